From an optimization exercise on the open Yosys and OpenROAD flow, aimed at small area, a short achievable clock period and few clock cycles; shortcuts taken in it are not production practice. Where RTL was checked, it was by simulation tests only, not by an equivalence proof against the original. Runs are listed by start time; runs that overlapped did not see each other's results, and the first one shown may already differ from the original design. Not every run is shown, and edits may drop behaviour that the tests do not exercise. Function not checked in runs 7, 9 to 14, 20, 22, 29 to 31, 33, 35, 38 and 39: the RTL went through the layout flow alone. No activity file was given, so power comes from the tool's default toggle rates.

--- flow/run.sh ---
#!/bin/bash
# synth_recipe.tcl (not shown) runs the flow's synth.tcl, then flattens the netlist and writes it again
# the make line also repeats each setting of config.mk as NAME=value (left out here)
make -C /OpenROAD-flow-scripts/flow DESIGN_CONFIG=/design/flow/config.mk WORK_HOME=/design/flow/orfs CLKGATE_MAP_FILE= SYNTH_SCRIPT=/design/flow/synth_recipe.tcl finish
--- flow/design.v ---
module gpio_top(
	wb_clk_i, wb_rst_i, wb_cyc_i, wb_adr_i, wb_dat_i, wb_sel_i, wb_we_i, wb_stb_i,
	wb_dat_o, wb_ack_o, wb_err_o, wb_inta_o,
	aux_i,
	ext_pad_i, ext_pad_o, ext_padoe_o
  , clk_pad_i 
);
parameter dw = 32;
parameter aw = 8;
parameter gw = 32;
input             wb_clk_i;	 
input             wb_rst_i;	 
input             wb_cyc_i;	 
input   [aw-1:0]	wb_adr_i;	 
input   [dw-1:0]	wb_dat_i;	 
input	  [3:0]     wb_sel_i;	 
input             wb_we_i;	 
input             wb_stb_i;	 
output  [dw-1:0]  wb_dat_o;	 
output            wb_ack_o;	 
output            wb_err_o;	 
output            wb_inta_o;	 
input	  [gw-1:0]  aux_i;		 
input   [gw-1:0]  ext_pad_i;	 
input             clk_pad_i;	 
output  [gw-1:0]  ext_pad_o;	 
output  [gw-1:0]  ext_padoe_o;	 
reg	[gw-1:0]	rgpio_in;	 
reg	[gw-1:0]	rgpio_out;	 
reg	[gw-1:0]	rgpio_oe;	 
reg	[gw-1:0]	rgpio_inte;	 
reg	[gw-1:0]	rgpio_ptrig;	 
reg	[gw-1:0]	rgpio_aux;	 
reg	[1:0]		rgpio_ctrl;	 
reg	[gw-1:0]	rgpio_ints;	 
reg	[gw-1:0]	rgpio_eclk;	 
reg	[gw-1:0]	rgpio_nec;	 
reg  [gw-1:0]  sync      ,
               ext_pad_s ;
wire            rgpio_out_sel;   
wire            rgpio_oe_sel;  
wire            rgpio_inte_sel;  
wire            rgpio_ptrig_sel; 
wire            rgpio_aux_sel;   
wire            rgpio_ctrl_sel;  
wire            rgpio_ints_sel;  
wire            rgpio_eclk_sel ;
wire            rgpio_nec_sel ;
wire            full_decoding;   
wire  [gw-1:0]  in_muxed;  
wire            wb_ack;    
wire            wb_err;    
wire            wb_inta;   
reg   [dw-1:0]  wb_dat;    
reg             wb_ack_o;  
reg             wb_err_o;  
reg             wb_inta_o;   
reg   [dw-1:0]  wb_dat_o;  
wire  [gw-1:0]  out_pad;   
reg   [gw-1:0]  ext_pad_o;   
wire  [gw-1:0]  extc_in;   
wire  [gw-1:0]  pext_clk;  
reg   [gw-1:0]  pextc_sampled;   
reg   [gw-1:0]  nextc_sampled;   
assign wb_ack = wb_cyc_i & wb_stb_i & !wb_err_o;
always @(posedge wb_clk_i or posedge wb_rst_i)
	if (wb_rst_i)
		wb_ack_o <= 1'b0;
	else
		wb_ack_o <= wb_ack & ~wb_ack_o & (!wb_err) ;
assign wb_err = wb_cyc_i & wb_stb_i & !full_decoding;
always @(posedge wb_clk_i or posedge wb_rst_i)
	if (wb_rst_i)
		wb_err_o <= 1'b0;
	else
		wb_err_o <= wb_err & ~wb_err_o;
assign full_decoding = (wb_adr_i[7:6] == {7-6+1{1'b0}}) &
			(wb_adr_i[1:0] == {1-0+1{1'b0}});
assign rgpio_out_sel = wb_cyc_i & wb_stb_i & (wb_adr_i[6-1:1+1] == 8'h1) & full_decoding;
assign rgpio_oe_sel = wb_cyc_i & wb_stb_i & (wb_adr_i[6-1:1+1] == 8'h2) & full_decoding;
assign rgpio_inte_sel = wb_cyc_i & wb_stb_i & (wb_adr_i[6-1:1+1] == 8'h3) & full_decoding;
assign rgpio_ptrig_sel = wb_cyc_i & wb_stb_i & (wb_adr_i[6-1:1+1] == 8'h4) & full_decoding;
assign rgpio_aux_sel = wb_cyc_i & wb_stb_i & (wb_adr_i[6-1:1+1] == 8'h5) & full_decoding;
assign rgpio_ctrl_sel = wb_cyc_i & wb_stb_i & (wb_adr_i[6-1:1+1] == 8'h6) & full_decoding;
assign rgpio_ints_sel = wb_cyc_i & wb_stb_i & (wb_adr_i[6-1:1+1] == 8'h7) & full_decoding;
assign rgpio_eclk_sel = wb_cyc_i & wb_stb_i & (wb_adr_i[6-1:1+1] == 8'h8) & full_decoding;
assign rgpio_nec_sel = wb_cyc_i & wb_stb_i & (wb_adr_i[6-1:1+1] == 8'h9) & full_decoding;
always @(posedge wb_clk_i or posedge wb_rst_i)
	if (wb_rst_i)
		rgpio_ctrl <= 2'b0;
	else if (rgpio_ctrl_sel && wb_we_i)
		rgpio_ctrl <= wb_dat_i[1:0];
	else if (rgpio_ctrl[0])
		rgpio_ctrl[1] <= rgpio_ctrl[1] | wb_inta_o;
always @(posedge wb_clk_i or posedge wb_rst_i)
	if (wb_rst_i)
		rgpio_out <= {gw{1'b0}};
	else if (rgpio_out_sel && wb_we_i)
    begin
     if ( wb_sel_i [3] == 1'b1 )
       rgpio_out [gw-1:24] <= wb_dat_i [gw-1:24] ;
     if ( wb_sel_i [2] == 1'b1 )
       rgpio_out [23:16] <= wb_dat_i [23:16] ;
     if ( wb_sel_i [1] == 1'b1 )
       rgpio_out [15:8] <= wb_dat_i [15:8] ;
     if ( wb_sel_i [0] == 1'b1 )
       rgpio_out [7:0] <= wb_dat_i [7:0] ;
   end
always @(posedge wb_clk_i or posedge wb_rst_i)
	if (wb_rst_i)
		rgpio_oe <= {gw{1'b0}};
	else if (rgpio_oe_sel && wb_we_i)
  begin
     if ( wb_sel_i [3] == 1'b1 )
       rgpio_oe [gw-1:24] <= wb_dat_i [gw-1:24] ;
     if ( wb_sel_i [2] == 1'b1 )
       rgpio_oe [23:16] <= wb_dat_i [23:16] ;
     if ( wb_sel_i [1] == 1'b1 )
       rgpio_oe [15:8] <= wb_dat_i [15:8] ;
     if ( wb_sel_i [0] == 1'b1 )
       rgpio_oe [7:0] <= wb_dat_i [7:0] ;
   end
always @(posedge wb_clk_i or posedge wb_rst_i)
	if (wb_rst_i)
		rgpio_inte <= {gw{1'b0}};
	else if (rgpio_inte_sel && wb_we_i)
  begin
     if ( wb_sel_i [3] == 1'b1 )
       rgpio_inte [gw-1:24] <= wb_dat_i [gw-1:24] ;
     if ( wb_sel_i [2] == 1'b1 )
       rgpio_inte [23:16] <= wb_dat_i [23:16] ;
     if ( wb_sel_i [1] == 1'b1 )
       rgpio_inte [15:8] <= wb_dat_i [15:8] ;
     if ( wb_sel_i [0] == 1'b1 )
       rgpio_inte [7:0] <= wb_dat_i [7:0] ;
   end
always @(posedge wb_clk_i or posedge wb_rst_i)
	if (wb_rst_i)
		rgpio_ptrig <= {gw{1'b0}};
	else if (rgpio_ptrig_sel && wb_we_i)
  begin
     if ( wb_sel_i [3] == 1'b1 )
       rgpio_ptrig [gw-1:24] <= wb_dat_i [gw-1:24] ;
     if ( wb_sel_i [2] == 1'b1 )
       rgpio_ptrig [23:16] <= wb_dat_i [23:16] ;
     if ( wb_sel_i [1] == 1'b1 )
       rgpio_ptrig [15:8] <= wb_dat_i [15:8] ;
     if ( wb_sel_i [0] == 1'b1 )
       rgpio_ptrig [7:0] <= wb_dat_i [7:0] ;
   end
always @(posedge wb_clk_i or posedge wb_rst_i)
	if (wb_rst_i)
		rgpio_aux <= {gw{1'b0}};
	else if (rgpio_aux_sel && wb_we_i)
  begin
     if ( wb_sel_i [3] == 1'b1 )
       rgpio_aux [gw-1:24] <= wb_dat_i [gw-1:24] ;
     if ( wb_sel_i [2] == 1'b1 )
       rgpio_aux [23:16] <= wb_dat_i [23:16] ;
     if ( wb_sel_i [1] == 1'b1 )
       rgpio_aux [15:8] <= wb_dat_i [15:8] ;
     if ( wb_sel_i [0] == 1'b1 )
       rgpio_aux [7:0] <= wb_dat_i [7:0] ;
   end
always @(posedge wb_clk_i or posedge wb_rst_i)
	if (wb_rst_i)
		rgpio_eclk <= {gw{1'b0}};
	else if (rgpio_eclk_sel && wb_we_i)
  begin
     if ( wb_sel_i [3] == 1'b1 )
       rgpio_eclk [gw-1:24] <= wb_dat_i [gw-1:24] ;
     if ( wb_sel_i [2] == 1'b1 )
       rgpio_eclk [23:16] <= wb_dat_i [23:16] ;
     if ( wb_sel_i [1] == 1'b1 )
       rgpio_eclk [15:8] <= wb_dat_i [15:8] ;
     if ( wb_sel_i [0] == 1'b1 )
       rgpio_eclk [7:0] <= wb_dat_i [7:0] ;
   end
always @(posedge wb_clk_i or posedge wb_rst_i)
	if (wb_rst_i)
		rgpio_nec <= {gw{1'b0}};
	else if (rgpio_nec_sel && wb_we_i)
  begin
     if ( wb_sel_i [3] == 1'b1 )
       rgpio_nec [gw-1:24] <= wb_dat_i [gw-1:24] ;
     if ( wb_sel_i [2] == 1'b1 )
       rgpio_nec [23:16] <= wb_dat_i [23:16] ;
     if ( wb_sel_i [1] == 1'b1 )
       rgpio_nec [15:8] <= wb_dat_i [15:8] ;
     if ( wb_sel_i [0] == 1'b1 )
       rgpio_nec [7:0] <= wb_dat_i [7:0] ;
   end
always @(posedge wb_clk_i or posedge wb_rst_i)
  if (wb_rst_i) begin
    sync      <= {gw{1'b0}} ; 
    ext_pad_s <= {gw{1'b0}} ; 
  end else begin
    sync      <= ext_pad_i  ; 
    ext_pad_s <= sync       ; 
  end
always @(posedge wb_clk_i or posedge wb_rst_i)
	if (wb_rst_i)
		rgpio_in <= {gw{1'b0}};
	else
		rgpio_in <= in_muxed;
reg  sync_clk,
     clk_s   ,
     clk_r   ;
wire pedge   ,
     nedge   ;
wire [gw-1:0] pedge_vec   ,
              nedge_vec   ;
wire [gw-1:0] in_lach     ;
assign pedge =  clk_s & !clk_r ; 
assign nedge = !clk_s &  clk_r ; 
assign pedge_vec = {gw{pedge}} ;   
assign nedge_vec = {gw{nedge}} ;   
assign in_lach = (~rgpio_nec & pedge_vec) | (rgpio_nec & nedge_vec) ;
assign extc_in = (in_lach & ext_pad_s) | (~in_lach & pextc_sampled) ;
always @(posedge wb_clk_i or posedge wb_rst_i)
  if (wb_rst_i) begin
    sync_clk <= 1'b0 ;
    clk_s    <= 1'b0 ;
    clk_r    <= 1'b0 ;
  end else begin
    sync_clk <= clk_pad_i ;
    clk_s    <= sync_clk  ;
    clk_r    <= clk_s     ;
  end
always @(posedge wb_clk_i or posedge wb_rst_i)
  if (wb_rst_i) begin
    pextc_sampled <= {gw{1'b0}};
  end else begin
    pextc_sampled <= extc_in ;
  end
assign in_muxed = (rgpio_eclk & pextc_sampled) | (~rgpio_eclk & ext_pad_s) ;
always @(wb_adr_i or rgpio_in or rgpio_out or rgpio_oe or rgpio_inte or
		rgpio_ptrig or rgpio_aux or rgpio_ctrl or rgpio_ints or rgpio_eclk or rgpio_nec)
	case (wb_adr_i[6-1:1+1])
  	8'h1: begin
			wb_dat[dw-1:0] = rgpio_out;
		end
		8'h2: begin
			wb_dat[dw-1:0] = rgpio_oe;
		end
		8'h3: begin
			wb_dat[dw-1:0] = rgpio_inte;
		end
		8'h4: begin
			wb_dat[dw-1:0] = rgpio_ptrig;
		end
		8'h9: begin
			wb_dat[dw-1:0] = rgpio_nec;
		end
		8'h8: begin
			wb_dat[dw-1:0] = rgpio_eclk;
		end
		8'h5: begin
			wb_dat[dw-1:0] = rgpio_aux;
		end
		8'h6: begin
			wb_dat[1:0] = rgpio_ctrl;
			wb_dat[dw-1:2] = {dw-2{1'b0}};
		end
		8'h7: begin
			wb_dat[dw-1:0] = rgpio_ints;
		end
		default: begin
			wb_dat[dw-1:0] = rgpio_in;
		end
	endcase
always @(posedge wb_clk_i or posedge wb_rst_i)
	if (wb_rst_i)
		wb_dat_o <= {dw{1'b0}};
	else
		wb_dat_o <= wb_dat;
always @(posedge wb_clk_i or posedge wb_rst_i)
	if (wb_rst_i)
		rgpio_ints <= {gw{1'b0}};
	else if (rgpio_ints_sel && wb_we_i)
		rgpio_ints <= wb_dat_i[gw-1:0];
	else if (rgpio_ctrl[0])
		rgpio_ints <= (rgpio_ints | ((in_muxed ^ rgpio_in) & ~(in_muxed ^ rgpio_ptrig)) & rgpio_inte);
assign wb_inta = |rgpio_ints ? rgpio_ctrl[0] : 1'b0;
always @(posedge wb_clk_i or posedge wb_rst_i)
	if (wb_rst_i)
		wb_inta_o <= 1'b0;
	else
		wb_inta_o <= wb_inta;
assign ext_padoe_o = rgpio_oe;
assign out_pad = rgpio_out & ~rgpio_aux | aux_i & rgpio_aux;
always @(posedge wb_clk_i or posedge wb_rst_i)
	if (wb_rst_i)
		ext_pad_o <= {gw{1'b0}};
	else
		ext_pad_o <= out_pad;
endmodule
--- flow/config.mk ---
export PLATFORM = sky130hd
export DESIGN_NAME = gpio_top
export DESIGN_NICKNAME = gpio_top
export VERILOG_FILES = /design/flow/design.v
export SDC_FILE = /design/flow/constraint.sdc
export NUM_CORES = 4
export LEC_CHECK = 0
export CAP_MARGIN = 20
export CORE_MARGIN = 2
export CORE_UTILIZATION = 40
export PLACE_DENSITY = 0.6
export SLEW_MARGIN = 20
--- flow/constraint.sdc ---
create_clock -name core_clock -period 5.0 [get_ports {wb_clk_i}]
set_input_delay 1.0000 -clock core_clock [delete_from_list [all_inputs] [get_ports {wb_clk_i}]]
set_output_delay 1.0000 -clock core_clock [all_outputs]
set_load 0.01 [all_outputs]
==> results of run 1 <==
-- metrics by stage --
step	power (mW)	utilization, %
final	8.176	50.31
after global routing	8.469	50.31
after CTS	8.264	50.31
after detailed placement	4.481	46.66
after global placement	4.470	46.65
after floorplan	4.175	-
-- synth_stat cells (26+ instances only) --
cell	n
a2bb2oi_1	31
clkbuf_1	59
a22oi_1	34
a22o_1	31
mux2_2	309
mux2i_1	34
nand2b_1	60
nand2_1	53
dfrtp_1	456
o21ai_0	26
nand3_1	59
nor2_1	46
a222oi_1	30
a221oi_1	31
-- how the worst min path moves through the flow --
stage / startpoint / to / slack, ns / cells past startpoint
2_1_floorplan: sync_clk / clk_s / 0.33 / 0
3_3_place_gp: sync[12] / ext_pad_s[12] / 0.33 / 0
3_5_place_dp: sync[15] / ext_pad_s[15] / 0.33 / 0
4_1_cts: sync[6] / ext_pad_s[6] / 0.34 / 0
5_1_grt: sync[6] / ext_pad_s[6] / 0.34 / 0
6_report: sync[26] / ext_pad_s[26] / 0.34 / 0
-- worst max-delay path, stage by stage --
cell,delay [ns]
clkdlybuf4s50_1,1.00
nor4b_4,0.40
and2_0,0.42
nand2_1,0.44
mux2_1,0.43
-- power groups by stage --
stage	clock network (mW)	logic, mW	registers (mW)
6_report	3.76	0.527	3.88
5_1_grt	4.00	0.572	3.90
4_1_cts	3.85	0.535	3.88
3_5_place_dp	0	0.533	3.95
3_3_place_gp	0	0.525	3.94
2_1_floorplan	0	0.235	3.94
-- kinds of logic (layout without fill, tap and decap cells) --
group           count (synthesis)  count (layout)
simple gates                  272             272
other cells                     0               1
buf+inv                        65             332
compound gates                204             204
mux                           354             354
flops                         456             456
-- area by class of cell --
| cell class | count | share of cell area, % |
|---|---|---|
| clock buffers | 81 | 6.738 |
| repair buffers | 239 | 10.18 |
| diodes | 1 | 0.01073 |
| multi-input cells | 830 | 30.31 |
| flip-flops and latches | 456 | 48.92 |
| well taps | 607 | 3.256 |
| clock inverters | 9 | 0.5150 |
| inverters | 3 | 0.06437 |
-- metal layers --
metal / GRT usage, % / vias up / wire [µm]
met2: 36.95 / 383 / 25900
met5: 0 / - / 0
met3: 4.141 / 92 / 3079
met1: 31.12 / 6546 / 23980
met4: 7.718 / 0 / 1515
li1: - / 5514 / -
==> flow_metrics.env, run 1 <==
export IMPL_synth_top_area_share_pct=61.11
export IMPL_die_y_um=220.1
export IMPL_rsz0062_at_grt="no"
export IMPL_timing_slew_headroom_pct=22.86
export IMPL_gp_congestion=0.8228
export IMPL_critPathCapture="rgpio_ptrig[4]"
export IMPL_drive_gt1_share_pct=26.33
export IMPL_clkTransAtPathRegs_ns=0.06
export IMPL_wire_per_inst_um=24.47
export IMPL_setup_worst_path_start="wb_adr_i[4]"
export IMPL_post_dp_hpwl_um=34510
export IMPL_row_count=79
export IMPL_antenna_found_initial=1
export IMPL_maxCapViolCount=0
export IMPL_num_fill_cells=4004
export IMPL_final_cell_mix="dfrtp_1 (456), mux2_2 (309), clkdlybuf4s50_1 (212), nand3_1 (59), nand2b_1 (59)"
export IMPL_areaGrowthSynthToFinish_pct=24.90
export IMPL_p_sw_share_pct=22.35
export IMPL_p_comb_share_pct=6.4
export IMPL_ant_nets=0
export IMPL_p_switching_mw=1.828
export IMPL_arrival_ns=3.71
export IMPL_synthXorXnorAreaFrac_pct=0
export IMPL_cts_tree="built"
export IMPL_synth_top_family_by_area="multiplexers"
export IMPL_layout_commonest_cell="dfrtp_1"
export IMPL_muxShareOfSynthArea_pct=21.12
export IMPL_worstSetupPathType="input pin to register"
export IMPL_multi_input_area_mm2=0.007069
export IMPL_post_cts_resized=0
export IMPL_stdcell_area_mm2=0.02332
export IMPL_synth_edf_count=0
export IMPL_root_buffer="clkbuf_16"
export IMPL_ys_types=43
export IMPL_vias=12535
export IMPL_core_area_mm2=0.04636
export IMPL_cts_buffers=50
export IMPL_r2r_start="clk_s"
export IMPL_synth_area_leader_cell="dfrtp_1"
export IMPL_outcome="timing/DRC/antenna clean"
export IMPL_required_ns=5.47
export IMPL_finalNonFillerCells=2226
export IMPL_netlist_area_mm2=0.01867
export IMPL_min_path_type="register to register"
export IMPL_dr_pass1_iters=6
export IMPL_overflow=0
export IMPL_synth_compound_area_share_pct=8.690
export IMPL_p_per_area_mw_per_mm2=350.6
export IMPL_vias_per_cell=5.631
export IMPL_power_share_clock_pct=46.0
export IMPL_finalSetupViolCount=0
export IMPL_grt_use_total_pct=22.87
export IMPL_dieArea_mm2=0.04843
export IMPL_endpoint_kind="register"
export IMPL_fin_ws_ns=1.759
export IMPL_die_w_um=220.1
export IMPL_skew_ns=0.01586
export IMPL_synth_nets=1465
export IMPL_synth_avg_cell_area_um2=13.82
export IMPL_htreeDepth=2
export IMPL_yosys_area_share_simple_pct=7.772
export IMPL_worstSetupStartpointType="input pin"
export IMPL_placed_area_mm2=0.02163
export IMPL_holdBufCountCts=0
export IMPL_seqPwrFrac_pct=47.5
export IMPL_vdd_ir_drop_max_v=0.0002190
export IMPL_yosys_area_share_adder_pct=0
export IMPL_drc_errors=0
export IMPL_ys_flop_type="dfrtp_1"
export IMPL_fin_hold_ws_ns=0.3385
export IMPL_synth_warnings=1
export IMPL_fmax_ghz=0.3086
export IMPL_yosysSeqAreaShare_pct=61.11
export IMPL_post_route_period_util_pct=64.82
export IMPL_ios=213
export IMPL_drt_iter0_markers=1068
export IMPL_drt_total_wl_um=54480
export IMPL_clkLatencyLatePin_ns=0.59
export IMPL_grt_max_degree=83
export IMPL_grt_pass1_wl_um=82470
export IMPL_ys_top_cells_by_area="dfrtp_1 (61%), mux2_2 (19%), nand2b_1 (2.0%), mux2i_1 (1.8%), a222oi_1 (1.6%)"
export IMPL_initial_core_util_pct=40.28
export IMPL_total_leakage_power_nw=10.59
export IMPL_worst_slew_pin_transition_ns=1.157
export IMPL_fin_crit_ns=3.241
export IMPL_hold_viol=0
export IMPL_placement_io_buffers=212
export IMPL_cts_setup_buffers=0
export IMPL_reg2reg_depth=5
export IMPL_nets=1694
export IMPL_cts_sinks=456
export IMPL_rrSetupSlack_ns=2.76
export IMPL_place_inst=2135
export IMPL_syn_instance_count=1351
export IMPL_worst_path_max_fanout=17
export IMPL_maxSlewViolCount=0
export IMPL_synth_seq_cells=456
export IMPL_cts_max_path_buffers=3
export IMPL_grt_pass1_vias=13311
export IMPL_intPower_mw=6.349
export IMPL_seq_area_mm2=0.01141
export IMPL_place_worst_setup_slack_ns=1.206
export IMPL_tns_ns=0
export IMPL_synthArstFlopShare_pct=100.0
Testbench counts, summed over its fixed seeds: cycles 48,000.
==> run 2, diff against run 1 <==
==> flow/design.v (replaced) <==
module gpio_top(
	wb_clk_i, wb_rst_i, wb_cyc_i, wb_adr_i, wb_dat_i, wb_sel_i, wb_we_i, wb_stb_i,
	wb_dat_o, wb_ack_o, wb_err_o, wb_inta_o,
	aux_i,
	ext_pad_i, ext_pad_o, ext_padoe_o,
	clk_pad_i
);
parameter dw = 32;
parameter aw = 8;
parameter gw = 32;
input             wb_clk_i;
input             wb_rst_i;
input             wb_cyc_i;
input   [aw-1:0]  wb_adr_i;
input   [dw-1:0]  wb_dat_i;
input   [3:0]     wb_sel_i;
input             wb_we_i;
input             wb_stb_i;
output  [dw-1:0]  wb_dat_o;
output            wb_ack_o;
output            wb_err_o;
output            wb_inta_o;
input   [gw-1:0]  aux_i;
input   [gw-1:0]  ext_pad_i;
input             clk_pad_i;
output  [gw-1:0]  ext_pad_o;
output  [gw-1:0]  ext_padoe_o;
reg  [gw-1:0] rgpio_in;
reg  [gw-1:0] rgpio_out;
reg  [gw-1:0] rgpio_oe;
reg  [gw-1:0] rgpio_inte;
reg  [gw-1:0] rgpio_ptrig;
reg  [gw-1:0] rgpio_aux;
reg  [1:0]    rgpio_ctrl;
reg  [gw-1:0] rgpio_ints;
reg  [gw-1:0] rgpio_eclk;
reg  [gw-1:0] rgpio_nec;
reg  [gw-1:0] sync, ext_pad_s;
reg  [gw-1:0] pextc_sampled;
reg           sync_clk, clk_s, clk_r;
reg           wb_inta_o;
reg  [gw-1:0] ext_pad_o;
wire       req    = wb_cyc_i & wb_stb_i;
wire       valid  = (wb_adr_i[7:6] == 2'b00) & (wb_adr_i[1:0] == 2'b00);
wire [3:0] ofs    = wb_adr_i[5:2];
wire       wr     = req & wb_we_i & valid;
assign wb_ack_o = req & valid & ~wb_rst_i;
assign wb_err_o = req & ~valid & ~wb_rst_i;
wire wr_out   = wr & (ofs == 4'h1);
wire wr_oe    = wr & (ofs == 4'h2);
wire wr_inte  = wr & (ofs == 4'h3);
wire wr_ptrig = wr & (ofs == 4'h4);
wire wr_aux   = wr & (ofs == 4'h5);
wire wr_ctrl  = wr & (ofs == 4'h6);
wire wr_ints  = wr & (ofs == 4'h7);
wire wr_eclk  = wr & (ofs == 4'h8);
wire wr_nec   = wr & (ofs == 4'h9);
function [gw-1:0] bytewr;
	input [gw-1:0] old;
	input [dw-1:0] d;
	input [3:0]    s;
	begin
		bytewr[31:24] = s[3] ? d[31:24] : old[31:24];
		bytewr[23:16] = s[2] ? d[23:16] : old[23:16];
		bytewr[15:8]  = s[1] ? d[15:8]  : old[15:8];
		bytewr[7:0]   = s[0] ? d[7:0]   : old[7:0];
	end
endfunction
always @(posedge wb_clk_i or posedge wb_rst_i)
	if (wb_rst_i) begin
		rgpio_out   <= {gw{1'b0}};
		rgpio_oe    <= {gw{1'b0}};
		rgpio_inte  <= {gw{1'b0}};
		rgpio_ptrig <= {gw{1'b0}};
		rgpio_aux   <= {gw{1'b0}};
		rgpio_eclk  <= {gw{1'b0}};
		rgpio_nec   <= {gw{1'b0}};
	end else begin
		if (wr_out)   rgpio_out   <= bytewr(rgpio_out,   wb_dat_i, wb_sel_i);
		if (wr_oe)    rgpio_oe    <= bytewr(rgpio_oe,    wb_dat_i, wb_sel_i);
		if (wr_inte)  rgpio_inte  <= bytewr(rgpio_inte,  wb_dat_i, wb_sel_i);
		if (wr_ptrig) rgpio_ptrig <= bytewr(rgpio_ptrig, wb_dat_i, wb_sel_i);
		if (wr_aux)   rgpio_aux   <= bytewr(rgpio_aux,   wb_dat_i, wb_sel_i);
		if (wr_eclk)  rgpio_eclk  <= bytewr(rgpio_eclk,  wb_dat_i, wb_sel_i);
		if (wr_nec)   rgpio_nec   <= bytewr(rgpio_nec,   wb_dat_i, wb_sel_i);
	end
always @(posedge wb_clk_i or posedge wb_rst_i)
	if (wb_rst_i)
		rgpio_ctrl <= 2'b0;
	else if (wr_ctrl)
		rgpio_ctrl <= wb_dat_i[1:0];
	else if (rgpio_ctrl[0])
		rgpio_ctrl[1] <= rgpio_ctrl[1] | wb_inta_o;
always @(posedge wb_clk_i or posedge wb_rst_i)
	if (wb_rst_i) begin
		sync      <= {gw{1'b0}};
		ext_pad_s <= {gw{1'b0}};
		sync_clk  <= 1'b0;
		clk_s     <= 1'b0;
		clk_r     <= 1'b0;
	end else begin
		sync      <= ext_pad_i;
		ext_pad_s <= sync;
		sync_clk  <= clk_pad_i;
		clk_s     <= sync_clk;
		clk_r     <= clk_s;
	end
wire          pedge   = clk_s & ~clk_r;
wire          nedge   = ~clk_s & clk_r;
wire [gw-1:0] in_lach = (~rgpio_nec & {gw{pedge}}) | (rgpio_nec & {gw{nedge}});
wire [gw-1:0] extc_in = (in_lach & ext_pad_s) | (~in_lach & pextc_sampled);
wire [gw-1:0] in_muxed = (rgpio_eclk & pextc_sampled) | (~rgpio_eclk & ext_pad_s);
always @(posedge wb_clk_i or posedge wb_rst_i)
	if (wb_rst_i) begin
		pextc_sampled <= {gw{1'b0}};
		rgpio_in      <= {gw{1'b0}};
	end else begin
		pextc_sampled <= extc_in;
		rgpio_in      <= in_muxed;
	end
always @(posedge wb_clk_i or posedge wb_rst_i)
	if (wb_rst_i)
		rgpio_ints <= {gw{1'b0}};
	else if (wr_ints)
		rgpio_ints <= wb_dat_i;
	else if (rgpio_ctrl[0])
		rgpio_ints <= rgpio_ints | (((in_muxed ^ rgpio_in) & ~(in_muxed ^ rgpio_ptrig)) & rgpio_inte);
always @(posedge wb_clk_i or posedge wb_rst_i)
	if (wb_rst_i)
		wb_inta_o <= 1'b0;
	else
		wb_inta_o <= (|rgpio_ints) & rgpio_ctrl[0];
assign ext_padoe_o = rgpio_oe;
always @(posedge wb_clk_i or posedge wb_rst_i)
	if (wb_rst_i)
		ext_pad_o <= {gw{1'b0}};
	else
		ext_pad_o <= (rgpio_out & ~rgpio_aux) | (aux_i & rgpio_aux);
reg [dw-1:0] rdat;
always @(*)
	case (ofs)
		4'h1:    rdat = rgpio_out;
		4'h2:    rdat = rgpio_oe;
		4'h3:    rdat = rgpio_inte;
		4'h4:    rdat = rgpio_ptrig;
		4'h5:    rdat = rgpio_aux;
		4'h6:    rdat = {{dw-2{1'b0}}, rgpio_ctrl};
		4'h7:    rdat = rgpio_ints;
		4'h8:    rdat = rgpio_eclk;
		4'h9:    rdat = rgpio_nec;
		default: rdat = rgpio_in;
	endcase
assign wb_dat_o = rdat;
endmodule
==> run 2 against run 1 <==
  * Still clean
  * Power fell by 7.8%
  * Register-to-register slack improved by 0.51 ns
  * Maximum frequency shrank 30%
  * Wire length fell by 6.2%
  * Synthesized cell count decreased by 0.52%
  * Core utilization grew 0.53 points
  * Non-clock buffer count is 8 higher
  * Clock skew grew 0.0082 ns
  * Clock power fell by 8.5%
  * Critical path depth grew 3
  * First-iteration DRC count down 15%
  * Count of clock-buffer cells in the layout fell by 15
  * Critical path type is now input pin to output port
  * Critical endpoint is now wb_dat_o[14]
  * Largest power group unchanged
==> flow_metrics.env, run 2 <==
export IMPL_power_mw=7.537
export IMPL_tns_ns=0
export IMPL_cts_sinks=422
export IMPL_ys_types=48
export IMPL_post_dp_hpwl_um=33730
export IMPL_path_delay_family="buffers and inverters"
export IMPL_cts_buffers=47
export IMPL_final_cell_mix="dfrtp_1 (422), mux2_1 (226), clkdlybuf4s50_1 (212), mux2_2 (95)"
export IMPL_dr_pass1_iters=6
export IMPL_cts_setup_buffers=0
export IMPL_vias_per_cell=5.593
export IMPL_clkLatencyLatePin_ns=0.59
export IMPL_grt_max_degree=124
export IMPL_syn_instance_count=1344
export IMPL_dieArea_mm2=0.04693
export IMPL_p_per_area_mw_per_mm2=333.8
export IMPL_yosysSeqAreaShare_pct=58.39
export IMPL_drc_errors=0
export IMPL_maxSlewViolCount=0
export IMPL_worst_slew_pin_transition_ns=0.8506
export IMPL_nets=1688
export IMPL_initial_core_util_pct=40.72
export IMPL_maxCapViolCount=0
export IMPL_synth_avg_cell_area_um2=13.46
export IMPL_arrival_ns=3.62
export IMPL_synth_seq_cells=422
export IMPL_fin_crit_ns=4.618
export IMPL_areaGrowthSynthToFinish_pct=24.84
export IMPL_fmax_ghz=0.2165
export IMPL_gp_congestion=0.8003
export IMPL_grt_pass1_vias=12704
export IMPL_timing_slew_headroom_pct=43.16
export IMPL_synth_warnings=1
export IMPL_row_count=77
export IMPL_rsz0062_at_grt="no"
export IMPL_hold_path_endpoint="ext_pad_s[21]"
export IMPL_antenna_found_initial=6
export IMPL_max_stage_delay_ns=0.68
export IMPL_rrSetupSlack_ns=3.27
export IMPL_synth_area_leader_cell="dfrtp_1"
export IMPL_path_cells="clkdlybuf4s50_1 -> buf_12 -> nor4b_4 -> buf_4 -> a22o_1 -> a221oi_1 -> nand4_1 -> clkdlybuf4s50_1"
export IMPL_netlist_area_mm2=0.01809
export IMPL_grt_pass1_wl_um=78400
export IMPL_total_leakage_power_nw=10.39
export IMPL_cts_tree="built"
export IMPL_ys_flop_type="dfrtp_1"
export IMPL_die_w_um=216.6
export IMPL_synth_edf_count=0
export IMPL_worstSetupStartpointType="input pin"
export IMPL_outcome="timing/DRC/antenna clean"
export IMPL_vdd_ir_drop_max_v=0.0002267
export IMPL_ys_top_cells_by_area="dfrtp_1 (58%), mux2_1 (14%), mux2_2 (5.9%), a22oi_1 (2.3%), mux2i_1 (1.7%)"
export IMPL_hold_depth=0
export IMPL_worst_path_max_fanout=19
export IMPL_post_route_period_util_pct=92.37
export IMPL_skew_ns=0.02403
export IMPL_post_cts_resized=0
export IMPL_hold_viol=0
export IMPL_holdBufCountCts=0
export IMPL_ios=213
export IMPL_worstSetupPathType="input pin to output port"
export IMPL_cp_slowest_cell="clkdlybuf4s50_1"
export IMPL_crit_top_cell="clkdlybuf4s50_1"
export IMPL_r2r_start="clk_s"
export IMPL_root_buffer="clkbuf_16"
export IMPL_ys_top_cells_by_count="dfrtp_1 (422), mux2_1 (226), mux2_2 (95)"
export IMPL_grt_use_total_pct=21.99
export IMPL_cts_max_path_buffers=3
export IMPL_htreeDepth=2
export IMPL_finalSetupViolCount=0
export IMPL_overflow=0
export IMPL_layout_commonest_cell="dfrtp_1"
export IMPL_hp_start="sync[21]"
export IMPL_placement_io_buffers=212
export IMPL_drt_iter0_markers=911
export IMPL_die_y_um=216.6
export IMPL_required_ns=4.00
export IMPL_ant_nets=0
export IMPL_core_area_mm2=0.04441
export IMPL_wire_per_inst_um=23.19
export IMPL_clkTransAtPathRegs_ns=0.06
export IMPL_crit_buf_inv=4
export IMPL_drt_total_wl_um=51090
export IMPL_synth_nets=1458
export IMPL_drive_gt1_share_pct=15.28
export IMPL_min_path_type="register to register"
export IMPL_synthArstFlopShare_pct=100.0
export IMPL_vias=12321
export IMPL_reg2reg_depth=5
export IMPL_endpoint_kind="output port"
export IMPL_synth_top_area_share_pct=58.39
export IMPL_yosysMostFrequentCell="dfrtp_1"
==> run 2: cell families (layout without fill, tap and decap cells) <==
kind of cell           after synthesis  in the layout  share of synthesized area, %
flip-flops                         422            422                         58.39
AO/OA/AOI/OAI                      207            207                         8.862
multiplexers                       352            352                         21.77
buffers and inverters               69            335                         1.723
other                                0              1                             0
AND/OR/NAND/NOR                    294            294                         9.256
==> run 2: layout make-up <==
cell class              instances  area [µm²]
well taps                     592       740.7
inverters                       3       15.01
clock inverters                19       158.9
multi-input cells             853        7252
fillers                      3834       21830
diodes                          1       2.502
flip-flops and latches        422       10560
repair buffers                247        2472
clock buffers                  66        1378
==> run 2: per-stage QoR <==
stage / util, % / hold WS [ns] / instance area, µm² / setup slack [ns] / std cells
floorplan: - / 0.3312 / 18090 / -1.693 / 1344
global placement: 47.37 / 0.3334 / 21040 / 0.4408 / 2117
detailed placement: 47.37 / 0.3347 / 21040 / 0.3988 / 2117
CTS: 50.83 / 0.3384 / 22580 / 0.3841 / 2202
global route: 50.84 / 0.3489 / 22580 / 0.2580 / 2203
finish: 50.84 / 0.3427 / 22580 / 0.3817 / 2203
==> run 2: where the power goes <==
group	switching [mW]	internal (mW)	total (mW)
clock network	1.42	2.02	3.44
logic	0.270	0.250	0.520
registers	0.0601	3.52	3.58
==> run 2: worst max-delay path by stage <==
stage / end / slack, ns / cells past startpoint / start
6_report: wb_dat_o[14] / 0.38 / 8 / wb_adr_i[5]
5_1_grt: wb_dat_o[10] / 0.26 / 8 / wb_adr_i[5]
4_1_cts: wb_dat_o[16] / 0.38 / 8 / wb_adr_i[5]
3_5_place_dp: wb_dat_o[16] / 0.40 / 8 / wb_adr_i[5]
3_3_place_gp: wb_dat_o[16] / 0.44 / 8 / wb_adr_i[5]
2_1_floorplan: asynchronous set/reset pin / -1.69 / 1 / wb_rst_i
==> run 2: metal layers <==
metal	track usage [%]	wire length [µm]	up-vias
li1	-	-	5484
met1	31.17	23420	6366
met2	33.61	23160	395
met3	4.982	3212	76
met4	6.849	1299	0
met5	0	0	-
==> run 2: worst register-to-register path, cell delays in order (launching register included) <==
cell and delay (ns):
dfrtp_1 0.43, nand2b_1 0.09, buf_4 0.48, nor2_1 0.10, a21oi_1 0.17, mux2_2 0.35
Testbench counts for the RTL of run 2, summed over its fixed seeds: cycles 24,000.
==> run 3, diff against run 2 <==
--- a/flow/config.mk
+++ b/flow/config.mk
@@ -9,4 +9,5 @@
 export CORE_MARGIN = 2
 export CORE_UTILIZATION = 40
 export PLACE_DENSITY = 0.6
+export SETUP_SLACK_MARGIN = 1.0
 export SLEW_MARGIN = 20
==> run 3 against run 2 <==
  * Still clean on timing, DRC and antenna
  * Synthesized cell count did not move
  * Setup slack improved by 0.67 ns
  * Core utilization rose by 0.28 points
  * Sequential power barely moved
  * Clock power hardly changed
==> flow_metrics.env, run 3 <==
export IMPL_skew_ns=0.02534
export IMPL_placement_io_buffers=212
export IMPL_syn_instance_count=1344
export IMPL_cts_max_path_buffers=3
export IMPL_seqPwrFrac_pct=47.5
export IMPL_arrival_ns=2.95
export IMPL_ys_types=48
export IMPL_post_route_period_util_pct=78.99
export IMPL_required_ns=4.00
export IMPL_row_count=77
export IMPL_cts_tree="built"
export IMPL_final_cell_mix="dfrtp_1 (422), mux2_1 (226), clkdlybuf4s50_1 (176), mux2_2 (95)"
export IMPL_worstSetupPathType="input pin to output port"
export IMPL_p_per_area_mw_per_mm2=332.1
export IMPL_htreeDepth=2
export IMPL_vias_per_cell=5.574
export IMPL_antenna_found_initial=6
export IMPL_finalSetupViolCount=0
export IMPL_netlist_area_mm2=0.01809
export IMPL_synth_nets=1458
export IMPL_ant_nets=0
export IMPL_synth_seq_cells=422
export IMPL_p_switching_mw=1.755
export IMPL_intPower_mw=5.783
export IMPL_die_w_um=216.6
export IMPL_fin_hold_ws_ns=0.3438
export IMPL_ys_top_cells_by_count="dfrtp_1 (422), mux2_1 (226), mux2_2 (95)"
export IMPL_dieArea_mm2=0.04693
export IMPL_fin_ws_ns=1.050
export IMPL_ys_top_cells_by_area="dfrtp_1 (58%), mux2_1 (14%), mux2_2 (5.9%), a22oi_1 (2.3%), mux2i_1 (1.7%)"
export IMPL_grt_use_total_pct=22.33
export IMPL_drc_errors=0
export IMPL_power_share_clock_pct=45.7
export IMPL_ios=213
export IMPL_p_sw_share_pct=23.28
export IMPL_areaGrowthSynthToFinish_pct=25.52
export IMPL_timing_slew_headroom_pct=42.78
export IMPL_grt_max_degree=124
export IMPL_ys_flop_type="dfrtp_1"
export IMPL_drt_total_wl_um=51720
export IMPL_vias=12313
export IMPL_cts_sinks=422
export IMPL_layout_commonest_cell="dfrtp_1"
export IMPL_yosysMostFrequentCell="dfrtp_1"
export IMPL_place_inst=2117
export IMPL_power_mw=7.538
export IMPL_synth_warnings=1
export IMPL_overflow=0
export IMPL_root_buffer="clkbuf_16"
export IMPL_maxCapViolCount=0
export IMPL_synth_edf_count=0
export IMPL_p_comb_share_pct=6.9
export IMPL_core_area_mm2=0.04441
export IMPL_worst_slew_pin_transition_ns=0.8562
export IMPL_dr_pass1_iters=7
export IMPL_vdd_ir_drop_max_v=0.0002251
export IMPL_synth_avg_cell_area_um2=13.46
export IMPL_finalNonFillerCells=2209
export IMPL_die_y_um=216.6
export IMPL_nets=1693
export IMPL_post_dp_hpwl_um=33730
export IMPL_clkTransAtPathRegs_ns=0.06
export IMPL_wire_per_inst_um=23.41
export IMPL_grt_pass1_wl_um=79450
export IMPL_worstSetupStartpointType="input pin"
export IMPL_endpoint_kind="output port"
export IMPL_outcome="timing/DRC/antenna clean"
export IMPL_worst_path_max_fanout=12
export IMPL_gp_congestion=0.8003
export IMPL_synth_area_leader_cell="dfrtp_1"
export IMPL_grt_pass1_vias=12727
export IMPL_drt_iter0_markers=941
export IMPL_synthArstFlopShare_pct=100.0
export IMPL_fin_crit_ns=3.950
export IMPL_place_worst_setup_slack_ns=0.3988
export IMPL_fmax_ghz=0.2532
export IMPL_cts_buffers=47
export IMPL_hold_viol=0
export IMPL_maxSlewViolCount=0
export IMPL_total_leakage_power_nw=10.55
export IMPL_synth_top_area_share_pct=58.39
export IMPL_min_path_type="register to register"
export IMPL_clkLatencyLatePin_ns=0.59
export IMPL_initial_core_util_pct=40.72
export IMPL_rsz0062_at_grt="no"
export IMPL_drive_gt1_share_pct=16.59
export IMPL_yosysSeqAreaShare_pct=58.39
run 3: stage by stage:
stage | utilization (%) | area (µm²) | setup TNS, ns
after floorplan | - | 18090 | -714.65
after global placement | 47.37 | 21040 | 0
after detailed placement | 47.37 | 21040 | 0
after CTS | 51.08 | 22690 | 0
after global routing | 51.11 | 22700 | 0
final | 51.11 | 22700 | 0
run 3: final timing paths:
check                                                  end  slack, ns  cells past startpoint   startpoint
worst max-delay path                          wb_dat_o[16]       1.05                      9  wb_adr_i[3]
worst min-delay path                         ext_pad_s[21]       0.34                      0     sync[21]
worst max register to register                    register       3.26                      5        clk_s
worst min register to register               ext_pad_s[21]       0.34                      0     sync[21]
max in group asynchronous       asynchronous set/reset pin       3.03                      3     wb_rst_i
min in group asynchronous                         sync[13]       0.90                      2     wb_rst_i
run 3: repair_timing:
action / 4_1_cts / 5_1_grt
endpoints found under the hold margin: 0 / 0
cloned: 3 / 0
setup buffers: 2 / 0
hold buffers: 0 / 0
gates resized for setup: 62 / 20
endpoints found under the setup margin: 32 / 15
pin swaps: 8 / 11
run 3: layer usage:
metal / global-route usage (%) / vias up / part of all wire (%)
met5: 0 / - / 0
met4: 6.781 / 0 / 2.5
met3: 4.632 / 77 / 6.3
met2: 34.04 / 401 / 45
met1: 32.08 / 6338 / 46
li1: - / 5497 / -
run 3: layout make-up:
type	count	area [µm²]
clock buffer	66	1378
tap	592	740.7
timing repair buffer	252	2549
inverter	3	15.01
antenna	2	5.005
multi-input combinational	853	7296
sequential	422	10560
fill	3829	21710
clock inverter	19	158.9
run 3: critical path, stage by stage:
cell,delay (ns)
dlygate4sd2_1,0.30
buf_12,0.18
nor4b_4,0.13
buf_4,0.16
buf_12,0.15
a22o_1,0.27
a221oi_1,0.23
nand4_1,0.21
clkdlybuf4s15_1,0.29
run 3: kinds of logic (layout without fill, tap and decap cells):
kind of cell | Yosys count | after routing | synth area share, %
simple gates | 294 | 294 | 9.256
other cells | 0 | 2 | 0
compound gates | 207 | 207 | 8.862
buf+inv | 69 | 340 | 1.723
mux | 352 | 352 | 21.77
flops | 422 | 422 | 58.39
run 3: power groups by stage:
stage / Clock, mW / Combinational, mW / Sequential, mW
floorplan: 0 / 0.249 / 3.62
detailed placement: 0 / 0.525 / 3.64
CTS: 3.52 / 0.526 / 3.58
global placement: 0 / 0.520 / 3.63
finish: 3.44 / 0.519 / 3.58
global route: 3.68 / 0.565 / 3.59
==> run 4, diff against run 3 <==
--- a/flow/config.mk
+++ b/flow/config.mk
@@ -9,5 +9,5 @@
 export CORE_MARGIN = 2
 export CORE_UTILIZATION = 40
 export PLACE_DENSITY = 0.6
-export SETUP_SLACK_MARGIN = 1.0
+export SETUP_SLACK_MARGIN = 2.0
 export SLEW_MARGIN = 20
==> run 4 against run 3 <==
  * Die area unchanged
  * Register-to-register slack worse by 0.04 ns
  * Setup slack improved by 0.33 ns
  * Hold slack worse by 0.0053 ns
  * Wire length grew 7.3%
  * Non-clock buffer count rose by 68
  * Sequential cell count is the same
  * Largest cell class unchanged
  * Clock skew fell by 0.0018 ns
  * Critical path depth up 2
  * Via count increased by 3.9%
  * Final cell count grew 3.1%
  * Maximum frequency grew 9.2%
==> flow_metrics.env, run 4 <==
export IMPL_outcome="timing/DRC/antenna clean"
export IMPL_drive_gt1_share_pct=23.65
export IMPL_grt_use_total_pct=23.72
export IMPL_dieArea_mm2=0.04693
export IMPL_arrival_ns=2.62
export IMPL_place_worst_setup_slack_ns=0.4743
export IMPL_vias_per_cell=5.620
export IMPL_post_dp_hpwl_um=34700
export IMPL_worst_slew_pin_transition_ns=0.8341
export IMPL_fin_crit_ns=3.616
export IMPL_layout_commonest_cell="dfrtp_1"
export IMPL_clkTransAtPathRegs_ns=0.06
export IMPL_netlist_area_mm2=0.01809
export IMPL_nets=1761
export IMPL_rsz0062_at_grt="yes"
export IMPL_path_cells="buf_8 -> buf_12 -> buf_12 -> nor4b_4 -> buf_6 -> buf_12 -> buf_6 -> a22o_1 -> a221oi_2 -> nand4_1 -> buf_2"
export IMPL_ant_nets=0
export IMPL_cp_slowest_cell="nor4b_4"
export IMPL_yosysMostFrequentCell="dfrtp_1"
export IMPL_drt_iter0_markers=1033
export IMPL_drt_total_wl_um=55500
export IMPL_ys_top_cells_by_count="dfrtp_1 (422), mux2_1 (226), mux2_2 (95)"
export IMPL_finalSetupViolCount=0
export IMPL_fin_ws_ns=1.384
export IMPL_fmax_ghz=0.2765
export IMPL_ios=213
export IMPL_ys_top_cells_by_area="dfrtp_1 (58%), mux2_1 (14%), mux2_2 (5.9%), a22oi_1 (2.3%), mux2i_1 (1.7%)"
export IMPL_post_route_period_util_pct=72.33
export IMPL_worstSetupPathType="input pin to output port"
export IMPL_initial_core_util_pct=40.72
export IMPL_hold_viol=0
export IMPL_endpoint_kind="output port"
export IMPL_ys_types=48
export IMPL_placement_io_buffers=212
export IMPL_hold_path_endpoint="ext_pad_s[5]"
export IMPL_areaGrowthSynthToFinish_pct=32.02
export IMPL_ys_flop_type="dfrtp_1"
export IMPL_syn_instance_count=1344
export IMPL_gp_congestion=0.8058
export IMPL_synth_top_area_share_pct=58.39
export IMPL_vdd_ir_drop_max_v=0.0001763
export IMPL_synth_edf_count=0
export IMPL_required_ns=4.00
export IMPL_grt_max_degree=68
export IMPL_skew_ns=0.02355
export IMPL_overflow=0
export IMPL_p_per_area_mw_per_mm2=322.9
export IMPL_core_area_mm2=0.04441
export IMPL_min_path_type="register to register"
export IMPL_cts_max_path_buffers=3
export IMPL_drc_errors=0
export IMPL_cts_sinks=422
export IMPL_r2r_start="clk_s"
export IMPL_crit_top_cell="buf_12"
export IMPL_reg2reg_depth=5
export IMPL_cts_tree="built"
export IMPL_synthArstFlopShare_pct=100.0
export IMPL_synth_seq_cells=422
export IMPL_yosysSeqAreaShare_pct=58.39
export IMPL_power_mw=7.709
export IMPL_rrSetupSlack_ns=3.22
export IMPL_cts_buffers=47
export IMPL_die_w_um=216.6
export IMPL_die_y_um=216.6
export IMPL_htreeDepth=2
export IMPL_synth_warnings=1
export IMPL_grt_pass1_vias=13319
export IMPL_maxSlewViolCount=0
export IMPL_final_cell_mix="dfrtp_1 (422), mux2_1 (226), clkdlybuf4s50_1 (170), mux2_2 (95), nor2_1 (55)"
export IMPL_timing_slew_headroom_pct=44.26
export IMPL_hp_start="sync[5]"
export IMPL_vias=12797
export IMPL_synth_avg_cell_area_um2=13.46
export IMPL_worstSetupStartpointType="input pin"
export IMPL_synth_nets=1458
export IMPL_row_count=77
export IMPL_worst_path_max_fanout=5
export IMPL_holdBufCountCts=0
export IMPL_dr_pass1_iters=7
export IMPL_hold_depth=0
export IMPL_root_buffer="clkbuf_16"
export IMPL_grt_pass1_wl_um=83710
export IMPL_max_stage_delay_ns=0.31
export IMPL_synth_area_leader_cell="dfrtp_1"
export IMPL_wire_per_inst_um=24.38
export IMPL_maxCapViolCount=0
export IMPL_total_leakage_power_nw=11.12
export IMPL_antenna_found_initial=3
export IMPL_clkLatencyLatePin_ns=0.59
run 4: final cells by class:
| type | count | area [µm²] |
|---|---|---|
| inverters | 3 | 15.01 |
| clock buffers | 75 | 1454 |
| well taps | 592 | 740.7 |
| fillers | 3682 | 20540 |
| diodes | 2 | 5.005 |
| repair buffers | 320 | 3461 |
| clock inverters | 10 | 125.1 |
| flip-flops and latches | 422 | 10560 |
| multi-input cells | 853 | 7516 |
run 4: logic make-up (layout without fill, tap and decap cells):
| family | Yosys count | count (layout) | synth area share, % |
|---|---|---|---|
| flops | 422 | 422 | 58.39 |
| mux | 352 | 352 | 21.77 |
| simple gates | 294 | 294 | 9.256 |
| compound gates | 207 | 207 | 8.862 |
| buf+inv | 69 | 408 | 1.723 |
| other cells | 0 | 2 | 0 |
run 4: report_power, final:
group,total [mW],switching (mW),internal [mW]
clock network,3.54,1.40,2.14
logic,0.591,0.295,0.296
registers,3.58,0.0633,3.52
total,7.71,1.76,5.95
run 4: what timing repair did:
item / in CTS / in global routing
pin swaps: 50 / 28
cloned: 8 / 1
endpoints found under the hold margin: 0 / 0
endpoints found under the setup margin: 62 / 34
setup buffers: 47 / 10
gates resized for setup: 237 / 43
run 4: worst max-delay path, delay by kind of cell:
family                 cells  cell delay [ns]
buffers and inverters      7             0.97
AOI/OAI and AO/OA          2             0.20
and+or+nand+nor            2             0.43
run 4: worst max path at each step:
stage               slack (ns)                    endpoint         from
floorplan                -1.69  asynchronous set/reset pin     wb_rst_i
global placement          0.49                wb_dat_o[24]  wb_adr_i[3]
detailed placement        0.47                wb_dat_o[24]  wb_adr_i[3]
CTS                       1.36                wb_dat_o[26]  wb_adr_i[5]
global route              1.35                wb_dat_o[30]  wb_adr_i[5]
finish                    1.38                wb_dat_o[30]  wb_adr_i[5]
run 4: layer usage:
metal / vias to the layer above / wire length (µm) / track usage [%]
met5: - / 13 / 0
met1: 6602 / 24800 / 33.57
li1: 5611 / - / -
met3: 106 / 3662 / 4.491
met4: 2 / 1786 / 8.881
met2: 476 / 25240 / 36.31
run 4: metrics by stage:
step | utilization, % | TNS, ns | area (µm²) | std cells | hold slack [ns]
2_1_floorplan | - | -714.65 | 18350 | 1344 | 0.3312
3_3_place_gp | 47.70 | 0 | 21180 | 2124 | 0.3336
3_5_place_dp | 47.70 | 0 | 21180 | 2124 | 0.3355
4_1_cts | 53.13 | 0 | 23600 | 2264 | 0.3461
5_1_grt | 53.75 | 0 | 23870 | 2276 | 0.3524
6_report | 53.76 | 0 | 23880 | 2277 | 0.3385
==> run 5, diff against run 4 <==
==> flow/flow/run.sh (new file) <==
#!/bin/bash
cp standard.sh standard_sh.txt
export BUFFER_PORTS_ARGS="-buffer_cell sky130_fd_sc_hd__buf_1"
bash standard.sh > standard.log 2>&1
==> flow/standard.sh (new file) <==
#!/bin/bash
# synth_recipe.tcl (not shown) runs the flow's synth.tcl, then flattens the netlist and writes it again
# the make line also repeats each setting of config.mk as NAME=value (left out here)
make -C /OpenROAD-flow-scripts/flow DESIGN_CONFIG=/design/flow/config.mk WORK_HOME=/design/flow/orfs CLKGATE_MAP_FILE= SYNTH_SCRIPT=/design/flow/synth_recipe.tcl "${@:-finish}"
--- a/flow/config.mk
+++ b/flow/config.mk
@@ -9,5 +9,4 @@
 export CORE_MARGIN = 2
 export CORE_UTILIZATION = 40
 export PLACE_DENSITY = 0.6
-export SETUP_SLACK_MARGIN = 2.0
 export SLEW_MARGIN = 20
removed: flow/run.sh
==> run 5 against run 4 <==
  * Global-route usage decreased by 1.4 points
  * Setup slack lost 0.65 ns
  * Via count decreased by 3.6%
  * Wire length is 5.9% lower
  * Hold slack improved by 0.0069 ns
  * Register-to-register slack improved by 0.03 ns
  * Design area fell by 11%
==> flow_metrics.env, run 5 <==
export IMPL_post_cts_resized=0
export IMPL_hold_viol=0
export IMPL_setup_worst_path_start="wb_adr_i[4]"
export IMPL_path_cells="buf_1 -> o21a_1 -> a21o_1 -> buf_12 -> nand2_1 -> nand4_1 -> buf_1"
export IMPL_min_path_type="register to register"
export IMPL_antenna_found_initial=4
export IMPL_max_stage_delay_ns=0.74
export IMPL_layout_commonest_cell="dfrtp_1"
export IMPL_required_ns=4.00
export IMPL_r2r_start="clk_r"
export IMPL_vias_per_cell=5.610
export IMPL_synth_top_area_share_pct=58.39
export IMPL_ys_top_cells_by_count="dfrtp_1 (422), mux2_1 (226), mux2_2 (95)"
export IMPL_dr_pass1_iters=5
export IMPL_cp_slowest_cell="buf_1"
export IMPL_cts_sinks=422
export IMPL_cts_buffers=46
export IMPL_worst_path_max_fanout=19
export IMPL_synth_edf_count=0
export IMPL_synthArstFlopShare_pct=100.0
export IMPL_arrival_ns=3.26
export IMPL_cts_tree="built"
export IMPL_areaGrowthSynthToFinish_pct=17.17
export IMPL_ios=213
export IMPL_grt_use_total_pct=22.32
export IMPL_die_w_um=216.6
export IMPL_maxCapViolCount=0
export IMPL_fmax_ghz=0.2346
export IMPL_p_per_area_mw_per_mm2=350.6
export IMPL_clkTransAtPathRegs_ns=0.06
export IMPL_holdBufCountCts=0
export IMPL_die_y_um=216.6
export IMPL_ys_flop_type="dfrtp_1"
export IMPL_vias=12337
export IMPL_worstSetupPathType="input pin to output port"
export IMPL_synth_seq_cells=422
export IMPL_drt_total_wl_um=52230
export IMPL_netlist_area_mm2=0.01809
export IMPL_stdcell_area_mm2=0.02119
export IMPL_yosysMostFrequentCell="dfrtp_1"
export IMPL_synth_area_leader_cell="dfrtp_1"
export IMPL_maxSlewViolCount=0
export IMPL_drive_gt1_share_pct=14.84
export IMPL_syn_instance_count=1344
export IMPL_grt_pass1_vias=12697
export IMPL_nets=1681
export IMPL_synth_nets=1458
export IMPL_worstSetupStartpointType="input pin"
export IMPL_yosysSeqAreaShare_pct=58.39
export IMPL_num_fill_cells=4010
export IMPL_placement_io_buffers=212
export IMPL_overflow=0
export IMPL_endpoint_kind="output port"
export IMPL_reg2reg_depth=5
export IMPL_timing_slew_headroom_pct=31.63
export IMPL_critPathCapture="wb_dat_o[15]"
export IMPL_worst_slew_pin_transition_ns=1.026
export IMPL_rrSetupSlack_ns=3.25
export IMPL_clkLatencyLatePin_ns=0.59
export IMPL_rsz0062_at_grt="no"
export IMPL_dieArea_mm2=0.04693
export IMPL_ys_types=48
export IMPL_initial_core_util_pct=40.72
export IMPL_gp_congestion=0.8062
export IMPL_outcome="timing/DRC/antenna clean"
export IMPL_finalSetupViolCount=0
export IMPL_drt_iter0_markers=908
export IMPL_row_count=77
export IMPL_synth_avg_cell_area_um2=13.46
export IMPL_post_route_period_util_pct=85.24
export IMPL_post_dp_hpwl_um=34060
export IMPL_total_leakage_power_nw=9.811
export IMPL_cts_max_path_buffers=3
export IMPL_fin_hold_ws_ns=0.3455
export IMPL_crit_top_cell="buf_1"
export IMPL_cts_setup_buffers=0
export IMPL_placed_area_mm2=0.01966
export IMPL_drc_errors=0
export IMPL_vdd_ir_drop_max_v=0.0002437
export IMPL_wire_per_inst_um=23.75
export IMPL_htreeDepth=2
export IMPL_skew_ns=0.02387
export IMPL_core_area_mm2=0.04441
export IMPL_root_buffer="clkbuf_16"
export IMPL_grt_pass1_wl_um=78990
export IMPL_ys_top_cells_by_area="dfrtp_1 (58%), mux2_1 (14%), mux2_2 (5.9%), a22oi_1 (2.3%), mux2i_1 (1.7%)"
export IMPL_final_cell_mix="dfrtp_1 (422), mux2_1 (226), buf_1 (212), mux2_2 (95)"
export IMPL_ant_nets=0
export IMPL_grt_max_degree=109
export IMPL_synth_warnings=1
export IMPL_fin_crit_ns=4.262
[run 5: cell counts after synthesis]
No cell type changed its count.
[run 5: layout make-up]
class | instances | area [µm²] | share of cell area [%]
Antenna cell | 3 | 7.507 | 0.03543
Tap cell | 592 | 740.7 | 3.495
Clock buffer | 68 | 1374 | 6.483
Timing Repair Buffer | 241 | 1089 | 5.137
Multi-Input combinational cell | 853 | 7252 | 34.22
Clock inverter | 17 | 153.9 | 0.7262
Sequential cell | 422 | 10560 | 49.83
Inverter | 3 | 15.01 | 0.07085
[run 5: worst min-delay path by stage]
| stage | from | endpoint | slack, ns | depth (start not counted) |
|---|---|---|---|---|
| 3_5_place_dp | sync[26] | ext_pad_s[26] | 0.33 | 0 |
| 6_report | sync[15] | ext_pad_s[15] | 0.35 | 0 |
| 2_1_floorplan | sync_clk | clk_s | 0.33 | 0 |
| 3_3_place_gp | sync[12] | ext_pad_s[12] | 0.33 | 0 |
| 4_1_cts | sync[26] | ext_pad_s[26] | 0.35 | 0 |
| 5_1_grt | sync[26] | ext_pad_s[26] | 0.36 | 0 |
[run 5: kinds of logic after synthesis]
kind of cell	share of synthesized area, %
buffers and inverters	1.723
and+or+nand+nor	9.256
AOI/OAI and AO/OA	8.862
muxes	21.77
DFF	58.39
[run 5: where the power goes]
group	internal, mW	switching (mW)
combinational	0.156	0.273
sequential	3.52	0.0615
clock	2.01	1.42
[run 5: metrics by stage]
step / instances / utilization (%) / TNS, ns / worst slack, ns / total power [mW]
2_1_floorplan: 1344 / - / -714.65 / -1.693 / 3.871
3_3_place_gp: 2111 / 44.26 / 0 / 0.7775 / 4.058
3_5_place_dp: 2111 / 44.26 / 0 / 0.7569 / 4.071
4_1_cts: 2196 / 47.70 / 0 / 0.7594 / 7.517
5_1_grt: 2198 / 47.71 / 0 / 0.5881 / 7.698
6_report: 2199 / 47.71 / 0 / 0.7382 / 7.430
[run 5: routing by layer]
layer	global-route usage, %	wire length [µm]
met5	0	27
met4	6.963	1157
met2	34.44	23850
met1	31.51	23630
met3	4.842	3572
[run 5: critical path, delay by kind of cell]
kind,cells,cell delay (ns)
buf+inv,3,1.20
compound gates,2,0.84
simple gates,2,0.22
==> run 6, diff against run 5 <==
==> flow/run.sh (new file) <==
#!/bin/bash
# synth_recipe.tcl (not shown) runs the flow's synth.tcl, then flattens the netlist and writes it again
# the make line also repeats each setting of config.mk as NAME=value (left out here)
make -C /OpenROAD-flow-scripts/flow DESIGN_CONFIG=/design/flow/config.mk WORK_HOME=/design/flow/orfs CLKGATE_MAP_FILE= SYNTH_SCRIPT=/design/flow/synth_recipe.tcl finish
--- a/flow/config.mk
+++ b/flow/config.mk
@@ -9,4 +9,5 @@
 export CORE_MARGIN = 2
 export CORE_UTILIZATION = 40
 export PLACE_DENSITY = 0.6
+export SETUP_SLACK_MARGIN = 3.0
 export SLEW_MARGIN = 20
removed: flow/flow/run.sh
removed: flow/standard.sh
==> run 6 against run 5 <==
  * Power rose by 8.3%
  * Still clean on timing, DRC and antenna
  * Design area rose by 25%
  * Synthesized area did not move
  * Clock skew is 0.014 ns lower
  * Critical endpoint is now wb_dat_o[23]
  * Register-to-register slack got worse by 0.03 ns
  * Synthesized cell count stayed put
  * Die area stayed put
  * Sequential power hardly changed
  * Final cell count grew 5.5%
  * Highest routed layer is now met4
  * Wire length rose by 17%
  * Via count grew 6.8%
  * Largest power group is now the clock network
==> flow_metrics.env, run 6 <==
export IMPL_outcome="timing/DRC/antenna clean"
export IMPL_hold_viol=0
export IMPL_ant_nets=0
export IMPL_post_dp_hpwl_um=34490
export IMPL_reg2reg_depth=5
export IMPL_multi_input_area_mm2=0.009200
export IMPL_cp_depth=10
export IMPL_overflow=0
export IMPL_maxCapViolCount=0
export IMPL_grt_use_total_pct=25.83
export IMPL_timing_slew_headroom_pct=42.07
export IMPL_place_inst=2117
export IMPL_synth_area_leader_cell="dfrtp_1"
export IMPL_cts_sinks=422
export IMPL_path_cells="buf_12 -> buf_12 -> nor4b_4 -> buf_6 -> buf_12 -> buf_16 -> a22o_1 -> a221oi_2 -> nand4_1 -> buf_2"
export IMPL_yosysSeqAreaShare_pct=58.39
export IMPL_path_delay_family="buffers and inverters"
export IMPL_drc_errors=0
export IMPL_areaGrowthSynthToFinish_pct=45.98
export IMPL_initial_core_util_pct=40.72
export IMPL_finalNonFillerCells=2320
export IMPL_cts_tree="built"
export IMPL_endpoint_kind="output port"
export IMPL_fin_hold_ws_ns=0.3439
export IMPL_grt_pass1_vias=14031
export IMPL_vias_per_cell=5.678
export IMPL_worstSetupPathType="input pin to output port"
export IMPL_post_route_period_util_pct=71.76
export IMPL_crit_buf_inv=6
export IMPL_antenna_found_initial=2
export IMPL_ys_types=48
export IMPL_vdd_ir_drop_max_v=0.0002211
export IMPL_place_worst_setup_slack_ns=0.2109
export IMPL_ys_top_cells_by_count="dfrtp_1 (422), mux2_1 (226), mux2_2 (95)"
export IMPL_root_buffer="clkbuf_16"
export IMPL_syn_instance_count=1344
export IMPL_synth_warnings=1
export IMPL_htreeDepth=2
export IMPL_nets=1806
export IMPL_die_y_um=216.6
export IMPL_netlist_area_mm2=0.01809
export IMPL_skew_ns=0.009718
export IMPL_synthArstFlopShare_pct=100.0
export IMPL_finalSetupViolCount=0
export IMPL_synth_nets=1458
export IMPL_worstSetupStartpointType="input pin"
export IMPL_cts_buffers=47
export IMPL_wire_per_inst_um=26.24
export IMPL_yosysMostFrequentCell="dfrtp_1"
export IMPL_total_leakage_power_nw=12.31
export IMPL_tns_ns=0
export IMPL_row_count=77
export IMPL_hold_depth=0
export IMPL_maxSlewViolCount=0
export IMPL_ios=213
export IMPL_dieArea_mm2=0.04693
export IMPL_seq_area_mm2=0.01056
export IMPL_grt_pass1_wl_um=90610
export IMPL_synth_top_area_share_pct=58.39
export IMPL_dr_pass1_iters=5
export IMPL_final_cell_mix="dfrtp_1 (421), mux2_4 (225), clkdlybuf4s50_1 (102), mux2_2 (95), buf_6 (93)"
export IMPL_synth_edf_count=0
export IMPL_placed_area_mm2=0.02238
export IMPL_ys_flop_type="dfrtp_1"
export IMPL_stdcell_area_mm2=0.02640
export IMPL_core_area_mm2=0.04441
export IMPL_fmax_ghz=0.2787
export IMPL_synth_avg_cell_area_um2=13.46
export IMPL_gp_congestion=0.8251
export IMPL_grt_max_degree=89
export IMPL_placement_io_buffers=212
export IMPL_drt_total_wl_um=60890
export IMPL_cp_slowest_cell="a22o_1"
export IMPL_num_fill_cells=3397
export IMPL_rsz0062_at_grt="yes"
export IMPL_fin_ws_ns=1.412
export IMPL_cts_max_path_buffers=3
export IMPL_clkLatencyLatePin_ns=0.58
export IMPL_max_stage_delay_ns=0.24
export IMPL_required_ns=4.00
export IMPL_drt_iter0_markers=969
export IMPL_fin_crit_ns=3.588
export IMPL_drive_gt1_share_pct=47.10
export IMPL_worst_slew_pin_transition_ns=0.8642
export IMPL_layout_commonest_cell="dfrtp_1"
export IMPL_vias=13173
export IMPL_worst_path_max_fanout=6
export IMPL_synth_seq_cells=422
export IMPL_min_path_type="register to register"
export IMPL_arrival_ns=2.59
export IMPL_die_w_um=216.6
export IMPL_clkTransAtPathRegs_ns=0.06
export IMPL_crit_top_cell="buf_12"
export IMPL_p_per_area_mw_per_mm2=304.7
export IMPL_ys_top_cells_by_area="dfrtp_1 (58%), mux2_1 (14%), mux2_2 (5.9%), a22oi_1 (2.3%), mux2i_1 (1.7%)"
[run 6: power by group]
group	internal, mW	total, mW	leakage, nW	switching [mW]
clock	2.38	3.80	0.821	1.42
sequential	3.52	3.58	5.42	0.0654
combinational	0.330	0.662	6.07	0.332
total	6.23	8.05	12.3	1.82
[run 6: logic make-up after synthesis]
| group | after synthesis | share of synthesized area (%) |
|---|---|---|
| simple gates | 294 | 9.256 |
| mux | 352 | 21.77 |
| flops | 422 | 58.39 |
| compound gates | 207 | 8.862 |
| buf+inv | 69 | 1.723 |
[run 6: layer usage]
layer / global-route usage [%] / part of all wire (%)
met5: 0 / 0
met4: 9.795 / 3.7
met3: 4.561 / 6.2
met2: 41.36 / 46
met1: 35.13 / 44
[run 6: stage by stage]
step | power [mW] | utilization (%)
after floorplan | 3.913 | -
final | 8.046 | 59.44
after CTS | 8.074 | 57.76
after global routing | 8.308 | 59.44
after detailed placement | 4.200 | 50.38
after global placement | 4.190 | 50.38
[run 6: layout make-up]
type,instances,area share [%]
multi-input combinational,853,34.85
tap,592,2.806
timing repair inverter,1,0.01896
clock inverter,17,1.213
antenna,2,0.01896
sequential,422,40.00
inverter,3,0.05687
timing repair buffer,364,15.81
clock buffer,66,5.227
[run 6: repair_timing]
item                                    CTS  global route
hold buffers                              0             0
cloned                                   19             5
pin swaps                                50            62
setup buffers                            74            20
resized for setup                       631           106
endpoints found under the setup margin  658           471
[run 6: worst paths after layout]
kind,slack (ns),endpoint,start
max in group asynchronous,3.28,rgpio_aux[3],wb_rst_i
min reg2reg,0.34,ext_pad_s[7],sync[7]
min,0.34,ext_pad_s[7],sync[7]
max,1.41,wb_dat_o[23],wb_adr_i[3]
min in group asynchronous,0.83,rgpio_inte[13],wb_rst_i
max reg2reg,3.22,register,clk_s
==> run 7, diff against run 6 <==
--- a/flow/design.v
+++ b/flow/design.v
@@ -136,19 +136,33 @@
 		ext_pad_o <= {gw{1'b0}};
 	else
 		ext_pad_o <= (rgpio_out & ~rgpio_aux) | (aux_i & rgpio_aux);
-reg [dw-1:0] rdat;
-always @(*)
-	case (ofs)
-		4'h1:    rdat = rgpio_out;
-		4'h2:    rdat = rgpio_oe;
-		4'h3:    rdat = rgpio_inte;
-		4'h4:    rdat = rgpio_ptrig;
-		4'h5:    rdat = rgpio_aux;
-		4'h6:    rdat = {{dw-2{1'b0}}, rgpio_ctrl};
-		4'h7:    rdat = rgpio_ints;
-		4'h8:    rdat = rgpio_eclk;
-		4'h9:    rdat = rgpio_nec;
+wire [3:0] ofs_r = wb_adr_i[5:2];
+wire [dw-1:0] ctrl_w = {{dw-2{1'b0}}, rgpio_ctrl};
+reg  [dw-1:0] g0, g1, g2, rdat;
+always @(*) begin
+	case (ofs_r[1:0])
+		2'd0: g0 = rgpio_in;
+		2'd1: g0 = rgpio_out;
+		2'd2: g0 = rgpio_oe;
+		default: g0 = rgpio_inte;
+	endcase
+	case (ofs_r[1:0])
+		2'd0: g1 = rgpio_ptrig;
+		2'd1: g1 = rgpio_aux;
+		2'd2: g1 = ctrl_w;
+		default: g1 = rgpio_ints;
+	endcase
+	case (ofs_r[1:0])
+		2'd0: g2 = rgpio_eclk;
+		2'd1: g2 = rgpio_nec;
+		default: g2 = rgpio_in;
+	endcase
+	case (ofs_r[3:2])
+		2'd0: rdat = g0;
+		2'd1: rdat = g1;
+		2'd2: rdat = g2;
 		default: rdat = rgpio_in;
 	endcase
+end
 assign wb_dat_o = rdat;
 endmodule
==> flow/flow/run.sh (new file) <==
#!/bin/bash
cp standard.sh standard_sh.txt
export BUFFER_PORTS_ARGS="-buffer_cell sky130_fd_sc_hd__buf_1"
bash standard.sh > standard.log 2>&1
==> flow/standard.sh (new file) <==
#!/bin/bash
# synth_recipe.tcl (not shown) runs the flow's synth.tcl, then flattens the netlist and writes it again
# the make line also repeats each setting of config.mk as NAME=value (left out here)
make -C /OpenROAD-flow-scripts/flow DESIGN_CONFIG=/design/flow/config.mk WORK_HOME=/design/flow/orfs CLKGATE_MAP_FILE= SYNTH_SCRIPT=/design/flow/synth_recipe.tcl "${@:-finish}"
--- a/flow/config.mk
+++ b/flow/config.mk
@@ -9,5 +9,5 @@
 export CORE_MARGIN = 2
 export CORE_UTILIZATION = 40
 export PLACE_DENSITY = 0.6
-export SETUP_SLACK_MARGIN = 3.0
+export SETUP_SLACK_MARGIN = 2.0
 export SLEW_MARGIN = 20
removed: flow/run.sh
==> run 7 against run 6 <==
  * Combinational power up 3.8%
  * Setup slack improved by 0.32 ns
  * Sequential cell count stayed put
  * Count of clock-buffer cells in the layout grew 2
  * Critical path depth is 3 lower
  * Die area grew 4.3%
  * Non-clock buffer count down 85
  * Critical path type unchanged
  * Hold slack barely moved
  * Clock skew about the same
  * Wire length shrank 7.9%
  * Via count fell by 1.2%
==> flow_metrics.env, run 7 <==
export IMPL_initial_core_util_pct=40.57
export IMPL_cts_max_path_buffers=3
export IMPL_ant_nets=0
export IMPL_cts_tree="built"
export IMPL_rrSetupSlack_ns=3.07
export IMPL_fmax_ghz=0.3063
export IMPL_ys_types=41
export IMPL_r2r_start="rgpio_ints[19]"
export IMPL_drt_iter0_markers=962
export IMPL_yosysSeqAreaShare_pct=55.91
export IMPL_dr_pass1_iters=5
export IMPL_antenna_found_initial=4
export IMPL_r2r_end="wb_inta_o"
export IMPL_synth_top_area_share_pct=55.91
export IMPL_synth_area_leader_cell="dfrtp_1"
export IMPL_place_worst_setup_slack_ns=1.101
export IMPL_vias_per_cell=5.535
export IMPL_grt_pass1_wl_um=83750
export IMPL_clkTransAtPathRegs_ns=0.06
export IMPL_worstSetupPathType="input pin to output port"
export IMPL_maxCapViolCount=0
export IMPL_wire_per_inst_um=23.84
export IMPL_row_count=79
export IMPL_grt_max_degree=120
export IMPL_clkLatencyLatePin_ns=0.58
export IMPL_min_path_type="register to register"
export IMPL_netlist_area_mm2=0.01889
export IMPL_place_inst=2209
export IMPL_vdd_ir_drop_max_v=0.0002711
export IMPL_fin_hold_ws_ns=0.3435
export IMPL_placement_io_buffers=212
export IMPL_post_route_period_util_pct=65.29
export IMPL_synth_avg_cell_area_um2=13.14
export IMPL_hold_depth=0
export IMPL_ys_top_cells_by_count="dfrtp_1 (422), mux2_2 (312), mux2i_1 (116)"
export IMPL_finalNonFillerCells=2351
export IMPL_synth_seq_cells=422
export IMPL_ios=213
export IMPL_p_per_area_mw_per_mm2=342.7
export IMPL_layout_commonest_cell="dfrtp_1"
export IMPL_fin_crit_ns=3.264
export IMPL_hold_path_endpoint="ext_pad_s[24]"
export IMPL_drive_gt1_share_pct=34.94
export IMPL_synth_edf_count=0
export IMPL_power_mw=8.116
export IMPL_worst_slew_pin_transition_ns=1.060
export IMPL_reg2reg_depth=3
export IMPL_drc_errors=0
export IMPL_total_leakage_power_nw=10.94
export IMPL_htreeDepth=2
export IMPL_nets=1817
export IMPL_syn_instance_count=1437
export IMPL_drt_total_wl_um=56060
export IMPL_vias=13012
export IMPL_arrival_ns=2.26
export IMPL_finalSetupViolCount=0
export IMPL_required_ns=4.00
export IMPL_setup_worst_path_start="wb_adr_i[3]"
export IMPL_fin_util_pct=50.87
export IMPL_cts_buffers=47
export IMPL_post_dp_hpwl_um=33210
export IMPL_synth_nets=1551
export IMPL_overflow=0
export IMPL_maxSlewViolCount=0
export IMPL_ys_top_cells_by_area="dfrtp_1 (56%), mux2_2 (19%), mux2i_1 (6.1%), a21oi_1 (2.8%), nand2b_1 (2.4%)"
export IMPL_timing_slew_headroom_pct=28.68
export IMPL_dieArea_mm2=0.04897
export IMPL_yosysMostFrequentCell="dfrtp_1"
export IMPL_grt_use_total_pct=22.47
export IMPL_hp_start="sync[24]"
export IMPL_root_buffer="clkbuf_16"
export IMPL_areaGrowthSynthToFinish_pct=25.38
export IMPL_die_y_um=221.3
export IMPL_worst_path_max_fanout=7
export IMPL_synth_warnings=1
export IMPL_cts_sinks=422
export IMPL_ys_flop_type="dfrtp_1"
export IMPL_outcome="timing/DRC/antenna clean"
export IMPL_core_area_mm2=0.04656
export IMPL_grt_pass1_vias=13387
export IMPL_worstSetupStartpointType="input pin"
export IMPL_endpoint_kind="output port"
export IMPL_die_w_um=221.3
export IMPL_rsz0062_at_grt="yes"
export IMPL_fin_ws_ns=1.736
export IMPL_final_cell_mix="dfrtp_1 (422), mux2_2 (311), buf_1 (178), mux2i_1 (110), a21oi_1 (96)"
export IMPL_hold_viol=0
export IMPL_stdcell_area_mm2=0.02368
export IMPL_skew_ns=0.009530
export IMPL_synthArstFlopShare_pct=100.0
export IMPL_placed_area_mm2=0.02052
export IMPL_tns_ns=0
export IMPL_gp_congestion=0.7871
## run 7: metal layers
layer,GRT usage [%],wire (µm),up-vias,share of wire (%)
met3,5.086,3326,87,5.9
met2,34.67,25810,386,46
li1,-,-,5823,-
met1,31.56,25430,6714,45
met4,6.971,1483,2,2.6
met5,0,12,-,0.021
## run 7: how the worst max path moves through the flow
stage	endpoint	slack (ns)	cells past startpoint
after floorplan	asynchronous set/reset pin	-1.69	1
after global placement	wb_dat_o[7]	1.12	7
after detailed placement	wb_dat_o[7]	1.10	7
after CTS	wb_dat_o[17]	1.69	8
after global routing	wb_dat_o[22]	1.69	7
final	wb_dat_o[22]	1.74	7
## run 7: area by class of cell
type | count | area, µm²
clock inverters | 18 | 325.3
diodes | 4 | 10.01
well taps | 607 | 759.5
clock buffers | 68 | 1408
flip-flops and latches | 422 | 10560
repair buffers | 279 | 2097
multi-input cells | 949 | 8504
inverters | 4 | 18.77
fillers | 4021 | 22870
## run 7: repair_timing
| action | CTS | global route |
|---|---|---|
| pin swaps | 14 | 20 |
| gates resized for setup | 110 | 51 |
| setup buffers | 23 | 3 |
| setup endpoints to repair | 88 | 49 |
| hold buffers | 0 | 0 |
| cloned | 21 | 5 |
## run 7: critical path: stages
cell and delay, ns:
clkbuf_16 0.15, or2_4 0.32, buf_12 0.17, buf_8 0.12, o211ai_1 0.17, o211a_1 0.19
buf_2 0.13
## run 7: logic make-up after synthesis
family	share of synthesized area [%]
flip-flops	55.91
multiplexers	27.73
AND/OR/NAND/NOR	7.240
AO/OA/AOI/OAI	7.565
buffers and inverters	1.557
## run 7: report_power, final
group          leakage, nW  internal, mW  switching [mW]
Sequential            5.43          3.52          0.0665
Clock                0.857          2.42            1.43
Combinational         4.65         0.304           0.384
==> run 8, diff against run 7 <==
--- a/flow/design.v
+++ b/flow/design.v
@@ -136,33 +136,19 @@
 		ext_pad_o <= {gw{1'b0}};
 	else
 		ext_pad_o <= (rgpio_out & ~rgpio_aux) | (aux_i & rgpio_aux);
-wire [3:0] ofs_r = wb_adr_i[5:2];
-wire [dw-1:0] ctrl_w = {{dw-2{1'b0}}, rgpio_ctrl};
-reg  [dw-1:0] g0, g1, g2, rdat;
-always @(*) begin
-	case (ofs_r[1:0])
-		2'd0: g0 = rgpio_in;
-		2'd1: g0 = rgpio_out;
-		2'd2: g0 = rgpio_oe;
-		default: g0 = rgpio_inte;
-	endcase
-	case (ofs_r[1:0])
-		2'd0: g1 = rgpio_ptrig;
-		2'd1: g1 = rgpio_aux;
-		2'd2: g1 = ctrl_w;
-		default: g1 = rgpio_ints;
-	endcase
-	case (ofs_r[1:0])
-		2'd0: g2 = rgpio_eclk;
-		2'd1: g2 = rgpio_nec;
-		default: g2 = rgpio_in;
-	endcase
-	case (ofs_r[3:2])
-		2'd0: rdat = g0;
-		2'd1: rdat = g1;
-		2'd2: rdat = g2;
+reg [dw-1:0] rdat;
+always @(*)
+	case (ofs)
+		4'h1:    rdat = rgpio_out;
+		4'h2:    rdat = rgpio_oe;
+		4'h3:    rdat = rgpio_inte;
+		4'h4:    rdat = rgpio_ptrig;
+		4'h5:    rdat = rgpio_aux;
+		4'h6:    rdat = {{dw-2{1'b0}}, rgpio_ctrl};
+		4'h7:    rdat = rgpio_ints;
+		4'h8:    rdat = rgpio_eclk;
+		4'h9:    rdat = rgpio_nec;
 		default: rdat = rgpio_in;
 	endcase
-end
 assign wb_dat_o = rdat;
 endmodule
==> run 8 against run 7 <==
  * Still clean on timing, DRC and antenna
  * First-iteration DRC count shrank 13%
  * Combinational power shrank 29%
  * Clock skew grew 0.0029 ns
  * Synthesized area shrank 4.2%
  * Count of clock-buffer cells in the layout grew 5
  * Critical path type unchanged
  * Critical endpoint is now wb_dat_o[31]
  * Largest power group is now registers
==> flow_metrics.env, run 8 <==
export IMPL_drc_errors=0
export IMPL_vias=12477
export IMPL_nets=1722
export IMPL_maxSlewViolCount=0
export IMPL_finalSetupViolCount=0
export IMPL_drive_gt1_share_pct=21.52
export IMPL_placement_io_buffers=212
export IMPL_cts_tree="built"
export IMPL_post_dp_hpwl_um=33640
export IMPL_root_buffer="clkbuf_16"
export IMPL_initial_core_util_pct=40.72
export IMPL_grt_pass1_wl_um=80310
export IMPL_drt_iter0_markers=835
export IMPL_p_per_area_mw_per_mm2=340.9
export IMPL_arrival_ns=2.47
export IMPL_grt_use_total_pct=22.71
export IMPL_post_route_period_util_pct=69.46
export IMPL_rrSetupSlack_ns=3.24
export IMPL_syn_instance_count=1344
export IMPL_grt_pass1_vias=12925
export IMPL_endpoint_kind="output port"
export IMPL_ys_top_cells_by_area="dfrtp_1 (58%), mux2_1 (14%), mux2_2 (5.9%), a22oi_1 (2.3%), mux2i_1 (1.7%)"
export IMPL_antenna_found_initial=5
export IMPL_maxCapViolCount=0
export IMPL_ios=213
export IMPL_vdd_ir_drop_max_v=0.0002206
export IMPL_cts_buffers=47
export IMPL_stdcell_area_mm2=0.02218
export IMPL_synthArstFlopShare_pct=100.0
export IMPL_worst_path_max_fanout=6
export IMPL_synth_nets=1458
export IMPL_cts_sinks=422
export IMPL_min_path_type="register to register"
export IMPL_core_area_mm2=0.04441
export IMPL_fin_ws_ns=1.527
export IMPL_row_count=77
export IMPL_total_leakage_power_nw=10.36
export IMPL_wire_per_inst_um=23.94
export IMPL_dr_pass1_iters=5
export IMPL_die_w_um=216.6
export IMPL_timing_slew_headroom_pct=36.01
export IMPL_synth_edf_count=0
export IMPL_vias_per_cell=5.568
export IMPL_ant_nets=0
export IMPL_place_worst_setup_slack_ns=0.9737
export IMPL_cts_max_path_buffers=3
export IMPL_skew_ns=0.01245
export IMPL_fmax_ghz=0.2879
export IMPL_ys_types=48
export IMPL_layout_commonest_cell="dfrtp_1"
export IMPL_dieArea_mm2=0.04693
export IMPL_placed_area_mm2=0.01971
export IMPL_overflow=0
export IMPL_synth_avg_cell_area_um2=13.46
export IMPL_gp_congestion=0.8030
export IMPL_outcome="timing/DRC/antenna clean"
export IMPL_synth_top_area_share_pct=58.39
export IMPL_worstSetupStartpointType="input pin"
export IMPL_drt_total_wl_um=53640
export IMPL_ys_top_cells_by_count="dfrtp_1 (422), mux2_1 (226), mux2_2 (95)"
export IMPL_grt_max_degree=155
export IMPL_required_ns=4.00
export IMPL_synth_seq_cells=422
export IMPL_fin_crit_ns=3.473
export IMPL_worstSetupPathType="input pin to output port"
export IMPL_yosysMostFrequentCell="dfrtp_1"
export IMPL_synth_warnings=1
export IMPL_yosysSeqAreaShare_pct=58.39
export IMPL_clkLatencyLatePin_ns=0.57
export IMPL_htreeDepth=2
export IMPL_hold_viol=0
export IMPL_rsz0062_at_grt="yes"
export IMPL_netlist_area_mm2=0.01809
export IMPL_ys_flop_type="dfrtp_1"
export IMPL_final_cell_mix="dfrtp_1 (422), mux2_1 (226), buf_1 (181), mux2_2 (95), nor2_1 (55)"
export IMPL_worst_slew_pin_transition_ns=0.9598
export IMPL_clkTransAtPathRegs_ns=0.06
export IMPL_fin_hold_ws_ns=0.3461
export IMPL_areaGrowthSynthToFinish_pct=22.64
export IMPL_synth_area_leader_cell="dfrtp_1"
export IMPL_die_y_um=216.6
==> run 8: changes by cell type after synthesis, moves of 30 or more <==
| cell | before | now |
|---|---|---|
| a2bb2oi_1 | 0 | 32 |
| nor2_1 | 88 | 56 |
| a22oi_1 | 1 | 56 |
| a21oi_1 | 104 | 20 |
| a31oi_1 | 32 | 2 |
| mux2i_1 | 116 | 30 |
| mux2_1 | 16 | 226 |
| mux2_2 | 312 | 95 |
==> run 8: critical path, stage by stage <==
cell and delay (ns):
buf_12 0.12, buf_2 0.16, and4b_4 0.23, buf_12 0.14, a221o_1 0.29, o32a_1 0.39
buf_2 0.15
==> run 8: cell families (layout without fill, tap and decap cells) <==
family	after synthesis	in the layout	synth area share, %
buf+inv	69	370	1.723
mux	352	352	21.77
compound gates	207	207	8.862
simple gates	294	294	9.256
flops	422	422	58.39
other cells	0	4	0
==> run 8: metrics by stage <==
step	power [mW]	setup TNS, ns	std cells	util [%]
finish	7.561	0	2241	49.94
global route	7.830	0	2238	49.93
CTS	7.638	0	2228	49.40
detailed placement	4.070	0	2114	44.37
global placement	4.060	0	2114	44.37
floorplan	3.889	-714.65	1344	-
==> run 8: final cells by class <==
| cell class | count | area, µm² |
|---|---|---|
| inverters | 3 | 15.01 |
| multi-input cells | 853 | 7536 |
| fillers | 3877 | 22230 |
| clock buffers | 73 | 1446 |
| diodes | 4 | 10.01 |
| flip-flops and latches | 422 | 10560 |
| clock inverters | 13 | 130.1 |
| repair buffers | 281 | 1743 |
| well taps | 592 | 740.7 |
==> run 8: repair_timing <==
| action | CTS | global route |
|---|---|---|
| hold buffers | 0 | 0 |
| gates resized for setup | 103 | 28 |
| gates cloned | 6 | 3 |
| buffers inserted | 22 | 6 |
| pin swaps | 33 | 20 |
| endpoints found under the setup margin | 33 | 32 |
==> run 8: path summary, 6_finish.rpt <==
check                             from            end  cells past startpoint
setup / recovery           wb_adr_i[3]   wb_dat_o[31]                      7
hold / removal                 sync[5]   ext_pad_s[5]                      0
setup reg to reg                 clk_r       register                      5
hold reg to reg                sync[5]   ext_pad_s[5]                      0
max in group asynchronous     wb_rst_i  ext_pad_s[21]                      3
min in group asynchronous     wb_rst_i  ext_pad_o[15]                      2
==> run 8: routing by layer <==
metal | vias up | GRT usage (%) | wire length, µm
li1 | 5565 | - | -
met1 | 6435 | 32.28 | 24410
met2 | 379 | 34.84 | 24380
met3 | 96 | 3.986 | 3090
met4 | 2 | 8.470 | 1746
met5 | - | 0 | 10
==> run 8: where the power goes <==
group / internal [mW] / switching, mW
Combinational: 0.202 / 0.287
Sequential: 3.52 / 0.0620
Clock: 2.09 / 1.40
Testbench counts for the RTL of run 8, summed over its fixed seeds: cycles 24,000.
==> run 9, diff against run 8 <==
--- a/flow/design.v
+++ b/flow/design.v
@@ -136,19 +136,33 @@
 		ext_pad_o <= {gw{1'b0}};
 	else
 		ext_pad_o <= (rgpio_out & ~rgpio_aux) | (aux_i & rgpio_aux);
-reg [dw-1:0] rdat;
-always @(*)
-	case (ofs)
-		4'h1:    rdat = rgpio_out;
-		4'h2:    rdat = rgpio_oe;
-		4'h3:    rdat = rgpio_inte;
-		4'h4:    rdat = rgpio_ptrig;
-		4'h5:    rdat = rgpio_aux;
-		4'h6:    rdat = {{dw-2{1'b0}}, rgpio_ctrl};
-		4'h7:    rdat = rgpio_ints;
-		4'h8:    rdat = rgpio_eclk;
-		4'h9:    rdat = rgpio_nec;
+wire [3:0] ofs_r = wb_adr_i[5:2];
+wire [dw-1:0] ctrl_w = {{dw-2{1'b0}}, rgpio_ctrl};
+reg  [dw-1:0] g0, g1, g2, rdat;
+always @(*) begin
+	case (ofs_r[1:0])
+		2'd0: g0 = rgpio_in;
+		2'd1: g0 = rgpio_out;
+		2'd2: g0 = rgpio_oe;
+		default: g0 = rgpio_inte;
+	endcase
+	case (ofs_r[1:0])
+		2'd0: g1 = rgpio_ptrig;
+		2'd1: g1 = rgpio_aux;
+		2'd2: g1 = ctrl_w;
+		default: g1 = rgpio_ints;
+	endcase
+	case (ofs_r[1:0])
+		2'd0: g2 = rgpio_eclk;
+		2'd1: g2 = rgpio_nec;
+		default: g2 = rgpio_in;
+	endcase
+	case (ofs_r[3:2])
+		2'd0: rdat = g0;
+		2'd1: rdat = g1;
+		2'd2: rdat = g2;
 		default: rdat = rgpio_in;
 	endcase
+end
 assign wb_dat_o = rdat;
 endmodule
--- a/flow/config.mk
+++ b/flow/config.mk
@@ -8,6 +8,7 @@
 export CAP_MARGIN = 20
 export CORE_MARGIN = 2
 export CORE_UTILIZATION = 40
+export CTS_BUF_LIST = sky130_fd_sc_hd__clkbuf_4 sky130_fd_sc_hd__clkbuf_8
 export PLACE_DENSITY = 0.6
 export SETUP_SLACK_MARGIN = 2.0
 export SLEW_MARGIN = 20
==> run 9 against run 8 <==
  * Largest cell class unchanged
  * Global-route usage is 0.56 points lower
  * Still clean
  * Non-clock buffer count grew 12
  * Core utilization rose by 0.26 points
==> flow_metrics.env, run 9 <==
export IMPL_outcome="timing/DRC/antenna clean"
export IMPL_ios=213
export IMPL_synth_top_area_share_pct=55.91
export IMPL_ys_top_cells_by_area="dfrtp_1 (56%), mux2_2 (19%), mux2i_1 (6.1%), a21oi_1 (2.8%), nand2b_1 (2.4%)"
export IMPL_synth_nets=1551
export IMPL_p_per_area_mw_per_mm2=320.2
export IMPL_drive_gt1_share_pct=36.50
export IMPL_required_ns=4.00
export IMPL_yosysSeqAreaShare_pct=55.91
export IMPL_dr_pass1_iters=5
export IMPL_final_cell_mix="dfrtp_1 (422), mux2_2 (312), buf_1 (180), mux2i_1 (110), clkbuf_8 (94)"
export IMPL_synthArstFlopShare_pct=100.0
export IMPL_fmax_ghz=0.2930
export IMPL_finalSetupViolCount=0
export IMPL_grt_use_total_pct=22.15
export IMPL_total_leakage_power_nw=10.87
export IMPL_ys_top_cells_by_count="dfrtp_1 (422), mux2_2 (312), mux2i_1 (116)"
export IMPL_endpoint_kind="output port"
export IMPL_place_worst_setup_slack_ns=1.101
export IMPL_vias=13060
export IMPL_stdcell_area_mm2=0.02337
export IMPL_fin_util_pct=50.20
export IMPL_ys_flop_type="dfrtp_1"
export IMPL_grt_max_degree=120
export IMPL_layout_commonest_cell="dfrtp_1"
export IMPL_die_y_um=221.3
export IMPL_wire_per_inst_um=23.18
export IMPL_initial_core_util_pct=40.57
export IMPL_drt_total_wl_um=55570
export IMPL_ys_types=41
export IMPL_placed_area_mm2=0.02052
export IMPL_synth_edf_count=0
export IMPL_place_inst=2209
export IMPL_min_path_type="register to register"
export IMPL_reg2reg_depth=3
export IMPL_drc_errors=0
export IMPL_cts_sinks=422
export IMPL_ant_nets=0
export IMPL_post_dp_hpwl_um=33210
export IMPL_cts_max_path_buffers=3
export IMPL_synth_avg_cell_area_um2=13.14
export IMPL_rsz0062_at_grt="yes"
export IMPL_holdBufCountCts=0
export IMPL_antenna_found_initial=2
export IMPL_worstSetupStartpointType="input pin"
export IMPL_worstSetupPathType="input pin to output port"
export IMPL_synth_seq_cells=422
export IMPL_power_mw=7.483
export IMPL_timing_slew_headroom_pct=37.32
export IMPL_clkLatencyLatePin_ns=0.64
export IMPL_hold_depth=0
export IMPL_areaGrowthSynthToFinish_pct=23.73
export IMPL_yosysMostFrequentCell="dfrtp_1"
export IMPL_cts_buffers=74
export IMPL_clkTransAtPathRegs_ns=0.06
export IMPL_multi_input_area_mm2=0.008441
export IMPL_netlist_area_mm2=0.01889
export IMPL_gp_congestion=0.7871
export IMPL_vias_per_cell=5.448
export IMPL_placement_io_buffers=212
export IMPL_die_w_um=221.3
export IMPL_hold_viol=0
export IMPL_worst_path_max_fanout=8
export IMPL_cts_tree="built"
export IMPL_synth_warnings=1
export IMPL_row_count=79
export IMPL_dieArea_mm2=0.04897
export IMPL_vdd_ir_drop_max_v=0.0001929
export IMPL_core_area_mm2=0.04656
export IMPL_fin_ws_ns=1.586
export IMPL_grt_pass1_vias=13422
export IMPL_finalNonFillerCells=2397
export IMPL_maxSlewViolCount=0
export IMPL_num_fill_cells=4120
export IMPL_seq_area_mm2=0.01056
export IMPL_nets=1857
export IMPL_arrival_ns=2.41
export IMPL_maxCapViolCount=0
export IMPL_synth_area_leader_cell="dfrtp_1"
export IMPL_fin_crit_ns=3.414
export IMPL_syn_instance_count=1437
export IMPL_skew_ns=0.02947
export IMPL_post_route_period_util_pct=68.27
export IMPL_htreeDepth=3
export IMPL_root_buffer="clkbuf_8"
export IMPL_worst_slew_pin_transition_ns=0.9375
export IMPL_overflow=0
export IMPL_drt_iter0_markers=1002
export IMPL_grt_pass1_wl_um=82660
-- run 9: changes by cell type in the layout (fill, tap and decap cells not counted), sizes merged, moves of 32 or more --
cell and change:
a2bb2oi -32, a21oi +84, mux2i +86, clkbuf +50
a22oi -55, nor2 +32
-- run 9: worst max-delay path, cell delays in order --
cell and delay [ns]:
clkbuf_16 0.15, buf_6 0.13, buf_16 0.13, buf_8 0.13, mux2i_1 0.14, nor2_1 0.06
a2111oi_0 0.37, a21oi_1 0.10, buf_2 0.17
-- run 9: stage by stage --
step,hold WS [ns],setup TNS (ns)
global placement,0.3339,0
detailed placement,0.3347,0
floorplan,0.3312,-714.65
global route,0.3528,0
finish,0.3351,0
CTS,0.3446,0
-- run 9: layout make-up --
class	count	area share (%)
multi-input cells	948	36.12
repair buffers	293	9.000
clock buffers	117	6.221
flip-flops and latches	422	45.19
diodes	1	0.01071
well taps	607	3.250
inverters	4	0.08031
clock inverters	5	0.1338
-- run 9: what timing repair did --
item,4_1_cts,5_1_grt
pin swaps,14,29
buffers inserted,24,20
resized for setup,100,53
setup endpoints to repair,74,43
cloned,12,9
-- run 9: logic make-up (layout without fill, tap and decap cells) --
| group | Yosys count | after routing | share of synthesized area, % |
|---|---|---|---|
| AOI/OAI and AO/OA | 231 | 231 | 7.565 |
| muxes | 461 | 461 | 27.73 |
| DFF | 422 | 422 | 55.91 |
| buffers and inverters | 71 | 419 | 1.557 |
| other | 0 | 1 | 0 |
| and+or+nand+nor | 252 | 256 | 7.240 |
-- run 9: metal layers --
layer | track usage, % | up-vias | share of wire, %
met5 | 0 | - | 0.018
met4 | 6.885 | 2 | 2.0
met3 | 4.594 | 74 | 5.7
met2 | 35.07 | 380 | 47
met1 | 30.60 | 6706 | 45
li1 | - | 5898 | -
-- run 9: final timing paths --
kind / startpoint / endpoint / slack, ns
setup / recovery: wb_adr_i[2] / wb_dat_o[9] / 1.59
hold / removal: sync[24] / ext_pad_s[24] / 0.34
setup reg to reg: rgpio_ints[10] / wb_inta_o / 3.11
hold reg to reg: sync[24] / ext_pad_s[24] / 0.34
max in group asynchronous: wb_rst_i / sync[21] / 3.24
min in group asynchronous: wb_rst_i / rgpio_ctrl[0] / 0.61
-- run 9: power breakdown --
part	switching, mW	internal, mW	leakage, nW
logic	0.376	0.299	4.66
clock network	1.40	1.83	0.793
registers	0.0667	3.52	5.43
total	1.84	5.64	10.9
==> run 10, diff against run 9 <==
==> flow/config.mk (replaced) <==
export PLATFORM = sky130hd
export DESIGN_NAME = gpio_top
export DESIGN_NICKNAME = gpio_top
export VERILOG_FILES = /design/flow/design.v
export SDC_FILE = /design/flow/constraint.sdc
export NUM_CORES = 4
export LEC_CHECK = 0
export ABC_CLOCK_PERIOD_IN_PS = 800
export CAP_MARGIN = 20
export CORE_MARGIN = 2
export CORE_UTILIZATION = 40
export PLACE_DENSITY = 0.6
export SETUP_SLACK_MARGIN = 2.0
export SLEW_MARGIN = 20
==> run 10 against run 9 <==
  * Register-to-register slack worse by 0.04 ns
  * Clock skew fell by 0.020 ns
  * Final cell count decreased by 1.9%
  * Combinational power increased by 2%
  * Hold slack improved by 0.0084 ns
  * Global-route usage is 0.32 points higher
  * Synthesized area is the same
  * Power increased by 8.4%
  * Die area stayed put
==> flow_metrics.env, run 10 <==
export IMPL_maxCapViolCount=0
export IMPL_r2r_end="wb_inta_o"
export IMPL_clkLatencyLatePin_ns=0.58
export IMPL_syn_instance_count=1437
export IMPL_root_buffer="clkbuf_16"
export IMPL_p_per_area_mw_per_mm2=342.7
export IMPL_row_count=79
export IMPL_synth_warnings=1
export IMPL_min_path_type="register to register"
export IMPL_yosysMostFrequentCell="dfrtp_1"
export IMPL_initial_core_util_pct=40.57
export IMPL_fin_hold_ws_ns=0.3435
export IMPL_r2r_start="rgpio_ints[19]"
export IMPL_rsz0062_at_grt="yes"
export IMPL_drt_iter0_markers=962
export IMPL_post_dp_hpwl_um=33210
export IMPL_rrSetupSlack_ns=3.07
export IMPL_dr_pass1_iters=5
export IMPL_synthArstFlopShare_pct=100.0
export IMPL_grt_max_degree=120
export IMPL_synth_area_leader_cell="dfrtp_1"
export IMPL_worst_slew_pin_transition_ns=1.060
export IMPL_reg2reg_depth=3
export IMPL_areaGrowthSynthToFinish_pct=25.38
export IMPL_post_route_period_util_pct=65.29
export IMPL_vias_per_cell=5.535
export IMPL_yosysSeqAreaShare_pct=55.91
export IMPL_ys_top_cells_by_area="dfrtp_1 (56%), mux2_2 (19%), mux2i_1 (6.1%), a21oi_1 (2.8%), nand2b_1 (2.4%)"
export IMPL_placement_io_buffers=212
export IMPL_antenna_found_initial=4
export IMPL_synth_avg_cell_area_um2=13.14
export IMPL_grt_use_total_pct=22.47
export IMPL_num_fill_cells=4021
export IMPL_worstSetupPathType="input pin to output port"
export IMPL_worst_path_max_fanout=7
export IMPL_holdBufCountCts=0
export IMPL_hold_viol=0
export IMPL_total_leakage_power_nw=10.94
export IMPL_arrival_ns=2.26
export IMPL_ys_flop_type="dfrtp_1"
export IMPL_die_y_um=221.3
export IMPL_layout_commonest_cell="dfrtp_1"
export IMPL_hold_depth=0
export IMPL_maxSlewViolCount=0
export IMPL_vias=13012
export IMPL_endpoint_kind="output port"
export IMPL_clkTransAtPathRegs_ns=0.06
export IMPL_ys_types=41
export IMPL_cts_max_path_buffers=3
export IMPL_required_ns=4.00
export IMPL_core_area_mm2=0.04656
export IMPL_grt_pass1_wl_um=83750
export IMPL_skew_ns=0.009530
export IMPL_synth_seq_cells=422
export IMPL_drc_errors=0
export IMPL_worstSetupStartpointType="input pin"
export IMPL_netlist_area_mm2=0.01889
export IMPL_cts_tree="built"
export IMPL_synth_nets=1551
export IMPL_vdd_ir_drop_max_v=0.0002711
export IMPL_dieArea_mm2=0.04897
export IMPL_cts_buffers=47
export IMPL_timing_slew_headroom_pct=28.68
export IMPL_ios=213
export IMPL_synth_top_area_share_pct=55.91
export IMPL_ant_nets=0
export IMPL_overflow=0
export IMPL_final_cell_mix="dfrtp_1 (422), mux2_2 (311), buf_1 (178), mux2i_1 (110), a21oi_1 (96)"
export IMPL_ys_top_cells_by_count="dfrtp_1 (422), mux2_2 (312), mux2i_1 (116)"
export IMPL_htreeDepth=2
export IMPL_drt_total_wl_um=56060
export IMPL_hold_path_endpoint="ext_pad_s[24]"
export IMPL_nets=1817
export IMPL_fin_crit_ns=3.264
export IMPL_die_w_um=221.3
export IMPL_power_mw=8.116
export IMPL_cts_sinks=422
export IMPL_outcome="timing/DRC/antenna clean"
export IMPL_wire_per_inst_um=23.84
export IMPL_grt_pass1_vias=13387
export IMPL_finalSetupViolCount=0
export IMPL_gp_congestion=0.7871
export IMPL_synth_edf_count=0
export IMPL_fmax_ghz=0.3063
export IMPL_hp_start="sync[24]"
export IMPL_drive_gt1_share_pct=34.94
run 10: cell types whose count changed in the layout (fill, tap and decap cells not counted), moves of 4 or more:
cell / change
clkbuf_2: +6
clkbuf_8: -80
buf_16: +5
buf_4: -15
o21ai_1: -5
clkbuf_4: -25
bufinv_16: +9
clkinv_2: +4
a21oi_2: -4
a21oi_1: +4
clkbuf_1: +8
clkbuf_16: +47
buf_6: -8
run 10: worst max-delay path by stage:
stage	startpoint	cells past startpoint	end	slack, ns
floorplan	wb_rst_i	1	asynchronous set/reset pin	-1.69
global placement	wb_adr_i[2]	7	wb_dat_o[7]	1.12
detailed placement	wb_adr_i[2]	7	wb_dat_o[7]	1.10
CTS	wb_adr_i[3]	8	wb_dat_o[17]	1.69
global route	wb_adr_i[3]	7	wb_dat_o[22]	1.69
finish	wb_adr_i[3]	7	wb_dat_o[22]	1.74
run 10: stage by stage:
stage / instance area, µm² / setup slack (ns) / std cells / utilization [%] / TNS, ns
detailed placement: 20520 / 1.101 / 2209 / 44.08 / 0
CTS: 23350 / 1.694 / 2339 / 50.15 / 0
global route: 23680 / 1.687 / 2349 / 50.86 / 0
floorplan: 19310 / -1.693 / 1437 / - / -714.65
finish: 23680 / 1.736 / 2351 / 50.87 / 0
global placement: 20520 / 1.120 / 2209 / 44.08 / 0
run 10: timing repair:
item,CTS,global route
setup endpoints to repair,88,49
buffers inserted,23,3
pin swaps,14,20
resized for setup,110,51
gates cloned,21,5
run 10: layout make-up:
type / count / area, µm² / share of cell area [%]
clock inverter: 18 / 325.3 / 1.374
timing repair buffer: 279 / 2097 / 8.855
multi-input combinational: 949 / 8504 / 35.91
tap: 607 / 759.5 / 3.207
clock buffer: 68 / 1408 / 5.944
inverter: 4 / 18.77 / 0.07925
sequential: 422 / 10560 / 44.59
antenna: 4 / 10.01 / 0.04227
run 10: per-layer routing:
layer / global-route usage [%] / vias up / share of wire, %
met5: 0 / - / 0.021
met4: 6.971 / 2 / 2.6
met3: 5.086 / 87 / 5.9
met2: 34.67 / 386 / 46
met1: 31.56 / 6714 / 45
li1: - / 5823 / -
run 10: kinds of logic after synthesis:
| family | Yosys count | share of synthesized area (%) |
|---|---|---|
| AOI/OAI and AO/OA | 231 | 7.565 |
| buffers and inverters | 71 | 1.557 |
| DFF | 422 | 55.91 |
| muxes | 461 | 27.73 |
| and+or+nand+nor | 252 | 7.240 |
run 10: where the power goes:
group	switching, mW	internal [mW]	total (mW)
sequential	0.0665	3.52	3.58
clock	1.43	2.42	3.85
combinational	0.384	0.304	0.687
total	1.88	6.24	8.12
run 10: critical path, stage by stage:
cell and delay [ns]:
clkbuf_16 0.15, or2_4 0.32, buf_12 0.17, buf_8 0.12
o211ai_1 0.17, o211a_1 0.19, buf_2 0.13
==> run 11, diff against run 10 <==
--- a/flow/design.v
+++ b/flow/design.v
@@ -55,17 +55,27 @@
 wire wr_ints  = wr & (ofs == 4'h7);
 wire wr_eclk  = wr & (ofs == 4'h8);
 wire wr_nec   = wr & (ofs == 4'h9);
-function [gw-1:0] bytewr;
-	input [gw-1:0] old;
-	input [dw-1:0] d;
-	input [3:0]    s;
-	begin
-		bytewr[31:24] = s[3] ? d[31:24] : old[31:24];
-		bytewr[23:16] = s[2] ? d[23:16] : old[23:16];
-		bytewr[15:8]  = s[1] ? d[15:8]  : old[15:8];
-		bytewr[7:0]   = s[0] ? d[7:0]   : old[7:0];
+wire [3:0] sel = wb_sel_i;
+wire [gw-1:0] out_d, oe_d, inte_d, ptrig_d, aux_d, eclk_d, nec_d;
+genvar b;
+generate
+	for (b = 0; b < 4; b = b + 1) begin : lane
+		wire en_out   = wr_out   & sel[b];
+		wire en_oe    = wr_oe    & sel[b];
+		wire en_inte  = wr_inte  & sel[b];
+		wire en_ptrig = wr_ptrig & sel[b];
+		wire en_aux   = wr_aux   & sel[b];
+		wire en_eclk  = wr_eclk  & sel[b];
+		wire en_nec   = wr_nec   & sel[b];
+		gpio_wlane u_out   (.en(en_out),   .en_n(~en_out),   .d(wb_dat_i[8*b+:8]), .q(rgpio_out[8*b+:8]),   .y(out_d[8*b+:8]));
+		gpio_wlane u_oe    (.en(en_oe),    .en_n(~en_oe),    .d(wb_dat_i[8*b+:8]), .q(rgpio_oe[8*b+:8]),    .y(oe_d[8*b+:8]));
+		gpio_wlane u_inte  (.en(en_inte),  .en_n(~en_inte),  .d(wb_dat_i[8*b+:8]), .q(rgpio_inte[8*b+:8]),  .y(inte_d[8*b+:8]));
+		gpio_wlane u_ptrig (.en(en_ptrig), .en_n(~en_ptrig), .d(wb_dat_i[8*b+:8]), .q(rgpio_ptrig[8*b+:8]), .y(ptrig_d[8*b+:8]));
+		gpio_wlane u_aux   (.en(en_aux),   .en_n(~en_aux),   .d(wb_dat_i[8*b+:8]), .q(rgpio_aux[8*b+:8]),   .y(aux_d[8*b+:8]));
+		gpio_wlane u_eclk  (.en(en_eclk),  .en_n(~en_eclk),  .d(wb_dat_i[8*b+:8]), .q(rgpio_eclk[8*b+:8]),  .y(eclk_d[8*b+:8]));
+		gpio_wlane u_nec   (.en(en_nec),   .en_n(~en_nec),   .d(wb_dat_i[8*b+:8]), .q(rgpio_nec[8*b+:8]),   .y(nec_d[8*b+:8]));
 	end
-endfunction
+endgenerate
 always @(posedge wb_clk_i or posedge wb_rst_i)
 	if (wb_rst_i) begin
 		rgpio_out   <= {gw{1'b0}};
@@ -76,13 +86,13 @@
 		rgpio_eclk  <= {gw{1'b0}};
 		rgpio_nec   <= {gw{1'b0}};
 	end else begin
-		if (wr_out)   rgpio_out   <= bytewr(rgpio_out,   wb_dat_i, wb_sel_i);
-		if (wr_oe)    rgpio_oe    <= bytewr(rgpio_oe,    wb_dat_i, wb_sel_i);
-		if (wr_inte)  rgpio_inte  <= bytewr(rgpio_inte,  wb_dat_i, wb_sel_i);
-		if (wr_ptrig) rgpio_ptrig <= bytewr(rgpio_ptrig, wb_dat_i, wb_sel_i);
-		if (wr_aux)   rgpio_aux   <= bytewr(rgpio_aux,   wb_dat_i, wb_sel_i);
-		if (wr_eclk)  rgpio_eclk  <= bytewr(rgpio_eclk,  wb_dat_i, wb_sel_i);
-		if (wr_nec)   rgpio_nec   <= bytewr(rgpio_nec,   wb_dat_i, wb_sel_i);
+		rgpio_out   <= out_d;
+		rgpio_oe    <= oe_d;
+		rgpio_inte  <= inte_d;
+		rgpio_ptrig <= ptrig_d;
+		rgpio_aux   <= aux_d;
+		rgpio_eclk  <= eclk_d;
+		rgpio_nec   <= nec_d;
 	end
 always @(posedge wb_clk_i or posedge wb_rst_i)
 	if (wb_rst_i)
@@ -137,32 +147,53 @@
 	else
 		ext_pad_o <= (rgpio_out & ~rgpio_aux) | (aux_i & rgpio_aux);
 wire [3:0] ofs_r = wb_adr_i[5:2];
-wire [dw-1:0] ctrl_w = {{dw-2{1'b0}}, rgpio_ctrl};
-reg  [dw-1:0] g0, g1, g2, rdat;
-always @(*) begin
-	case (ofs_r[1:0])
-		2'd0: g0 = rgpio_in;
-		2'd1: g0 = rgpio_out;
-		2'd2: g0 = rgpio_oe;
-		default: g0 = rgpio_inte;
-	endcase
-	case (ofs_r[1:0])
-		2'd0: g1 = rgpio_ptrig;
-		2'd1: g1 = rgpio_aux;
-		2'd2: g1 = ctrl_w;
-		default: g1 = rgpio_ints;
-	endcase
-	case (ofs_r[1:0])
-		2'd0: g2 = rgpio_eclk;
-		2'd1: g2 = rgpio_nec;
-		default: g2 = rgpio_in;
-	endcase
-	case (ofs_r[3:2])
-		2'd0: rdat = g0;
-		2'd1: rdat = g1;
-		2'd2: rdat = g2;
-		default: rdat = rgpio_in;
-	endcase
-end
-assign wb_dat_o = rdat;
+genvar i;
+generate
+	for (b = 0; b < 4; b = b + 1) begin : rd
+		wire [9:0] s;
+		gpio_rdec u_dec (.a(ofs_r), .s(s));
+		for (i = 8*b; i < 8*b+8; i = i + 1) begin : bt
+			if (i < 2) begin : c
+				gpio_rbit_c u_bit (.s(s), .r({rgpio_nec[i], rgpio_eclk[i], rgpio_ints[i], rgpio_ctrl[i],
+					rgpio_aux[i], rgpio_ptrig[i], rgpio_inte[i], rgpio_oe[i], rgpio_out[i], rgpio_in[i]}),
+					.y(wb_dat_o[i]));
+			end else begin : n
+				gpio_rbit u_bit (.s(s), .r({rgpio_nec[i], rgpio_eclk[i], rgpio_ints[i],
+					rgpio_aux[i], rgpio_ptrig[i], rgpio_inte[i], rgpio_oe[i], rgpio_out[i], rgpio_in[i]}),
+					.y(wb_dat_o[i]));
+			end
+		end
+	end
+endgenerate
 endmodule
+module gpio_wlane(en, en_n, d, q, y);
+input        en, en_n;
+input  [7:0] d, q;
+output [7:0] y;
+assign y = ({8{en}} & d) | ({8{en_n}} & q);
+endmodule
+module gpio_rdec(a, s);
+input  [3:0] a;
+output [9:0] s;
+assign s[0] = (a == 4'd0) | (a >= 4'd10);
+assign s[1] = (a == 4'd1);
+assign s[2] = (a == 4'd2);
+assign s[3] = (a == 4'd3);
+assign s[4] = (a == 4'd4);
+assign s[5] = (a == 4'd5);
+assign s[6] = (a == 4'd6);
+assign s[7] = (a == 4'd7);
+assign s[8] = (a == 4'd8);
+assign s[9] = (a == 4'd9);
+endmodule
+module gpio_rbit_c(s, r, y);
+input  [9:0] s, r;
+output       y;
+assign y = |(s & r);
+endmodule
+module gpio_rbit(s, r, y);
+input  [9:0] s;
+input  [8:0] r;
+output       y;
+assign y = |({s[9:7], s[5:0]} & r);
+endmodule
==> flow/run.sh (new file) <==
#!/bin/bash
# synth_recipe.tcl (not shown) runs the flow's synth.tcl, then flattens the netlist and writes it again
# the make line also repeats each setting of config.mk as NAME=value (left out here)
make -C /OpenROAD-flow-scripts/flow DESIGN_CONFIG=/design/flow/config.mk WORK_HOME=/design/flow/orfs CLKGATE_MAP_FILE= SYNTH_SCRIPT=/design/flow/synth_recipe.tcl finish
--- a/flow/config.mk
+++ b/flow/config.mk
@@ -5,10 +5,11 @@
 export SDC_FILE = /design/flow/constraint.sdc
 export NUM_CORES = 4
 export LEC_CHECK = 0
-export ABC_CLOCK_PERIOD_IN_PS = 800
 export CAP_MARGIN = 20
 export CORE_MARGIN = 2
 export CORE_UTILIZATION = 40
 export PLACE_DENSITY = 0.6
 export SETUP_SLACK_MARGIN = 2.0
 export SLEW_MARGIN = 20
+export SYNTH_HIERARCHICAL = 1
+export SYNTH_MINIMUM_KEEP_SIZE = 0
removed: flow/flow/run.sh
removed: flow/standard.sh
==> run 11 against run 10 <==
  * First-iteration DRC count grew 51%
  * Critical endpoint is now wb_dat_o[10]
  * Setup slack lost 0.16 ns
  * Still clean
  * Non-clock buffer count is 24 higher
==> flow_metrics.env, run 11 <==
export IMPL_ant_nets=0
export IMPL_initial_core_util_pct=40.66
export IMPL_grt_pass1_vias=14036
export IMPL_core_area_mm2=0.04441
export IMPL_vias_per_cell=5.902
export IMPL_syn_instance_count=1402
export IMPL_total_leakage_power_nw=10.18
export IMPL_worst_path_max_fanout=8
export IMPL_rrSetupSlack_ns=2.59
export IMPL_cts_tree="built"
export IMPL_num_fill_cells=3829
export IMPL_worst_slew_pin_transition_ns=1.002
export IMPL_clkTransAtPathRegs_ns=0.06
export IMPL_maxCapViolCount=0
export IMPL_row_count=77
export IMPL_synth_nets=1516
export IMPL_clkLatencyLatePin_ns=0.57
export IMPL_seqPwrFrac_pct=47.8
export IMPL_wire_per_inst_um=24.64
export IMPL_nets=1790
export IMPL_intPower_mw=5.737
export IMPL_power_mw=7.486
export IMPL_cts_sinks=422
export IMPL_antenna_found_initial=2
export IMPL_required_ns=4.00
export IMPL_rsz0062_at_grt="yes"
export IMPL_power_share_clock_pct=44.0
export IMPL_placement_io_buffers=212
export IMPL_grt_max_degree=135
export IMPL_dieArea_mm2=0.04686
export IMPL_cts_max_path_buffers=3
export IMPL_hold_depth=0
export IMPL_fmax_ghz=0.2919
export IMPL_p_switching_mw=1.749
export IMPL_fin_crit_ns=3.426
export IMPL_p_per_area_mw_per_mm2=322.0
export IMPL_grt_pass1_wl_um=87370
export IMPL_root_buffer="clkbuf_16"
export IMPL_drive_gt1_share_pct=22.78
export IMPL_final_cell_mix="dfrtp_1 (422), a22o_1 (256), clkdlybuf4s50_1 (170), mux2_2 (96), nand2b_1 (70)"
export IMPL_arrival_ns=2.43
export IMPL_layout_commonest_cell="dfrtp_1"
export IMPL_post_dp_hpwl_um=35190
export IMPL_reg2reg_depth=5
export IMPL_vias=13581
export IMPL_ios=213
export IMPL_maxSlewViolCount=0
export IMPL_worstSetupStartpointType="input pin"
export IMPL_overflow=0
export IMPL_grt_use_total_pct=24.51
export IMPL_min_path_type="register to register"
export IMPL_synth_warnings=7
export IMPL_r2r_start="clk_s"
export IMPL_post_route_period_util_pct=68.52
export IMPL_p_comb_share_pct=8.2
export IMPL_seq_area_mm2=0.01056
export IMPL_drt_total_wl_um=56710
export IMPL_worstSetupPathType="input pin to output port"
export IMPL_die_w_um=216.5
export IMPL_hold_path_endpoint="ext_pad_s[12]"
export IMPL_drc_errors=0
export IMPL_htreeDepth=2
export IMPL_vdd_ir_drop_max_v=0.0002135
export IMPL_p_sw_share_pct=23.36
export IMPL_fin_util_pct=52.34
export IMPL_hold_viol=0
export IMPL_finalSetupViolCount=0
export IMPL_gp_congestion=0.8572
export IMPL_timing_slew_headroom_pct=32.89
export IMPL_outcome="timing/DRC/antenna clean"
export IMPL_multi_input_area_mm2=0.007392
export IMPL_areaGrowthSynthToFinish_pct=28.73
export IMPL_hp_start="sync[12]"
export IMPL_netlist_area_mm2=0.01806
export IMPL_cts_buffers=46
export IMPL_endpoint_kind="output port"
export IMPL_synth_avg_cell_area_um2=12.88
export IMPL_drt_iter0_markers=1456
export IMPL_skew_ns=0.01780
export IMPL_dr_pass1_iters=7
export IMPL_die_y_um=216.5
==> run 11: critical path: stages <==
cell      delay (ns)
buf_12          0.11
buf_12          0.14
or4_4           0.57
nand2_8         0.12
buf_6           0.11
a222oi_1        0.08
nand3_1         0.13
buf_2           0.15
==> run 11: timing repair <==
item	4_1_cts	5_1_grt
buffers inserted	40	6
hold buffers	0	0
setup endpoints to repair	255	71
resized for setup	260	16
pin swaps	87	35
hold endpoints to repair	0	0
gates cloned	9	0
==> run 11: worst max-delay path by stage <==
stage / start / end
detailed placement: wb_adr_i[4] / wb_dat_o[15]
global route: wb_adr_i[4] / wb_dat_o[7]
CTS: wb_adr_i[2] / wb_dat_o[12]
global placement: wb_adr_i[3] / wb_dat_o[27]
finish: wb_adr_i[2] / wb_dat_o[10]
floorplan: wb_rst_i / asynchronous set/reset pin
==> run 11: through the flow <==
step                      worst slack [ns]  cell area (µm²)  TNS (ns)  hold WS, ns  std cells
final                                1.574            23250         0       0.3429       2301
after global routing                 1.523            23240         0       0.3486       2300
after floorplan                     -1.693            18160   -714.65       0.3312       1402
after detailed placement            0.4386            20850         0       0.3356       2165
after global placement              0.1271            20850         0       0.3320       2165
after CTS                            1.583            23150         0       0.3485       2294
==> run 11: power by group through the flow <==
| stage | Sequential, mW | Clock (mW) | Combinational, mW |
|---|---|---|---|
| finish | 3.58 | 3.29 | 0.615 |
| global route | 3.59 | 3.52 | 0.666 |
| CTS | 3.58 | 3.36 | 0.613 |
| detailed placement | 3.64 | 0 | 0.540 |
| global placement | 3.64 | 0 | 0.532 |
| floorplan | 3.62 | 0 | 0.248 |
==> run 11: routing by layer <==
metal | track usage, % | vias to the layer above | share of wire, %
met1 | 33.55 | 6945 | 43
met3 | 5.347 | 107 | 7.7
met2 | 38.29 | 566 | 46
li1 | - | 5961 | -
met5 | 0 | - | 0.023
met4 | 9.292 | 2 | 3.2
==> run 11: layout make-up <==
cell class                      instances  area share (%)
Antenna cell                            1         0.01076
Clock buffer                           66           5.667
Clock inverter                         14          0.5436
Inverter                                3         0.06459
Multi-Input combinational cell        900           31.80
Sequential cell                       422           45.43
Tap cell                              592           3.186
Timing Repair Buffer                  303           13.30
==> run 12, diff against run 11 <==
==> flow/flow/run.sh (new file) <==
#!/bin/bash
cp standard.sh standard_sh.txt
export BUFFER_PORTS_ARGS="-buffer_cell sky130_fd_sc_hd__buf_1"
bash standard.sh > standard.log 2>&1
==> flow/standard.sh (new file) <==
#!/bin/bash
# synth_recipe.tcl (not shown) runs the flow's synth.tcl, then flattens the netlist and writes it again
# the make line also repeats each setting of config.mk as NAME=value (left out here)
make -C /OpenROAD-flow-scripts/flow DESIGN_CONFIG=/design/flow/config.mk WORK_HOME=/design/flow/orfs CLKGATE_MAP_FILE= SYNTH_SCRIPT=/design/flow/synth_recipe.tcl "${@:-finish}"
removed: flow/run.sh
==> run 12 against run 11 <==
  * Design area is 6.3% lower
  * Synthesized area stayed put
  * Largest cell class unchanged
  * Clock skew is 0.0036 ns higher
  * Sequential power hardly changed
  * Register-to-register slack better by 0.37 ns
  * Die area stayed put
==> flow_metrics.env, run 12 <==
export IMPL_outcome="timing/DRC/antenna clean"
export IMPL_total_leakage_power_nw=9.509
export IMPL_drive_gt1_share_pct=20.95
export IMPL_maxSlewViolCount=0
export IMPL_synth_nets=1516
export IMPL_reg2reg_depth=3
export IMPL_p_switching_mw=1.734
export IMPL_finalSetupViolCount=0
export IMPL_clkTransAtPathRegs_ns=0.06
export IMPL_row_count=77
export IMPL_syn_instance_count=1402
export IMPL_power_mw=7.421
export IMPL_synth_warnings=7
export IMPL_grt_use_total_pct=24.05
export IMPL_areaGrowthSynthToFinish_pct=20.64
export IMPL_grt_pass1_wl_um=85440
export IMPL_cts_sinks=422
export IMPL_dr_pass1_iters=9
export IMPL_place_worst_setup_slack_ns=0.7619
export IMPL_vdd_ir_drop_max_v=0.0001981
export IMPL_stdcell_area_mm2=0.02179
export IMPL_endpoint_kind="output port"
export IMPL_dieArea_mm2=0.04686
export IMPL_multi_input_area_mm2=0.007347
export IMPL_place_inst=2153
export IMPL_seqPwrFrac_pct=48.2
export IMPL_clkLatencyLatePin_ns=0.57
export IMPL_hold_depth=0
export IMPL_grt_pass1_vias=13854
export IMPL_fin_hold_ws_ns=0.3430
export IMPL_wire_per_inst_um=24.76
export IMPL_initial_core_util_pct=40.66
export IMPL_worstSetupStartpointType="input pin"
export IMPL_drc_errors=0
export IMPL_intPower_mw=5.687
export IMPL_gp_congestion=0.8365
export IMPL_hold_viol=0
export IMPL_layout_commonest_cell="dfrtp_1"
export IMPL_final_cell_mix="dfrtp_1 (422), a22o_1 (256), buf_1 (181), mux2_2 (96), nand2b_1 (71)"
export IMPL_seq_area_mm2=0.01056
export IMPL_finalNonFillerCells=2279
export IMPL_required_ns=4.00
export IMPL_die_w_um=216.5
export IMPL_p_per_area_mw_per_mm2=340.6
export IMPL_fin_util_pct=49.05
export IMPL_fin_ws_ns=1.610
export IMPL_overflow=0
export IMPL_fmax_ghz=0.2950
export IMPL_root_buffer="clkbuf_16"
export IMPL_grt_max_degree=149
export IMPL_vias_per_cell=5.929
export IMPL_synth_avg_cell_area_um2=12.88
export IMPL_rrSetupSlack_ns=2.96
export IMPL_p_sw_share_pct=23.36
export IMPL_ios=213
export IMPL_vias=13513
export IMPL_htreeDepth=2
export IMPL_antenna_found_initial=3
export IMPL_cts_tree="built"
export IMPL_ant_nets=0
export IMPL_placed_area_mm2=0.01938
export IMPL_netlist_area_mm2=0.01806
export IMPL_num_fill_cells=3962
export IMPL_placement_io_buffers=212
export IMPL_core_area_mm2=0.04441
export IMPL_min_path_type="register to register"
export IMPL_power_share_clock_pct=44.9
export IMPL_fin_crit_ns=3.390
export IMPL_timing_slew_headroom_pct=41.14
export IMPL_arrival_ns=2.39
export IMPL_tns_ns=0
export IMPL_post_dp_hpwl_um=35160
export IMPL_cts_buffers=47
export IMPL_drt_total_wl_um=56440
export IMPL_worst_slew_pin_transition_ns=0.8830
export IMPL_post_route_period_util_pct=67.80
export IMPL_cts_max_path_buffers=3
export IMPL_worstSetupPathType="input pin to output port"
export IMPL_worst_path_max_fanout=8
export IMPL_p_comb_share_pct=6.9
export IMPL_nets=1771
export IMPL_skew_ns=0.02143
export IMPL_rsz0062_at_grt="yes"
export IMPL_drt_iter0_markers=1285
export IMPL_die_y_um=216.5
export IMPL_maxCapViolCount=0
-- run 12: final timing paths --
kind	startpoint	to
worst max register to register	clk_r	register
worst min-delay path	sync[30]	ext_pad_s[30]
worst max-delay path	wb_adr_i[5]	wb_dat_o[25]
max in group asynchronous	wb_rst_i	rgpio_oe[7]
worst min register to register	sync[30]	ext_pad_s[30]
min in group asynchronous	wb_rst_i	sync[31]
-- run 12: power groups by stage --
stage               Clock (mW)  Sequential [mW]  Combinational (mW)
floorplan                    0             3.62               0.248
detailed placement           0             3.64               0.441
global placement             0             3.64               0.432
CTS                       3.40             3.58               0.505
finish                    3.33             3.58               0.512
global route              3.54             3.59               0.557
-- run 12: area by class of cell --
class	instances	share of cell area, %
well taps	592	3.400
repair buffers	283	7.656
clock buffers	71	6.272
diodes	2	0.02297
flip-flops and latches	422	48.47
inverters	3	0.06892
clock inverters	6	0.3848
multi-input cells	900	33.72
-- run 12: critical path, stage by stage --
cell       delay, ns
clkbuf_16       0.15
buf_12          0.14
or4_4           0.55
nand2_8         0.13
a222oi_1        0.11
nand3_1         0.15
buf_2           0.14
-- run 12: layer usage --
layer  global-route usage (%)  routed length, µm  vias up
li1                         -                  -     5920
met4                    9.384               1853        2
met2                    38.11              26370      571
met1                    31.86              23460     6911
met3                    5.979               4737      109
met5                        0                 16        -
-- run 12: timing repair --
item / in CTS / in global routing
pin swaps: 46 / 17
hold buffers: 0 / 0
gates cloned: 3 / 2
gates resized for setup: 104 / 19
setup endpoints to repair: 33 / 32
buffers inserted: 37 / 5
==> run 13, diff against run 12 <==
--- a/flow/design.v
+++ b/flow/design.v
@@ -42,19 +42,21 @@
 reg  [gw-1:0] ext_pad_o;
 wire       req    = wb_cyc_i & wb_stb_i;
 wire       valid  = (wb_adr_i[7:6] == 2'b00) & (wb_adr_i[1:0] == 2'b00);
-wire [3:0] ofs    = wb_adr_i[5:2];
 wire       wr     = req & wb_we_i & valid;
 assign wb_ack_o = req & valid & ~wb_rst_i;
 assign wb_err_o = req & ~valid & ~wb_rst_i;
-wire wr_out   = wr & (ofs == 4'h1);
-wire wr_oe    = wr & (ofs == 4'h2);
-wire wr_inte  = wr & (ofs == 4'h3);
-wire wr_ptrig = wr & (ofs == 4'h4);
-wire wr_aux   = wr & (ofs == 4'h5);
-wire wr_ctrl  = wr & (ofs == 4'h6);
-wire wr_ints  = wr & (ofs == 4'h7);
-wire wr_eclk  = wr & (ofs == 4'h8);
-wire wr_nec   = wr & (ofs == 4'h9);
+wire [3:0] pn, qn;
+gpio_pdec u_pdec_p (.a(wb_adr_i[3:2]), .yn(pn));
+gpio_pdec u_pdec_q (.a(wb_adr_i[5:4]), .yn(qn));
+wire wr_out   = wr & ~pn[1] & ~qn[0];
+wire wr_oe    = wr & ~pn[2] & ~qn[0];
+wire wr_inte  = wr & ~pn[3] & ~qn[0];
+wire wr_ptrig = wr & ~pn[0] & ~qn[1];
+wire wr_aux   = wr & ~pn[1] & ~qn[1];
+wire wr_ctrl  = wr & ~pn[2] & ~qn[1];
+wire wr_ints  = wr & ~pn[3] & ~qn[1];
+wire wr_eclk  = wr & ~pn[0] & ~qn[2];
+wire wr_nec   = wr & ~pn[1] & ~qn[2];
 wire [3:0] sel = wb_sel_i;
 wire [gw-1:0] out_d, oe_d, inte_d, ptrig_d, aux_d, eclk_d, nec_d;
 genvar b;
@@ -146,12 +148,11 @@
 		ext_pad_o <= {gw{1'b0}};
 	else
 		ext_pad_o <= (rgpio_out & ~rgpio_aux) | (aux_i & rgpio_aux);
-wire [3:0] ofs_r = wb_adr_i[5:2];
 genvar i;
 generate
 	for (b = 0; b < 4; b = b + 1) begin : rd
 		wire [9:0] s;
-		gpio_rdec u_dec (.a(ofs_r), .s(s));
+		gpio_rsel u_sel (.pn(pn), .qn(qn), .a1(wb_adr_i[3]), .s(s));
 		for (i = 8*b; i < 8*b+8; i = i + 1) begin : bt
 			if (i < 2) begin : c
 				gpio_rbit_c u_bit (.s(s), .r({rgpio_nec[i], rgpio_eclk[i], rgpio_ints[i], rgpio_ctrl[i],
@@ -172,28 +173,63 @@
 output [7:0] y;
 assign y = ({8{en}} & d) | ({8{en_n}} & q);
 endmodule
-module gpio_rdec(a, s);
-input  [3:0] a;
+module gpio_pdec(a, yn);
+input  [1:0] a;
+output [3:0] yn;
+wire [1:0] an;
+gpio_inv   u_i0 (.a(a[0]), .y(an[0]));
+gpio_inv   u_i1 (.a(a[1]), .y(an[1]));
+gpio_nand2 u_n0 (.a(an[1]), .b(an[0]), .y(yn[0]));
+gpio_nand2 u_n1 (.a(an[1]), .b(a[0]),  .y(yn[1]));
+gpio_nand2 u_n2 (.a(a[1]),  .b(an[0]), .y(yn[2]));
+gpio_nand2 u_n3 (.a(a[1]),  .b(a[0]),  .y(yn[3]));
+endmodule
+module gpio_inv(a, y);
+input  a;
+output y;
+assign y = ~a;
+endmodule
+module gpio_nand2(a, b, y);
+input  a, b;
+output y;
+assign y = ~(a & b);
+endmodule
+module gpio_rsel(pn, qn, a1, s);
+input  [3:0] pn, qn;
+input        a1;
 output [9:0] s;
-assign s[0] = (a == 4'd0) | (a >= 4'd10);
-assign s[1] = (a == 4'd1);
-assign s[2] = (a == 4'd2);
-assign s[3] = (a == 4'd3);
-assign s[4] = (a == 4'd4);
-assign s[5] = (a == 4'd5);
-assign s[6] = (a == 4'd6);
-assign s[7] = (a == 4'd7);
-assign s[8] = (a == 4'd8);
-assign s[9] = (a == 4'd9);
+assign s[1] = ~(pn[1] | qn[0]);
+assign s[2] = ~(pn[2] | qn[0]);
+assign s[3] = ~(pn[3] | qn[0]);
+assign s[4] = ~(pn[0] | qn[1]);
+assign s[5] = ~(pn[1] | qn[1]);
+assign s[6] = ~(pn[2] | qn[1]);
+assign s[7] = ~(pn[3] | qn[1]);
+assign s[8] = ~(pn[0] | qn[2]);
+assign s[9] = ~(pn[1] | qn[2]);
+assign s[0] = ~(pn[0] | qn[0]) | ~qn[3] | (~qn[2] & a1);
+endmodule
+module gpio_aoi222(a1, a2, b1, b2, c1, c2, y);
+input  a1, a2, b1, b2, c1, c2;
+output y;
+assign y = ~((a1 & a2) | (b1 & b2) | (c1 & c2));
 endmodule
 module gpio_rbit_c(s, r, y);
 input  [9:0] s, r;
 output       y;
-assign y = |(s & r);
+wire x0, x1, x2;
+gpio_aoi222 u0 (.a1(s[1]), .a2(r[1]), .b1(s[2]), .b2(r[2]), .c1(s[3]), .c2(r[3]), .y(x0));
+gpio_aoi222 u1 (.a1(s[4]), .a2(r[4]), .b1(s[5]), .b2(r[5]), .c1(s[7]), .c2(r[7]), .y(x1));
+gpio_aoi222 u2 (.a1(s[8]), .a2(r[8]), .b1(s[9]), .b2(r[9]), .c1(s[0]), .c2(r[0]), .y(x2));
+assign y = ~(x0 & x1 & x2 & ~(s[6] & r[6]));
 endmodule
 module gpio_rbit(s, r, y);
 input  [9:0] s;
 input  [8:0] r;
 output       y;
-assign y = |({s[9:7], s[5:0]} & r);
-endmodule
+wire x0, x1, x2;
+gpio_aoi222 u0 (.a1(s[1]), .a2(r[1]), .b1(s[2]), .b2(r[2]), .c1(s[3]), .c2(r[3]), .y(x0));
+gpio_aoi222 u1 (.a1(s[4]), .a2(r[4]), .b1(s[5]), .b2(r[5]), .c1(s[7]), .c2(r[6]), .y(x1));
+gpio_aoi222 u2 (.a1(s[8]), .a2(r[7]), .b1(s[9]), .b2(r[8]), .c1(s[0]), .c2(r[0]), .y(x2));
+assign y = ~(x0 & x1 & x2);
+endmodule
--- a/flow/config.mk
+++ b/flow/config.mk
@@ -8,6 +8,8 @@
 export CAP_MARGIN = 20
 export CORE_MARGIN = 2
 export CORE_UTILIZATION = 40
+export CTS_BUF_LIST = sky130_fd_sc_hd__clkbuf_8
+export CTS_CLUSTER_SIZE = 20
 export PLACE_DENSITY = 0.6
 export SETUP_SLACK_MARGIN = 2.0
 export SLEW_MARGIN = 20
==> run 13 against run 12 <==
  * Global-route usage increased by 0.47 points
  * Still clean
  * Core utilization decreased by 1.2 points
  * Synthesized area decreased by 1.4%
  * Final cell count decreased by 0.79%
  * Critical endpoint is now wb_dat_o[20]
  * Synthesized cell count decreased by 2.1%
  * Sequential share of layout area increased by 1.6 points
  * Via count increased by 0.30%
  * Die area decreased by 1.4%
  * Critical path depth increased by 1
  * Power decreased by 2.6%
  * Clock power decreased by 6.0%
==> flow_metrics.env, run 13 <==
export IMPL_fin_util_pct=47.86
export IMPL_vdd_ir_drop_max_v=0.0002313
export IMPL_grt_pass1_wl_um=86080
export IMPL_power_mw=7.226
export IMPL_tns_ns=0
export IMPL_grt_max_degree=115
export IMPL_dieArea_mm2=0.04621
export IMPL_post_dp_hpwl_um=36170
export IMPL_intPower_mw=5.407
export IMPL_synth_nets=1487
export IMPL_row_count=77
export IMPL_fmax_ghz=0.2816
export IMPL_p_sw_share_pct=25.16
export IMPL_ios=213
export IMPL_die_w_um=215.0
export IMPL_final_cell_mix="dfrtp_1 (421), a22o_1 (224), buf_1 (199), nor2_1 (104), a222oi_1 (96)"
export IMPL_cts_buffers=73
export IMPL_worst_slew_pin_transition_ns=1.077
export IMPL_drc_errors=0
export IMPL_vias_per_cell=5.994
export IMPL_die_y_um=215.0
export IMPL_fin_crit_ns=3.551
export IMPL_grt_use_total_pct=24.52
export IMPL_power_share_clock_pct=43.3
export IMPL_p_switching_mw=1.818
export IMPL_rsz0062_at_grt="yes"
export IMPL_seqPwrFrac_pct=49.8
export IMPL_maxCapViolCount=0
export IMPL_p_comb_share_pct=7.0
export IMPL_htreeDepth=3
export IMPL_cts_max_path_buffers=3
export IMPL_ant_nets=0
export IMPL_hold_viol=0
export IMPL_root_buffer="clkbuf_8"
export IMPL_skew_ns=0.02412
export IMPL_drt_iter0_markers=1949
export IMPL_num_fill_cells=3990
export IMPL_syn_instance_count=1373
export IMPL_arrival_ns=2.55
export IMPL_timing_slew_headroom_pct=28.18
export IMPL_antenna_found_initial=4
export IMPL_clkLatencyLatePin_ns=0.66
export IMPL_cts_tree="built"
export IMPL_gp_congestion=0.8545
export IMPL_post_route_period_util_pct=71.02
export IMPL_initial_core_util_pct=40.43
export IMPL_vias=13553
export IMPL_worstSetupStartpointType="input pin"
export IMPL_clkTransAtPathRegs_ns=0.06
export IMPL_p_per_area_mw_per_mm2=342.9
export IMPL_core_area_mm2=0.04403
export IMPL_drt_total_wl_um=56740
export IMPL_layout_commonest_cell="dfrtp_1"
export IMPL_maxSlewViolCount=0
export IMPL_overflow=0
export IMPL_netlist_area_mm2=0.01780
export IMPL_nets=1732
export IMPL_drive_gt1_share_pct=18.94
export IMPL_wire_per_inst_um=25.09
export IMPL_areaGrowthSynthToFinish_pct=18.38
export IMPL_grt_pass1_vias=14082
export IMPL_finalSetupViolCount=0
export IMPL_holdBufCountCts=0
export IMPL_placement_io_buffers=212
export IMPL_required_ns=4.00
export IMPL_worst_path_max_fanout=8
export IMPL_endpoint_kind="output port"
export IMPL_dr_pass1_iters=9
export IMPL_total_leakage_power_nw=9.373
export IMPL_outcome="timing/DRC/antenna clean"
export IMPL_worstSetupPathType="input pin to output port"
export IMPL_synth_avg_cell_area_um2=12.96
export IMPL_synth_warnings=7
export IMPL_min_path_type="register to register"
export IMPL_cts_sinks=422
==> run 13: layout make-up <==
| class | instances | area [µm²] | area share [%] |
|---|---|---|---|
| clock buffer | 92 | 1266 | 6.009 |
| timing repair buffer | 247 | 1222 | 5.801 |
| inverter | 10 | 62.56 | 0.2969 |
| antenna | 1 | 2.502 | 0.01188 |
| multi-input combinational | 864 | 7042 | 33.42 |
| sequential | 422 | 10560 | 50.12 |
| clock inverter | 33 | 175.2 | 0.8313 |
| tap | 592 | 740.7 | 3.515 |
==> run 13: worst paths after layout <==
check                                      to  cells after the start   startpoint  slack, ns
worst min-delay path            ext_pad_s[19]                      0     sync[19]       0.34
worst max-delay path             wb_dat_o[20]                      8  wb_adr_i[2]       1.45
worst max register to register       register                      4        clk_s       2.73
min in group asynchronous            sync[24]                      2     wb_rst_i       0.54
worst min register to register  ext_pad_s[19]                      0     sync[19]       0.34
max in group asynchronous        rgpio_oe[10]                      4     wb_rst_i       3.18
==> run 13: what timing repair did <==
item | CTS | global route
pin swaps | 50 | 22
cloned | 3 | 1
endpoints found under the setup margin | 33 | 32
setup buffers | 18 | 9
hold endpoints to repair | 0 | 0
resized for setup | 100 | 11
==> run 13: stage by stage <==
| step | cell area, µm² | setup WS (ns) | cells | hold slack (ns) |
|---|---|---|---|---|
| global route | 21070 | 1.438 | 2260 | 0.3507 |
| floorplan | 17830 | -1.693 | 1373 | 0.3312 |
| finish | 21070 | 1.449 | 2261 | 0.3419 |
| detailed placement | 18880 | 1.022 | 2104 | 0.3347 |
| global placement | 18880 | 1.105 | 2104 | 0.3329 |
| CTS | 20930 | 1.545 | 2250 | 0.3436 |
==> run 13: metal layers <==
metal | global-route usage [%] | up-vias | part of all wire [%]
met5 | 0 | - | 0.078
met4 | 10.14 | 6 | 3.6
met3 | 7.530 | 139 | 9.8
met2 | 36.43 | 726 | 44
met1 | 33.40 | 6825 | 42
li1 | - | 5857 | -
==> run 13: power groups by stage <==
| stage | logic (mW) | registers, mW | clock network [mW] |
|---|---|---|---|
| 3_3_place_gp | 0.432 | 3.65 | 0 |
| 6_report | 0.505 | 3.60 | 3.13 |
| 2_1_floorplan | 0.259 | 3.63 | 0 |
| 5_1_grt | 0.552 | 3.60 | 3.36 |
| 3_5_place_dp | 0.441 | 3.65 | 0 |
| 4_1_cts | 0.495 | 3.59 | 3.21 |
==> run 13: worst max-delay path, cell delays in order <==
cell	delay [ns]
buf_12	0.08
clkinvlp_4	0.18
nand2_8	0.17
buf_12	0.11
o221ai_4	0.19
a222oi_1	0.41
nand3_1	0.21
buf_1	0.18
==> run 14, diff against run 13 <==
--- a/flow/config.mk
+++ b/flow/config.mk
@@ -8,8 +8,6 @@
 export CAP_MARGIN = 20
 export CORE_MARGIN = 2
 export CORE_UTILIZATION = 40
-export CTS_BUF_LIST = sky130_fd_sc_hd__clkbuf_8
-export CTS_CLUSTER_SIZE = 20
 export PLACE_DENSITY = 0.6
 export SETUP_SLACK_MARGIN = 2.0
 export SLEW_MARGIN = 20
==> run 14 against run 13 <==
  * Via count decreased by 0.35%
  * Hold slack gained 0.0029 ns
  * Setup slack better by 0.082 ns
  * Global-route usage down 0.21 points
  * Synthesized area did not move
  * Wire length is 0.93% lower
  * Register-to-register slack is essentially flat
  * Power increased by 5.7%
  * Critical path depth unchanged
  * Clock power is 13% higher
  * Die area stayed put
  * Design area increased by 1.2%
  * Largest power group unchanged
==> flow_metrics.env, run 14 <==
export IMPL_row_count=77
export IMPL_fin_ws_ns=1.531
export IMPL_place_inst=2104
export IMPL_nets=1711
export IMPL_drt_total_wl_um=56210
export IMPL_reg2reg_depth=4
export IMPL_synth_avg_cell_area_um2=12.96
export IMPL_timing_slew_headroom_pct=29.67
export IMPL_synth_warnings=7
export IMPL_power_mw=7.637
export IMPL_crit_buf_inv=4
export IMPL_skew_ns=0.009218
export IMPL_rrSetupSlack_ns=2.73
export IMPL_cp_slowest_cell="a222oi_1"
export IMPL_ant_nets=0
export IMPL_place_worst_setup_slack_ns=1.022
export IMPL_grt_max_degree=115
export IMPL_layout_commonest_cell="dfrtp_1"
export IMPL_worst_path_max_fanout=8
export IMPL_initial_core_util_pct=40.43
export IMPL_core_area_mm2=0.04403
export IMPL_cts_tree="built"
export IMPL_grt_pass1_wl_um=85810
export IMPL_outcome="timing/DRC/antenna clean"
export IMPL_synth_nets=1487
export IMPL_worstSetupStartpointType="input pin"
export IMPL_required_ns=4.00
export IMPL_worstSetupPathType="input pin to output port"
export IMPL_p_per_area_mw_per_mm2=358.3
export IMPL_die_y_um=215.0
export IMPL_path_delay_family="compound AO/OA/AOI/OAI gates"
export IMPL_post_dp_hpwl_um=36170
export IMPL_drive_gt1_share_pct=18.15
export IMPL_cts_buffers=47
export IMPL_maxCapViolCount=0
export IMPL_dr_pass1_iters=6
export IMPL_clkLatencyLatePin_ns=0.57
export IMPL_path_cells="buf_12 -> clkinvlp_4 -> nand2_8 -> buf_12 -> o221ai_4 -> a222oi_1 -> nand3_1 -> buf_2"
export IMPL_fin_hold_ws_ns=0.3448
export IMPL_placement_io_buffers=212
export IMPL_total_leakage_power_nw=9.401
export IMPL_tns_ns=0
export IMPL_maxSlewViolCount=0
export IMPL_grt_use_total_pct=24.32
export IMPL_drc_errors=0
export IMPL_overflow=0
export IMPL_die_w_um=215.0
export IMPL_vias_per_cell=6.072
export IMPL_antenna_found_initial=4
export IMPL_fin_crit_ns=3.469
export IMPL_ios=213
export IMPL_dieArea_mm2=0.04621
export IMPL_areaGrowthSynthToFinish_pct=19.74
export IMPL_finalNonFillerCells=2224
export IMPL_rsz0062_at_grt="yes"
export IMPL_root_buffer="clkbuf_16"
export IMPL_fmax_ghz=0.2883
export IMPL_final_cell_mix="dfrtp_1 (421), a22o_1 (224), buf_1 (195), nor2_1 (104), a222oi_1 (96)"
export IMPL_r2r_start="clk_s"
export IMPL_cts_sinks=422
export IMPL_hold_viol=0
export IMPL_vias=13505
export IMPL_gp_congestion=0.8545
export IMPL_finalSetupViolCount=0
export IMPL_max_stage_delay_ns=0.44
export IMPL_wire_per_inst_um=25.28
export IMPL_cp_depth=8
export IMPL_vdd_ir_drop_max_v=0.0001957
export IMPL_clkTransAtPathRegs_ns=0.05
export IMPL_holdBufCountCts=0
export IMPL_drt_iter0_markers=1765
export IMPL_endpoint_kind="output port"
export IMPL_htreeDepth=2
export IMPL_critPathCapture="wb_dat_o[26]"
export IMPL_grt_pass1_vias=13828
export IMPL_num_fill_cells=3922
export IMPL_cts_max_path_buffers=3
export IMPL_post_route_period_util_pct=69.38
export IMPL_setup_worst_path_start="wb_adr_i[2]"
export IMPL_worst_slew_pin_transition_ns=1.055
export IMPL_syn_instance_count=1373
export IMPL_min_path_type="register to register"
export IMPL_netlist_area_mm2=0.01780
export IMPL_crit_top_cell="buf_12"
export IMPL_arrival_ns=2.47
run 14: how the worst min path moves through the flow:
stage,endpoint,depth (start not counted),startpoint
after floorplan,clk_s,0,sync_clk
after global placement,ext_pad_s[21],0,sync[21]
final,ext_pad_s[29],0,sync[29]
after global routing,ext_pad_s[21],0,sync[21]
after detailed placement,ext_pad_s[17],0,sync[17]
after CTS,ext_pad_s[21],0,sync[21]
run 14: repair_timing:
| action | in CTS | in global routing |
|---|---|---|
| endpoints found under the hold margin | 0 | 0 |
| setup endpoints to repair | 37 | 32 |
| cloned | 5 | 0 |
| pin swaps | 60 | 31 |
| resized for setup | 111 | 20 |
| setup buffers | 25 | 6 |
run 14: worst register-to-register path, delay by kind of cell, from the launching register on:
kind | cells | cell delay [ns]
compound gates | 1 | 0.07
simple gates | 2 | 0.99
flops | 1 | 0.80
mux | 1 | 0.30
run 14: layer usage:
layer  wire, µm  vias up  track usage (%)  part of all wire [%]
met5         43        -                0                 0.076
met4       2162        6            10.19                   3.8
met3       5128      136            6.143                   9.1
met2      25060      696            36.35                    45
met1      23820     6863            33.74                    42
li1           -     5804                -                     -
run 14: area by class of cell:
cell class	count	area, µm²	share of cell area [%]
flip-flops and latches	422	10560	49.55
multi-input cells	865	7077	33.20
clock buffers	64	1383	6.486
repair buffers	251	1284	6.023
well taps	592	740.7	3.475
clock inverters	19	202.7	0.9509
inverters	10	65.06	0.3052
diodes	1	2.502	0.01174
run 14: through the flow:
step / instance area, µm² / utilization [%]
global route: 21310 / 48.41
global placement: 18880 / 42.89
detailed placement: 18880 / 42.89
finish: 21320 / 48.41
CTS: 21190 / 48.13
floorplan: 17830 / -
run 14: report_power, final:
| part | total (mW) | switching (mW) | internal, mW | leakage, nW |
|---|---|---|---|---|
| Clock | 3.53 | 1.40 | 2.13 | 0.786 |
| Combinational | 0.514 | 0.322 | 0.192 | 3.04 |
| Sequential | 3.59 | 0.0751 | 3.52 | 5.58 |
| Total | 7.64 | 1.79 | 5.84 | 9.40 |
==> run 15, diff against run 14 <==
--- a/flow/design.v
+++ b/flow/design.v
@@ -42,21 +42,19 @@
 reg  [gw-1:0] ext_pad_o;
 wire       req    = wb_cyc_i & wb_stb_i;
 wire       valid  = (wb_adr_i[7:6] == 2'b00) & (wb_adr_i[1:0] == 2'b00);
+wire [3:0] ofs    = wb_adr_i[5:2];
 wire       wr     = req & wb_we_i & valid;
 assign wb_ack_o = req & valid & ~wb_rst_i;
 assign wb_err_o = req & ~valid & ~wb_rst_i;
-wire [3:0] pn, qn;
-gpio_pdec u_pdec_p (.a(wb_adr_i[3:2]), .yn(pn));
-gpio_pdec u_pdec_q (.a(wb_adr_i[5:4]), .yn(qn));
-wire wr_out   = wr & ~pn[1] & ~qn[0];
-wire wr_oe    = wr & ~pn[2] & ~qn[0];
-wire wr_inte  = wr & ~pn[3] & ~qn[0];
-wire wr_ptrig = wr & ~pn[0] & ~qn[1];
-wire wr_aux   = wr & ~pn[1] & ~qn[1];
-wire wr_ctrl  = wr & ~pn[2] & ~qn[1];
-wire wr_ints  = wr & ~pn[3] & ~qn[1];
-wire wr_eclk  = wr & ~pn[0] & ~qn[2];
-wire wr_nec   = wr & ~pn[1] & ~qn[2];
+wire wr_out   = wr & (ofs == 4'h1);
+wire wr_oe    = wr & (ofs == 4'h2);
+wire wr_inte  = wr & (ofs == 4'h3);
+wire wr_ptrig = wr & (ofs == 4'h4);
+wire wr_aux   = wr & (ofs == 4'h5);
+wire wr_ctrl  = wr & (ofs == 4'h6);
+wire wr_ints  = wr & (ofs == 4'h7);
+wire wr_eclk  = wr & (ofs == 4'h8);
+wire wr_nec   = wr & (ofs == 4'h9);
 wire [3:0] sel = wb_sel_i;
 wire [gw-1:0] out_d, oe_d, inte_d, ptrig_d, aux_d, eclk_d, nec_d;
 genvar b;
@@ -148,6 +146,15 @@
 		ext_pad_o <= {gw{1'b0}};
 	else
 		ext_pad_o <= (rgpio_out & ~rgpio_aux) | (aux_i & rgpio_aux);
+wire [3:0] pn, qn;
+assign pn[0] = ~(wb_adr_i[3:2] == 2'd0);
+assign pn[1] = ~(wb_adr_i[3:2] == 2'd1);
+assign pn[2] = ~(wb_adr_i[3:2] == 2'd2);
+assign pn[3] = ~(wb_adr_i[3:2] == 2'd3);
+assign qn[0] = ~(wb_adr_i[5:4] == 2'd0);
+assign qn[1] = ~(wb_adr_i[5:4] == 2'd1);
+assign qn[2] = ~(wb_adr_i[5:4] == 2'd2);
+assign qn[3] = ~(wb_adr_i[5:4] == 2'd3);
 genvar i;
 generate
 	for (b = 0; b < 4; b = b + 1) begin : rd
@@ -173,27 +180,6 @@
 output [7:0] y;
 assign y = ({8{en}} & d) | ({8{en_n}} & q);
 endmodule
-module gpio_pdec(a, yn);
-input  [1:0] a;
-output [3:0] yn;
-wire [1:0] an;
-gpio_inv   u_i0 (.a(a[0]), .y(an[0]));
-gpio_inv   u_i1 (.a(a[1]), .y(an[1]));
-gpio_nand2 u_n0 (.a(an[1]), .b(an[0]), .y(yn[0]));
-gpio_nand2 u_n1 (.a(an[1]), .b(a[0]),  .y(yn[1]));
-gpio_nand2 u_n2 (.a(a[1]),  .b(an[0]), .y(yn[2]));
-gpio_nand2 u_n3 (.a(a[1]),  .b(a[0]),  .y(yn[3]));
-endmodule
-module gpio_inv(a, y);
-input  a;
-output y;
-assign y = ~a;
-endmodule
-module gpio_nand2(a, b, y);
-input  a, b;
-output y;
-assign y = ~(a & b);
-endmodule
 module gpio_rsel(pn, qn, a1, s);
 input  [3:0] pn, qn;
 input        a1;
==> run 15 against run 14 <==
  * Core utilization decreased by 0.26 points
  * Sequential share of layout area increased by 0.26 points
  * Register-to-register slack got worse by 0.04 ns
  * Sequential cell count unchanged
  * Non-clock buffer count decreased by 4
  * Hold slack got worse by 0.0027 ns
  * Synthesized area about the same
  * Wire length decreased by 2.8%
  * Sequential power about the same
  * Critical path depth decreased by 1
  * Synthesized cell count decreased by 0.15%
  * Power increased by 2.2%
  * Critical path type unchanged
  * Highest routed layer unchanged
==> flow_metrics.env, run 15 <==
export IMPL_timing_slew_headroom_pct=31.37
export IMPL_layout_commonest_cell="dfrtp_1"
export IMPL_core_area_mm2=0.04403
export IMPL_max_stage_delay_ns=0.32
export IMPL_holdBufCountCts=0
export IMPL_synth_nets=1485
export IMPL_wire_per_inst_um=24.62
export IMPL_rsz0062_at_grt="yes"
export IMPL_cp_slowest_cell="or2_4"
export IMPL_final_cell_mix="dfrtp_1 (422), a22o_1 (224), buf_1 (184), a222oi_1 (96), mux2_2 (92)"
export IMPL_worst_slew_pin_transition_ns=1.027
export IMPL_num_fill_cells=3951
export IMPL_root_buffer="clkbuf_16"
export IMPL_vias=13223
export IMPL_dr_pass1_iters=9
export IMPL_areaGrowthSynthToFinish_pct=19.14
export IMPL_cts_sinks=422
export IMPL_required_ns=4.00
export IMPL_nets=1702
export IMPL_synth_warnings=7
export IMPL_setup_worst_path_start="wb_adr_i[3]"
export IMPL_drt_iter0_markers=1624
export IMPL_placed_area_mm2=0.01896
export IMPL_post_dp_hpwl_um=36410
export IMPL_overflow=0
export IMPL_antenna_found_initial=4
export IMPL_netlist_area_mm2=0.01779
export IMPL_critPathCapture="wb_dat_o[11]"
export IMPL_worst_path_max_fanout=8
export IMPL_cts_max_path_buffers=3
export IMPL_drive_gt1_share_pct=20.01
export IMPL_htreeDepth=2
export IMPL_vdd_ir_drop_max_v=0.0002318
export IMPL_grt_use_total_pct=23.53
export IMPL_stdcell_area_mm2=0.02120
export IMPL_endpoint_kind="output port"
export IMPL_drt_total_wl_um=54620
export IMPL_worstSetupPathType="input pin to output port"
export IMPL_vias_per_cell=5.962
export IMPL_die_y_um=214.9
export IMPL_ant_nets=0
export IMPL_grt_pass1_wl_um=83220
export IMPL_power_mw=7.807
export IMPL_syn_instance_count=1371
export IMPL_placement_io_buffers=212
export IMPL_cts_tree="built"
export IMPL_maxCapViolCount=0
export IMPL_fmax_ghz=0.2916
export IMPL_die_w_um=214.9
export IMPL_outcome="timing/DRC/antenna clean"
export IMPL_p_per_area_mw_per_mm2=368.3
export IMPL_row_count=77
export IMPL_skew_ns=0.02045
export IMPL_dieArea_mm2=0.04619
export IMPL_rrSetupSlack_ns=2.69
export IMPL_worstSetupStartpointType="input pin"
export IMPL_arrival_ns=2.43
export IMPL_fin_crit_ns=3.430
export IMPL_cts_buffers=47
export IMPL_synth_avg_cell_area_um2=12.98
export IMPL_initial_core_util_pct=40.42
export IMPL_gp_congestion=0.9041
export IMPL_maxSlewViolCount=0
export IMPL_ios=213
export IMPL_fin_hold_ws_ns=0.3421
export IMPL_clkLatencyLatePin_ns=0.58
export IMPL_grt_max_degree=128
export IMPL_total_leakage_power_nw=9.285
export IMPL_post_route_period_util_pct=68.59
export IMPL_r2r_start="clk_s"
export IMPL_drc_errors=0
export IMPL_min_path_type="register to register"
export IMPL_finalSetupViolCount=0
export IMPL_reg2reg_depth=4
export IMPL_grt_pass1_vias=13372
export IMPL_hold_viol=0
export IMPL_path_cells="buf_12 -> or2_4 -> buf_4 -> nor2_4 -> a222oi_1 -> nand3_1 -> buf_1"
export IMPL_clkTransAtPathRegs_ns=0.06
-- run 15: cell count changes in the layout (fill, tap and decap cells not counted), moves of 7 or more --
cell      change
buf_1        -11
nor2_1       -32
buf_2         +7
and2_2        -8
a21oi_2      +30
nor2_4        -8
inv_1         +7
a311oi_1     -32
nand2_8       -8
nor2_2       +11
a31oi_1      +32
-- run 15: repair_timing --
action,4_1_cts,5_1_grt
pin swaps,42,30
setup endpoints to repair,74,90
gates resized for setup,86,18
buffers inserted,17,5
gates cloned,4,0
-- run 15: worst min-delay path by stage --
stage	start	slack, ns	to	cells after the start
floorplan	sync_clk	0.33	clk_s	0
global placement	sync[0]	0.33	ext_pad_s[0]	0
detailed placement	sync[8]	0.33	ext_pad_s[8]	0
CTS	sync[7]	0.34	ext_pad_s[7]	0
global route	sync[13]	0.35	ext_pad_s[13]	0
finish	sync[22]	0.34	ext_pad_s[22]	0
-- run 15: where the power goes --
part / switching [mW] / leakage, nW / internal, mW
logic: 0.310 / 3.04 / 0.187
registers: 0.0685 / 5.42 / 3.52
clock network: 1.43 / 0.832 / 2.30
-- run 15: area by class of cell --
type	count	area, µm²	share of cell area [%]
repair buffers	247	1244	5.866
diodes	2	5.005	0.02361
inverters	13	52.55	0.2479
flip-flops and latches	422	10560	49.81
well taps	592	740.7	3.494
multi-input cells	857	6910	32.60
clock buffers	67	1434	6.763
clock inverters	18	254.0	1.198
-- run 15: stage by stage --
stage          TNS [ns]  util (%)  worst slack [ns]  cells
2_1_floorplan   -714.65         -            -1.693   1371
3_5_place_dp          0     43.06             1.116   2105
4_1_cts               0     47.96             1.623   2211
6_report              0     48.15             1.570   2218
5_1_grt               0     48.15             1.526   2217
3_3_place_gp          0     43.06             1.201   2105
-- run 15: critical path: cells and delay by family --
| kind | cells | cell delay, ns |
|---|---|---|
| and+or+nand+nor | 3 | 0.77 |
| buffers and inverters | 3 | 0.48 |
| AOI/OAI and AO/OA | 1 | 0.18 |
-- run 15: metal layers --
metal	share of wire [%]	GRT usage, %
met4	3.1	7.986
met3	8.0	5.916
met2	46	35.97
met1	43	32.65
met5	0.15	1.042
Testbench counts for the RTL of run 15, summed over its fixed seeds: cycles 24,000.
==> run 16, diff against run 15 <==
--- a/flow/config.mk
+++ b/flow/config.mk
@@ -7,8 +7,8 @@
 export LEC_CHECK = 0
 export CAP_MARGIN = 20
 export CORE_MARGIN = 2
-export CORE_UTILIZATION = 40
-export PLACE_DENSITY = 0.6
+export CORE_UTILIZATION = 60
+export PLACE_DENSITY = 0.75
 export SETUP_SLACK_MARGIN = 2.0
 export SLEW_MARGIN = 20
 export SYNTH_HIERARCHICAL = 1
==> run 16 against run 15 <==
  * Via count rose by 4.8%
  * Synthesized cell count did not move
  * Sequential cell count did not move
  * Still clean
  * Count of clock-buffer cells in the layout rose by 3
  * Synthesized area did not move
  * Design area fell by 0.16%
  * First-iteration DRC count rose by 26%
  * Core utilization rose by 24 points
  * Critical path depth rose by 1
  * Sequential share of layout area rose by 0.079 points
==> flow_metrics.env, run 16 <==
export IMPL_vdd_ir_drop_max_v=0.0002798
export IMPL_rsz0062_at_grt="yes"
export IMPL_dr_pass1_iters=11
export IMPL_cts_buffers=44
export IMPL_finalNonFillerCells=2035
export IMPL_finalSetupViolCount=0
export IMPL_core_area_mm2=0.02940
export IMPL_tns_ns=0
export IMPL_path_cells="buf_12 -> or2_4 -> buf_4 -> o221ai_4 -> buf_12 -> a222oi_1 -> nand3_1 -> clkbuf_2"
export IMPL_grt_pass1_vias=13864
export IMPL_worstSetupPathType="input pin to output port"
export IMPL_wire_per_inst_um=25.63
export IMPL_hp_start="sync[15]"
export IMPL_endpoint_kind="output port"
export IMPL_skew_ns=0.01754
export IMPL_grt_use_total_pct=33.17
export IMPL_maxSlewViolCount=0
export IMPL_hold_path_endpoint="ext_pad_s[15]"
export IMPL_gp_congestion=0.9184
export IMPL_reg2reg_depth=4
export IMPL_grt_max_degree=140
export IMPL_cts_sinks=422
export IMPL_cts_max_path_buffers=3
export IMPL_initial_core_util_pct=60.52
export IMPL_dieArea_mm2=0.03105
export IMPL_row_count=63
export IMPL_holdBufCountCts=0
export IMPL_outcome="timing/DRC/antenna clean"
export IMPL_synth_warnings=7
export IMPL_maxCapViolCount=0
export IMPL_cp_slowest_cell="a222oi_1"
export IMPL_cts_tree="built"
export IMPL_min_path_type="register to register"
export IMPL_required_ns=4.00
export IMPL_worst_path_max_fanout=8
export IMPL_placement_io_buffers=212
export IMPL_r2r_start="clk_s"
export IMPL_post_route_period_util_pct=69.08
export IMPL_hold_viol=0
export IMPL_drt_iter0_markers=2039
export IMPL_rrSetupSlack_ns=2.69
export IMPL_areaGrowthSynthToFinish_pct=18.95
export IMPL_htreeDepth=2
export IMPL_crit_top_cell="buf_12"
export IMPL_netlist_area_mm2=0.01779
export IMPL_drc_errors=0
export IMPL_final_cell_mix="dfrtp_1 (422), a22o_1 (224), buf_1 (179), a222oi_1 (96), mux2_2 (92)"
export IMPL_fmax_ghz=0.2895
export IMPL_vias=13860
export IMPL_syn_instance_count=1371
export IMPL_ant_nets=0
export IMPL_layout_commonest_cell="dfrtp_1"
export IMPL_drive_gt1_share_pct=21.23
export IMPL_crit_buf_inv=4
export IMPL_worstSetupStartpointType="input pin"
export IMPL_die_y_um=176.2
export IMPL_vias_per_cell=6.811
export IMPL_clkLatencyLatePin_ns=0.54
export IMPL_max_stage_delay_ns=0.34
export IMPL_antenna_found_initial=2
export IMPL_root_buffer="clkbuf_16"
export IMPL_drt_total_wl_um=52150
export IMPL_arrival_ns=2.45
export IMPL_fin_crit_ns=3.454
export IMPL_total_leakage_power_nw=9.387
export IMPL_clkTransAtPathRegs_ns=0.05
export IMPL_nets=1724
export IMPL_place_inst=1897
export IMPL_hold_depth=0
export IMPL_grt_pass1_wl_um=79340
export IMPL_timing_slew_headroom_pct=32.63
export IMPL_synth_avg_cell_area_um2=12.98
export IMPL_power_mw=7.446
export IMPL_worst_slew_pin_transition_ns=1.008
export IMPL_die_w_um=176.2
export IMPL_synth_nets=1485
export IMPL_post_dp_hpwl_um=33320
export IMPL_ios=213
export IMPL_path_delay_family="buffers and inverters"
export IMPL_num_fill_cells=1979
export IMPL_overflow=0
export IMPL_p_per_area_mw_per_mm2=351.8
## run 16: what timing repair did
action	CTS	global route
resized for setup	106	27
pin swaps	44	54
endpoints found under the setup margin	97	53
setup buffers	39	13
gates cloned	5	0
## run 16: layout make-up
class,count,area [µm²],share of cell area [%]
diodes,1,2.502,0.01182
clock buffers,70,1391,6.573
clock inverters,10,116.4,0.5497
inverters,13,52.55,0.2483
multi-input cells,857,6979,32.97
flip-flops and latches,422,10560,49.89
well taps,390,488.0,2.305
repair buffers,272,1577,7.448
## run 16: how the worst max path moves through the flow
| stage | startpoint | to | cells after the start | slack (ns) |
|---|---|---|---|---|
| 3_5_place_dp | wb_adr_i[3] | wb_dat_o[11] | 6 | 1.18 |
| 2_1_floorplan | wb_rst_i | asynchronous set/reset pin | 1 | -1.69 |
| 4_1_cts | wb_adr_i[4] | wb_dat_o[30] | 6 | 1.64 |
| 6_report | wb_adr_i[4] | wb_dat_o[11] | 8 | 1.55 |
| 5_1_grt | wb_adr_i[4] | wb_dat_o[30] | 6 | 1.54 |
| 3_3_place_gp | wb_adr_i[3] | wb_dat_o[11] | 6 | 1.28 |
## run 16: power breakdown
group          switching (mW)  leakage, nW  internal, mW
Sequential             0.0712         5.42          3.52
Combinational           0.313         3.23         0.212
Clock                    1.33        0.740          2.01
Total                    1.71         9.39          5.74
## run 16: through the flow
stage	setup WS (ns)	utilization (%)	hold WS (ns)	instance area, µm²
final	1.546	71.99	0.3453	21170
after global routing	1.539	71.99	0.3549	21170
after CTS	1.638	71.35	0.3474	20980
after detailed placement	1.185	63.38	0.3347	18640
after global placement	1.276	63.38	0.3323	18640
after floorplan	-1.693	-	0.3312	17890
## run 16: per-layer routing
| layer | share of wire, % | global-route usage, % | up-vias |
|---|---|---|---|
| li1 | - | - | 5811 |
| met4 | 4.2 | 14.43 | 2 |
| met3 | 11 | 7.020 | 178 |
| met2 | 47 | 51.47 | 975 |
| met1 | 38 | 45.69 | 6894 |
| met5 | 0.025 | 0 | - |
==> run 17, diff against run 16 <==
--- a/flow/config.mk
+++ b/flow/config.mk
@@ -7,9 +7,9 @@
 export LEC_CHECK = 0
 export CAP_MARGIN = 20
 export CORE_MARGIN = 2
-export CORE_UTILIZATION = 60
-export PLACE_DENSITY = 0.75
-export SETUP_SLACK_MARGIN = 2.0
+export CORE_UTILIZATION = 40
+export PLACE_DENSITY = 0.6
+export SETUP_SLACK_MARGIN = 2.5
 export SLEW_MARGIN = 20
 export SYNTH_HIERARCHICAL = 1
 export SYNTH_MINIMUM_KEEP_SIZE = 0
==> run 17 against run 16 <==
  * Via count fell by 1.9%
  * Clock skew rose by 0.012 ns
  * Sequential power barely moved
  * Design area rose by 2.5%
  * Final cell count rose by 10%
  * Sequential share of layout area fell by 1.2 points
  * Maximum frequency fell by 1.3%
  * Power rose by 2.4%
  * Register-to-register slack improved by 0.23 ns
  * Synthesized area did not move
  * Synthesized cell count did not move
  * Non-clock buffer count rose by 6
  * Critical path type unchanged
  * Largest cell class unchanged
==> flow_metrics.env, run 17 <==
export IMPL_outcome="timing/DRC/antenna clean"
export IMPL_path_cells="buf_12 -> or2_4 -> buf_12 -> buf_12 -> nor2_4 -> a222oi_1 -> nand3_1 -> buf_2"
export IMPL_die_w_um=214.9
export IMPL_root_buffer="clkbuf_16"
export IMPL_vias=13601
export IMPL_post_dp_hpwl_um=39940
export IMPL_num_fill_cells=3943
export IMPL_cts_max_path_buffers=3
export IMPL_core_area_mm2=0.04403
export IMPL_rrSetupSlack_ns=2.92
export IMPL_crit_buf_inv=4
export IMPL_maxCapViolCount=0
export IMPL_max_stage_delay_ns=0.53
export IMPL_drive_gt1_share_pct=25.00
export IMPL_ios=213
export IMPL_grt_use_total_pct=24.22
export IMPL_fin_crit_ns=3.499
export IMPL_worst_slew_pin_transition_ns=1.269
export IMPL_p_per_area_mw_per_mm2=351.5
export IMPL_setup_worst_path_start="wb_adr_i[2]"
export IMPL_total_leakage_power_nw=9.557
export IMPL_path_delay_family="compound AO/OA/AOI/OAI gates"
export IMPL_clkLatencyLatePin_ns=0.59
export IMPL_netlist_area_mm2=0.01779
export IMPL_power_mw=7.626
export IMPL_wire_per_inst_um=25.29
export IMPL_arrival_ns=2.50
export IMPL_drc_errors=0
export IMPL_gp_congestion=0.9303
export IMPL_fmax_ghz=0.2858
export IMPL_antenna_found_initial=1
export IMPL_overflow=0
export IMPL_r2r_start="clk_r"
export IMPL_required_ns=4.00
export IMPL_cp_slowest_cell="a222oi_1"
export IMPL_htreeDepth=2
export IMPL_placement_io_buffers=212
export IMPL_holdBufCountCts=0
export IMPL_crit_top_cell="buf_12"
export IMPL_post_route_period_util_pct=69.98
export IMPL_synth_avg_cell_area_um2=12.98
export IMPL_grt_max_degree=112
export IMPL_hold_viol=0
export IMPL_worstSetupPathType="input pin to output port"
export IMPL_vdd_ir_drop_max_v=0.0003073
export IMPL_nets=1732
export IMPL_synth_nets=1485
export IMPL_areaGrowthSynthToFinish_pct=21.92
export IMPL_layout_commonest_cell="dfrtp_1"
export IMPL_ant_nets=0
export IMPL_endpoint_kind="output port"
export IMPL_seq_area_mm2=0.01056
export IMPL_drt_total_wl_um=56840
export IMPL_timing_slew_headroom_pct=15.42
export IMPL_dieArea_mm2=0.04619
export IMPL_die_y_um=214.9
export IMPL_cts_buffers=47
export IMPL_finalSetupViolCount=0
export IMPL_grt_pass1_wl_um=85530
export IMPL_syn_instance_count=1371
export IMPL_grt_pass1_vias=13290
export IMPL_drt_iter0_markers=1774
export IMPL_vias_per_cell=6.050
export IMPL_row_count=77
export IMPL_initial_core_util_pct=40.42
export IMPL_cts_tree="built"
export IMPL_worst_path_max_fanout=8
export IMPL_hp_start="sync[26]"
export IMPL_antennaDiodeCount=0
export IMPL_cts_sinks=422
export IMPL_worstSetupStartpointType="input pin"
export IMPL_final_cell_mix="dfrtp_1 (422), a22o_1 (224), buf_1 (187), a222oi_1 (96), mux2_2 (92)"
export IMPL_rsz0062_at_grt="yes"
export IMPL_min_path_type="register to register"
export IMPL_clkTransAtPathRegs_ns=0.06
export IMPL_tns_ns=0
export IMPL_multi_input_area_mm2=0.007163
export IMPL_synth_warnings=7
export IMPL_dr_pass1_iters=10
export IMPL_skew_ns=0.02913
export IMPL_maxSlewViolCount=0
[run 17: worst paths after layout]
kind                                 endpoint  cells past startpoint
worst max-delay path              wb_dat_o[7]                      8
worst min-delay path            ext_pad_s[26]                      0
worst max register to register       register                      5
worst min register to register  ext_pad_s[26]                      0
max in group asynchronous       rgpio_out[10]                      3
min in group asynchronous        rgpio_nec[7]                      2
[run 17: final cells by class]
cell class	instances	share of cell area, %
Tap cell	592	3.414
Timing Repair Buffer	278	7.324
Multi-Input combinational cell	856	33.02
Clock inverter	26	1.165
Clock buffer	61	6.084
Sequential cell	422	48.67
Inverter	13	0.3230
[run 17: metrics by stage]
stage	setup WS, ns	utilization, %	instance area [µm²]	hold WS, ns	instances
finish	1.501	49.28	21700	0.3430	2248
global route	1.483	49.28	21700	0.3505	2248
CTS	1.575	48.07	21170	0.3452	2222
detailed placement	1.205	43.25	19040	0.3347	2101
global placement	1.223	43.25	19040	0.3341	2101
floorplan	-1.693	-	18160	0.3312	1371
[run 17: routing by layer]
layer | part of all wire [%] | global-route usage [%]
met3 | 7.7 | 4.147
met1 | 45 | 35.45
met5 | 0 | 0
met2 | 45 | 36.50
met4 | 2.5 | 8.125
[run 17: power by group]
| group | switching (mW) | total [mW] | internal (mW) |
|---|---|---|---|
| clock | 1.44 | 3.51 | 2.07 |
| sequential | 0.0723 | 3.59 | 3.52 |
| combinational | 0.330 | 0.529 | 0.199 |
| total | 1.84 | 7.63 | 5.79 |
[run 17: repair_timing]
action                     in CTS  in global routing
setup endpoints to repair     219                267
gates cloned                    2                  2
hold endpoints to repair        0                  0
pin swaps                      30                 65
buffers inserted               32                 24
gates resized for setup        81                106
==> run 18, diff against run 17 <==
--- a/flow/config.mk
+++ b/flow/config.mk
@@ -8,8 +8,10 @@
 export CAP_MARGIN = 20
 export CORE_MARGIN = 2
 export CORE_UTILIZATION = 40
+export CTS_CLUSTER_DIAMETER = 80
+export CTS_CLUSTER_SIZE = 24
 export PLACE_DENSITY = 0.6
-export SETUP_SLACK_MARGIN = 2.5
+export SETUP_SLACK_MARGIN = 2.0
 export SLEW_MARGIN = 20
 export SYNTH_HIERARCHICAL = 1
 export SYNTH_MINIMUM_KEEP_SIZE = 0
==> run 18 against run 17 <==
  * The layout now fails its checks (antenna violations)
  * Highest routed layer is now met5
  * Clock power decreased by 28%
  * Count of clock-buffer cells in the layout down 31
  * Critical path type unchanged
  * Clock skew fell by 0.012 ns
==> flow_metrics.env, run 18 <==
export IMPL_cts_sinks=422
export IMPL_p_per_area_mw_per_mm2=321.5
export IMPL_dieArea_mm2=0.04619
export IMPL_fin_crit_ns=3.400
export IMPL_vias=13049
export IMPL_cts_tree="built"
export IMPL_setup_worst_path_start="wb_adr_i[5]"
export IMPL_synth_avg_cell_area_um2=12.98
export IMPL_root_buffer="clkbuf_16"
export IMPL_synth_warnings=7
export IMPL_post_dp_hpwl_um=36410
export IMPL_skew_ns=0.01697
export IMPL_fin_hold_ws_ns=0.3520
export IMPL_power_share_clock_pct=38.1
export IMPL_vdd_ir_drop_max_v=0.0002383
export IMPL_fmax_ghz=0.2941
export IMPL_cts_max_path_buffers=3
export IMPL_p_comb_share_pct=7.6
export IMPL_cts_buffers=26
export IMPL_p_sw_share_pct=25.07
export IMPL_timing_slew_headroom_pct=29.41
export IMPL_clkTransAtPathRegs_ns=0.08
export IMPL_arrival_ns=2.40
export IMPL_hold_viol=0
export IMPL_hold_path_endpoint="ext_pad_s[18]"
export IMPL_vias_per_cell=5.975
export IMPL_intPower_mw=4.940
export IMPL_ios=213
export IMPL_hp_start="sync[18]"
export IMPL_netlist_area_mm2=0.01779
export IMPL_rsz0062_at_grt="yes"
export IMPL_total_leakage_power_nw=8.940
export IMPL_outcome="finished with violations"
export IMPL_seqPwrFrac_pct=54.3
export IMPL_grt_pass1_vias=13110
export IMPL_ant_nets=1
export IMPL_nets=1682
export IMPL_min_path_type="register to register"
export IMPL_stdcell_area_mm2=0.02051
export IMPL_die_w_um=214.9
export IMPL_initial_core_util_pct=40.42
export IMPL_worstSetupPathType="input pin to output port"
export IMPL_antenna_found_initial=3
export IMPL_wire_per_inst_um=24.75
export IMPL_maxCapViolCount=0
export IMPL_clkLatencyLatePin_ns=0.58
export IMPL_violatedChecks="antenna violations"
export IMPL_drt_total_wl_um=54050
export IMPL_overflow=0
export IMPL_final_cell_mix="dfrtp_1 (422), a22o_1 (224), buf_1 (182), a222oi_1 (96), mux2_2 (92)"
export IMPL_grt_use_total_pct=23.10
export IMPL_hold_depth=0
export IMPL_gp_congestion=0.9041
export IMPL_post_route_period_util_pct=68.00
export IMPL_drive_gt1_share_pct=18.23
export IMPL_rrSetupSlack_ns=2.70
export IMPL_dr_pass1_iters=14
export IMPL_required_ns=4.00
export IMPL_endpoint_kind="output port"
export IMPL_grt_pass1_wl_um=82320
export IMPL_p_switching_mw=1.653
export IMPL_syn_instance_count=1371
export IMPL_htreeDepth=1
export IMPL_finalSetupViolCount=0
export IMPL_placed_area_mm2=0.01896
export IMPL_reg2reg_depth=4
export IMPL_grt_max_degree=128
export IMPL_worst_path_max_fanout=8
export IMPL_core_area_mm2=0.04403
export IMPL_areaGrowthSynthToFinish_pct=15.24
export IMPL_row_count=77
export IMPL_layout_commonest_cell="dfrtp_1"
export IMPL_placement_io_buffers=212
export IMPL_maxSlewViolCount=0
export IMPL_die_y_um=214.9
export IMPL_worst_slew_pin_transition_ns=1.057
export IMPL_drt_iter0_markers=1566
export IMPL_r2r_start="clk_s"
export IMPL_worstSetupStartpointType="input pin"
export IMPL_synth_nets=1485
export IMPL_drc_errors=0
==> run 18: worst max-delay path by stage <==
| stage | to | slack [ns] | cells after the start |
|---|---|---|---|
| after detailed placement | wb_dat_o[11] | 1.12 | 6 |
| after global placement | wb_dat_o[11] | 1.20 | 6 |
| final | wb_dat_o[14] | 1.60 | 7 |
| after floorplan | asynchronous set/reset pin | -1.69 | 1 |
| after global routing | wb_dat_o[23] | 1.56 | 6 |
| after CTS | wb_dat_o[26] | 1.63 | 6 |
==> run 18: final cells by class <==
class	count	area, µm²
diodes	7	17.52
fillers	4020	23520
well taps	592	740.7
multi-input cells	856	6892
repair buffers	249	1310
inverters	13	52.55
clock inverters	15	246.5
flip-flops and latches	422	10560
clock buffers	30	686.9
==> run 18: metal layers <==
layer  track usage, %  vias up  share of wire, %
met5           0.3125        -             0.020
met4            6.968        2               2.8
met3            4.473       93               7.2
met2            35.94      585                46
met1            32.80     6643                44
li1                 -     5726                 -
==> run 18: stage by stage <==
step	power (mW)	cells	util, %	setup TNS, ns	setup slack (ns)
global route	6.850	2178	46.54	0	1.558
detailed placement	4.092	2105	43.06	0	1.116
finish	6.592	2184	46.57	0	1.600
global placement	4.080	2105	43.06	0	1.201
CTS	6.665	2177	46.47	0	1.628
floorplan	3.889	1371	-	-714.65	-1.693
==> run 18: power by group through the flow <==
stage / clock [mW] / sequential [mW] / combinational, mW
final: 2.51 / 3.58 / 0.500
after global placement: 0 / 3.64 / 0.441
after detailed placement: 0 / 3.64 / 0.448
after CTS: 2.59 / 3.58 / 0.500
after floorplan: 0 / 3.62 / 0.265
after global routing: 2.71 / 3.59 / 0.543
==> run 18: critical path, stage by stage <==
cell,delay [ns]
buf_12,0.12
nand2b_4,0.20
buf_4,0.17
nor2_2,0.42
a222oi_1,0.17
nand3_1,0.16
clkbuf_2,0.15
==> run 18: repair_timing <==
action	4_1_cts	5_1_grt
gates resized for setup	94	14
gates cloned	4	0
setup endpoints to repair	73	90
pin swaps	52	35
setup buffers	23	0
hold buffers	0	0
hold endpoints to repair	0	0
==> run 19, diff against run 18 <==
--- a/flow/config.mk
+++ b/flow/config.mk
@@ -8,10 +8,8 @@
 export CAP_MARGIN = 20
 export CORE_MARGIN = 2
 export CORE_UTILIZATION = 40
-export CTS_CLUSTER_DIAMETER = 80
-export CTS_CLUSTER_SIZE = 24
 export PLACE_DENSITY = 0.6
-export SETUP_SLACK_MARGIN = 2.0
+export SETUP_SLACK_MARGIN = 1.5
 export SLEW_MARGIN = 20
 export SYNTH_HIERARCHICAL = 1
 export SYNTH_MINIMUM_KEEP_SIZE = 0
==> run 19 against run 18 <==
  * Now clean on timing, DRC and antenna
  * Wire length is 1.6% higher
  * Synthesized cell count stayed put
  * Register-to-register slack better by 0.04 ns
  * Sequential power hardly changed
  * First-iteration DRC count is 4.8% higher
  * Setup slack worse by 0.057 ns
  * Global-route usage is 0.47 points higher
  * Die area stayed put
==> flow_metrics.env, run 19 <==
export IMPL_cts_buffers=47
export IMPL_maxCapViolCount=0
export IMPL_path_delay_family="buffers and inverters"
export IMPL_grt_pass1_wl_um=83370
export IMPL_power_mw=7.656
export IMPL_grt_max_degree=106
export IMPL_p_per_area_mw_per_mm2=364.5
export IMPL_maxSlewViolCount=0
export IMPL_areaGrowthSynthToFinish_pct=18.04
export IMPL_use_met3_pct=5.605
export IMPL_fin_crit_ns=3.457
export IMPL_min_path_type="register to register"
export IMPL_worst_slew_pin_transition_ns=0.9853
export IMPL_clkLatencyLatePin_ns=0.57
export IMPL_post_route_period_util_pct=69.14
export IMPL_root_buffer="clkbuf_16"
export IMPL_met1_usage_pct=31.87
export IMPL_wire_per_inst_um=24.73
export IMPL_endpoint_kind="output port"
export IMPL_grt_busiest_layer="met2"
export IMPL_worstSetupStartpointType="input pin"
export IMPL_final_cell_mix="dfrtp_1 (422), a22o_1 (224), buf_1 (205), a222oi_1 (96), mux2_2 (92)"
export IMPL_max_stage_delay_ns=0.37
export IMPL_fmax_ghz=0.2893
export IMPL_dieArea_mm2=0.04619
export IMPL_total_leakage_power_nw=9.178
export IMPL_cts_max_path_buffers=3
export IMPL_gr_usage_met2_pct=36.75
export IMPL_grt_pass1_vias=13343
export IMPL_place_worst_setup_slack_ns=0.9285
export IMPL_vias=13160
export IMPL_vdd_ir_drop_max_v=0.0001856
export IMPL_initial_core_util_pct=40.42
export IMPL_drt_iter0_markers=1641
export IMPL_vias_per_cell=5.928
export IMPL_cts_sinks=422
export IMPL_skew_ns=0.007324
export IMPL_worst_path_max_fanout=7
export IMPL_worstSetupPathType="input pin to output port"
export IMPL_path_cells="buf_6 -> or2_4 -> nor2_2 -> buf_4 -> buf_4 -> a222oi_1 -> nand3_1 -> buf_1"
export IMPL_core_area_mm2=0.04403
export IMPL_post_dp_hpwl_um=37100
export IMPL_cp_slowest_cell="a222oi_1"
export IMPL_arrival_ns=2.46
export IMPL_finalNonFillerCells=2220
export IMPL_drc_errors=0
export IMPL_ant_nets=0
export IMPL_clkTransAtPathRegs_ns=0.06
export IMPL_die_w_um=214.9
export IMPL_cts_tree="built"
export IMPL_ios=213
export IMPL_crit_buf_inv=4
export IMPL_timing_slew_headroom_pct=34.18
export IMPL_drt_total_wl_um=54900
export IMPL_outcome="timing/DRC/antenna clean"
export IMPL_drive_gt1_share_pct=18.14
export IMPL_row_count=77
export IMPL_hold_viol=0
export IMPL_antenna_found_initial=3
export IMPL_dr_pass1_iters=8
export IMPL_layout_commonest_cell="dfrtp_1"
export IMPL_gp_congestion=0.9082
export IMPL_num_fill_cells=3967
export IMPL_fin_hold_ws_ns=0.3415
export IMPL_fin_ws_ns=1.543
export IMPL_nets=1708
export IMPL_synth_warnings=7
export IMPL_placement_io_buffers=212
export IMPL_finalSetupViolCount=0
export IMPL_die_y_um=214.9
export IMPL_htreeDepth=2
export IMPL_synth_nets=1485
export IMPL_grt_use_total_pct=23.57
export IMPL_place_inst=2107
export IMPL_netlist_area_mm2=0.01779
export IMPL_crit_top_cell="buf_4"
export IMPL_overflow=0
export IMPL_required_ns=4.00
export IMPL_syn_instance_count=1371
export IMPL_rsz0062_at_grt="no"
export IMPL_synth_avg_cell_area_um2=12.98
## run 19: what timing repair did
action | CTS | global route
endpoints found under the setup margin | 32 | 24
setup buffers | 17 | 11
gates resized for setup | 64 | 24
pin swaps | 6 | 13
cloned | 2 | 0
hold buffers | 0 | 0
## run 19: cell type report
cell class	instances	area [µm²]	area share [%]
Sequential cell	422	10560	50.28
Multi-Input combinational cell	855	6815	32.45
Clock buffer	65	1356	6.457
Timing Repair Buffer	255	1240	5.903
Tap cell	592	740.7	3.527
Clock inverter	16	234.0	1.114
Inverter	13	52.55	0.2502
Antenna cell	2	5.005	0.02383
## run 19: routing by layer
metal  routed length, µm  share of wire, %
met5                  27             0.049
met4                1843               3.4
met3                4763               8.7
met2               25380                46
met1               22890                42
## run 19: where the power goes
group | leakage, nW | switching, mW | internal (mW)
combinational | 2.97 | 0.301 | 0.180
clock | 0.789 | 1.40 | 2.19
sequential | 5.42 | 0.0702 | 3.52
## run 19: final timing paths
check	from	end	slack (ns)	depth (start not counted)
max in group asynchronous	wb_rst_i	ext_pad_o[3]	3.35	3
max reg2reg	clk_r	register	2.74	3
max	wb_adr_i[5]	wb_dat_o[2]	1.54	8
min in group asynchronous	wb_rst_i	rgpio_out[7]	0.60	2
min reg2reg	sync[18]	ext_pad_s[18]	0.34	0
min	sync[18]	ext_pad_s[18]	0.34	0
## run 19: per-stage QoR
stage	TNS [ns]	instance area (µm²)	utilization [%]
floorplan	-714.65	17800	-
global placement	0	18880	42.89
detailed placement	0	18880	42.89
CTS	0	20830	47.31
global route	0	21000	47.69
finish	0	21000	47.71
==> run 20, diff against run 19 <==
--- a/flow/design.v
+++ b/flow/design.v
@@ -42,19 +42,21 @@
 reg  [gw-1:0] ext_pad_o;
 wire       req    = wb_cyc_i & wb_stb_i;
 wire       valid  = (wb_adr_i[7:6] == 2'b00) & (wb_adr_i[1:0] == 2'b00);
-wire [3:0] ofs    = wb_adr_i[5:2];
 wire       wr     = req & wb_we_i & valid;
 assign wb_ack_o = req & valid & ~wb_rst_i;
 assign wb_err_o = req & ~valid & ~wb_rst_i;
-wire wr_out   = wr & (ofs == 4'h1);
-wire wr_oe    = wr & (ofs == 4'h2);
-wire wr_inte  = wr & (ofs == 4'h3);
-wire wr_ptrig = wr & (ofs == 4'h4);
-wire wr_aux   = wr & (ofs == 4'h5);
-wire wr_ctrl  = wr & (ofs == 4'h6);
-wire wr_ints  = wr & (ofs == 4'h7);
-wire wr_eclk  = wr & (ofs == 4'h8);
-wire wr_nec   = wr & (ofs == 4'h9);
+wire [3:0] pn, qn;
+gpio_pdec u_pdec_p (.a(wb_adr_i[3:2]), .yn(pn));
+gpio_pdec u_pdec_q (.a(wb_adr_i[5:4]), .yn(qn));
+wire wr_out   = wr & ~pn[1] & ~qn[0];
+wire wr_oe    = wr & ~pn[2] & ~qn[0];
+wire wr_inte  = wr & ~pn[3] & ~qn[0];
+wire wr_ptrig = wr & ~pn[0] & ~qn[1];
+wire wr_aux   = wr & ~pn[1] & ~qn[1];
+wire wr_ctrl  = wr & ~pn[2] & ~qn[1];
+wire wr_ints  = wr & ~pn[3] & ~qn[1];
+wire wr_eclk  = wr & ~pn[0] & ~qn[2];
+wire wr_nec   = wr & ~pn[1] & ~qn[2];
 wire [3:0] sel = wb_sel_i;
 wire [gw-1:0] out_d, oe_d, inte_d, ptrig_d, aux_d, eclk_d, nec_d;
 genvar b;
@@ -146,21 +148,25 @@
 		ext_pad_o <= {gw{1'b0}};
 	else
 		ext_pad_o <= (rgpio_out & ~rgpio_aux) | (aux_i & rgpio_aux);
-wire [3:0] pn, qn;
-assign pn[0] = ~(wb_adr_i[3:2] == 2'd0);
-assign pn[1] = ~(wb_adr_i[3:2] == 2'd1);
-assign pn[2] = ~(wb_adr_i[3:2] == 2'd2);
-assign pn[3] = ~(wb_adr_i[3:2] == 2'd3);
-assign qn[0] = ~(wb_adr_i[5:4] == 2'd0);
-assign qn[1] = ~(wb_adr_i[5:4] == 2'd1);
-assign qn[2] = ~(wb_adr_i[5:4] == 2'd2);
-assign qn[3] = ~(wb_adr_i[5:4] == 2'd3);
+wire [3:0] pn_r0, qn_r0, pn_r1, qn_r1;
+gpio_pdec u_pdec_p0 (.a(wb_adr_i[3:2]), .yn(pn_r0));
+gpio_pdec u_pdec_q0 (.a(wb_adr_i[5:4]), .yn(qn_r0));
+gpio_pdec u_pdec_p1 (.a(wb_adr_i[3:2]), .yn(pn_r1));
+gpio_pdec u_pdec_q1 (.a(wb_adr_i[5:4]), .yn(qn_r1));
 genvar i;
 generate
-	for (b = 0; b < 4; b = b + 1) begin : rd
+	for (b = 0; b < 8; b = b + 1) begin : rd
+		wire [3:0] rpn, rqn;
 		wire [9:0] s;
-		gpio_rsel u_sel (.pn(pn), .qn(qn), .a1(wb_adr_i[3]), .s(s));
-		for (i = 8*b; i < 8*b+8; i = i + 1) begin : bt
+		if (b < 4) begin : lo
+			assign rpn = pn_r0;
+			assign rqn = qn_r0;
+		end else begin : hi
+			assign rpn = pn_r1;
+			assign rqn = qn_r1;
+		end
+		gpio_rsel u_sel (.pn(rpn), .qn(rqn), .a1(wb_adr_i[3]), .s(s));
+		for (i = 4*b; i < 4*b+4; i = i + 1) begin : bt
 			if (i < 2) begin : c
 				gpio_rbit_c u_bit (.s(s), .r({rgpio_nec[i], rgpio_eclk[i], rgpio_ints[i], rgpio_ctrl[i],
 					rgpio_aux[i], rgpio_ptrig[i], rgpio_inte[i], rgpio_oe[i], rgpio_out[i], rgpio_in[i]}),
@@ -179,6 +185,27 @@
 input  [7:0] d, q;
 output [7:0] y;
 assign y = ({8{en}} & d) | ({8{en_n}} & q);
+endmodule
+module gpio_pdec(a, yn);
+input  [1:0] a;
+output [3:0] yn;
+wire [1:0] an;
+gpio_inv   u_i0 (.a(a[0]), .y(an[0]));
+gpio_inv   u_i1 (.a(a[1]), .y(an[1]));
+gpio_nand2 u_n0 (.a(an[1]), .b(an[0]), .y(yn[0]));
+gpio_nand2 u_n1 (.a(an[1]), .b(a[0]),  .y(yn[1]));
+gpio_nand2 u_n2 (.a(a[1]),  .b(an[0]), .y(yn[2]));
+gpio_nand2 u_n3 (.a(a[1]),  .b(a[0]),  .y(yn[3]));
+endmodule
+module gpio_inv(a, y);
+input  a;
+output y;
+assign y = ~a;
+endmodule
+module gpio_nand2(a, b, y);
+input  a, b;
+output y;
+assign y = ~(a & b);
 endmodule
 module gpio_rsel(pn, qn, a1, s);
 input  [3:0] pn, qn;
--- a/flow/config.mk
+++ b/flow/config.mk
@@ -9,7 +9,7 @@
 export CORE_MARGIN = 2
 export CORE_UTILIZATION = 40
 export PLACE_DENSITY = 0.6
-export SETUP_SLACK_MARGIN = 1.5
+export SETUP_SLACK_MARGIN = 2.0
 export SLEW_MARGIN = 20
 export SYNTH_HIERARCHICAL = 1
 export SYNTH_MINIMUM_KEEP_SIZE = 0
==> run 20 against run 19 <==
  * Largest power group unchanged
  * First-iteration DRC count is 6.2% higher
  * Highest routed layer unchanged
  * Count of clock-buffer cells in the layout is 4 higher
  * Hold slack better by 0.0031 ns
==> flow_metrics.env, run 20 <==
export IMPL_outcome="timing/DRC/antenna clean"
export IMPL_grt_pass1_vias=14096
export IMPL_rsz0062_at_grt="yes"
export IMPL_rrSetupSlack_ns=2.60
export IMPL_seqPwrFrac_pct=47.3
export IMPL_finalNonFillerCells=2290
export IMPL_p_sw_share_pct=23.71
export IMPL_post_route_period_util_pct=69.61
export IMPL_intPower_mw=5.796
export IMPL_p_comb_share_pct=7.0
export IMPL_maxSlewViolCount=0
export IMPL_die_y_um=216.6
export IMPL_power_share_clock_pct=45.7
export IMPL_worst_path_max_fanout=6
export IMPL_netlist_area_mm2=0.01808
export IMPL_cts_max_path_buffers=3
export IMPL_clkTransAtPathRegs_ns=0.06
export IMPL_drc_errors=0
export IMPL_die_w_um=216.6
export IMPL_hold_viol=0
export IMPL_dieArea_mm2=0.04692
export IMPL_power_mw=7.597
export IMPL_clkLatencyLatePin_ns=0.59
export IMPL_total_leakage_power_nw=9.560
export IMPL_cts_tree="built"
export IMPL_drt_iter0_markers=1742
export IMPL_ant_nets=0
export IMPL_synth_avg_cell_area_um2=12.59
export IMPL_core_area_mm2=0.04441
export IMPL_syn_instance_count=1436
export IMPL_synth_nets=1550
export IMPL_root_buffer="clkbuf_16"
export IMPL_vias=13801
export IMPL_areaGrowthSynthToFinish_pct=18.55
export IMPL_p_switching_mw=1.801
export IMPL_htreeDepth=2
export IMPL_post_dp_hpwl_um=38120
export IMPL_finalSetupViolCount=0
export IMPL_min_path_type="register to register"
export IMPL_timing_slew_headroom_pct=31.27
export IMPL_path_cells="buf_12 -> clkinvlp_4 -> buf_12 -> nand2_8 -> buf_4 -> o221ai_4 -> a222oi_1 -> nand3_1 -> buf_2"
export IMPL_overflow=0
export IMPL_seq_area_mm2=0.01056
export IMPL_layout_commonest_cell="dfrtp_1"
export IMPL_holdBufCountCts=0
export IMPL_fmax_ghz=0.2873
export IMPL_required_ns=4.00
export IMPL_p_per_area_mw_per_mm2=354.4
export IMPL_multi_input_area_mm2=0.007163
export IMPL_fin_hold_ws_ns=0.3446
export IMPL_cp_slowest_cell="a222oi_1"
export IMPL_crit_top_cell="buf_12"
export IMPL_placement_io_buffers=212
export IMPL_endpoint_kind="output port"
export IMPL_ios=213
export IMPL_skew_ns=0.01639
export IMPL_vias_per_cell=6.027
export IMPL_maxCapViolCount=0
export IMPL_wire_per_inst_um=25.26
export IMPL_place_inst=2170
export IMPL_synth_warnings=7
export IMPL_crit_buf_inv=5
export IMPL_worstSetupStartpointType="input pin"
export IMPL_path_delay_family="buffers and inverters"
export IMPL_final_cell_mix="dfrtp_1 (422), a22o_1 (224), buf_1 (193), nor2_1 (150), a222oi_1 (96)"
export IMPL_max_stage_delay_ns=0.34
export IMPL_antenna_found_initial=3
export IMPL_tns_ns=0
export IMPL_initial_core_util_pct=40.71
export IMPL_gp_congestion=0.9186
export IMPL_fin_util_pct=48.27
export IMPL_row_count=77
export IMPL_worstSetupPathType="input pin to output port"
export IMPL_arrival_ns=2.48
export IMPL_fin_crit_ns=3.480
export IMPL_worst_slew_pin_transition_ns=1.029
export IMPL_grt_max_degree=142
export IMPL_nets=1776
export IMPL_num_fill_cells=3949
export IMPL_cts_buffers=46
export IMPL_dr_pass1_iters=8
export IMPL_grt_pass1_wl_um=87460
export IMPL_cts_sinks=422
export IMPL_drive_gt1_share_pct=17.09
export IMPL_grt_use_total_pct=24.57
export IMPL_vdd_ir_drop_max_v=0.0002653
export IMPL_drt_total_wl_um=57840
[run 20: cell count changes in the layout (fill, tap and decap cells not counted), moves of 7 or more]
cell / change
a311oi_1: +32
nand2_1: +8
buf_4: -11
a31oi_1: -32
nand2_4: +9
nand2_8: +7
buf_1: -12
and2_2: +8
nor2_4: -10
nor2_1: +73
a21oi_2: -30
buf_2: +10
[run 20: final timing paths]
kind                              from                    endpoint  depth (start not counted)
setup / recovery           wb_adr_i[4]                wb_dat_o[30]                          9
hold / removal                 sync[6]                ext_pad_s[6]                          0
setup reg to reg                 clk_s                    register                          4
hold reg to reg                sync[6]                ext_pad_s[6]                          0
max in group asynchronous     wb_rst_i  asynchronous set/reset pin                          3
min in group asynchronous     wb_rst_i               ext_pad_o[16]                          2
[run 20: final cells by class]
| cell class | instances | share of cell area [%] |
|---|---|---|
| multi-input combinational | 918 | 33.42 |
| inverter | 22 | 0.4728 |
| tap | 592 | 3.455 |
| timing repair buffer | 252 | 6.210 |
| sequential | 422 | 49.26 |
| antenna | 1 | 0.01167 |
| clock buffer | 69 | 6.339 |
| clock inverter | 14 | 0.8346 |
[run 20: timing repair]
| action | 4_1_cts | 5_1_grt |
|---|---|---|
| pin swaps | 57 | 29 |
| gates cloned | 6 | 1 |
| setup buffers | 21 | 8 |
| resized for setup | 92 | 14 |
| endpoints found under the setup margin | 33 | 33 |
[run 20: power groups by stage]
stage / combinational [mW] / clock, mW / sequential (mW)
final: 0.533 / 3.47 / 3.59
after global routing: 0.579 / 3.69 / 3.60
after CTS: 0.520 / 3.54 / 3.59
after detailed placement: 0.462 / 0 / 3.65
after global placement: 0.452 / 0 / 3.65
after floorplan: 0.274 / 0 / 3.63
[run 20: through the flow]
stage	setup WS (ns)	instance area (µm²)
finish	1.520	21440
global route	1.509	21430
CTS	1.627	21280
detailed placement	0.9675	19150
global placement	1.059	19150
floorplan	-1.693	18090
[run 20: layer usage]
layer | vias up | global-route usage [%] | share of wire [%]
met3 | 134 | 4.884 | 8.4
met2 | 704 | 38.61 | 46
met4 | 4 | 9.384 | 3.4
met5 | - | 0 | 0.048
li1 | 6015 | - | -
met1 | 6944 | 33.66 | 42
==> run 21, diff against run 20 <==
==> flow/design.v: back to that of run 15 <==
==> flow/flow/run.sh (replaced) <==
#!/bin/bash
export BUFFER_PORTS_ARGS="-buffer_cell sky130_fd_sc_hd__buf_1"
export CTS_ARGS="-sink_clustering_enable -repair_clock_nets -sink_clustering_size 24 -sink_clustering_max_diameter 80 -dont_use_dummy_load"
bash standard.sh > standard.log 2>&1
==> run 21 against run 20 <==
  * Now fails the layout checks on antenna violations
  * Sequential power is essentially flat
  * Largest cell class unchanged
  * Combinational power shrank 5.8%
  * First-iteration DRC count shrank 2.9%
  * Sequential cell count is the same
  * Highest routed layer unchanged
  * Global-route usage shrank 1.5 points
  * Sequential share of layout area grew 2.9 points
  * Setup slack gained 0.027 ns
  * Via count shrank 5.9%
  * Clock skew grew 0.015 ns
  * Power shrank 19%
==> flow_metrics.env, run 21 <==
export IMPL_outcome="finished with violations"
export IMPL_violatedChecks="antenna violations"
export IMPL_netlist_area_mm2=0.01779
export IMPL_core_area_mm2=0.04403
export IMPL_p_comb_share_pct=8.2
export IMPL_antenna_found_initial=3
export IMPL_dr_pass1_iters=8
export IMPL_cts_sinks=422
export IMPL_worst_path_max_fanout=8
export IMPL_finalNonFillerCells=2165
export IMPL_place_inst=2105
export IMPL_synth_avg_cell_area_um2=12.98
export IMPL_place_worst_setup_slack_ns=1.116
export IMPL_nets=1682
export IMPL_placement_io_buffers=212
export IMPL_power_share_clock_pct=33.4
export IMPL_p_per_area_mw_per_mm2=302.7
export IMPL_num_fill_cells=4038
export IMPL_fin_ws_ns=1.547
export IMPL_die_w_um=214.9
export IMPL_clkLatencyLatePin_ns=0.58
export IMPL_layout_commonest_cell="dfrtp_1"
export IMPL_cts_tree="built"
export IMPL_fmax_ghz=0.2896
export IMPL_grt_pass1_vias=13070
export IMPL_drt_total_wl_um=54000
export IMPL_seqPwrFrac_pct=58.4
export IMPL_intPower_mw=4.623
export IMPL_cts_max_path_buffers=3
export IMPL_finalSetupViolCount=0
export IMPL_grt_pass1_wl_um=82110
export IMPL_hold_viol=0
export IMPL_worst_slew_pin_transition_ns=1.069
export IMPL_holdBufCountCts=0
export IMPL_total_leakage_power_nw=8.813
export IMPL_tns_ns=0
export IMPL_skew_ns=0.03139
export IMPL_endpoint_kind="output port"
export IMPL_vias=12986
export IMPL_cts_buffers=26
export IMPL_rsz0062_at_grt="yes"
export IMPL_dieArea_mm2=0.04619
export IMPL_drt_iter0_markers=1692
export IMPL_htreeDepth=1
export IMPL_fin_util_pct=45.96
export IMPL_die_y_um=214.9
export IMPL_root_buffer="clkbuf_16"
export IMPL_ios=213
export IMPL_vias_per_cell=5.998
export IMPL_maxSlewViolCount=0
export IMPL_drive_gt1_share_pct=17.43
export IMPL_rrSetupSlack_ns=2.69
export IMPL_synth_nets=1485
export IMPL_post_dp_hpwl_um=36410
export IMPL_maxCapViolCount=0
export IMPL_p_switching_mw=1.502
export IMPL_wire_per_inst_um=24.94
export IMPL_p_sw_share_pct=24.53
export IMPL_required_ns=4.00
export IMPL_worstSetupStartpointType="input pin"
export IMPL_grt_max_degree=128
export IMPL_overflow=0
export IMPL_grt_use_total_pct=23.06
export IMPL_vdd_ir_drop_max_v=0.0002379
export IMPL_areaGrowthSynthToFinish_pct=13.73
export IMPL_min_path_type="register to register"
export IMPL_initial_core_util_pct=40.42
export IMPL_clkTransAtPathRegs_ns=0.09
export IMPL_post_route_period_util_pct=69.06
export IMPL_worstSetupPathType="input pin to output port"
export IMPL_gp_congestion=0.9041
export IMPL_synth_warnings=7
export IMPL_drc_errors=0
export IMPL_syn_instance_count=1371
export IMPL_ant_nets=1
export IMPL_fin_crit_ns=3.453
export IMPL_arrival_ns=2.45
export IMPL_final_cell_mix="dfrtp_1 (422), a22o_1 (224), buf_1 (182), a222oi_1 (96), mux2_2 (92)"
export IMPL_timing_slew_headroom_pct=28.56
export IMPL_row_count=77
==> run 21: cell types whose count changed in the layout (fill, tap and decap cells not counted), moves of 12 or more <==
cell,previous run,this run
nor2_4,2,21
clkbuf_16,47,26
clkbuf_1,12,0
a31oi_1,0,32
a21oi_2,0,30
a311oi_1,32,0
nor2_1,150,72
==> run 21: power by group through the flow <==
stage	logic (mW)	registers (mW)	clock network, mW
6_report	0.502	3.58	2.04
2_1_floorplan	0.265	3.62	0
4_1_cts	0.500	3.58	2.11
3_5_place_dp	0.448	3.64	0
5_1_grt	0.545	3.59	2.23
3_3_place_gp	0.441	3.64	0
==> run 21: final timing paths <==
check	startpoint	cells after the start	to
worst max-delay path	wb_adr_i[5]	6	wb_dat_o[20]
worst min-delay path	sync[17]	0	ext_pad_s[17]
worst max register to register	clk_s	4	register
worst min register to register	sync[17]	0	ext_pad_s[17]
max in group asynchronous	wb_rst_i	3	rgpio_ints[28]
min in group asynchronous	wb_rst_i	2	ext_pad_s[5]
==> run 21: layer usage <==
layer	global-route usage, %	vias up	wire length [µm]
met5	0.3125	-	11
met4	6.574	2	1512
met3	4.515	91	4153
met2	36.07	600	24930
met1	32.69	6593	23390
li1	-	5700	-
==> run 21: through the flow <==
stage	total power, mW	area (µm²)	hold WS (ns)
2_1_floorplan	3.889	17890	0.3312
6_report	6.126	20240	0.3482
5_1_grt	6.367	20220	0.3588
3_5_place_dp	4.092	18960	0.3347
3_3_place_gp	4.080	18960	0.3338
4_1_cts	6.190	20180	0.3504
==> run 21: layout make-up <==
cell class,count,area (µm²),share of cell area [%]
clock buffer,26,650.6,3.215
multi-input combinational,856,6900,34.10
tap,592,740.7,3.660
timing repair buffer,249,1315,6.498
antenna,7,17.52,0.08656
sequential,422,10560,52.18
inverter,13,52.55,0.2597
==> run 21: critical path: stages <==
cell and delay (ns):
buf_12 0.10, or2_4 0.23, o221ai_4 0.21, a222oi_1 0.51, nand3_1 0.21, buf_2 0.19
==> run 21: repair_timing <==
item	in CTS	in global routing
buffers inserted	23	0
hold endpoints to repair	0	0
pin swaps	52	32
gates resized for setup	95	15
cloned	4	0
setup endpoints to repair	77	58
Testbench counts for the RTL of run 21, summed over its fixed seeds: cycles 24,000.
==> run 22, diff against run 21 <==
--- a/flow/design.v
+++ b/flow/design.v
@@ -42,19 +42,21 @@
 reg  [gw-1:0] ext_pad_o;
 wire       req    = wb_cyc_i & wb_stb_i;
 wire       valid  = (wb_adr_i[7:6] == 2'b00) & (wb_adr_i[1:0] == 2'b00);
-wire [3:0] ofs    = wb_adr_i[5:2];
 wire       wr     = req & wb_we_i & valid;
 assign wb_ack_o = req & valid & ~wb_rst_i;
 assign wb_err_o = req & ~valid & ~wb_rst_i;
-wire wr_out   = wr & (ofs == 4'h1);
-wire wr_oe    = wr & (ofs == 4'h2);
-wire wr_inte  = wr & (ofs == 4'h3);
-wire wr_ptrig = wr & (ofs == 4'h4);
-wire wr_aux   = wr & (ofs == 4'h5);
-wire wr_ctrl  = wr & (ofs == 4'h6);
-wire wr_ints  = wr & (ofs == 4'h7);
-wire wr_eclk  = wr & (ofs == 4'h8);
-wire wr_nec   = wr & (ofs == 4'h9);
+wire [3:0] p, q;
+gpio_pdec u_pdec_p (.a(wb_adr_i[3:2]), .y(p));
+gpio_pdec u_pdec_q (.a(wb_adr_i[5:4]), .y(q));
+wire wr_out   = wr & p[1] & q[0];
+wire wr_oe    = wr & p[2] & q[0];
+wire wr_inte  = wr & p[3] & q[0];
+wire wr_ptrig = wr & p[0] & q[1];
+wire wr_aux   = wr & p[1] & q[1];
+wire wr_ctrl  = wr & p[2] & q[1];
+wire wr_ints  = wr & p[3] & q[1];
+wire wr_eclk  = wr & p[0] & q[2];
+wire wr_nec   = wr & p[1] & q[2];
 wire [3:0] sel = wb_sel_i;
 wire [gw-1:0] out_d, oe_d, inte_d, ptrig_d, aux_d, eclk_d, nec_d;
 genvar b;
@@ -146,20 +148,11 @@
 		ext_pad_o <= {gw{1'b0}};
 	else
 		ext_pad_o <= (rgpio_out & ~rgpio_aux) | (aux_i & rgpio_aux);
-wire [3:0] pn, qn;
-assign pn[0] = ~(wb_adr_i[3:2] == 2'd0);
-assign pn[1] = ~(wb_adr_i[3:2] == 2'd1);
-assign pn[2] = ~(wb_adr_i[3:2] == 2'd2);
-assign pn[3] = ~(wb_adr_i[3:2] == 2'd3);
-assign qn[0] = ~(wb_adr_i[5:4] == 2'd0);
-assign qn[1] = ~(wb_adr_i[5:4] == 2'd1);
-assign qn[2] = ~(wb_adr_i[5:4] == 2'd2);
-assign qn[3] = ~(wb_adr_i[5:4] == 2'd3);
 genvar i;
 generate
 	for (b = 0; b < 4; b = b + 1) begin : rd
 		wire [9:0] s;
-		gpio_rsel u_sel (.pn(pn), .qn(qn), .a1(wb_adr_i[3]), .s(s));
+		gpio_rsel u_sel (.p(p), .q(q), .a1(wb_adr_i[3]), .s(s));
 		for (i = 8*b; i < 8*b+8; i = i + 1) begin : bt
 			if (i < 2) begin : c
 				gpio_rbit_c u_bit (.s(s), .r({rgpio_nec[i], rgpio_eclk[i], rgpio_ints[i], rgpio_ctrl[i],
@@ -180,20 +173,46 @@
 output [7:0] y;
 assign y = ({8{en}} & d) | ({8{en_n}} & q);
 endmodule
-module gpio_rsel(pn, qn, a1, s);
-input  [3:0] pn, qn;
+module gpio_pdec(a, y);
+input  [1:0] a;
+output [3:0] y;
+wire [1:0] an;
+gpio_inv  u_i0 (.a(a[0]), .y(an[0]));
+gpio_inv  u_i1 (.a(a[1]), .y(an[1]));
+gpio_nor2 u_n0 (.a(a[1]),  .b(a[0]),  .y(y[0]));
+gpio_nor2 u_n1 (.a(a[1]),  .b(an[0]), .y(y[1]));
+gpio_nor2 u_n2 (.a(an[1]), .b(a[0]),  .y(y[2]));
+gpio_nor2 u_n3 (.a(an[1]), .b(an[0]), .y(y[3]));
+endmodule
+module gpio_inv(a, y);
+input  a;
+output y;
+assign y = ~a;
+endmodule
+module gpio_nor2(a, b, y);
+input  a, b;
+output y;
+assign y = ~(a | b);
+endmodule
+module gpio_and2(a, b, y);
+input  a, b;
+output y;
+assign y = a & b;
+endmodule
+module gpio_rsel(p, q, a1, s);
+input  [3:0] p, q;
 input        a1;
 output [9:0] s;
-assign s[1] = ~(pn[1] | qn[0]);
-assign s[2] = ~(pn[2] | qn[0]);
-assign s[3] = ~(pn[3] | qn[0]);
-assign s[4] = ~(pn[0] | qn[1]);
-assign s[5] = ~(pn[1] | qn[1]);
-assign s[6] = ~(pn[2] | qn[1]);
-assign s[7] = ~(pn[3] | qn[1]);
-assign s[8] = ~(pn[0] | qn[2]);
-assign s[9] = ~(pn[1] | qn[2]);
-assign s[0] = ~(pn[0] | qn[0]) | ~qn[3] | (~qn[2] & a1);
+gpio_and2 u1 (.a(p[1]), .b(q[0]), .y(s[1]));
+gpio_and2 u2 (.a(p[2]), .b(q[0]), .y(s[2]));
+gpio_and2 u3 (.a(p[3]), .b(q[0]), .y(s[3]));
+gpio_and2 u4 (.a(p[0]), .b(q[1]), .y(s[4]));
+gpio_and2 u5 (.a(p[1]), .b(q[1]), .y(s[5]));
+gpio_and2 u6 (.a(p[2]), .b(q[1]), .y(s[6]));
+gpio_and2 u7 (.a(p[3]), .b(q[1]), .y(s[7]));
+gpio_and2 u8 (.a(p[0]), .b(q[2]), .y(s[8]));
+gpio_and2 u9 (.a(p[1]), .b(q[2]), .y(s[9]));
+assign s[0] = (p[0] & q[0]) | q[3] | (q[2] & a1);
 endmodule
 module gpio_aoi222(a1, a2, b1, b2, c1, c2, y);
 input  a1, a2, b1, b2, c1, c2;
==> flow/flow/run.sh (replaced) <==
#!/bin/bash
cp standard.sh standard_sh.txt
export BUFFER_PORTS_ARGS="-buffer_cell sky130_fd_sc_hd__buf_1"
bash standard.sh > standard.log 2>&1
--- a/flow/config.mk
+++ b/flow/config.mk
@@ -8,6 +8,8 @@
 export CAP_MARGIN = 20
 export CORE_MARGIN = 2
 export CORE_UTILIZATION = 40
+export CTS_CLUSTER_DIAMETER = 80
+export CTS_CLUSTER_SIZE = 24
 export PLACE_DENSITY = 0.6
 export SETUP_SLACK_MARGIN = 2.0
 export SLEW_MARGIN = 20
==> run 22 against run 21 <==
  * The run now finishes clean
  * Design area is 0.18% lower
  * Combinational power shrank 4.6%
  * Highest routed layer unchanged
  * Critical path depth grew 1
  * Clock power is 15% higher
  * First-iteration DRC count increased by 17%
  * Sequential power about the same
  * Via count is 1.4% higher
==> flow_metrics.env, run 22 <==
export IMPL_outcome="timing/DRC/antenna clean"
export IMPL_maxSlewViolCount=0
export IMPL_syn_instance_count=1371
export IMPL_clkLatencyLatePin_ns=0.59
export IMPL_cts_buffers=25
export IMPL_min_path_type="register to register"
export IMPL_arrival_ns=2.43
export IMPL_endpoint_kind="output port"
export IMPL_synth_avg_cell_area_um2=13.08
export IMPL_worst_path_max_fanout=8
export IMPL_fin_util_pct=45.68
export IMPL_finalNonFillerCells=2160
export IMPL_drive_gt1_share_pct=16.07
export IMPL_overflow=0
export IMPL_clkTransAtPathRegs_ns=0.08
export IMPL_drt_iter0_markers=1974
export IMPL_antennaDiodeCount=0
export IMPL_areaGrowthSynthToFinish_pct=12.61
export IMPL_synth_warnings=7
export IMPL_cts_sinks=422
export IMPL_fmax_ghz=0.2920
export IMPL_skew_ns=0.02644
export IMPL_gp_congestion=0.8728
export IMPL_worstSetupStartpointType="input pin"
export IMPL_grt_use_total_pct=23.44
export IMPL_grt_max_degree=167
export IMPL_die_y_um=215.8
export IMPL_synth_nets=1485
export IMPL_dr_pass1_iters=7
export IMPL_die_w_um=215.8
export IMPL_placement_io_buffers=212
export IMPL_nets=1668
export IMPL_final_cell_mix="dfrtp_1 (422), a22o_1 (224), buf_1 (193), a222oi_1 (96), mux2_2 (86)"
export IMPL_grt_pass1_vias=13353
export IMPL_required_ns=4.00
export IMPL_post_dp_hpwl_um=36770
export IMPL_timing_slew_headroom_pct=29.38
export IMPL_vias=13170
export IMPL_cts_tree="built"
export IMPL_vias_per_cell=6.097
export IMPL_holdBufCountCts=0
export IMPL_hold_viol=0
export IMPL_wire_per_inst_um=25.69
export IMPL_maxCapViolCount=0
export IMPL_drc_errors=0
export IMPL_cts_max_path_buffers=3
export IMPL_root_buffer="clkbuf_16"
export IMPL_ant_nets=0
export IMPL_fin_crit_ns=3.425
export IMPL_initial_core_util_pct=40.57
export IMPL_netlist_area_mm2=0.01794
export IMPL_ios=213
export IMPL_rsz0062_at_grt="yes"
export IMPL_row_count=77
export IMPL_finalSetupViolCount=0
export IMPL_total_leakage_power_nw=9.120
export IMPL_dieArea_mm2=0.04656
export IMPL_post_route_period_util_pct=68.51
export IMPL_vdd_ir_drop_max_v=0.0001951
export IMPL_core_area_mm2=0.04422
export IMPL_p_per_area_mw_per_mm2=317.8
export IMPL_power_mw=6.419
export IMPL_layout_commonest_cell="dfrtp_1"
export IMPL_antenna_found_initial=1
export IMPL_worst_slew_pin_transition_ns=1.057
export IMPL_place_inst=2098
export IMPL_htreeDepth=1
export IMPL_grt_pass1_wl_um=83530
export IMPL_drt_total_wl_um=55500
export IMPL_worstSetupPathType="input pin to output port"
## run 22: final timing paths
path | start | slack [ns] | end | depth (start not counted)
hold / removal | sync[29] | 0.35 | ext_pad_s[29] | 0
setup reg to reg | clk_s | 2.62 | register | 4
max in group asynchronous | wb_rst_i | 2.91 | rgpio_ptrig[2] | 4
min in group asynchronous | wb_rst_i | 0.60 | ext_pad_o[20] | 3
setup / recovery | wb_adr_i[5] | 1.57 | wb_dat_o[26] | 7
hold reg to reg | sync[29] | 0.35 | ext_pad_s[29] | 0
## run 22: layout make-up
class                   instances  area (µm²)
fillers                      4079       24020
flip-flops and latches        422       10560
multi-input cells             821        6736
repair buffers                239        1136
well taps                     592       740.7
clock buffers                  28       656.9
inverters                      45       190.2
clock inverters                13       180.2
## run 22: report_power, final
group	switching [mW]	total (mW)	internal, mW
logic	0.301	0.479	0.178
registers	0.0726	3.59	3.51
clock network	1.26	2.35	1.10
## run 22: timing repair
item,4_1_cts,5_1_grt
endpoints found under the setup margin,43,32
pin swaps,63,23
gates cloned,3,1
gates resized for setup,99,24
buffers inserted,11,6
## run 22: through the flow
step	TNS [ns]	cell area, µm²	setup WS [ns]	hold slack (ns)
after floorplan	-721.02	17950	-3.935	0.3312
after global placement	0	18960	1.010	0.3326
after detailed placement	0	18960	0.9584	0.3347
after CTS	0	20100	1.567	0.3543
after global routing	0	20200	1.530	0.3538
final	0	20200	1.575	0.3507
## run 22: layer usage
metal	wire length, µm	GRT usage [%]
met5	16	0
met4	1972	8.437
met3	4242	3.749
met2	25630	36.44
met1	23630	33.27
## run 22: worst max-delay path, cell delays in order
cell and delay, ns:
buf_12 0.10, nor2_4 0.07, buf_12 0.13, a221o_2 0.45, a222oi_1 0.37, nand3_1 0.15
clkbuf_2 0.15
==> run 23, diff against run 22 <==
--- a/flow/design.v
+++ b/flow/design.v
@@ -48,6 +48,12 @@
 wire [3:0] p, q;
 gpio_pdec u_pdec_p (.a(wb_adr_i[3:2]), .y(p));
 gpio_pdec u_pdec_q (.a(wb_adr_i[5:4]), .y(q));
+wire [2:0] tn;
+wire       a4n;
+gpio_inv   u_a4n (.a(wb_adr_i[4]), .y(a4n));
+gpio_nand2 u_t0  (.a(p[0]), .b(q[0]), .y(tn[0]));
+gpio_nand2 u_t1  (.a(wb_adr_i[5]), .b(wb_adr_i[4]), .y(tn[1]));
+gpio_nand3 u_t2  (.a(wb_adr_i[5]), .b(a4n), .c(wb_adr_i[3]), .y(tn[2]));
 wire wr_out   = wr & p[1] & q[0];
 wire wr_oe    = wr & p[2] & q[0];
 wire wr_inte  = wr & p[3] & q[0];
@@ -152,7 +158,7 @@
 generate
 	for (b = 0; b < 4; b = b + 1) begin : rd
 		wire [9:0] s;
-		gpio_rsel u_sel (.p(p), .q(q), .a1(wb_adr_i[3]), .s(s));
+		gpio_rsel u_sel (.p(p), .q(q), .tn(tn), .s(s));
 		for (i = 8*b; i < 8*b+8; i = i + 1) begin : bt
 			if (i < 2) begin : c
 				gpio_rbit_c u_bit (.s(s), .r({rgpio_nec[i], rgpio_eclk[i], rgpio_ints[i], rgpio_ctrl[i],
@@ -194,14 +200,24 @@
 output y;
 assign y = ~(a | b);
 endmodule
+module gpio_nand2(a, b, y);
+input  a, b;
+output y;
+assign y = ~(a & b);
+endmodule
+module gpio_nand3(a, b, c, y);
+input  a, b, c;
+output y;
+assign y = ~(a & b & c);
+endmodule
 module gpio_and2(a, b, y);
 input  a, b;
 output y;
 assign y = a & b;
 endmodule
-module gpio_rsel(p, q, a1, s);
+module gpio_rsel(p, q, tn, s);
 input  [3:0] p, q;
-input        a1;
+input  [2:0] tn;
 output [9:0] s;
 gpio_and2 u1 (.a(p[1]), .b(q[0]), .y(s[1]));
 gpio_and2 u2 (.a(p[2]), .b(q[0]), .y(s[2]));
@@ -212,7 +228,7 @@
 gpio_and2 u7 (.a(p[3]), .b(q[1]), .y(s[7]));
 gpio_and2 u8 (.a(p[0]), .b(q[2]), .y(s[8]));
 gpio_and2 u9 (.a(p[1]), .b(q[2]), .y(s[9]));
-assign s[0] = (p[0] & q[0]) | q[3] | (q[2] & a1);
+gpio_nand3 u0 (.a(tn[0]), .b(tn[1]), .c(tn[2]), .y(s[0]));
 endmodule
 module gpio_aoi222(a1, a2, b1, b2, c1, c2, y);
 input  a1, a2, b1, b2, c1, c2;
==> run 23 against run 22 <==
  * Still clean on timing, DRC and antenna
  * Clock power hardly changed
  * Final cell count barely moved
  * Global-route usage down 0.37 points
  * Wire length decreased by 1.4%
  * Design area grew 0.45%
  * First-iteration DRC count decreased by 21%
  * Register-to-register slack about the same
  * Non-clock buffer count down 2
  * Combinational power is 0.8% higher
  * Setup slack better by 0.020 ns
  * Count of clock-buffer cells in the layout is 2 lower
  * Highest routed layer unchanged
==> flow_metrics.env, run 23 <==
export IMPL_outcome="timing/DRC/antenna clean"
export IMPL_vias=12986
export IMPL_gp_congestion=0.8953
export IMPL_clkTransAtPathRegs_ns=0.09
export IMPL_final_cell_mix="dfrtp_1 (422), a22o_1 (224), buf_1 (194), a222oi_1 (96), mux2_2 (86)"
export IMPL_grt_use_total_pct=23.07
export IMPL_row_count=77
export IMPL_tns_ns=0
export IMPL_core_area_mm2=0.04422
export IMPL_layout_commonest_cell="dfrtp_1"
export IMPL_grt_max_degree=133
export IMPL_max_stage_delay_ns=0.41
export IMPL_cts_max_path_buffers=3
export IMPL_antennaDiodeCount=0
export IMPL_maxSlewViolCount=0
export IMPL_synth_warnings=7
export IMPL_hp_start="sync[18]"
export IMPL_required_ns=4.00
export IMPL_p_sw_share_pct=24.91
export IMPL_synth_avg_cell_area_um2=13.05
export IMPL_hold_viol=0
export IMPL_total_leakage_power_nw=9.142
export IMPL_arrival_ns=2.40
export IMPL_drt_total_wl_um=54740
export IMPL_antenna_found_initial=3
export IMPL_syn_instance_count=1374
export IMPL_endpoint_kind="output port"
export IMPL_fin_ws_ns=1.595
export IMPL_p_comb_share_pct=7.5
export IMPL_grt_pass1_wl_um=81680
export IMPL_worst_slew_pin_transition_ns=1.036
export IMPL_r2r_start="clk_s"
export IMPL_worstSetupStartpointType="input pin"
export IMPL_hold_depth=0
export IMPL_ant_nets=0
export IMPL_min_path_type="register to register"
export IMPL_crit_top_cell="buf_12"
export IMPL_dr_pass1_iters=7
export IMPL_skew_ns=0.01856
export IMPL_drt_iter0_markers=1560
export IMPL_intPower_mw=4.810
export IMPL_path_cells="buf_12 -> clkinv_8 -> nor2_4 -> buf_12 -> and2_4 -> a222oi_1 -> nand4_1 -> buf_2"
export IMPL_cts_tree="built"
export IMPL_vdd_ir_drop_max_v=0.0002411
export IMPL_htreeDepth=1
export IMPL_nets=1667
export IMPL_netlist_area_mm2=0.01793
export IMPL_vias_per_cell=6.018
export IMPL_dieArea_mm2=0.04654
export IMPL_num_fill_cells=3994
export IMPL_timing_slew_headroom_pct=30.96
export IMPL_p_per_area_mw_per_mm2=315.7
export IMPL_power_share_clock_pct=36.5
export IMPL_cts_sinks=422
export IMPL_place_worst_setup_slack_ns=1.012
export IMPL_hold_path_endpoint="ext_pad_s[18]"
export IMPL_fin_crit_ns=3.405
export IMPL_post_dp_hpwl_um=35850
export IMPL_grt_pass1_vias=12957
export IMPL_rrSetupSlack_ns=2.61
export IMPL_placement_io_buffers=212
export IMPL_fin_util_pct=45.88
export IMPL_p_switching_mw=1.596
export IMPL_maxCapViolCount=0
export IMPL_wire_per_inst_um=25.37
export IMPL_worst_path_max_fanout=7
export IMPL_finalNonFillerCells=2158
export IMPL_cp_slowest_cell="a222oi_1"
export IMPL_die_y_um=215.7
export IMPL_die_w_um=215.7
export IMPL_rsz0062_at_grt="yes"
export IMPL_finalSetupViolCount=0
export IMPL_seqPwrFrac_pct=55.9
export IMPL_drive_gt1_share_pct=15.84
export IMPL_fmax_ghz=0.2937
export IMPL_worstSetupPathType="input pin to output port"
export IMPL_synth_nets=1488
export IMPL_post_route_period_util_pct=68.10
export IMPL_place_inst=2102
export IMPL_cts_buffers=25
export IMPL_areaGrowthSynthToFinish_pct=13.16
export IMPL_root_buffer="clkbuf_16"
export IMPL_placed_area_mm2=0.01895
export IMPL_stdcell_area_mm2=0.02029
export IMPL_ios=213
export IMPL_reg2reg_depth=4
export IMPL_holdBufCountCts=0
export IMPL_initial_core_util_pct=40.55
export IMPL_clkLatencyLatePin_ns=0.57
export IMPL_overflow=0
export IMPL_drc_errors=0
## run 23: changes by cell type in the layout (fill, tap and decap cells not counted), moves of 3 or more
cell,change
clkinv_4,+3
and2_2,-7
nor2_2,-4
inv_8,-4
nand3_4,+4
buf_4,-5
clkinvlp_4,+3
buf_6,-6
buf_8,+3
and2_4,+7
clkinv_8,+4
a221o_2,-4
## run 23: how the worst max path moves through the flow
stage	start	end	slack, ns	cells past startpoint
3_3_place_gp	wb_adr_i[4]	wb_dat_o[0]	1.02	7
3_5_place_dp	wb_adr_i[4]	wb_dat_o[5]	1.01	8
2_1_floorplan	wb_rst_i	wb_ack_o	-3.94	2
6_report	wb_adr_i[2]	wb_dat_o[0]	1.60	8
4_1_cts	wb_adr_i[4]	wb_dat_o[5]	1.64	8
5_1_grt	wb_adr_i[2]	wb_dat_o[0]	1.59	8
## run 23: metal layers
layer	vias to the layer above	track usage [%]	wire length, µm
met5	-	0	34
met4	6	8.184	1926
met3	109	4.637	4214
met2	605	35.10	24690
met1	6581	32.85	23880
li1	5685	-	-
## run 23: area by class of cell
type,count,area (µm²),area share [%]
Inverter,46,192.7,0.9496
Clock buffer,26,639.4,3.151
Multi-Input combinational cell,820,6782,33.42
Timing Repair Buffer,237,1155,5.692
Sequential cell,422,10560,52.04
Clock inverter,14,216.5,1.067
Timing Repair inverter,1,5.005,0.02467
Tap cell,592,740.7,3.650
## run 23: per-stage QoR
| stage | power (mW) | hold WS, ns |
|---|---|---|
| after floorplan | 3.889 | 0.3312 |
| after global placement | 4.082 | 0.3310 |
| after detailed placement | 4.093 | 0.3347 |
| after CTS | 6.477 | 0.3521 |
| after global routing | 6.652 | 0.3556 |
| final | 6.406 | 0.3502 |
## run 23: power by group through the flow
stage / Clock [mW] / Sequential [mW] / Combinational, mW
floorplan: 0 / 3.63 / 0.259
global placement: 0 / 3.65 / 0.435
detailed placement: 0 / 3.65 / 0.443
CTS: 2.41 / 3.58 / 0.479
global route: 2.52 / 3.60 / 0.531
finish: 2.34 / 3.58 / 0.483
## run 23: worst max-delay path: cells and delay by family
| kind | cells | cell delay (ns) |
|---|---|---|
| AND/OR/NAND/NOR | 3 | 0.49 |
| buffers and inverters | 4 | 0.50 |
| AO/OA/AOI/OAI | 1 | 0.41 |
## run 23: repair_timing
action                     CTS  global route
resized for setup          113            23
setup endpoints to repair  113            41
gates cloned                 4             1
pin swaps                   63            36
buffers inserted             4             7
Testbench counts for the RTL of run 23, summed over its fixed seeds: cycles 24,000.
==> run 24, diff against run 23 <==
==> flow/flow/run.sh (replaced) <==
#!/bin/bash
# The standard layout (standard.sh, its synthesis unchanged), with:
#  - every port buffered by a small buf cell instead of the default delay
#    buffer;
#  - more antenna repair iterations after detailed routing;
#  - a check of the finished layout for antenna violations; if any remain,
#    the layout is made again with the placement density lower bound
#    nudged, at most three times in all.
# Each attempt's tool output goes to standard_N.log, each check's to
# check_N.log.
export BUFFER_PORTS_ARGS="-buffer_cell sky130_fd_sc_hd__buf_1"
export MAX_REPAIR_ANTENNAS_ITER_DRT=10
export CTS_ARGS="-sink_clustering_enable -repair_clock_nets -sink_clustering_size 24 -sink_clustering_max_diameter 80 -dont_use_dummy_load"
RES=orfs/results/sky130hd/gpio_top/base/6_final.odb
cat > check_antennas.tcl <<EOT
read_db $RES
set n [check_antennas]
puts "ANTENNA_VIOLATIONS \$n"
EOT
addons=(0 0.2 0.3)
for n in 1 2 3; do
  if [[ $n -gt 1 ]]; then
    rm -rf orfs out/final.def
    mkdir -p out
    export PLACE_DENSITY_LB_ADDON=${addons[$((n-1))]}
  fi
  bash standard.sh > standard_$n.log 2>&1
  status=$?
  if [[ $status -eq 0 && -f out/final.def && -f $RES ]]; then
    openroad -no_init -exit check_antennas.tcl > check_$n.log 2>&1
    if grep -q '^ANTENNA_VIOLATIONS 0$' check_$n.log; then
      exit 0
    fi
  fi
done
exit 0
==> run 24 against run 23 <==
  * Still clean
  * Synthesized cell count did not move
  * Via count is 0.20% lower
  * Sequential share of layout area rose by 0.70 points
  * First-iteration DRC count increased by 12%
  * Maximum frequency shrank 0.20%
  * Core utilization down 0.61 points
  * Count of clock-buffer cells in the layout is 1 lower
  * Synthesized area unchanged
  * Sequential power barely moved
  * Register-to-register slack worse by 0.02 ns
  * Non-clock buffer count down 2
==> flow_metrics.env, run 24 <==
export IMPL_outcome="timing/DRC/antenna clean"
export IMPL_vdd_ir_drop_max_v=0.0002395
export IMPL_power_mw=6.045
export IMPL_fmax_ghz=0.2931
export IMPL_power_share_clock_pct=32.8
export IMPL_worstSetupPathType="input pin to output port"
export IMPL_row_count=77
export IMPL_tns_ns=0
export IMPL_cts_tree="built"
export IMPL_timing_slew_headroom_pct=32.59
export IMPL_maxCapViolCount=0
export IMPL_endpoint_kind="output port"
export IMPL_path_delay_family="buffers and inverters"
export IMPL_multi_input_area_mm2=0.006766
export IMPL_layout_commonest_cell="dfrtp_1"
export IMPL_rsz0062_at_grt="yes"
export IMPL_p_sw_share_pct=24.29
export IMPL_path_cells="buf_12 -> clkinv_8 -> nor2_4 -> buf_12 -> and2_4 -> a222oi_1 -> nand4_1 -> buf_2"
export IMPL_crit_top_cell="buf_12"
export IMPL_fin_crit_ns=3.412
export IMPL_max_stage_delay_ns=0.41
export IMPL_grt_pass1_vias=12932
export IMPL_worst_slew_pin_transition_ns=1.011
export IMPL_finalSetupViolCount=0
export IMPL_min_path_type="register to register"
export IMPL_grt_use_total_pct=23.09
export IMPL_antenna_found_initial=3
export IMPL_drive_gt1_share_pct=14.66
export IMPL_intPower_mw=4.577
export IMPL_fin_ws_ns=1.588
export IMPL_seq_area_mm2=0.01056
export IMPL_dr_pass1_iters=6
export IMPL_initial_core_util_pct=40.55
export IMPL_crit_buf_inv=4
export IMPL_p_switching_mw=1.469
export IMPL_die_w_um=215.7
export IMPL_netlist_area_mm2=0.01793
export IMPL_clkLatencyLatePin_ns=0.57
export IMPL_arrival_ns=2.41
export IMPL_required_ns=4.00
export IMPL_final_cell_mix="dfrtp_1 (422), a22o_1 (224), buf_1 (196), a222oi_1 (96), mux2_2 (86)"
export IMPL_worstSetupStartpointType="input pin"
export IMPL_wire_per_inst_um=25.51
export IMPL_synth_nets=1488
export IMPL_hp_start="sync[18]"
export IMPL_r2r_start="clk_s"
export IMPL_ant_nets=0
export IMPL_die_y_um=215.7
export IMPL_place_worst_setup_slack_ns=1.012
export IMPL_worst_path_max_fanout=7
export IMPL_synth_avg_cell_area_um2=13.05
export IMPL_nets=1664
export IMPL_drt_iter0_markers=1753
export IMPL_setup_worst_path_start="wb_adr_i[2]"
export IMPL_gp_congestion=0.8953
export IMPL_drc_errors=0
export IMPL_syn_instance_count=1374
export IMPL_skew_ns=0.03148
export IMPL_post_dp_hpwl_um=35850
export IMPL_areaGrowthSynthToFinish_pct=11.67
export IMPL_overflow=0
export IMPL_fin_hold_ws_ns=0.3389
export IMPL_grt_max_degree=133
export IMPL_synth_warnings=7
export IMPL_vias=12960
export IMPL_maxSlewViolCount=0
export IMPL_cp_slowest_cell="a222oi_1"
export IMPL_post_route_period_util_pct=68.23
export IMPL_cts_max_path_buffers=3
export IMPL_p_comb_share_pct=7.9
export IMPL_vias_per_cell=6.053
export IMPL_grt_pass1_wl_um=81730
export IMPL_cts_sinks=422
export IMPL_clkTransAtPathRegs_ns=0.09
export IMPL_drt_total_wl_um=54610
export IMPL_total_leakage_power_nw=9.024
export IMPL_ios=213
export IMPL_num_fill_cells=4008
export IMPL_seqPwrFrac_pct=59.3
export IMPL_p_per_area_mw_per_mm2=301.9
export IMPL_dieArea_mm2=0.04654
export IMPL_cts_buffers=25
export IMPL_hold_viol=0
export IMPL_core_area_mm2=0.04422
export IMPL_htreeDepth=1
export IMPL_placement_io_buffers=212
export IMPL_root_buffer="clkbuf_16"
-- run 24: worst paths after layout --
check	end	slack, ns	depth (start not counted)
hold reg to reg	ext_pad_s[18]	0.34	0
max in group asynchronous	sync[12]	2.63	4
setup reg to reg	register	2.59	4
hold / removal	ext_pad_s[18]	0.34	0
setup / recovery	wb_dat_o[0]	1.59	8
min in group asynchronous	sync[26]	0.45	2
-- run 24: metrics by stage --
step | util [%] | instance area, µm² | instances
5_1_grt | 45.27 | 20020 | 2140
4_1_cts | 45.12 | 19950 | 2135
3_5_place_dp | 42.86 | 18950 | 2102
2_1_floorplan | - | 17940 | 1374
3_3_place_gp | 42.86 | 18950 | 2102
6_report | 45.28 | 20020 | 2141
-- run 24: repair_timing --
| item | 4_1_cts | 5_1_grt |
|---|---|---|
| buffers inserted | 4 | 5 |
| gates cloned | 4 | 0 |
| gates resized for setup | 113 | 14 |
| setup endpoints to repair | 113 | 41 |
| pin swaps | 63 | 27 |
| hold buffers | 0 | 0 |
-- run 24: area by class of cell --
cell class                      count  share of cell area (%)
Antenna cell                        1                 0.01250
Clock buffer                       25                   3.124
Inverter                           46                  0.9436
Multi-Input combinational cell    819                   33.79
Sequential cell                   422                   52.74
Tap cell                          592                   3.699
Timing Repair Buffer              235                   5.661
Timing Repair inverter              1                 0.02500
-- run 24: worst reg2reg max path: stages (launching register included) --
cell,delay (ns)
dfrtp_1,0.80
nand2b_2,0.74
nor2_1,0.33
a21oi_1,0.08
mux2_1,0.33
-- run 24: metal layers --
metal	track usage, %	share of wire [%]	vias to the layer above
li1	-	-	5655
met1	32.84	43	6628
met2	35.19	46	578
met3	4.708	7.9	93
met4	8.069	3.1	6
met5	0	0.062	-
-- run 24: power by group through the flow --
| stage | sequential [mW] | clock, mW | combinational [mW] |
|---|---|---|---|
| 6_report | 3.58 | 1.98 | 0.480 |
| 2_1_floorplan | 3.63 | 0 | 0.259 |
| 3_3_place_gp | 3.65 | 0 | 0.435 |
| 4_1_cts | 3.58 | 2.04 | 0.479 |
| 5_1_grt | 3.60 | 2.16 | 0.526 |
| 3_5_place_dp | 3.65 | 0 | 0.443 |
==> run 25, diff against run 24 <==
--- a/flow/flow/run.sh
+++ b/flow/flow/run.sh
@@ -10,7 +10,7 @@
 # check_N.log.
 export BUFFER_PORTS_ARGS="-buffer_cell sky130_fd_sc_hd__buf_1"
 export MAX_REPAIR_ANTENNAS_ITER_DRT=10
-export CTS_ARGS="-sink_clustering_enable -repair_clock_nets -sink_clustering_size 24 -sink_clustering_max_diameter 80 -dont_use_dummy_load"
+export CTS_ARGS="-sink_clustering_enable -repair_clock_nets -sink_clustering_size 16 -sink_clustering_max_diameter 60 -dont_use_dummy_load -buf_list sky130_fd_sc_hd__clkbuf_8"
 RES=orfs/results/sky130hd/gpio_top/base/6_final.odb
 cat > check_antennas.tcl <<EOT
 read_db $RES
==> run 25 against run 24 <==
  * Still clean
  * Wire length grew 0.52%
  * Sequential cell count did not move
  * Register-to-register slack gained 0.04 ns
  * Sequential share of layout area up 0.55 points
  * Final cell count rose by 0.33%
  * Hold slack improved by 0.0097 ns
  * Critical path type unchanged
  * Largest cell class unchanged
  * Largest power group unchanged
==> flow_metrics.env, run 25 <==
export IMPL_outcome="timing/DRC/antenna clean"
export IMPL_endpoint_kind="output port"
export IMPL_min_path_type="register to register"
export IMPL_core_area_mm2=0.04422
export IMPL_drive_gt1_share_pct=14.85
export IMPL_post_dp_hpwl_um=35850
export IMPL_skew_ns=0.07691
export IMPL_rsz0062_at_grt="yes"
export IMPL_vias=13058
export IMPL_placement_io_buffers=212
export IMPL_root_buffer="clkbuf_8"
export IMPL_rrSetupSlack_ns=2.63
export IMPL_worst_path_max_fanout=8
export IMPL_cts_max_path_buffers=3
export IMPL_dieArea_mm2=0.04654
export IMPL_reg2reg_depth=4
export IMPL_cts_tree="built"
export IMPL_dr_pass1_iters=7
export IMPL_grt_pass1_wl_um=82200
export IMPL_syn_instance_count=1374
export IMPL_finalNonFillerCells=2148
export IMPL_die_y_um=215.7
export IMPL_path_delay_family="buffers and inverters"
export IMPL_max_stage_delay_ns=0.44
export IMPL_wire_per_inst_um=25.56
export IMPL_worst_slew_pin_transition_ns=1.004
export IMPL_final_cell_mix="dfrtp_1 (422), a22o_1 (224), buf_1 (200), a222oi_1 (96), mux2_2 (86)"
export IMPL_ios=213
export IMPL_tns_ns=0
export IMPL_ant_nets=0
export IMPL_fin_crit_ns=3.393
export IMPL_worstSetupStartpointType="input pin"
export IMPL_drt_iter0_markers=1675
export IMPL_netlist_area_mm2=0.01793
export IMPL_maxSlewViolCount=0
export IMPL_nets=1672
export IMPL_grt_max_degree=133
export IMPL_antennaDiodeCount=0
export IMPL_r2r_start="clk_s"
export IMPL_drt_total_wl_um=54900
export IMPL_clkTransAtPathRegs_ns=0.09
export IMPL_grt_use_total_pct=23.36
export IMPL_hold_viol=0
export IMPL_worstSetupPathType="input pin to output port"
export IMPL_finalSetupViolCount=0
export IMPL_drc_errors=0
export IMPL_cts_sinks=422
export IMPL_p_per_area_mw_per_mm2=293.2
export IMPL_setup_worst_path_start="wb_adr_i[2]"
export IMPL_synth_avg_cell_area_um2=13.05
export IMPL_cp_slowest_cell="a222oi_1"
export IMPL_place_inst=2102
export IMPL_timing_slew_headroom_pct=33.04
export IMPL_synth_warnings=7
export IMPL_maxCapViolCount=0
export IMPL_initial_core_util_pct=40.55
export IMPL_vias_per_cell=6.079
export IMPL_die_w_um=215.7
export IMPL_areaGrowthSynthToFinish_pct=10.52
export IMPL_htreeDepth=2
export IMPL_row_count=77
export IMPL_vdd_ir_drop_max_v=0.0001615
export IMPL_synth_nets=1488
export IMPL_overflow=0
export IMPL_gp_congestion=0.8953
export IMPL_clkLatencyLatePin_ns=0.63
export IMPL_critPathCapture="wb_dat_o[17]"
export IMPL_cts_buffers=36
export IMPL_grt_pass1_vias=13031
export IMPL_layout_commonest_cell="dfrtp_1"
export IMPL_post_route_period_util_pct=67.86
export IMPL_path_cells="buf_12 -> inv_8 -> nor2_4 -> buf_6 -> and2_4 -> a222oi_1 -> nand3_1 -> buf_2"
export IMPL_required_ns=4.00
export IMPL_cp_depth=8
export IMPL_fmax_ghz=0.2947
export IMPL_arrival_ns=2.39
export IMPL_antenna_found_initial=3
export IMPL_total_leakage_power_nw=8.931
export IMPL_crit_buf_inv=4
-- run 25: final cells by class --
| cell class | instances | area (µm²) |
|---|---|---|
| well taps | 592 | 740.7 |
| repair buffers | 232 | 1069 |
| flip-flops and latches | 422 | 10560 |
| repair inverters | 1 | 5.005 |
| multi-input cells | 819 | 6764 |
| clock buffers | 36 | 495.5 |
| inverters | 46 | 183.9 |
| fillers | 4042 | 24400 |
-- run 25: routing by layer --
metal | global-route usage, % | routed length [µm] | share of wire (%)
met5 | 0 | 34 | 0.062
met4 | 9.448 | 2058 | 3.7
met3 | 5.088 | 4466 | 8.1
met2 | 35.23 | 24670 | 45
met1 | 32.80 | 23670 | 43
-- run 25: repair_timing --
item                       in CTS  in global routing
buffers inserted                4                  2
resized for setup             112                 10
setup endpoints to repair      91                 40
cloned                          4                  0
pin swaps                      52                 32
hold buffers                    0                  0
-- run 25: how the worst min path moves through the flow --
stage              from  cells after the start  slack [ns]            end
6_report       sync[13]                      0        0.35  ext_pad_s[13]
5_1_grt        sync[29]                      0        0.36  ext_pad_s[29]
4_1_cts        wb_rst_i                      2        0.34  rgpio_nec[25]
3_5_place_dp   sync[28]                      0        0.33  ext_pad_s[28]
3_3_place_gp   sync[20]                      0        0.33  ext_pad_s[20]
2_1_floorplan  sync_clk                      0        0.33          clk_s
-- run 25: worst register-to-register path, stage by stage (launching register included) --
cell	delay [ns]
dfrtp_1	0.79
nand2b_2	0.73
nor2_1	0.30
a21oi_1	0.08
mux2_1	0.34
-- run 25: report_power, final --
| part | switching (mW) | internal, mW | total [mW] |
|---|---|---|---|
| combinational | 0.302 | 0.172 | 0.473 |
| clock | 1.10 | 0.648 | 1.75 |
| sequential | 0.0707 | 3.51 | 3.58 |
| total | 1.48 | 4.33 | 5.81 |
-- run 25: per-stage QoR --
| stage | setup WS (ns) | cell area [µm²] | hold WS [ns] | power (mW) | utilization [%] |
|---|---|---|---|---|---|
| 2_1_floorplan | -3.935 | 17940 | 0.3312 | 3.889 | - |
| 3_3_place_gp | 1.020 | 18950 | 0.3310 | 4.082 | 42.86 |
| 3_5_place_dp | 1.012 | 18950 | 0.3347 | 4.093 | 42.86 |
| 4_1_cts | 1.641 | 19780 | 0.3394 | 5.890 | 44.73 |
| 5_1_grt | 1.582 | 19820 | 0.3585 | 6.061 | 44.82 |
| 6_report | 1.607 | 19820 | 0.3486 | 5.810 | 44.82 |
==> run 26, diff against run 25 <==
--- a/flow/flow/run.sh
+++ b/flow/flow/run.sh
@@ -2,6 +2,8 @@
 # The standard layout (standard.sh, its synthesis unchanged), with:
 #  - every port buffered by a small buf cell instead of the default delay
 #    buffer;
+#  - clock tree synthesis with clkbuf_8 buffers, sink clusters of at most
+#    16 flip-flops, and no dummy loads;
 #  - more antenna repair iterations after detailed routing;
 #  - a check of the finished layout for antenna violations; if any remain,
 #    the layout is made again with the placement density lower bound
==> run 26 against run 25 <==
  * Core utilization is the same
  * Via count is the same
  * First-iteration DRC count is the same
  * Power is the same
  * Synthesized area is the same
  * Non-clock buffer count is the same
  * Setup slack is the same
  * Sequential cell count is the same
  * Still clean on timing, DRC and antenna
==> flow_metrics.env, run 26 <==
export IMPL_path_delay_family="buffers and inverters"
export IMPL_required_ns=4.00
export IMPL_finalNonFillerCells=2148
export IMPL_gp_congestion=0.8953
export IMPL_antenna_found_initial=3
export IMPL_final_cell_mix="dfrtp_1 (422), a22o_1 (224), buf_1 (200), a222oi_1 (96), mux2_2 (86)"
export IMPL_rsz0062_at_grt="yes"
export IMPL_synth_avg_cell_area_um2=13.05
export IMPL_vias=13058
export IMPL_ios=213
export IMPL_finalSetupViolCount=0
export IMPL_grt_pass1_wl_um=82200
export IMPL_clkLatencyLatePin_ns=0.63
export IMPL_fin_ws_ns=1.607
export IMPL_timing_slew_headroom_pct=33.04
export IMPL_total_leakage_power_nw=8.931
export IMPL_worstSetupPathType="input pin to output port"
export IMPL_fmax_ghz=0.2947
export IMPL_tns_ns=0
export IMPL_grt_use_total_pct=23.36
export IMPL_die_y_um=215.7
export IMPL_grt_pass1_vias=13031
export IMPL_grt_max_degree=133
export IMPL_core_area_mm2=0.04422
export IMPL_worstSetupStartpointType="input pin"
export IMPL_skew_ns=0.07691
export IMPL_maxSlewViolCount=0
export IMPL_wire_per_inst_um=25.56
export IMPL_clkTransAtPathRegs_ns=0.09
export IMPL_die_w_um=215.7
export IMPL_layout_commonest_cell="dfrtp_1"
export IMPL_cts_max_path_buffers=3
export IMPL_place_worst_setup_slack_ns=1.012
export IMPL_row_count=77
export IMPL_antennaDiodeCount=0
export IMPL_outcome="timing/DRC/antenna clean"
export IMPL_hold_viol=0
export IMPL_cts_tree="built"
export IMPL_synth_nets=1488
export IMPL_syn_instance_count=1374
export IMPL_drive_gt1_share_pct=14.85
export IMPL_post_route_period_util_pct=67.86
export IMPL_multi_input_area_mm2=0.006764
export IMPL_vdd_ir_drop_max_v=0.0001615
export IMPL_htreeDepth=2
export IMPL_cp_slowest_cell="a222oi_1"
export IMPL_initial_core_util_pct=40.55
export IMPL_seq_area_mm2=0.01056
export IMPL_drt_iter0_markers=1675
export IMPL_power_mw=5.810
export IMPL_worst_path_max_fanout=8
export IMPL_maxCapViolCount=0
export IMPL_netlist_area_mm2=0.01793
export IMPL_synth_warnings=7
export IMPL_cts_buffers=36
export IMPL_areaGrowthSynthToFinish_pct=10.52
export IMPL_min_path_type="register to register"
export IMPL_dieArea_mm2=0.04654
export IMPL_endpoint_kind="output port"
export IMPL_placement_io_buffers=212
export IMPL_place_inst=2102
export IMPL_drc_errors=0
export IMPL_root_buffer="clkbuf_8"
export IMPL_fin_crit_ns=3.393
export IMPL_arrival_ns=2.39
export IMPL_vias_per_cell=6.079
export IMPL_p_per_area_mw_per_mm2=293.2
export IMPL_overflow=0
export IMPL_num_fill_cells=4042
export IMPL_post_dp_hpwl_um=35850
export IMPL_path_cells="buf_12 -> inv_8 -> nor2_4 -> buf_6 -> and2_4 -> a222oi_1 -> nand3_1 -> buf_2"
export IMPL_cts_sinks=422
export IMPL_ant_nets=0
export IMPL_crit_buf_inv=4
export IMPL_max_stage_delay_ns=0.44
export IMPL_worst_slew_pin_transition_ns=1.004
export IMPL_dr_pass1_iters=7
export IMPL_nets=1672
export IMPL_drt_total_wl_um=54900
[run 26: cell counts in the layout (fill, tap and decap cells not counted)]
Identical to the previous run, type by type.
[run 26: layout make-up]
type,instances,area share [%]
clock buffer,36,2.500
inverter,46,0.9281
multi-input combinational,819,34.13
sequential,422,53.29
tap,592,3.738
timing repair buffer,232,5.392
timing repair inverter,1,0.02525
[run 26: where the power goes]
group / switching, mW / total, mW / internal [mW]
clock network: 1.10 / 1.75 / 0.648
logic: 0.302 / 0.473 / 0.172
registers: 0.0707 / 3.58 / 3.51
[run 26: worst paths after layout]
kind | startpoint | to | slack [ns] | depth (start not counted)
max | wb_adr_i[2] | wb_dat_o[17] | 1.61 | 8
min | sync[13] | ext_pad_s[13] | 0.35 | 0
max reg2reg | clk_s | register | 2.63 | 4
min reg2reg | sync[13] | ext_pad_s[13] | 0.35 | 0
max in group asynchronous | wb_rst_i | sync[12] | 2.71 | 4
min in group asynchronous | wb_rst_i | rgpio_nec[25] | 0.39 | 2
[run 26: worst register-to-register path: stages, from the launching register on]
cell and delay (ns):
dfrtp_1 0.79, nand2b_2 0.73, nor2_1 0.30, a21oi_1 0.08
mux2_1 0.34
[run 26: metrics by stage]
stage / area (µm²) / hold WS [ns] / utilization (%)
final: 19820 / 0.3486 / 44.82
after global routing: 19820 / 0.3585 / 44.82
after CTS: 19780 / 0.3394 / 44.73
after detailed placement: 18950 / 0.3347 / 42.86
after global placement: 18950 / 0.3310 / 42.86
after floorplan: 17940 / 0.3312 / -
[run 26: layer usage]
| metal | up-vias | share of wire, % | global-route usage [%] |
|---|---|---|---|
| li1 | 5655 | - | - |
| met1 | 6603 | 43 | 32.80 |
| met2 | 665 | 45 | 35.23 |
| met3 | 129 | 8.1 | 5.088 |
| met4 | 6 | 3.7 | 9.448 |
| met5 | - | 0.062 | 0 |
[run 26: timing repair]
action,CTS,global route
endpoints found under the setup margin,91,40
endpoints found under the hold margin,0,0
hold buffers,0,0
buffers inserted,4,2
gates cloned,4,0
gates resized for setup,112,10
pin swaps,52,32
==> run 27, diff against run 26 <==
--- a/flow/config.mk
+++ b/flow/config.mk
@@ -11,7 +11,7 @@
 export CTS_CLUSTER_DIAMETER = 80
 export CTS_CLUSTER_SIZE = 24
 export PLACE_DENSITY = 0.6
-export SETUP_SLACK_MARGIN = 2.0
+export SETUP_SLACK_MARGIN = 1.65
 export SLEW_MARGIN = 20
 export SYNTH_HIERARCHICAL = 1
 export SYNTH_MINIMUM_KEEP_SIZE = 0
==> run 27 against run 26 <==
  * Still clean
  * Combinational power is 1% higher
  * Design area is 0.49% higher
  * Setup slack worse by 0.031 ns
  * Sequential share of layout area is 0.26 points lower
  * Count of clock-buffer cells in the layout is 4 higher
  * Hold slack worse by 0.036 ns
  * Synthesized cell count stayed put
  * Die area stayed put
  * Via count is 0.87% higher
  * Sequential cell count stayed put
  * Largest cell class unchanged
==> flow_metrics.env, run 27 <==
export IMPL_ios=213
export IMPL_power_share_clock_pct=31.1
export IMPL_placed_area_mm2=0.01898
export IMPL_antennaDiodeCount=0
export IMPL_num_fill_cells=4094
export IMPL_synth_nets=1488
export IMPL_min_path_type="register to register"
export IMPL_r2r_start="clk_s"
export IMPL_overflow=0
export IMPL_clkTransAtPathRegs_ns=0.10
export IMPL_gp_congestion=0.8975
export IMPL_total_leakage_power_nw=8.989
export IMPL_dr_pass1_iters=7
export IMPL_vdd_ir_drop_max_v=0.0001406
export IMPL_intPower_mw=4.405
export IMPL_stdcell_area_mm2=0.01991
export IMPL_cts_tree="built"
export IMPL_drt_iter0_markers=1789
export IMPL_antenna_found_initial=2
export IMPL_worst_path_max_fanout=8
export IMPL_cts_max_path_buffers=3
export IMPL_die_y_um=215.7
export IMPL_post_dp_hpwl_um=35920
export IMPL_grt_max_degree=161
export IMPL_initial_core_util_pct=40.55
export IMPL_areaGrowthSynthToFinish_pct=11.06
export IMPL_hold_path_endpoint="ext_pad_s[30]"
export IMPL_worst_slew_pin_transition_ns=1.143
export IMPL_skew_ns=0.06298
export IMPL_required_ns=4.00
export IMPL_worstSetupStartpointType="input pin"
export IMPL_finalNonFillerCells=2154
export IMPL_outcome="timing/DRC/antenna clean"
export IMPL_fmax_ghz=0.2920
export IMPL_drc_errors=0
export IMPL_post_route_period_util_pct=68.49
export IMPL_vias=13172
export IMPL_timing_slew_headroom_pct=23.62
export IMPL_rrSetupSlack_ns=2.59
export IMPL_final_cell_mix="dfrtp_1 (422), a22o_1 (224), buf_1 (201), a222oi_1 (96), mux2_2 (86)"
export IMPL_root_buffer="clkbuf_8"
export IMPL_place_worst_setup_slack_ns=1.130
export IMPL_vias_per_cell=6.115
export IMPL_reg2reg_depth=4
export IMPL_arrival_ns=2.42
export IMPL_p_sw_share_pct=25.35
export IMPL_hold_viol=0
export IMPL_drt_total_wl_um=55780
export IMPL_ant_nets=0
export IMPL_maxCapViolCount=0
export IMPL_p_switching_mw=1.496
export IMPL_hp_start="sync[30]"
export IMPL_hold_depth=0
export IMPL_finalSetupViolCount=0
export IMPL_rsz0062_at_grt="yes"
export IMPL_core_area_mm2=0.04422
export IMPL_maxSlewViolCount=0
export IMPL_row_count=77
export IMPL_endpoint_kind="output port"
export IMPL_fin_crit_ns=3.424
export IMPL_htreeDepth=2
export IMPL_placement_io_buffers=212
export IMPL_holdBufCountCts=0
export IMPL_p_comb_share_pct=8.1
export IMPL_layout_commonest_cell="dfrtp_1"
export IMPL_fin_ws_ns=1.576
export IMPL_die_w_um=215.7
export IMPL_synth_warnings=7
export IMPL_dieArea_mm2=0.04654
export IMPL_power_mw=5.901
export IMPL_synth_avg_cell_area_um2=13.05
export IMPL_cts_sinks=422
export IMPL_place_inst=2104
export IMPL_cts_buffers=40
export IMPL_wire_per_inst_um=25.89
export IMPL_grt_use_total_pct=23.88
export IMPL_clkLatencyLatePin_ns=0.65
export IMPL_seqPwrFrac_pct=60.8
export IMPL_grt_pass1_vias=13500
export IMPL_grt_pass1_wl_um=84660
export IMPL_p_per_area_mw_per_mm2=296.3
export IMPL_worstSetupPathType="input pin to output port"
export IMPL_netlist_area_mm2=0.01793
export IMPL_syn_instance_count=1374
export IMPL_nets=1678
export IMPL_drive_gt1_share_pct=15.11
[run 27: cell type report]
| cell class | count | area, µm² | share of cell area, % |
|---|---|---|---|
| repair buffers | 235 | 1106 | 5.554 |
| multi-input cells | 819 | 6753 | 33.91 |
| flip-flops and latches | 422 | 10560 | 53.03 |
| well taps | 592 | 740.7 | 3.720 |
| inverters | 46 | 203.9 | 1.024 |
| clock buffers | 40 | 550.5 | 2.765 |
[run 27: worst max-delay path, cell delays in order]
cell and delay, ns:
buf_12 0.11, clkinv_8 0.05, nor2_4 0.04, buf_8 0.14, and2_4 0.19, a222oi_1 0.49
nand3_1 0.20, buf_2 0.19
[run 27: worst max path at each step]
stage / from / to / slack, ns / depth (start not counted)
global route: wb_adr_i[2] / wb_dat_o[25] / 1.54 / 8
detailed placement: wb_adr_i[4] / wb_dat_o[0] / 1.13 / 7
finish: wb_adr_i[2] / wb_dat_o[25] / 1.58 / 8
CTS: wb_adr_i[2] / wb_dat_o[25] / 1.61 / 8
global placement: wb_adr_i[4] / wb_dat_o[2] / 1.19 / 7
floorplan: wb_rst_i / wb_ack_o / -3.94 / 2
[run 27: through the flow]
stage / setup TNS, ns / utilization (%) / hold slack, ns
6_report: 0 / 45.03 / 0.3130
5_1_grt: 0 / 45.03 / 0.3342
4_1_cts: 0 / 44.75 / 0.3150
3_5_place_dp: 0 / 42.91 / 0.3347
3_3_place_gp: 0 / 42.91 / 0.3337
2_1_floorplan: -721.02 / - / 0.3312
[run 27: per-layer routing]
metal	vias to the layer above	GRT usage [%]	routed length (µm)	share of wire [%]
li1	5662	-	-	-
met5	-	0	26	0.047
met2	647	36.89	25610	46
met1	6717	32.69	23400	42
met3	142	4.919	4506	8.1
met4	4	10.37	2238	4.0
[run 27: power by group through the flow]
| stage | sequential, mW | combinational (mW) | clock [mW] |
|---|---|---|---|
| after floorplan | 3.63 | 0.259 | 0 |
| after global placement | 3.65 | 0.440 | 0 |
| after detailed placement | 3.65 | 0.449 | 0 |
| after CTS | 3.58 | 0.476 | 1.91 |
| after global routing | 3.60 | 0.527 | 2.02 |
| final | 3.59 | 0.480 | 1.84 |
[run 27: repair_timing]
| item | 4_1_cts | 5_1_grt |
|---|---|---|
| resized for setup | 100 | 35 |
| endpoints found under the hold margin | 0 | 0 |
| pin swaps | 26 | 35 |
| cloned | 3 | 1 |
| setup buffers | 3 | 3 |
| endpoints found under the setup margin | 32 | 28 |
==> run 28, diff against run 27 <==
==> flow/config.mk (replaced) <==
export PLATFORM = sky130hd
export DESIGN_NAME = gpio_top
export DESIGN_NICKNAME = gpio_top
export VERILOG_FILES = /design/flow/design.v
export SDC_FILE = /design/flow/constraint.sdc
export NUM_CORES = 4
export LEC_CHECK = 0
export CAP_MARGIN = 20
export CORE_MARGIN = 2
export CORE_UTILIZATION = 50
export PLACE_DENSITY = 0.65
export SETUP_SLACK_MARGIN = 2.0
export SLEW_MARGIN = 20
export SYNTH_HIERARCHICAL = 1
export SYNTH_MINIMUM_KEEP_SIZE = 0
==> run 28 against run 27 <==
  * Still clean
  * Critical path depth did not move
  * Clock skew fell by 0.016 ns
  * Count of clock-buffer cells in the layout fell by 3
  * Sequential power barely moved
  * Final cell count fell by 5.9%
  * Critical path type unchanged
==> flow_metrics.env, run 28 <==
export IMPL_core_area_mm2=0.03548
export IMPL_syn_instance_count=1374
export IMPL_dr_pass1_iters=8
export IMPL_rrSetupSlack_ns=2.64
export IMPL_drt_iter0_markers=1791
export IMPL_grt_pass1_wl_um=81450
export IMPL_cts_sinks=422
export IMPL_synth_avg_cell_area_um2=13.05
export IMPL_finalNonFillerCells=2026
export IMPL_worstSetupStartpointType="input pin"
export IMPL_num_fill_cells=3021
export IMPL_vias=13368
export IMPL_dr_wl_met3_um=5291
export IMPL_routed_wl_met2_um=23770
export IMPL_place_inst=1970
export IMPL_vdd_ir_drop_max_v=0.0002051
export IMPL_ant_nets=0
export IMPL_timing_slew_headroom_pct=24.79
export IMPL_place_worst_setup_slack_ns=1.021
export IMPL_drc_errors=0
export IMPL_overflow=0
export IMPL_drive_gt1_share_pct=15.45
export IMPL_fin_crit_ns=3.394
export IMPL_fin_ws_ns=1.606
export IMPL_antenna_found_initial=4
export IMPL_holdBufCountCts=0
export IMPL_cts_tree="built"
export IMPL_dieArea_mm2=0.03739
export IMPL_r2r_start="clk_s"
export IMPL_synth_warnings=7
export IMPL_fmax_ghz=0.2946
export IMPL_vias_per_cell=6.598
export IMPL_gp_congestion=0.8912
export IMPL_row_count=69
export IMPL_initial_core_util_pct=50.53
export IMPL_maxSlewViolCount=0
export IMPL_p_per_area_mw_per_mm2=293.7
export IMPL_final_cell_mix="dfrtp_1 (422), a22o_1 (224), buf_1 (194), a222oi_1 (96), mux2_2 (86)"
export IMPL_drt_total_wl_um=53290
export IMPL_synth_nets=1488
export IMPL_outcome="timing/DRC/antenna clean"
export IMPL_endpoint_kind="output port"
export IMPL_finalSetupViolCount=0
export IMPL_grt_max_degree=128
export IMPL_die_y_um=193.4
export IMPL_worst_slew_pin_transition_ns=1.126
export IMPL_skew_ns=0.04681
export IMPL_ios=213
export IMPL_hold_viol=0
export IMPL_post_route_period_util_pct=67.88
export IMPL_worst_path_max_fanout=8
export IMPL_die_w_um=193.4
export IMPL_maxCapViolCount=0
export IMPL_cts_buffers=37
export IMPL_areaGrowthSynthToFinish_pct=10.36
export IMPL_root_buffer="clkbuf_8"
export IMPL_netlist_area_mm2=0.01793
export IMPL_total_leakage_power_nw=9.004
export IMPL_layout_commonest_cell="dfrtp_1"
export IMPL_required_ns=4.00
export IMPL_fin_hold_ws_ns=0.3036
export IMPL_worstSetupPathType="input pin to output port"
export IMPL_placement_io_buffers=212
export IMPL_clkTransAtPathRegs_ns=0.09
export IMPL_rsz0062_at_grt="yes"
export IMPL_wl_met1_um=22090
export IMPL_reg2reg_depth=4
export IMPL_post_dp_hpwl_um=33680
export IMPL_min_path_type="register to register"
export IMPL_hold_path_endpoint="ext_pad_s[27]"
export IMPL_htreeDepth=2
export IMPL_clkLatencyLatePin_ns=0.58
export IMPL_nets=1676
export IMPL_power_mw=5.812
export IMPL_hp_start="sync[27]"
export IMPL_top_layer="met4"
export IMPL_arrival_ns=2.39
export IMPL_grt_use_total_pct=28.17
export IMPL_wire_per_inst_um=26.30
export IMPL_hold_depth=0
export IMPL_cts_max_path_buffers=3
export IMPL_grt_pass1_vias=13508
-- run 28: area by class of cell --
cell class                 instances  area, µm²  area share, %
antenna                            5      12.51        0.06323
clock buffer                      37      509.2          2.574
inverter                          46      191.4         0.9674
multi-input combinational        820       6787          34.30
sequential                       422      10560          53.37
tap                              461      576.8          2.915
timing repair buffer             235       1151          5.817
-- run 28: worst max path at each step --
stage	from	to	slack, ns	depth (start not counted)
finish	wb_adr_i[2]	wb_dat_o[0]	1.61	8
global route	wb_adr_i[2]	wb_dat_o[0]	1.60	8
CTS	wb_adr_i[2]	wb_dat_o[0]	1.67	8
detailed placement	wb_adr_i[3]	wb_dat_o[0]	1.02	7
global placement	wb_adr_i[4]	wb_dat_o[0]	1.09	8
floorplan	wb_rst_i	wb_ack_o	-3.94	2
-- run 28: power by group --
part	total (mW)	leakage (nW)	switching (mW)	internal (mW)
Clock	1.75	0.266	1.08	0.665
Combinational	0.479	3.16	0.300	0.179
Sequential	3.59	5.58	0.0732	3.51
-- run 28: metal layers --
| layer | up-vias | global-route usage [%] |
|---|---|---|
| met5 | - | 0 |
| met4 | 0 | 11.68 |
| met3 | 157 | 7.462 |
| met2 | 800 | 42.05 |
| met1 | 6729 | 39.24 |
| li1 | 5682 | - |
-- run 28: worst max-delay path, cell delays in order --
cell and delay, ns:
buf_12 0.11, clkinv_8 0.04, nor2_4 0.06, buf_12 0.14
and2_4 0.20, a222oi_1 0.38, nand4_1 0.24, buf_2 0.21
-- run 28: repair_timing --
action | 4_1_cts | 5_1_grt
endpoints found under the setup margin | 32 | 32
endpoints found under the hold margin | 0 | 0
gates resized for setup | 120 | 23
pin swaps | 79 | 37
gates cloned | 6 | 0
setup buffers | 5 | 3
-- run 28: through the flow --
step                      cell area, µm²  utilization (%)  setup TNS [ns]
after CTS                          19700            55.51               0
after global routing               19780            55.75               0
after global placement             18780            52.94               0
after detailed placement           18780            52.94               0
final                              19790            55.77               0
after floorplan                    17940                -         -721.02
==> run 29, diff against run 28 <==
--- a/flow/design.v
+++ b/flow/design.v
@@ -156,10 +156,10 @@
 		ext_pad_o <= (rgpio_out & ~rgpio_aux) | (aux_i & rgpio_aux);
 genvar i;
 generate
-	for (b = 0; b < 4; b = b + 1) begin : rd
+	for (b = 0; b < 8; b = b + 1) begin : rd
 		wire [9:0] s;
 		gpio_rsel u_sel (.p(p), .q(q), .tn(tn), .s(s));
-		for (i = 8*b; i < 8*b+8; i = i + 1) begin : bt
+		for (i = 4*b; i < 4*b+4; i = i + 1) begin : bt
 			if (i < 2) begin : c
 				gpio_rbit_c u_bit (.s(s), .r({rgpio_nec[i], rgpio_eclk[i], rgpio_ints[i], rgpio_ctrl[i],
 					rgpio_aux[i], rgpio_ptrig[i], rgpio_inte[i], rgpio_oe[i], rgpio_out[i], rgpio_in[i]}),
--- a/flow/config.mk
+++ b/flow/config.mk
@@ -7,8 +7,10 @@
 export LEC_CHECK = 0
 export CAP_MARGIN = 20
 export CORE_MARGIN = 2
-export CORE_UTILIZATION = 50
-export PLACE_DENSITY = 0.65
+export CORE_UTILIZATION = 40
+export CTS_CLUSTER_DIAMETER = 80
+export CTS_CLUSTER_SIZE = 24
+export PLACE_DENSITY = 0.6
 export SETUP_SLACK_MARGIN = 2.0
 export SLEW_MARGIN = 20
 export SYNTH_HIERARCHICAL = 1
==> run 29 against run 28 <==
  * Still clean
  * Count of clock-buffer cells in the layout up 1
  * Critical path depth did not move
  * Sequential share of layout area decreased by 1.7 points
  * Synthesized area grew 1.2%
  * Clock skew rose by 0.012 ns
  * Wire length is 6.9% higher
  * Sequential cell count unchanged
  * Critical path type unchanged
==> flow_metrics.env, run 29 <==
export IMPL_endpoint_kind="output port"
export IMPL_clkTransAtPathRegs_ns=0.06
export IMPL_core_area_mm2=0.04509
export IMPL_grt_pass1_wl_um=85100
export IMPL_drt_total_wl_um=56980
export IMPL_row_count=78
export IMPL_worst_path_max_fanout=8
export IMPL_die_y_um=217.0
export IMPL_root_buffer="clkbuf_8"
export IMPL_worst_slew_pin_transition_ns=1.010
export IMPL_arrival_ns=2.38
export IMPL_synth_nets=1524
export IMPL_post_route_period_util_pct=67.51
export IMPL_maxSlewViolCount=0
export IMPL_drive_gt1_share_pct=17.60
export IMPL_fmax_ghz=0.2962
export IMPL_nets=1718
export IMPL_finalNonFillerCells=2202
export IMPL_grt_use_total_pct=23.96
export IMPL_initial_core_util_pct=40.26
export IMPL_timing_slew_headroom_pct=32.51
export IMPL_crit_buf_inv=4
export IMPL_grt_pass1_vias=13570
export IMPL_netlist_area_mm2=0.01815
export IMPL_cp_depth=8
export IMPL_die_w_um=217.0
export IMPL_cts_sinks=422
export IMPL_syn_instance_count=1410
export IMPL_outcome="timing/DRC/antenna clean"
export IMPL_post_dp_hpwl_um=37520
export IMPL_worstSetupStartpointType="input pin"
export IMPL_cts_buffers=38
export IMPL_dr_pass1_iters=10
export IMPL_ant_nets=0
export IMPL_drt_iter0_markers=1589
export IMPL_crit_top_cell="buf_12"
export IMPL_r2r_start="clk_s"
export IMPL_setup_worst_path_start="wb_adr_i[2]"
export IMPL_worstSetupPathType="input pin to output port"
export IMPL_p_per_area_mw_per_mm2=289.6
export IMPL_placement_io_buffers=212
export IMPL_rsz0062_at_grt="yes"
export IMPL_place_inst=2148
export IMPL_wire_per_inst_um=25.88
export IMPL_ios=213
export IMPL_vdd_ir_drop_max_v=0.0001323
export IMPL_path_cells="buf_12 -> clkinv_8 -> nor2_4 -> buf_12 -> and2_4 -> a222oi_1 -> nand3_1 -> buf_2"
export IMPL_clkLatencyLatePin_ns=0.62
export IMPL_place_worst_setup_slack_ns=1.197
export IMPL_vias_per_cell=6.058
export IMPL_areaGrowthSynthToFinish_pct=12.69
export IMPL_rrSetupSlack_ns=2.66
export IMPL_antennaDiodeCount=0
export IMPL_drc_errors=0
export IMPL_cts_max_path_buffers=3
export IMPL_cts_tree="built"
export IMPL_htreeDepth=2
export IMPL_fin_crit_ns=3.376
export IMPL_synth_avg_cell_area_um2=12.87
export IMPL_maxCapViolCount=0
export IMPL_critPathCapture="wb_dat_o[9]"
export IMPL_skew_ns=0.05926
export IMPL_antenna_found_initial=1
export IMPL_required_ns=4.00
export IMPL_max_stage_delay_ns=0.43
export IMPL_cp_slowest_cell="a222oi_1"
export IMPL_dieArea_mm2=0.04710
export IMPL_final_cell_mix="dfrtp_1 (422), a22o_1 (224), buf_1 (180), a222oi_1 (96), mux2_2 (86)"
export IMPL_overflow=0
export IMPL_path_delay_family="buffers and inverters"
export IMPL_min_path_type="register to register"
export IMPL_grt_max_degree=163
export IMPL_reg2reg_depth=4
export IMPL_total_leakage_power_nw=9.293
export IMPL_tns_ns=0
export IMPL_synth_warnings=7
export IMPL_layout_commonest_cell="dfrtp_1"
export IMPL_vias=13340
export IMPL_hold_viol=0
export IMPL_finalSetupViolCount=0
export IMPL_fin_ws_ns=1.624
export IMPL_gp_congestion=0.8897
## run 29: per-layer routing
layer	up-vias	routed length, µm	global-route usage [%]
met1	6757	23750	32.98
met3	127	4876	4.416
met2	666	26380	37.90
met4	2	1953	8.836
li1	5788	-	-
met5	-	13	0
## run 29: worst register-to-register path, stage by stage, from the launching register on
cell and delay, ns:
dfrtp_1 0.81, nand2b_2 0.67, nor2_1 0.27, a21oi_1 0.08, mux2_1 0.36
## run 29: how the worst min path moves through the flow
stage / from / end / depth (start not counted)
2_1_floorplan: sync_clk / clk_s / 0
3_3_place_gp: sync[22] / ext_pad_s[22] / 0
3_5_place_dp: sync[28] / ext_pad_s[28] / 0
4_1_cts: sync[29] / ext_pad_s[29] / 0
5_1_grt: sync[31] / ext_pad_s[31] / 0
6_report: sync[29] / ext_pad_s[29] / 0
## run 29: timing repair
action                                  CTS  global route
hold buffers                              0             0
gates cloned                              7             2
endpoints found under the setup margin   42            32
buffers inserted                          5             2
gates resized for setup                 129            43
pin swaps                                96            64
## run 29: power breakdown
part | internal [mW] | switching, mW | leakage [nW]
Combinational | 0.203 | 0.328 | 3.44
Sequential | 3.51 | 0.0740 | 5.58
Clock | 0.682 | 1.12 | 0.273
## run 29: through the flow
stage	power, mW	instance area, µm²	hold slack (ns)	utilization, %
2_1_floorplan	3.897	18170	0.3312	-
3_3_place_gp	4.100	19230	0.3322	42.66
3_5_place_dp	4.114	19230	0.3355	42.66
4_1_cts	5.980	20270	0.3521	44.95
5_1_grt	6.177	20450	0.3560	45.37
6_report	5.923	20450	0.3510	45.37
## run 29: area by class of cell
type | instances | area, µm²
Sequential cell | 422 | 10560
Tap cell | 600 | 750.7
Clock buffer | 38 | 523.0
Fill cell | 4237 | 24630
Timing Repair Buffer | 240 | 1338
Inverter | 46 | 216.5
Multi-Input combinational cell | 855 | 7062
Timing Repair inverter | 1 | 5.005
==> run 30, diff against run 29 <==
--- a/flow/design.v
+++ b/flow/design.v
@@ -156,10 +156,10 @@
 		ext_pad_o <= (rgpio_out & ~rgpio_aux) | (aux_i & rgpio_aux);
 genvar i;
 generate
-	for (b = 0; b < 8; b = b + 1) begin : rd
+	for (b = 0; b < 4; b = b + 1) begin : rd
 		wire [9:0] s;
 		gpio_rsel u_sel (.p(p), .q(q), .tn(tn), .s(s));
-		for (i = 4*b; i < 4*b+4; i = i + 1) begin : bt
+		for (i = 8*b; i < 8*b+8; i = i + 1) begin : bt
 			if (i < 2) begin : c
 				gpio_rbit_c u_bit (.s(s), .r({rgpio_nec[i], rgpio_eclk[i], rgpio_ints[i], rgpio_ctrl[i],
 					rgpio_aux[i], rgpio_ptrig[i], rgpio_inte[i], rgpio_oe[i], rgpio_out[i], rgpio_in[i]}),
@@ -230,27 +230,47 @@
 gpio_and2 u9 (.a(p[1]), .b(q[2]), .y(s[9]));
 gpio_nand3 u0 (.a(tn[0]), .b(tn[1]), .c(tn[2]), .y(s[0]));
 endmodule
-module gpio_aoi222(a1, a2, b1, b2, c1, c2, y);
-input  a1, a2, b1, b2, c1, c2;
-output y;
-assign y = ~((a1 & a2) | (b1 & b2) | (c1 & c2));
+module gpio_and4(a, b, c, d, y);
+input  a, b, c, d;
+output y;
+assign y = a & b & c & d;
+endmodule
+module gpio_nand4(a, b, c, d, y);
+input  a, b, c, d;
+output y;
+assign y = ~(a & b & c & d);
 endmodule
 module gpio_rbit_c(s, r, y);
 input  [9:0] s, r;
 output       y;
-wire x0, x1, x2;
-gpio_aoi222 u0 (.a1(s[1]), .a2(r[1]), .b1(s[2]), .b2(r[2]), .c1(s[3]), .c2(r[3]), .y(x0));
-gpio_aoi222 u1 (.a1(s[4]), .a2(r[4]), .b1(s[5]), .b2(r[5]), .c1(s[7]), .c2(r[7]), .y(x1));
-gpio_aoi222 u2 (.a1(s[8]), .a2(r[8]), .b1(s[9]), .b2(r[9]), .c1(s[0]), .c2(r[0]), .y(x2));
-assign y = ~(x0 & x1 & x2 & ~(s[6] & r[6]));
+wire [9:0] x;
+wire z0, z1;
+genvar k;
+generate
+	for (k = 0; k < 10; k = k + 1) begin : t
+		gpio_nand2 u (.a(s[k]), .b(r[k]), .y(x[k]));
+	end
+endgenerate
+gpio_and4  u0 (.a(x[1]), .b(x[2]), .c(x[3]), .d(x[4]), .y(z0));
+gpio_and4  u1 (.a(x[5]), .b(x[6]), .c(x[7]), .d(x[8]), .y(z1));
+gpio_nand4 u2 (.a(z0), .b(z1), .c(x[9]), .d(x[0]), .y(y));
 endmodule
 module gpio_rbit(s, r, y);
 input  [9:0] s;
 input  [8:0] r;
 output       y;
-wire x0, x1, x2;
-gpio_aoi222 u0 (.a1(s[1]), .a2(r[1]), .b1(s[2]), .b2(r[2]), .c1(s[3]), .c2(r[3]), .y(x0));
-gpio_aoi222 u1 (.a1(s[4]), .a2(r[4]), .b1(s[5]), .b2(r[5]), .c1(s[7]), .c2(r[6]), .y(x1));
-gpio_aoi222 u2 (.a1(s[8]), .a2(r[7]), .b1(s[9]), .b2(r[8]), .c1(s[0]), .c2(r[0]), .y(x2));
-assign y = ~(x0 & x1 & x2);
-endmodule
+wire [8:0] x;
+wire z0, z1;
+gpio_nand2 u_t0 (.a(s[0]), .b(r[0]), .y(x[0]));
+gpio_nand2 u_t1 (.a(s[1]), .b(r[1]), .y(x[1]));
+gpio_nand2 u_t2 (.a(s[2]), .b(r[2]), .y(x[2]));
+gpio_nand2 u_t3 (.a(s[3]), .b(r[3]), .y(x[3]));
+gpio_nand2 u_t4 (.a(s[4]), .b(r[4]), .y(x[4]));
+gpio_nand2 u_t5 (.a(s[5]), .b(r[5]), .y(x[5]));
+gpio_nand2 u_t6 (.a(s[7]), .b(r[6]), .y(x[6]));
+gpio_nand2 u_t7 (.a(s[8]), .b(r[7]), .y(x[7]));
+gpio_nand2 u_t8 (.a(s[9]), .b(r[8]), .y(x[8]));
+gpio_and4  u0 (.a(x[1]), .b(x[2]), .c(x[3]), .d(x[4]), .y(z0));
+gpio_and4  u1 (.a(x[5]), .b(x[6]), .c(x[7]), .d(x[8]), .y(z1));
+gpio_nand3 u2 (.a(z0), .b(z1), .c(x[0]), .y(y));
+endmodule
==> run 30 against run 29 <==
  * Sequential share of layout area down 1.6 points
  * Combinational power down 3%
  * Hold slack worse by 0.013 ns
  * First-iteration DRC count down 29%
  * Clock skew down 0.012 ns
  * Highest routed layer unchanged
  * Count of clock-buffer cells in the layout up 2
  * Still clean on timing, DRC and antenna
==> flow_metrics.env, run 30 <==
export IMPL_worstSetupPathType="input pin to output port"
export IMPL_fin_util_pct=45.63
export IMPL_dr_pass1_iters=5
export IMPL_cts_sinks=422
export IMPL_finalNonFillerCells=2433
export IMPL_core_area_mm2=0.04626
export IMPL_drt_iter0_markers=1128
export IMPL_final_cell_mix="dfrtp_1 (422), nand2_1 (282), a22o_1 (224), buf_1 (176), mux2_2 (86)"
export IMPL_p_per_area_mw_per_mm2=282.1
export IMPL_intPower_mw=4.428
export IMPL_finalSetupViolCount=0
export IMPL_outcome="timing/DRC/antenna clean"
export IMPL_reg2reg_depth=4
export IMPL_rrSetupSlack_ns=2.57
export IMPL_synth_nets=1744
export IMPL_areaGrowthSynthToFinish_pct=13.42
export IMPL_root_buffer="clkbuf_8"
export IMPL_fmax_ghz=0.3062
export IMPL_grt_max_degree=184
export IMPL_antennaDiodeCount=0
export IMPL_required_ns=4.00
export IMPL_netlist_area_mm2=0.01861
export IMPL_post_route_period_util_pct=65.32
export IMPL_drc_errors=0
export IMPL_hold_depth=0
export IMPL_maxCapViolCount=0
export IMPL_skew_ns=0.04762
export IMPL_placed_area_mm2=0.01967
export IMPL_timing_slew_headroom_pct=24.99
export IMPL_seqPwrFrac_pct=60.2
export IMPL_worstSetupStartpointType="input pin"
export IMPL_wire_per_inst_um=23.97
export IMPL_drt_total_wl_um=58310
export IMPL_seq_area_mm2=0.01056
export IMPL_die_w_um=219.7
export IMPL_holdBufCountCts=0
export IMPL_place_inst=2373
export IMPL_drive_gt1_share_pct=17.52
export IMPL_worst_path_max_fanout=10
export IMPL_synth_warnings=7
export IMPL_layout_commonest_cell="dfrtp_1"
export IMPL_stdcell_area_mm2=0.02111
export IMPL_arrival_ns=2.27
export IMPL_post_dp_hpwl_um=38640
export IMPL_maxSlewViolCount=0
export IMPL_cts_buffers=40
export IMPL_path_cells="buf_12 -> nor2_4 -> buf_8 -> and2_4 -> nand2_1 -> and4_1 -> nand3_1 -> buf_2"
export IMPL_cp_slowest_cell="and2_4"
export IMPL_ios=213
export IMPL_multi_input_area_mm2=0.007641
export IMPL_placement_io_buffers=212
export IMPL_clkTransAtPathRegs_ns=0.08
export IMPL_initial_core_util_pct=40.23
export IMPL_synth_avg_cell_area_um2=11.42
export IMPL_rsz0062_at_grt="yes"
export IMPL_grt_pass1_wl_um=87730
export IMPL_hold_viol=0
export IMPL_ant_nets=0
export IMPL_min_path_type="register to register"
export IMPL_cts_tree="built"
export IMPL_p_comb_share_pct=8.6
export IMPL_power_share_clock_pct=31.1
export IMPL_clkLatencyLatePin_ns=0.62
export IMPL_max_stage_delay_ns=0.21
export IMPL_antenna_found_initial=1
export IMPL_fin_hold_ws_ns=0.3382
export IMPL_cts_max_path_buffers=3
export IMPL_fin_crit_ns=3.266
export IMPL_p_sw_share_pct=25.64
export IMPL_vias_per_cell=5.776
export IMPL_nets=1942
export IMPL_total_leakage_power_nw=9.533
export IMPL_num_fill_cells=4378
export IMPL_die_y_um=219.7
export IMPL_worst_slew_pin_transition_ns=1.123
export IMPL_gp_congestion=0.8704
export IMPL_row_count=79
export IMPL_vdd_ir_drop_max_v=0.0001660
export IMPL_grt_use_total_pct=24.31
export IMPL_grt_pass1_vias=14297
export IMPL_htreeDepth=2
export IMPL_syn_instance_count=1630
export IMPL_endpoint_kind="output port"
export IMPL_vias=14053
export IMPL_overflow=0
export IMPL_dieArea_mm2=0.04827
export IMPL_p_switching_mw=1.526
run 30: power by group through the flow:
stage	clock (mW)	sequential (mW)	combinational, mW
2_1_floorplan	0	3.63	0.254
3_3_place_gp	0	3.65	0.437
3_5_place_dp	0	3.65	0.446
4_1_cts	1.94	3.59	0.512
5_1_grt	2.06	3.60	0.562
6_report	1.85	3.59	0.514
run 30: repair_timing:
action,in CTS,in global routing
cloned,3,0
resized for setup,206,26
setup buffers,16,0
endpoints found under the setup margin,49,33
pin swaps,84,28
run 30: through the flow:
stage               setup TNS, ns  worst slack, ns  total power, mW
floorplan                 -721.02           -3.935            3.883
global placement                0            1.020            4.083
detailed placement              0           0.9932            4.097
CTS                             0            1.769            6.034
global route                    0            1.702            6.223
finish                          0            1.734            5.954
run 30: critical path, delay by kind of cell:
kind                   cells  cell delay, ns
AND/OR/NAND/NOR            5            0.81
buffers and inverters      3            0.46
run 30: worst paths after layout:
check | startpoint | endpoint
worst max-delay path | wb_adr_i[5] | wb_dat_o[26]
worst max register to register | clk_s | register
min in group asynchronous | wb_rst_i | rgpio_out[24]
max in group asynchronous | wb_rst_i | asynchronous set/reset pin
worst min register to register | sync[16] | ext_pad_s[16]
worst min-delay path | sync[16] | ext_pad_s[16]
run 30: cell type report:
| type | count | share of cell area, % |
|---|---|---|
| sequential | 422 | 50.03 |
| multi-input combinational | 1075 | 36.20 |
| timing repair buffer | 243 | 6.686 |
| tap | 607 | 3.598 |
| clock buffer | 40 | 2.608 |
| inverter | 46 | 0.8832 |
run 30: metal layers:
layer / vias up / routed length [µm] / track usage [%]
met3: 125 / 3626 / 4.431
met1: 7225 / 24970 / 32.75
met4: 2 / 1989 / 9.060
met5: - / 16 / 0
met2: 511 / 27710 / 39.22
li1: 6190 / - / -
==> run 31, diff against run 30 <==
--- a/flow/design.v
+++ b/flow/design.v
@@ -48,12 +48,6 @@
 wire [3:0] p, q;
 gpio_pdec u_pdec_p (.a(wb_adr_i[3:2]), .y(p));
 gpio_pdec u_pdec_q (.a(wb_adr_i[5:4]), .y(q));
-wire [2:0] tn;
-wire       a4n;
-gpio_inv   u_a4n (.a(wb_adr_i[4]), .y(a4n));
-gpio_nand2 u_t0  (.a(p[0]), .b(q[0]), .y(tn[0]));
-gpio_nand2 u_t1  (.a(wb_adr_i[5]), .b(wb_adr_i[4]), .y(tn[1]));
-gpio_nand3 u_t2  (.a(wb_adr_i[5]), .b(a4n), .c(wb_adr_i[3]), .y(tn[2]));
 wire wr_out   = wr & p[1] & q[0];
 wire wr_oe    = wr & p[2] & q[0];
 wire wr_inte  = wr & p[3] & q[0];
@@ -158,7 +152,7 @@
 generate
 	for (b = 0; b < 4; b = b + 1) begin : rd
 		wire [9:0] s;
-		gpio_rsel u_sel (.p(p), .q(q), .tn(tn), .s(s));
+		gpio_rsel u_sel (.a(wb_adr_i[5:2]), .s(s));
 		for (i = 8*b; i < 8*b+8; i = i + 1) begin : bt
 			if (i < 2) begin : c
 				gpio_rbit_c u_bit (.s(s), .r({rgpio_nec[i], rgpio_eclk[i], rgpio_ints[i], rgpio_ctrl[i],
@@ -215,10 +209,18 @@
 output y;
 assign y = a & b;
 endmodule
-module gpio_rsel(p, q, tn, s);
-input  [3:0] p, q;
-input  [2:0] tn;
+module gpio_rsel(a, s);
+input  [3:0] a;
 output [9:0] s;
+wire [3:0] p, q;
+wire [2:0] tn;
+wire       a2n;
+gpio_pdec  u_p  (.a(a[1:0]), .y(p));
+gpio_pdec  u_q  (.a(a[3:2]), .y(q));
+gpio_inv   u_a2n (.a(a[2]), .y(a2n));
+gpio_nand2 u_t0 (.a(p[0]), .b(q[0]), .y(tn[0]));
+gpio_nand2 u_t1 (.a(a[3]), .b(a[2]), .y(tn[1]));
+gpio_nand3 u_t2 (.a(a[3]), .b(a2n), .c(a[1]), .y(tn[2]));
 gpio_and2 u1 (.a(p[1]), .b(q[0]), .y(s[1]));
 gpio_and2 u2 (.a(p[2]), .b(q[0]), .y(s[2]));
 gpio_and2 u3 (.a(p[3]), .b(q[0]), .y(s[3]));
@@ -230,47 +232,27 @@
 gpio_and2 u9 (.a(p[1]), .b(q[2]), .y(s[9]));
 gpio_nand3 u0 (.a(tn[0]), .b(tn[1]), .c(tn[2]), .y(s[0]));
 endmodule
-module gpio_and4(a, b, c, d, y);
-input  a, b, c, d;
-output y;
-assign y = a & b & c & d;
-endmodule
-module gpio_nand4(a, b, c, d, y);
-input  a, b, c, d;
-output y;
-assign y = ~(a & b & c & d);
+module gpio_aoi222(a1, a2, b1, b2, c1, c2, y);
+input  a1, a2, b1, b2, c1, c2;
+output y;
+assign y = ~((a1 & a2) | (b1 & b2) | (c1 & c2));
 endmodule
 module gpio_rbit_c(s, r, y);
 input  [9:0] s, r;
 output       y;
-wire [9:0] x;
-wire z0, z1;
-genvar k;
-generate
-	for (k = 0; k < 10; k = k + 1) begin : t
-		gpio_nand2 u (.a(s[k]), .b(r[k]), .y(x[k]));
-	end
-endgenerate
-gpio_and4  u0 (.a(x[1]), .b(x[2]), .c(x[3]), .d(x[4]), .y(z0));
-gpio_and4  u1 (.a(x[5]), .b(x[6]), .c(x[7]), .d(x[8]), .y(z1));
-gpio_nand4 u2 (.a(z0), .b(z1), .c(x[9]), .d(x[0]), .y(y));
+wire x0, x1, x2;
+gpio_aoi222 u0 (.a1(s[1]), .a2(r[1]), .b1(s[2]), .b2(r[2]), .c1(s[3]), .c2(r[3]), .y(x0));
+gpio_aoi222 u1 (.a1(s[4]), .a2(r[4]), .b1(s[5]), .b2(r[5]), .c1(s[7]), .c2(r[7]), .y(x1));
+gpio_aoi222 u2 (.a1(s[8]), .a2(r[8]), .b1(s[9]), .b2(r[9]), .c1(s[0]), .c2(r[0]), .y(x2));
+assign y = ~(x0 & x1 & x2 & ~(s[6] & r[6]));
 endmodule
 module gpio_rbit(s, r, y);
 input  [9:0] s;
 input  [8:0] r;
 output       y;
-wire [8:0] x;
-wire z0, z1;
-gpio_nand2 u_t0 (.a(s[0]), .b(r[0]), .y(x[0]));
-gpio_nand2 u_t1 (.a(s[1]), .b(r[1]), .y(x[1]));
-gpio_nand2 u_t2 (.a(s[2]), .b(r[2]), .y(x[2]));
-gpio_nand2 u_t3 (.a(s[3]), .b(r[3]), .y(x[3]));
-gpio_nand2 u_t4 (.a(s[4]), .b(r[4]), .y(x[4]));
-gpio_nand2 u_t5 (.a(s[5]), .b(r[5]), .y(x[5]));
-gpio_nand2 u_t6 (.a(s[7]), .b(r[6]), .y(x[6]));
-gpio_nand2 u_t7 (.a(s[8]), .b(r[7]), .y(x[7]));
-gpio_nand2 u_t8 (.a(s[9]), .b(r[8]), .y(x[8]));
-gpio_and4  u0 (.a(x[1]), .b(x[2]), .c(x[3]), .d(x[4]), .y(z0));
-gpio_and4  u1 (.a(x[5]), .b(x[6]), .c(x[7]), .d(x[8]), .y(z1));
-gpio_nand3 u2 (.a(z0), .b(z1), .c(x[0]), .y(y));
-endmodule
+wire x0, x1, x2;
+gpio_aoi222 u0 (.a1(s[1]), .a2(r[1]), .b1(s[2]), .b2(r[2]), .c1(s[3]), .c2(r[3]), .y(x0));
+gpio_aoi222 u1 (.a1(s[4]), .a2(r[4]), .b1(s[5]), .b2(r[5]), .c1(s[7]), .c2(r[6]), .y(x1));
+gpio_aoi222 u2 (.a1(s[8]), .a2(r[7]), .b1(s[9]), .b2(r[8]), .c1(s[0]), .c2(r[0]), .y(x2));
+assign y = ~(x0 & x1 & x2);
+endmodule
==> run 31 against run 30 <==
  * Still clean
  * Power fell by 1.4%
  * Clock skew increased by 0.010 ns
  * Maximum frequency fell by 2.5%
  * Design area shrank 4.6%
  * Setup slack worse by 0.082 ns
  * Non-clock buffer count is 15 lower
  * Sequential cell count unchanged
  * Combinational power down 4.5%
  * Wire length shrank 4.3%
  * Via count is 4.7% lower
  * Global-route usage is 0.68 points lower
  * Highest routed layer unchanged
==> flow_metrics.env, run 31 <==
export IMPL_fin_hold_ws_ns=0.3286
export IMPL_power_mw=5.869
export IMPL_finalNonFillerCells=2212
export IMPL_vias_per_cell=6.052
export IMPL_hold_viol=0
export IMPL_maxSlewViolCount=0
export IMPL_worst_slew_pin_transition_ns=1.132
export IMPL_timing_slew_headroom_pct=24.41
export IMPL_fin_crit_ns=3.348
export IMPL_cts_sinks=422
export IMPL_netlist_area_mm2=0.01814
export IMPL_layout_commonest_cell="dfrtp_1"
export IMPL_die_w_um=217.0
export IMPL_grt_use_total_pct=23.63
export IMPL_p_per_area_mw_per_mm2=291.6
export IMPL_placement_io_buffers=212
export IMPL_post_dp_hpwl_um=35400
export IMPL_overflow=0
export IMPL_drt_total_wl_um=55800
export IMPL_cts_max_path_buffers=3
export IMPL_synth_avg_cell_area_um2=12.69
export IMPL_drt_iter0_markers=2060
export IMPL_rsz0062_at_grt="yes"
export IMPL_min_path_type="register to register"
export IMPL_dr_pass1_iters=9
export IMPL_worst_path_max_fanout=6
export IMPL_drive_gt1_share_pct=15.29
export IMPL_finalSetupViolCount=0
export IMPL_clkLatencyLatePin_ns=0.62
export IMPL_stdcell_area_mm2=0.02013
export IMPL_place_inst=2164
export IMPL_nets=1725
export IMPL_fin_util_pct=44.64
export IMPL_antenna_found_initial=3
export IMPL_drc_errors=0
export IMPL_outcome="timing/DRC/antenna clean"
export IMPL_synth_warnings=7
export IMPL_skew_ns=0.05779
export IMPL_grt_pass1_wl_um=83680
export IMPL_total_leakage_power_nw=9.158
export IMPL_synth_nets=1544
export IMPL_grt_max_degree=166
export IMPL_placed_area_mm2=0.01916
export IMPL_num_fill_cells=4241
export IMPL_core_area_mm2=0.04509
export IMPL_arrival_ns=2.35
export IMPL_worstSetupPathType="input pin to output port"
export IMPL_wire_per_inst_um=25.23
export IMPL_ios=213
export IMPL_htreeDepth=2
export IMPL_gp_congestion=0.8620
export IMPL_vias=13387
export IMPL_root_buffer="clkbuf_8"
export IMPL_post_route_period_util_pct=66.96
export IMPL_clkTransAtPathRegs_ns=0.10
export IMPL_endpoint_kind="output port"
export IMPL_cts_buffers=38
export IMPL_fmax_ghz=0.2987
export IMPL_syn_instance_count=1430
export IMPL_required_ns=4.00
export IMPL_vdd_ir_drop_max_v=0.0001764
export IMPL_cts_tree="built"
export IMPL_row_count=78
export IMPL_grt_pass1_vias=13296
export IMPL_dieArea_mm2=0.04708
export IMPL_die_y_um=217.0
export IMPL_worstSetupStartpointType="input pin"
export IMPL_maxCapViolCount=0
export IMPL_final_cell_mix="dfrtp_1 (422), a22o_1 (224), buf_1 (191), a222oi_1 (96), mux2_2 (86)"
export IMPL_ant_nets=0
export IMPL_areaGrowthSynthToFinish_pct=10.93
export IMPL_initial_core_util_pct=40.24
run 31: per-stage QoR:
step           setup TNS [ns]  worst slack (ns)
2_1_floorplan         -721.02            -3.935
3_3_place_gp                0            0.9454
3_5_place_dp                0            0.8347
4_1_cts                     0             1.716
5_1_grt                     0             1.606
6_report                    0             1.652
run 31: area by class of cell:
class	count	area, µm²	area share (%)
repair buffers	228	1131	5.619
well taps	600	750.7	3.730
inverters	65	257.7	1.281
diodes	3	7.507	0.03730
flip-flops and latches	422	10560	52.46
clock buffers	38	523.0	2.598
multi-input cells	856	6898	34.27
run 31: critical path, cell delays in order:
cell	delay [ns]
buf_12	0.12
buf_16	0.14
inv_2	0.04
nor2_1	0.04
and2_4	0.18
buf_12	0.14
a222oi_1	0.35
nand3_1	0.16
buf_2	0.17
run 31: worst paths after layout:
kind / from / endpoint / slack, ns / cells after the start
worst max-delay path: wb_adr_i[5] / wb_dat_o[6] / 1.65 / 9
min in group asynchronous: wb_rst_i / sync[16] / 0.59 / 3
worst min register to register: sync[9] / ext_pad_s[9] / 0.33 / 0
worst max register to register: clk_s / register / 2.56 / 4
max in group asynchronous: wb_rst_i / clk_r / 2.98 / 4
worst min-delay path: sync[9] / ext_pad_s[9] / 0.33 / 0
run 31: what timing repair did:
action / in CTS / in global routing
gates resized for setup: 123 / 23
cloned: 4 / 0
setup endpoints to repair: 32 / 32
pin swaps: 89 / 31
setup buffers: 0 / 3
hold buffers: 0 / 0
run 31: power by group:
group	total [mW]	switching (mW)	internal (mW)
Sequential	3.58	0.0711	3.51
Clock	1.79	1.11	0.682
Combinational	0.491	0.308	0.183
run 31: routing by layer:
layer	GRT usage (%)	up-vias	wire length, µm
met5	0	-	9
met4	9.795	2	2229
li1	-	5800	-
met3	5.716	126	4972
met2	34.38	667	24240
met1	33.78	6792	24350
==> run 32, diff against run 31 <==
--- a/flow/design.v
+++ b/flow/design.v
@@ -232,27 +232,47 @@
 gpio_and2 u9 (.a(p[1]), .b(q[2]), .y(s[9]));
 gpio_nand3 u0 (.a(tn[0]), .b(tn[1]), .c(tn[2]), .y(s[0]));
 endmodule
-module gpio_aoi222(a1, a2, b1, b2, c1, c2, y);
-input  a1, a2, b1, b2, c1, c2;
-output y;
-assign y = ~((a1 & a2) | (b1 & b2) | (c1 & c2));
+module gpio_and4(a, b, c, d, y);
+input  a, b, c, d;
+output y;
+assign y = a & b & c & d;
+endmodule
+module gpio_nand4(a, b, c, d, y);
+input  a, b, c, d;
+output y;
+assign y = ~(a & b & c & d);
 endmodule
 module gpio_rbit_c(s, r, y);
 input  [9:0] s, r;
 output       y;
-wire x0, x1, x2;
-gpio_aoi222 u0 (.a1(s[1]), .a2(r[1]), .b1(s[2]), .b2(r[2]), .c1(s[3]), .c2(r[3]), .y(x0));
-gpio_aoi222 u1 (.a1(s[4]), .a2(r[4]), .b1(s[5]), .b2(r[5]), .c1(s[7]), .c2(r[7]), .y(x1));
-gpio_aoi222 u2 (.a1(s[8]), .a2(r[8]), .b1(s[9]), .b2(r[9]), .c1(s[0]), .c2(r[0]), .y(x2));
-assign y = ~(x0 & x1 & x2 & ~(s[6] & r[6]));
+wire [9:0] x;
+wire z0, z1;
+genvar k;
+generate
+	for (k = 0; k < 10; k = k + 1) begin : t
+		gpio_nand2 u (.a(s[k]), .b(r[k]), .y(x[k]));
+	end
+endgenerate
+gpio_and4  u0 (.a(x[1]), .b(x[2]), .c(x[3]), .d(x[4]), .y(z0));
+gpio_and4  u1 (.a(x[5]), .b(x[6]), .c(x[7]), .d(x[8]), .y(z1));
+gpio_nand4 u2 (.a(z0), .b(z1), .c(x[9]), .d(x[0]), .y(y));
 endmodule
 module gpio_rbit(s, r, y);
 input  [9:0] s;
 input  [8:0] r;
 output       y;
-wire x0, x1, x2;
-gpio_aoi222 u0 (.a1(s[1]), .a2(r[1]), .b1(s[2]), .b2(r[2]), .c1(s[3]), .c2(r[3]), .y(x0));
-gpio_aoi222 u1 (.a1(s[4]), .a2(r[4]), .b1(s[5]), .b2(r[5]), .c1(s[7]), .c2(r[6]), .y(x1));
-gpio_aoi222 u2 (.a1(s[8]), .a2(r[7]), .b1(s[9]), .b2(r[8]), .c1(s[0]), .c2(r[0]), .y(x2));
-assign y = ~(x0 & x1 & x2);
-endmodule
+wire [8:0] x;
+wire z0, z1;
+gpio_nand2 u_t0 (.a(s[0]), .b(r[0]), .y(x[0]));
+gpio_nand2 u_t1 (.a(s[1]), .b(r[1]), .y(x[1]));
+gpio_nand2 u_t2 (.a(s[2]), .b(r[2]), .y(x[2]));
+gpio_nand2 u_t3 (.a(s[3]), .b(r[3]), .y(x[3]));
+gpio_nand2 u_t4 (.a(s[4]), .b(r[4]), .y(x[4]));
+gpio_nand2 u_t5 (.a(s[5]), .b(r[5]), .y(x[5]));
+gpio_nand2 u_t6 (.a(s[7]), .b(r[6]), .y(x[6]));
+gpio_nand2 u_t7 (.a(s[8]), .b(r[7]), .y(x[7]));
+gpio_nand2 u_t8 (.a(s[9]), .b(r[8]), .y(x[8]));
+gpio_and4  u0 (.a(x[1]), .b(x[2]), .c(x[3]), .d(x[4]), .y(z0));
+gpio_and4  u1 (.a(x[5]), .b(x[6]), .c(x[7]), .d(x[8]), .y(z1));
+gpio_nand3 u2 (.a(z0), .b(z1), .c(x[0]), .y(y));
+endmodule
==> run 32 against run 31 <==
  * Critical path type unchanged
  * Sequential share of layout area is 3.2 points lower
  * Maximum frequency is 5.7% higher
  * Clock skew is 0.017 ns lower
  * Via count is 6.7% higher
  * Still clean
  * Final cell count is 12% higher
  * Critical path depth is 1 lower
  * Sequential power hardly changed
  * Core utilization is 1.5 points higher
  * Register-to-register slack better by 0.09 ns
  * Setup slack better by 0.18 ns
  * Hold slack worse by 0.013 ns
==> flow_metrics.env, run 32 <==
export IMPL_stdcell_area_mm2=0.02143
export IMPL_power_share_clock_pct=31.6
export IMPL_seq_area_mm2=0.01056
export IMPL_worst_path_max_fanout=9
export IMPL_worstSetupStartpointType="input pin"
export IMPL_timing_slew_headroom_pct=29.23
export IMPL_final_cell_mix="dfrtp_1 (422), nand2_1 (282), a22o_1 (224), buf_1 (176), mux2_2 (86)"
export IMPL_vias_per_cell=5.751
export IMPL_place_worst_setup_slack_ns=1.008
export IMPL_drt_iter0_markers=1423
export IMPL_rsz0062_at_grt="yes"
export IMPL_setup_worst_path_start="wb_adr_i[2]"
export IMPL_die_w_um=220.9
export IMPL_grt_pass1_vias=14875
export IMPL_clkTransAtPathRegs_ns=0.09
export IMPL_intPower_mw=4.470
export IMPL_wire_per_inst_um=23.40
export IMPL_power_mw=6.020
export IMPL_hold_depth=0
export IMPL_reg2reg_depth=4
export IMPL_clkLatencyLatePin_ns=0.64
export IMPL_grt_pass1_wl_um=89290
export IMPL_cts_buffers=42
export IMPL_die_y_um=220.9
export IMPL_cts_max_path_buffers=3
export IMPL_p_sw_share_pct=25.74
export IMPL_hold_path_endpoint="ext_pad_s[31]"
export IMPL_place_inst=2429
export IMPL_max_stage_delay_ns=0.23
export IMPL_grt_max_degree=166
export IMPL_outcome="timing/DRC/antenna clean"
export IMPL_finalSetupViolCount=0
export IMPL_worstSetupPathType="input pin to output port"
export IMPL_dieArea_mm2=0.04881
export IMPL_ios=213
export IMPL_min_path_type="register to register"
export IMPL_syn_instance_count=1686
export IMPL_nets=1992
export IMPL_endpoint_kind="output port"
export IMPL_p_comb_share_pct=8.8
export IMPL_gp_congestion=0.8795
export IMPL_maxSlewViolCount=0
export IMPL_required_ns=4.00
export IMPL_multi_input_area_mm2=0.007903
export IMPL_fin_crit_ns=3.167
export IMPL_p_switching_mw=1.550
export IMPL_dr_pass1_iters=6
export IMPL_rrSetupSlack_ns=2.65
export IMPL_antenna_found_initial=3
export IMPL_core_area_mm2=0.04646
export IMPL_vdd_ir_drop_max_v=0.0002215
export IMPL_maxCapViolCount=0
export IMPL_holdBufCountCts=0
export IMPL_placement_io_buffers=212
export IMPL_areaGrowthSynthToFinish_pct=13.83
export IMPL_p_per_area_mw_per_mm2=280.9
export IMPL_post_dp_hpwl_um=38280
export IMPL_cts_sinks=422
export IMPL_grt_use_total_pct=23.61
export IMPL_synth_avg_cell_area_um2=11.17
export IMPL_row_count=79
export IMPL_netlist_area_mm2=0.01883
export IMPL_num_fill_cells=4388
export IMPL_cts_tree="built"
export IMPL_ant_nets=0
export IMPL_cp_slowest_cell="and2_4"
export IMPL_worst_slew_pin_transition_ns=1.059
export IMPL_layout_commonest_cell="dfrtp_1"
export IMPL_synth_nets=1800
export IMPL_drive_gt1_share_pct=18.60
export IMPL_arrival_ns=2.17
export IMPL_root_buffer="clkbuf_8"
export IMPL_fin_util_pct=46.13
export IMPL_drt_total_wl_um=58150
export IMPL_r2r_start="clk_s"
export IMPL_path_cells="buf_16 -> buf_8 -> nor2_4 -> and2_4 -> nand2_1 -> and4_1 -> nand3_2 -> buf_6"
export IMPL_fmax_ghz=0.3158
export IMPL_drc_errors=0
export IMPL_total_leakage_power_nw=9.630
export IMPL_fin_ws_ns=1.833
export IMPL_hp_start="sync[31]"
export IMPL_synth_warnings=7
export IMPL_overflow=0
export IMPL_hold_viol=0
export IMPL_finalNonFillerCells=2485
export IMPL_skew_ns=0.04072
export IMPL_initial_core_util_pct=40.52
export IMPL_post_route_period_util_pct=63.34
export IMPL_seqPwrFrac_pct=59.6
export IMPL_htreeDepth=2
export IMPL_vias=14290
export IMPL_placed_area_mm2=0.01988
run 32: through the flow:
| step | hold slack [ns] | setup TNS [ns] |
|---|---|---|
| global placement | 0.3331 | 0 |
| global route | 0.3372 | 0 |
| detailed placement | 0.3347 | 0 |
| finish | 0.3161 | 0 |
| floorplan | 0.3312 | -721.02 |
| CTS | 0.3232 | 0 |
run 32: timing repair:
action	CTS	global route
cloned	1	0
buffers inserted	4	7
pin swaps	82	65
gates resized for setup	228	58
endpoints found under the setup margin	54	32
run 32: power groups by stage:
stage | registers, mW | clock network (mW) | logic (mW)
2_1_floorplan | 3.63 | 0 | 0.261
3_3_place_gp | 3.65 | 0 | 0.445
3_5_place_dp | 3.65 | 0 | 0.453
4_1_cts | 3.59 | 1.98 | 0.518
5_1_grt | 3.60 | 2.11 | 0.582
6_report | 3.59 | 1.90 | 0.530
run 32: worst max-delay path by stage:
stage | slack (ns) | depth (start not counted) | to
detailed placement | 1.01 | 9 | wb_dat_o[23]
global route | 1.80 | 9 | wb_dat_o[8]
global placement | 1.06 | 9 | wb_dat_o[23]
finish | 1.83 | 8 | wb_dat_o[8]
floorplan | -3.94 | 2 | wb_ack_o
CTS | 1.85 | 8 | wb_dat_o[1]
run 32: worst max-delay path: cells and delay by family:
| kind | cells | cell delay [ns] |
|---|---|---|
| AND/OR/NAND/NOR | 5 | 0.77 |
| buffers and inverters | 3 | 0.39 |
run 32: area by class of cell:
cell class              count  share of cell area (%)
flip-flops and latches    422                   49.28
multi-input cells        1112                   36.88
repair buffers            235                   6.358
well taps                 607                   3.544
clock buffers              42                   2.697
inverters                  65                   1.220
diodes                      2                 0.02335
run 32: routing by layer:
layer / wire (µm) / up-vias / global-route usage (%)
met5: 0 / - / 0
met4: 1982 / 0 / 8.530
met3: 3876 / 135 / 4.209
met2: 27600 / 588 / 38.17
met1: 24690 / 7224 / 31.92
li1: - / 6343 / -
Testbench counts for the RTL of run 32, summed over its fixed seeds: cycles 24,000.
==> run 33, diff against run 32 <==
--- a/flow/design.v
+++ b/flow/design.v
@@ -232,47 +232,27 @@
 gpio_and2 u9 (.a(p[1]), .b(q[2]), .y(s[9]));
 gpio_nand3 u0 (.a(tn[0]), .b(tn[1]), .c(tn[2]), .y(s[0]));
 endmodule
-module gpio_and4(a, b, c, d, y);
-input  a, b, c, d;
-output y;
-assign y = a & b & c & d;
-endmodule
-module gpio_nand4(a, b, c, d, y);
-input  a, b, c, d;
-output y;
-assign y = ~(a & b & c & d);
+module gpio_aoi222(a1, a2, b1, b2, c1, c2, y);
+input  a1, a2, b1, b2, c1, c2;
+output y;
+assign y = ~((a1 & a2) | (b1 & b2) | (c1 & c2));
 endmodule
 module gpio_rbit_c(s, r, y);
 input  [9:0] s, r;
 output       y;
-wire [9:0] x;
-wire z0, z1;
-genvar k;
-generate
-	for (k = 0; k < 10; k = k + 1) begin : t
-		gpio_nand2 u (.a(s[k]), .b(r[k]), .y(x[k]));
-	end
-endgenerate
-gpio_and4  u0 (.a(x[1]), .b(x[2]), .c(x[3]), .d(x[4]), .y(z0));
-gpio_and4  u1 (.a(x[5]), .b(x[6]), .c(x[7]), .d(x[8]), .y(z1));
-gpio_nand4 u2 (.a(z0), .b(z1), .c(x[9]), .d(x[0]), .y(y));
+wire x0, x1, x2;
+gpio_aoi222 u0 (.a1(s[1]), .a2(r[1]), .b1(s[2]), .b2(r[2]), .c1(s[3]), .c2(r[3]), .y(x0));
+gpio_aoi222 u1 (.a1(s[4]), .a2(r[4]), .b1(s[5]), .b2(r[5]), .c1(s[7]), .c2(r[7]), .y(x1));
+gpio_aoi222 u2 (.a1(s[8]), .a2(r[8]), .b1(s[9]), .b2(r[9]), .c1(s[0]), .c2(r[0]), .y(x2));
+assign y = ~(x0 & x1 & x2 & ~(s[6] & r[6]));
 endmodule
 module gpio_rbit(s, r, y);
 input  [9:0] s;
 input  [8:0] r;
 output       y;
-wire [8:0] x;
-wire z0, z1;
-gpio_nand2 u_t0 (.a(s[0]), .b(r[0]), .y(x[0]));
-gpio_nand2 u_t1 (.a(s[1]), .b(r[1]), .y(x[1]));
-gpio_nand2 u_t2 (.a(s[2]), .b(r[2]), .y(x[2]));
-gpio_nand2 u_t3 (.a(s[3]), .b(r[3]), .y(x[3]));
-gpio_nand2 u_t4 (.a(s[4]), .b(r[4]), .y(x[4]));
-gpio_nand2 u_t5 (.a(s[5]), .b(r[5]), .y(x[5]));
-gpio_nand2 u_t6 (.a(s[7]), .b(r[6]), .y(x[6]));
-gpio_nand2 u_t7 (.a(s[8]), .b(r[7]), .y(x[7]));
-gpio_nand2 u_t8 (.a(s[9]), .b(r[8]), .y(x[8]));
-gpio_and4  u0 (.a(x[1]), .b(x[2]), .c(x[3]), .d(x[4]), .y(z0));
-gpio_and4  u1 (.a(x[5]), .b(x[6]), .c(x[7]), .d(x[8]), .y(z1));
-gpio_nand3 u2 (.a(z0), .b(z1), .c(x[0]), .y(y));
-endmodule
+wire x0, x1, x2;
+gpio_aoi222 u0 (.a1(s[1]), .a2(r[1]), .b1(s[2]), .b2(r[2]), .c1(s[3]), .c2(r[3]), .y(x0));
+gpio_aoi222 u1 (.a1(s[4]), .a2(r[4]), .b1(s[5]), .b2(r[5]), .c1(s[7]), .c2(r[6]), .y(x1));
+gpio_aoi222 u2 (.a1(s[8]), .a2(r[7]), .b1(s[9]), .b2(r[8]), .c1(s[0]), .c2(r[0]), .y(x2));
+assign y = ~(x0 & x1 & x2);
+endmodule
--- a/flow/config.mk
+++ b/flow/config.mk
@@ -8,10 +8,8 @@
 export CAP_MARGIN = 20
 export CORE_MARGIN = 2
 export CORE_UTILIZATION = 40
-export CTS_CLUSTER_DIAMETER = 80
-export CTS_CLUSTER_SIZE = 24
 export PLACE_DENSITY = 0.6
-export SETUP_SLACK_MARGIN = 2.0
+export SETUP_SLACK_MARGIN = 1.8
 export SLEW_MARGIN = 20
 export SYNTH_HIERARCHICAL = 1
 export SYNTH_MINIMUM_KEEP_SIZE = 0
==> run 33 against run 32 <==
  * Still clean on timing, DRC and antenna
  * Die area fell by 3.5%
  * Combinational power fell by 7.4%
  * Core utilization fell by 1.5 points
  * Design area fell by 6.0%
  * Clock skew rose by 0.018 ns
  * Register-to-register slack got worse by 0.11 ns
  * Largest cell class unchanged
  * Largest power group unchanged
==> flow_metrics.env, run 33 <==
export IMPL_outcome="timing/DRC/antenna clean"
export IMPL_ios=213
export IMPL_post_route_period_util_pct=66.55
export IMPL_tns_ns=0
export IMPL_path_delay_family="buffers and inverters"
export IMPL_root_buffer="clkbuf_8"
export IMPL_cts_max_path_buffers=3
export IMPL_power_mw=5.874
export IMPL_endpoint_kind="output port"
export IMPL_max_stage_delay_ns=0.37
export IMPL_vdd_ir_drop_max_v=0.0001768
export IMPL_grt_pass1_vias=13306
export IMPL_syn_instance_count=1430
export IMPL_row_count=78
export IMPL_die_y_um=217.0
export IMPL_dr_pass1_iters=6
export IMPL_min_path_type="register to register"
export IMPL_arrival_ns=2.33
export IMPL_synth_warnings=7
export IMPL_die_w_um=217.0
export IMPL_seq_area_mm2=0.01056
export IMPL_worstSetupPathType="input pin to output port"
export IMPL_p_per_area_mw_per_mm2=291.7
export IMPL_wire_per_inst_um=25.25
export IMPL_vias_per_cell=6.081
export IMPL_drc_errors=0
export IMPL_cp_slowest_cell="a222oi_1"
export IMPL_total_leakage_power_nw=9.157
export IMPL_fin_util_pct=44.66
export IMPL_required_ns=4.00
export IMPL_fin_ws_ns=1.673
export IMPL_antenna_found_initial=2
export IMPL_path_cells="buf_12 -> buf_16 -> inv_2 -> nor2_2 -> and2_4 -> a222oi_1 -> nand4_1 -> buf_2"
export IMPL_placed_area_mm2=0.01916
export IMPL_overflow=0
export IMPL_areaGrowthSynthToFinish_pct=10.98
export IMPL_hold_depth=0
export IMPL_fmax_ghz=0.3005
export IMPL_finalNonFillerCells=2210
export IMPL_synth_nets=1544
export IMPL_finalSetupViolCount=0
export IMPL_place_inst=2164
export IMPL_reg2reg_depth=4
export IMPL_final_cell_mix="dfrtp_1 (422), a22o_1 (224), buf_1 (192), a222oi_1 (96), mux2_2 (86)"
export IMPL_grt_pass1_wl_um=83680
export IMPL_hold_viol=0
export IMPL_multi_input_area_mm2=0.006909
export IMPL_worstSetupStartpointType="input pin"
export IMPL_post_dp_hpwl_um=35400
export IMPL_cts_buffers=38
export IMPL_num_fill_cells=4253
export IMPL_clkTransAtPathRegs_ns=0.10
export IMPL_fin_hold_ws_ns=0.3314
export IMPL_rrSetupSlack_ns=2.54
export IMPL_worst_slew_pin_transition_ns=1.137
export IMPL_maxCapViolCount=0
export IMPL_ant_nets=0
export IMPL_cts_tree="built"
export IMPL_fin_crit_ns=3.327
export IMPL_nets=1725
export IMPL_crit_buf_inv=4
export IMPL_initial_core_util_pct=40.24
export IMPL_drt_iter0_markers=1900
export IMPL_drive_gt1_share_pct=15.23
export IMPL_grt_use_total_pct=23.62
export IMPL_maxSlewViolCount=0
export IMPL_grt_max_degree=166
export IMPL_netlist_area_mm2=0.01814
export IMPL_worst_path_max_fanout=6
export IMPL_layout_commonest_cell="dfrtp_1"
export IMPL_stdcell_area_mm2=0.02014
export IMPL_placement_io_buffers=212
export IMPL_timing_slew_headroom_pct=24.04
export IMPL_core_area_mm2=0.04509
export IMPL_clkLatencyLatePin_ns=0.62
export IMPL_vias=13439
export IMPL_cts_sinks=422
export IMPL_cp_depth=8
export IMPL_rsz0062_at_grt="yes"
export IMPL_htreeDepth=2
export IMPL_dieArea_mm2=0.04708
export IMPL_place_worst_setup_slack_ns=0.8347
export IMPL_skew_ns=0.05865
export IMPL_synth_avg_cell_area_um2=12.69
export IMPL_gp_congestion=0.8620
export IMPL_drt_total_wl_um=55790
## run 33: timing repair
item / in CTS / in global routing
gates resized for setup: 122 / 23
hold buffers: 0 / 0
pin swaps: 81 / 36
setup endpoints to repair: 32 / 32
gates cloned: 4 / 0
buffers inserted: 0 / 3
## run 33: final timing paths
path | from | end
worst max-delay path | wb_adr_i[5] | wb_dat_o[0]
worst min-delay path | sync[9] | ext_pad_s[9]
worst max register to register | clk_s | register
worst min register to register | sync[9] | ext_pad_s[9]
max in group asynchronous | wb_rst_i | asynchronous set/reset pin
min in group asynchronous | wb_rst_i | sync[16]
## run 33: routing by layer
layer  track usage, %  up-vias  part of all wire [%]
li1                 -     5799                     -
met1            33.77     6878                    44
met2            34.36      628                    44
met3            5.702      132                   8.4
met4            9.863        2                   3.9
met5                0        -                 0.016
## run 33: power by group
group          leakage [nW]  switching, mW  internal, mW
clock                 0.273           1.12         0.682
sequential             5.58         0.0713          3.51
combinational          3.31          0.308         0.183
## run 33: worst register-to-register path: stages (launching register included)
cell	delay, ns
dfrtp_1	0.82
nand2b_2	0.78
nor2_1	0.30
a21oi_1	0.08
mux2_1	0.36
## run 33: final cells by class
type                       count  share of cell area, %
inverter                      65                  1.317
antenna                        1                0.01243
timing repair buffer         228                  5.592
tap                          600                  3.728
clock buffer                  38                  2.597
sequential                   422                  52.44
multi-input combinational    856                  34.31
==> run 34, diff against run 33 <==
--- a/flow/design.v
+++ b/flow/design.v
@@ -232,27 +232,47 @@
 gpio_and2 u9 (.a(p[1]), .b(q[2]), .y(s[9]));
 gpio_nand3 u0 (.a(tn[0]), .b(tn[1]), .c(tn[2]), .y(s[0]));
 endmodule
-module gpio_aoi222(a1, a2, b1, b2, c1, c2, y);
-input  a1, a2, b1, b2, c1, c2;
-output y;
-assign y = ~((a1 & a2) | (b1 & b2) | (c1 & c2));
+module gpio_and4(a, b, c, d, y);
+input  a, b, c, d;
+output y;
+assign y = a & b & c & d;
+endmodule
+module gpio_nand4(a, b, c, d, y);
+input  a, b, c, d;
+output y;
+assign y = ~(a & b & c & d);
 endmodule
 module gpio_rbit_c(s, r, y);
 input  [9:0] s, r;
 output       y;
-wire x0, x1, x2;
-gpio_aoi222 u0 (.a1(s[1]), .a2(r[1]), .b1(s[2]), .b2(r[2]), .c1(s[3]), .c2(r[3]), .y(x0));
-gpio_aoi222 u1 (.a1(s[4]), .a2(r[4]), .b1(s[5]), .b2(r[5]), .c1(s[7]), .c2(r[7]), .y(x1));
-gpio_aoi222 u2 (.a1(s[8]), .a2(r[8]), .b1(s[9]), .b2(r[9]), .c1(s[0]), .c2(r[0]), .y(x2));
-assign y = ~(x0 & x1 & x2 & ~(s[6] & r[6]));
+wire [9:0] x;
+wire z0, z1;
+genvar k;
+generate
+	for (k = 0; k < 10; k = k + 1) begin : t
+		gpio_nand2 u (.a(s[k]), .b(r[k]), .y(x[k]));
+	end
+endgenerate
+gpio_and4  u0 (.a(x[1]), .b(x[2]), .c(x[3]), .d(x[4]), .y(z0));
+gpio_and4  u1 (.a(x[5]), .b(x[6]), .c(x[7]), .d(x[8]), .y(z1));
+gpio_nand4 u2 (.a(z0), .b(z1), .c(x[9]), .d(x[0]), .y(y));
 endmodule
 module gpio_rbit(s, r, y);
 input  [9:0] s;
 input  [8:0] r;
 output       y;
-wire x0, x1, x2;
-gpio_aoi222 u0 (.a1(s[1]), .a2(r[1]), .b1(s[2]), .b2(r[2]), .c1(s[3]), .c2(r[3]), .y(x0));
-gpio_aoi222 u1 (.a1(s[4]), .a2(r[4]), .b1(s[5]), .b2(r[5]), .c1(s[7]), .c2(r[6]), .y(x1));
-gpio_aoi222 u2 (.a1(s[8]), .a2(r[7]), .b1(s[9]), .b2(r[8]), .c1(s[0]), .c2(r[0]), .y(x2));
-assign y = ~(x0 & x1 & x2);
-endmodule
+wire [8:0] x;
+wire z0, z1;
+gpio_nand2 u_t0 (.a(s[0]), .b(r[0]), .y(x[0]));
+gpio_nand2 u_t1 (.a(s[1]), .b(r[1]), .y(x[1]));
+gpio_nand2 u_t2 (.a(s[2]), .b(r[2]), .y(x[2]));
+gpio_nand2 u_t3 (.a(s[3]), .b(r[3]), .y(x[3]));
+gpio_nand2 u_t4 (.a(s[4]), .b(r[4]), .y(x[4]));
+gpio_nand2 u_t5 (.a(s[5]), .b(r[5]), .y(x[5]));
+gpio_nand2 u_t6 (.a(s[7]), .b(r[6]), .y(x[6]));
+gpio_nand2 u_t7 (.a(s[8]), .b(r[7]), .y(x[7]));
+gpio_nand2 u_t8 (.a(s[9]), .b(r[8]), .y(x[8]));
+gpio_and4  u0 (.a(x[1]), .b(x[2]), .c(x[3]), .d(x[4]), .y(z0));
+gpio_and4  u1 (.a(x[5]), .b(x[6]), .c(x[7]), .d(x[8]), .y(z1));
+gpio_nand3 u2 (.a(z0), .b(z1), .c(x[0]), .y(y));
+endmodule
==> run 34 against run 33 <==
  * Critical path depth rose by 1
  * Setup slack improved by 0.15 ns
  * Largest cell class unchanged
  * Clock power up 6%
  * Wire length rose by 3.5%
  * Global-route usage fell by 0.27 points
  * Power up 1.9%
  * Die area rose by 3.7%
  * Hold slack lost 0.020 ns
  * First-iteration DRC count shrank 29%
  * Design area is 4.3% higher
  * Highest routed layer is now met4
  * Still clean on timing, DRC and antenna
  * Combinational power grew 0.8%
==> flow_metrics.env, run 34 <==
export IMPL_ant_nets=0
export IMPL_required_ns=4.00
export IMPL_grt_pass1_vias=14715
export IMPL_synth_avg_cell_area_um2=11.17
export IMPL_layout_commonest_cell="dfrtp_1"
export IMPL_p_per_area_mw_per_mm2=284.9
export IMPL_arrival_ns=2.17
export IMPL_die_y_um=220.9
export IMPL_wire_per_inst_um=23.32
export IMPL_tns_ns=0
export IMPL_clkLatencyLatePin_ns=0.64
export IMPL_post_dp_hpwl_um=38280
export IMPL_total_leakage_power_nw=9.440
export IMPL_dr_pass1_iters=6
export IMPL_clkTransAtPathRegs_ns=0.09
export IMPL_worstSetupStartpointType="input pin"
export IMPL_drt_total_wl_um=57740
export IMPL_die_w_um=220.9
export IMPL_min_path_type="register to register"
export IMPL_core_area_mm2=0.04646
export IMPL_outcome="timing/DRC/antenna clean"
export IMPL_placed_area_mm2=0.01988
export IMPL_synth_nets=1800
export IMPL_worstSetupPathType="input pin to output port"
export IMPL_timing_slew_headroom_pct=29.51
export IMPL_fmax_ghz=0.3152
export IMPL_maxCapViolCount=0
export IMPL_rsz0062_at_grt="yes"
export IMPL_syn_instance_count=1686
export IMPL_final_cell_mix="dfrtp_1 (422), nand2_1 (312), a22o_1 (224), buf_1 (180), mux2_2 (86)"
export IMPL_cts_max_path_buffers=3
export IMPL_cts_buffers=42
export IMPL_grt_use_total_pct=23.36
export IMPL_holdBufCountCts=0
export IMPL_overflow=0
export IMPL_vdd_ir_drop_max_v=0.0002151
export IMPL_htreeDepth=2
export IMPL_skew_ns=0.04873
export IMPL_netlist_area_mm2=0.01883
export IMPL_drive_gt1_share_pct=15.32
export IMPL_worst_slew_pin_transition_ns=1.055
export IMPL_dieArea_mm2=0.04881
export IMPL_vias_per_cell=5.770
export IMPL_antenna_found_initial=3
export IMPL_post_route_period_util_pct=63.45
export IMPL_stdcell_area_mm2=0.02101
export IMPL_grt_max_degree=166
export IMPL_grt_pass1_wl_um=88310
export IMPL_nets=1983
export IMPL_drc_errors=0
export IMPL_hold_viol=0
export IMPL_placement_io_buffers=212
export IMPL_finalSetupViolCount=0
export IMPL_root_buffer="clkbuf_8"
export IMPL_drt_iter0_markers=1353
export IMPL_worst_path_max_fanout=8
export IMPL_fin_crit_ns=3.173
export IMPL_synth_warnings=7
export IMPL_num_fill_cells=4427
export IMPL_cts_sinks=422
export IMPL_maxSlewViolCount=0
export IMPL_row_count=79
export IMPL_vias=14287
export IMPL_cts_tree="built"
export IMPL_fin_util_pct=45.21
export IMPL_ios=213
export IMPL_endpoint_kind="output port"
export IMPL_areaGrowthSynthToFinish_pct=11.58
export IMPL_initial_core_util_pct=40.52
export IMPL_gp_congestion=0.8795
==> run 34: power by group <==
| part | leakage (nW) | internal, mW | switching, mW |
|---|---|---|---|
| sequential | 5.58 | 3.51 | 0.0723 |
| clock | 0.302 | 0.750 | 1.15 |
| combinational | 3.56 | 0.182 | 0.313 |
==> run 34: stage by stage <==
| step | hold WS, ns | worst slack (ns) | total power [mW] | std cells |
|---|---|---|---|---|
| detailed placement | 0.3347 | 1.008 | 4.104 | 2429 |
| global placement | 0.3331 | 1.059 | 4.092 | 2429 |
| global route | 0.3371 | 1.790 | 6.254 | 2475 |
| finish | 0.3115 | 1.827 | 5.985 | 2476 |
| CTS | 0.3232 | 1.797 | 6.040 | 2471 |
| floorplan | 0.3312 | -3.935 | 3.890 | 1686 |
==> run 34: layer usage <==
layer | GRT usage (%) | routed length [µm]
met4 | 8.638 | 1956
met2 | 37.61 | 27360
met5 | 0 | 0
met1 | 31.75 | 24930
met3 | 3.970 | 3497
==> run 34: timing repair <==
item,in CTS,in global routing
gates resized for setup,127,70
gates cloned,0,1
setup buffers,0,2
setup endpoints to repair,32,32
endpoints found under the hold margin,0,0
pin swaps,8,36
==> run 34: cell type report <==
class	instances	area [µm²]	area share, %
multi-input combinational	1112	7717	36.74
antenna	2	5.005	0.02383
tap	607	759.5	3.616
timing repair buffer	226	1137	5.415
sequential	422	10560	50.27
clock buffer	42	578.1	2.752
inverter	65	247.7	1.179
==> run 34: worst paths after layout <==
| path | from | slack (ns) | depth (start not counted) | endpoint |
|---|---|---|---|---|
| worst min-delay path | sync[31] | 0.31 | 0 | ext_pad_s[31] |
| worst max register to register | clk_s | 2.64 | 4 | register |
| worst max-delay path | wb_adr_i[4] | 1.83 | 9 | wb_dat_o[8] |
| max in group asynchronous | wb_rst_i | 2.88 | 4 | rgpio_oe[18] |
| worst min register to register | sync[31] | 0.31 | 0 | ext_pad_s[31] |
| min in group asynchronous | wb_rst_i | 0.54 | 3 | ext_pad_o[25] |
==> run 34: critical path, cell delays in order <==
cell	delay, ns
buf_12	0.10
buf_8	0.11
inv_1	0.05
nor2_2	0.16
and2_4	0.25
nand2_1	0.07
and4_1	0.18
nand3_2	0.12
buf_6	0.12
Testbench counts for the RTL of run 34, summed over its fixed seeds: cycles 24,000.
==> run 35, diff against run 34 <==
--- a/flow/design.v
+++ b/flow/design.v
@@ -232,47 +232,27 @@
 gpio_and2 u9 (.a(p[1]), .b(q[2]), .y(s[9]));
 gpio_nand3 u0 (.a(tn[0]), .b(tn[1]), .c(tn[2]), .y(s[0]));
 endmodule
-module gpio_and4(a, b, c, d, y);
-input  a, b, c, d;
-output y;
-assign y = a & b & c & d;
-endmodule
-module gpio_nand4(a, b, c, d, y);
-input  a, b, c, d;
-output y;
-assign y = ~(a & b & c & d);
+module gpio_aoi222(a1, a2, b1, b2, c1, c2, y);
+input  a1, a2, b1, b2, c1, c2;
+output y;
+assign y = ~((a1 & a2) | (b1 & b2) | (c1 & c2));
 endmodule
 module gpio_rbit_c(s, r, y);
 input  [9:0] s, r;
 output       y;
-wire [9:0] x;
-wire z0, z1;
-genvar k;
-generate
-	for (k = 0; k < 10; k = k + 1) begin : t
-		gpio_nand2 u (.a(s[k]), .b(r[k]), .y(x[k]));
-	end
-endgenerate
-gpio_and4  u0 (.a(x[1]), .b(x[2]), .c(x[3]), .d(x[4]), .y(z0));
-gpio_and4  u1 (.a(x[5]), .b(x[6]), .c(x[7]), .d(x[8]), .y(z1));
-gpio_nand4 u2 (.a(z0), .b(z1), .c(x[9]), .d(x[0]), .y(y));
+wire x0, x1, x2;
+gpio_aoi222 u0 (.a1(s[1]), .a2(r[1]), .b1(s[2]), .b2(r[2]), .c1(s[3]), .c2(r[3]), .y(x0));
+gpio_aoi222 u1 (.a1(s[4]), .a2(r[4]), .b1(s[5]), .b2(r[5]), .c1(s[7]), .c2(r[7]), .y(x1));
+gpio_aoi222 u2 (.a1(s[8]), .a2(r[8]), .b1(s[9]), .b2(r[9]), .c1(s[0]), .c2(r[0]), .y(x2));
+assign y = ~(x0 & x1 & x2 & ~(s[6] & r[6]));
 endmodule
 module gpio_rbit(s, r, y);
 input  [9:0] s;
 input  [8:0] r;
 output       y;
-wire [8:0] x;
-wire z0, z1;
-gpio_nand2 u_t0 (.a(s[0]), .b(r[0]), .y(x[0]));
-gpio_nand2 u_t1 (.a(s[1]), .b(r[1]), .y(x[1]));
-gpio_nand2 u_t2 (.a(s[2]), .b(r[2]), .y(x[2]));
-gpio_nand2 u_t3 (.a(s[3]), .b(r[3]), .y(x[3]));
-gpio_nand2 u_t4 (.a(s[4]), .b(r[4]), .y(x[4]));
-gpio_nand2 u_t5 (.a(s[5]), .b(r[5]), .y(x[5]));
-gpio_nand2 u_t6 (.a(s[7]), .b(r[6]), .y(x[6]));
-gpio_nand2 u_t7 (.a(s[8]), .b(r[7]), .y(x[7]));
-gpio_nand2 u_t8 (.a(s[9]), .b(r[8]), .y(x[8]));
-gpio_and4  u0 (.a(x[1]), .b(x[2]), .c(x[3]), .d(x[4]), .y(z0));
-gpio_and4  u1 (.a(x[5]), .b(x[6]), .c(x[7]), .d(x[8]), .y(z1));
-gpio_nand3 u2 (.a(z0), .b(z1), .c(x[0]), .y(y));
-endmodule
+wire x0, x1, x2;
+gpio_aoi222 u0 (.a1(s[1]), .a2(r[1]), .b1(s[2]), .b2(r[2]), .c1(s[3]), .c2(r[3]), .y(x0));
+gpio_aoi222 u1 (.a1(s[4]), .a2(r[4]), .b1(s[5]), .b2(r[5]), .c1(s[7]), .c2(r[6]), .y(x1));
+gpio_aoi222 u2 (.a1(s[8]), .a2(r[7]), .b1(s[9]), .b2(r[8]), .c1(s[0]), .c2(r[0]), .y(x2));
+assign y = ~(x0 & x1 & x2);
+endmodule
--- a/flow/config.mk
+++ b/flow/config.mk
@@ -9,7 +9,6 @@
 export CORE_MARGIN = 2
 export CORE_UTILIZATION = 40
 export PLACE_DENSITY = 0.6
-export SETUP_SLACK_MARGIN = 1.8
 export SLEW_MARGIN = 20
 export SYNTH_HIERARCHICAL = 1
 export SYNTH_MINIMUM_KEEP_SIZE = 0
==> run 35 against run 34 <==
  * Still clean on timing, DRC and antenna
  * Final cell count is 11% lower
  * Clock skew rose by 0.0083 ns
  * Combinational power down 9.9%
  * Via count shrank 7.2%
  * Global-route usage down 0.21 points
  * Setup slack worse by 1.1 ns
  * Design area fell by 6.3%
  * Sequential cell count did not move
  * Synthesized cell count decreased by 15%
==> flow_metrics.env, run 35 <==
export IMPL_p_per_area_mw_per_mm2=295.9
export IMPL_path_cells="buf_1 -> nor2_1 -> nand2_1 -> nand3_1 -> a222oi_1 -> nand4_1 -> buf_1"
export IMPL_vias=13261
export IMPL_cts_max_path_buffers=3
export IMPL_required_ns=4.00
export IMPL_drive_gt1_share_pct=9.988
export IMPL_vdd_ir_drop_max_v=0.0001762
export IMPL_dieArea_mm2=0.04708
export IMPL_max_stage_delay_ns=0.65
export IMPL_fin_ws_ns=0.7543
export IMPL_maxCapViolCount=0
export IMPL_stdcell_area_mm2=0.01969
export IMPL_clkLatencyLatePin_ns=0.62
export IMPL_dr_pass1_iters=7
export IMPL_row_count=78
export IMPL_min_path_type="register to register"
export IMPL_grt_pass1_vias=13148
export IMPL_post_dp_hpwl_um=35400
export IMPL_endpoint_kind="output port"
export IMPL_reg2reg_depth=4
export IMPL_hold_path_endpoint="ext_pad_s[9]"
export IMPL_gp_congestion=0.8620
export IMPL_htreeDepth=2
export IMPL_maxSlewViolCount=0
export IMPL_cts_sinks=422
export IMPL_worstSetupStartpointType="input pin"
export IMPL_grt_max_degree=166
export IMPL_syn_instance_count=1430
export IMPL_ios=213
export IMPL_worst_path_max_fanout=19
export IMPL_clkTransAtPathRegs_ns=0.10
export IMPL_fin_hold_ws_ns=0.3312
export IMPL_initial_core_util_pct=40.24
export IMPL_placement_io_buffers=212
export IMPL_ant_nets=0
export IMPL_num_fill_cells=4274
export IMPL_antenna_found_initial=5
export IMPL_areaGrowthSynthToFinish_pct=8.509
export IMPL_cp_slowest_cell="buf_1"
export IMPL_synth_warnings=7
export IMPL_tns_ns=0
export IMPL_rsz0062_at_grt="no"
export IMPL_nets=1718
export IMPL_arrival_ns=3.25
export IMPL_cts_buffers=38
export IMPL_overflow=0
export IMPL_multi_input_area_mm2=0.006711
export IMPL_grt_pass1_wl_um=82100
export IMPL_netlist_area_mm2=0.01814
export IMPL_placed_area_mm2=0.01916
export IMPL_hp_start="sync[9]"
export IMPL_worst_slew_pin_transition_ns=1.134
export IMPL_total_leakage_power_nw=8.919
export IMPL_worstSetupPathType="input pin to output port"
export IMPL_grt_use_total_pct=23.15
export IMPL_cts_setup_buffers=0
export IMPL_final_cell_mix="dfrtp_1 (422), a22o_1 (224), buf_1 (212), a222oi_1 (96), mux2_2 (86)"
export IMPL_root_buffer="clkbuf_8"
export IMPL_p_comb_share_pct=7.7
export IMPL_seq_area_mm2=0.01056
export IMPL_intPower_mw=4.350
export IMPL_drc_errors=0
export IMPL_fin_crit_ns=4.246
export IMPL_finalSetupViolCount=0
export IMPL_r2r_start="clk_s"
export IMPL_synth_avg_cell_area_um2=12.69
export IMPL_die_w_um=217.0
export IMPL_wire_per_inst_um=24.81
export IMPL_die_y_um=217.0
export IMPL_hold_viol=0
export IMPL_rrSetupSlack_ns=2.54
export IMPL_vias_per_cell=6.014
export IMPL_cts_tree="built"
export IMPL_seqPwrFrac_pct=61.5
export IMPL_power_share_clock_pct=30.8
export IMPL_fmax_ghz=0.2355
export IMPL_synth_nets=1544
export IMPL_skew_ns=0.05704
export IMPL_timing_slew_headroom_pct=24.27
export IMPL_crit_top_cell="buf_1"
export IMPL_p_switching_mw=1.477
export IMPL_post_cts_resized=0
export IMPL_layout_commonest_cell="dfrtp_1"
export IMPL_p_sw_share_pct=25.35
export IMPL_holdBufCountCts=0
export IMPL_place_worst_setup_slack_ns=0.8347
export IMPL_hold_depth=0
export IMPL_core_area_mm2=0.04509
export IMPL_drt_iter0_markers=1822
export IMPL_drt_total_wl_um=54720
export IMPL_post_route_period_util_pct=84.91
export IMPL_outcome="timing/DRC/antenna clean"
[run 35: power by group through the flow]
stage | sequential [mW] | combinational (mW) | clock (mW)
global placement | 3.65 | 0.440 | 0
CTS | 3.58 | 0.453 | 1.86
floorplan | 3.63 | 0.266 | 0
detailed placement | 3.65 | 0.450 | 0
finish | 3.59 | 0.446 | 1.80
global route | 3.60 | 0.495 | 1.99
[run 35: metal layers]
metal  wire length, µm  vias up  track usage (%)  part of all wire, %
li1                  -     5783                -                    -
met1             23610     6701            32.85                   43
met2             23800      652            33.74                   44
met3              5065      123            5.786                  9.3
met4              2225        2            9.795                  4.1
met5                 9        -                0                0.016
[run 35: worst max-delay path by stage]
stage	from	end	cells past startpoint
detailed placement	wb_adr_i[3]	wb_dat_o[28]	7
global route	wb_adr_i[3]	wb_dat_o[0]	7
CTS	wb_adr_i[3]	wb_dat_o[28]	7
finish	wb_adr_i[3]	wb_dat_o[0]	7
global placement	wb_adr_i[3]	wb_dat_o[30]	7
floorplan	wb_rst_i	wb_ack_o	2
[run 35: through the flow]
step | power, mW | instances | utilization, %
2_1_floorplan | 3.896 | 1430 | -
3_3_place_gp | 4.086 | 2164 | 42.49
3_5_place_dp | 4.101 | 2164 | 42.49
4_1_cts | 5.895 | 2202 | 43.65
5_1_grt | 6.086 | 2203 | 43.66
6_report | 5.827 | 2205 | 43.67
[run 35: final cells by class]
cell class                      count  share of cell area, %
Multi-Input combinational cell    856                  34.09
Sequential cell                   422                  53.63
Tap cell                          600                  3.813
Antenna cell                        3                0.03813
Timing Repair Buffer              221                  4.512
Inverter                           65                  1.258
Clock buffer                       38                  2.656
[run 35: critical path, delay by kind of cell]
kind            cells  cell delay, ns
buf+inv             2            0.83
simple gates        4            0.90
compound gates      1            0.51
==> run 36, diff against run 35 <==
--- a/flow/design.v
+++ b/flow/design.v
@@ -232,27 +232,47 @@
 gpio_and2 u9 (.a(p[1]), .b(q[2]), .y(s[9]));
 gpio_nand3 u0 (.a(tn[0]), .b(tn[1]), .c(tn[2]), .y(s[0]));
 endmodule
-module gpio_aoi222(a1, a2, b1, b2, c1, c2, y);
-input  a1, a2, b1, b2, c1, c2;
-output y;
-assign y = ~((a1 & a2) | (b1 & b2) | (c1 & c2));
+module gpio_and4(a, b, c, d, y);
+input  a, b, c, d;
+output y;
+assign y = a & b & c & d;
+endmodule
+module gpio_nand4(a, b, c, d, y);
+input  a, b, c, d;
+output y;
+assign y = ~(a & b & c & d);
 endmodule
 module gpio_rbit_c(s, r, y);
 input  [9:0] s, r;
 output       y;
-wire x0, x1, x2;
-gpio_aoi222 u0 (.a1(s[1]), .a2(r[1]), .b1(s[2]), .b2(r[2]), .c1(s[3]), .c2(r[3]), .y(x0));
-gpio_aoi222 u1 (.a1(s[4]), .a2(r[4]), .b1(s[5]), .b2(r[5]), .c1(s[7]), .c2(r[7]), .y(x1));
-gpio_aoi222 u2 (.a1(s[8]), .a2(r[8]), .b1(s[9]), .b2(r[9]), .c1(s[0]), .c2(r[0]), .y(x2));
-assign y = ~(x0 & x1 & x2 & ~(s[6] & r[6]));
+wire [9:0] x;
+wire z0, z1;
+genvar k;
+generate
+	for (k = 0; k < 10; k = k + 1) begin : t
+		gpio_nand2 u (.a(s[k]), .b(r[k]), .y(x[k]));
+	end
+endgenerate
+gpio_and4  u0 (.a(x[1]), .b(x[2]), .c(x[3]), .d(x[4]), .y(z0));
+gpio_and4  u1 (.a(x[5]), .b(x[6]), .c(x[7]), .d(x[8]), .y(z1));
+gpio_nand4 u2 (.a(z0), .b(z1), .c(x[9]), .d(x[0]), .y(y));
 endmodule
 module gpio_rbit(s, r, y);
 input  [9:0] s;
 input  [8:0] r;
 output       y;
-wire x0, x1, x2;
-gpio_aoi222 u0 (.a1(s[1]), .a2(r[1]), .b1(s[2]), .b2(r[2]), .c1(s[3]), .c2(r[3]), .y(x0));
-gpio_aoi222 u1 (.a1(s[4]), .a2(r[4]), .b1(s[5]), .b2(r[5]), .c1(s[7]), .c2(r[6]), .y(x1));
-gpio_aoi222 u2 (.a1(s[8]), .a2(r[7]), .b1(s[9]), .b2(r[8]), .c1(s[0]), .c2(r[0]), .y(x2));
-assign y = ~(x0 & x1 & x2);
-endmodule
+wire [8:0] x;
+wire z0, z1;
+gpio_nand2 u_t0 (.a(s[0]), .b(r[0]), .y(x[0]));
+gpio_nand2 u_t1 (.a(s[1]), .b(r[1]), .y(x[1]));
+gpio_nand2 u_t2 (.a(s[2]), .b(r[2]), .y(x[2]));
+gpio_nand2 u_t3 (.a(s[3]), .b(r[3]), .y(x[3]));
+gpio_nand2 u_t4 (.a(s[4]), .b(r[4]), .y(x[4]));
+gpio_nand2 u_t5 (.a(s[5]), .b(r[5]), .y(x[5]));
+gpio_nand2 u_t6 (.a(s[7]), .b(r[6]), .y(x[6]));
+gpio_nand2 u_t7 (.a(s[8]), .b(r[7]), .y(x[7]));
+gpio_nand2 u_t8 (.a(s[9]), .b(r[8]), .y(x[8]));
+gpio_and4  u0 (.a(x[1]), .b(x[2]), .c(x[3]), .d(x[4]), .y(z0));
+gpio_and4  u1 (.a(x[5]), .b(x[6]), .c(x[7]), .d(x[8]), .y(z1));
+gpio_nand3 u2 (.a(z0), .b(z1), .c(x[0]), .y(y));
+endmodule
==> run 36 against run 35 <==
  * Still clean on timing, DRC and antenna
  * Synthesized area increased by 3.8%
  * Clock skew down 0.011 ns
  * Sequential share of layout area is 2.0 points lower
  * Setup slack better by 0.29 ns
  * First-iteration DRC count down 28%
  * Non-clock buffer count up 2
  * Synthesized cell count rose by 18%
  * Via count increased by 7.0%
  * Die area up 3.7%
  * Clock power up 6%
==> flow_metrics.env, run 36 <==
export IMPL_outcome="timing/DRC/antenna clean"
export IMPL_post_dp_hpwl_um=38280
export IMPL_seq_area_mm2=0.01056
export IMPL_overflow=0
export IMPL_gp_congestion=0.8795
export IMPL_p_per_area_mw_per_mm2=290.1
export IMPL_placement_io_buffers=212
export IMPL_final_cell_mix="dfrtp_1 (422), nand2_1 (318), a22o_1 (224), buf_1 (212), mux2_2 (86)"
export IMPL_required_ns=4.00
export IMPL_nets=1980
export IMPL_cts_max_path_buffers=3
export IMPL_min_path_type="register to register"
export IMPL_synth_warnings=7
export IMPL_vdd_ir_drop_max_v=0.0002137
export IMPL_crit_buf_inv=4
export IMPL_grt_pass1_wl_um=87860
export IMPL_fmax_ghz=0.2526
export IMPL_cts_buffers=42
export IMPL_multi_input_area_mm2=0.007392
export IMPL_drt_iter0_markers=1319
export IMPL_worstSetupStartpointType="input pin"
export IMPL_clkLatencyLatePin_ns=0.63
export IMPL_areaGrowthSynthToFinish_pct=8.674
export IMPL_skew_ns=0.04574
export IMPL_post_cts_resized=0
export IMPL_grt_use_total_pct=23.26
export IMPL_rsz0062_at_grt="no"
export IMPL_cp_slowest_cell="buf_1"
export IMPL_die_y_um=220.9
export IMPL_drc_errors=0
export IMPL_wire_per_inst_um=23.12
export IMPL_num_fill_cells=4469
export IMPL_row_count=79
export IMPL_path_delay_family="simple AND/OR/NAND/NOR gates"
export IMPL_hold_viol=0
export IMPL_dr_pass1_iters=6
export IMPL_cts_tree="built"
export IMPL_endpoint_kind="output port"
export IMPL_worst_slew_pin_transition_ns=1.038
export IMPL_place_worst_setup_slack_ns=1.008
export IMPL_holdBufCountCts=0
export IMPL_fin_crit_ns=3.959
export IMPL_fin_ws_ns=1.041
export IMPL_vias_per_cell=5.738
export IMPL_max_stage_delay_ns=0.46
export IMPL_htreeDepth=2
export IMPL_ant_nets=0
export IMPL_initial_core_util_pct=40.52
export IMPL_cts_setup_buffers=0
export IMPL_post_route_period_util_pct=79.19
export IMPL_drt_total_wl_um=57190
export IMPL_antenna_found_initial=3
export IMPL_worst_path_max_fanout=10
export IMPL_ios=213
export IMPL_netlist_area_mm2=0.01883
export IMPL_total_leakage_power_nw=9.094
export IMPL_cts_sinks=422
export IMPL_die_w_um=220.9
export IMPL_synth_nets=1800
export IMPL_vias=14190
export IMPL_crit_top_cell="buf_1"
export IMPL_path_cells="buf_1 -> buf_4 -> inv_1 -> nor2_1 -> and2_1 -> nand2_1 -> and4_1 -> nand3_1 -> buf_1"
export IMPL_layout_commonest_cell="dfrtp_1"
export IMPL_stdcell_area_mm2=0.02046
export IMPL_placed_area_mm2=0.01988
export IMPL_grt_max_degree=166
export IMPL_fin_util_pct=44.04
export IMPL_drive_gt1_share_pct=8.906
export IMPL_clkTransAtPathRegs_ns=0.09
export IMPL_synth_avg_cell_area_um2=11.17
export IMPL_arrival_ns=2.96
export IMPL_maxCapViolCount=0
export IMPL_grt_pass1_vias=14591
export IMPL_timing_slew_headroom_pct=30.63
export IMPL_dieArea_mm2=0.04881
export IMPL_syn_instance_count=1686
export IMPL_maxSlewViolCount=0
export IMPL_finalSetupViolCount=0
export IMPL_root_buffer="clkbuf_8"
export IMPL_core_area_mm2=0.04646
export IMPL_worstSetupPathType="input pin to output port"
==> run 36: stage by stage <==
| step | instances | total power [mW] | hold WS (ns) | TNS (ns) |
|---|---|---|---|---|
| 2_1_floorplan | 1686 | 3.890 | 0.3312 | -721.02 |
| 3_3_place_gp | 2429 | 4.092 | 0.3331 | 0 |
| 3_5_place_dp | 2429 | 4.104 | 0.3347 | 0 |
| 4_1_cts | 2471 | 6.018 | 0.3232 | 0 |
| 5_1_grt | 2472 | 6.203 | 0.3372 | 0 |
| 6_report | 2473 | 5.936 | 0.3171 | 0 |
==> run 36: where the power goes <==
| part | switching [mW] | internal [mW] |
|---|---|---|
| Clock | 1.15 | 0.750 |
| Sequential | 0.0721 | 3.51 |
| Combinational | 0.298 | 0.149 |
==> run 36: path summary, 6_finish.rpt <==
path	startpoint	end	slack (ns)	cells after the start
worst max register to register	clk_s	register	2.67	4
worst max-delay path	wb_adr_i[3]	wb_dat_o[23]	1.04	9
worst min-delay path	sync[31]	ext_pad_s[31]	0.32	0
max in group asynchronous	wb_rst_i	rgpio_in[18]	2.91	4
min in group asynchronous	wb_rst_i	ext_pad_o[25]	0.55	3
worst min register to register	sync[31]	ext_pad_s[31]	0.32	0
==> run 36: metal layers <==
layer	GRT usage, %	routed length [µm]
met1	31.61	24700
met2	37.57	27070
met3	3.997	3628
met4	8.292	1791
met5	0	0
==> run 36: final cells by class <==
cell class / instances / area share (%)
tap: 607 / 3.712
timing repair buffer: 223 / 4.477
sequential: 422 / 51.62
inverter: 65 / 1.211
multi-input combinational: 1112 / 36.13
clock buffer: 42 / 2.826
antenna: 2 / 0.02446
Testbench counts for the RTL of run 36, summed over its fixed seeds: cycles 24,000.
==> run 37, diff against run 36 <==
--- a/flow/flow/run.sh
+++ b/flow/flow/run.sh
@@ -12,7 +12,7 @@
 # check_N.log.
 export BUFFER_PORTS_ARGS="-buffer_cell sky130_fd_sc_hd__buf_1"
 export MAX_REPAIR_ANTENNAS_ITER_DRT=10
-export CTS_ARGS="-sink_clustering_enable -repair_clock_nets -sink_clustering_size 16 -sink_clustering_max_diameter 60 -dont_use_dummy_load -buf_list sky130_fd_sc_hd__clkbuf_8"
+export CTS_ARGS="-sink_clustering_enable -repair_clock_nets -sink_clustering_size 10 -sink_clustering_max_diameter 50 -dont_use_dummy_load -buf_list {sky130_fd_sc_hd__clkbuf_4 sky130_fd_sc_hd__clkbuf_8}"
 RES=orfs/results/sky130hd/gpio_top/base/6_final.odb
 cat > check_antennas.tcl <<EOT
 read_db $RES
--- a/flow/config.mk
+++ b/flow/config.mk
@@ -9,6 +9,7 @@
 export CORE_MARGIN = 2
 export CORE_UTILIZATION = 40
 export PLACE_DENSITY = 0.6
+export SETUP_SLACK_MARGIN = 1.8
 export SLEW_MARGIN = 20
 export SYNTH_HIERARCHICAL = 1
 export SYNTH_MINIMUM_KEEP_SIZE = 0
==> run 37 against run 36 <==
  * Still clean on timing, DRC and antenna
  * Clock skew fell by 0.022 ns
  * Via count rose by 0.53%
  * Critical path depth did not move
  * Combinational power rose by 11%
==> flow_metrics.env, run 37 <==
export IMPL_outcome="timing/DRC/antenna clean"
export IMPL_top_layer="met5"
export IMPL_drc_errors=0
export IMPL_ant_nets=0
export IMPL_nets=1996
export IMPL_clkTransAtPathRegs_ns=0.07
export IMPL_root_buffer="clkbuf_8"
export IMPL_endpoint_kind="output port"
export IMPL_post_dp_hpwl_um=38280
export IMPL_fin_hold_ws_ns=0.3428
export IMPL_grt_pass1_vias=14885
export IMPL_drt_iter0_markers=1247
export IMPL_dieArea_mm2=0.04881
export IMPL_dr_wl_met3_um=3726
export IMPL_syn_instance_count=1686
export IMPL_num_fill_cells=4405
export IMPL_grt_max_degree=166
export IMPL_worst_slew_pin_transition_ns=1.041
export IMPL_max_stage_delay_ns=0.24
export IMPL_drive_gt1_share_pct=15.85
export IMPL_row_count=79
export IMPL_stdcell_area_mm2=0.02117
export IMPL_antenna_found_initial=3
export IMPL_netlist_area_mm2=0.01883
export IMPL_cts_tree="built"
export IMPL_maxSlewViolCount=0
export IMPL_tns_ns=0
export IMPL_intPower_mw=4.669
export IMPL_rsz0062_at_grt="yes"
export IMPL_power_share_clock_pct=34.8
export IMPL_layout_commonest_cell="dfrtp_1"
export IMPL_cts_sinks=422
export IMPL_finalSetupViolCount=0
export IMPL_final_cell_mix="dfrtp_1 (422), nand2_1 (313), a22o_1 (224), buf_1 (180), mux2_2 (86)"
export IMPL_path_cells="buf_12 -> buf_8 -> inv_1 -> nor2_2 -> and2_4 -> nand2_1 -> and4_1 -> nand3_2 -> buf_6"
export IMPL_p_sw_share_pct=25.46
export IMPL_die_w_um=220.9
export IMPL_core_area_mm2=0.04646
export IMPL_required_ns=4.00
export IMPL_gp_congestion=0.8795
export IMPL_maxCapViolCount=0
export IMPL_fmax_ghz=0.3151
export IMPL_p_switching_mw=1.595
export IMPL_arrival_ns=2.17
export IMPL_htreeDepth=2
export IMPL_cts_max_path_buffers=3
export IMPL_p_comb_share_pct=7.9
export IMPL_routed_wl_met2_um=27170
export IMPL_place_worst_setup_slack_ns=1.008
export IMPL_skew_ns=0.02387
export IMPL_overflow=0
export IMPL_ios=213
export IMPL_drt_total_wl_um=57930
export IMPL_initial_core_util_pct=40.52
export IMPL_grt_use_total_pct=23.47
export IMPL_vias=14265
export IMPL_vias_per_cell=5.734
export IMPL_cp_slowest_cell="and2_4"
export IMPL_wire_per_inst_um=23.28
export IMPL_holdBufCountCts=0
export IMPL_p_per_area_mw_per_mm2=295.8
export IMPL_synth_nets=1800
export IMPL_post_route_period_util_pct=63.48
export IMPL_placed_area_mm2=0.01988
export IMPL_grt_pass1_wl_um=88820
export IMPL_synth_avg_cell_area_um2=11.17
export IMPL_vdd_ir_drop_max_v=0.0001823
export IMPL_dr_pass1_iters=6
export IMPL_total_leakage_power_nw=9.531
export IMPL_min_path_type="register to register"
export IMPL_synth_warnings=7
export IMPL_seqPwrFrac_pct=57.3
export IMPL_fin_ws_ns=1.826
export IMPL_timing_slew_headroom_pct=30.44
export IMPL_placement_io_buffers=212
export IMPL_cts_buffers=55
export IMPL_fin_crit_ns=3.174
export IMPL_clkLatencyLatePin_ns=0.64
export IMPL_wl_met1_um=24850
export IMPL_worstSetupPathType="input pin to output port"
export IMPL_areaGrowthSynthToFinish_pct=12.48
export IMPL_hold_viol=0
export IMPL_worst_path_max_fanout=8
export IMPL_worstSetupStartpointType="input pin"
export IMPL_die_y_um=220.9
run 37: cell count changes in the layout (fill, tap and decap cells not counted), moves of 9 or more:
cell,previous run,this run
and2_1,55,23
nand3_1,38,20
buf_1,212,180
nor2_2,0,13
nor2_4,0,11
and2_4,0,32
nand3_2,0,16
nor2_1,72,48
clkbuf_8,42,55
buf_6,0,9
buf_2,0,14
run 37: metal layers:
metal,global-route usage [%],up-vias
met5,0,-
met4,9.179,2
met3,4.183,154
met2,37.49,516
met1,31.85,7238
li1,-,6355
run 37: cell type report:
cell class / instances / area, µm² / share of cell area (%)
multi-input cells: 1112 / 7710 / 36.41
flip-flops and latches: 422 / 10560 / 49.87
well taps: 607 / 759.5 / 3.587
clock buffers: 55 / 757.0 / 3.575
diodes: 1 / 2.502 / 0.01182
repair buffers: 226 / 1137 / 5.371
inverters: 65 / 247.7 / 1.170
run 37: power groups by stage:
stage	combinational (mW)	sequential [mW]	clock (mW)
after floorplan	0.261	3.63	0
after global placement	0.445	3.65	0
after detailed placement	0.453	3.65	0
after CTS	0.476	3.59	2.26
after global routing	0.545	3.60	2.40
final	0.494	3.59	2.18
run 37: final timing paths:
| kind | start | end | slack (ns) | cells past startpoint |
|---|---|---|---|---|
| min | sync[14] | ext_pad_s[14] | 0.34 | 0 |
| max in group asynchronous | wb_rst_i | asynchronous set/reset pin | 2.94 | 4 |
| min in group asynchronous | wb_rst_i | sync[25] | 0.55 | 3 |
| max reg2reg | clk_s | register | 2.70 | 4 |
| max | wb_adr_i[4] | wb_dat_o[8] | 1.83 | 9 |
| min reg2reg | sync[14] | ext_pad_s[14] | 0.34 | 0 |
run 37: critical path, delay by kind of cell:
kind / cells / cell delay, ns
buffers and inverters: 4 / 0.39
AND/OR/NAND/NOR: 5 / 0.77
run 37: repair_timing:
item                                    4_1_cts  5_1_grt
gates resized for setup                     127       68
setup buffers                                 0        2
cloned                                        0        1
endpoints found under the setup margin       32       32
pin swaps                                     8       34
run 37: metrics by stage:
stage	std cells	total power, mW	util, %
2_1_floorplan	1686	3.890	-
3_3_place_gp	2429	4.092	42.78
3_5_place_dp	2429	4.104	42.78
4_1_cts	2484	6.328	44.95
5_1_grt	2488	6.545	45.58
6_report	2488	6.264	45.58
==> run 38, diff against run 37 <==
--- a/flow/design.v
+++ b/flow/design.v
@@ -150,10 +150,10 @@
 		ext_pad_o <= (rgpio_out & ~rgpio_aux) | (aux_i & rgpio_aux);
 genvar i;
 generate
-	for (b = 0; b < 4; b = b + 1) begin : rd
+	for (b = 0; b < 2; b = b + 1) begin : rd
 		wire [9:0] s;
 		gpio_rsel u_sel (.a(wb_adr_i[5:2]), .s(s));
-		for (i = 8*b; i < 8*b+8; i = i + 1) begin : bt
+		for (i = 16*b; i < 16*b+16; i = i + 1) begin : bt
 			if (i < 2) begin : c
 				gpio_rbit_c u_bit (.s(s), .r({rgpio_nec[i], rgpio_eclk[i], rgpio_ints[i], rgpio_ctrl[i],
 					rgpio_aux[i], rgpio_ptrig[i], rgpio_inte[i], rgpio_oe[i], rgpio_out[i], rgpio_in[i]}),
--- a/flow/flow/run.sh
+++ b/flow/flow/run.sh
@@ -12,7 +12,7 @@
 # check_N.log.
 export BUFFER_PORTS_ARGS="-buffer_cell sky130_fd_sc_hd__buf_1"
 export MAX_REPAIR_ANTENNAS_ITER_DRT=10
-export CTS_ARGS="-sink_clustering_enable -repair_clock_nets -sink_clustering_size 10 -sink_clustering_max_diameter 50 -dont_use_dummy_load -buf_list {sky130_fd_sc_hd__clkbuf_4 sky130_fd_sc_hd__clkbuf_8}"
+export CTS_ARGS="-sink_clustering_enable -repair_clock_nets -sink_clustering_size 16 -sink_clustering_max_diameter 60 -dont_use_dummy_load -buf_list sky130_fd_sc_hd__clkbuf_8"
 RES=orfs/results/sky130hd/gpio_top/base/6_final.odb
 cat > check_antennas.tcl <<EOT
 read_db $RES
==> run 38 against run 37 <==
  * Critical path type unchanged
  * Wire length increased by 1.7%
  * Core utilization rose by 0.41 points
  * Largest power group unchanged
  * Count of clock-buffer cells in the layout decreased by 17
  * Register-to-register slack got worse by 0.05 ns
  * Critical endpoint is now wb_dat_o[0]
  * Sequential share of layout area fell by 0.24 points
  * Sequential power is essentially flat
==> flow_metrics.env, run 38 <==
export IMPL_clkLatencyLatePin_ns=0.63
export IMPL_grt_pass1_wl_um=86590
export IMPL_worst_path_max_fanout=9
export IMPL_skew_ns=0.04931
export IMPL_synth_warnings=7
export IMPL_fin_hold_ws_ns=0.3365
export IMPL_dieArea_mm2=0.04824
export IMPL_fmax_ghz=0.3111
export IMPL_arrival_ns=2.21
export IMPL_tns_ns=0
export IMPL_final_cell_mix="dfrtp_1 (422), nand2_1 (312), a22o_1 (224), buf_1 (176), mux2_2 (86)"
export IMPL_endpoint_kind="output port"
export IMPL_worst_slew_pin_transition_ns=1.122
export IMPL_synth_avg_cell_area_um2=11.36
export IMPL_row_count=79
export IMPL_nets=1963
export IMPL_num_fill_cells=4335
export IMPL_total_leakage_power_nw=9.563
export IMPL_syn_instance_count=1638
export IMPL_ios=213
export IMPL_layout_commonest_cell="dfrtp_1"
export IMPL_place_inst=2394
export IMPL_critPathCapture="wb_dat_o[0]"
export IMPL_die_w_um=219.6
export IMPL_cts_sinks=422
export IMPL_post_route_period_util_pct=64.29
export IMPL_placement_io_buffers=212
export IMPL_cts_max_path_buffers=3
export IMPL_finalNonFillerCells=2454
export IMPL_areaGrowthSynthToFinish_pct=14.38
export IMPL_overflow=0
export IMPL_timing_slew_headroom_pct=25.02
export IMPL_die_y_um=219.6
export IMPL_stdcell_area_mm2=0.02128
export IMPL_netlist_area_mm2=0.01860
export IMPL_maxCapViolCount=0
export IMPL_worstSetupPathType="input pin to output port"
export IMPL_fin_ws_ns=1.785
export IMPL_wire_per_inst_um=24.02
export IMPL_rsz0062_at_grt="yes"
export IMPL_grt_use_total_pct=23.91
export IMPL_dr_pass1_iters=5
export IMPL_vdd_ir_drop_max_v=0.0002311
export IMPL_power_mw=5.894
export IMPL_seq_area_mm2=0.01056
export IMPL_antennaDiodeCount=0
export IMPL_synth_nets=1752
export IMPL_fin_crit_ns=3.215
export IMPL_outcome="timing/DRC/antenna clean"
export IMPL_p_per_area_mw_per_mm2=277.0
export IMPL_core_area_mm2=0.04626
export IMPL_reg2reg_depth=4
export IMPL_root_buffer="clkbuf_8"
export IMPL_gp_congestion=0.8578
export IMPL_vias_per_cell=5.758
export IMPL_placed_area_mm2=0.01974
export IMPL_initial_core_util_pct=40.21
export IMPL_grt_pass1_vias=14170
export IMPL_worstSetupStartpointType="input pin"
export IMPL_antenna_found_initial=2
export IMPL_hold_viol=0
export IMPL_ant_nets=0
export IMPL_cts_buffers=38
export IMPL_rrSetupSlack_ns=2.65
export IMPL_vias=14130
export IMPL_drc_errors=0
export IMPL_fin_util_pct=45.99
export IMPL_drt_total_wl_um=58940
export IMPL_setup_worst_path_start="wb_adr_i[2]"
export IMPL_clkTransAtPathRegs_ns=0.10
export IMPL_htreeDepth=2
export IMPL_maxSlewViolCount=0
export IMPL_place_worst_setup_slack_ns=0.9287
export IMPL_drive_gt1_share_pct=15.92
export IMPL_multi_input_area_mm2=0.007440
export IMPL_cts_tree="built"
export IMPL_post_dp_hpwl_um=36880
export IMPL_finalSetupViolCount=0
export IMPL_min_path_type="register to register"
export IMPL_drt_iter0_markers=1224
export IMPL_required_ns=4.00
export IMPL_r2r_start="clk_s"
export IMPL_grt_max_degree=179
-- run 38: cell count changes in the layout (fill, tap and decap cells not counted), moves of 7 or more --
cell and delta:
buf_2 +11, clkbuf_16 +7, clkbuf_8 -17, inv_1 -12, and2_4 -16, nand3_1 -9
buf_12 +18
-- run 38: report_power, final --
part / internal, mW / switching, mW
Combinational: 0.198 / 0.304
Clock: 0.682 / 1.13
Sequential: 3.51 / 0.0721
Total: 4.39 / 1.50
-- run 38: per-layer routing --
layer	share of wire, %	vias to the layer above	GRT usage, %
met5	0.053	-	0
met4	3.8	4	8.926
met3	7.5	142	5.066
met2	46	581	38.37
met1	42	7152	31.93
li1	-	6251	-
-- run 38: worst max-delay path, cell delays in order --
cell and delay (ns):
buf_12 0.12, nor2_2 0.17, and2_4 0.24, buf_12 0.14, nand2_1 0.05, and4_1 0.19
nand4_1 0.13, buf_2 0.16
-- run 38: area by class of cell --
type / instances / share of cell area (%)
Multi-Input combinational cell: 1074 / 34.97
Timing Repair Buffer: 258 / 8.369
Tap cell: 607 / 3.570
Inverter: 55 / 0.9998
Sequential cell: 422 / 49.64
Clock buffer: 38 / 2.458
-- run 38: what timing repair did --
action | CTS | global route
pin swaps | 16 | 22
cloned | 3 | 8
gates resized for setup | 123 | 65
buffers inserted | 8 | 3
setup endpoints to repair | 32 | 32
hold buffers | 0 | 0
-- run 38: how the worst min path moves through the flow --
stage / start / to / slack, ns / depth (start not counted)
CTS: sync[9] / ext_pad_s[9] / 0.34 / 0
floorplan: sync_clk / clk_s / 0.33 / 0
global route: sync[11] / ext_pad_s[11] / 0.36 / 0
detailed placement: sync_clk / clk_s / 0.33 / 0
global placement: sync[2] / ext_pad_s[2] / 0.33 / 0
finish: sync[9] / ext_pad_s[9] / 0.34 / 0
==> run 39, diff against run 38 <==
--- a/flow/design.v
+++ b/flow/design.v
@@ -232,47 +232,27 @@
 gpio_and2 u9 (.a(p[1]), .b(q[2]), .y(s[9]));
 gpio_nand3 u0 (.a(tn[0]), .b(tn[1]), .c(tn[2]), .y(s[0]));
 endmodule
-module gpio_and4(a, b, c, d, y);
-input  a, b, c, d;
-output y;
-assign y = a & b & c & d;
-endmodule
-module gpio_nand4(a, b, c, d, y);
-input  a, b, c, d;
-output y;
-assign y = ~(a & b & c & d);
+module gpio_aoi222(a1, a2, b1, b2, c1, c2, y);
+input  a1, a2, b1, b2, c1, c2;
+output y;
+assign y = ~((a1 & a2) | (b1 & b2) | (c1 & c2));
 endmodule
 module gpio_rbit_c(s, r, y);
 input  [9:0] s, r;
 output       y;
-wire [9:0] x;
-wire z0, z1;
-genvar k;
-generate
-	for (k = 0; k < 10; k = k + 1) begin : t
-		gpio_nand2 u (.a(s[k]), .b(r[k]), .y(x[k]));
-	end
-endgenerate
-gpio_and4  u0 (.a(x[1]), .b(x[2]), .c(x[3]), .d(x[4]), .y(z0));
-gpio_and4  u1 (.a(x[5]), .b(x[6]), .c(x[7]), .d(x[8]), .y(z1));
-gpio_nand4 u2 (.a(z0), .b(z1), .c(x[9]), .d(x[0]), .y(y));
+wire x0, x1, x2;
+gpio_aoi222 u0 (.a1(s[1]), .a2(r[1]), .b1(s[2]), .b2(r[2]), .c1(s[3]), .c2(r[3]), .y(x0));
+gpio_aoi222 u1 (.a1(s[4]), .a2(r[4]), .b1(s[5]), .b2(r[5]), .c1(s[7]), .c2(r[7]), .y(x1));
+gpio_aoi222 u2 (.a1(s[8]), .a2(r[8]), .b1(s[9]), .b2(r[9]), .c1(s[0]), .c2(r[0]), .y(x2));
+assign y = ~(x0 & x1 & x2 & ~(s[6] & r[6]));
 endmodule
 module gpio_rbit(s, r, y);
 input  [9:0] s;
 input  [8:0] r;
 output       y;
-wire [8:0] x;
-wire z0, z1;
-gpio_nand2 u_t0 (.a(s[0]), .b(r[0]), .y(x[0]));
-gpio_nand2 u_t1 (.a(s[1]), .b(r[1]), .y(x[1]));
-gpio_nand2 u_t2 (.a(s[2]), .b(r[2]), .y(x[2]));
-gpio_nand2 u_t3 (.a(s[3]), .b(r[3]), .y(x[3]));
-gpio_nand2 u_t4 (.a(s[4]), .b(r[4]), .y(x[4]));
-gpio_nand2 u_t5 (.a(s[5]), .b(r[5]), .y(x[5]));
-gpio_nand2 u_t6 (.a(s[7]), .b(r[6]), .y(x[6]));
-gpio_nand2 u_t7 (.a(s[8]), .b(r[7]), .y(x[7]));
-gpio_nand2 u_t8 (.a(s[9]), .b(r[8]), .y(x[8]));
-gpio_and4  u0 (.a(x[1]), .b(x[2]), .c(x[3]), .d(x[4]), .y(z0));
-gpio_and4  u1 (.a(x[5]), .b(x[6]), .c(x[7]), .d(x[8]), .y(z1));
-gpio_nand3 u2 (.a(z0), .b(z1), .c(x[0]), .y(y));
-endmodule
+wire x0, x1, x2;
+gpio_aoi222 u0 (.a1(s[1]), .a2(r[1]), .b1(s[2]), .b2(r[2]), .c1(s[3]), .c2(r[3]), .y(x0));
+gpio_aoi222 u1 (.a1(s[4]), .a2(r[4]), .b1(s[5]), .b2(r[5]), .c1(s[7]), .c2(r[6]), .y(x1));
+gpio_aoi222 u2 (.a1(s[8]), .a2(r[7]), .b1(s[9]), .b2(r[8]), .c1(s[0]), .c2(r[0]), .y(x2));
+assign y = ~(x0 & x1 & x2);
+endmodule
==> run 39 against run 38 <==
  * Combinational power grew 3%
  * Final cell count shrank 11%
  * Synthesized area is 3.7% lower
  * Sequential cell count stayed put
  * Critical endpoint is now wb_dat_o[1]
  * Largest cell class unchanged
  * Highest routed layer unchanged
==> flow_metrics.env, run 39 <==
export IMPL_timing_slew_headroom_pct=31.57
export IMPL_fmax_ghz=0.2883
export IMPL_reg2reg_depth=5
export IMPL_initial_core_util_pct=40.52
export IMPL_required_ns=4.00
export IMPL_grt_pass1_vias=13577
export IMPL_die_y_um=215.7
export IMPL_dr_pass1_iters=9
export IMPL_tns_ns=0
export IMPL_root_buffer="clkbuf_8"
export IMPL_maxSlewViolCount=0
export IMPL_vias=13392
export IMPL_total_leakage_power_nw=9.267
export IMPL_final_cell_mix="dfrtp_1 (421), a22o_1 (224), buf_1 (185), a222oi_1 (96), mux2_2 (86)"
export IMPL_vias_per_cell=6.112
export IMPL_synth_nets=1496
export IMPL_rrSetupSlack_ns=2.95
export IMPL_netlist_area_mm2=0.01792
export IMPL_cts_sinks=422
export IMPL_post_dp_hpwl_um=35990
export IMPL_htreeDepth=2
export IMPL_endpoint_kind="output port"
export IMPL_ios=213
export IMPL_p_sw_share_pct=25.26
export IMPL_hp_start="sync[30]"
export IMPL_finalNonFillerCells=2191
export IMPL_worstSetupPathType="input pin to output port"
export IMPL_num_fill_cells=4080
export IMPL_ant_nets=0
export IMPL_clkTransAtPathRegs_ns=0.10
export IMPL_drt_iter0_markers=1868
export IMPL_r2r_start="clk_r"
export IMPL_antennaDiodeCount=0
export IMPL_hold_viol=0
export IMPL_overflow=0
export IMPL_grt_max_degree=190
export IMPL_post_route_period_util_pct=69.38
export IMPL_synth_warnings=7
export IMPL_holdBufCountCts=0
export IMPL_p_comb_share_pct=8.7
export IMPL_skew_ns=0.06909
export IMPL_seqPwrFrac_pct=60.9
export IMPL_rsz0062_at_grt="yes"
export IMPL_power_mw=5.890
export IMPL_synth_avg_cell_area_um2=12.97
export IMPL_cts_buffers=38
export IMPL_placed_area_mm2=0.01906
export IMPL_arrival_ns=2.47
export IMPL_areaGrowthSynthToFinish_pct=13.88
export IMPL_cts_max_path_buffers=3
export IMPL_row_count=77
export IMPL_outcome="timing/DRC/antenna clean"
export IMPL_layout_commonest_cell="dfrtp_1"
export IMPL_cts_tree="built"
export IMPL_dieArea_mm2=0.04651
export IMPL_power_share_clock_pct=30.4
export IMPL_finalSetupViolCount=0
export IMPL_drive_gt1_share_pct=16.82
export IMPL_worst_slew_pin_transition_ns=1.026
export IMPL_p_switching_mw=1.488
export IMPL_placement_io_buffers=212
export IMPL_grt_use_total_pct=24.66
export IMPL_fin_crit_ns=3.469
export IMPL_hold_depth=0
export IMPL_gp_congestion=0.8604
export IMPL_drc_errors=0
export IMPL_nets=1715
export IMPL_intPower_mw=4.402
export IMPL_worst_path_max_fanout=8
export IMPL_min_path_type="register to register"
export IMPL_drt_total_wl_um=57810
export IMPL_clkLatencyLatePin_ns=0.63
export IMPL_antenna_found_initial=3
export IMPL_worstSetupStartpointType="input pin"
export IMPL_core_area_mm2=0.04422
export IMPL_p_per_area_mw_per_mm2=288.6
export IMPL_hold_path_endpoint="ext_pad_s[30]"
export IMPL_stdcell_area_mm2=0.02041
export IMPL_setup_worst_path_start="wb_adr_i[5]"
export IMPL_grt_pass1_wl_um=86180
export IMPL_maxCapViolCount=0
export IMPL_vdd_ir_drop_max_v=0.0001800
export IMPL_die_w_um=215.7
export IMPL_wire_per_inst_um=26.39
export IMPL_place_inst=2125
export IMPL_syn_instance_count=1382
==> run 39: area by class of cell <==
cell class	instances	area [µm²]	share of cell area, %
Sequential cell	422	10560	51.75
Multi-Input combinational cell	818	6641	32.54
Timing Repair Buffer	265	1720	8.430
Tap cell	592	740.7	3.630
Clock buffer	38	523.0	2.563
Inverter	55	215.2	1.055
Timing Repair inverter	1	5.005	0.02452
==> run 39: per-layer routing <==
layer / up-vias / GRT usage, % / share of wire (%)
li1: 5740 / - / -
met1: 6847 / 33.46 / 42
met2: 673 / 38.55 / 46
met3: 126 / 4.905 / 7.8
met4: 6 / 10.71 / 3.7
met5: - / 0 / 0.064
==> run 39: what timing repair did <==
action	4_1_cts	5_1_grt
resized for setup	138	9
endpoints found under the setup margin	33	32
buffers inserted	13	4
gates cloned	9	1
pin swaps	88	30
==> run 39: worst max-delay path by stage <==
stage / cells past startpoint / end
3_3_place_gp: 8 / wb_dat_o[2]
6_report: 9 / wb_dat_o[1]
5_1_grt: 9 / wb_dat_o[25]
3_5_place_dp: 8 / wb_dat_o[2]
4_1_cts: 9 / wb_dat_o[16]
2_1_floorplan: 2 / wb_ack_o
==> run 39: worst max-delay path, cell delays in order <==
cell	delay (ns)
buf_8	0.11
buf_8	0.13
inv_2	0.05
nor2_2	0.03
and2_4	0.17
buf_12	0.16
a222oi_1	0.34
nand4_1	0.26
buf_2	0.21
==> run 39: through the flow <==
| stage | util, % | hold slack [ns] | setup WS, ns |
|---|---|---|---|
| finish | 46.15 | 0.2970 | 1.531 |
| global route | 46.15 | 0.3193 | 1.524 |
| CTS | 45.90 | 0.3043 | 1.603 |
| detailed placement | 43.11 | 0.3347 | 0.8986 |
| global placement | 43.11 | 0.3337 | 0.9353 |
| floorplan | - | 0.3312 | -3.935 |
==> run 39: power by group through the flow <==
| stage | Sequential (mW) | Combinational, mW | Clock (mW) |
|---|---|---|---|
| 6_report | 3.59 | 0.514 | 1.79 |
| 5_1_grt | 3.60 | 0.561 | 1.99 |
| 4_1_cts | 3.59 | 0.510 | 1.86 |
| 3_5_place_dp | 3.65 | 0.445 | 0 |
| 3_3_place_gp | 3.65 | 0.435 | 0 |
| 2_1_floorplan | 3.63 | 0.258 | 0 |

[port drivers added, routing unchanged]
The results above use ideal ports. As a check the final layouts listed here were re-extracted and re-timed, cells and wires unchanged. Step 1: set_driving_cell puts a clkbuf_16 on wb_clk_i and a buf_2 on each other input, an assumption about the parent block. Step 2 times the ports against the registers' clock, not the clock port: input delays grow and output delays shrink by t, the midpoint of the rising clock arrivals with the driver on. Slacks: no drivers / after step 1 / after step 2; pairs: no drivers / after step 1.
run	t (ns)	setup slack, ns	hold slack, ns	worst setup path after step 2	worst register clock-pin slew, ns
run 1	0.638	1.759 / 1.784 / 1.146	0.338 / 0.338 / 0.338	input to register	0.06 / 0.06
run 2	0.631	0.382 / 0.356 / 0.356	0.343 / 0.343 / 0.343	input to output	0.06 / 0.06
run 3	0.635	1.050 / 1.021 / 1.021	0.344 / 0.344 / 0.344	input to output	0.06 / 0.06
run 4	0.631	1.384 / 1.343 / 1.343	0.339 / 0.339 / 0.339	input to output	0.06 / 0.06
run 5	0.626	0.738 / 0.671 / 0.671	0.345 / 0.345 / 0.345	input to output	0.06 / 0.06
run 6	0.625	1.412 / 1.348 / 1.348	0.344 / 0.344 / 0.344	input to output	0.07 / 0.07
run 7	0.630	1.736 / 1.525 / 1.382	0.344 / 0.344 / 0.344	input to register	0.07 / 0.07
run 8	0.623	1.527 / 1.443 / 1.443	0.346 / 0.346 / 0.346	input to output	0.07 / 0.07
run 9	0.675	1.586 / 1.527 / 1.474	0.335 / 0.335 / 0.335	input to register	0.06 / 0.06
run 10	0.630	1.736 / 1.525 / 1.382	0.344 / 0.344 / 0.344	input to register	0.07 / 0.07
run 11	0.621	1.574 / 1.518 / 1.432	0.343 / 0.343 / 0.343	input to register	0.06 / 0.06
run 12	0.613	1.610 / 1.487 / 1.487	0.343 / 0.343 / 0.343	input to output	0.06 / 0.06
run 13	0.692	1.449 / 1.317 / 1.317	0.342 / 0.342 / 0.342	input to output	0.06 / 0.06
run 14	0.619	1.531 / 1.409 / 1.409	0.345 / 0.345 / 0.345	input to output	0.06 / 0.06
run 15	0.627	1.570 / 1.465 / 1.252	0.342 / 0.342 / 0.342	input to register	0.06 / 0.06
run 16	0.591	1.546 / 1.449 / 1.389	0.345 / 0.345 / 0.345	input to register	0.07 / 0.07
run 17	0.639	1.501 / 1.356 / 1.356	0.343 / 0.343 / 0.343	input to output	0.07 / 0.07
run 18	0.627	1.600 / 1.490 / 1.467	0.352 / 0.352 / 0.352	input to register	0.10 / 0.10
run 19	0.623	1.543 / 1.450 / 1.156	0.342 / 0.342 / 0.342	input to register	0.06 / 0.06
run 20	0.632	1.520 / 1.441 / 1.441	0.345 / 0.345 / 0.345	input to output	0.07 / 0.07
run 21	0.621	1.547 / 1.399 / 1.399	0.348 / 0.348 / 0.348	input to output	0.10 / 0.10
run 22	0.630	1.575 / 1.466 / 1.466	0.351 / 0.351 / 0.351	input to output	0.10 / 0.10
run 23	0.612	1.595 / 1.490 / 1.443	0.350 / 0.350 / 0.350	input to register	0.10 / 0.10
run 24	0.606	1.588 / 1.493 / 1.456	0.339 / 0.339 / 0.339	input to register	0.10 / 0.10
run 25	0.649	1.607 / 1.498 / 1.388	0.349 / 0.349 / 0.349	input to register	0.10 / 0.10
run 26	0.649	1.607 / 1.498 / 1.388	0.349 / 0.349 / 0.349	input to register	0.10 / 0.10
run 27	0.666	1.576 / 1.525 / 1.335	0.313 / 0.313 / 0.313	input to register	0.11 / 0.11
run 28	0.605	1.606 / 1.541 / 1.501	0.304 / 0.304 / 0.304	input to register	0.11 / 0.11
run 29	0.649	1.624 / 1.511 / 1.440	0.351 / 0.351 / 0.351	input to register	0.10 / 0.10
run 30	0.659	1.734 / 1.651 / 1.579	0.338 / 0.338 / 0.338	input to register	0.10 / 0.10
run 31	0.645	1.652 / 1.575 / 1.450	0.329 / 0.329 / 0.329	input to register	0.10 / 0.10
run 32	0.659	1.833 / 1.671 / 1.392	0.316 / 0.316 / 0.316	input to register	0.10 / 0.10
run 33	0.643	1.673 / 1.574 / 1.443	0.331 / 0.331 / 0.331	input to register	0.10 / 0.10
run 34	0.660	1.827 / 1.653 / 1.406	0.311 / 0.311 / 0.311	input to register	0.11 / 0.11
run 35	0.647	0.754 / 0.648 / 0.648	0.331 / 0.331 / 0.331	input to output	0.10 / 0.10
run 36	0.657	1.041 / 0.974 / 0.974	0.317 / 0.317 / 0.317	input to output	0.11 / 0.11
run 37	0.681	1.826 / 1.657 / 1.422	0.343 / 0.343 / 0.343	input to register	0.08 / 0.08
run 38	0.644	1.785 / 1.615 / 1.520	0.336 / 0.336 / 0.336	input to register	0.10 / 0.10
run 39	0.648	1.531 / 1.453 / 1.453	0.297 / 0.297 / 0.297	input to output	0.10 / 0.10
For run 1, which loses most, drivers alone change the setup slack by +0.025 ns; drivers and shift together by -0.613 ns.
